Source: an optimization exercise on an open RTL-to-GDS flow (aim: small area, a short achievable clock period and few clock cycles per item). Production flows keep margins and buffers that such runs may drop. At most, simulation tests tie the RTL to the original design; equivalence was not proved. Runs are listed by start time; runs that overlapped did not see each other's results, and the first one shown may already differ from the original design. The series may have gaps, and a smaller design here may also do less where the tests do not look. No functional check of the RTL was part of runs 2 to 7, 11, 12, 15 and 32 to 35. Power and IR drop assume default switching activity.

==> flow/design.v <==
`timescale 1ns / 1ps
module division_float_32(clock, start, operand1, operand2, result, finish, illegal);
	input clock;  
	input start;  
	input [31:0] operand1, operand2;  
	output reg [31:0] result;  
	output reg finish;  
	output illegal;  
	reg [7:0] exponent;
	reg [23:0] significand1, significand2;
	reg [95:0] temp_operand1, temp_operand2;  
	reg [95:0] sub_result;
	reg [5:0] step;  
	always @(posedge clock) begin  
		if(start) begin
			significand1 = {1'b1, operand1[22:0]};
			significand2 = {1'b1, operand2[22:0]};
			temp_operand1 = {significand1, 24'b0};  
			temp_operand2 = {significand2, 48'b0};  
			finish = 0;
			step = 0;
		end
		if(step == 48) begin  
			sub_result = temp_operand1;  
			exponent = 127 + operand1[30:23] - operand2[30:23];
			if(sub_result[72:48] * 2 > significand2) begin
				sub_result = sub_result + 1;
			end
			if(sub_result[24]) begin
				result[22:0] = sub_result[23:1];
			end else begin
				exponent = exponent - 1;
				result[22:0] = sub_result[22:0];
			end
			if((127 + operand1[30:23]) < operand2[30:23]) begin
				exponent = 0;
			end
			result[31] = operand1[31] ^ operand2[31];
			result[30:23] = exponent;
			if(operand1 == 0) result = 0;
			finish = 1;
		end else begin  
			temp_operand1 = temp_operand1 << 1;  
			if (temp_operand1 >= temp_operand2) temp_operand1 = temp_operand1 - temp_operand2 + 1;
			step = step + 1;  
		end
	end
	assign illegal = (operand2 == 0) ? 1 : 0;  
endmodule
==> flow/run.sh <==
#!/bin/bash
# synth_recipe.tcl (not shown) runs the flow's synth.tcl, then flattens the netlist and writes it again
# the make line also repeats each setting of config.mk as NAME=value (left out here)
make -C /OpenROAD-flow-scripts/flow DESIGN_CONFIG=/design/flow/config.mk WORK_HOME=/design/flow/orfs CLKGATE_MAP_FILE= SYNTH_SCRIPT=/design/flow/synth_recipe.tcl finish
==> flow/config.mk <==
export PLATFORM = sky130hd
export DESIGN_NAME = division_float_32
export DESIGN_NICKNAME = division_float_32
export VERILOG_FILES = /design/flow/design.v
export SDC_FILE = /design/flow/constraint.sdc
export NUM_CORES = 4
export LEC_CHECK = 0
export CAP_MARGIN = 20
export CORE_MARGIN = 2
export CORE_UTILIZATION = 40
export SLEW_MARGIN = 20
==> flow/constraint.sdc <==
create_clock -name core_clock -period 5.5 [get_ports {clock}]
set_input_delay 1.1000 -clock core_clock [delete_from_list [all_inputs] [get_ports {clock}]]
set_output_delay 1.1000 -clock core_clock [all_outputs]
set_load 0.01 [all_outputs]
==> impl_metrics.csv, run 1 <==
group,metric,value,unit
outcome,status,"timing/DRC/antenna clean",
synthesis,synth_cells,2658,
timing,worst_pin_slew,764,ps
clock_network,cts_resized,0,
finish,layout_common_cells,"nand2_1 (312), inv_1 (260), dfxtp_1 (222), nor2_1 (217), ha_1 (217)",
setup_path,r2r-start,"temp_operand1[1]",
synthesis,netlist_area,20800,sq um
global_route,grt_pass1_wl,98.9,mm
detailed_routing,wl_per_cell,17.6,um
timing,setup_viol,0,
detailed_routing,drc,0,
global_route,grt_max_degree,62,
detailed_routing,drtIter0Drc,1226,
timing,hold_slack,428,ps
synthesis,syn_avg_cell_area,7.81,sq um
synthesis,synthFlopType,"dfxtp_1",
timing,finalHoldViolations,0,
synthesis,synth-seq-area-share,26.0,%
finish,layout_commonest_cell,"nand2_1",
setup_path,worst_path_largest_cell_delay,480,ps
finish,stdcell_area,23900,sq um
setup_path,reg2reg_to,"temp_operand1[82]",
placed_design,port_buffers,99,
finish,drive_gt1_share,7.01,%
timing,slew_violations,0,
global_route,grt-busiest-layer,"met2",
floorplan,die_h,232,um
setup_path,path_buf_inv,5,
synthesis,ys_types,102,
global_route,globalRouteOverflowTotal,0,
hold_path,min_path_cells,1,
setup_path,crit_type,"input port to register",
power,p_leak,10.9,nW
global_route,grt_use_met1,30.4,%
detailed_routing,drtPass1Iterations,5,
clock_network,cts_max_path_buffers,3,
hold_path,holdPathEnd,"significand2[23]",
setup_path,cp_top_family,"compound AO/OA/AOI/OAI gates",
clock_network,postCtsHoldBufs,0,
placed_design,finalWeightedCongestion,0.943,
global_route,track_usage,22.6,%
clock_network,cts_buffers,31,
clock_network,clkLatencyLatePin,600,ps
setup_path,reg2reg_slack,1230,ps
setup_path,cp.arrival,5450,ps
placed_design,place_hpwl,48.8,mm
hold_path,min_from,"significand2[23]",
finish,stdcell_count,3478,
detailed_routing,ant_nets,0,
timing,relSlewSlack,49.1,%
hold_path,hp-class,"register to register",
setup_path,startpoint_type,"input port",
finish,syn_to_final_growth,15.0,%
setup_path,path_cells,"buf_4, inv_4, buf_12, nand2_1, ha_1, ha_1, inv_1, fa_1, nor2b_1, o21bai_1, a31o_1, a211oi_2, o21ai_2, o41ai_1, buf_4, a21o_1, a21o_1, a21oi_1, mux2i_1, nor3_1",
finish,antennaDiodeCount,0,
setup_path,cpMaxStageDelayCell,"o41ai_1",
timing,fin_skew,24.8,ps
placed_design,place_inst,3421,
synthesis,synth_fp_nets,2977,
floorplan,dieArea,53800,sq um
global_route,grt_pass1_vias,18800,
setup_path,critPathRequiredTime,6010,ps
synthesis,async_flop_share,0,%
synthesis,yosysWarnings,1,
clock_network,htree_levels,1,
global_route,grtUsageMet3,2.04,%
finish,fillers,5106,
global_route,met2_usage,38.7,%
clock_network,cts_tree,"yes",
finish,layout.nets,3093,
timing,tns,0,ps
detailed_routing,drt-vias-per-instance,5.45,
setup_path,endpoint_kind,"register",
clock_network,cts-root-buf,"clkbuf_16",
timing,period_needed,4940,ps
job,max_cap_violations,0,
clock_network,clock_sinks,254,
timing,clock.fmax,0.203,GHz
detailed_routing,wl,61.1,mm
floorplan,die_x,232,um
setup_path,crit_fanout,42,
floorplan,core,51300,sq um
global_route,antenna_found_initial,0,
floorplan,initial_core_util,40.5,%
synthesis,synth_edf_count,32,
floorplan,std_cell_rows,83,
power,peakVddDrop,0.000390,V
floorplan,ios,100,
setup_path,worstRegToRegCells,17,
clock_network,cts.clk_slew.worst_paths,60,ps
clock_network,postCtsSetupBuffers,0,
timing,finalCritPeriodShare,89.7,%
power,p_per_area,549,nW/um^2
synthesis,ys_ff_latch,254,
placed_design,dpl_cell_area,22900,sq um
detailed_routing,route.vias.total,18900,
timing,rsz0062_at_grt,"no",
==> cell usage after synthesis (all sizes together) (45+ instances only) <==
library cell | instances | area share [%]
nand2 | 313 | 5.7
a21boi | 53 | 1.9
xor2 | 56 | 2.4
xnor2 | 76 | 3.3
clkbuf | 61 | 1.1
o21ai | 182 | 4.4
inv | 264 | 4.8
nor2 | 219 | 4.0
nor2b | 97 | 3.0
ha | 217 | 13
dfxtp | 222 | 21
a21oi | 216 | 5.2
nand3 | 53 | 1.3
nor3 | 45 | 1.2
==> worst max path at each step <==
stage,startpoint,to,slack (ps),cells after the start
after global routing,start,temp_operand1[80],270,21
final,start,temp_operand1[82],560,20
after detailed placement,start,temp_operand1[89],70,19
after floorplan,start,temp_operand1[89],120,21
after CTS,operand2[2],temp_operand1[82],670,17
after global placement,operand2[2],temp_operand1[82],100,17
==> stage by stage <==
stage	setup slack [ps]	power (mW)	util (%)
after floorplan	125	8.73	-
after global placement	105	10.9	44.6
after detailed placement	73.7	11.0	44.6
after CTS	668	13.1	46.5
after global routing	267	14.2	46.5
final	565	13.1	46.5
==> flip-flops by register name, summed over array words and instances (netlist names) <==
| register | cells |
|---|---|
| temp_operand2 | 96 |
| temp_operand1 | 95 |
| result | 32 |
| significand2 | 24 |
| step | 6 |
| finish | 1 |
==> routing by layer <==
layer	share of wire (%)	up-vias
met5	0	-
met4	2.4	0
met3	4.5	82
met2	47	440
met1	46	8950
li1	-	9466
==> power breakdown <==
| group | internal [mW] | total [mW] | leakage (nW) | switching, mW |
|---|---|---|---|---|
| Clock | 1.19 | 2.06 | 0.488 | 0.867 |
| Combinational | 3.45 | 8.41 | 8.27 | 4.96 |
| Sequential | 2.37 | 2.64 | 2.13 | 0.270 |
==> logic make-up (layout without fill, tap and decap cells) <==
| group | count (synthesis) | in the layout | share of synthesized area (%) |
|---|---|---|---|
| xor+xnor | 132 | 132 | 5.69 |
| buf+inv | 363 | 503 | 6.95 |
| compound gates | 688 | 688 | 21.0 |
| fa+ha+maj | 254 | 254 | 16.6 |
| mux | 52 | 52 | 2.60 |
| flops | 254 | 254 | 26.0 |
| simple gates | 915 | 915 | 21.2 |
==> layout make-up <==
cell class,count,area (sq um),share of cell area (%)
Clock inverter,12,130,0.545
Clock buffer,45,872,3.65
Multi-Input combinational cell,2041,13900,58.4
Sequential cell,254,5410,22.6
Tap cell,680,851,3.56
Inverter,264,996,4.17
Timing Repair Buffer,182,1690,7.06
==> worst register-to-register path, cell delays in order, from the launching register on <==
cell      delay (ps)
dfxtp_1          380
nor2b_1          180
ha_1             320
ha_1             190
inv_1             60
fa_1             380
nor2b_1          200
o21bai_1         150
a31o_1           270
a211oi_2         320
o21ai_2          160
o41ai_1          480
buf_4            200
a21o_1           270
a21o_1           220
a21oi_1          120
mux2i_1          140
nor3_1           170
Testbench counts, summed over its fixed seeds: cycles 100,352, items 2,048.
==> run 2: changes to the inputs <==
==> flow/design.v (replaced) <==
module division_float_32(clock, start, operand1, operand2, result, finish, illegal);
	input clock;
	input start;
	input [31:0] operand1, operand2;
	output [31:0] result;
	output finish;
	output illegal;
	wire [23:0] m1 = {1'b1, operand1[22:0]};
	wire [23:0] m2 = {1'b1, operand2[22:0]};
	reg  [25:0] d3;
	reg  [7:0]  exp_r;
	reg         unf_r, zero_r, sign_r;
	always @(posedge clock) begin
		d3     <= {1'b0, m2, 1'b0} + {2'b0, m2};
		exp_r  <= 8'd127 + operand1[30:23] - operand2[30:23];
		unf_r  <= ({1'b0, operand1[30:23]} + 9'd127) < {1'b0, operand2[30:23]};
		zero_r <= (operand1 == 32'd0);
		sign_r <= operand1[31] ^ operand2[31];
	end
	reg  [25:1] x;
	reg  [26:0] q;
	wire done = q[26];
	wire [26:0] c1 = {1'b0, x, 1'b0} - {3'b0, m2};
	wire [26:0] c2 = {1'b0, x, 1'b0} - {2'b0, m2, 1'b0};
	wire [26:0] c3 = {1'b0, x, 1'b0} - {1'b0, d3};
	wire ge1 = ~c1[26];
	wire ge2 = ~c2[26];
	wire ge3 = ~c3[26];
	wire [1:0] dig = ge3 ? 2'd3 : ge2 ? 2'd2 : ge1 ? 2'd1 : 2'd0;
	wire [23:0] w = ge3 ? c3[23:0] : ge2 ? c2[23:0] : ge1 ? c1[23:0] : {x[23:1], 1'b0};
	always @(posedge clock) begin
		if (start) begin
			x <= {1'b0, m1};
			q <= 27'd1;
		end else if (!done) begin
			x <= {w, 1'b0};
			q <= {q[24:0], dig};
		end
	end
	wire [24:0] Q = q[25:1];
	wire rnd = q[0] & (x[25:2] != 24'd0);
	wire [25:0] Qr = {1'b0, Q} + rnd;
	wire [22:0] frac = Qr[24] ? Qr[23:1] : Qr[22:0];
	wire [7:0] expo = unf_r ? 8'd0 : (Qr[24] ? exp_r : exp_r - 8'd1);
	assign result = zero_r ? 32'd0 : {sign_r, expo, frac};
	assign finish = done;
	assign illegal = (operand2 == 32'd0);
endmodule
==> run 2 against run 1 <==
Still clean on timing, DRC and antenna. Critical path depth is 4 lower. Sequential cell count is 165 lower. Synthesized cell count is 55% lower. Final cell count is 53% lower. Worst hold slack better by 99 ps. Combinational power is 56% lower. Critical endpoint is now result[30]. Largest power group unchanged. Highest routed layer unchanged.
==> impl_metrics.csv, run 2 <==
group,metric,value,unit
synthesis,synth_edf_count,23,
clock_network,htree_levels,3,
setup_path,crit_type,"register to output port",
floorplan,die_x,159,um
timing,slew_violations,0,
synthesis,netlist_area,9570,sq um
clock_network,cts_max_path_buffers,2,
clock_network,postCtsHoldBufs,0,
synthesis,yosysWarnings,1,
timing,relSlewSlack,37.5,%
detailed_routing,route.vias.total,8941,
setup_path,cp.arrival,4200,ps
synthesis,synth_cells,1206,
detailed_routing,drc,0,
global_route,grt_pass1_vias,8612,
placed_design,port_buffers,99,
hold_path,hp-class,"register to register",
synthesis,synth.most_common_cell,"nor2_1",
timing,clock.fmax,0.189,GHz
global_route,track_usage,22.6,%
finish,stdcell_area,11400,sq um
detailed_routing,drtPass1Iterations,5,
synthesis,synth_top_cell_area_share,16.9,%
timing,tns,0,ps
clock_network,cts-root-buf,"clkbuf_16",
clock_network,cts_tree,"yes",
power,peakVddDrop,0.000183,V
floorplan,initial_core_util,40.8,%
clock_network,cts_buffers,9,
finish,layout_common_cells,"nor2_1 (129), ha_1 (129), clkdlybuf4s50_1 (98), a21oi_1 (90), inv_1 (84)",
detailed_routing,wl_per_cell,16.9,um
timing,rsz0062_at_grt,"yes",
timing,setup_viol,0,
detailed_routing,ant_nets,0,
job,max_cap_violations,0,
setup_path,startpoint_type,"register",
finish,fillers,2356,
synthesis,syn_avg_cell_area,7.93,sq um
global_route,globalRouteOverflowTotal,0,
detailed_routing,wl,27.7,mm
synthesis,synth_fp_nets,1406,
setup_path,reg2reg_slack,1420,ps
power,p_leak,4.86,nW
synthesis,synthTopCellsByCount,"nor2_1 (130), ha_1 (129), a21oi_1 (90)",
synthesis,synth_top_area_cell,"ha_1",
timing,finalCritPeriodShare,96.3,%
clock_network,clock_sinks,89,
floorplan,die_h,159,um
power,p_per_area,470,nW/um^2
placed_design,finalWeightedCongestion,0.935,
finish,syn_to_final_growth,18.8,%
clock_network,clkLatencyLatePin,360,ps
synthesis,yosys-top-cells-area,"ha_1 (17%), dfxtp_1 (14%), edfxtp_1 (7.2%)",
placed_design,place_hpwl,22.6,mm
setup_path,endpoint_kind,"output port",
synthesis,synthFlopType,"dfxtp_1",
synthesis,async_flop_share,0,%
timing,finalHoldViolations,0,
floorplan,std_cell_rows,56,
detailed_routing,drtIter0Drc,704,
finish,drive_gt1_share,5.25,%
floorplan,ios,100,
finish,layout.nets,1510,
global_route,grt_max_degree,69,
setup_path,crit_fanout,5,
floorplan,core,23500,sq um
global_route,antenna_found_initial,1,
finish,regArea,2010,sq um
finish,largest_reg_flops,27,
placed_design,dpl_cell_area,11000,sq um
timing,worst_pin_slew,934,ps
synthesis,ys_ff_latch,89,
clock_network,cts.clk_slew.worst_paths,70,ps
synthesis,ys_types,68,
timing,fin_skew,14.1,ps
outcome,status,"timing/DRC/antenna clean",
global_route,grt_pass1_wl,44.3,mm
finish,multi_input_area,7110,sq um
finish,final_util,48.4,%
synthesis,synth-seq-area-share,21.0,%
floorplan,dieArea,25200,sq um
timing,period_needed,5300,ps
setup_path,critPathRequiredTime,4400,ps
finish,antennaDiodeCount,0,
detailed_routing,drt-vias-per-instance,5.47,
==> run 2: cell count changes after synthesis, sizes merged, moves of 88 or more <==
cell | before | now
a21oi | 216 | 90
dfxtp | 222 | 66
ha | 217 | 129
inv | 264 | 84
nand2 | 313 | 72
nor2 | 219 | 130
o21ai | 182 | 79
==> run 2: cell type report <==
| type | instances | area share (%) |
|---|---|---|
| multi-input cells | 994 | 62.6 |
| repair buffers | 132 | 10.9 |
| clock inverters | 4 | 0.231 |
| well taps | 319 | 3.51 |
| clock buffers | 12 | 2.36 |
| flip-flops and latches | 89 | 17.7 |
| inverters | 84 | 2.77 |
==> run 2: timing repair <==
item / CTS / global route
setup endpoints to repair: 3 / 20
pin swaps: 0 / 2
resized for setup: 4 / 5
setup buffers: 0 / 7
==> run 2: logic make-up after synthesis <==
| logic type | share of synthesized area (%) |
|---|---|
| mux | 3.36 |
| buf+inv | 5.26 |
| fa+ha+maj | 17.9 |
| simple gates | 18.7 |
| xor+xnor | 10.4 |
| compound gates | 23.3 |
| flops | 21.0 |
==> run 2: worst max-delay path, cell delays in order, from the launching register on <==
cell and delay, ps:
edfxtp_1 480, nor4_2 300, buf_4 160, nand4_1 120, o21a_1 240, ha_1 220
ha_1 230, nand4_1 200, nor3_4 70, nand4_1 200, nor2_4 80, xor2_2 150
or4_1 500, nor3_2 210, xnor2_1 80, nor2_1 80, clkdlybuf4s50_1 530
==> run 2: worst paths after layout <==
kind,from,cells past startpoint,end
worst min-delay path,q[1],2,q[1]
worst min register to register,q[1],2,q[1]
worst max-delay path,x[18],16,result[30]
worst max register to register,x[4],11,x[15]
==> run 2: per-stage QoR <==
stage | setup slack (ps) | hold slack, ps | total power [mW] | cells
after floorplan | 1200 | 484 | 3.68 | 1206
after global placement | 334 | 503 | 4.61 | 1611
after detailed placement | 274 | 512 | 4.63 | 1611
after CTS | 71.7 | 532 | 5.29 | 1627
after global routing | -47.0 | 576 | 5.83 | 1634
final | 202 | 526 | 5.35 | 1634
==> run 2: layer usage <==
layer / vias up / GRT usage (%) / routed length, um
met1: 4126 / 31.7 / 13400
met3: 28 / 2.18 / 1430
met5: - / 0 / 0
met4: 0 / 7.34 / 551
li1: 4569 / - / -
met2: 218 / 36.4 / 12200
==> run 2: report_power, final <==
group / switching (mW) / internal (mW) / total (mW)
clock network: 0.282 / 0.346 / 0.628
logic: 2.06 / 1.61 / 3.67
registers: 0.171 / 0.875 / 1.05
==> run 3: changes to the inputs <==
==> flow/design.v (replaced) <==
module division_float_32(clock, start, operand1, operand2, result, finish, illegal);
	input clock;
	input start;
	input [31:0] operand1, operand2;
	output [31:0] result;
	output finish;
	output illegal;
	wire [23:0] m1 = {1'b1, operand1[22:0]};
	wire [23:0] m2 = {1'b1, operand2[22:0]};
	reg  [23:0] d1;
	reg  [25:0] d3;
	reg  [7:0]  exp_r;
	reg         unf_r, zero_r, sign_r;
	always @(posedge clock) begin
		d1     <= m2;
		d3     <= {1'b0, m2, 1'b0} + {2'b0, m2};
		exp_r  <= 8'd127 + operand1[30:23] - operand2[30:23];
		unf_r  <= ({1'b0, operand1[30:23]} + 9'd127) < {1'b0, operand2[30:23]};
		zero_r <= (operand1 == 32'd0);
		sign_r <= operand1[31] ^ operand2[31];
	end
	function automatic [25:0] digit(input [25:0] X, input [23:0] d, input [25:0] t);
		reg [26:0] c1, c2, c3;
		begin
			c1 = {1'b0, X} - {3'b0, d};
			c2 = {1'b0, X} - {2'b0, d, 1'b0};
			c3 = {1'b0, X} - {1'b0, t};
			if (!c3[26])      digit = {2'd3, c3[23:0]};
			else if (!c2[26]) digit = {2'd2, c2[23:0]};
			else if (!c1[26]) digit = {2'd1, c1[23:0]};
			else              digit = {2'd0, X[23:0]};
		end
	endfunction
	reg  [25:1] x;
	reg  [28:0] q;
	wire done = q[28];
	wire [25:0] s1 = digit({x, 1'b0}, d1, d3);
	wire [25:0] s2 = digit({s1[23:0], 2'b0}, d1, d3);
	always @(posedge clock) begin
		if (start) begin
			x <= {1'b0, m1};
			q <= 29'd1;
		end else if (!done) begin
			x <= {s2[23:0], 1'b0};
			q <= {q[24:0], s1[25:24], s2[25:24]};
		end
	end
	wire [24:0] Q = q[27:3];
	wire rnd = q[2] & ((q[1:0] != 2'd0) | (x[25:2] != 24'd0));
	wire [25:0] Qr = {1'b0, Q} + rnd;
	wire [22:0] frac = Qr[24] ? Qr[23:1] : Qr[22:0];
	wire [7:0] expo = unf_r ? 8'd0 : (Qr[24] ? exp_r : exp_r - 8'd1);
	assign result = zero_r ? 32'd0 : {sign_r, expo, frac};
	assign finish = done;
	assign illegal = (operand2 == 32'd0);
endmodule
==> run 3 against run 2 <==
Now fails the layout checks on setup timing. Largest cell class unchanged. Critical path type is now register to register. Count of clock-buffer cells in the layout is 9 higher. Final area rose by 90%. Synthesized cell count up 53%.
==> impl_metrics.csv, run 3 <==
group,metric,value,unit
outcome,status,"finished with violations",
outcome,check.faults,"setup timing",
finish,stdcell_count,2877,
synthesis,yosys-top-cells-area,"ha_1 (17%), dfxtp_1 (13%), xnor2_1 (5.9%)",
detailed_routing,wl,55.2,mm
setup_path,reg2reg_slack,-220,ps
hold_path,hp-class,"register to register",
setup_path,crit_type,"register to register",
timing,tns,-2880,ps
setup_path,worstRegToRegCells,23,
job,max_cap_violations,0,
detailed_routing,drtIter0Drc,1139,
global_route,grt_pass1_vias,15000,
clock_network,clock_sinks,113,
detailed_routing,drt-vias-per-instance,5.61,
timing,setup_viol,25,
finish,layout_commonest_cell,"buf_4",
global_route,grt_pass1_wl,81.4,mm
synthesis,yosysWarnings,1,
synthesis,synth_fp_nets,2110,
finish,largest_reg_flops,29,
global_route,track_usage,28.6,%
synthesis,synth_top_area_cell,"ha_1",
timing,finalWorstSetupSlack,-215,ps
detailed_routing,drc,0,
synthesis,synthTopCellsByCount,"ha_1 (198), nor2_1 (164), a21oi_1 (155)",
synthesis,ys_types,99,
setup_path,cp_top_family,"compound AO/OA/AOI/OAI gates",
detailed_routing,drtPass1Iterations,5,
synthesis,syn_avg_cell_area,7.78,sq um
synthesis,netlist_area,14300,sq um
global_route,globalRouteOverflowTotal,0,
timing,finalCritPeriodShare,104,%
synthesis,synth_cells,1841,
placed_design,finalWeightedCongestion,0.992,
setup_path,cpMaxStageDelayCell,"edfxtp_1",
synthesis,ys_ff_latch,113,
global_route,grt_max_degree,44,
placed_design,port_buffers,99,
clock_network,cts-root-buf,"clkbuf_16",
setup_path,endpoint,"x[11]",
clock_network,htree_levels,4,
synthesis,async_flop_share,0,%
detailed_routing,route.vias.total,16100,
setup_path,r2r-start,"x[4]",
setup_path,crit_cells,23,
setup_path,cp.arrival,5870,ps
floorplan,die_x,193,um
clock_network,clkLatencyLatePin,430,ps
timing,clock.fmax,0.175,GHz
finish,layout_common_cells,"buf_4 (450), ha_1 (175), nor2_1 (150), nand2_1 (140), a21oi_1 (124)",
placed_design,pre_cts_ws,-795,ps
finish,fillers,3070,
setup_path,critPathRequiredTime,5650,ps
clock_network,postCtsHoldBufs,0,
setup_path,startpoint_type,"register",
timing,relSlewSlack,44.9,%
finish,antennaDiodeCount,0,
timing,finalHoldViolations,0,
timing,hold_slack,542,ps
floorplan,std_cell_rows,69,
setup_path,worst_path_largest_cell_delay,500,ps
finish,layout.nets,2672,
hold_path,min_path_cells,2,
setup_path,path_buf_inv,3,
timing,fin_skew,8.05,ps
placed_design,place_inst,2765,
timing,worst_pin_slew,826,ps
global_route,antenna_found_initial,1,
clock_network,cts_max_path_buffers,2,
synthesis,synthFlopType,"dfxtp_1",
setup_path,crit_fanout,8,
finish,syn_to_final_growth,51.1,%
setup_path,path_cells,"buf_6, ha_1, o21a_1, o31a_1, o41a_1, o21ai_4, a21oi_4, buf_6, mux2i_4, o21ai_4, ha_4, or3_4, or3_4, o2111a_2, o31ai_2, nand2b_1, a41o_1, a21o_4, a31oi_4, buf_12, o41ai_4, a31oi_1, o21ai_1",
clock_network,cts.clk_slew.worst_paths,60,ps
floorplan,core,35400,sq um
placed_design,place_hpwl,43.6,mm
timing,slew_violations,0,
floorplan,dieArea,37300,sq um
detailed_routing,wl_per_cell,19.2,um
detailed_routing,ant_nets,0,
synthesis,synth-seq-area-share,17.4,%
setup_path,reg2reg_to,"x[11]",
clock_network,cts_buffers,17,
finish,drive_gt1_share,31.6,%
floorplan,ios,100,
setup_path,startpoint,"x[4]",
synthesis,synth.most_common_cell,"ha_1",
clock_network,cts_tree,"yes",
floorplan,initial_core_util,40.4,%
timing,rsz0062_at_grt,"yes",
synthesis,synth_top_cell_area_share,17.3,%
setup_path,endpoint_kind,"register",
synthesis,synth_edf_count,23,
floorplan,die_h,193,um
timing,period_needed,5720,ps
## run 3: final cells by class
| type | count | area (sq um) | area share [%] |
|---|---|---|---|
| clock buffers | 21 | 483 | 2.23 |
| clock inverters | 11 | 124 | 0.573 |
| multi-input cells | 1553 | 12400 | 57.4 |
| inverters | 124 | 468 | 2.16 |
| flip-flops and latches | 113 | 2500 | 11.6 |
| well taps | 461 | 577 | 2.67 |
| repair buffers | 594 | 5060 | 23.4 |
## run 3: worst min-delay path by stage
| stage | startpoint | slack [ps] | end |
|---|---|---|---|
| after floorplan | q[1] | 470 | q[1] |
| after global placement | q[3] | 500 | q[3] |
| after detailed placement | q[3] | 530 | q[7] |
| after CTS | q[3] | 540 | q[7] |
| after global routing | q[23] | 580 | q[23] |
| final | q[3] | 540 | q[7] |
## run 3: cells by family (layout without fill, tap and decap cells)
family                     count (synthesis)  count (layout)  synth area share (%)
adders and majority gates                203             203                  18.0
xor gates and xnor gates                 162             162                  9.91
muxes                                     52              52                  3.66
buffers and inverters                    175             750                  5.00
and+or+nand+nor                          565             565                  19.2
DFF                                      113             113                  17.4
AOI/OAI and AO/OA                        571             571                  26.8
## run 3: metrics by stage
step	util, %	cell area [sq um]
after floorplan	-	14400
after global placement	53.2	18800
after detailed placement	53.2	18800
after CTS	57.8	20500
after global routing	61.1	21600
final	61.1	21600
## run 3: metal layers
metal  up-vias  wire [um]  GRT usage, %
li1       7861          -             -
met1      7689      25800          41.3
met3        75       3690          3.51
met4         0       1440          8.22
met5         -          0             0
met2       512      24200          44.6
## run 3: worst register-to-register path: stages (launching register included)
cell      delay (ps)
edfxtp_1         500
buf_6            170
ha_1             290
o21a_1           130
o31a_1           190
o41a_1           280
o21ai_4          120
a21oi_4          290
buf_6            190
mux2i_4          260
o21ai_4          120
ha_4             180
or3_4            330
or3_4            340
o2111a_2         280
o31ai_2          210
nand2b_1         110
a41o_1           250
a21o_4           240
a31oi_4          250
buf_12           180
o41ai_4           90
a31oi_1          270
o21ai_1          170
## run 3: timing repair
item	4_1_cts	5_1_grt
setup buffers	44	32
endpoints found under the hold margin	0	0
pin swaps	64	94
resized for setup	154	195
endpoints found under the setup margin	49	57
gates cloned	2	4
Power of run 3 is not shown: default switching activity piles up to over one toggle a cycle in this logic, so the estimate is an artifact.
==> run 4: changes to the inputs <==
==> flow/design.v (replaced) <==
module division_float_32(clock, start, operand1, operand2, result, finish, illegal);
	input clock;
	input start;
	input [31:0] operand1, operand2;
	output [31:0] result;
	output finish;
	output illegal;
	wire [23:0] m1 = {1'b1, operand1[22:0]};
	wire [23:0] m2 = {1'b1, operand2[22:0]};
	wire        big = operand1[22:0] >= operand2[22:0];    
	wire [23:0] m2d = m2 - 24'd1;                          
	reg  [7:0]  exp_r;
	reg         zero_r, sign_r;
	reg  [22:0] d;
	always @(posedge clock) begin
		d <= operand2[22:0];
		exp_r  <= (({1'b0, operand1[30:23]} + 9'd127) < {1'b0, operand2[30:23]} || operand1 == 32'd0) ? 8'd0 :
		          operand1[30:23] + ~operand2[30:23] + 8'd127 + {7'd0, big};
		zero_r <= (operand1 == 32'd0);
		sign_r <= (operand1[31] ^ operand2[31]) & (operand1 != 32'd0);
	end
	function automatic [25:0] step(input [24:0] r, input [22:0] dd, input inj);
		reg [25:0] c;
		begin
			c = {1'b0, r} - {2'b01, dd};
			step = c[25] ? {1'b0, r[23:0], inj} : {1'b1, c[23:0], inj};
		end
	endfunction
	reg  [24:0] r;       
	reg  [22:0] L;       
	reg  [3:0]  cnt;
	wire done = (cnt == 4'd12);
	wire [25:0] s0 = step(r, d, L[22]);
	wire [25:0] s1 = step(s0[24:0], d, L[21]);
	always @(posedge clock) begin
		if (start)
			r <= big ? {1'b0, m1} : {m1, 1'b0};
		else
			r <= s1[24:0];
		if (start) begin
			L   <= big ? {1'b0, m2d[23:2]} : m2d[23:1];
			cnt <= 4'd0;
		end else if (!done) begin
			L   <= {L[20:0], s0[25], s1[25]};
			cnt <= cnt + 4'd1;
		end
	end
	assign result = {sign_r, exp_r, L & {23{~zero_r}}};
	assign finish = done;
	assign illegal = (operand2 == 32'd0);
endmodule
--- a/flow/config.mk
+++ b/flow/config.mk
@@ -9,3 +9,4 @@
 export CORE_MARGIN = 2
 export CORE_UTILIZATION = 40
+export SETUP_SLACK_MARGIN = 1.5
 export SLEW_MARGIN = 20
==> run 4 against run 3 <==
Now clean on timing, DRC and antenna. Via count is 53% lower. Sequential share of layout area increased by 5.9 points. First-iteration DRC count fell by 60%. Maximum frequency increased by 24%. Register-to-register slack improved by 1100 ps. Critical path type unchanged. Largest cell class unchanged.
==> impl_metrics.csv, run 4 <==
group,metric,value,unit
synthesis,syn_avg_cell_area,8.49,sq um
timing,finalHoldViolations,0,
setup_path,r2r-start,"d[8]",
placed_design,port_buffers,99,
setup_path,cpMaxStageDelayCell,"a221o_2",
setup_path,cp.arrival,4820,ps
detailed_routing,wl_met1,11.9,mm
clock_network,cts_tree,"yes",
hold_path,hp-class,"register to register",
floorplan,core,19600,sq um
synthesis,ys_ff_latch,85,
setup_path,reg2reg_slack,890,ps
clock_network,cts_max_path_buffers,2,
clock_network,postCtsHoldBufs,0,
synthesis,netlist_area,8060,sq um
finish,drive_gt1_share,26.2,%
timing,finalCritPeriodShare,83.7,%
detailed_routing,drtPass1Iterations,5,
setup_path,crit_fanout,8,
floorplan,die_h,146,um
floorplan,std_cell_rows,51,
job,max_cap_violations,0,
global_route,grt_pass1_wl,39.3,mm
outcome,status,"timing/DRC/antenna clean",
clock_network,clkLatencyLatePin,360,ps
synthesis,synth.most_common_cell,"inv_1",
global_route,globalRouteOverflowTotal,0,
synthesis,synth_top_cell_area_share,15.4,%
setup_path,reg2reg_to,"r[13]",
clock_network,clock_sinks,85,
synthesis,synth_edf_count,23,
setup_path,worst_path_largest_cell_delay,450,ps
timing,slew_violations,0,
finish,largest_reg_flops,25,
detailed_routing,highest_layer,"met4",
timing,rsz0062_at_grt,"yes",
global_route,track_usage,23.1,%
synthesis,yosys-top-cells-area,"dfxtp_1 (15%), ha_1 (15%), mux2i_1 (9.1%)",
detailed_routing,drtIter0Drc,453,
floorplan,initial_core_util,41.1,%
synthesis,synth_top_area_cell,"dfxtp_1",
detailed_routing,met3WireLength,1.18,mm
clock_network,cts_buffers,9,
detailed_routing,wl,25.3,mm
synthesis,synthFlopType,"dfxtp_1",
floorplan,dieArea,21300,sq um
floorplan,die_x,146,um
clock_network,cts-root-buf,"clkbuf_16",
global_route,grt_pass1_vias,7397,
timing,setup_viol,0,
synthesis,yosysWarnings,1,
placed_design,finalWeightedCongestion,0.870,
global_route,grt_max_degree,65,
hold_path,min_from,"cnt[3]",
floorplan,ios,100,
hold_path,min_path_cells,1,
detailed_routing,drt-vias-per-instance,5.52,
setup_path,crit_type,"register to register",
setup_path,crit_cells,21,
timing,tns,0,ps
detailed_routing,wl_per_cell,18.3,um
timing,relSlewSlack,34.5,%
synthesis,async_flop_share,0,%
finish,layout.nets,1272,
setup_path,path_buf_inv,4,
detailed_routing,drc,0,
detailed_routing,wl_met2,11.3,mm
hold_path,holdPathEnd,"cnt[3]",
timing,period_needed,4610,ps
synthesis,ys_types,74,
synthesis,synth-seq-area-share,24.0,%
placed_design,pre_cts_ws,405,ps
detailed_routing,route.vias.total,7608,
detailed_routing,ant_nets,0,
timing,fin_skew,6.39,ps
finish,syn_to_final_growth,37.9,%
synthesis,synth_cells,949,
setup_path,crit_top_cell,"a21o_1",
timing,worst_pin_slew,980,ps
global_route,antenna_found_initial,1,
timing,hold_slack,507,ps
setup_path,worstRegToRegCells,21,
synthesis,synth_fp_nets,1113,
finish,layout_commonest_cell,"inv_1",
clock_network,htree_levels,3,
timing,clock.fmax,0.217,GHz
setup_path,path_cells,"inv_2, ha_4, a21o_1, a21o_1, a221oi_2, nand2_2, a221o_2, buf_6, mux2_4, ha_4, a21o_1, a31o_2, a22oi_2, nand3b_1, o221ai_2, o2bb2ai_2, o21a_4, buf_12, buf_16, mux2i_2, mux2i_1",
timing,finalWorstSetupSlack,895,ps
clock_network,cts.clk_slew.worst_paths,70,ps
setup_path,critPathRequiredTime,5710,ps
setup_path,endpoint_kind,"register",
placed_design,place_hpwl,17.7,mm
finish,layout_common_cells,"inv_1 (83), nor2_1 (70), mux2i_1 (70), buf_4 (62)",
synthesis,synthTopCellsByCount,"inv_1 (98), ha_1 (95), nor2_1 (77)",
setup_path,cp_top_family,"compound AO/OA/AOI/OAI gates",
setup_path,startpoint_type,"register",
==> run 4: cell types whose count changed in the layout (fill, tap and decap cells not counted), sizes merged, moves of 25 or more <==
cell / previous run / this run
a21oi: 156 / 70
mux2i: 49 / 74
xor2: 66 / 20
inv: 127 / 99
nand2b: 36 / 7
ha: 198 / 95
nand2: 142 / 40
nor2: 168 / 77
dfxtp: 90 / 62
a211oi: 36 / 4
o21ai: 118 / 36
a21o: 61 / 19
buf: 492 / 86
xnor2: 96 / 47
==> run 4: metal layers <==
metal	track usage (%)	vias to the layer above
met5	0	-
met4	9.71	0
met3	2.85	47
met2	36.8	232
met1	31.5	3575
li1	-	3754
==> run 4: metrics by stage <==
step                instances  instance area, sq um  util (%)
floorplan                 949                  8200         -
global placement         1295                  9450      48.2
detailed placement       1295                  9450      48.2
CTS                      1363                 10800      55.0
global route             1379                 11100      56.7
finish                   1379                 11100      56.7
==> run 4: cell families after synthesis <==
group	after synthesis	synth area share (%)
adders and majority gates	98	15.5
DFF	85	24.0
AOI/OAI and AO/OA	213	17.6
muxes	100	12.9
and+or+nand+nor	261	16.4
buffers and inverters	125	6.31
xor gates and xnor gates	67	7.38
==> run 4: final cells by class <==
cell class,count,area [sq um]
antenna,1,2.50
clock buffer,10,229
clock inverter,6,62.6
fill,1755,8480
inverter,98,368
multi-input combinational,739,6570
sequential,85,1940
tap,265,332
timing repair buffer,175,1610
==> run 4: worst max path at each step <==
stage	start	end	slack [ps]
after floorplan	d[4]	r[4]	1170
after global placement	operand2[15]	exp_r[6]	440
after detailed placement	operand2[15]	exp_r[6]	410
after CTS	d[4]	r[4]	870
after global routing	d[8]	r[13]	680
final	d[8]	r[13]	890
==> run 4: what timing repair did <==
item | CTS | global route
pin swaps | 45 | 51
endpoints found under the setup margin | 54 | 30
gates cloned | 3 | 0
gates resized for setup | 171 | 121
endpoints found under the hold margin | 0 | 0
buffers inserted | 49 | 15
Power of run 4 is not shown: the default activity estimate is doubtful for this run.
==> run 5: changes to the inputs <==
--- a/flow/config.mk
+++ b/flow/config.mk
@@ -9,4 +9,3 @@
 export CORE_MARGIN = 2
 export CORE_UTILIZATION = 40
-export SETUP_SLACK_MARGIN = 1.5
 export SLEW_MARGIN = 20
==> run 5 against run 4 <==
Worst setup slack got worse by 520 ps. Critical path depth is 1 lower. Worst hold slack barely moved. Register-to-register slack got worse by 520 ps. Die area unchanged. Area after synthesis is the same. Count of clock-buffer cells in the layout rose by 2. Final area fell by 13%. First-iteration DRC count shrank 17%. Wire length down 12%. Critical endpoint is now r[4].
==> impl_metrics.csv, run 5 <==
group,metric,value,unit
finish,layout.nets,1211,
placed_design,port_buffers,99,
setup_path,startpoint,"d[0]",
floorplan,ios,100,
detailed_routing,drt-vias-per-instance,5.36,
detailed_routing,drtPass1Iterations,5,
synthesis,synthFlopType,"dfxtp_1",
timing,hold_slack,507,ps
timing,finalCritPeriodShare,93.1,%
synthesis,synth-seq-area-share,24.0,%
global_route,antenna_found_initial,0,
synthesis,netlist_area,8060,sq um
floorplan,die_x,146,um
synthesis,synth_fp_nets,1113,
timing,tns,0,ps
clock_network,cts_max_path_buffers,2,
hold_path,min_from,"cnt[3]",
timing,worst_pin_slew,1020,ps
timing,setup_viol,0,
setup_path,crit_type,"register to register",
global_route,grt_max_degree,65,
detailed_routing,ant_nets,0,
floorplan,dieArea,21300,sq um
hold_path,min_path_cells,1,
setup_path,crit_top_cell,"a21oi_1",
synthesis,synthTopCellsByCount,"inv_1 (98), ha_1 (95), nor2_1 (77)",
floorplan,die_h,146,um
finish,syn_to_final_growth,20.6,%
detailed_routing,drtIter0Drc,374,
detailed_routing,wl_per_cell,16.9,um
floorplan,core,19600,sq um
floorplan,std_cell_rows,51,
setup_path,startpoint_type,"register",
placed_design,place_hpwl,18.0,mm
setup_path,cpMaxStageDelayCell,"ha_2",
synthesis,yosysWarnings,1,
setup_path,cp.arrival,5360,ps
timing,slew_violations,0,
clock_network,cts_tree,"yes",
power,peakVddDrop,0.000234,V
timing,finalHoldViolations,0,
clock_network,cts_buffers,9,
synthesis,synth_cells,949,
clock_network,postCtsSetupBuffers,0,
global_route,grt_pass1_wl,36.3,mm
clock_network,htree_levels,3,
synthesis,synth_top_area_cell,"dfxtp_1",
synthesis,async_flop_share,0,%
power,p_leak,4.24,nW
job,max_cap_violations,0,
synthesis,ys_types,74,
synthesis,synth.most_common_cell,"inv_1",
synthesis,synth_top_cell_area_share,15.4,%
setup_path,path_buf_inv,2,
clock_network,clock_sinks,85,
synthesis,yosys-top-cells-area,"dfxtp_1 (15%), ha_1 (15%), mux2i_1 (9.1%)",
finish,antennaDiodeCount,0,
setup_path,cp_top_family,"compound AO/OA/AOI/OAI gates",
synthesis,synth_edf_count,23,
global_route,globalRouteOverflowTotal,0,
setup_path,path_cells,"ha_1, inv_1, fa_1, a21o_1, a22oi_1, o211ai_1, or2_2, a21oi_1, xor2_1, a21oi_1, ha_2, and4_1, and2_1, nand3_1, a21oi_2, o221ai_1, o2bb2ai_1, o21a_4, buf_12, a311o_1",
finish,drive_gt1_share,7.13,%
synthesis,syn_avg_cell_area,8.49,sq um
placed_design,finalWeightedCongestion,0.917,
timing,period_needed,5120,ps
floorplan,initial_core_util,41.1,%
detailed_routing,wl,22.3,mm
detailed_routing,route.vias.total,7062,
outcome,status,"timing/DRC/antenna clean",
clock_network,postCtsHoldBufs,0,
timing,relSlewSlack,32.2,%
power,p_per_area,598,nW/um^2
finish,largest_reg_flops,25,
setup_path,endpoint_kind,"register",
clock_network,cts-root-buf,"clkbuf_16",
clock_network,clkLatencyLatePin,350,ps
setup_path,crit_cells,20,
global_route,grt_pass1_vias,6879,
setup_path,r2r-start,"d[0]",
timing,clock.fmax,0.195,GHz
setup_path,crit_fanout,16,
finish,layout_common_cells,"inv_1 (98), clkdlybuf4s50_1 (98), ha_1 (94), nor2_1 (76), mux2i_1 (73)",
synthesis,ys_ff_latch,85,
clock_network,cts.clk_slew.worst_paths,60,ps
hold_path,hp-class,"register to register",
finish,fillers,1916,
timing,rsz0062_at_grt,"no",
setup_path,worstRegToRegCells,20,
detailed_routing,drc,0,
setup_path,worst_path_largest_cell_delay,450,ps
global_route,track_usage,21.2,%
timing,fin_skew,6.54,ps
setup_path,critPathRequiredTime,5740,ps
[run 5: cell counts after synthesis]
No cell type changed its count.
[run 5: path summary, 6_finish.rpt]
path,endpoint,slack [ps]
max,r[4],380
min reg2reg,cnt[3],510
max reg2reg,r[4],380
min,cnt[3],510
[run 5: layer usage]
metal / vias up / global-route usage (%) / wire, um
li1: 3628 / - / -
met1: 3245 / 30.4 / 11000
met2: 162 / 32.7 / 9690
met3: 27 / 2.63 / 1120
met4: 0 / 7.45 / 450
met5: - / 0 / 0
[run 5: through the flow]
| stage | util (%) | total power [mW] | setup WS (ps) | std cells | instance area (sq um) |
|---|---|---|---|---|---|
| finish | 49.6 | 5.81 | 377 | 1317 | 9720 |
| global route | 49.6 | 6.34 | 68.2 | 1317 | 9720 |
| CTS | 49.4 | 5.74 | 170 | 1317 | 9680 |
| detailed placement | 47.9 | 5.07 | 245 | 1301 | 9390 |
| global placement | 47.9 | 5.08 | 240 | 1301 | 9390 |
| floorplan | - | 4.11 | 867 | 949 | 8060 |
[run 5: worst reg2reg max path: stages, from the launching register on]
cell and delay (ps):
dfxtp_1 360, ha_1 180, inv_1 50, fa_1 400, a21o_1 220, a22oi_1 160, o211ai_1 220, or2_2 370
a21oi_1 270, xor2_1 210, a21oi_1 150, ha_2 450, and4_1 250, and2_1 150, nand3_1 140, a21oi_2 230
o221ai_1 170, o2bb2ai_1 210, o21a_4 300, buf_12 170, a311o_1 360
[run 5: cells by family after synthesis]
group	count (synthesis)	share of synthesized area, %
AOI/OAI and AO/OA	213	17.6
xor gates and xnor gates	67	7.38
adders and majority gates	98	15.5
buffers and inverters	125	6.31
DFF	85	24.0
muxes	100	12.9
and+or+nand+nor	261	16.4
[run 5: where the power goes]
part	total (mW)	leakage, nW	internal, mW	switching [mW]
sequential	0.929	0.762	0.830	0.0998
clock	0.629	0.144	0.364	0.266
combinational	4.25	3.34	1.95	2.31
[run 5: cell type report]
cell class	instances	area [sq um]	area share, %
multi-input combinational	739	5670	58.3
tap	265	332	3.41
inverter	98	368	3.78
timing repair buffer	114	1120	11.6
sequential	85	1930	19.9
clock buffer	12	246	2.54
clock inverter	4	47.5	0.489
[run 5: what timing repair did]
action	CTS	global route
hold endpoints to repair	0	0
setup endpoints to repair	0	23
resized for setup	0	8
==> run 6: changes to the inputs <==
--- a/flow/config.mk
+++ b/flow/config.mk
@@ -8,4 +8,4 @@
 export CAP_MARGIN = 20
 export CORE_MARGIN = 2
-export CORE_UTILIZATION = 40
+export CORE_UTILIZATION = 70
 export SLEW_MARGIN = 20
==> run 6 against run 5 <==
Final area fell by 2.5%. Still clean on timing, DRC and antenna. Via count is 5.5% higher. Count of clock-buffer cells in the layout decreased by 3. Highest routed layer unchanged. Sequential share of layout area up 0.51 points. Largest power group unchanged. Non-clock buffer count shrank 4. Combinational power barely moved.
==> impl_metrics.csv, run 6 <==
group,metric,value,unit
setup_path,critPathRequiredTime,5700,ps
synthesis,synth_top_cell_area_share,15.4,%
finish,fillers,725,
setup_path,worst_path_largest_cell_delay,590,ps
placed_design,place_hpwl,16.7,mm
timing,rsz0062_at_grt,"no",
detailed_routing,drt-vias-per-instance,6.25,
detailed_routing,ant_nets,0,
synthesis,ys_types,74,
timing,slew_violations,0,
placed_design,port_buffers,99,
detailed_routing,route.vias.total,7447,
floorplan,die_h,111,um
clock_network,clock_sinks,85,
clock_network,cts_max_path_buffers,2,
setup_path,startpoint_type,"register",
floorplan,dieArea,12400,sq um
clock_network,cts-root-buf,"clkbuf_16",
floorplan,ios,100,
placed_design,place_inst,1174,
timing,period_needed,5140,ps
power,p_leak,4.20,nW
synthesis,synth.most_common_cell,"inv_1",
synthesis,ys_ff_latch,85,
finish,stdcell_count,1191,
global_route,grt_max_degree,65,
clock_network,postCtsHoldBufs,0,
outcome,status,"timing/DRC/antenna clean",
synthesis,netlist_area,8060,sq um
synthesis,async_flop_share,0,%
clock_network,clkLatencyLatePin,350,ps
synthesis,synth-seq-area-share,24.0,%
timing,worst_pin_slew,968,ps
global_route,grt_pass1_vias,7203,
setup_path,path_buf_inv,2,
finish,antennaDiodeCount,0,
synthesis,syn_avg_cell_area,8.49,sq um
timing,clock.fmax,0.195,GHz
power,peakVddDrop,0.000486,V
synthesis,synthFlopType,"dfxtp_1",
floorplan,std_cell_rows,39,
synthesis,yosysWarnings,1,
finish,final_util,83.7,%
job,max_cap_violations,0,
detailed_routing,wl_per_cell,17.9,um
global_route,track_usage,34.2,%
detailed_routing,drc,0,
timing,relSlewSlack,35.3,%
setup_path,path_cells,"ha_1, inv_1, fa_1, a21o_1, a22oi_1, o211ai_1, o41ai_1, nor4b_1, a311oi_1, mux2_2, ha_1, and3_1, and2_1, a22oi_1, nand3b_1, o221ai_1, o2bb2ai_1, o21a_2, buf_12, mux2i_1, mux2i_1",
synthesis,synth_fp_nets,1113,
setup_path,cp_top_family,"compound AO/OA/AOI/OAI gates",
hold_path,hp-class,"register to register",
timing,fin_skew,8.98,ps
timing,tns,0,ps
timing,finalCritPeriodShare,93.4,%
setup_path,crit_fanout,23,
finish,layout.nets,1207,
finish,layout_common_cells,"inv_1 (98), clkdlybuf4s50_1 (98), ha_1 (95), nor2_1 (77), mux2i_1 (73)",
detailed_routing,drtPass1Iterations,6,
setup_path,cpMaxStageDelayCell,"o41ai_1",
finish,syn_to_final_growth,17.6,%
global_route,grt_pass1_wl,34.5,mm
clock_network,cts_tree,"yes",
synthesis,synth_cells,949,
detailed_routing,drtIter0Drc,523,
detailed_routing,wl,21.4,mm
synthesis,synth_top_area_cell,"dfxtp_1",
setup_path,endpoint_kind,"register",
finish,largest_reg_flops,25,
synthesis,synth_edf_count,23,
floorplan,initial_core_util,71.2,%
timing,finalHoldViolations,0,
synthesis,yosys-top-cells-area,"dfxtp_1 (15%), ha_1 (15%), mux2i_1 (9.1%)",
synthesis,synthTopCellsByCount,"inv_1 (98), ha_1 (95), nor2_1 (77)",
clock_network,cts.clk_slew.worst_paths,70,ps
finish,drive_gt1_share,6.49,%
floorplan,core,11300,sq um
setup_path,cp.arrival,5340,ps
clock_network,cts_buffers,9,
power,p_per_area,607,nW/um^2
timing,setup_viol,0,
clock_network,htree_levels,3,
setup_path,crit_type,"register to register",
global_route,antenna_found_initial,0,
global_route,globalRouteOverflowTotal,0,
placed_design,finalWeightedCongestion,0.943,
floorplan,die_x,111,um
==> run 6: area by class of cell <==
cell class	count	area, sq um	share of cell area [%]
Tap cell	143	179	1.89
Inverter	98	368	3.88
Clock inverter	7	50.0	0.528
Multi-Input combinational cell	739	5640	59.5
Sequential cell	85	1930	20.4
Timing Repair Buffer	110	1080	11.4
Clock buffer	9	225	2.38
==> run 6: final timing paths <==
check | start | endpoint | slack (ps) | cells past startpoint
min | cnt[3] | cnt[3] | 510 | 1
max | d[0] | r[5] | 360 | 21
min reg2reg | cnt[3] | cnt[3] | 510 | 1
max reg2reg | d[0] | r[5] | 360 | 21
==> run 6: cell families after synthesis <==
family	share of synthesized area [%]
adder cells (fa/ha/maj)	15.5
flip-flops	24.0
AND/OR/NAND/NOR	16.4
buffers and inverters	6.31
multiplexers	12.9
XOR/XNOR	7.38
AO/OA/AOI/OAI	17.6
==> run 6: repair_timing <==
item / 4_1_cts / 5_1_grt
setup buffers: 0 / 1
resized for setup: 0 / 2
setup endpoints to repair: 0 / 18
==> run 6: through the flow <==
| step | hold slack (ps) | area (sq um) | total power [mW] | setup WS, ps |
|---|---|---|---|---|
| CTS | 506 | 9460 | 5.65 | 196 |
| detailed placement | 487 | 9190 | 5.03 | 207 |
| global route | 519 | 9480 | 6.19 | 86.1 |
| finish | 508 | 9480 | 5.75 | 362 |
| floorplan | 461 | 8060 | 4.11 | 867 |
| global placement | 490 | 9190 | 4.91 | 392 |
==> run 6: layer usage <==
metal | up-vias | part of all wire (%) | global-route usage [%]
met3 | 60 | 6.6 | 5.63
met5 | - | 0 | 0
met4 | 0 | 3.5 | 13.7
met2 | 284 | 47 | 56.7
met1 | 3489 | 43 | 44.5
li1 | 3614 | - | -
==> run 6: power by group <==
group	leakage [nW]	switching, mW	internal [mW]
clock network	0.129	0.268	0.307
registers	0.762	0.0895	0.830
logic	3.31	2.33	1.92
total	4.20	2.69	3.06
==> run 6: worst register-to-register path: cells and delay by family (launching register included) <==
kind,cells,cell delay (ps)
AOI/OAI and AO/OA,9,2250
buffers and inverters,2,240
adders and majority gates,3,860
DFF,1,360
and+or+nand+nor,4,690
muxes,3,600
==> run 7: changes to the inputs <==
--- a/flow/design.v
+++ b/flow/design.v
@@ -9,5 +9,4 @@
 	wire [23:0] m2 = {1'b1, operand2[22:0]};
 	wire        big = operand1[22:0] >= operand2[22:0];    
-	wire [23:0] m2d = m2 - 24'd1;                          
 	reg  [7:0]  exp_r;
 	reg         zero_r, sign_r;
@@ -29,19 +28,18 @@
 	reg  [24:0] r;       
 	reg  [22:0] L;       
-	reg  [3:0]  cnt;
-	wire done = (cnt == 4'd12);
+	reg  [4:0]  cnt;
+	wire done = (cnt == 5'd24);
 	wire [25:0] s0 = step(r, d, L[22]);
-	wire [25:0] s1 = step(s0[24:0], d, L[21]);
 	always @(posedge clock) begin
 		if (start)
 			r <= big ? {1'b0, m1} : {m1, 1'b0};
 		else
-			r <= s1[24:0];
+			r <= s0[24:0];
 		if (start) begin
-			L   <= big ? {1'b0, m2d[23:2]} : m2d[23:1];
-			cnt <= 4'd0;
+			L   <= big ? {1'b0, m2[23:2]} : m2[23:1];
+			cnt <= 5'd0;
 		end else if (!done) begin
-			L   <= {L[20:0], s0[25], s1[25]};
-			cnt <= cnt + 4'd1;
+			L   <= {L[21:0], s0[25]};
+			cnt <= cnt + 5'd1;
 		end
 	end
==> run 7 against run 6 <==
Still clean on timing, DRC and antenna. Clock power is 14% lower. Area after synthesis decreased by 23%. Critical path depth decreased by 4. Final cell count is 23% lower. Synthesized cell count is 25% lower. Worst setup slack gained 660 ps. Sequential cell count rose by 1. Clock skew up 5.3 ps.
==> impl_metrics.csv, run 7 <==
group,metric,value,unit
setup_path,crit_type,"input port to register",
timing,finalHoldViolations,0,
detailed_routing,route.vias.total,5650,
finish,antennaDiodeCount,0,
clock_network,cts_tree,"yes",
setup_path,cp.arrival,4710,ps
timing,clock.fmax,0.223,GHz
floorplan,core,8640,sq um
hold_path,hp-class,"register to register",
power,p_per_area,398,nW/um^2
clock_network,htree_levels,3,
floorplan,die_h,98.0,um
floorplan,dieArea,9590,sq um
timing,rsz0062_at_grt,"no",
timing,finalCritPeriodShare,81.4,%
timing,period_needed,4480,ps
placed_design,pre_cts_ws,702,ps
placed_design,finalWeightedCongestion,0.938,
timing,relSlewSlack,36.8,%
placed_design,place_hpwl,12.8,mm
clock_network,postCtsSetupBuffers,0,
clock_network,cts.clk_slew.worst_paths,90,ps
synthesis,synth_fp_nets,852,
global_route,track_usage,35.6,%
finish,fillers,481,
global_route,grt_pass1_wl,27.6,mm
synthesis,synth-seq-area-share,31.6,%
floorplan,die_x,98.0,um
clock_network,cts_max_path_buffers,2,
timing,setup_viol,0,
power,p_leak,3.42,nW
synthesis,synth.most_common_cell,"inv_1",
clock_network,cts-root-buf,"clkbuf_8",
timing,hold_slack,522,ps
detailed_routing,ant_nets,0,
setup_path,startpoint_type,"input port",
job,max_cap_violations,0,
hold_path,min_from,"cnt[1]",
clock_network,clock_sinks,86,
setup_path,r2r-start,"d[1]",
hold_path,holdPathEnd,"cnt[1]",
synthesis,syn_avg_cell_area,8.67,sq um
synthesis,async_flop_share,0,%
timing,fin_skew,14.3,ps
timing,worst_pin_slew,946,ps
setup_path,critPathRequiredTime,5730,ps
finish,syn_to_final_growth,19.6,%
finish,drive_gt1_share,3.60,%
setup_path,crit_fanout,5,
synthesis,synth_top_area_cell,"dfxtp_1",
setup_path,reg2reg_to,"r[4]",
global_route,antenna_found_initial,0,
global_route,globalRouteOverflowTotal,0,
finish,layout.nets,940,
synthesis,yosysWarnings,1,
synthesis,synth_top_cell_area_share,20.4,%
finish,layout_commonest_cell,"clkdlybuf4s50_1",
global_route,grt_pass1_vias,5567,
synthesis,synthFlopType,"dfxtp_1",
outcome,status,"timing/DRC/antenna clean",
clock_network,cts_resized,0,
synthesis,synth_cells,713,
hold_path,min_path_cells,2,
synthesis,ys_ff_latch,86,
clock_network,postCtsHoldBufs,0,
synthesis,ys_types,56,
finish,layout_common_cells,"clkdlybuf4s50_1 (98), inv_1 (87), a21oi_1 (75), ha_1 (71), nor2_1 (64)",
global_route,grt_max_degree,93,
clock_network,cts_buffers,9,
finish,multi_input_area,3750,sq um
setup_path,reg2reg_slack,2100,ps
detailed_routing,wl,16.9,mm
synthesis,netlist_area,6180,sq um
synthesis,synthTopCellsByCount,"inv_1 (87), a21oi_1 (75), ha_1 (71)",
finish,regArea,1950,sq um
timing,finalWorstSetupSlack,1020,ps
clock_network,clkLatencyLatePin,360,ps
detailed_routing,drc,0,
timing,slew_violations,0,
floorplan,ios,100,
synthesis,synth_edf_count,23,
power,finalPower,2.95,mW
power,peakVddDrop,0.000223,V
floorplan,std_cell_rows,34,
floorplan,initial_core_util,71.5,%
detailed_routing,wl_per_cell,18.5,um
detailed_routing,drt-vias-per-instance,6.18,
detailed_routing,drtIter0Drc,388,
synthesis,yosys-top-cells-area,"dfxtp_1 (20%), ha_1 (14%), edfxtp_1 (11%)",
setup_path,endpoint_kind,"register",
timing,tns,0,ps
placed_design,port_buffers,99,
setup_path,worstRegToRegCells,11,
finish,largest_reg_flops,25,
detailed_routing,drtPass1Iterations,8,
[run 7: changes by cell type in the layout (fill, tap and decap cells not counted), moves of 9 or more]
cell / before / now
mux2_2: 22 / 0
nand3_1: 18 / 8
inv_1: 98 / 87
mux2i_1: 73 / 51
nor2_1: 77 / 64
clkbuf_16: 9 / 0
nor3_1: 29 / 8
a211oi_1: 4 / 17
nand2_1: 39 / 22
xnor2_1: 46 / 17
ha_1: 95 / 71
o21ai_0: 30 / 17
clkbuf_8: 0 / 9
[run 7: layout make-up]
class                           count  area share (%)
Clock buffer                       10            1.73
Clock inverter                      6            1.22
Inverter                           88            4.47
Multi-Input combinational cell    514            50.7
Sequential cell                    86            26.4
Tap cell                          108            1.83
Timing Repair Buffer              102            13.6
[run 7: through the flow]
stage               utilization, %  cells  area, sq um
floorplan                        -    713         6180
global placement              83.1    898         7170
detailed placement            83.1    898         7170
CTS                           85.6    914         7390
global route                  85.6    914         7390
finish                        85.6    914         7390
[run 7: cell families after synthesis]
family / after synthesis / synth area share [%]
compound gates: 183 / 18.7
simple gates: 174 / 14.0
buf+inv: 113 / 7.76
flops: 86 / 31.6
fa+ha+maj: 73 / 15.0
mux: 51 / 8.26
xor+xnor: 33 / 4.68
[run 7: report_power, final]
part	internal [mW]	total (mW)	leakage, nW	switching [mW]
Clock	0.260	0.495	0.109	0.235
Combinational	0.689	1.57	2.55	0.880
Sequential	0.801	0.880	0.763	0.0790
Total	1.75	2.95	3.42	1.19
[run 7: worst max-delay path, stage by stage]
cell and delay (ps):
clkdlybuf4s50_1 570, inv_1 70, ha_1 290, a21o_1 160
a211oi_1 240, o21ai_1 120, a221oi_2 220, o21ai_1 100
a211o_2 310, ha_1 220, fa_1 410, a21o_1 170
a21o_1 190, a21o_1 170, a21oi_1 160, xor2_1 170
nor2_1 50
[run 7: metal layers]
layer | share of wire, % | GRT usage, % | up-vias
met4 | 4.5 | 17.7 | 0
met2 | 48 | 58.5 | 279
li1 | - | - | 2681
met5 | 0 | 0 | -
met1 | 41 | 46.1 | 2634
met3 | 6.8 | 4.80 | 56
[run 7: worst max path at each step]
stage	startpoint	end	slack [ps]	cells after the start
global route	operand2[4]	exp_r[6]	770	17
detailed placement	operand2[4]	exp_r[6]	700	17
finish	operand2[4]	exp_r[6]	1020	17
CTS	operand2[4]	exp_r[6]	1050	17
global placement	operand2[4]	exp_r[6]	810	17
floorplan	operand2[4]	exp_r[6]	1230	18
==> run 8: changes to the inputs <==
--- a/flow/design.v
+++ b/flow/design.v
@@ -28,18 +28,19 @@
 	reg  [24:0] r;       
 	reg  [22:0] L;       
-	reg  [4:0]  cnt;
-	wire done = (cnt == 5'd24);
+	reg  [3:0]  cnt;
+	wire done = (cnt == 4'd12);
 	wire [25:0] s0 = step(r, d, L[22]);
+	wire [25:0] s1 = step(s0[24:0], d, L[21]);
 	always @(posedge clock) begin
 		if (start)
 			r <= big ? {1'b0, m1} : {m1, 1'b0};
 		else
-			r <= s0[24:0];
+			r <= s1[24:0];
 		if (start) begin
 			L   <= big ? {1'b0, m2[23:2]} : m2[23:1];
-			cnt <= 5'd0;
+			cnt <= 4'd0;
 		end else if (!done) begin
-			L   <= {L[21:0], s0[25]};
-			cnt <= cnt + 5'd1;
+			L   <= {L[20:0], s0[25], s1[25]};
+			cnt <= cnt + 4'd1;
 		end
 	end
==> flow/flow/run.sh (new file) <==
#!/bin/bash
# The standard layout, with plain buffers (sky130_fd_sc_hd__buf_1) on the
# ports instead of the default delay-cell buffers.
set -euo pipefail
bash standard.sh BUFFER_PORTS_ARGS="-buffer_cell sky130_fd_sc_hd__buf_1" finish > standard_flow.log 2>&1
==> flow/standard.sh (new file) <==
#!/bin/bash
# synth_recipe.tcl (not shown) runs the flow's synth.tcl, then flattens the netlist and writes it again
# the make line also repeats each setting of config.mk as NAME=value (left out here)
make -C /OpenROAD-flow-scripts/flow DESIGN_CONFIG=/design/flow/config.mk WORK_HOME=/design/flow/orfs CLKGATE_MAP_FILE= SYNTH_SCRIPT=/design/flow/synth_recipe.tcl "${@:-finish}"
removed: flow/run.sh
==> run 8 against run 7 <==
Sequential cell count down 1. Clock skew down 3.6 ps. Via count up 26%. Worst hold slack better by 14 ps. Count of clock-buffer cells in the layout unchanged. Final area up 11%. Critical endpoint is now r[13].
==> impl_metrics.csv, run 8 <==
group,metric,value,unit
setup_path,worstRegToRegCells,20,
setup_path,r2r-start,"d[9]",
hold_path,min_path_cells,1,
setup_path,endpoint_kind,"register",
finish,stdcell_area,8230,sq um
timing,slew_violations,0,
finish,fillers,721,
clock_network,postCtsHoldBufs,0,
setup_path,reg2reg_to,"r[13]",
detailed_routing,ant_nets,0,
finish,layout_common_cells,"nor2_1 (109), inv_1 (100), buf_1 (98), a21oi_1 (94), ha_1 (93)",
clock_network,htree_levels,3,
timing,relSlewSlack,30.5,%
timing,tns,0,ps
timing,period_needed,5300,ps
setup_path,cp.arrival,5580,ps
global_route,grt_max_degree,68,
synthesis,synthFlopType,"dfxtp_1",
floorplan,core,10300,sq um
finish,largest_reg_flops,25,
synthesis,yosys-top-cells-area,"dfxtp_1 (17%), ha_1 (16%), edfxtp_1 (9.3%)",
global_route,grt_pass1_vias,7010,
synthesis,synthTopCellsByCount,"nor2_1 (109), inv_1 (100), a21oi_1 (95)",
floorplan,std_cell_rows,37,
floorplan,dieArea,11400,sq um
clock_network,cts.clk_slew.worst_paths,100,ps
floorplan,ios,100,
detailed_routing,met3WireLength,1.66,mm
global_route,track_usage,37.0,%
floorplan,die_h,107,um
placed_design,place_hpwl,16.2,mm
timing,setup_viol,0,
finish,layout_commonest_cell,"nor2_1",
hold_path,min_from,"cnt[3]",
detailed_routing,drc,0,
synthesis,synth_top_area_cell,"dfxtp_1",
setup_path,reg2reg_slack,200,ps
outcome,status,"timing/DRC/antenna clean",
detailed_routing,wl_per_cell,18.4,um
placed_design,finalWeightedCongestion,0.991,
hold_path,holdPathEnd,"cnt[3]",
clock_network,clock_sinks,85,
timing,clock.fmax,0.189,GHz
synthesis,synth_fp_nets,1062,
synthesis,synth.most_common_cell,"nor2_1",
synthesis,ys_ff_latch,85,
setup_path,startpoint_type,"register",
timing,fin_skew,10.7,ps
hold_path,hp-class,"register to register",
detailed_routing,drtPass1Iterations,5,
global_route,globalRouteOverflowTotal,0,
clock_network,cts_tree,"yes",
placed_design,pre_cts_ws,121,ps
synthesis,synth_cells,899,
floorplan,initial_core_util,72.0,%
placed_design,port_buffers,99,
placed_design,dpl_cell_area,7900,sq um
detailed_routing,highest_layer,"met4",
detailed_routing,wl_met2,9.89,mm
detailed_routing,route.vias.total,7133,
detailed_routing,drt-vias-per-instance,6.27,
synthesis,netlist_area,7400,sq um
finish,layout.nets,1159,
clock_network,cts_max_path_buffers,2,
synthesis,synth_edf_count,23,
synthesis,yosysWarnings,1,
timing,finalWorstSetupSlack,197,ps
clock_network,cts_buffers,9,
detailed_routing,wl,21.0,mm
global_route,grt_pass1_wl,33.7,mm
timing,worst_pin_slew,1040,ps
setup_path,crit_fanout,18,
finish,drive_gt1_share,6.69,%
job,max_cap_violations,0,
setup_path,crit_type,"register to register",
finish,syn_to_final_growth,11.3,%
synthesis,syn_avg_cell_area,8.23,sq um
clock_network,cts-root-buf,"clkbuf_8",
synthesis,synth_top_cell_area_share,16.8,%
detailed_routing,wl_met1,8.73,mm
global_route,antenna_found_initial,0,
timing,finalCritPeriodShare,96.4,%
synthesis,ys_types,71,
timing,hold_slack,536,ps
floorplan,die_x,107,um
timing,finalHoldViolations,0,
clock_network,clkLatencyLatePin,390,ps
synthesis,synth-seq-area-share,26.1,%
setup_path,critPathRequiredTime,5770,ps
detailed_routing,drtIter0Drc,579,
synthesis,async_flop_share,0,%
run 8: what timing repair did:
item	4_1_cts	5_1_grt
endpoints found under the setup margin	1	24
pin swaps	0	7
buffers inserted	0	5
gates resized for setup	1	16
run 8: area by class of cell:
cell class / count / area (sq um) / share of cell area, %
Tap cell: 136 / 170 / 2.07
Clock buffer: 10 / 149 / 1.81
Antenna cell: 1 / 2.50 / 0.0304
Timing Repair Buffer: 111 / 479 / 5.82
Clock inverter: 6 / 51.3 / 0.623
Multi-Input combinational cell: 688 / 5070 / 61.6
Sequential cell: 85 / 1930 / 23.5
Inverter: 101 / 379 / 4.60
run 8: how the worst max path moves through the flow:
| stage | start | to | slack (ps) | cells past startpoint |
|---|---|---|---|---|
| final | d[9] | r[13] | 200 | 20 |
| after global routing | d[1] | r[13] | -140 | 20 |
| after CTS | d[1] | r[13] | 140 | 21 |
| after detailed placement | d[9] | L[0] | 120 | 19 |
| after global placement | d[6] | r[13] | 300 | 18 |
| after floorplan | d[6] | L[0] | 520 | 21 |
run 8: metal layers:
layer | vias up | GRT usage (%)
met5 | - | 0
met2 | 343 | 60.1
met3 | 72 | 6.99
li1 | 3400 | -
met4 | 0 | 16.2
met1 | 3318 | 48.1
run 8: worst max-delay path, cell delays in order (launching register included):
cell	delay, ps
dfxtp_1	330
inv_1	60
ha_1	370
nand4_1	230
a211o_1	360
a21oi_4	180
o31ai_4	120
a211oi_4	230
buf_4	180
mux2_2	360
ha_1	390
a21o_1	280
nor4_4	80
a2111oi_2	410
o211ai_1	200
a21oi_1	260
o32a_1	210
a21boi_4	240
nor3_4	60
buf_4	230
a221o_1	380
run 8: logic make-up after synthesis:
kind of cell	synth area share, %
compound gates	24.3
simple gates	16.1
buf+inv	6.66
fa+ha+maj	16.7
flops	26.1
xor+xnor	5.56
mux	4.62
run 8: per-stage QoR:
| step | util [%] | instances |
|---|---|---|
| 5_1_grt | 80.1 | 1137 |
| 4_1_cts | 78.8 | 1132 |
| 6_report | 80.1 | 1138 |
| 3_5_place_dp | 76.8 | 1116 |
| 2_1_floorplan | - | 899 |
| 3_3_place_gp | 76.8 | 1116 |
Power of run 8 is not shown: the default activity estimate is doubtful for this run.
==> run 9: changes to the inputs <==
--- a/flow/design.v
+++ b/flow/design.v
@@ -21,11 +21,18 @@
 	function automatic [25:0] step(input [24:0] r, input [22:0] dd, input inj);
 		reg [25:0] c;
+		reg [31:0] gt, eq;
+		reg [24:0] b;
+		reg ge;
+		reg [12:0] lo;
+		reg [13:0] h0, h1, hi;
+		integer i, s;
 		begin
+			gt = 0; eq = 0;
 			c = {1'b0, r} - {2'b01, dd};
 			step = c[25] ? {1'b0, r[23:0], inj} : {1'b1, c[23:0], inj};
 		end
 	endfunction
-	reg  [24:0] r;       
-	reg  [22:0] L;       
+	reg  [24:0] r;
+	reg  [22:0] L;
 	reg  [3:0]  cnt;
 	wire done = (cnt == 4'd12);
--- a/flow/config.mk
+++ b/flow/config.mk
@@ -6,6 +6,7 @@
 export NUM_CORES = 4
 export LEC_CHECK = 0
+export ABC_AREA = 1
 export CAP_MARGIN = 20
 export CORE_MARGIN = 2
-export CORE_UTILIZATION = 70
+export CORE_UTILIZATION = 55
 export SLEW_MARGIN = 20
==> run 9 against run 8 <==
Still clean on timing, DRC and antenna. Utilization is 19 points lower. Non-clock buffer count is 8 lower. Final area is 13% higher. Area after synthesis is 16% higher. Maximum frequency is 19% higher. Sequential share of layout area is 2.7 points lower. Critical endpoint is now L[0].
==> impl_metrics.csv, run 9 <==
group,metric,value,unit
synthesis,ys_ff_latch,85,
detailed_routing,drt-vias-per-instance,5.48,
setup_path,r2r-start,"d[3]",
finish,layout_commonest_cell,"nand2_1",
timing,worst_pin_slew,942,ps
detailed_routing,ant_nets,0,
power,power_frac_clock,11.9,%
timing,clock.fmax,0.224,GHz
clock_network,htree_levels,3,
synthesis,synth_top_family_by_area,"simple AND/OR/NAND/NOR gates",
timing,finalWorstSetupSlack,1030,ps
detailed_routing,drc,0,
timing,slew_violations,0,
synthesis,synth_edf_count,23,
detailed_routing,wl,25.6,mm
synthesis,synthSimpleGateAreaFrac,33.9,%
global_route,grt_max_degree,89,
power,p_per_area,606,nW/um^2
setup_path,startpoint_type,"register",
synthesis,yosys-top-cells-area,"nand2_1 (15%), dfxtp_1 (15%), ha_1 (14%)",
clock_network,cts.clk_slew.worst_paths,60,ps
global_route,track_usage,31.3,%
synthesis,synth_cells,1317,
finish,drive_gt1_share,4.21,%
global_route,antenna_found_initial,0,
synthesis,synth-compound-area-share,12.0,%
timing,relSlewSlack,37.1,%
floorplan,ios,100,
setup_path,crit_fanout,30,
clock_network,cts-root-buf,"clkbuf_16",
power,p_comb_share,72.2,%
floorplan,initial_core_util,56.3,%
power,p_sw_share,54.1,%
synthesis,synthTopCellsByCount,"nand2_1 (333), inv_1 (219), nor2_1 (103)",
setup_path,cpMaxStageDelayCell,"ha_1",
synthesis,ys_types,45,
synthesis,yosysWarnings,1,
timing,finalCritPeriodShare,81.2,%
setup_path,cp_top_family,"simple AND/OR/NAND/NOR gates",
floorplan,die_h,129,um
synthesis,synth-seq-area-share,22.6,%
power,intPower,2.59,mW
setup_path,worst_path_largest_cell_delay,380,ps
finish,antennaDiodeCount,0,
floorplan,std_cell_rows,45,
finish,layout_common_cells,"nand2_1 (333), inv_1 (219), nor2_1 (103), buf_1 (99), ha_1 (94)",
setup_path,reg2reg_to,"L[0]",
timing,period_needed,4470,ps
floorplan,core,15200,sq um
placed_design,port_buffers,99,
synthesis,yosys-mux-area-fraction,0,%
clock_network,cts_tree,"yes",
hold_path,min_path_cells,1,
timing,finalHoldViolations,0,
finish,largest_reg_flops,25,
clock_network,cts_resized,0,
clock_network,clock_sinks,85,
global_route,grt_pass1_vias,8027,
setup_path,crit_type,"register to register",
placed_design,pre_cts_ws,1110,ps
synthesis,synth_fp_nets,1480,
timing,tns,0,ps
finish,layout.nets,1559,
synthesis,async_flop_share,0,%
power,power.switching,3.05,mW
floorplan,dieArea,16600,sq um
synthesis,netlist_area,8550,sq um
clock_network,cts_buffers,9,
clock_network,postCtsSetupBuffers,0,
setup_path,worstRegToRegCells,24,
job,max_cap_violations,0,
timing,rsz0062_at_grt,"no",
finish,syn_to_final_growth,8.78,%
global_route,globalRouteOverflowTotal,0,
power,seq_power_share,16.0,%
detailed_routing,drtPass1Iterations,5,
placed_design,place_hpwl,21.0,mm
hold_path,hp-class,"register to register",
timing,setup_viol,0,
power,p_leak,4.80,nW
hold_path,min_from,"cnt[2]",
setup_path,path_cells,"inv_1, ha_1, nand2_2, inv_2, nand2_1, nand2_1, nand2_1, nand3_2, nand2_2, nand3_4, inv_4, nand2_1, o21ai_1, ha_1, a21oi_1, nor2_1, nor2_1, nand2_1, nand4_1, nand3_1, nand3_4, nand2_8, nor2_2, a21oi_1",
synthesis,synth_top_area_cell,"nand2_1",
clock_network,cts_max_path_buffers,2,
setup_path,critPathRequiredTime,5600,ps
setup_path,endpoint_kind,"register",
setup_path,cp.arrival,4570,ps
synthesis,synth_top_cell_area_share,14.6,%
detailed_routing,wl_per_cell,16.1,um
clock_network,postCtsHoldBufs,0,
setup_path,path_buf_inv,3,
clock_network,clkLatencyLatePin,350,ps
global_route,grt_pass1_wl,40.5,mm
synthesis,synthFlopType,"dfxtp_1",
detailed_routing,drtIter0Drc,519,
power,peakVddDrop,0.000328,V
hold_path,holdPathEnd,"cnt[2]",
synthesis,synthXorXnorAreaFrac,4.51,%
synthesis,synth-adder-area-share,14.5,%
placed_design,finalWeightedCongestion,1.04,
synthesis,synth.most_common_cell,"nand2_1",
detailed_routing,route.vias.total,8710,
floorplan,die_x,129,um
outcome,status,"timing/DRC/antenna clean",
synthesis,syn_avg_cell_area,6.49,sq um
setup_path,reg2reg_slack,1030,ps
setup_path,crit_top_cell,"nand2_1",
timing,fin_skew,4.89,ps
## run 9: changes by cell type in the layout (fill, tap and decap cells not counted), moves of 10 or more
cell	change
mux2i_1	-24
inv_1	+119
a221o_1	-16
nand4_1	+40
xor2_1	+12
clkbuf_16	+10
a21o_1	-18
o21a_1	-11
o21ai_0	+38
xnor2_1	-15
nor2b_1	-30
nand2_1	+294
nand3_1	+74
## run 9: how the worst max path moves through the flow
stage | from | slack (ps) | cells after the start | end
6_report | d[3] | 1030 | 24 | L[0]
5_1_grt | d[2] | 610 | 24 | L[0]
4_1_cts | d[3] | 1090 | 24 | L[0]
3_5_place_dp | d[8] | 1110 | 24 | L[0]
3_3_place_gp | d[8] | 1210 | 24 | L[0]
2_1_floorplan | operand2[22] | 1760 | 23 | exp_r[6]
## run 9: routing by layer
layer	vias up	GRT usage, %	wire [um]
met1	3883	42.2	11800
met2	316	49.7	11200
met4	0	10.9	781
li1	4463	-	-
met3	48	6.74	1870
met5	-	0	0
## run 9: power groups by stage
| stage | registers (mW) | logic [mW] | clock network (mW) |
|---|---|---|---|
| finish | 0.902 | 4.07 | 0.669 |
| global placement | 0.913 | 3.96 | 0 |
| floorplan | 0.891 | 3.19 | 0 |
| CTS | 0.899 | 3.99 | 0.675 |
| detailed placement | 0.912 | 3.96 | 0 |
| global route | 0.914 | 4.50 | 0.696 |
## run 9: cells by family after synthesis
group | after synthesis
AO/OA/AOI/OAI | 190
adder cells (fa/ha/maj) | 97
XOR/XNOR | 44
buffers and inverters | 259
flip-flops | 85
AND/OR/NAND/NOR | 642
## run 9: through the flow
step	util (%)	total power [mW]	std cells	instance area (sq um)	hold slack [ps]
CTS	61.0	5.57	1588	9280	470
floorplan	-	4.08	1317	8550	432
global placement	58.9	4.87	1572	8950	458
global route	61.2	6.11	1589	9300	496
detailed placement	58.9	4.88	1572	8950	457
finish	61.2	5.64	1589	9300	465
## run 9: area by class of cell
type | count | area, sq um
fill | 1543 | 5900
clock buffer | 13 | 283
clock inverter | 3 | 40.0
multi-input combinational | 973 | 5550
sequential | 85 | 1930
inverter | 224 | 843
timing repair buffer | 103 | 422
tap | 188 | 235
Testbench counts for the RTL of run 9, summed over its fixed seeds: cycles 26,624, items 2,048.
==> run 10: changes to the inputs <==
==> flow/run.sh (new file) <==
#!/bin/bash
# synth_recipe.tcl (not shown) runs the flow's synth.tcl, then flattens the netlist and writes it again
# the make line also repeats each setting of config.mk as NAME=value (left out here)
make -C /OpenROAD-flow-scripts/flow DESIGN_CONFIG=/design/flow/config.mk WORK_HOME=/design/flow/orfs CLKGATE_MAP_FILE= SYNTH_SCRIPT=/design/flow/synth_recipe.tcl finish
removed: flow/flow/run.sh
removed: flow/standard.sh
==> run 10 against run 9 <==
Still clean. Largest power group unchanged. Worst setup slack better by 170 ps. Synthesized cell count stayed put. Wire length is 0.96% higher. Worst hold slack better by 9.8 ps. Critical path type unchanged. Final cell count stayed put. Sequential power hardly changed.
==> impl_metrics.csv, run 10 <==
group,metric,value,unit
outcome,status,"timing/DRC/antenna clean",
clock_network,clkLatencyLatePin,360,ps
timing,relSlewSlack,36.8,%
synthesis,synth_top_cell_area_share,14.6,%
placed_design,dpl_cell_area,9580,sq um
placed_design,finalWeightedCongestion,0.973,
timing,rsz0062_at_grt,"no",
placed_design,place_hpwl,20.9,mm
floorplan,initial_core_util,56.3,%
floorplan,core,15200,sq um
detailed_routing,wl,25.9,mm
synthesis,syn_avg_cell_area,6.49,sq um
global_route,grt_max_degree,89,
synthesis,synthTopCellsByCount,"nand2_1 (333), inv_1 (219), nor2_1 (103)",
finish,stdcell_area,9910,sq um
synthesis,yosys-top-cells-area,"nand2_1 (15%), dfxtp_1 (15%), ha_1 (14%)",
timing,finalHoldViolations,0,
setup_path,crit_type,"register to register",
power,finalPower,5.72,mW
finish,regArea,1930,sq um
clock_network,postCtsHoldBufs,0,
setup_path,endpoint_kind,"register",
global_route,globalRouteOverflowTotal,0,
setup_path,cpMaxStageDelayCell,"ha_1",
setup_path,critPathRequiredTime,5740,ps
finish,antennaDiodeCount,0,
synthesis,async_flop_share,0,%
finish,syn_to_final_growth,15.9,%
clock_network,postCtsSetupBuffers,0,
synthesis,synth_fp_nets,1480,
clock_network,htree_levels,3,
global_route,grt_pass1_wl,40.7,mm
finish,drive_gt1_share,4.35,%
placed_design,pre_cts_ws,854,ps
detailed_routing,drc,0,
finish,layout_commonest_cell,"nand2_1",
timing,setup_viol,0,
timing,period_needed,4300,ps
synthesis,synth_top_area_cell,"nand2_1",
detailed_routing,drt-vias-per-instance,5.51,
synthesis,ys_types,45,
synthesis,ys_ff_latch,85,
setup_path,cp.arrival,4530,ps
floorplan,ios,100,
floorplan,die_x,129,um
synthesis,synth.most_common_cell,"nand2_1",
synthesis,synth_edf_count,23,
setup_path,startpoint_type,"register",
clock_network,cts.clk_slew.worst_paths,60,ps
detailed_routing,drtIter0Drc,645,
synthesis,synthFlopType,"dfxtp_1",
finish,largest_reg_flops,25,
timing,finalCritPeriodShare,78.1,%
setup_path,crit_fanout,30,
floorplan,die_h,129,um
global_route,grt_pass1_vias,8235,
finish,layout.nets,1559,
detailed_routing,route.vias.total,8748,
power,p_leak,5.06,nW
finish,multi_input_area,5550,sq um
clock_network,cts-root-buf,"clkbuf_16",
floorplan,std_cell_rows,45,
setup_path,path_cells,"inv_1, ha_1, a21oi_1, nand2_1, inv_1, nand2_1, nand2_1, nand3_4, inv_4, nand2_1, nand2_1, ha_1, a21oi_1, nand2_1, a21boi_0, or2_2, nand3_1, xor2_1, nand2_1, nand2_1, nand2_1, nand2_1",
timing,slew_violations,0,
floorplan,dieArea,16600,sq um
placed_design,port_buffers,99,
clock_network,cts_buffers,9,
setup_path,worst_path_largest_cell_delay,370,ps
power,peakVddDrop,0.000245,V
finish,fillers,1491,
hold_path,hp-class,"register to register",
clock_network,clock_sinks,85,
detailed_routing,wl_per_cell,16.3,um
synthesis,synth_cells,1317,
clock_network,cts_tree,"yes",
timing,tns,0,ps
clock_network,cts_resized,0,
setup_path,crit_top_cell,"nand2_1",
synthesis,yosysWarnings,1,
power,p_per_area,578,nW/um^2
setup_path,reg2reg_slack,1200,ps
detailed_routing,drtPass1Iterations,5,
global_route,antenna_found_initial,0,
detailed_routing,ant_nets,0,
job,max_cap_violations,0,
finish,layout_common_cells,"nand2_1 (332), inv_1 (219), nor2_1 (103), clkdlybuf4s50_1 (99), ha_1 (94)",
synthesis,synth-seq-area-share,22.6,%
timing,fin_skew,9.46,ps
timing,worst_pin_slew,948,ps
synthesis,netlist_area,8550,sq um
timing,finalWorstSetupSlack,1200,ps
timing,clock.fmax,0.233,GHz
clock_network,cts_max_path_buffers,2,
global_route,track_usage,31.6,%
[run 10: cell type report]
cell class / count / share of cell area, %
Clock buffer: 12 / 2.81
Timing Repair Buffer: 103 / 10.3
Inverter: 224 / 8.51
Multi-Input combinational cell: 973 / 56.0
Sequential cell: 85 / 19.5
Clock inverter: 4 / 0.518
Tap cell: 188 / 2.37
[run 10: cell families after synthesis]
family | count (synthesis) | share of synthesized area (%)
compound gates | 190 | 12.0
fa+ha+maj | 97 | 14.5
simple gates | 642 | 33.9
flops | 85 | 22.6
xor+xnor | 44 | 4.51
buf+inv | 259 | 12.5
[run 10: critical path, delay by kind of cell (launching register included)]
kind / cells / cell delay [ps]
AO/OA/AOI/OAI: 3 / 870
XOR/XNOR: 1 / 180
adder cells (fa/ha/maj): 2 / 720
buffers and inverters: 3 / 500
flip-flops: 1 / 300
AND/OR/NAND/NOR: 13 / 1600
[run 10: worst paths after layout]
path / from / endpoint / cells past startpoint
setup reg to reg: d[16] / r[23] / 22
setup / recovery: d[16] / r[23] / 22
hold reg to reg: cnt[2] / cnt[2] / 1
hold / removal: cnt[2] / cnt[2] / 1
[run 10: through the flow]
stage	util, %	hold WS, ps	std cells
after floorplan	-	432	1317
after detailed placement	63.0	466	1573
after CTS	65.2	481	1589
final	65.2	474	1589
after global routing	65.2	496	1589
after global placement	63.0	470	1573
[run 10: layer usage]
metal	vias up	track usage (%)	part of all wire [%]	routed length [um]
li1	4453	-	-	-
met1	3915	42.0	46	11800
met2	321	49.3	43	11100
met3	59	7.03	7.5	1950
met4	0	14.0	4.1	1070
met5	-	0	0	0
[run 10: power breakdown]
part	internal (mW)	switching [mW]
logic	1.47	2.68
registers	0.814	0.0877
clock network	0.408	0.270
total	2.69	3.04
==> run 11: changes to the inputs <==
--- a/flow/design.v
+++ b/flow/design.v
@@ -20,15 +20,17 @@
 	end
 	function automatic [25:0] step(input [24:0] r, input [22:0] dd, input inj);
+		reg [24:0] b, g, p, G, P, G2, P2;
 		reg [25:0] c;
-		reg [31:0] gt, eq;
-		reg [24:0] b;
-		reg ge;
-		reg [12:0] lo;
-		reg [13:0] h0, h1, hi;
+		reg [23:0] diff;
 		integer i, s;
 		begin
-			gt = 0; eq = 0;
-			c = {1'b0, r} - {2'b01, dd};
-			step = c[25] ? {1'b0, r[23:0], inj} : {1'b1, c[23:0], inj};
+			b = {1'b1, 1'b0, ~dd};
+			g = r & b;
+			p = r | b;
+			G = g; P = p; G[0] = g[0] | p[0]; P[0] = 1'b0;
+			for (s = 1; s < 25; s = s * 2) begin G2 = G; P2 = P; for (i = 0; i < 25; i = i + 1) if ((i / s) % 2 == 1) begin G2[i] = G[i] | (P[i] & G[(i/s)*s-1]); P2[i] = P[i] & P[(i/s)*s-1]; end G = G2; P = P2; end
+			c = {G, 1'b1};
+			diff = r[23:0] ^ ({24{c[25]}} & (b[23:0] ^ c[23:0]));
+			step = {c[25], diff, inj};
 		end
 	endfunction
@@ -36,17 +38,18 @@
 	reg  [22:0] L;
 	reg  [3:0]  cnt;
-	wire done = (cnt == 4'd12);
+	wire done = (cnt == 4'd8);
 	wire [25:0] s0 = step(r, d, L[22]);
 	wire [25:0] s1 = step(s0[24:0], d, L[21]);
+	wire [25:0] s2 = step(s1[24:0], d, L[20]);
 	always @(posedge clock) begin
 		if (start)
 			r <= big ? {1'b0, m1} : {m1, 1'b0};
 		else
-			r <= s1[24:0];
+			r <= s2[24:0];
 		if (start) begin
 			L   <= big ? {1'b0, m2[23:2]} : m2[23:1];
 			cnt <= 4'd0;
 		end else if (!done) begin
-			L   <= {L[20:0], s0[25], s1[25]};
+			L   <= {L[19:0], s0[25], s1[25], s2[25]};
 			cnt <= cnt + 4'd1;
 		end
==> flow/flow/run.sh (new file) <==
#!/bin/bash
# The standard layout, with plain buffers (sky130_fd_sc_hd__buf_1) on the
# ports instead of the default delay-cell buffers.
set -euo pipefail
bash standard.sh BUFFER_PORTS_ARGS="-buffer_cell sky130_fd_sc_hd__buf_1" finish > standard_flow.log 2>&1
==> flow/standard.sh (new file) <==
#!/bin/bash
# synth_recipe.tcl (not shown) runs the flow's synth.tcl, then flattens the netlist and writes it again
# the make line also repeats each setting of config.mk as NAME=value (left out here)
make -C /OpenROAD-flow-scripts/flow DESIGN_CONFIG=/design/flow/config.mk WORK_HOME=/design/flow/orfs CLKGATE_MAP_FILE= SYNTH_SCRIPT=/design/flow/synth_recipe.tcl "${@:-finish}"
removed: flow/run.sh
==> run 11 against run 10 <==
Clock skew increased by 0.88 ps. Critical path depth is 18 higher. Die area is 12% higher. Synthesized cell count rose by 24%. Count of clock-buffer cells in the layout shrank 2. Wire length rose by 9.2%. Area after synthesis up 13%. Maximum frequency decreased by 13%. Critical path type unchanged. Highest routed layer unchanged.
==> impl_metrics.csv, run 11 <==
group,metric,value,unit
global_route,antenna_found_initial,0,
finish,largest_reg_flops,25,
floorplan,ios,100,
global_route,globalRouteOverflowTotal,0,
timing,fin_skew,10.3,ps
synthesis,synth_top_cell_area_share,18.9,%
floorplan,die_x,136,um
timing,worst_pin_slew,1040,ps
clock_network,cts_tree,"yes",
clock_network,clock_sinks,85,
setup_path,crit_type,"register to register",
detailed_routing,drc,0,
job,max_cap_violations,0,
floorplan,dieArea,18600,sq um
detailed_routing,ant_nets,0,
timing,tns,0,ps
floorplan,die_h,136,um
setup_path,endpoint_kind,"register",
finish,layout_common_cells,"nand2_1 (483), inv_1 (237), nand3_1 (190), nor2_1 (108), buf_1 (98)",
outcome,status,"timing/DRC/antenna clean",
synthesis,netlist_area,9620,sq um
synthesis,ys_ff_latch,85,
global_route,grt_pass1_wl,45.8,mm
detailed_routing,wl_per_cell,14.6,um
clock_network,clkLatencyLatePin,350,ps
timing,rsz0062_at_grt,"no",
detailed_routing,drt-vias-per-instance,5.37,
clock_network,postCtsSetupBuffers,0,
setup_path,crit_fanout,49,
timing,period_needed,4960,ps
placed_design,finalWeightedCongestion,0.945,
hold_path,hp-class,"register to register",
placed_design,place_hpwl,22.7,mm
floorplan,core,17200,sq um
synthesis,synth.most_common_cell,"nand2_1",
placed_design,port_buffers,99,
global_route,track_usage,31.0,%
floorplan,std_cell_rows,48,
finish,syn_to_final_growth,8.18,%
clock_network,cts_buffers,9,
detailed_routing,route.vias.total,10400,
synthesis,synthTopCellsByCount,"nand2_1 (484), inv_1 (238), nand3_1 (190)",
clock_network,cts.clk_slew.worst_paths,70,ps
synthesis,synth_cells,1629,
setup_path,cpMaxStageDelayCell,"dfxtp_1",
synthesis,syn_avg_cell_area,5.91,sq um
setup_path,startpoint_type,"register",
clock_network,cts_max_path_buffers,2,
synthesis,synth_top_area_cell,"nand2_1",
synthesis,yosysWarnings,1,
timing,clock.fmax,0.202,GHz
finish,layout.nets,1825,
timing,slew_violations,0,
timing,setup_viol,0,
finish,antennaDiodeCount,0,
setup_path,critPathRequiredTime,5790,ps
detailed_routing,drtIter0Drc,760,
synthesis,synth-seq-area-share,20.1,%
floorplan,initial_core_util,56.0,%
synthesis,synthFlopType,"dfxtp_1",
clock_network,htree_levels,3,
setup_path,crit_top_cell,"nand2_1",
synthesis,synth_edf_count,23,
finish,drive_gt1_share,9.51,%
synthesis,async_flop_share,0,%
global_route,grt_max_degree,65,
finish,layout_commonest_cell,"nand2_1",
timing,finalHoldViolations,0,
synthesis,ys_types,52,
timing,relSlewSlack,30.4,%
synthesis,yosys-top-cells-area,"nand2_1 (19%), dfxtp_1 (13%), nand3_1 (9.9%)",
synthesis,synth_fp_nets,1744,
setup_path,worst_path_largest_cell_delay,410,ps
global_route,grt_pass1_vias,9448,
setup_path,cp.arrival,5240,ps
timing,finalCritPeriodShare,90.1,%
clock_network,cts-root-buf,"clkbuf_16",
detailed_routing,drtPass1Iterations,5,
detailed_routing,wl,28.3,mm
-- run 11: kinds of logic (layout without fill, tap and decap cells) --
logic type | count (synthesis) | after routing | synth area share, %
buffers and inverters | 337 | 421 | 15.2
DFF | 85 | 85 | 20.1
xor gates and xnor gates | 42 | 42 | 4.06
adders and majority gates | 49 | 49 | 6.45
and+or+nand+nor | 903 | 904 | 41.8
AOI/OAI and AO/OA | 213 | 213 | 12.4
-- run 11: path summary, 6_finish.rpt --
check | start | slack, ps | endpoint | depth (start not counted)
max | r[3] | 540 | r[21] | 40
min | cnt[3] | 500 | cnt[3] | 1
max reg2reg | r[3] | 540 | r[21] | 40
min reg2reg | cnt[3] | 500 | cnt[3] | 1
-- run 11: metal layers --
metal	routed length, um	part of all wire [%]	global-route usage, %	up-vias
met5	0	0	0	-
met4	681	2.4	9.38	0
met3	1990	7.0	4.55	43
met2	11800	42	47.9	350
met1	13800	49	44.6	4625
li1	-	-	-	5385
-- run 11: final cells by class --
cell class	count	area, sq um
Tap cell	225	282
Clock buffer	10	229
Fill cell	1792	6770
Clock inverter	5	58.8
Timing Repair Buffer	126	588
Sequential cell	85	1930
Multi-Input combinational cell	1208	6270
Inverter	280	1050
-- run 11: through the flow --
step	util (%)	cells	worst slack, ps	cell area [sq um]	hold WS [ps]
finish	60.6	1939	543	10400	501
global route	60.6	1939	28.3	10400	539
CTS	60.5	1939	341	10400	502
detailed placement	58.8	1924	384	10100	485
global placement	58.8	1924	503	10100	476
floorplan	-	1629	1100	9620	464
-- run 11: timing repair --
action | in CTS | in global routing
resized for setup | 0 | 3
endpoints found under the setup margin | 0 | 25
hold buffers | 0 | 0
-- run 11: worst max-delay path, delay by kind of cell, from the launching register on --
family	cells	cell delay (ps)
simple gates	35	4090
flops	1	410
buf+inv	5	330
Power of run 11 is left out: the tool's default activity adds up to more than one toggle a clock period on the data nets, which glitch-free logic cannot reach.
==> run 12: changes to the inputs <==
--- a/flow/design.v
+++ b/flow/design.v
@@ -38,18 +38,17 @@
 	reg  [22:0] L;
 	reg  [3:0]  cnt;
-	wire done = (cnt == 4'd8);
+	wire done = (cnt == 4'd12);
 	wire [25:0] s0 = step(r, d, L[22]);
 	wire [25:0] s1 = step(s0[24:0], d, L[21]);
-	wire [25:0] s2 = step(s1[24:0], d, L[20]);
 	always @(posedge clock) begin
 		if (start)
 			r <= big ? {1'b0, m1} : {m1, 1'b0};
 		else
-			r <= s2[24:0];
+			r <= s1[24:0];
 		if (start) begin
 			L   <= big ? {1'b0, m2[23:2]} : m2[23:1];
 			cnt <= 4'd0;
 		end else if (!done) begin
-			L   <= {L[19:0], s0[25], s1[25], s2[25]};
+			L   <= {L[20:0], s0[25], s1[25]};
 			cnt <= cnt + 4'd1;
 		end
==> run 12 against run 11 <==
Sequential cell count stayed put. Worst setup slack better by 960 ps. Register-to-register slack better by 1100 ps. Maximum frequency is 24% higher. Die area down 17%. Synthesized cell count down 23%. Final area is 18% lower. Highest routed layer unchanged. First-iteration DRC count down 32%. Area after synthesis down 18%. Critical endpoint is now exp_r[6]. Sequential share of layout area increased by 4.0 points. Final cell count decreased by 22%. Critical path depth down 18.
==> impl_metrics.csv, run 12 <==
group,metric,value,unit
synthesis,synth_top_area_cell,"nand2_1",
synthesis,synth-seq-area-share,24.4,%
clock_network,postCtsSetupBuffers,0,
floorplan,initial_core_util,56.7,%
placed_design,place_inst,1501,
synthesis,synth_fp_nets,1370,
setup_path,critPathRequiredTime,5780,ps
synthesis,ys_types,49,
floorplan,std_cell_rows,43,
global_route,grt_pass1_wl,33.3,mm
power,finalPower,4.81,mW
detailed_routing,drtPass1Iterations,5,
synthesis,yosys-top-cells-area,"nand2_1 (16%), dfxtp_1 (16%), inv_1 (10%)",
global_route,grt_pass1_vias,6921,
setup_path,path_cells,"buf_1, inv_1, ha_1, nand2_1, o21ai_0, a41oi_1, o221ai_1, nand2_1, o211ai_1, nand4_1, nand2_2, ha_1, inv_1, fa_1, o31ai_1, inv_1, nor2_1, nor2_1, nor2_1, nor2_1, or2_2, a21oi_1",
floorplan,core,14000,sq um
finish,fillers,1441,
clock_network,htree_levels,3,
hold_path,min_path_cells,2,
power,peakVddDrop,0.000238,V
setup_path,crit_fanout,4,
setup_path,cp.arrival,4280,ps
finish,largest_reg_flops,25,
finish,layout_commonest_cell,"nand2_1",
clock_network,cts.clk_slew.worst_paths,60,ps
synthesis,yosysWarnings,1,
setup_path,worst_path_largest_cell_delay,420,ps
setup_path,worstRegToRegCells,26,
power,p_leak,4.58,nW
synthesis,synthTopCellsByCount,"nand2_1 (331), inv_1 (211), nand3_1 (110)",
detailed_routing,ant_nets,0,
setup_path,startpoint_type,"input port",
clock_network,cts-root-buf,"clkbuf_16",
synthesis,async_flop_share,0,%
timing,hold_slack,496,ps
placed_design,port_buffers,99,
finish,multi_input_area,4880,sq um
timing,setup_viol,0,
timing,finalCritPeriodShare,72.6,%
setup_path,crit_top_cell,"nor2_1",
synthesis,synth_top_cell_area_share,15.7,%
global_route,grt_max_degree,66,
clock_network,clock_sinks,85,
finish,drive_gt1_share,6.81,%
finish,antennaDiodeCount,0,
timing,finalHoldViolations,0,
detailed_routing,wl_per_cell,13.7,um
floorplan,dieArea,15400,sq um
timing,tns,0,ps
clock_network,postCtsHoldBufs,0,
timing,rsz0062_at_grt,"no",
floorplan,die_x,124,um
synthesis,synth.most_common_cell,"nand2_1",
finish,stdcell_area,8560,sq um
detailed_routing,drtIter0Drc,518,
global_route,globalRouteOverflowTotal,0,
synthesis,synthFlopType,"dfxtp_1",
job,max_cap_violations,0,
power,p_per_area,562,nW/um^2
clock_network,clkLatencyLatePin,350,ps
hold_path,hp-class,"register to register",
clock_network,cts_buffers,9,
synthesis,syn_avg_cell_area,6.31,sq um
placed_design,place_hpwl,16.3,mm
floorplan,die_h,124,um
timing,relSlewSlack,38.8,%
finish,final_util,61.2,%
finish,layout.nets,1447,
placed_design,finalWeightedCongestion,0.885,
synthesis,synth_cells,1255,
timing,slew_violations,0,
clock_network,cts_max_path_buffers,2,
finish,regArea,1930,sq um
synthesis,netlist_area,7930,sq um
timing,finalWorstSetupSlack,1510,ps
synthesis,ys_ff_latch,85,
detailed_routing,wl,20.7,mm
timing,worst_pin_slew,917,ps
global_route,antenna_found_initial,0,
placed_design,dpl_cell_area,8280,sq um
floorplan,ios,100,
synthesis,synth_edf_count,23,
setup_path,cpMaxStageDelayCell,"fa_1",
timing,period_needed,3990,ps
finish,stdcell_count,1517,
detailed_routing,drc,0,
timing,fin_skew,7.50,ps
timing,clock.fmax,0.250,GHz
detailed_routing,drt-vias-per-instance,5.21,
placed_design,pre_cts_ws,1160,ps
global_route,track_usage,27.7,%
setup_path,endpoint_kind,"register",
detailed_routing,route.vias.total,7907,
finish,syn_to_final_growth,8.04,%
outcome,status,"timing/DRC/antenna clean",
finish,layout_common_cells,"nand2_1 (330), inv_1 (211), nand3_1 (110), buf_1 (98), nor2_1 (93)",
clock_network,cts_resized,0,
clock_network,cts_tree,"yes",
setup_path,crit_type,"input port to register",
## run 12: cell types whose count changed after synthesis, sizes merged, moves of 9 or more
| cell | delta |
|---|---|
| nand3 | -76 |
| o21ai | -9 |
| buf | -20 |
| nor2 | -23 |
| nand2 | -162 |
| inv | -56 |
## run 12: path summary, 6_finish.rpt
path          startpoint  slack [ps]       end
max          operand2[2]        1510  exp_r[6]
min               cnt[1]         500    cnt[1]
max reg2reg         d[6]        1630     r[10]
min reg2reg       cnt[1]         500    cnt[1]
## run 12: layout make-up
type                       instances  area share, %
sequential                        85           22.6
timing repair buffer             103           4.71
inverter                         223           9.78
tap                              180           2.63
clock inverter                     1         0.0585
clock buffer                      15           3.26
multi-input combinational        910           57.0
## run 12: layer usage
layer	track usage (%)	vias up	part of all wire, %
met2	41.4	211	41
met4	7.23	0	1.4
met3	4.30	18	5.8
li1	-	4190	-
met5	0	-	0
met1	41.4	3488	52
## run 12: cells by family (layout without fill, tap and decap cells)
| kind of cell | Yosys count | count (layout) | synth area share [%] |
|---|---|---|---|
| fa+ha+maj | 49 | 49 | 7.83 |
| xor+xnor | 33 | 33 | 3.74 |
| simple gates | 636 | 636 | 36.4 |
| flops | 85 | 85 | 24.4 |
| buf+inv | 260 | 342 | 14.1 |
| compound gates | 192 | 192 | 13.6 |
## run 12: power by group
group,internal [mW],switching [mW]
clock,0.346,0.253
sequential,0.808,0.100
combinational,1.09,2.22
total,2.24,2.57
## run 12: critical path, delay by kind of cell
kind                       cells  cell delay [ps]
adders and majority gates      3              880
AOI/OAI and AO/OA              6             1030
buffers and inverters          4              350
and+or+nand+nor                9              940
==> run 13: changes to the inputs <==
--- a/flow/design.v
+++ b/flow/design.v
@@ -9,4 +9,6 @@
 	wire [23:0] m2 = {1'b1, operand2[22:0]};
 	wire        big = operand1[22:0] >= operand2[22:0];    
+	wire [7:0]  ex0 = operand1[30:23] + ~operand2[30:23] + 8'd127;
+	wire [7:0]  ex1 = operand1[30:23] + ~operand2[30:23] + 8'd128;
 	reg  [7:0]  exp_r;
 	reg         zero_r, sign_r;
@@ -15,20 +17,74 @@
 		d <= operand2[22:0];
 		exp_r  <= (({1'b0, operand1[30:23]} + 9'd127) < {1'b0, operand2[30:23]} || operand1 == 32'd0) ? 8'd0 :
-		          operand1[30:23] + ~operand2[30:23] + 8'd127 + {7'd0, big};
+		          big ? ex1 : ex0;
 		zero_r <= (operand1 == 32'd0);
 		sign_r <= (operand1[31] ^ operand2[31]) & (operand1 != 32'd0);
 	end
 	function automatic [25:0] step(input [24:0] r, input [22:0] dd, input inj);
-		reg [24:0] b, g, p, G, P, G2, P2;
+		reg [24:0] b, g, p;
+		reg [24:0] G1, P1;
+		reg [24:0] G2, P2;
+		reg [24:0] G3, P3;
+		reg [24:0] G4, P4;
+		reg [24:0] G5, P5;
+		reg [24:0] G6, P6;
 		reg [25:0] c;
 		reg [23:0] diff;
-		integer i, s;
 		begin
 			b = {1'b1, 1'b0, ~dd};
 			g = r & b;
 			p = r | b;
-			G = g; P = p; G[0] = g[0] | p[0]; P[0] = 1'b0;
-			for (s = 1; s < 25; s = s * 2) begin G2 = G; P2 = P; for (i = 0; i < 25; i = i + 1) if ((i / s) % 2 == 1) begin G2[i] = G[i] | (P[i] & G[(i/s)*s-1]); P2[i] = P[i] & P[(i/s)*s-1]; end G = G2; P = P2; end
-			c = {G, 1'b1};
+			g[0] = g[0] | p[0];   
+			G1 = g; P1 = p;
+			G1[1] = g[1] | (p[1] & g[0]); P1[1] = p[1] & p[0];
+			G1[3] = g[3] | (p[3] & g[2]); P1[3] = p[3] & p[2];
+			G1[5] = g[5] | (p[5] & g[4]); P1[5] = p[5] & p[4];
+			G1[7] = g[7] | (p[7] & g[6]); P1[7] = p[7] & p[6];
+			G1[9] = g[9] | (p[9] & g[8]); P1[9] = p[9] & p[8];
+			G1[11] = g[11] | (p[11] & g[10]); P1[11] = p[11] & p[10];
+			G1[13] = g[13] | (p[13] & g[12]); P1[13] = p[13] & p[12];
+			G1[15] = g[15] | (p[15] & g[14]); P1[15] = p[15] & p[14];
+			G1[17] = g[17] | (p[17] & g[16]); P1[17] = p[17] & p[16];
+			G1[19] = g[19] | (p[19] & g[18]); P1[19] = p[19] & p[18];
+			G1[21] = g[21] | (p[21] & g[20]); P1[21] = p[21] & p[20];
+			G1[23] = g[23] | (p[23] & g[22]); P1[23] = p[23] & p[22];
+			G2 = G1; P2 = P1;
+			G2[3] = G1[3] | (P1[3] & G1[1]); P2[3] = P1[3] & P1[1];
+			G2[7] = G1[7] | (P1[7] & G1[5]); P2[7] = P1[7] & P1[5];
+			G2[11] = G1[11] | (P1[11] & G1[9]); P2[11] = P1[11] & P1[9];
+			G2[15] = G1[15] | (P1[15] & G1[13]); P2[15] = P1[15] & P1[13];
+			G2[19] = G1[19] | (P1[19] & G1[17]); P2[19] = P1[19] & P1[17];
+			G2[23] = G1[23] | (P1[23] & G1[21]); P2[23] = P1[23] & P1[21];
+			G3 = G2; P3 = P2;
+			G3[5] = G2[5] | (P2[5] & G2[3]); P3[5] = P2[5] & P2[3];
+			G3[7] = G2[7] | (P2[7] & G2[3]); P3[7] = P2[7] & P2[3];
+			G3[13] = G2[13] | (P2[13] & G2[11]); P3[13] = P2[13] & P2[11];
+			G3[15] = G2[15] | (P2[15] & G2[11]); P3[15] = P2[15] & P2[11];
+			G3[21] = G2[21] | (P2[21] & G2[19]); P3[21] = P2[21] & P2[19];
+			G3[23] = G2[23] | (P2[23] & G2[19]); P3[23] = P2[23] & P2[19];
+			G4 = G3; P4 = P3;
+			G4[9] = G3[9] | (P3[9] & G3[7]); P4[9] = P3[9] & P3[7];
+			G4[11] = G3[11] | (P3[11] & G3[7]); P4[11] = P3[11] & P3[7];
+			G4[13] = G3[13] | (P3[13] & G3[7]); P4[13] = P3[13] & P3[7];
+			G4[15] = G3[15] | (P3[15] & G3[7]); P4[15] = P3[15] & P3[7];
+			G5 = G4; P5 = P4;
+			G5[17] = G4[17] | (P4[17] & G4[15]); P5[17] = P4[17] & P4[15];
+			G5[19] = G4[19] | (P4[19] & G4[15]); P5[19] = P4[19] & P4[15];
+			G5[21] = G4[21] | (P4[21] & G4[15]); P5[21] = P4[21] & P4[15];
+			G5[23] = G4[23] | (P4[23] & G4[15]); P5[23] = P4[23] & P4[15];
+			G6 = G5; P6 = P5;
+			G6[2] = G5[2] | (P5[2] & G5[1]); P6[2] = P5[2] & P5[1];
+			G6[4] = G5[4] | (P5[4] & G5[3]); P6[4] = P5[4] & P5[3];
+			G6[6] = G5[6] | (P5[6] & G5[5]); P6[6] = P5[6] & P5[5];
+			G6[8] = G5[8] | (P5[8] & G5[7]); P6[8] = P5[8] & P5[7];
+			G6[10] = G5[10] | (P5[10] & G5[9]); P6[10] = P5[10] & P5[9];
+			G6[12] = G5[12] | (P5[12] & G5[11]); P6[12] = P5[12] & P5[11];
+			G6[14] = G5[14] | (P5[14] & G5[13]); P6[14] = P5[14] & P5[13];
+			G6[16] = G5[16] | (P5[16] & G5[15]); P6[16] = P5[16] & P5[15];
+			G6[18] = G5[18] | (P5[18] & G5[17]); P6[18] = P5[18] & P5[17];
+			G6[20] = G5[20] | (P5[20] & G5[19]); P6[20] = P5[20] & P5[19];
+			G6[22] = G5[22] | (P5[22] & G5[21]); P6[22] = P5[22] & P5[21];
+			G6[24] = G5[24] | (P5[24] & G5[23]); P6[24] = P5[24] & P5[23];
+			c = {G6, 1'b1};
 			diff = r[23:0] ^ ({24{c[25]}} & (b[23:0] ^ c[23:0]));
 			step = {c[25], diff, inj};
--- a/flow/config.mk
+++ b/flow/config.mk
@@ -10,3 +10,4 @@
 export CORE_MARGIN = 2
 export CORE_UTILIZATION = 55
+export SETUP_SLACK_MARGIN = 1.0
 export SLEW_MARGIN = 20
==> run 13 against run 12 <==
Utilization rose by 0.75 points. Final cell count is 5.5% lower. Combinational power shrank 8.2%. Non-clock buffer count is 1 lower. Worst hold slack worse by 28 ps. First-iteration DRC count grew 3.7%. Count of clock-buffer cells in the layout stayed put. Critical path type is now register to register. Largest cell class unchanged.
==> impl_metrics.csv, run 13 <==
group,metric,value,unit
outcome,status,"timing/DRC/antenna clean",
synthesis,synthTopCellsByCount,"nand2_1 (296), inv_1 (165), nand3_1 (125)",
placed_design,dpl_cell_area,7860,sq um
job,max_cap_violations,0,
global_route,antenna_found_initial,0,
finish,fillers,1326,
detailed_routing,drc,0,
global_route,grt_pass1_wl,34.2,mm
timing,tns,0,ps
setup_path,endpoint_kind,"register",
clock_network,cts.clk_slew.worst_paths,60,ps
setup_path,crit_type,"register to register",
floorplan,core,13200,sq um
finish,syn_to_final_growth,10.3,%
power,finalPower,4.59,mW
synthesis,yosys-top-cells-area,"dfxtp_1 (17%), nand2_1 (15%), edfxtp_1 (9.3%)",
synthesis,async_flop_share,0,%
floorplan,ios,100,
finish,antennaDiodeCount,0,
floorplan,die_h,120,um
detailed_routing,wl,20.4,mm
synthesis,syn_avg_cell_area,6.33,sq um
clock_network,cts_buffers,9,
finish,layout_commonest_cell,"nand2_1",
timing,fin_skew,8.93,ps
detailed_routing,drtIter0Drc,537,
synthesis,synth_cells,1171,
setup_path,cp.arrival,4150,ps
finish,stdcell_count,1433,
synthesis,netlist_area,7410,sq um
finish,multi_input_area,4610,sq um
synthesis,yosysWarnings,1,
timing,finalHoldViolations,0,
placed_design,place_hpwl,15.8,mm
detailed_routing,drt-vias-per-instance,5.36,
clock_network,htree_levels,3,
synthesis,synth_top_area_cell,"dfxtp_1",
synthesis,synth_fp_nets,1280,
floorplan,initial_core_util,56.2,%
timing,slew_violations,0,
synthesis,synth-seq-area-share,26.1,%
global_route,grt_max_degree,73,
detailed_routing,wl_per_cell,14.2,um
timing,worst_pin_slew,1080,ps
global_route,grt_pass1_vias,7053,
finish,largest_reg_flops,25,
clock_network,clock_sinks,85,
clock_network,cts_max_path_buffers,2,
clock_network,cts_resized,0,
hold_path,hp-class,"register to register",
finish,regArea,1930,sq um
synthesis,synth.most_common_cell,"nand2_1",
synthesis,synth_edf_count,23,
global_route,track_usage,29.7,%
setup_path,startpoint_type,"register",
hold_path,min_path_cells,2,
power,peakVddDrop,0.000439,V
timing,setup_viol,0,
timing,rsz0062_at_grt,"no",
power,p_per_area,562,nW/um^2
finish,layout_common_cells,"nand2_1 (296), inv_1 (164), nand3_1 (124), buf_1 (99), a21oi_1 (91)",
timing,clock.fmax,0.255,GHz
synthesis,ys_ff_latch,85,
placed_design,finalWeightedCongestion,0.891,
placed_design,place_inst,1417,
detailed_routing,route.vias.total,7688,
clock_network,postCtsSetupBuffers,0,
detailed_routing,drtPass1Iterations,5,
global_route,globalRouteOverflowTotal,0,
placed_design,port_buffers,99,
setup_path,worstRegToRegCells,27,
synthesis,synth_top_cell_area_share,16.8,%
timing,finalCritPeriodShare,71.3,%
setup_path,crit_fanout,42,
finish,stdcell_area,8170,sq um
clock_network,clkLatencyLatePin,350,ps
floorplan,std_cell_rows,42,
timing,period_needed,3920,ps
finish,layout.nets,1361,
setup_path,critPathRequiredTime,5730,ps
power,p_leak,4.15,nW
clock_network,postCtsHoldBufs,0,
floorplan,die_x,120,um
timing,relSlewSlack,28.1,%
detailed_routing,ant_nets,0,
clock_network,cts_tree,"yes",
floorplan,dieArea,14400,sq um
clock_network,cts-root-buf,"clkbuf_16",
finish,drive_gt1_share,5.73,%
synthesis,ys_types,47,
synthesis,synthFlopType,"dfxtp_1",
-- run 13: report_power, final --
group | internal [mW] | switching [mW]
registers | 0.808 | 0.100
logic | 0.990 | 2.05
clock network | 0.387 | 0.260
total | 2.18 | 2.41
-- run 13: worst max-delay path: stages, from the launching register on --
cell and delay (ps):
dfxtp_1 370, inv_1 70, nand2_1 90, nand2_1 70, nand2_2 90, nand2_2 50, nand2_2 110, nand2_2 90
nand2_4 120, nand2_4 80, nand2_4 100, nand2_2 70, nand2_4 390, inv_2 190, o21ai_1 240, nand3_1 130
nand2_1 90, inv_1 50, nand2_1 70, nor2_1 60, nor2_2 120, nand2_4 110, nand3_4 90, nand3_4 420
nand2_1 230, a21oi_1 90, o21ai_1 90, nand2_1 70
-- run 13: layout make-up --
cell class	instances	share of cell area, %
inverter	185	8.50
sequential	85	23.6
tap	176	2.69
clock inverter	1	0.0919
multi-input combinational	869	56.5
timing repair buffer	102	4.82
clock buffer	15	3.80
-- run 13: logic make-up after synthesis --
logic type	after synthesis	synth area share [%]
fa+ha+maj	43	7.36
simple gates	577	34.9
compound gates	208	14.9
xor+xnor	41	5.05
buf+inv	217	11.7
flops	85	26.1
-- run 13: per-stage QoR --
| stage | setup slack [ps] | utilization, % | hold slack [ps] |
|---|---|---|---|
| 6_report | 1580 | 62.0 | 468 |
| 3_5_place_dp | 1380 | 59.6 | 463 |
| 5_1_grt | 1130 | 62.0 | 509 |
| 3_3_place_gp | 1440 | 59.6 | 465 |
| 2_1_floorplan | 2320 | - | 444 |
| 4_1_cts | 1560 | 62.0 | 472 |
-- run 13: worst paths after layout --
| kind | start | endpoint | slack (ps) |
|---|---|---|---|
| min | cnt[3] | cnt[3] | 470 |
| min reg2reg | cnt[3] | cnt[3] | 470 |
| max reg2reg | r[0] | r[4] | 1580 |
| max | r[0] | r[4] | 1580 |
-- run 13: per-layer routing --
layer | track usage, % | share of wire [%] | vias to the layer above
li1 | - | - | 3989
met1 | 42.0 | 47 | 3419
met2 | 46.3 | 44 | 242
met3 | 3.61 | 6.7 | 38
met4 | 11.4 | 2.7 | 0
met5 | 0 | 0 | -
Testbench counts for the RTL of run 13, summed over its fixed seeds: cycles 26,624, items 2,048.
==> run 14: changes to the inputs <==
--- a/flow/config.mk
+++ b/flow/config.mk
@@ -10,4 +10,4 @@
 export CORE_MARGIN = 2
 export CORE_UTILIZATION = 55
-export SETUP_SLACK_MARGIN = 1.0
+export SETUP_SLACK_MARGIN = 2.0
 export SLEW_MARGIN = 20
==> run 14 against run 13 <==
Still clean on timing, DRC and antenna. Clock skew barely moved. Count of clock-buffer cells in the layout did not move. Global-route usage rose by 2.5 points.
==> impl_metrics.csv, run 14 <==
group,metric,value,unit
setup_path,cp.arrival,2380,ps
synthesis,synth-adder-area-share,7.36,%
detailed_routing,ant_nets,0,
setup_path,startpoint_type,"input port",
global_route,antenna_found_initial,0,
detailed_routing,drt-vias-per-instance,5.66,
synthesis,synth-seq-area-share,26.1,%
finish,syn_to_final_growth,28.9,%
synthesis,netlist_area,7410,sq um
timing,tns,0,ps
floorplan,die_x,120,um
synthesis,ys_types,47,
finish,layout.nets,1430,
setup_path,crit_fanout,4,
synthesis,synth_top_family_by_area,"simple AND/OR/NAND/NOR gates",
synthesis,synthFlopType,"dfxtp_1",
detailed_routing,route.vias.total,8500,
finish,drive_gt1_share,22.0,%
synthesis,synthTopCellsByCount,"nand2_1 (296), inv_1 (165), nand3_1 (125)",
timing,finalCritPeriodShare,63.2,%
timing,period_needed,3480,ps
placed_design,finalWeightedCongestion,0.891,
finish,layout_commonest_cell,"nand2_1",
finish,final_util,72.4,%
floorplan,initial_core_util,56.2,%
synthesis,syn_avg_cell_area,6.33,sq um
timing,rsz0062_at_grt,"yes",
clock_network,clkLatencyLatePin,350,ps
outcome,status,"timing/DRC/antenna clean",
timing,setup_viol,0,
finish,stdcell_count,1502,
global_route,track_usage,32.2,%
setup_path,endpoint_kind,"output port",
floorplan,ios,100,
detailed_routing,drtPass1Iterations,5,
synthesis,yosys-mux-area-fraction,0,%
floorplan,dieArea,14400,sq um
finish,fillers,1155,
hold_path,hp-class,"register to register",
clock_network,cts-root-buf,"clkbuf_16",
synthesis,ys_ff_latch,85,
detailed_routing,wl,24.9,mm
timing,clock.fmax,0.288,GHz
clock_network,clock_sinks,85,
global_route,globalRouteOverflowTotal,0,
finish,largest_reg_flops,25,
clock_network,cts_max_path_buffers,2,
synthesis,synthXorXnorAreaFrac,5.05,%
job,max_cap_violations,0,
synthesis,yosysWarnings,1,
detailed_routing,drc,0,
clock_network,cts_buffers,9,
synthesis,synth_top_area_cell,"dfxtp_1",
synthesis,synthSimpleGateAreaFrac,34.9,%
synthesis,synth_fp_nets,1280,
placed_design,dpl_cell_area,7860,sq um
detailed_routing,drtIter0Drc,882,
detailed_routing,wl_per_cell,16.6,um
global_route,grt_pass1_wl,36.3,mm
finish,layout_common_cells,"nand2_1 (246), inv_1 (151), nand3_1 (100), buf_1 (99), a21oi_1 (85)",
timing,slew_violations,0,
synthesis,synth_top_cell_area_share,16.8,%
global_route,grt_max_degree,73,
floorplan,core,13200,sq um
timing,fin_skew,8.82,ps
placed_design,place_hpwl,15.8,mm
timing,finalHoldViolations,0,
setup_path,critPathRequiredTime,4400,ps
global_route,grt_pass1_vias,7197,
synthesis,synth_cells,1171,
clock_network,cts.clk_slew.worst_paths,60,ps
placed_design,port_buffers,99,
synthesis,synth-compound-area-share,14.9,%
clock_network,htree_levels,3,
placed_design,place_inst,1417,
floorplan,die_h,120,um
clock_network,cts_tree,"yes",
finish,stdcell_area,9550,sq um
synthesis,async_flop_share,0,%
timing,relSlewSlack,24.4,%
synthesis,yosys-top-cells-area,"dfxtp_1 (17%), nand2_1 (15%), edfxtp_1 (9.3%)",
synthesis,synth_edf_count,23,
clock_network,postCtsHoldBufs,0,
finish,antennaDiodeCount,0,
synthesis,synth.most_common_cell,"nand2_1",
timing,worst_pin_slew,1130,ps
setup_path,crit_type,"input port to output port",
floorplan,std_cell_rows,42,
run 14: cell counts after synthesis:
No cell type changed its count.
run 14: stage by stage:
stage	worst slack, ps	hold slack [ps]
floorplan	2320	444
global placement	1440	465
detailed placement	1380	463
CTS	1990	472
global route	1890	509
finish	2020	469
run 14: cell type report:
| type | count | area [sq um] | area share [%] |
|---|---|---|---|
| multi-input cells | 880 | 5410 | 56.6 |
| flip-flops and latches | 85 | 1990 | 20.9 |
| repair buffers | 159 | 895 | 9.37 |
| inverters | 185 | 706 | 7.39 |
| clock buffers | 15 | 310 | 3.25 |
| well taps | 176 | 220 | 2.31 |
| clock inverters | 1 | 7.51 | 0.0786 |
| repair inverters | 1 | 7.51 | 0.0786 |
run 14: worst max-delay path: stages:
cell,delay (ps)
buf_1,200
nor4_4,380
nand4_1,220
nor4_2,270
buf_1,200
run 14: kinds of logic (layout without fill, tap and decap cells):
family                     count (synthesis)  after routing
AOI/OAI and AO/OA                        208            208
xor gates and xnor gates                  41             41
adders and majority gates                 43             43
buffers and inverters                    217            361
DFF                                       85             85
and+or+nand+nor                          577            588
run 14: timing repair:
action	4_1_cts	5_1_grt
buffers inserted	7	50
cloned	6	6
resized for setup	21	197
pin swaps	6	73
setup endpoints to repair	30	50
run 14: metal layers:
layer | global-route usage [%] | share of wire, %
met3 | 4.61 | 9.2
met2 | 50.0 | 45
met1 | 45.0 | 42
met5 | 0 | 0
met4 | 12.8 | 4.0
run 14: final timing paths:
kind | from | to | slack, ps | depth (start not counted)
min | cnt[3] | cnt[3] | 470 | 2
max | operand2[16] | illegal | 2020 | 5
max reg2reg | r[21] | r[7] | 2070 | 19
min reg2reg | cnt[3] | cnt[3] | 470 | 2
Power of run 14 is not shown: the default activity estimate is doubtful for this run.
==> run 15: changes to the inputs <==
--- a/flow/design.v
+++ b/flow/design.v
@@ -29,4 +29,6 @@
 		reg [24:0] G5, P5;
 		reg [24:0] G6, P6;
+		reg [24:0] G7, P7;
+		reg [24:0] G8, P8;
 		reg [25:0] c;
 		reg [23:0] diff;
@@ -57,34 +59,34 @@
 			G2[23] = G1[23] | (P1[23] & G1[21]); P2[23] = P1[23] & P1[21];
 			G3 = G2; P3 = P2;
-			G3[5] = G2[5] | (P2[5] & G2[3]); P3[5] = P2[5] & P2[3];
 			G3[7] = G2[7] | (P2[7] & G2[3]); P3[7] = P2[7] & P2[3];
-			G3[13] = G2[13] | (P2[13] & G2[11]); P3[13] = P2[13] & P2[11];
 			G3[15] = G2[15] | (P2[15] & G2[11]); P3[15] = P2[15] & P2[11];
-			G3[21] = G2[21] | (P2[21] & G2[19]); P3[21] = P2[21] & P2[19];
 			G3[23] = G2[23] | (P2[23] & G2[19]); P3[23] = P2[23] & P2[19];
 			G4 = G3; P4 = P3;
-			G4[9] = G3[9] | (P3[9] & G3[7]); P4[9] = P3[9] & P3[7];
-			G4[11] = G3[11] | (P3[11] & G3[7]); P4[11] = P3[11] & P3[7];
-			G4[13] = G3[13] | (P3[13] & G3[7]); P4[13] = P3[13] & P3[7];
 			G4[15] = G3[15] | (P3[15] & G3[7]); P4[15] = P3[15] & P3[7];
 			G5 = G4; P5 = P4;
-			G5[17] = G4[17] | (P4[17] & G4[15]); P5[17] = P4[17] & P4[15];
-			G5[19] = G4[19] | (P4[19] & G4[15]); P5[19] = P4[19] & P4[15];
-			G5[21] = G4[21] | (P4[21] & G4[15]); P5[21] = P4[21] & P4[15];
 			G5[23] = G4[23] | (P4[23] & G4[15]); P5[23] = P4[23] & P4[15];
 			G6 = G5; P6 = P5;
-			G6[2] = G5[2] | (P5[2] & G5[1]); P6[2] = P5[2] & P5[1];
-			G6[4] = G5[4] | (P5[4] & G5[3]); P6[4] = P5[4] & P5[3];
-			G6[6] = G5[6] | (P5[6] & G5[5]); P6[6] = P5[6] & P5[5];
-			G6[8] = G5[8] | (P5[8] & G5[7]); P6[8] = P5[8] & P5[7];
-			G6[10] = G5[10] | (P5[10] & G5[9]); P6[10] = P5[10] & P5[9];
-			G6[12] = G5[12] | (P5[12] & G5[11]); P6[12] = P5[12] & P5[11];
-			G6[14] = G5[14] | (P5[14] & G5[13]); P6[14] = P5[14] & P5[13];
-			G6[16] = G5[16] | (P5[16] & G5[15]); P6[16] = P5[16] & P5[15];
-			G6[18] = G5[18] | (P5[18] & G5[17]); P6[18] = P5[18] & P5[17];
-			G6[20] = G5[20] | (P5[20] & G5[19]); P6[20] = P5[20] & P5[19];
-			G6[22] = G5[22] | (P5[22] & G5[21]); P6[22] = P5[22] & P5[21];
-			G6[24] = G5[24] | (P5[24] & G5[23]); P6[24] = P5[24] & P5[23];
-			c = {G6, 1'b1};
+			G6[11] = G5[11] | (P5[11] & G5[7]); P6[11] = P5[11] & P5[7];
+			G6[19] = G5[19] | (P5[19] & G5[15]); P6[19] = P5[19] & P5[15];
+			G7 = G6; P7 = P6;
+			G7[5] = G6[5] | (P6[5] & G6[3]); P7[5] = P6[5] & P6[3];
+			G7[9] = G6[9] | (P6[9] & G6[7]); P7[9] = P6[9] & P6[7];
+			G7[13] = G6[13] | (P6[13] & G6[11]); P7[13] = P6[13] & P6[11];
+			G7[17] = G6[17] | (P6[17] & G6[15]); P7[17] = P6[17] & P6[15];
+			G7[21] = G6[21] | (P6[21] & G6[19]); P7[21] = P6[21] & P6[19];
+			G8 = G7; P8 = P7;
+			G8[2] = G7[2] | (P7[2] & G7[1]); P8[2] = P7[2] & P7[1];
+			G8[4] = G7[4] | (P7[4] & G7[3]); P8[4] = P7[4] & P7[3];
+			G8[6] = G7[6] | (P7[6] & G7[5]); P8[6] = P7[6] & P7[5];
+			G8[8] = G7[8] | (P7[8] & G7[7]); P8[8] = P7[8] & P7[7];
+			G8[10] = G7[10] | (P7[10] & G7[9]); P8[10] = P7[10] & P7[9];
+			G8[12] = G7[12] | (P7[12] & G7[11]); P8[12] = P7[12] & P7[11];
+			G8[14] = G7[14] | (P7[14] & G7[13]); P8[14] = P7[14] & P7[13];
+			G8[16] = G7[16] | (P7[16] & G7[15]); P8[16] = P7[16] & P7[15];
+			G8[18] = G7[18] | (P7[18] & G7[17]); P8[18] = P7[18] & P7[17];
+			G8[20] = G7[20] | (P7[20] & G7[19]); P8[20] = P7[20] & P7[19];
+			G8[22] = G7[22] | (P7[22] & G7[21]); P8[22] = P7[22] & P7[21];
+			G8[24] = G7[24] | (P7[24] & G7[23]); P8[24] = P7[24] & P7[23];
+			c = {G8, 1'b1};
 			diff = r[23:0] ^ ({24{c[25]}} & (b[23:0] ^ c[23:0]));
 			step = {c[25], diff, inj};
--- a/flow/config.mk
+++ b/flow/config.mk
@@ -10,4 +10,3 @@
 export CORE_MARGIN = 2
 export CORE_UTILIZATION = 55
-export SETUP_SLACK_MARGIN = 2.0
 export SLEW_MARGIN = 20
==> run 15 against run 14 <==
Final area is 14% lower. First-iteration DRC count is 41% lower. Global-route usage is 3.2 points lower. Critical path type is now register to register. Final cell count is 3.6% lower. Wire length is 18% lower. Register-to-register slack worse by 820 ps. Highest routed layer unchanged. Area after synthesis is 0.71% higher. Utilization is 11 points lower. Critical path depth is 21 higher. Via count is 9.4% lower. Sequential cell count stayed put. Die area is 0.68% higher.
==> impl_metrics.csv, run 15 <==
group,metric,value,unit
setup_path,worstRegToRegCells,26,
power,peakVddDrop,0.000222,V
hold_path,min_path_cells,1,
floorplan,std_cell_rows,42,
clock_network,postCtsSetupBuffers,0,
clock_network,clkLatencyLatePin,350,ps
setup_path,cpMaxStageDelayCell,"nand2_2",
timing,slew_violations,0,
timing,finalCritPeriodShare,77.2,%
setup_path,path_buf_inv,2,
clock_network,cts_max_path_buffers,2,
placed_design,place_inst,1432,
synthesis,yosysWarnings,1,
detailed_routing,drt-vias-per-instance,5.32,
synthesis,synth_fp_nets,1296,
setup_path,cp.arrival,4490,ps
power,p_per_area,543,nW/um^2
detailed_routing,drc,0,
finish,stdcell_count,1448,
placed_design,finalWeightedCongestion,0.916,
setup_path,reg2reg_to,"r[6]",
finish,drive_gt1_share,5.50,%
floorplan,ios,100,
clock_network,cts-root-buf,"clkbuf_16",
setup_path,endpoint_kind,"register",
floorplan,dieArea,14500,sq um
global_route,antenna_found_initial,0,
detailed_routing,route.vias.total,7700,
global_route,globalRouteOverflowTotal,0,
timing,worst_pin_slew,1010,ps
synthesis,synth_edf_count,23,
setup_path,crit_fanout,48,
clock_network,cts_tree,"yes",
job,max_cap_violations,0,
setup_path,critPathRequiredTime,5740,ps
floorplan,die_h,120,um
global_route,grt_pass1_wl,33.6,mm
floorplan,initial_core_util,56.3,%
synthesis,synth-seq-area-share,25.9,%
outcome,status,"timing/DRC/antenna clean",
detailed_routing,wl_per_cell,14.0,um
detailed_routing,drtIter0Drc,519,
synthesis,ys_ff_latch,85,
timing,period_needed,4250,ps
finish,antennaDiodeCount,0,
clock_network,cts_resized,0,
clock_network,cts_buffers,9,
timing,finalWorstSetupSlack,1250,ps
finish,layout_common_cells,"nand2_1 (315), inv_1 (184), buf_1 (99), nand3_1 (98), nor2_1 (95)",
global_route,grt_max_degree,80,
clock_network,cts.clk_slew.worst_paths,70,ps
clock_network,clock_sinks,85,
timing,relSlewSlack,32.6,%
floorplan,core,13200,sq um
placed_design,place_hpwl,15.8,mm
synthesis,synth_top_cell_area_share,16.6,%
finish,largest_reg_flops,25,
timing,setup_viol,0,
synthesis,synth_top_area_cell,"dfxtp_1",
clock_network,postCtsHoldBufs,0,
hold_path,hp-class,"register to register",
detailed_routing,drtPass1Iterations,5,
placed_design,pre_cts_ws,1280,ps
clock_network,htree_levels,3,
synthesis,synth_cells,1187,
floorplan,die_x,120,um
power,p_leak,4.23,nW
setup_path,crit_type,"register to register",
setup_path,r2r-start,"d[6]",
hold_path,min_from,"cnt[2]",
finish,syn_to_final_growth,9.56,%
timing,tns,0,ps
global_route,track_usage,29.0,%
synthesis,async_flop_share,0,%
setup_path,worst_path_largest_cell_delay,560,ps
synthesis,yosys-top-cells-area,"dfxtp_1 (17%), nand2_1 (16%), inv_1 (9.3%)",
synthesis,netlist_area,7460,sq um
setup_path,startpoint_type,"register",
global_route,grt_pass1_vias,6932,
synthesis,synthTopCellsByCount,"nand2_1 (315), inv_1 (185), nand3_1 (99)",
placed_design,port_buffers,99,
timing,finalHoldViolations,0,
hold_path,holdPathEnd,"cnt[2]",
setup_path,cp_top_family,"simple AND/OR/NAND/NOR gates",
detailed_routing,ant_nets,0,
synthesis,ys_types,49,
finish,layout.nets,1376,
finish,layout_commonest_cell,"nand2_1",
synthesis,syn_avg_cell_area,6.28,sq um
synthesis,synth.most_common_cell,"nand2_1",
setup_path,reg2reg_slack,1250,ps
timing,rsz0062_at_grt,"no",
timing,fin_skew,9.25,ps
synthesis,synthFlopType,"dfxtp_1",
timing,clock.fmax,0.236,GHz
detailed_routing,wl,20.3,mm
-- run 15: changes by cell type in the layout (fill, tap and decap cells not counted), moves of 10 or more --
cell and change:
inv_2 -21, nand2_1 +69, inv_1 +33, buf_4 -47
nor2_1 +32, dfxtp_1 +31, nand2_2 -39, nor2_2 -14
o21ai_0 -11, nand3_4 -14, o22ai_1 +10, dfxtp_2 -22
-- run 15: worst max path at each step --
stage / from / end / slack [ps] / cells past startpoint
after floorplan: operand1[24] / exp_r[1] / 2180 / 16
after global placement: d[12] / r[14] / 1350 / 26
after detailed placement: d[2] / r[6] / 1280 / 28
after CTS: d[2] / r[6] / 1240 / 28
after global routing: d[12] / r[4] / 740 / 25
final: d[6] / r[6] / 1250 / 26
-- run 15: cells by family (layout without fill, tap and decap cells) --
logic type | count (synthesis) | after routing | synth area share (%)
AOI/OAI and AO/OA | 195 | 195 | 14.1
adders and majority gates | 43 | 43 | 7.31
and+or+nand+nor | 594 | 594 | 35.2
DFF | 85 | 85 | 25.9
xor gates and xnor gates | 40 | 40 | 5.05
buffers and inverters | 230 | 315 | 12.4
-- run 15: metal layers --
metal / track usage (%) / wire, um
met1: 41.3 / 9900
met2: 45.1 / 8840
met3: 3.87 / 1060
met4: 10.2 / 515
met5: 0 / 0
-- run 15: area by class of cell --
type / instances / area (sq um)
clock buffers: 10 / 229
clock inverters: 6 / 48.8
fillers: 1330 / 5070
inverters: 196 / 736
multi-input cells: 872 / 4610
flip-flops and latches: 85 / 1930
well taps: 176 / 220
repair buffers: 103 / 402
-- run 15: report_power, final --
group	internal, mW	switching [mW]	total [mW]
clock	0.310	0.273	0.583
sequential	0.807	0.0971	0.904
combinational	0.974	1.98	2.95
-- run 15: stage by stage --
| stage | util (%) | instance area [sq um] | hold slack, ps | power (mW) |
|---|---|---|---|---|
| detailed placement | 59.6 | 7900 | 461 | 3.84 |
| floorplan | - | 7460 | 431 | 3.38 |
| global route | 61.7 | 8170 | 526 | 4.94 |
| CTS | 61.7 | 8170 | 475 | 4.44 |
| finish | 61.7 | 8170 | 472 | 4.44 |
| global placement | 59.6 | 7900 | 455 | 3.81 |
==> run 16: changes to the inputs <==
==> flow/design.v: back to that of run 13 <==
==> run 16 against run 15 <==
Global-route usage up 0.72 points. Highest routed layer unchanged. Register-to-register slack better by 320 ps. Area after synthesis down 0.70%. Maximum frequency up 8.2%. Worst hold slack worse by 4.2 ps. Clock power up 11%. Sequential cell count unchanged. Utilization up 0.25 points. Sequential power up 0.4%. Sequential share of layout area unchanged. Critical path depth up 1.
==> impl_metrics.csv, run 16 <==
group,metric,value,unit
detailed_routing,wl,20.4,mm
floorplan,ios,100,
detailed_routing,drc,0,
synthesis,synthSimpleGateAreaFrac,34.9,%
global_route,grt_pass1_vias,7053,
power,p_per_area,562,nW/um^2
clock_network,postCtsSetupBuffers,0,
synthesis,synth_cells,1171,
clock_network,htree_levels,3,
timing,relSlewSlack,28.1,%
synthesis,yosys-top-cells-area,"dfxtp_1 (17%), nand2_1 (15%), edfxtp_1 (9.3%)",
synthesis,synth-adder-area-share,7.36,%
synthesis,synth-compound-area-share,14.9,%
global_route,globalRouteOverflowTotal,0,
placed_design,place_inst,1417,
synthesis,netlist_area,7410,sq um
floorplan,std_cell_rows,42,
floorplan,dieArea,14400,sq um
synthesis,synth_top_area_cell,"dfxtp_1",
synthesis,synthXorXnorAreaFrac,5.05,%
setup_path,crit_fanout,42,
clock_network,cts_buffers,9,
timing,hold_slack,468,ps
floorplan,initial_core_util,56.2,%
finish,layout.nets,1361,
detailed_routing,drtPass1Iterations,5,
finish,largest_reg_flops,25,
power,p_leak,4.15,nW
setup_path,endpoint_kind,"register",
finish,drive_gt1_share,5.73,%
placed_design,finalWeightedCongestion,0.891,
detailed_routing,ant_nets,0,
global_route,grt_pass1_wl,34.2,mm
floorplan,die_h,120,um
timing,rsz0062_at_grt,"no",
timing,setup_viol,0,
finish,layout_common_cells,"nand2_1 (296), inv_1 (164), nand3_1 (124), buf_1 (99), a21oi_1 (91)",
finish,final_util,62.0,%
finish,layout_commonest_cell,"nand2_1",
timing,period_needed,3920,ps
detailed_routing,route.vias.total,7688,
clock_network,cts_resized,0,
clock_network,cts.clk_slew.worst_paths,60,ps
synthesis,synth_top_family_by_area,"simple AND/OR/NAND/NOR gates",
timing,worst_pin_slew,1080,ps
job,max_cap_violations,0,
finish,antennaDiodeCount,0,
finish,fillers,1326,
detailed_routing,drtIter0Drc,537,
placed_design,place_hpwl,15.8,mm
clock_network,cts_tree,"yes",
synthesis,syn_avg_cell_area,6.33,sq um
clock_network,cts_max_path_buffers,2,
global_route,grt_max_degree,73,
timing,tns,0,ps
synthesis,async_flop_share,0,%
synthesis,synthFlopType,"dfxtp_1",
global_route,track_usage,29.7,%
power,peakVddDrop,0.000439,V
setup_path,startpoint_type,"register",
synthesis,synth_fp_nets,1280,
floorplan,die_x,120,um
timing,finalCritPeriodShare,71.3,%
timing,fin_skew,8.93,ps
synthesis,synth-seq-area-share,26.1,%
setup_path,crit_type,"register to register",
synthesis,yosys-mux-area-fraction,0,%
global_route,antenna_found_initial,0,
setup_path,critPathRequiredTime,5730,ps
timing,clock.fmax,0.255,GHz
clock_network,clock_sinks,85,
detailed_routing,wl_per_cell,14.2,um
finish,stdcell_count,1433,
setup_path,cp.arrival,4150,ps
timing,slew_violations,0,
synthesis,ys_ff_latch,85,
synthesis,ys_types,47,
synthesis,synth_edf_count,23,
clock_network,postCtsHoldBufs,0,
clock_network,cts-root-buf,"clkbuf_16",
detailed_routing,drt-vias-per-instance,5.36,
synthesis,yosysWarnings,1,
synthesis,synthTopCellsByCount,"nand2_1 (296), inv_1 (165), nand3_1 (125)",
timing,finalHoldViolations,0,
synthesis,synth_top_cell_area_share,16.8,%
placed_design,port_buffers,99,
floorplan,core,13200,sq um
outcome,status,"timing/DRC/antenna clean",
synthesis,synth.most_common_cell,"nand2_1",
finish,syn_to_final_growth,10.3,%
power,finalPower,4.59,mW
hold_path,hp-class,"register to register",
clock_network,clkLatencyLatePin,350,ps
==> run 16: power by group <==
part           switching (mW)  internal (mW)  leakage, nW
combinational            2.05          0.990         3.23
sequential              0.100          0.808        0.769
clock                   0.260          0.387        0.152
==> run 16: cell type report <==
type	instances	area [sq um]	share of cell area, %
timing repair buffer	102	394	4.82
clock buffer	15	310	3.80
sequential	85	1930	23.6
tap	176	220	2.69
multi-input combinational	869	4610	56.5
clock inverter	1	7.51	0.0919
inverter	185	694	8.50
==> run 16: per-stage QoR <==
| stage | cell area (sq um) | setup WS [ps] |
|---|---|---|
| after floorplan | 7410 | 2320 |
| after global placement | 7860 | 1440 |
| after detailed placement | 7860 | 1380 |
| after CTS | 8170 | 1560 |
| after global routing | 8170 | 1130 |
| final | 8170 | 1580 |
==> run 16: critical path, stage by stage, from the launching register on <==
cell and delay (ps):
dfxtp_1 370, inv_1 70, nand2_1 90, nand2_1 70, nand2_2 90, nand2_2 50
nand2_2 110, nand2_2 90, nand2_4 120, nand2_4 80, nand2_4 100, nand2_2 70
nand2_4 390, inv_2 190, o21ai_1 240, nand3_1 130, nand2_1 90, inv_1 50
nand2_1 70, nor2_1 60, nor2_2 120, nand2_4 110, nand3_4 90, nand3_4 420
nand2_1 230, a21oi_1 90, o21ai_1 90, nand2_1 70
==> run 16: worst paths after layout <==
| path | startpoint | end | slack, ps | cells after the start |
|---|---|---|---|---|
| worst max-delay path | r[0] | r[4] | 1580 | 27 |
| worst min-delay path | cnt[3] | cnt[3] | 470 | 2 |
| worst max register to register | r[0] | r[4] | 1580 | 27 |
| worst min register to register | cnt[3] | cnt[3] | 470 | 2 |
==> run 16: cells by family after synthesis <==
logic type / after synthesis
compound gates: 208
simple gates: 577
flops: 85
fa+ha+maj: 43
xor+xnor: 41
buf+inv: 217
==> run 16: layer usage <==
metal | part of all wire (%) | GRT usage (%) | vias to the layer above
li1 | - | - | 3989
met1 | 47 | 42.0 | 3419
met2 | 44 | 46.3 | 242
met3 | 6.7 | 3.61 | 38
met4 | 2.7 | 11.4 | 0
met5 | 0 | 0 | -
Testbench counts for the RTL of run 16, summed over its fixed seeds: cycles 26,624, items 2,048.
==> run 17: changes to the inputs <==
--- a/flow/config.mk
+++ b/flow/config.mk
@@ -10,3 +10,4 @@
 export CORE_MARGIN = 2
 export CORE_UTILIZATION = 55
+export SETUP_SLACK_MARGIN = 1.6
 export SLEW_MARGIN = 20
==> run 17 against run 16 <==
Combinational power increased by 12%. Utilization increased by 1.1 points. Synthesized cell count unchanged. Worst setup slack improved by 210 ps. Wire length increased by 6.5%. Non-clock buffer count increased by 3. Power increased by 7.8%. Worst hold slack about the same. Clock skew about the same. Final area increased by 1.7%.
==> impl_metrics.csv, run 17 <==
group,metric,value,unit
timing,rsz0062_at_grt,"yes",
finish,final_util,63.0,%
synthesis,netlist_area,7410,sq um
finish,drive_gt1_share,7.04,%
finish,largest_reg_flops,25,
placed_design,place_hpwl,15.8,mm
detailed_routing,wl,21.7,mm
power,p_sw_share,53.7,%
global_route,grtUsageMet3,3.61,%
timing,finalHoldViolations,0,
clock_network,cts_max_path_buffers,2,
global_route,grt_pass1_vias,7053,
hold_path,min_path_cells,2,
finish,layout_commonest_cell,"nand2_1",
finish,stdcell_area,8310,sq um
global_route,grt_use_met1,42.0,%
floorplan,std_cell_rows,42,
power,p_comb_share,68.4,%
floorplan,die_h,120,um
setup_path,endpoint_kind,"output port",
synthesis,synthFlopType,"dfxtp_1",
job,max_cap_violations,0,
finish,layout_common_cells,"nand2_1 (296), inv_1 (163), nand3_1 (124), buf_1 (99), a21oi_1 (89)",
synthesis,synth_edf_count,23,
floorplan,ios,100,
hold_path,min_from,"cnt[3]",
synthesis,synth_top_area_cell,"dfxtp_1",
global_route,grt-busiest-layer,"met2",
synthesis,synthTopCellsByCount,"nand2_1 (296), inv_1 (165), nand3_1 (125)",
floorplan,die_x,120,um
setup_path,worstRegToRegCells,15,
power,power.switching,2.66,mW
timing,slew_violations,0,
timing,tns,0,ps
detailed_routing,wl_per_cell,15.1,um
timing,fin_skew,8.84,ps
global_route,met2_usage,46.3,%
clock_network,cts_tree,"yes",
synthesis,synth.most_common_cell,"nand2_1",
clock_network,cts-root-buf,"clkbuf_16",
power,p_leak,4.20,nW
synthesis,synth_top_cell_area_share,16.8,%
synthesis,yosys-top-cells-area,"dfxtp_1 (17%), nand2_1 (15%), edfxtp_1 (9.3%)",
global_route,grt_pass1_wl,34.2,mm
clock_network,htree_levels,3,
timing,finalWorstSetupSlack,1790,ps
synthesis,yosysWarnings,1,
placed_design,pre_cts_ws,1380,ps
clock_network,clock_sinks,85,
setup_path,cp.arrival,2610,ps
setup_path,crit_type,"input port to output port",
floorplan,initial_core_util,56.2,%
finish,layout.nets,1368,
setup_path,startpoint_type,"input port",
timing,finalCritPeriodShare,67.5,%
floorplan,core,13200,sq um
synthesis,async_flop_share,0,%
setup_path,reg2reg_slack,1820,ps
detailed_routing,drt-vias-per-instance,5.44,
global_route,track_usage,29.7,%
timing,period_needed,3710,ps
setup_path,cpMaxStageDelayCell,"nor4_1",
setup_path,worst_path_largest_cell_delay,530,ps
global_route,grt_max_degree,73,
hold_path,holdPathEnd,"cnt[3]",
timing,relSlewSlack,26.6,%
synthesis,synth-seq-area-share,26.1,%
power,power_frac_clock,13.2,%
setup_path,critPathRequiredTime,4400,ps
detailed_routing,ant_nets,0,
detailed_routing,drtPass1Iterations,5,
setup_path,path_buf_inv,2,
placed_design,dpl_cell_area,7860,sq um
finish,syn_to_final_growth,12.2,%
hold_path,hp-class,"register to register",
outcome,status,"timing/DRC/antenna clean",
setup_path,reg2reg_to,"L[0]",
clock_network,cts.clk_slew.worst_paths,60,ps
clock_network,cts_buffers,9,
timing,setup_viol,0,
setup_path,crit_fanout,4,
synthesis,syn_avg_cell_area,6.33,sq um
setup_path,r2r-start,"d[3]",
global_route,globalRouteOverflowTotal,0,
global_route,antenna_found_initial,0,
setup_path,cp_top_family,"simple AND/OR/NAND/NOR gates",
synthesis,ys_types,47,
placed_design,finalWeightedCongestion,0.891,
power,p_per_area,596,nW/um^2
finish,antennaDiodeCount,0,
power,peakVddDrop,0.000315,V
detailed_routing,drtIter0Drc,607,
setup_path,path_cells,"buf_1, nor4_1, nand4_1, nor4_1, buf_1",
clock_network,clkLatencyLatePin,350,ps
timing,worst_pin_slew,1100,ps
detailed_routing,route.vias.total,7833,
floorplan,dieArea,14400,sq um
timing,clock.fmax,0.269,GHz
synthesis,synth_fp_nets,1280,
placed_design,port_buffers,99,
detailed_routing,drc,0,
power,seq_power_share,18.4,%
synthesis,ys_ff_latch,85,
power,intPower,2.29,mW
synthesis,synth_cells,1171,
## run 17: cell counts after synthesis
No cell type changed its count.
## run 17: routing by layer
metal | routed length [um] | vias up
met2 | 9420 | 287
met3 | 1710 | 42
met5 | 0 | -
met1 | 10000 | 3498
li1 | - | 4006
met4 | 534 | 0
## run 17: cell families after synthesis
group	after synthesis	synth area share (%)
xor gates and xnor gates	41	5.05
adders and majority gates	43	7.36
DFF	85	26.1
buffers and inverters	217	11.7
AOI/OAI and AO/OA	208	14.9
and+or+nand+nor	577	34.9
## run 17: worst reg2reg max path: stages (launching register included)
cell	delay, ps
dfxtp_1	430
nand2_1	110
a21oi_1	180
nand2_2	120
nand2_2	110
nand2_4	90
nand2_4	100
nand2_4	80
nand2_4	150
nand2_8	160
inv_2	200
nor3_1	90
xnor2_1	840
nand3_4	490
nand2_1	170
o21ai_0	90
## run 17: through the flow
| stage | hold slack, ps | instances | total power [mW] |
|---|---|---|---|
| 3_5_place_dp | 463 | 1417 | 3.93 |
| 3_3_place_gp | 465 | 1417 | 3.90 |
| 5_1_grt | 509 | 1440 | 5.46 |
| 4_1_cts | 472 | 1433 | 4.61 |
| 6_report | 469 | 1440 | 4.95 |
| 2_1_floorplan | 444 | 1171 | 3.44 |
## run 17: layout make-up
cell class	count	area, sq um
clock inverters	1	7.51
flip-flops and latches	85	1940
multi-input cells	873	4720
repair buffers	105	417
well taps	176	220
fillers	1316	4880
inverters	185	698
clock buffers	15	310
## run 17: power by group through the flow
stage	Combinational (mW)	Sequential, mW	Clock, mW
3_3_place_gp	2.98	0.919	0
2_1_floorplan	2.55	0.898	0
6_report	3.39	0.910	0.653
5_1_grt	3.85	0.928	0.674
4_1_cts	3.04	0.907	0.657
3_5_place_dp	3.01	0.918	0
## run 17: worst max-delay path by stage
stage | depth (start not counted) | startpoint | endpoint | slack, ps
floorplan | 14 | operand2[8] | exp_r[7] | 2320
global placement | 15 | operand2[8] | exp_r[7] | 1440
detailed placement | 15 | operand2[8] | exp_r[7] | 1380
CTS | 27 | r[0] | r[18] | 1720
global route | 25 | r[0] | L[0] | 1580
finish | 5 | operand2[16] | illegal | 1790
## run 17: timing repair
action / 4_1_cts / 5_1_grt
resized for setup: 1 / 15
hold buffers: 0 / 0
endpoints found under the setup margin: 4 / 27
cloned: 0 / 4
buffers inserted: 0 / 3
pin swaps: 0 / 2
==> run 18: changes to the inputs <==
--- a/flow/config.mk
+++ b/flow/config.mk
@@ -10,4 +10,4 @@
 export CORE_MARGIN = 2
 export CORE_UTILIZATION = 55
-export SETUP_SLACK_MARGIN = 1.6
+export SETUP_SLACK_MARGIN = 1.8
 export SLEW_MARGIN = 20
==> run 18 against run 17 <==
Still clean. Non-clock buffer count rose by 13. Final area rose by 4.2%. Final cell count rose by 1.4%. Global-route usage rose by 0.72 points. Power rose by 12%. Synthesized cell count did not move. Worst hold slack barely moved. Die area did not move. Register-to-register slack improved by 220 ps. Clock power barely moved. Area after synthesis did not move. First-iteration DRC count rose by 18%. Critical endpoint unchanged. Largest power group unchanged.
==> impl_metrics.csv, run 18 <==
group,metric,value,unit
global_route,globalRouteOverflowTotal,0,
setup_path,r2r-start,"r[17]",
synthesis,synthTopCellsByCount,"nand2_1 (296), inv_1 (165), nand3_1 (125)",
power,p_leak,4.33,nW
power,seq_power_share,16.6,%
timing,finalCritPeriodShare,65.8,%
hold_path,hp-class,"register to register",
finish,layout_commonest_cell,"nand2_1",
timing,setup_viol,0,
finish,layout_common_cells,"nand2_1 (288), inv_1 (163), nand3_1 (120), buf_1 (99), a21oi_1 (89)",
floorplan,dieArea,14400,sq um
floorplan,die_x,120,um
synthesis,synthXorXnorAreaFrac,5.05,%
setup_path,cpMaxStageDelayCell,"nor4_2",
synthesis,synth-compound-area-share,14.9,%
synthesis,synth_cells,1171,
clock_network,cts_buffers,9,
floorplan,core,13200,sq um
synthesis,async_flop_share,0,%
finish,antennaDiodeCount,0,
setup_path,path_buf_inv,2,
setup_path,path_cells,"buf_1, nor4_2, nand4_1, nor4_1, buf_1",
placed_design,port_buffers,99,
synthesis,synth_top_family_by_area,"simple AND/OR/NAND/NOR gates",
clock_network,cts-root-buf,"clkbuf_16",
floorplan,die_h,120,um
global_route,grt_pass1_wl,34.8,mm
synthesis,synth_top_cell_area_share,16.8,%
synthesis,synth_top_area_cell,"dfxtp_1",
power,p_per_area,638,nW/um^2
detailed_routing,wl_per_cell,16.0,um
power,p_sw_share,53.5,%
detailed_routing,drc,0,
setup_path,worst_path_largest_cell_delay,430,ps
detailed_routing,wl,23.3,mm
global_route,track_usage,30.4,%
setup_path,critPathRequiredTime,4400,ps
hold_path,holdPathEnd,"cnt[3]",
setup_path,worstRegToRegCells,18,
global_route,antenna_found_initial,0,
power,power_frac_clock,11.8,%
synthesis,synth-seq-area-share,26.1,%
placed_design,finalWeightedCongestion,0.891,
timing,relSlewSlack,26.7,%
synthesis,yosys-top-cells-area,"dfxtp_1 (17%), nand2_1 (15%), edfxtp_1 (9.3%)",
setup_path,endpoint_kind,"output port",
finish,final_util,65.7,%
synthesis,ys_types,47,
finish,fillers,1263,
synthesis,syn_avg_cell_area,6.33,sq um
timing,rsz0062_at_grt,"yes",
timing,fin_skew,9.11,ps
synthesis,synth-adder-area-share,7.36,%
clock_network,cts.clk_slew.worst_paths,60,ps
floorplan,initial_core_util,56.2,%
timing,clock.fmax,0.276,GHz
global_route,grt_pass1_vias,7104,
synthesis,yosysWarnings,1,
detailed_routing,ant_nets,0,
clock_network,clock_sinks,85,
timing,hold_slack,468,ps
setup_path,startpoint_type,"input port",
floorplan,ios,100,
job,max_cap_violations,0,
clock_network,cts_max_path_buffers,2,
finish,layout.nets,1388,
setup_path,crit_fanout,4,
finish,largest_reg_flops,25,
detailed_routing,drt-vias-per-instance,5.52,
synthesis,synthFlopType,"dfxtp_1",
setup_path,reg2reg_to,"L[0]",
synthesis,ys_ff_latch,85,
synthesis,yosys-mux-area-fraction,0,%
clock_network,cts_tree,"yes",
clock_network,htree_levels,3,
placed_design,place_hpwl,15.8,mm
detailed_routing,drtPass1Iterations,5,
timing,period_needed,3620,ps
timing,tns,0,ps
outcome,status,"timing/DRC/antenna clean",
finish,regArea,1940,sq um
detailed_routing,route.vias.total,8061,
synthesis,synth.most_common_cell,"nand2_1",
timing,slew_violations,0,
hold_path,min_path_cells,2,
setup_path,reg2reg_slack,2040,ps
setup_path,cp.arrival,2520,ps
global_route,grt_max_degree,73,
power,p_comb_share,71.6,%
timing,finalHoldViolations,0,
synthesis,synth_fp_nets,1280,
setup_path,crit_top_cell,"buf_1",
clock_network,clkLatencyLatePin,350,ps
finish,drive_gt1_share,10.1,%
synthesis,synthSimpleGateAreaFrac,34.9,%
synthesis,netlist_area,7410,sq um
floorplan,std_cell_rows,42,
power,power.switching,2.96,mW
setup_path,cp_top_family,"simple AND/OR/NAND/NOR gates",
timing,worst_pin_slew,1100,ps
finish,multi_input_area,4920,sq um
finish,syn_to_final_growth,17.0,%
synthesis,synth_edf_count,23,
setup_path,crit_type,"input port to output port",
power,intPower,2.57,mW
power,peakVddDrop,0.000321,V
detailed_routing,drtIter0Drc,716,
hold_path,min_from,"cnt[3]",
[run 18: cell counts after synthesis]
Identical to the previous run, type by type.
[run 18: repair_timing]
item,in CTS,in global routing
pin swaps,1,17
buffers inserted,0,16
hold buffers,0,0
hold endpoints to repair,0,0
gates cloned,1,10
gates resized for setup,4,44
setup endpoints to repair,27,28
[run 18: cells by family after synthesis]
| family | Yosys count |
|---|---|
| simple gates | 577 |
| buf+inv | 217 |
| compound gates | 208 |
| flops | 85 |
| fa+ha+maj | 43 |
| xor+xnor | 41 |
[run 18: how the worst max path moves through the flow]
| stage | slack (ps) | endpoint | startpoint | cells after the start |
|---|---|---|---|---|
| 6_report | 1880 | illegal | operand2[16] | 5 |
| 5_1_grt | 1770 | exp_r[6] | operand2[8] | 14 |
| 4_1_cts | 1790 | r[18] | d[0] | 27 |
| 3_5_place_dp | 1380 | exp_r[7] | operand2[8] | 15 |
| 3_3_place_gp | 1440 | exp_r[7] | operand2[8] | 15 |
| 2_1_floorplan | 2320 | exp_r[7] | operand2[8] | 14 |
[run 18: final cells by class]
cell class	count	share of cell area (%)
multi-input combinational	879	56.8
sequential	85	22.4
inverter	185	8.06
timing repair buffer	118	6.41
clock buffer	15	3.58
tap	176	2.54
clock inverter	1	0.0866
timing repair inverter	1	0.0578
[run 18: through the flow]
stage / cells / setup WS [ps] / power (mW) / instance area, sq um
detailed placement: 1417 / 1380 / 3.93 / 7860
global route: 1460 / 1770 / 6.03 / 8660
finish: 1460 / 1880 / 5.53 / 8660
CTS: 1434 / 1790 / 4.71 / 8210
floorplan: 1171 / 2320 / 3.44 / 7410
global placement: 1417 / 1440 / 3.90 / 7860
[run 18: per-layer routing]
metal | vias up | share of wire (%) | routed length (um) | global-route usage, %
li1 | 4057 | - | - | -
met1 | 3614 | 44 | 10300 | 42.5
met2 | 340 | 44 | 10300 | 47.4
met3 | 50 | 8.4 | 1960 | 4.52
met4 | 0 | 3.3 | 781 | 11.8
met5 | - | 0 | 0 | 0
[run 18: power by group through the flow]
stage	Sequential (mW)	Combinational (mW)	Clock [mW]
6_report	0.916	3.96	0.653
3_5_place_dp	0.918	3.01	0
4_1_cts	0.907	3.15	0.657
5_1_grt	0.933	4.42	0.675
3_3_place_gp	0.919	2.98	0
2_1_floorplan	0.898	2.55	0
[run 18: worst register-to-register path, cell delays in order (launching register included)]
cell and delay, ps:
dfxtp_1 450, or2_1 160, nand2_1 120, nor4_4 410, nand2_8 200, nand2_8 180
nand3_2 140, xor2_4 200, nand2_1 110, nand2_1 110, nor2_1 60, nor2_2 180
nor2_2 80, nor2_4 120, buf_12 150, nand3_4 150, buf_12 220, nand2_1 50
o21ai_0 80
==> run 19: changes to the inputs <==
--- a/flow/design.v
+++ b/flow/design.v
@@ -8,7 +8,9 @@
 	wire [23:0] m1 = {1'b1, operand1[22:0]};
 	wire [23:0] m2 = {1'b1, operand2[22:0]};
-	wire        big = operand1[22:0] >= operand2[22:0];    
-	wire [7:0]  ex0 = operand1[30:23] + ~operand2[30:23] + 8'd127;
-	wire [7:0]  ex1 = operand1[30:23] + ~operand2[30:23] + 8'd128;
+	wire        big = ge23(operand1[22:0], operand2[22:0]);    
+	wire [9:0]  u   = {2'b0, operand1[30:23]} + {2'b0, ~operand2[30:23]} + 10'd128;
+	wire        unf = (u[9:8] == 2'b00);
+	wire [7:0]  ex1 = u[7:0];
+	wire [7:0]  ex0 = u[7:0] - 8'd1;
 	reg  [7:0]  exp_r;
 	reg         zero_r, sign_r;
@@ -16,9 +18,75 @@
 	always @(posedge clock) begin
 		d <= operand2[22:0];
-		exp_r  <= (({1'b0, operand1[30:23]} + 9'd127) < {1'b0, operand2[30:23]} || operand1 == 32'd0) ? 8'd0 :
+		exp_r  <= (unf || operand1 == 32'd0) ? 8'd0 :
 		          big ? ex1 : ex0;
 		zero_r <= (operand1 == 32'd0);
 		sign_r <= (operand1[31] ^ operand2[31]) & (operand1 != 32'd0);
 	end
+	function automatic ge23(input [22:0] a, input [22:0] bb);
+		reg [22:0] g, p;
+		reg [22:0] G1, P1;
+		reg [22:0] G2, P2;
+		reg [22:0] G3, P3;
+		reg [22:0] G4, P4;
+		reg [22:0] G5, P5;
+		begin
+			g = a & ~bb; p = a | ~bb;
+			g[0] = g[0] | p[0];
+			G1 = g; P1 = p;
+			G1[1] = g[1] | (p[1] & g[0]); P1[1] = p[1] & p[0];
+			G1[3] = g[3] | (p[3] & g[2]); P1[3] = p[3] & p[2];
+			G1[5] = g[5] | (p[5] & g[4]); P1[5] = p[5] & p[4];
+			G1[7] = g[7] | (p[7] & g[6]); P1[7] = p[7] & p[6];
+			G1[9] = g[9] | (p[9] & g[8]); P1[9] = p[9] & p[8];
+			G1[11] = g[11] | (p[11] & g[10]); P1[11] = p[11] & p[10];
+			G1[13] = g[13] | (p[13] & g[12]); P1[13] = p[13] & p[12];
+			G1[15] = g[15] | (p[15] & g[14]); P1[15] = p[15] & p[14];
+			G1[17] = g[17] | (p[17] & g[16]); P1[17] = p[17] & p[16];
+			G1[19] = g[19] | (p[19] & g[18]); P1[19] = p[19] & p[18];
+			G1[21] = g[21] | (p[21] & g[20]); P1[21] = p[21] & p[20];
+			G2 = G1; P2 = P1;
+			G2[2] = G1[2] | (P1[2] & G1[1]); P2[2] = P1[2] & P1[1];
+			G2[3] = G1[3] | (P1[3] & G1[1]); P2[3] = P1[3] & P1[1];
+			G2[6] = G1[6] | (P1[6] & G1[5]); P2[6] = P1[6] & P1[5];
+			G2[7] = G1[7] | (P1[7] & G1[5]); P2[7] = P1[7] & P1[5];
+			G2[10] = G1[10] | (P1[10] & G1[9]); P2[10] = P1[10] & P1[9];
+			G2[11] = G1[11] | (P1[11] & G1[9]); P2[11] = P1[11] & P1[9];
+			G2[14] = G1[14] | (P1[14] & G1[13]); P2[14] = P1[14] & P1[13];
+			G2[15] = G1[15] | (P1[15] & G1[13]); P2[15] = P1[15] & P1[13];
+			G2[18] = G1[18] | (P1[18] & G1[17]); P2[18] = P1[18] & P1[17];
+			G2[19] = G1[19] | (P1[19] & G1[17]); P2[19] = P1[19] & P1[17];
+			G2[22] = G1[22] | (P1[22] & G1[21]); P2[22] = P1[22] & P1[21];
+			G3 = G2; P3 = P2;
+			G3[4] = G2[4] | (P2[4] & G2[3]); P3[4] = P2[4] & P2[3];
+			G3[5] = G2[5] | (P2[5] & G2[3]); P3[5] = P2[5] & P2[3];
+			G3[6] = G2[6] | (P2[6] & G2[3]); P3[6] = P2[6] & P2[3];
+			G3[7] = G2[7] | (P2[7] & G2[3]); P3[7] = P2[7] & P2[3];
+			G3[12] = G2[12] | (P2[12] & G2[11]); P3[12] = P2[12] & P2[11];
+			G3[13] = G2[13] | (P2[13] & G2[11]); P3[13] = P2[13] & P2[11];
+			G3[14] = G2[14] | (P2[14] & G2[11]); P3[14] = P2[14] & P2[11];
+			G3[15] = G2[15] | (P2[15] & G2[11]); P3[15] = P2[15] & P2[11];
+			G3[20] = G2[20] | (P2[20] & G2[19]); P3[20] = P2[20] & P2[19];
+			G3[21] = G2[21] | (P2[21] & G2[19]); P3[21] = P2[21] & P2[19];
+			G3[22] = G2[22] | (P2[22] & G2[19]); P3[22] = P2[22] & P2[19];
+			G4 = G3; P4 = P3;
+			G4[8] = G3[8] | (P3[8] & G3[7]); P4[8] = P3[8] & P3[7];
+			G4[9] = G3[9] | (P3[9] & G3[7]); P4[9] = P3[9] & P3[7];
+			G4[10] = G3[10] | (P3[10] & G3[7]); P4[10] = P3[10] & P3[7];
+			G4[11] = G3[11] | (P3[11] & G3[7]); P4[11] = P3[11] & P3[7];
+			G4[12] = G3[12] | (P3[12] & G3[7]); P4[12] = P3[12] & P3[7];
+			G4[13] = G3[13] | (P3[13] & G3[7]); P4[13] = P3[13] & P3[7];
+			G4[14] = G3[14] | (P3[14] & G3[7]); P4[14] = P3[14] & P3[7];
+			G4[15] = G3[15] | (P3[15] & G3[7]); P4[15] = P3[15] & P3[7];
+			G5 = G4; P5 = P4;
+			G5[16] = G4[16] | (P4[16] & G4[15]); P5[16] = P4[16] & P4[15];
+			G5[17] = G4[17] | (P4[17] & G4[15]); P5[17] = P4[17] & P4[15];
+			G5[18] = G4[18] | (P4[18] & G4[15]); P5[18] = P4[18] & P4[15];
+			G5[19] = G4[19] | (P4[19] & G4[15]); P5[19] = P4[19] & P4[15];
+			G5[20] = G4[20] | (P4[20] & G4[15]); P5[20] = P4[20] & P4[15];
+			G5[21] = G4[21] | (P4[21] & G4[15]); P5[21] = P4[21] & P4[15];
+			G5[22] = G4[22] | (P4[22] & G4[15]); P5[22] = P4[22] & P4[15];
+			ge23 = G5[22];
+		end
+	endfunction
 	function automatic [25:0] step(input [24:0] r, input [22:0] dd, input inj);
 		reg [24:0] b, g, p;
--- a/flow/config.mk
+++ b/flow/config.mk
@@ -10,4 +10,3 @@
 export CORE_MARGIN = 2
 export CORE_UTILIZATION = 55
-export SETUP_SLACK_MARGIN = 1.8
 export SLEW_MARGIN = 20
==> run 19 against run 18 <==
Clock skew is 4.0 ps lower. Critical path depth increased by 22. Critical path type is now register to register. Highest routed layer unchanged. First-iteration DRC count is 22% lower. Worst hold slack improved by 2.9 ps.
==> impl_metrics.csv, run 19 <==
group,metric,value,unit
clock_network,cts.clk_slew.worst_paths,60,ps
finish,syn_to_final_growth,10.1,%
setup_path,startpoint_type,"register",
finish,layout_commonest_cell,"nand2_1",
finish,layout_common_cells,"nand2_1 (308), inv_1 (174), nand3_1 (119), nor2_1 (99), buf_1 (98)",
synthesis,yosys-top-cells-area,"dfxtp_1 (17%), nand2_1 (16%), edfxtp_1 (9.7%)",
detailed_routing,drc,0,
synthesis,synth.most_common_cell,"nand2_1",
global_route,track_usage,28.2,%
placed_design,port_buffers,99,
detailed_routing,drtPass1Iterations,5,
timing,tns,0,ps
finish,layout.nets,1320,
synthesis,synth_cells,1155,
synthesis,synthTopCellsByCount,"nand2_1 (309), inv_1 (174), nand3_1 (119)",
setup_path,critPathRequiredTime,5740,ps
setup_path,cp.arrival,4400,ps
placed_design,place_hpwl,14.7,mm
clock_network,cts_max_path_buffers,2,
clock_network,cts_buffers,9,
detailed_routing,wl_per_cell,13.8,um
setup_path,crit_type,"register to register",
finish,antennaDiodeCount,0,
finish,stdcell_area,7840,sq um
setup_path,endpoint_kind,"register",
synthesis,ys_types,53,
power,peakVddDrop,0.000401,V
detailed_routing,drt-vias-per-instance,5.32,
timing,rsz0062_at_grt,"no",
global_route,grt_pass1_wl,31.9,mm
global_route,globalRouteOverflowTotal,0,
clock_network,postCtsSetupBuffers,0,
timing,slew_violations,0,
finish,largest_reg_flops,25,
global_route,grt_pass1_vias,6625,
clock_network,clock_sinks,85,
floorplan,die_x,118,um
timing,finalHoldViolations,0,
timing,setup_viol,0,
hold_path,hp-class,"register to register",
job,max_cap_violations,0,
synthesis,synth_top_cell_area_share,17.4,%
placed_design,place_inst,1396,
global_route,antenna_found_initial,0,
clock_network,cts_tree,"yes",
timing,worst_pin_slew,1090,ps
synthesis,yosysWarnings,1,
placed_design,finalWeightedCongestion,0.905,
setup_path,crit_fanout,45,
synthesis,synth_fp_nets,1240,
finish,stdcell_count,1412,
timing,relSlewSlack,27.2,%
finish,fillers,1265,
synthesis,synth-seq-area-share,27.2,%
floorplan,initial_core_util,56.4,%
clock_network,clkLatencyLatePin,350,ps
timing,hold_slack,471,ps
clock_network,cts_resized,0,
timing,period_needed,4160,ps
synthesis,netlist_area,7110,sq um
detailed_routing,wl,19.5,mm
synthesis,syn_avg_cell_area,6.16,sq um
power,p_leak,4.01,nW
synthesis,synth_edf_count,23,
placed_design,dpl_cell_area,7530,sq um
timing,fin_skew,5.11,ps
floorplan,die_h,118,um
synthesis,synthFlopType,"dfxtp_1",
floorplan,dieArea,13900,sq um
detailed_routing,drtIter0Drc,556,
power,p_per_area,579,nW/um^2
clock_network,cts-root-buf,"clkbuf_16",
clock_network,postCtsHoldBufs,0,
synthesis,ys_ff_latch,85,
synthesis,async_flop_share,0,%
detailed_routing,ant_nets,0,
clock_network,htree_levels,3,
timing,clock.fmax,0.240,GHz
outcome,status,"timing/DRC/antenna clean",
detailed_routing,route.vias.total,7517,
synthesis,synth_top_area_cell,"dfxtp_1",
finish,drive_gt1_share,5.48,%
floorplan,std_cell_rows,41,
floorplan,core,12600,sq um
floorplan,ios,100,
global_route,grt_max_degree,51,
timing,finalCritPeriodShare,75.6,%
## run 19: cell types whose count changed after synthesis, moves of 9 or more
cell,previous run,this run
a21oi_1,91,66
ha_1,42,18
inv_1,165,174
nand2_1,296,309
nor2_1,74,99
o21ai_0,82,70
o22ai_1,0,16
## run 19: layout make-up
| class | count | area [sq um] | area share (%) |
|---|---|---|---|
| Multi-Input combinational cell | 846 | 4270 | 54.5 |
| Sequential cell | 85 | 1930 | 24.7 |
| Inverter | 191 | 717 | 9.15 |
| Timing Repair Buffer | 102 | 395 | 5.05 |
| Clock buffer | 11 | 243 | 3.10 |
| Tap cell | 172 | 215 | 2.75 |
| Clock inverter | 5 | 60.1 | 0.766 |
## run 19: stage by stage
step,worst slack [ps],power [mW],util (%)
5_1_grt,874,5.04,62.1
6_report,1340,4.54,62.1
2_1_floorplan,2010,3.44,-
4_1_cts,1350,4.53,62.1
3_3_place_gp,1430,3.85,59.7
3_5_place_dp,1370,3.89,59.7
## run 19: final timing paths
kind           from  slack [ps]     end  cells after the start
max            r[3]        1340   r[10]                     27
min          cnt[3]         470  cnt[3]                      2
max reg2reg    r[3]        1340   r[10]                     27
min reg2reg  cnt[3]         470  cnt[3]                      2
## run 19: worst max-delay path, stage by stage (launching register included)
cell and delay [ps]:
dfxtp_1 370, inv_1 90, nand2_1 100, nand2_1 70, clkinv_1 60, nand2_2 60
nand2_4 100, nand2_4 60, nand2_4 100, nand2_2 70, nand2_4 110, nand2_4 80
nand2_8 250, inv_1 190, o21ai_1 240, nand3_1 130, nand2_1 90, inv_1 50
nand2_1 50, nand2_1 60, nor2_2 140, nand2_4 90, nand3_2 80, nand3_2 750
nand2_1 360, a21oi_1 100, o21ai_1 100, nand2_1 60
## run 19: cells by family (layout without fill, tap and decap cells)
family / Yosys count / after routing / share of synthesized area, %
simple gates: 600 / 600 / 37.5
buf+inv: 224 / 309 / 12.8
compound gates: 197 / 197 / 15.3
flops: 85 / 85 / 27.2
xor+xnor: 30 / 30 / 3.80
fa+ha+maj: 19 / 19 / 3.45
## run 19: metal layers
layer,global-route usage [%],vias up,wire length (um)
li1,-,3909,-
met1,40.6,3352,9410
met2,44.9,240,8640
met3,3.10,16,1200
met4,7.98,0,246
met5,0,-,0
## run 19: power by group
| part | switching, mW | internal (mW) | total (mW) |
|---|---|---|---|
| Combinational | 2.03 | 0.970 | 3.00 |
| Clock | 0.267 | 0.365 | 0.632 |
| Sequential | 0.0964 | 0.810 | 0.907 |
| Total | 2.39 | 2.15 | 4.54 |
Testbench counts for the RTL of run 19, summed over its fixed seeds: cycles 26,624, items 2,048.
==> run 20: changes to the inputs <==
--- a/flow/config.mk
+++ b/flow/config.mk
@@ -10,3 +10,5 @@
 export CORE_MARGIN = 2
 export CORE_UTILIZATION = 55
+export CTS_BUF_LIST = sky130_fd_sc_hd__clkbuf_2 sky130_fd_sc_hd__clkbuf_4 sky130_fd_sc_hd__clkbuf_8
+export SETUP_SLACK_MARGIN = 1.6
 export SLEW_MARGIN = 20
==> run 20 against run 19 <==
Critical path depth down 11. Sequential power is essentially flat. Wire length grew 4.0%. Worst setup slack better by 490 ps. Utilization hardly changed. Power up 2.2%. First-iteration DRC count is 9.0% higher. Final cell count is 0.35% higher. Largest cell class unchanged.
==> impl_metrics.csv, run 20 <==
group,metric,value,unit
outcome,status,"timing/DRC/antenna clean",
finish,layout_commonest_cell,"nand2_1",
floorplan,dieArea,13900,sq um
placed_design,place_inst,1396,
hold_path,hp-class,"register to register",
clock_network,cts_max_path_buffers,2,
detailed_routing,drt-vias-per-instance,5.33,
detailed_routing,wl,20.3,mm
floorplan,initial_core_util,56.4,%
clock_network,postCtsHoldBufs,0,
global_route,globalRouteOverflowTotal,0,
power,p_leak,3.99,nW
global_route,grt_pass1_wl,31.9,mm
power,finalPower,4.64,mW
setup_path,path_cells,"buf_1, o22ai_1, nand2_1, o21ai_0, a21oi_1, nor2_1, nor2_1, a21oi_1, o22ai_1, nand3_1, o2111ai_1, nand2_1, nand2_2, clkinvlp_2, o21ai_0, o21ai_1",
global_route,track_usage,28.2,%
clock_network,cts-root-buf,"clkbuf_8",
synthesis,synth_cells,1155,
setup_path,startpoint_type,"input port",
detailed_routing,drtPass1Iterations,5,
clock_network,htree_levels,3,
synthesis,synthFlopType,"dfxtp_1",
synthesis,syn_avg_cell_area,6.16,sq um
finish,multi_input_area,4340,sq um
setup_path,worst_path_largest_cell_delay,660,ps
finish,stdcell_count,1417,
setup_path,endpoint_kind,"register",
synthesis,synth_fp_nets,1240,
floorplan,core,12600,sq um
finish,largest_reg_flops,25,
setup_path,cpMaxStageDelayCell,"clkinvlp_2",
timing,finalHoldViolations,0,
detailed_routing,drtIter0Drc,606,
detailed_routing,drc,0,
detailed_routing,wl_per_cell,14.3,um
finish,drive_gt1_share,6.18,%
finish,layout.nets,1325,
timing,period_needed,3670,ps
synthesis,synth_edf_count,23,
timing,finalCritPeriodShare,66.7,%
setup_path,critPathRequiredTime,5760,ps
synthesis,yosys-top-cells-area,"dfxtp_1 (17%), nand2_1 (16%), edfxtp_1 (9.7%)",
setup_path,crit_fanout,35,
finish,antennaDiodeCount,0,
timing,clock.fmax,0.273,GHz
clock_network,cts_tree,"yes",
synthesis,ys_types,53,
floorplan,die_h,118,um
detailed_routing,ant_nets,0,
placed_design,port_buffers,99,
timing,setup_viol,0,
clock_network,cts.clk_slew.worst_paths,90,ps
timing,rsz0062_at_grt,"yes",
detailed_routing,route.vias.total,7554,
timing,tns,0,ps
timing,worst_pin_slew,1020,ps
synthesis,synth-seq-area-share,27.2,%
setup_path,cp.arrival,3930,ps
synthesis,yosysWarnings,1,
synthesis,netlist_area,7110,sq um
placed_design,finalWeightedCongestion,0.905,
floorplan,ios,100,
timing,slew_violations,0,
job,max_cap_violations,0,
timing,relSlewSlack,32.1,%
finish,final_util,62.1,%
synthesis,async_flop_share,0,%
power,peakVddDrop,0.000355,V
finish,regArea,1930,sq um
clock_network,clkLatencyLatePin,380,ps
synthesis,synth.most_common_cell,"nand2_1",
synthesis,synth_top_cell_area_share,17.4,%
synthesis,synth_top_area_cell,"dfxtp_1",
floorplan,std_cell_rows,41,
synthesis,synthTopCellsByCount,"nand2_1 (309), inv_1 (174), nand3_1 (119)",
global_route,grt_pass1_vias,6654,
placed_design,place_hpwl,14.7,mm
finish,fillers,1271,
global_route,grt_max_degree,51,
finish,syn_to_final_growth,10.1,%
synthesis,ys_ff_latch,85,
global_route,antenna_found_initial,0,
power,p_per_area,592,nW/um^2
timing,fin_skew,7.23,ps
finish,layout_common_cells,"nand2_1 (308), inv_1 (173), nand3_1 (119), nor2_1 (99), buf_1 (98)",
clock_network,cts_buffers,9,
floorplan,die_x,118,um
clock_network,clock_sinks,85,
setup_path,crit_type,"input port to register",
[run 20: cell counts after synthesis]
No cell type changed its count.
[run 20: cell type report]
cell class | count | share of cell area (%)
Clock inverter | 5 | 0.767
Multi-Input combinational cell | 849 | 55.4
Sequential cell | 85 | 24.7
Timing Repair inverter | 1 | 0.0639
Tap cell | 172 | 2.75
Timing Repair Buffer | 103 | 5.30
Inverter | 191 | 9.20
Clock buffer | 11 | 1.85
[run 20: final timing paths]
| kind | startpoint | endpoint | slack [ps] | cells after the start |
|---|---|---|---|---|
| setup / recovery | operand1[1] | r[6] | 1830 | 16 |
| hold / removal | cnt[3] | cnt[3] | 470 | 2 |
| setup reg to reg | d[2] | r[17] | 1930 | 27 |
| hold reg to reg | cnt[3] | cnt[3] | 470 | 2 |
[run 20: what timing repair did]
item	CTS	global route
pin swaps	0	3
resized for setup	1	6
cloned	0	4
endpoints found under the setup margin	25	34
buffers inserted	0	1
[run 20: per-stage QoR]
| stage | setup WS [ps] | hold WS (ps) | area [sq um] |
|---|---|---|---|
| after floorplan | 2010 | 445 | 7110 |
| after global placement | 1430 | 465 | 7530 |
| after detailed placement | 1370 | 469 | 7530 |
| after CTS | 1710 | 482 | 7750 |
| after global routing | 1550 | 499 | 7840 |
| final | 1830 | 475 | 7840 |
[run 20: cells by family (layout without fill, tap and decap cells)]
group	after synthesis	count (layout)	share of synthesized area, %
AOI/OAI and AO/OA	197	197	15.3
and+or+nand+nor	600	603	37.5
xor gates and xnor gates	30	30	3.80
adders and majority gates	19	19	3.45
DFF	85	85	27.2
buffers and inverters	224	311	12.8
[run 20: layer usage]
layer	GRT usage [%]	up-vias	wire, um
met5	0	-	0
met4	7.53	0	285
met3	3.10	21	1340
met2	45.1	240	8930
met1	40.5	3372	9720
li1	-	3921	-
[run 20: critical path, delay by kind of cell]
kind            cells  cell delay [ps]
compound gates      8             1090
simple gates        6              900
buf+inv             2              830
[run 20: power breakdown]
group	internal, mW	switching [mW]	total, mW
clock	0.227	0.250	0.477
sequential	0.809	0.0962	0.906
combinational	1.06	2.20	3.25
total	2.09	2.54	4.64
==> run 21: changes to the inputs <==
--- a/flow/config.mk
+++ b/flow/config.mk
@@ -10,5 +10,4 @@
 export CORE_MARGIN = 2
 export CORE_UTILIZATION = 55
-export CTS_BUF_LIST = sky130_fd_sc_hd__clkbuf_2 sky130_fd_sc_hd__clkbuf_4 sky130_fd_sc_hd__clkbuf_8
-export SETUP_SLACK_MARGIN = 1.6
+export SETUP_SLACK_MARGIN = 1.9
 export SLEW_MARGIN = 20
==> run 21 against run 20 <==
Clock skew is 0.76 ps lower. Sequential power increased by 0.8%. Global-route usage increased by 1.2 points. Sequential share of layout area shrank 1.3 points. Critical path depth decreased by 11. Critical path type is now input port to output port. Worst hold slack worse by 3.4 ps. Highest routed layer unchanged.
==> impl_metrics.csv, run 21 <==
group,metric,value,unit
outcome,status,"timing/DRC/antenna clean",
synthesis,synth_top_area_cell,"dfxtp_1",
synthesis,async_flop_share,0,%
setup_path,critPathRequiredTime,4400,ps
finish,stdcell_area,8310,sq um
power,power.switching,2.85,mW
floorplan,core,12600,sq um
setup_path,worstRegToRegCells,27,
finish,layout_commonest_cell,"nand2_1",
timing,rsz0062_at_grt,"yes",
power,peakVddDrop,0.000336,V
clock_network,cts_buffers,9,
synthesis,synthTopCellsByCount,"nand2_1 (309), inv_1 (174), nand3_1 (119)",
timing,finalWorstSetupSlack,2070,ps
placed_design,dpl_cell_area,7530,sq um
timing,finalHoldViolations,0,
floorplan,initial_core_util,56.4,%
synthesis,ys_ff_latch,85,
finish,syn_to_final_growth,16.9,%
synthesis,synth_cells,1155,
global_route,grt_pass1_wl,33.1,mm
clock_network,clkLatencyLatePin,350,ps
hold_path,min_path_cells,2,
hold_path,hp-class,"register to register",
synthesis,synth-seq-area-share,27.2,%
placed_design,finalWeightedCongestion,0.905,
placed_design,port_buffers,99,
clock_network,postCtsHoldBufs,0,
detailed_routing,drt-vias-per-instance,5.43,
detailed_routing,wl,21.6,mm
clock_network,htree_levels,3,
timing,worst_pin_slew,989,ps
floorplan,std_cell_rows,41,
synthesis,synth_top_cell_area_share,17.4,%
detailed_routing,drtPass1Iterations,6,
timing,finalCritPeriodShare,62.4,%
floorplan,die_h,118,um
setup_path,crit_type,"input port to output port",
finish,largest_reg_flops,25,
timing,relSlewSlack,33.9,%
finish,final_util,65.9,%
global_route,globalRouteOverflowTotal,0,
timing,slew_violations,0,
global_route,grt_pass1_vias,6750,
power,p_per_area,648,nW/um^2
power,power_frac_clock,11.8,%
power,p_sw_share,52.9,%
placed_design,pre_cts_ws,1370,ps
clock_network,cts_max_path_buffers,2,
finish,drive_gt1_share,10.5,%
finish,layout.nets,1350,
clock_network,cts_tree,"yes",
detailed_routing,wl_per_cell,15.0,um
setup_path,cp.arrival,2330,ps
setup_path,crit_fanout,6,
finish,regArea,1940,sq um
synthesis,yosysWarnings,1,
power,p_leak,4.17,nW
finish,antennaDiodeCount,0,
power,intPower,2.54,mW
synthesis,ys_types,53,
power,seq_power_share,16.9,%
timing,fin_skew,6.47,ps
setup_path,endpoint_kind,"output port",
finish,multi_input_area,4530,sq um
detailed_routing,drc,0,
synthesis,synth_edf_count,23,
placed_design,place_hpwl,14.7,mm
timing,setup_viol,0,
floorplan,die_x,118,um
finish,layout_common_cells,"nand2_1 (295), inv_1 (171), nand3_1 (118), buf_1 (98), nor2_1 (95)",
clock_network,cts.clk_slew.worst_paths,60,ps
global_route,grt_max_degree,51,
synthesis,synth_fp_nets,1240,
timing,period_needed,3430,ps
global_route,antenna_found_initial,0,
synthesis,netlist_area,7110,sq um
synthesis,yosys-top-cells-area,"dfxtp_1 (17%), nand2_1 (16%), edfxtp_1 (9.7%)",
detailed_routing,route.vias.total,7825,
floorplan,ios,100,
power,finalPower,5.39,mW
synthesis,syn_avg_cell_area,6.16,sq um
power,p_comb_share,71.3,%
finish,fillers,1215,
clock_network,clock_sinks,85,
job,max_cap_violations,0,
global_route,track_usage,29.4,%
synthesis,synthFlopType,"dfxtp_1",
timing,tns,0,ps
setup_path,startpoint_type,"input port",
floorplan,dieArea,13900,sq um
clock_network,cts-root-buf,"clkbuf_16",
synthesis,synth.most_common_cell,"nand2_1",
detailed_routing,ant_nets,0,
detailed_routing,drtIter0Drc,621,
timing,clock.fmax,0.292,GHz
[run 21: layout make-up]
| class | count | share of cell area [%] |
|---|---|---|
| clock inverter | 5 | 0.722 |
| timing repair buffer | 123 | 7.18 |
| tap | 172 | 2.59 |
| inverter | 191 | 8.71 |
| multi-input combinational | 854 | 54.5 |
| timing repair inverter | 1 | 0.0903 |
| sequential | 85 | 23.3 |
| clock buffer | 11 | 2.92 |
[run 21: path summary, 6_finish.rpt]
path	from	end	slack (ps)
setup / recovery	operand2[21]	illegal	2070
setup reg to reg	d[5]	r[10]	2120
hold reg to reg	cnt[3]	cnt[3]	470
hold / removal	cnt[3]	cnt[3]	470
[run 21: repair_timing]
action	in CTS	in global routing
gates resized for setup	6	51
setup buffers	3	18
endpoints found under the setup margin	33	49
gates cloned	3	6
pin swaps	2	18
[run 21: critical path: stages]
cell and delay, ps:
buf_1 150, nor4_1 450, nand4_1 230, nor4_1 220
buf_1 180
[run 21: cells by family (layout without fill, tap and decap cells)]
family,Yosys count,in the layout,synth area share (%)
AOI/OAI and AO/OA,197,197,15.3
xor gates and xnor gates,30,30,3.80
adders and majority gates,19,19,3.45
buffers and inverters,224,331,12.8
DFF,85,85,27.2
and+or+nand+nor,600,608,37.5
[run 21: through the flow]
stage,instances,hold slack (ps)
3_3_place_gp,1396,465
3_5_place_dp,1396,469
2_1_floorplan,1155,445
4_1_cts,1418,478
6_report,1442,471
5_1_grt,1442,494
[run 21: power groups by stage]
stage | Sequential (mW) | Clock [mW] | Combinational, mW
4_1_cts | 0.905 | 0.639 | 3.21
5_1_grt | 0.928 | 0.662 | 4.28
6_report | 0.913 | 0.635 | 3.84
3_3_place_gp | 0.914 | 0 | 2.94
3_5_place_dp | 0.916 | 0 | 2.97
2_1_floorplan | 0.898 | 0 | 2.54
[run 21: per-layer routing]
metal / vias up / part of all wire (%) / global-route usage (%) / routed length [um]
met2: 291 / 46 / 47.0 / 9890
li1: 3989 / - / - / -
met4: 0 / 2.3 / 8.51 / 487
met1: 3508 / 45 / 42.0 / 9730
met3: 37 / 7.1 / 3.00 / 1540
met5: - / 0 / 0 / 0
==> run 22: changes to the inputs <==
--- a/flow/config.mk
+++ b/flow/config.mk
@@ -10,4 +10,4 @@
 export CORE_MARGIN = 2
 export CORE_UTILIZATION = 55
-export SETUP_SLACK_MARGIN = 1.9
+export SETUP_SLACK_MARGIN = 1.6
 export SLEW_MARGIN = 20
==> run 22 against run 21 <==
Area after synthesis stayed put. Sequential cell count stayed put. Critical path depth is 12 higher. Worst setup slack worse by 230 ps. Final cell count is 1.7% lower. Maximum frequency is 6.3% lower. Count of clock-buffer cells in the layout stayed put. Power is 11% lower. Utilization is 3.0 points lower.
==> impl_metrics.csv, run 22 <==
group,metric,value,unit
outcome,status,"timing/DRC/antenna clean",
timing,worst_pin_slew,995,ps
floorplan,dieArea,13900,sq um
global_route,grt_pass1_wl,31.9,mm
synthesis,synthTopCellsByCount,"nand2_1 (309), inv_1 (174), nand3_1 (119)",
synthesis,async_flop_share,0,%
setup_path,cp.arrival,3740,ps
timing,fin_skew,5.14,ps
synthesis,synth_edf_count,23,
clock_network,cts-root-buf,"clkbuf_16",
detailed_routing,wl,20.5,mm
synthesis,synthFlopType,"dfxtp_1",
power,finalPower,4.79,mW
finish,antennaDiodeCount,0,
timing,setup_viol,0,
synthesis,synth_top_area_cell,"dfxtp_1",
synthesis,netlist_area,7110,sq um
clock_network,cts_tree,"yes",
power,p_sw_share,53.8,%
synthesis,synth.most_common_cell,"nand2_1",
timing,rsz0062_at_grt,"yes",
clock_network,htree_levels,3,
power,p_per_area,604,nW/um^2
power,p_comb_share,67.8,%
floorplan,die_h,118,um
setup_path,crit_type,"input port to register",
global_route,grtUsageMet3,3.10,%
setup_path,endpoint_kind,"register",
timing,finalCritPeriodShare,66.6,%
setup_path,startpoint_type,"input port",
floorplan,std_cell_rows,41,
clock_network,postCtsHoldBufs,0,
setup_path,crit_top_cell,"o21ai_0",
clock_network,cts_max_path_buffers,2,
synthesis,synth_top_cell_area_share,17.4,%
floorplan,die_x,118,um
detailed_routing,drt-vias-per-instance,5.35,
setup_path,r2r-start,"d[2]",
setup_path,worstRegToRegCells,27,
detailed_routing,drc,0,
timing,relSlewSlack,33.5,%
synthesis,synth_cells,1155,
floorplan,core,12600,sq um
synthesis,ys_ff_latch,85,
synthesis,syn_avg_cell_area,6.16,sq um
timing,slew_violations,0,
global_route,track_usage,28.2,%
placed_design,port_buffers,99,
synthesis,yosysWarnings,1,
setup_path,worst_path_largest_cell_delay,420,ps
global_route,grt_max_degree,51,
clock_network,cts_buffers,9,
finish,drive_gt1_share,6.18,%
clock_network,clkLatencyLatePin,350,ps
timing,tns,0,ps
floorplan,initial_core_util,56.4,%
global_route,grt_pass1_vias,6623,
finish,layout_commonest_cell,"nand2_1",
detailed_routing,route.vias.total,7588,
setup_path,startpoint,"operand2[1]",
synthesis,ys_types,53,
finish,syn_to_final_growth,11.5,%
hold_path,min_path_cells,2,
global_route,met2_usage,44.8,%
synthesis,yosys-top-cells-area,"dfxtp_1 (17%), nand2_1 (16%), edfxtp_1 (9.7%)",
power,power.switching,2.58,mW
finish,layout_common_cells,"nand2_1 (308), inv_1 (173), nand3_1 (119), nor2_1 (99), buf_1 (98)",
power,power_frac_clock,13.2,%
setup_path,reg2reg_to,"r[17]",
power,intPower,2.22,mW
global_route,globalRouteOverflowTotal,0,
detailed_routing,wl_per_cell,14.5,um
global_route,grt-busiest-layer,"met2",
detailed_routing,drtIter0Drc,718,
global_route,grt_use_met1,40.7,%
synthesis,synth_fp_nets,1240,
global_route,antenna_found_initial,0,
setup_path,critPathRequiredTime,5570,ps
power,peakVddDrop,0.000324,V
timing,period_needed,3660,ps
detailed_routing,drtPass1Iterations,5,
job,max_cap_violations,0,
power,seq_power_share,18.9,%
setup_path,path_cells,"buf_1, inv_1, o22ai_1, nand2_1, o21ai_0, a21oi_1, nor2_1, nor2_1, a21oi_1, o22ai_1, nand3_1, o2111ai_1, nand2_1, nand2_2, buf_4, o21ai_0, o21ai_0",
power,p_leak,4.03,nW
timing,clock.fmax,0.273,GHz
hold_path,hp-class,"register to register",
placed_design,place_hpwl,14.7,mm
timing,hold_slack,472,ps
timing,finalHoldViolations,0,
detailed_routing,ant_nets,0,
clock_network,clock_sinks,85,
setup_path,endpoint,"L[2]",
finish,largest_reg_flops,25,
synthesis,synth-seq-area-share,27.2,%
placed_design,finalWeightedCongestion,0.905,
floorplan,ios,100,
finish,layout.nets,1326,
setup_path,crit_fanout,42,
setup_path,cpMaxStageDelayCell,"buf_4",
clock_network,cts.clk_slew.worst_paths,60,ps
setup_path,reg2reg_slack,1920,ps
-- run 22: how the worst min path moves through the flow --
stage               startpoint  endpoint
finish                  cnt[3]    cnt[3]
global route            cnt[3]    cnt[3]
CTS                     cnt[3]    cnt[3]
detailed placement      cnt[3]    cnt[3]
global placement        cnt[3]    cnt[3]
floorplan               cnt[3]    cnt[3]
-- run 22: layer usage --
metal / part of all wire, % / vias to the layer above / wire, um
met1: 48 / 3380 / 9830
met4: 1.3 / 0 / 270
met2: 44 / 258 / 9030
li1: - / 3930 / -
met5: 0 / - / 0
met3: 6.7 / 20 / 1370
-- run 22: layout make-up --
cell class	instances	area, sq um
Timing Repair inverter	1	7.51
Clock inverter	5	60.1
Clock buffer	11	243
Multi-Input combinational cell	849	4340
Sequential cell	85	1930
Fill cell	1264	4690
Timing Repair Buffer	104	410
Tap cell	172	215
Inverter	191	721
-- run 22: worst max-delay path, delay by kind of cell --
family | cells | cell delay [ps]
buffers and inverters | 3 | 620
and+or+nand+nor | 6 | 790
AOI/OAI and AO/OA | 8 | 1190
-- run 22: cells by family (layout without fill, tap and decap cells) --
logic type	count (synthesis)	in the layout	share of synthesized area [%]
adders and majority gates	19	19	3.45
xor gates and xnor gates	30	30	3.80
buffers and inverters	224	312	12.8
DFF	85	85	27.2
AOI/OAI and AO/OA	197	197	15.3
and+or+nand+nor	600	603	37.5
-- run 22: stage by stage --
| stage | setup WS [ps] | std cells | utilization (%) | area [sq um] |
|---|---|---|---|---|
| 6_report | 1840 | 1418 | 62.8 | 7930 |
| 2_1_floorplan | 2010 | 1155 | - | 7110 |
| 3_3_place_gp | 1430 | 1396 | 59.7 | 7530 |
| 5_1_grt | 1560 | 1418 | 62.8 | 7930 |
| 3_5_place_dp | 1370 | 1396 | 59.7 | 7530 |
| 4_1_cts | 1710 | 1412 | 62.2 | 7840 |
-- run 22: power by group through the flow --
stage	clock [mW]	sequential, mW	combinational, mW
final	0.635	0.907	3.25
after global routing	0.663	0.923	3.69
after CTS	0.639	0.905	3.00
after detailed placement	0	0.916	2.97
after global placement	0	0.914	2.94
after floorplan	0	0.898	2.54
-- run 22: what timing repair did --
item | 4_1_cts | 5_1_grt
pin swaps | 0 | 3
buffers inserted | 0 | 2
resized for setup | 1 | 7
cloned | 0 | 4
endpoints found under the setup margin | 25 | 35
==> run 23: changes to the inputs <==
--- a/flow/config.mk
+++ b/flow/config.mk
@@ -10,4 +10,5 @@
 export CORE_MARGIN = 2
 export CORE_UTILIZATION = 55
-export SETUP_SLACK_MARGIN = 1.6
+export CTS_BUF_LIST = sky130_fd_sc_hd__clkbuf_2 sky130_fd_sc_hd__clkbuf_4 sky130_fd_sc_hd__clkbuf_8
+export SETUP_SLACK_MARGIN = 1.9
 export SLEW_MARGIN = 20
==> run 23 against run 22 <==
Clock power down 25%. Largest cell class unchanged. Final cell count is 2.0% higher. Sequential power is 1% higher. Worst setup slack better by 240 ps.
==> impl_metrics.csv, run 23 <==
group,metric,value,unit
outcome,status,"timing/DRC/antenna clean",
finish,layout.nets,1354,
synthesis,synthFlopType,"dfxtp_1",
synthesis,synthXorXnorAreaFrac,3.80,%
floorplan,initial_core_util,56.4,%
clock_network,htree_levels,3,
synthesis,syn_avg_cell_area,6.16,sq um
timing,finalWorstSetupSlack,2070,ps
placed_design,place_hpwl,14.7,mm
synthesis,synth-adder-area-share,3.45,%
detailed_routing,wl_per_cell,15.1,um
timing,relSlewSlack,34.0,%
setup_path,startpoint_type,"register",
timing,rsz0062_at_grt,"no",
detailed_routing,drtIter0Drc,699,
timing,finalCritPeriodShare,62.3,%
clock_network,cts-root-buf,"clkbuf_8",
timing,period_needed,3430,ps
global_route,grt_pass1_vias,6725,
floorplan,ios,100,
synthesis,yosys-mux-area-fraction,0,%
timing,finalHoldViolations,0,
finish,fillers,1212,
synthesis,synth-compound-area-share,15.3,%
global_route,grt_pass1_wl,32.8,mm
finish,syn_to_final_growth,17.0,%
clock_network,clock_sinks,85,
synthesis,synth-seq-area-share,27.2,%
placed_design,pre_cts_ws,1370,ps
timing,setup_viol,0,
detailed_routing,ant_nets,0,
synthesis,synth.most_common_cell,"nand2_1",
timing,tns,0,ps
power,seq_power_share,17.1,%
floorplan,die_x,118,um
global_route,globalRouteOverflowTotal,0,
finish,antennaDiodeCount,0,
synthesis,synth_top_family_by_area,"simple AND/OR/NAND/NOR gates",
power,p_leak,4.16,nW
power,intPower,2.46,mW
setup_path,endpoint_kind,"register",
setup_path,crit_type,"register to register",
timing,fin_skew,9.07,ps
finish,layout_common_cells,"nand2_1 (297), inv_1 (171), nand3_1 (117), buf_1 (98), nor2_1 (95)",
placed_design,port_buffers,99,
floorplan,std_cell_rows,41,
power,peakVddDrop,0.000287,V
synthesis,synth_fp_nets,1240,
detailed_routing,drtPass1Iterations,5,
synthesis,synth_edf_count,23,
synthesis,synth_cells,1155,
floorplan,dieArea,13900,sq um
clock_network,cts_tree,"yes",
detailed_routing,drc,0,
detailed_routing,wl,21.9,mm
synthesis,synthTopCellsByCount,"nand2_1 (309), inv_1 (174), nand3_1 (119)",
clock_network,clkLatencyLatePin,380,ps
detailed_routing,route.vias.total,7903,
clock_network,cts_max_path_buffers,2,
finish,largest_reg_flops,25,
power,p_per_area,644,nW/um^2
synthesis,yosys-top-cells-area,"dfxtp_1 (17%), nand2_1 (16%), edfxtp_1 (9.7%)",
synthesis,synth_top_area_cell,"dfxtp_1",
timing,slew_violations,0,
placed_design,finalWeightedCongestion,0.905,
clock_network,cts.clk_slew.worst_paths,90,ps
synthesis,synthSimpleGateAreaFrac,37.5,%
floorplan,core,12600,sq um
synthesis,ys_types,53,
synthesis,netlist_area,7110,sq um
timing,worst_pin_slew,987,ps
synthesis,async_flop_share,0,%
power,power.switching,2.90,mW
power,p_sw_share,54.0,%
detailed_routing,drt-vias-per-instance,5.47,
power,p_comb_share,74.0,%
setup_path,crit_fanout,6,
hold_path,hp-class,"register to register",
floorplan,die_h,118,um
global_route,track_usage,29.2,%
clock_network,cts_buffers,9,
setup_path,critPathRequiredTime,5770,ps
setup_path,cp.arrival,3690,ps
job,max_cap_violations,0,
synthesis,synth_top_cell_area_share,17.4,%
power,power_frac_clock,8.9,%
global_route,antenna_found_initial,0,
global_route,grt_max_degree,51,
synthesis,ys_ff_latch,85,
finish,layout_commonest_cell,"nand2_1",
finish,drive_gt1_share,11.2,%
timing,clock.fmax,0.292,GHz
synthesis,yosysWarnings,1,
==> run 23: critical path, stage by stage, from the launching register on <==
cell and delay (ps):
dfxtp_2 410, nand2_1 80, nand2_1 90, clkinv_1 100, nand2_2 100, nand2_4 80
nand2_4 80, nand2_4 70, nand2_2 80, nand2_4 90, nand2_8 160, nand2_8 100
buf_4 150, nand3_2 110, xor2_4 180, nand2_1 120, nand2_2 120, nor2_2 60
nor2_4 140, nor2_2 80, nor2_4 200, buf_6 140, nand3_4 80, buf_4 210
nand2_1 70, nand2_1 40, nand3_1 100, nand2_1 60
==> run 23: cells by family after synthesis <==
| logic type | count (synthesis) |
|---|---|
| buf+inv | 224 |
| xor+xnor | 30 |
| compound gates | 197 |
| flops | 85 |
| simple gates | 600 |
| fa+ha+maj | 19 |
==> run 23: area by class of cell <==
| class | count | area (sq um) | area share, % |
|---|---|---|---|
| clock buffers | 11 | 145 | 1.74 |
| clock inverters | 5 | 60.1 | 0.722 |
| inverters | 191 | 724 | 8.71 |
| multi-input cells | 854 | 4590 | 55.1 |
| flip-flops and latches | 85 | 1940 | 23.4 |
| well taps | 172 | 215 | 2.59 |
| repair buffers | 127 | 639 | 7.68 |
| repair inverters | 1 | 7.51 | 0.0902 |
==> run 23: final timing paths <==
kind	start	to	slack, ps	cells past startpoint
max	d[2]	r[21]	2070	27
min	cnt[3]	cnt[3]	470	2
max reg2reg	d[2]	r[21]	2070	27
min reg2reg	cnt[3]	cnt[3]	470	2
==> run 23: routing by layer <==
metal / global-route usage, % / part of all wire [%] / vias up
met2: 46.8 / 45 / 304
met1: 41.8 / 45 / 3558
met3: 3.10 / 7.7 / 41
li1: - / - / 4000
met4: 7.83 / 2.4 / 0
met5: 0 / 0 / -
==> run 23: stage by stage <==
| step | total power [mW] | instances | area, sq um | util [%] | hold WS, ps |
|---|---|---|---|---|---|
| floorplan | 3.44 | 1155 | 7110 | - | 445 |
| global placement | 3.85 | 1396 | 7530 | 59.7 | 465 |
| detailed placement | 3.89 | 1396 | 7530 | 59.7 | 469 |
| CTS | 4.59 | 1417 | 7820 | 62.0 | 482 |
| global route | 5.85 | 1446 | 8320 | 65.9 | 499 |
| finish | 5.36 | 1446 | 8320 | 65.9 | 475 |
==> run 23: timing repair <==
action | CTS | global route
cloned | 2 | 7
endpoints found under the setup margin | 30 | 48
hold buffers | 0 | 0
gates resized for setup | 6 | 59
buffers inserted | 3 | 22
pin swaps | 2 | 16
==> run 23: power groups by stage <==
stage,Clock [mW],Sequential [mW],Combinational (mW)
6_report,0.478,0.917,3.97
5_1_grt,0.512,0.934,4.40
4_1_cts,0.482,0.904,3.20
3_5_place_dp,0,0.916,2.97
3_3_place_gp,0,0.914,2.94
2_1_floorplan,0,0.898,2.54
==> run 24: changes to the inputs <==
--- a/flow/config.mk
+++ b/flow/config.mk
@@ -11,4 +11,4 @@
 export CORE_UTILIZATION = 55
 export CTS_BUF_LIST = sky130_fd_sc_hd__clkbuf_2 sky130_fd_sc_hd__clkbuf_4 sky130_fd_sc_hd__clkbuf_8
-export SETUP_SLACK_MARGIN = 1.9
+export SETUP_SLACK_MARGIN = 2.2
 export SLEW_MARGIN = 20
==> run 24 against run 23 <==
Synthesized cell count unchanged. Highest routed layer is now met5. Still clean on timing, DRC and antenna. Via count up 6.5%. Critical path depth up 2. Sequential cell count unchanged. Area after synthesis unchanged. Worst setup slack better by 69 ps.
==> impl_metrics.csv, run 24 <==
group,metric,value,unit
setup_path,crit_cells,29,
global_route,globalRouteOverflowTotal,0,
setup_path,crit_fanout,8,
floorplan,initial_core_util,56.4,%
floorplan,core,12600,sq um
setup_path,startpoint_type,"register",
setup_path,worstRegToRegCells,29,
setup_path,reg2reg_slack,2140,ps
finish,drive_gt1_share,25.2,%
synthesis,synth_top_cell_area_share,17.4,%
clock_network,cts_tree,"yes",
synthesis,netlist_area,7110,sq um
timing,finalCritPeriodShare,61.0,%
floorplan,ios,100,
detailed_routing,wl_per_cell,16.5,um
setup_path,critPathRequiredTime,5780,ps
setup_path,path_buf_inv,3,
floorplan,die_x,118,um
synthesis,synth_edf_count,23,
finish,layout_commonest_cell,"nand2_1",
timing,tns,0,ps
detailed_routing,drc,0,
synthesis,synth.most_common_cell,"nand2_1",
job,max_cap_violations,0,
synthesis,synthFlopType,"dfxtp_1",
clock_network,htree_levels,3,
setup_path,startpoint,"r[1]",
finish,syn_to_final_growth,31.1,%
setup_path,endpoint_kind,"register",
clock_network,cts_max_path_buffers,2,
global_route,track_usage,31.6,%
synthesis,yosys-top-cells-area,"dfxtp_1 (17%), nand2_1 (16%), edfxtp_1 (9.7%)",
synthesis,synth_top_area_cell,"dfxtp_1",
setup_path,endpoint,"r[20]",
outcome,status,"timing/DRC/antenna clean",
floorplan,std_cell_rows,41,
clock_network,clkLatencyLatePin,390,ps
detailed_routing,drtPass1Iterations,7,
setup_path,cp_top_family,"simple AND/OR/NAND/NOR gates",
clock_network,cts.clk_slew.worst_paths,100,ps
timing,fin_skew,11.4,ps
detailed_routing,drt-vias-per-instance,5.68,
setup_path,cp.arrival,3640,ps
clock_network,clock_sinks,85,
timing,relSlewSlack,30.7,%
global_route,grt_pass1_vias,7212,
clock_network,cts_buffers,9,
floorplan,die_h,118,um
timing,rsz0062_at_grt,"yes",
finish,antennaDiodeCount,0,
timing,period_needed,3360,ps
detailed_routing,drtIter0Drc,922,
detailed_routing,wl,24.5,mm
timing,finalHoldViolations,0,
synthesis,ys_ff_latch,85,
setup_path,worst_path_largest_cell_delay,370,ps
synthesis,ys_types,53,
synthesis,synth_cells,1155,
timing,clock.fmax,0.298,GHz
finish,layout_common_cells,"nand2_1 (257), inv_1 (161), nand3_1 (92), nor2_1 (86), buf_1 (83)",
finish,fillers,1082,
setup_path,r2r-start,"r[1]",
floorplan,dieArea,13900,sq um
finish,layout.nets,1389,
detailed_routing,ant_nets,0,
setup_path,cpMaxStageDelayCell,"dfxtp_2",
placed_design,place_hpwl,15.1,mm
clock_network,cts-root-buf,"clkbuf_8",
synthesis,synth-seq-area-share,27.2,%
synthesis,syn_avg_cell_area,6.16,sq um
placed_design,port_buffers,99,
global_route,grt_max_degree,51,
hold_path,hp-class,"register to register",
synthesis,async_flop_share,0,%
synthesis,yosysWarnings,1,
finish,largest_reg_flops,25,
detailed_routing,route.vias.total,8413,
synthesis,synthTopCellsByCount,"nand2_1 (309), inv_1 (174), nand3_1 (119)",
global_route,antenna_found_initial,1,
finish,multi_input_area,5130,sq um
timing,slew_violations,0,
finish,regArea,2000,sq um
clock_network,postCtsHoldBufs,0,
synthesis,synth_fp_nets,1240,
timing,setup_viol,0,
setup_path,crit_type,"register to register",
timing,worst_pin_slew,1040,ps
setup_path,reg2reg_to,"r[20]",
global_route,grt_pass1_wl,35.4,mm
placed_design,finalWeightedCongestion,0.948,
run 24: cells by family after synthesis:
group                    after synthesis  synth area share, %
buffers and inverters                224                 12.8
XOR/XNOR                              30                 3.80
adder cells (fa/ha/maj)               19                 3.45
AO/OA/AOI/OAI                        197                 15.3
flip-flops                            85                 27.2
AND/OR/NAND/NOR                      600                 37.5
run 24: stage by stage:
step / hold WS [ps] / util, % / setup WS (ps) / std cells / instance area, sq um
after floorplan: 445 / - / 2210 / 1155 / 7120
after global placement: 465 / 59.8 / 1270 / 1396 / 7540
after detailed placement: 469 / 59.8 / 1210 / 1396 / 7540
after CTS: 484 / 65.5 / 2200 / 1435 / 8260
after global routing: 509 / 73.9 / 1940 / 1481 / 9330
final: 480 / 73.9 / 2140 / 1481 / 9330
run 24: metal layers:
metal	GRT usage [%]	up-vias	routed length, um	part of all wire (%)
li1	-	4075	-	-
met1	44.7	3831	10300	42
met2	48.7	422	11000	45
met3	6.73	83	2250	9.2
met4	8.96	2	884	3.6
met5	0	-	11	0.045
run 24: repair_timing:
action | 4_1_cts | 5_1_grt
setup buffers | 16 | 38
pin swaps | 15 | 72
setup endpoints to repair | 48 | 46
resized for setup | 71 | 192
cloned | 7 | 8
run 24: final cells by class:
cell class	instances	share of cell area (%)
clock buffer	9	1.33
clock inverter	7	1.39
inverter	191	7.79
multi-input combinational	856	55.0
sequential	85	21.4
tap	172	2.31
timing repair buffer	160	10.7
timing repair inverter	1	0.0805
run 24: worst min-delay path by stage:
stage	endpoint	from	slack [ps]	cells past startpoint
after global routing	cnt[3]	cnt[3]	510	2
final	cnt[3]	cnt[3]	480	2
after detailed placement	cnt[3]	cnt[3]	470	2
after floorplan	cnt[3]	cnt[3]	440	2
after global placement	cnt[3]	cnt[3]	460	2
after CTS	cnt[3]	cnt[3]	480	2
run 24: worst reg2reg max path, delay by kind of cell (launching register included):
family                 cells  cell delay, ps
AND/OR/NAND/NOR           26            2490
buffers and inverters      3             380
flip-flops                 1             370
Power of run 24 is not shown: the default activity estimate is doubtful for this run.
==> run 25: changes to the inputs <==
--- a/flow/config.mk
+++ b/flow/config.mk
@@ -10,5 +10,4 @@
 export CORE_MARGIN = 2
 export CORE_UTILIZATION = 55
-export CTS_BUF_LIST = sky130_fd_sc_hd__clkbuf_2 sky130_fd_sc_hd__clkbuf_4 sky130_fd_sc_hd__clkbuf_8
-export SETUP_SLACK_MARGIN = 2.2
+export SETUP_SLACK_MARGIN = 2.0
 export SLEW_MARGIN = 20
==> run 25 against run 24 <==
Non-clock buffer count down 28. First-iteration DRC count decreased by 30%. Critical endpoint is now illegal. Die area unchanged. Highest routed layer is now met4. Clock skew fell by 5.9 ps. Utilization down 5.4 points. Area after synthesis did not move.
==> impl_metrics.csv, run 25 <==
group,metric,value,unit
job,max_cap_violations,0,
detailed_routing,ant_nets,0,
detailed_routing,wl_per_cell,15.3,um
power,finalPower,5.61,mW
synthesis,ys_ff_latch,85,
finish,syn_to_final_growth,21.6,%
clock_network,cts-root-buf,"clkbuf_16",
finish,stdcell_area,8650,sq um
global_route,grt_max_degree,51,
floorplan,core,12600,sq um
timing,rsz0062_at_grt,"no",
setup_path,path_buf_inv,2,
detailed_routing,drtIter0Drc,650,
setup_path,cp.arrival,2310,ps
finish,drive_gt1_share,15.9,%
placed_design,place_hpwl,14.7,mm
power,p_per_area,649,nW/um^2
detailed_routing,drc,0,
clock_network,htree_levels,3,
placed_design,port_buffers,99,
hold_path,min_from,"cnt[3]",
setup_path,endpoint_kind,"output port",
synthesis,synth_top_cell_area_share,17.4,%
setup_path,path_cells,"buf_1, nor4_1, nand4_1, nor4_1, buf_1",
floorplan,die_h,118,um
clock_network,cts_buffers,9,
synthesis,syn_avg_cell_area,6.16,sq um
timing,tns,0,ps
setup_path,startpoint_type,"input port",
finish,layout_commonest_cell,"nand2_1",
synthesis,synthFlopType,"dfxtp_1",
placed_design,dpl_cell_area,7530,sq um
setup_path,crit_fanout,6,
setup_path,critPathRequiredTime,4400,ps
timing,slew_violations,0,
power,p_leak,4.27,nW
timing,relSlewSlack,34.0,%
synthesis,synth_edf_count,23,
timing,finalHoldViolations,0,
global_route,antenna_found_initial,0,
finish,final_util,68.5,%
timing,clock.fmax,0.293,GHz
hold_path,min_path_cells,2,
floorplan,std_cell_rows,41,
setup_path,r2r-start,"d[2]",
floorplan,ios,100,
clock_network,cts_tree,"yes",
timing,finalCritPeriodShare,62.1,%
floorplan,die_x,118,um
finish,layout_common_cells,"nand2_1 (278), inv_1 (168), nand3_1 (113), buf_1 (98), nor2_1 (92)",
timing,finalWorstSetupSlack,2090,ps
setup_path,reg2reg_slack,2100,ps
synthesis,async_flop_share,0,%
global_route,grt_pass1_wl,33.7,mm
synthesis,synth_fp_nets,1240,
finish,antennaDiodeCount,0,
finish,stdcell_count,1451,
global_route,track_usage,30.0,%
clock_network,clock_sinks,85,
synthesis,yosysWarnings,1,
hold_path,hp-class,"register to register",
timing,hold_slack,471,ps
global_route,grt_pass1_vias,6817,
timing,fin_skew,5.47,ps
synthesis,synthTopCellsByCount,"nand2_1 (309), inv_1 (174), nand3_1 (119)",
setup_path,cpMaxStageDelayCell,"nor4_1",
placed_design,place_inst,1396,
detailed_routing,drtPass1Iterations,5,
placed_design,pre_cts_ws,1370,ps
detailed_routing,drt-vias-per-instance,5.47,
synthesis,ys_types,53,
placed_design,finalWeightedCongestion,0.905,
setup_path,reg2reg_to,"r[6]",
setup_path,worst_path_largest_cell_delay,440,ps
clock_network,cts_max_path_buffers,2,
hold_path,holdPathEnd,"cnt[3]",
power,peakVddDrop,0.000342,V
clock_network,clkLatencyLatePin,350,ps
floorplan,initial_core_util,56.4,%
finish,largest_reg_flops,25,
floorplan,dieArea,13900,sq um
setup_path,cp_top_family,"simple AND/OR/NAND/NOR gates",
timing,worst_pin_slew,988,ps
synthesis,synth-seq-area-share,27.2,%
setup_path,crit_type,"input port to output port",
synthesis,synth_top_area_cell,"dfxtp_1",
timing,setup_viol,0,
outcome,status,"timing/DRC/antenna clean",
setup_path,worstRegToRegCells,27,
synthesis,yosys-top-cells-area,"dfxtp_1 (17%), nand2_1 (16%), edfxtp_1 (9.7%)",
detailed_routing,wl,22.2,mm
synthesis,synth.most_common_cell,"nand2_1",
finish,layout.nets,1359,
clock_network,cts.clk_slew.worst_paths,60,ps
timing,period_needed,3410,ps
synthesis,netlist_area,7110,sq um
global_route,globalRouteOverflowTotal,0,
detailed_routing,route.vias.total,7931,
synthesis,synth_cells,1155,
[run 25: area by class of cell]
cell class | instances | area (sq um)
clock buffers | 11 | 243
clock inverters | 5 | 60.1
fillers | 1166 | 3970
inverters | 191 | 727
multi-input cells | 854 | 4760
flip-flops and latches | 85 | 1970
well taps | 172 | 215
repair buffers | 132 | 661
repair inverters | 1 | 7.51
[run 25: cell families after synthesis]
logic type / Yosys count / share of synthesized area [%]
AND/OR/NAND/NOR: 600 / 37.5
buffers and inverters: 224 / 12.8
AO/OA/AOI/OAI: 197 / 15.3
flip-flops: 85 / 27.2
XOR/XNOR: 30 / 3.80
adder cells (fa/ha/maj): 19 / 3.45
[run 25: worst max path at each step]
| stage | from | end | slack, ps | cells past startpoint |
|---|---|---|---|---|
| detailed placement | operand2[1] | exp_r[5] | 1370 | 18 |
| global route | r[10] | r[20] | 1910 | 26 |
| global placement | d[4] | r[6] | 1430 | 26 |
| finish | operand2[21] | illegal | 2090 | 5 |
| CTS | r[3] | r[16] | 2020 | 27 |
| floorplan | operand2[25] | exp_r[2] | 2010 | 16 |
[run 25: tightest hold or removal path, stage by stage (launching register included)]
cell and delay, ps:
dfxtp_1 310, inv_1 60, a21oi_1 60
[run 25: repair_timing]
item / CTS / global route
hold buffers: 0 / 0
setup endpoints to repair: 38 / 44
cloned: 5 / 4
pin swaps: 4 / 39
setup buffers: 4 / 26
gates resized for setup: 11 / 131
[run 25: power by group]
group,leakage (nW),total [mW],switching [mW],internal [mW]
Sequential,0.770,0.920,0.101,0.819
Combinational,3.36,4.06,2.63,1.43
Clock,0.134,0.634,0.269,0.365
[run 25: routing by layer]
metal | vias up | wire length (um) | GRT usage [%]
met5 | - | 0 | 0
met4 | 0 | 563 | 9.56
met3 | 40 | 1680 | 3.10
met2 | 314 | 10100 | 48.0
met1 | 3569 | 9890 | 42.6
li1 | 4008 | - | -
==> run 26: changes to the inputs <==
--- a/flow/config.mk
+++ b/flow/config.mk
@@ -10,4 +10,4 @@
 export CORE_MARGIN = 2
 export CORE_UTILIZATION = 55
-export SETUP_SLACK_MARGIN = 2.0
+export SETUP_SLACK_MARGIN = 1.8
 export SLEW_MARGIN = 20
==> run 26 against run 25 <==
Final area decreased by 5.3%. Largest cell class unchanged. Area after synthesis unchanged. Power decreased by 5.8%. Still clean on timing, DRC and antenna. Count of clock-buffer cells in the layout unchanged. Worst hold slack about the same. Combinational power decreased by 7.9%. Sequential share of layout area increased by 0.79 points. Final cell count decreased by 1.4%. Largest power group unchanged. Via count decreased by 2.3%. Wire length decreased by 3.5%. First-iteration DRC count increased by 1.7%. Die area unchanged.
==> impl_metrics.csv, run 26 <==
group,metric,value,unit
clock_network,cts_buffers,9,
global_route,globalRouteOverflowTotal,0,
setup_path,cpMaxStageDelayCell,"dfxtp_1",
placed_design,dpl_cell_area,7530,sq um
synthesis,ys_types,53,
floorplan,die_x,118,um
clock_network,cts_tree,"yes",
floorplan,dieArea,13900,sq um
finish,drive_gt1_share,8.02,%
global_route,track_usage,28.9,%
placed_design,finalWeightedCongestion,0.905,
detailed_routing,route.vias.total,7748,
detailed_routing,wl_per_cell,15.0,um
finish,largest_reg_flops,25,
finish,layout_common_cells,"nand2_1 (304), inv_1 (172), nand3_1 (119), buf_1 (98), nor2_1 (97)",
finish,fillers,1227,
synthesis,yosys-top-cells-area,"dfxtp_1 (17%), nand2_1 (16%), edfxtp_1 (9.7%)",
synthesis,synth_cells,1155,
detailed_routing,wl,21.4,mm
finish,antennaDiodeCount,0,
power,p_per_area,645,nW/um^2
placed_design,port_buffers,99,
setup_path,cp.arrival,3750,ps
detailed_routing,drtPass1Iterations,6,
placed_design,place_hpwl,14.7,mm
floorplan,ios,100,
job,max_cap_violations,0,
timing,finalWorstSetupSlack,2000,ps
synthesis,synth-seq-area-share,27.2,%
power,power_frac_clock,12.0,%
power,p_sw_share,53.0,%
global_route,antenna_found_initial,0,
timing,clock.fmax,0.286,GHz
synthesis,ys_ff_latch,85,
power,intPower,2.48,mW
timing,relSlewSlack,34.5,%
timing,finalCritPeriodShare,63.7,%
timing,finalHoldViolations,0,
power,p_comb_share,70.7,%
global_route,grt_pass1_wl,32.5,mm
setup_path,crit_type,"register to register",
setup_path,startpoint_type,"register",
timing,rsz0062_at_grt,"yes",
detailed_routing,drtIter0Drc,661,
setup_path,crit_fanout,9,
outcome,status,"timing/DRC/antenna clean",
timing,setup_viol,0,
clock_network,cts_max_path_buffers,2,
finish,layout_commonest_cell,"nand2_1",
power,seq_power_share,17.3,%
setup_path,critPathRequiredTime,5740,ps
synthesis,synth_fp_nets,1240,
timing,tns,0,ps
floorplan,core,12600,sq um
setup_path,endpoint_kind,"register",
clock_network,cts-root-buf,"clkbuf_16",
clock_network,clkLatencyLatePin,350,ps
synthesis,synth_top_area_cell,"dfxtp_1",
detailed_routing,ant_nets,0,
power,peakVddDrop,0.000334,V
clock_network,htree_levels,3,
synthesis,synthTopCellsByCount,"nand2_1 (309), inv_1 (174), nand3_1 (119)",
hold_path,hp-class,"register to register",
finish,syn_to_final_growth,15.2,%
global_route,grt_max_degree,51,
detailed_routing,drc,0,
timing,worst_pin_slew,980,ps
finish,regArea,1940,sq um
finish,stdcell_area,8190,sq um
synthesis,yosysWarnings,1,
finish,multi_input_area,4480,sq um
timing,slew_violations,0,
floorplan,die_h,118,um
synthesis,synth.most_common_cell,"nand2_1",
detailed_routing,drt-vias-per-instance,5.41,
power,finalPower,5.29,mW
global_route,grt_pass1_vias,6700,
setup_path,worst_path_largest_cell_delay,420,ps
clock_network,clock_sinks,85,
timing,hold_slack,471,ps
power,power.switching,2.80,mW
hold_path,min_path_cells,2,
floorplan,initial_core_util,56.4,%
clock_network,cts.clk_slew.worst_paths,60,ps
timing,period_needed,3500,ps
placed_design,pre_cts_ws,1370,ps
setup_path,worstRegToRegCells,27,
floorplan,std_cell_rows,41,
synthesis,synthFlopType,"dfxtp_1",
finish,layout.nets,1339,
synthesis,netlist_area,7110,sq um
setup_path,crit_top_cell,"nand2_1",
synthesis,async_flop_share,0,%
synthesis,syn_avg_cell_area,6.16,sq um
synthesis,synth_top_cell_area_share,17.4,%
power,p_leak,4.12,nW
timing,fin_skew,5.46,ps
synthesis,synth_edf_count,23,
## run 26: cell types whose count changed in the layout (fill, tap and decap cells not counted), moves of 5 or more
cell     previous run  this run
nand2_1           278       304
nand3_1           113       119
nand2_2            33        11
nor2_1             92        97
o21ai_0            61        70
dfxtp_2            25         3
dfxtp_1            34        59
buf_4              28        12
nand3_2            10         4
## run 26: repair_timing
| item | in CTS | in global routing |
|---|---|---|
| gates cloned | 1 | 8 |
| resized for setup | 4 | 25 |
| hold endpoints to repair | 0 | 0 |
| buffers inserted | 0 | 10 |
| hold buffers | 0 | 0 |
| pin swaps | 1 | 7 |
| endpoints found under the setup margin | 29 | 47 |
## run 26: cells by family after synthesis
logic type | count (synthesis) | share of synthesized area, %
AND/OR/NAND/NOR | 600 | 37.5
buffers and inverters | 224 | 12.8
AO/OA/AOI/OAI | 197 | 15.3
flip-flops | 85 | 27.2
XOR/XNOR | 30 | 3.80
adder cells (fa/ha/maj) | 19 | 3.45
## run 26: routing by layer
layer  vias to the layer above  GRT usage, %  part of all wire, %
met5                         -          1.47                    0
met1                      3454          41.1                   46
met2                       305          45.3                   44
met4                         0          9.56                  2.0
li1                       3961             -                    -
met3                        28          3.54                  7.7
## run 26: critical path, delay by kind of cell (launching register included)
| kind | cells | cell delay [ps] |
|---|---|---|
| simple gates | 22 | 2120 |
| xor+xnor | 1 | 190 |
| buf+inv | 4 | 650 |
| flops | 1 | 420 |
## run 26: path summary, 6_finish.rpt
kind,end,slack (ps),startpoint
max,r[12],2000,d[3]
min,cnt[3],470,cnt[3]
min reg2reg,cnt[3],470,cnt[3]
max reg2reg,r[12],2000,d[3]
## run 26: final cells by class
cell class / count / area share (%)
Clock inverter: 5 / 0.733
Timing Repair Buffer: 114 / 6.50
Multi-Input combinational cell: 852 / 54.6
Inverter: 191 / 8.84
Sequential cell: 85 / 23.6
Clock buffer: 11 / 2.96
Timing Repair inverter: 1 / 0.0916
Tap cell: 172 / 2.63
## run 26: power groups by stage
stage	clock network (mW)	registers [mW]	logic, mW
after floorplan	0	0.898	2.54
after global placement	0	0.914	2.94
after detailed placement	0	0.916	2.97
after CTS	0.639	0.905	3.09
after global routing	0.663	0.928	4.17
final	0.636	0.912	3.74
## run 26: per-stage QoR
stage	instances	util (%)
2_1_floorplan	1155	-
3_3_place_gp	1396	59.7
3_5_place_dp	1396	59.7
4_1_cts	1413	62.4
5_1_grt	1431	64.9
6_report	1431	64.9
==> run 27: changes to the inputs <==
--- a/flow/config.mk
+++ b/flow/config.mk
@@ -9,5 +9,5 @@
 export CAP_MARGIN = 20
 export CORE_MARGIN = 2
-export CORE_UTILIZATION = 55
-export SETUP_SLACK_MARGIN = 1.8
+export CORE_UTILIZATION = 65
+export SETUP_SLACK_MARGIN = 1.9
 export SLEW_MARGIN = 20
==> run 27 against run 26 <==
Via count increased by 2.0%. Maximum frequency increased by 2.0%. Critical endpoint is now L[1]. Sequential share of layout area increased by 0.79 points. Critical path depth decreased by 10. Combinational power decreased by 5%.
==> impl_metrics.csv, run 27 <==
group,metric,value,unit
global_route,antenna_found_initial,0,
synthesis,synth_fp_nets,1240,
synthesis,synth.most_common_cell,"nand2_1",
timing,hold_slack,480,ps
global_route,globalRouteOverflowTotal,0,
timing,clock.fmax,0.291,GHz
detailed_routing,wl,20.5,mm
floorplan,core,10700,sq um
setup_path,startpoint,"operand1[1]",
setup_path,path_cells,"buf_1, o22ai_1, nand2_1, o21ai_0, a21oi_1, nor2_1, nor2_1, a21oi_1, o22ai_1, nand3_1, o2111ai_1, nand2_1, nand2_2, buf_6, a21oi_1, o21ai_1, o21ai_0",
finish,layout_commonest_cell,"nand2_1",
clock_network,cts.clk_slew.worst_paths,100,ps
finish,largest_reg_flops,25,
finish,stdcell_area,7910,sq um
synthesis,synth_edf_count,23,
placed_design,place_hpwl,14.3,mm
floorplan,initial_core_util,66.2,%
detailed_routing,wl_per_cell,14.8,um
setup_path,reg2reg_slack,2100,ps
power,power_frac_clock,9.3,%
detailed_routing,drt-vias-per-instance,5.69,
power,p_leak,4.05,nW
synthesis,async_flop_share,0,%
detailed_routing,route.vias.total,7905,
power,finalPower,4.92,mW
synthesis,synth_cells,1155,
power,p_per_area,621,nW/um^2
setup_path,crit_fanout,74,
detailed_routing,drtPass1Iterations,8,
detailed_routing,ant_nets,0,
synthesis,syn_avg_cell_area,6.16,sq um
timing,tns,0,ps
detailed_routing,drtIter0Drc,856,
placed_design,port_buffers,99,
finish,drive_gt1_share,6.96,%
clock_network,cts_max_path_buffers,2,
timing,period_needed,3430,ps
synthesis,yosysWarnings,1,
timing,slew_violations,0,
setup_path,startpoint_type,"input port",
synthesis,yosys-top-cells-area,"dfxtp_1 (17%), nand2_1 (16%), edfxtp_1 (9.7%)",
timing,finalCritPeriodShare,62.4,%
synthesis,synth_top_area_cell,"dfxtp_1",
synthesis,synthFlopType,"dfxtp_1",
outcome,status,"timing/DRC/antenna clean",
global_route,track_usage,32.8,%
clock_network,clock_sinks,85,
synthesis,synth_top_cell_area_share,17.4,%
detailed_routing,drc,0,
setup_path,cpMaxStageDelayCell,"buf_6",
floorplan,dieArea,11800,sq um
global_route,grt_pass1_vias,6509,
floorplan,ios,100,
setup_path,critPathRequiredTime,5560,ps
power,seq_power_share,18.5,%
setup_path,cp.arrival,3490,ps
placed_design,finalWeightedCongestion,0.985,
finish,syn_to_final_growth,11.2,%
setup_path,crit_top_cell,"a21oi_1",
timing,relSlewSlack,35.5,%
timing,worst_pin_slew,968,ps
setup_path,worst_path_largest_cell_delay,410,ps
finish,antennaDiodeCount,0,
synthesis,ys_types,53,
synthesis,synthTopCellsByCount,"nand2_1 (309), inv_1 (174), nand3_1 (119)",
clock_network,htree_levels,3,
setup_path,r2r-start,"d[6]",
hold_path,min_from,"cnt[3]",
job,max_cap_violations,0,
setup_path,endpoint_kind,"register",
timing,rsz0062_at_grt,"yes",
setup_path,crit_type,"input port to register",
synthesis,synth-seq-area-share,27.2,%
clock_network,cts-root-buf,"clkbuf_8",
timing,finalHoldViolations,0,
hold_path,hp-class,"register to register",
global_route,grt_pass1_wl,30.7,mm
finish,layout_common_cells,"nand2_1 (308), inv_1 (173), nand3_1 (119), buf_1 (98), nor2_1 (97)",
global_route,grt_max_degree,75,
synthesis,ys_ff_latch,85,
clock_network,cts_buffers,9,
synthesis,netlist_area,7110,sq um
power,peakVddDrop,0.000356,V
clock_network,cts_tree,"yes",
power,intPower,2.20,mW
floorplan,die_h,109,um
power,p_sw_share,55.2,%
timing,setup_viol,0,
finish,layout.nets,1330,
placed_design,dpl_cell_area,7490,sq um
clock_network,clkLatencyLatePin,370,ps
power,p_comb_share,72.1,%
floorplan,std_cell_rows,38,
power,power.switching,2.71,mW
floorplan,die_x,109,um
timing,fin_skew,15.4,ps
[run 27: final cells by class]
cell class,count,area (sq um)
inverters,191,721
clock inverters,6,52.6
fillers,967,2830
well taps,140,175
clock buffers,10,149
multi-input cells,852,4430
repair buffers,106,454
flip-flops and latches,85,1930
[run 27: kinds of logic (layout without fill, tap and decap cells)]
| logic type | Yosys count | after routing | synth area share (%) |
|---|---|---|---|
| and+or+nand+nor | 600 | 606 | 37.5 |
| buffers and inverters | 224 | 313 | 12.8 |
| AOI/OAI and AO/OA | 197 | 197 | 15.3 |
| DFF | 85 | 85 | 27.2 |
| xor gates and xnor gates | 30 | 30 | 3.80 |
| adders and majority gates | 19 | 19 | 3.45 |
[run 27: worst paths after layout]
kind                            endpoint  depth (start not counted)
worst max-delay path                L[1]                         17
worst min-delay path              cnt[3]                          2
worst max register to register     r[21]                         26
worst min register to register    cnt[3]                          2
[run 27: power by group through the flow]
| stage | Combinational [mW] | Sequential [mW] | Clock (mW) |
|---|---|---|---|
| floorplan | 2.54 | 0.898 | 0 |
| global route | 3.95 | 0.926 | 0.492 |
| global placement | 2.90 | 0.917 | 0 |
| detailed placement | 2.94 | 0.917 | 0 |
| CTS | 2.97 | 0.904 | 0.463 |
| finish | 3.55 | 0.910 | 0.459 |
[run 27: metrics by stage]
step           utilization, %  cells  setup slack (ps)
2_1_floorplan               -   1155              2010
3_3_place_gp             69.7   1363              1480
3_5_place_dp             69.7   1363              1490
4_1_cts                  71.7   1379              1910
5_1_grt                  73.6   1390              1880
6_report                 73.6   1390              2070
[run 27: critical path, delay by kind of cell]
| kind | cells | cell delay (ps) |
|---|---|---|
| compound gates | 9 | 1250 |
| buf+inv | 2 | 600 |
| simple gates | 6 | 530 |
[run 27: what timing repair did]
action	4_1_cts	5_1_grt
pin swaps	0	5
endpoints found under the setup margin	27	36
cloned	0	6
setup buffers	0	5
gates resized for setup	2	18
hold endpoints to repair	0	0
hold buffers	0	0
[run 27: metal layers]
layer / vias up / wire [um] / GRT usage (%)
met4: 0 / 506 / 8.79
met5: - / 0 / 0
met2: 403 / 9140 / 50.4
met1: 3505 / 8780 / 48.6
li1: 3955 / - / -
met3: 42 / 2110 / 4.06
==> run 28: changes to the inputs <==
--- a/flow/design.v
+++ b/flow/design.v
@@ -15,5 +15,5 @@
 	reg  [7:0]  exp_r;
 	reg         zero_r, sign_r;
-	reg  [22:0] d;
+	reg  [22:0] d;       
 	always @(posedge clock) begin
 		d <= operand2[22:0];
@@ -97,4 +97,6 @@
 		reg [24:0] G5, P5;
 		reg [24:0] G6, P6;
+		reg [24:0] G7, P7;
+		reg [24:0] G8, P8;
 		reg [25:0] c;
 		reg [23:0] diff;
@@ -125,40 +127,40 @@
 			G2[23] = G1[23] | (P1[23] & G1[21]); P2[23] = P1[23] & P1[21];
 			G3 = G2; P3 = P2;
-			G3[5] = G2[5] | (P2[5] & G2[3]); P3[5] = P2[5] & P2[3];
 			G3[7] = G2[7] | (P2[7] & G2[3]); P3[7] = P2[7] & P2[3];
-			G3[13] = G2[13] | (P2[13] & G2[11]); P3[13] = P2[13] & P2[11];
 			G3[15] = G2[15] | (P2[15] & G2[11]); P3[15] = P2[15] & P2[11];
-			G3[21] = G2[21] | (P2[21] & G2[19]); P3[21] = P2[21] & P2[19];
 			G3[23] = G2[23] | (P2[23] & G2[19]); P3[23] = P2[23] & P2[19];
 			G4 = G3; P4 = P3;
-			G4[9] = G3[9] | (P3[9] & G3[7]); P4[9] = P3[9] & P3[7];
-			G4[11] = G3[11] | (P3[11] & G3[7]); P4[11] = P3[11] & P3[7];
-			G4[13] = G3[13] | (P3[13] & G3[7]); P4[13] = P3[13] & P3[7];
 			G4[15] = G3[15] | (P3[15] & G3[7]); P4[15] = P3[15] & P3[7];
 			G5 = G4; P5 = P4;
-			G5[17] = G4[17] | (P4[17] & G4[15]); P5[17] = P4[17] & P4[15];
-			G5[19] = G4[19] | (P4[19] & G4[15]); P5[19] = P4[19] & P4[15];
-			G5[21] = G4[21] | (P4[21] & G4[15]); P5[21] = P4[21] & P4[15];
 			G5[23] = G4[23] | (P4[23] & G4[15]); P5[23] = P4[23] & P4[15];
 			G6 = G5; P6 = P5;
-			G6[2] = G5[2] | (P5[2] & G5[1]); P6[2] = P5[2] & P5[1];
-			G6[4] = G5[4] | (P5[4] & G5[3]); P6[4] = P5[4] & P5[3];
-			G6[6] = G5[6] | (P5[6] & G5[5]); P6[6] = P5[6] & P5[5];
-			G6[8] = G5[8] | (P5[8] & G5[7]); P6[8] = P5[8] & P5[7];
-			G6[10] = G5[10] | (P5[10] & G5[9]); P6[10] = P5[10] & P5[9];
-			G6[12] = G5[12] | (P5[12] & G5[11]); P6[12] = P5[12] & P5[11];
-			G6[14] = G5[14] | (P5[14] & G5[13]); P6[14] = P5[14] & P5[13];
-			G6[16] = G5[16] | (P5[16] & G5[15]); P6[16] = P5[16] & P5[15];
-			G6[18] = G5[18] | (P5[18] & G5[17]); P6[18] = P5[18] & P5[17];
-			G6[20] = G5[20] | (P5[20] & G5[19]); P6[20] = P5[20] & P5[19];
-			G6[22] = G5[22] | (P5[22] & G5[21]); P6[22] = P5[22] & P5[21];
-			G6[24] = G5[24] | (P5[24] & G5[23]); P6[24] = P5[24] & P5[23];
-			c = {G6, 1'b1};
+			G6[11] = G5[11] | (P5[11] & G5[7]); P6[11] = P5[11] & P5[7];
+			G6[19] = G5[19] | (P5[19] & G5[15]); P6[19] = P5[19] & P5[15];
+			G7 = G6; P7 = P6;
+			G7[5] = G6[5] | (P6[5] & G6[3]); P7[5] = P6[5] & P6[3];
+			G7[9] = G6[9] | (P6[9] & G6[7]); P7[9] = P6[9] & P6[7];
+			G7[13] = G6[13] | (P6[13] & G6[11]); P7[13] = P6[13] & P6[11];
+			G7[17] = G6[17] | (P6[17] & G6[15]); P7[17] = P6[17] & P6[15];
+			G7[21] = G6[21] | (P6[21] & G6[19]); P7[21] = P6[21] & P6[19];
+			G8 = G7; P8 = P7;
+			G8[2] = G7[2] | (P7[2] & G7[1]); P8[2] = P7[2] & P7[1];
+			G8[4] = G7[4] | (P7[4] & G7[3]); P8[4] = P7[4] & P7[3];
+			G8[6] = G7[6] | (P7[6] & G7[5]); P8[6] = P7[6] & P7[5];
+			G8[8] = G7[8] | (P7[8] & G7[7]); P8[8] = P7[8] & P7[7];
+			G8[10] = G7[10] | (P7[10] & G7[9]); P8[10] = P7[10] & P7[9];
+			G8[12] = G7[12] | (P7[12] & G7[11]); P8[12] = P7[12] & P7[11];
+			G8[14] = G7[14] | (P7[14] & G7[13]); P8[14] = P7[14] & P7[13];
+			G8[16] = G7[16] | (P7[16] & G7[15]); P8[16] = P7[16] & P7[15];
+			G8[18] = G7[18] | (P7[18] & G7[17]); P8[18] = P7[18] & P7[17];
+			G8[20] = G7[20] | (P7[20] & G7[19]); P8[20] = P7[20] & P7[19];
+			G8[22] = G7[22] | (P7[22] & G7[21]); P8[22] = P7[22] & P7[21];
+			G8[24] = G7[24] | (P7[24] & G7[23]); P8[24] = P7[24] & P7[23];
+			c = {G8, 1'b1};
 			diff = r[23:0] ^ ({24{c[25]}} & (b[23:0] ^ c[23:0]));
 			step = {c[25], diff, inj};
 		end
 	endfunction
-	reg  [24:0] r;
-	reg  [22:0] L;
+	reg  [24:0] r;       
+	reg  [22:0] L;       
 	reg  [3:0]  cnt;
 	wire done = (cnt == 4'd12);
--- a/flow/config.mk
+++ b/flow/config.mk
@@ -9,5 +9,5 @@
 export CAP_MARGIN = 20
 export CORE_MARGIN = 2
-export CORE_UTILIZATION = 65
+export CORE_UTILIZATION = 55
 export SETUP_SLACK_MARGIN = 1.9
 export SLEW_MARGIN = 20
==> run 28 against run 27 <==
Final cell count grew 1.7%. Synthesized cell count down 1.6%. Clock power increased by 29%. Area after synthesis decreased by 0.67%.
==> impl_metrics.csv, run 28 <==
group,metric,value,unit
synthesis,synth_edf_count,23,
floorplan,dieArea,13800,sq um
finish,antennaDiodeCount,0,
setup_path,cp.arrival,2300,ps
synthesis,ys_ff_latch,85,
hold_path,min_path_cells,1,
finish,regArea,1950,sq um
setup_path,startpoint_type,"input port",
hold_path,min_from,"cnt[2]",
setup_path,crit_fanout,6,
timing,period_needed,3400,ps
floorplan,die_x,117,um
hold_path,holdPathEnd,"cnt[2]",
setup_path,crit_type,"input port to output port",
synthesis,async_flop_share,0,%
detailed_routing,ant_nets,0,
setup_path,endpoint_kind,"output port",
setup_path,cpMaxStageDelayCell,"nor4_1",
setup_path,r2r-start,"r[0]",
timing,clock.fmax,0.294,GHz
power,p_sw_share,53.3,%
power,p_leak,4.14,nW
finish,layout_commonest_cell,"nand2_1",
clock_network,cts-root-buf,"clkbuf_16",
global_route,grt_pass1_wl,33.0,mm
synthesis,synth_cells,1137,
synthesis,synthTopCellsByCount,"nand2_1 (318), inv_1 (166), nand3_1 (102)",
synthesis,synth-seq-area-share,27.3,%
synthesis,yosysWarnings,1,
power,p_comb_share,71.0,%
timing,finalHoldViolations,0,
finish,multi_input_area,4460,sq um
placed_design,port_buffers,99,
synthesis,netlist_area,7070,sq um
floorplan,ios,100,
synthesis,yosys-top-cells-area,"dfxtp_1 (18%), nand2_1 (17%), edfxtp_1 (9.8%)",
timing,tns,0,ps
setup_path,reg2reg_slack,2120,ps
hold_path,hp-class,"register to register",
power,peakVddDrop,0.000319,V
finish,layout.nets,1321,
clock_network,cts_buffers,9,
detailed_routing,route.vias.total,7752,
synthesis,synth_fp_nets,1222,
global_route,globalRouteOverflowTotal,0,
job,max_cap_violations,0,
global_route,grt_max_degree,67,
global_route,track_usage,29.3,%
floorplan,core,12600,sq um
timing,worst_pin_slew,1060,ps
power,power.switching,2.75,mW
clock_network,cts_max_path_buffers,2,
setup_path,reg2reg_to,"r[13]",
clock_network,clock_sinks,85,
clock_network,cts.clk_slew.worst_paths,60,ps
detailed_routing,wl,21.3,mm
global_route,grt_pass1_vias,6864,
placed_design,place_inst,1379,
setup_path,worstRegToRegCells,28,
detailed_routing,drtPass1Iterations,8,
power,seq_power_share,17.5,%
clock_network,postCtsHoldBufs,0,
synthesis,syn_avg_cell_area,6.22,sq um
clock_network,cts_tree,"yes",
setup_path,startpoint,"operand2[11]",
synthesis,ys_types,53,
synthesis,synthFlopType,"dfxtp_1",
timing,relSlewSlack,29.3,%
detailed_routing,drt-vias-per-instance,5.49,
setup_path,path_cells,"buf_1, nor4_1, nand4_1, nor2_1, buf_1",
clock_network,htree_levels,3,
finish,fillers,1231,
power,power_frac_clock,11.5,%
outcome,status,"timing/DRC/antenna clean",
setup_path,crit_top_cell,"buf_1",
detailed_routing,drtIter0Drc,740,
detailed_routing,drc,0,
timing,finalCritPeriodShare,61.8,%
placed_design,finalWeightedCongestion,0.884,
floorplan,std_cell_rows,41,
setup_path,critPathRequiredTime,4400,ps
setup_path,worst_path_largest_cell_delay,490,ps
timing,hold_slack,474,ps
timing,fin_skew,9.88,ps
power,intPower,2.42,mW
finish,drive_gt1_share,9.83,%
finish,syn_to_final_growth,15.3,%
power,finalPower,5.17,mW
finish,largest_reg_flops,25,
floorplan,die_h,117,um
finish,stdcell_count,1413,
placed_design,place_hpwl,14.6,mm
clock_network,clkLatencyLatePin,350,ps
synthesis,synth_top_cell_area_share,17.6,%
global_route,antenna_found_initial,0,
finish,layout_common_cells,"nand2_1 (315), inv_1 (165), nand3_1 (102), buf_1 (98), nor2_1 (95)",
power,p_per_area,634,nW/um^2
synthesis,synth.most_common_cell,"nand2_1",
timing,setup_viol,0,
timing,rsz0062_at_grt,"no",
detailed_routing,wl_per_cell,15.1,um
synthesis,synth_top_area_cell,"dfxtp_1",
floorplan,initial_core_util,56.2,%
timing,slew_violations,0,
-- run 28: cell count changes in the layout (fill, tap and decap cells not counted), sizes merged, moves of 3 or more --
| cell | previous run | this run |
|---|---|---|
| clkinv | 9 | 2 |
| buf | 105 | 112 |
| nand2 | 325 | 339 |
| a21oi | 68 | 48 |
| o21ai | 90 | 93 |
| a31oi | 1 | 4 |
| o211ai | 5 | 8 |
| or2 | 2 | 6 |
| clkinvlp | 1 | 4 |
| o22ai | 16 | 20 |
| nand3b | 2 | 5 |
| nand3 | 129 | 109 |
| nor2 | 106 | 102 |
-- run 28: what timing repair did --
item,CTS,global route
endpoints found under the setup margin,27,44
resized for setup,3,32
buffers inserted,2,9
gates cloned,1,6
pin swaps,2,6
-- run 28: power groups by stage --
| stage | Sequential, mW | Clock [mW] | Combinational, mW |
|---|---|---|---|
| 2_1_floorplan | 0.898 | 0 | 2.52 |
| 3_3_place_gp | 0.912 | 0 | 2.95 |
| 3_5_place_dp | 0.915 | 0 | 2.98 |
| 4_1_cts | 0.903 | 0.596 | 3.17 |
| 5_1_grt | 0.923 | 0.612 | 4.11 |
| 6_report | 0.906 | 0.592 | 3.67 |
-- run 28: worst max-delay path by stage --
stage | end | cells after the start
finish | illegal | 5
global route | r[1] | 25
CTS | exp_r[6] | 18
detailed placement | exp_r[6] | 18
global placement | exp_r[6] | 18
floorplan | exp_r[6] | 16
-- run 28: cell families after synthesis --
| kind of cell | synth area share [%] |
|---|---|
| flops | 27.3 |
| buf+inv | 12.4 |
| fa+ha+maj | 3.47 |
| compound gates | 15.4 |
| simple gates | 37.6 |
| xor+xnor | 3.82 |
-- run 28: cell type report --
type / count / share of cell area, %
clock buffers: 11 / 2.98
clock inverters: 5 / 0.445
inverters: 186 / 8.61
multi-input cells: 840 / 54.8
flip-flops and latches: 85 / 23.9
well taps: 172 / 2.64
repair buffers: 114 / 6.68
-- run 28: worst max-delay path: cells and delay by family --
kind | cells | cell delay, ps
AND/OR/NAND/NOR | 3 | 860
buffers and inverters | 2 | 340
-- run 28: layer usage --
metal  vias up  track usage, %  part of all wire, %
met5         -               0                    0
met4         0            10.8                  2.2
met3        31            3.84                  7.2
met2       283            46.7                   45
met1      3531            40.8                   45
li1       3907               -                    -
-- run 28: through the flow --
| stage | area, sq um | util (%) | worst slack [ps] |
|---|---|---|---|
| final | 8150 | 64.8 | 2100 |
| after global routing | 8150 | 64.8 | 1880 |
| after CTS | 7840 | 62.4 | 1890 |
| after floorplan | 7070 | - | 2180 |
| after global placement | 7500 | 59.7 | 1530 |
| after detailed placement | 7500 | 59.7 | 1350 |
Testbench counts for the RTL of run 28, summed over its fixed seeds: cycles 26,624, items 2,048.
==> run 29: changes to the inputs <==
--- a/flow/config.mk
+++ b/flow/config.mk
@@ -9,5 +9,6 @@
 export CAP_MARGIN = 20
 export CORE_MARGIN = 2
-export CORE_UTILIZATION = 55
+export CORE_UTILIZATION = 65
 export SETUP_SLACK_MARGIN = 1.9
 export SLEW_MARGIN = 20
+export TNS_END_PERCENT = 20
==> run 29 against run 28 <==
Still clean on timing, DRC and antenna. Sequential cell count stayed put. Power is 5.9% lower. Sequential share of layout area is 0.61 points higher. Die area is 15% lower. Global-route usage is 3.1 points higher. Wire length is 6.8% lower. Clock power is 15% lower. Critical path type is now input port to register. Largest power group unchanged.
==> impl_metrics.csv, run 29 <==
group,metric,value,unit
outcome,status,"timing/DRC/antenna clean",
detailed_routing,drtPass1Iterations,7,
setup_path,r2r-start,"r[0]",
setup_path,crit_fanout,67,
timing,clock.fmax,0.291,GHz
setup_path,reg2reg_slack,2100,ps
finish,largest_reg_flops,25,
timing,finalWorstSetupSlack,2060,ps
finish,antennaDiodeCount,0,
timing,setup_viol,0,
global_route,track_usage,32.5,%
synthesis,syn_avg_cell_area,6.22,sq um
clock_network,clock_sinks,85,
setup_path,cp.arrival,3550,ps
floorplan,die_h,108,um
floorplan,core,10700,sq um
detailed_routing,ant_nets,0,
power,power.switching,2.63,mW
setup_path,critPathRequiredTime,5600,ps
detailed_routing,route.vias.total,7707,
power,p_comb_share,71.0,%
clock_network,cts_max_path_buffers,2,
clock_network,clkLatencyLatePin,380,ps
synthesis,async_flop_share,0,%
synthesis,netlist_area,7070,sq um
synthesis,synthTopCellsByCount,"nand2_1 (318), inv_1 (166), nand3_1 (102)",
global_route,antenna_found_initial,0,
timing,finalCritPeriodShare,62.6,%
detailed_routing,wl_per_cell,14.4,um
clock_network,cts.clk_slew.worst_paths,90,ps
floorplan,dieArea,11700,sq um
synthesis,yosys-top-cells-area,"dfxtp_1 (18%), nand2_1 (17%), edfxtp_1 (9.8%)",
synthesis,synth-seq-area-share,27.3,%
setup_path,crit_type,"input port to register",
power,seq_power_share,18.7,%
power,peakVddDrop,0.000439,V
clock_network,cts-root-buf,"clkbuf_8",
detailed_routing,drtIter0Drc,650,
power,power_frac_clock,10.3,%
power,p_leak,4.07,nW
global_route,grt_pass1_wl,30.2,mm
floorplan,std_cell_rows,38,
finish,layout.nets,1315,
floorplan,die_x,108,um
timing,finalHoldViolations,0,
global_route,globalRouteOverflowTotal,0,
power,p_sw_share,54.1,%
finish,layout_common_cells,"nand2_1 (314), inv_1 (165), nand3_1 (101), buf_1 (98), nor2_1 (95)",
timing,fin_skew,16.2,ps
clock_network,postCtsHoldBufs,0,
placed_design,place_hpwl,13.9,mm
synthesis,synth_fp_nets,1222,
finish,layout_commonest_cell,"nand2_1",
synthesis,yosysWarnings,1,
placed_design,port_buffers,99,
synthesis,synth_edf_count,23,
global_route,grt_max_degree,68,
placed_design,finalWeightedCongestion,0.888,
timing,rsz0062_at_grt,"yes",
clock_network,cts_tree,"yes",
floorplan,initial_core_util,65.8,%
synthesis,synth_cells,1137,
detailed_routing,drt-vias-per-instance,5.61,
synthesis,synth_top_area_cell,"dfxtp_1",
setup_path,worstRegToRegCells,26,
floorplan,ios,100,
global_route,grt_pass1_vias,6662,
placed_design,pre_cts_ws,1150,ps
setup_path,reg2reg_to,"r[16]",
synthesis,ys_types,53,
hold_path,hp-class,"register to register",
power,p_per_area,615,nW/um^2
setup_path,endpoint_kind,"register",
timing,period_needed,3440,ps
setup_path,startpoint,"operand2[3]",
setup_path,endpoint,"L[1]",
detailed_routing,wl,19.8,mm
clock_network,cts_buffers,9,
synthesis,ys_ff_latch,85,
timing,worst_pin_slew,1030,ps
timing,relSlewSlack,30.9,%
finish,syn_to_final_growth,11.9,%
timing,tns,0,ps
setup_path,startpoint_type,"input port",
job,max_cap_violations,0,
power,intPower,2.23,mW
detailed_routing,drc,0,
synthesis,synth_top_cell_area_share,17.6,%
timing,slew_violations,0,
synthesis,synth.most_common_cell,"nand2_1",
clock_network,htree_levels,3,
finish,drive_gt1_share,9.15,%
synthesis,synthFlopType,"dfxtp_1",
==> run 29: cell count changes in the layout (fill, tap and decap cells not counted), moves of 4 or more <==
| cell | change |
|---|---|
| inv_4 | +4 |
| clkbuf_8 | +8 |
| dfxtp_1 | +5 |
| dfxtp_2 | -4 |
| clkbuf_16 | -9 |
==> run 29: cell type report <==
| class | instances | area, sq um |
|---|---|---|
| sequential | 85 | 1940 |
| clock inverter | 6 | 63.8 |
| multi-input combinational | 838 | 4390 |
| timing repair buffer | 110 | 492 |
| inverter | 186 | 702 |
| fill | 959 | 2840 |
| clock buffer | 10 | 149 |
| tap | 140 | 175 |
==> run 29: per-layer routing <==
layer | global-route usage [%] | wire length, um | part of all wire (%)
met4 | 12.2 | 578 | 2.9
met1 | 43.9 | 8580 | 43
met3 | 4.52 | 1740 | 8.7
met2 | 52.9 | 8940 | 45
met5 | 0 | 0 | 0
==> run 29: kinds of logic after synthesis <==
logic type,synth area share (%)
compound gates,15.4
xor+xnor,3.82
fa+ha+maj,3.47
buf+inv,12.4
flops,27.3
simple gates,37.6
==> run 29: power groups by stage <==
stage	clock network, mW	logic (mW)	registers, mW
finish	0.502	3.45	0.907
global route	0.532	3.85	0.923
CTS	0.503	2.99	0.901
detailed placement	0	2.96	0.916
global placement	0	2.90	0.915
floorplan	0	2.52	0.898
==> run 29: how the worst min path moves through the flow <==
stage            from      to  slack (ps)  depth (start not counted)
3_3_place_gp   cnt[2]  cnt[2]         450                          1
6_report       cnt[2]  cnt[2]         480                          1
2_1_floorplan  cnt[2]  cnt[2]         430                          1
5_1_grt        cnt[2]  cnt[2]         530                          1
4_1_cts        cnt[2]  cnt[2]         470                          1
3_5_place_dp   cnt[2]  cnt[2]         460                          1
==> run 29: per-stage QoR <==
stage                     hold slack [ps]  utilization [%]  cell area [sq um]  power (mW)  cells
after global routing                  530             73.6               7910        5.31   1375
after global placement                448             69.5               7460        3.82   1347
after floorplan                       432                -               7070        3.41   1137
after CTS                             474             71.7               7700        4.39   1366
after detailed placement              457             69.5               7460        3.87   1347
final                                 476             73.6               7910        4.86   1375
==> run 29: timing repair <==
item                                    CTS  global route
pin swaps                                 0             5
resized for setup                         1            26
endpoints found under the hold margin     0             0
buffers inserted                          3             5
endpoints found under the setup margin   23            39
gates cloned                              0             4
==> run 29: critical path: stages <==
cell	delay, ps
buf_1	150
inv_1	80
or2_2	290
o2111ai_1	100
nand3_1	110
nand2_1	70
nand3_1	60
o21ai_0	80
a21oi_1	90
o21a_1	180
o21ai_1	190
nand2_2	80
buf_8	230
clkinvlp_4	140
buf_6	180
o21ai_0	90
a21oi_1	210
a31oi_1	60
==> run 30: changes to the inputs <==
--- a/flow/config.mk
+++ b/flow/config.mk
@@ -12,3 +12,2 @@
 export SETUP_SLACK_MARGIN = 1.9
 export SLEW_MARGIN = 20
-export TNS_END_PERCENT = 20
==> run 30 against run 29 <==
Non-clock buffer count shrank 2. Die area is the same. Count of clock-buffer cells in the layout is the same. Register-to-register slack improved by 20 ps. Critical path type is now register to register.
==> impl_metrics.csv, run 30 <==
group,metric,value,unit
setup_path,worstRegToRegCells,29,
global_route,grt_pass1_vias,6691,
setup_path,worst_path_largest_cell_delay,340,ps
power,p_sw_share,54.3,%
timing,slew_violations,0,
placed_design,port_buffers,99,
setup_path,endpoint_kind,"register",
detailed_routing,drt-vias-per-instance,5.59,
finish,layout_common_cells,"nand2_1 (314), inv_1 (165), nand3_1 (101), buf_1 (98), nor2_1 (95)",
outcome,status,"timing/DRC/antenna clean",
floorplan,die_x,108,um
clock_network,cts_buffers,9,
setup_path,crit_fanout,11,
global_route,antenna_found_initial,0,
clock_network,clkLatencyLatePin,380,ps
finish,largest_reg_flops,25,
timing,worst_pin_slew,1040,ps
synthesis,yosys-top-cells-area,"dfxtp_1 (18%), nand2_1 (17%), edfxtp_1 (9.8%)",
synthesis,ys_types,53,
timing,fin_skew,15.6,ps
power,p_per_area,609,nW/um^2
power,p_leak,4.07,nW
synthesis,synth.most_common_cell,"nand2_1",
synthesis,synth_fp_nets,1222,
synthesis,synth_edf_count,23,
power,finalPower,4.81,mW
synthesis,netlist_area,7070,sq um
setup_path,startpoint_type,"register",
detailed_routing,ant_nets,0,
floorplan,die_h,108,um
finish,syn_to_final_growth,11.8,%
timing,period_needed,3380,ps
clock_network,cts_tree,"yes",
power,seq_power_share,18.8,%
setup_path,startpoint,"r[0]",
setup_path,reg2reg_to,"r[14]",
synthesis,ys_ff_latch,85,
detailed_routing,drc,0,
detailed_routing,drtPass1Iterations,7,
setup_path,r2r-start,"r[0]",
power,peakVddDrop,0.000453,V
global_route,track_usage,33.1,%
detailed_routing,wl,19.8,mm
detailed_routing,wl_per_cell,14.4,um
timing,setup_viol,0,
setup_path,reg2reg_slack,2120,ps
clock_network,cts-root-buf,"clkbuf_8",
timing,rsz0062_at_grt,"yes",
floorplan,core,10700,sq um
synthesis,syn_avg_cell_area,6.22,sq um
synthesis,synth-seq-area-share,27.3,%
clock_network,htree_levels,3,
finish,antennaDiodeCount,0,
hold_path,hp-class,"register to register",
clock_network,cts.clk_slew.worst_paths,90,ps
global_route,globalRouteOverflowTotal,0,
synthesis,synthTopCellsByCount,"nand2_1 (318), inv_1 (166), nand3_1 (102)",
placed_design,finalWeightedCongestion,0.888,
setup_path,crit_top_cell,"nand2_1",
synthesis,synthFlopType,"dfxtp_1",
finish,drive_gt1_share,9.08,%
timing,finalCritPeriodShare,61.4,%
setup_path,cp_top_family,"simple AND/OR/NAND/NOR gates",
synthesis,synth_cells,1137,
synthesis,async_flop_share,0,%
setup_path,path_buf_inv,1,
job,max_cap_violations,0,
floorplan,std_cell_rows,38,
floorplan,ios,100,
setup_path,crit_type,"register to register",
synthesis,yosysWarnings,1,
placed_design,place_hpwl,13.9,mm
timing,tns,0,ps
timing,clock.fmax,0.296,GHz
power,power.switching,2.61,mW
floorplan,initial_core_util,65.8,%
setup_path,crit_cells,29,
global_route,grt_max_degree,68,
timing,finalHoldViolations,0,
synthesis,synth_top_cell_area_share,17.6,%
detailed_routing,route.vias.total,7681,
finish,final_util,73.5,%
setup_path,cpMaxStageDelayCell,"dfxtp_1",
setup_path,endpoint,"r[14]",
power,p_comb_share,70.8,%
detailed_routing,drtIter0Drc,727,
global_route,grt_pass1_wl,30.7,mm
clock_network,cts_max_path_buffers,2,
clock_network,clock_sinks,85,
clock_network,postCtsHoldBufs,0,
synthesis,synth_top_area_cell,"dfxtp_1",
finish,layout_commonest_cell,"nand2_1",
setup_path,cp.arrival,3650,ps
finish,layout.nets,1313,
power,power_frac_clock,10.4,%
power,intPower,2.20,mW
floorplan,dieArea,11700,sq um
timing,relSlewSlack,30.3,%
setup_path,critPathRequiredTime,5770,ps
==> run 30: cell types whose count changed in the layout (fill, tap and decap cells not counted) <==
cell	change
buf_4	-2
buf_8	-1
o21ai_2	+1
o21ai_1	-1
buf_12	+1
==> run 30: kinds of logic (layout without fill, tap and decap cells) <==
group,Yosys count,count (layout),synth area share [%]
AO/OA/AOI/OAI,187,187,15.4
buffers and inverters,218,310,12.4
AND/OR/NAND/NOR,598,602,37.6
adder cells (fa/ha/maj),19,19,3.47
XOR/XNOR,30,30,3.82
flip-flops,85,85,27.3
==> run 30: worst min-delay path by stage <==
stage          startpoint      to  slack, ps  cells past startpoint
5_1_grt            cnt[2]  cnt[2]        530                      1
2_1_floorplan      cnt[2]  cnt[2]        430                      1
6_report           cnt[2]  cnt[2]        480                      1
3_3_place_gp       cnt[2]  cnt[2]        450                      1
4_1_cts            cnt[2]  cnt[2]        470                      1
3_5_place_dp       cnt[2]  cnt[2]        460                      1
==> run 30: timing repair <==
action / 4_1_cts / 5_1_grt
setup buffers: 5 / 1
setup endpoints to repair: 23 / 39
gates cloned: 1 / 3
pin swaps: 1 / 3
resized for setup: 2 / 27
==> run 30: area by class of cell <==
cell class / count / area (sq um)
clock inverter: 6 / 63.8
multi-input combinational: 838 / 4390
sequential: 85 / 1940
fill: 966 / 2840
timing repair buffer: 108 / 482
inverter: 186 / 702
tap: 140 / 175
clock buffer: 10 / 149
==> run 30: power by group through the flow <==
stage | sequential [mW] | clock (mW) | combinational [mW]
detailed placement | 0.916 | 0 | 2.96
global placement | 0.915 | 0 | 2.90
CTS | 0.901 | 0.503 | 3.15
global route | 0.922 | 0.532 | 3.81
finish | 0.907 | 0.500 | 3.41
floorplan | 0.898 | 0 | 2.52
==> run 30: layer usage <==
metal	vias to the layer above	part of all wire [%]	global-route usage, %
li1	3883	-	-
met1	3402	44	44.4
met2	347	45	54.0
met3	49	8.3	5.00
met4	0	2.8	12.6
met5	-	0	0
==> run 30: per-stage QoR <==
stage               std cells  setup slack, ps  area [sq um]  hold WS (ps)
floorplan                1137             2180          7070           432
global placement         1347             1300          7460           448
detailed placement       1347             1150          7460           457
CTS                      1369             1910          7750           474
global route             1373             1870          7900           530
finish                   1373             2120          7900           476
==> run 31: changes to the inputs <==
==> flow/flow/run.sh (replaced) <==
#!/bin/bash
# The standard layout (standard.sh: the standard synthesis and ORFS flow),
# with plain buffers (sky130_fd_sc_hd__buf_1) on the ports instead of the
# default delay-cell buffers. make's full output goes to standard_flow.log;
# ORFS keeps each step's own log under orfs/logs/.
set -euo pipefail
bash standard.sh BUFFER_PORTS_ARGS="-buffer_cell sky130_fd_sc_hd__buf_1" finish > standard_flow.log 2>&1
--- a/flow/config.mk
+++ b/flow/config.mk
@@ -9,5 +9,5 @@
 export CAP_MARGIN = 20
 export CORE_MARGIN = 2
-export CORE_UTILIZATION = 65
+export CORE_UTILIZATION = 55
 export SETUP_SLACK_MARGIN = 1.9
 export SLEW_MARGIN = 20
==> run 31 against run 30 <==
Final cell count up 2.9%. Sequential cell count unchanged. Synthesized cell count unchanged. Non-clock buffer count up 6. Clock power up 18%. Final area up 3.1%. Utilization down 8.7 points. Via count up 0.92%. Critical endpoint is now illegal. Highest routed layer unchanged.
==> impl_metrics.csv, run 31 <==
group,metric,value,unit
outcome,status,"timing/DRC/antenna clean",
global_route,grt_pass1_wl,33.0,mm
detailed_routing,ant_nets,0,
finish,stdcell_area,8150,sq um
synthesis,synth_top_cell_area_share,17.6,%
finish,stdcell_count,1413,
finish,antennaDiodeCount,0,
detailed_routing,drt-vias-per-instance,5.49,
global_route,grt_pass1_vias,6864,
setup_path,r2r-start,"r[0]",
detailed_routing,route.vias.total,7752,
timing,finalHoldViolations,0,
floorplan,die_x,117,um
placed_design,place_hpwl,14.6,mm
finish,largest_reg_flops,25,
placed_design,place_inst,1379,
clock_network,cts.clk_slew.worst_paths,60,ps
setup_path,reg2reg_slack,2120,ps
synthesis,yosysWarnings,1,
detailed_routing,drtPass1Iterations,8,
synthesis,ys_ff_latch,85,
timing,fin_skew,9.88,ps
floorplan,ios,100,
clock_network,cts_max_path_buffers,2,
timing,setup_viol,0,
clock_network,clock_sinks,85,
clock_network,clkLatencyLatePin,350,ps
timing,finalCritPeriodShare,61.8,%
synthesis,synthTopCellsByCount,"nand2_1 (318), inv_1 (166), nand3_1 (102)",
hold_path,holdPathEnd,"cnt[2]",
clock_network,cts_buffers,9,
timing,worst_pin_slew,1060,ps
setup_path,cp.arrival,2300,ps
timing,finalWorstSetupSlack,2100,ps
global_route,antenna_found_initial,0,
synthesis,synth-seq-area-share,27.3,%
global_route,track_usage,29.3,%
power,peakVddDrop,0.000319,V
timing,tns,0,ps
detailed_routing,wl,21.3,mm
placed_design,dpl_cell_area,7500,sq um
finish,layout_common_cells,"nand2_1 (315), inv_1 (165), nand3_1 (102), buf_1 (98), nor2_1 (95)",
synthesis,synth.most_common_cell,"nand2_1",
synthesis,netlist_area,7070,sq um
clock_network,cts-root-buf,"clkbuf_16",
synthesis,async_flop_share,0,%
floorplan,std_cell_rows,41,
synthesis,synth_fp_nets,1222,
hold_path,min_path_cells,1,
synthesis,synth_edf_count,23,
setup_path,startpoint_type,"input port",
finish,drive_gt1_share,9.83,%
floorplan,die_h,117,um
finish,syn_to_final_growth,15.3,%
timing,rsz0062_at_grt,"no",
placed_design,finalWeightedCongestion,0.884,
timing,slew_violations,0,
setup_path,endpoint_kind,"output port",
timing,hold_slack,474,ps
timing,clock.fmax,0.294,GHz
timing,relSlewSlack,29.3,%
synthesis,synth_cells,1137,
placed_design,port_buffers,99,
setup_path,reg2reg_to,"r[13]",
timing,period_needed,3400,ps
synthesis,synth_top_area_cell,"dfxtp_1",
floorplan,core,12600,sq um
setup_path,critPathRequiredTime,4400,ps
hold_path,min_from,"cnt[2]",
setup_path,crit_type,"input port to output port",
power,finalPower,5.17,mW
clock_network,cts_tree,"yes",
setup_path,crit_fanout,6,
synthesis,ys_types,53,
synthesis,synthFlopType,"dfxtp_1",
detailed_routing,wl_per_cell,15.1,um
floorplan,initial_core_util,56.2,%
finish,layout.nets,1321,
detailed_routing,drc,0,
power,p_per_area,634,nW/um^2
power,p_leak,4.14,nW
synthesis,yosys-top-cells-area,"dfxtp_1 (18%), nand2_1 (17%), edfxtp_1 (9.8%)",
global_route,globalRouteOverflowTotal,0,
synthesis,syn_avg_cell_area,6.22,sq um
finish,layout_commonest_cell,"nand2_1",
clock_network,htree_levels,3,
hold_path,hp-class,"register to register",
placed_design,pre_cts_ws,1350,ps
global_route,grt_max_degree,67,
job,max_cap_violations,0,
finish,final_util,64.8,%
floorplan,dieArea,13800,sq um
detailed_routing,drtIter0Drc,740,
setup_path,worstRegToRegCells,28,
## run 31: cell counts after synthesis
Identical to the previous run, type by type.
## run 31: power by group
group          total [mW]  switching, mW  internal, mW
combinational        3.67           2.38          1.29
clock               0.592          0.273         0.319
sequential          0.906         0.0948         0.812
total                5.17           2.75          2.42
## run 31: worst max-delay path, cell delays in order
cell,delay [ps]
buf_1,160
nor4_1,490
nand4_1,180
nor2_1,190
buf_1,180
## run 31: area by class of cell
type | instances | area [sq um]
Tap cell | 172 | 215
Fill cell | 1231 | 4420
Clock buffer | 11 | 243
Timing Repair Buffer | 114 | 544
Clock inverter | 5 | 36.3
Sequential cell | 85 | 1950
Multi-Input combinational cell | 840 | 4460
Inverter | 186 | 702
## run 31: timing repair
item,in CTS,in global routing
cloned,1,6
endpoints found under the setup margin,27,44
pin swaps,2,6
hold buffers,0,0
buffers inserted,2,9
resized for setup,3,32
## run 31: worst max path at each step
stage / depth (start not counted) / start / end / slack, ps
2_1_floorplan: 16 / operand2[26] / exp_r[6] / 2180
3_3_place_gp: 18 / operand2[3] / exp_r[6] / 1530
3_5_place_dp: 18 / operand2[3] / exp_r[6] / 1350
4_1_cts: 18 / operand2[3] / exp_r[6] / 1890
5_1_grt: 25 / d[8] / r[1] / 1880
6_report: 5 / operand2[11] / illegal / 2100
## run 31: cell families after synthesis
family	after synthesis	share of synthesized area [%]
AND/OR/NAND/NOR	598	37.6
buffers and inverters	218	12.4
AO/OA/AOI/OAI	187	15.4
flip-flops	85	27.3
XOR/XNOR	30	3.82
adder cells (fa/ha/maj)	19	3.47
## run 31: per-layer routing
metal  GRT usage, %  part of all wire (%)  vias to the layer above
met2           46.7                    45                      283
met5              0                     0                        -
met1           40.8                    45                     3531
met3           3.84                   7.2                       31
met4           10.8                   2.2                        0
li1               -                     -                     3907
==> run 32: changes to the inputs <==
--- a/flow/design.v
+++ b/flow/design.v
@@ -176,9 +176,9 @@
 			cnt <= 4'd0;
 		end else if (!done) begin
-			L   <= {L[20:0], s0[25], s1[25]};
+			L   <= {L[20:0], s0[25] & ~zero_r, s1[25] & ~zero_r};
 			cnt <= cnt + 4'd1;
 		end
 	end
-	assign result = {sign_r, exp_r, L & {23{~zero_r}}};
+	assign result = {sign_r, exp_r, L};
 	assign finish = done;
 	assign illegal = (operand2 == 32'd0);
--- a/flow/config.mk
+++ b/flow/config.mk
@@ -9,5 +9,5 @@
 export CAP_MARGIN = 20
 export CORE_MARGIN = 2
-export CORE_UTILIZATION = 55
+export CORE_UTILIZATION = 70
 export SETUP_SLACK_MARGIN = 1.9
 export SLEW_MARGIN = 20
==> run 32 against run 31 <==
Synthesized cell count fell by 1.8%. Critical path depth rose by 15. Combinational power fell by 5%. Via count rose by 1.5%. Final area fell by 4.7%. Still clean on timing, DRC and antenna. Critical endpoint is now r[11]. Utilization rose by 16 points. Final cell count fell by 4.5%. Largest power group unchanged.
==> impl_metrics.csv, run 32 <==
group,metric,value,unit
synthesis,synth.most_common_cell,"nand2_1",
synthesis,netlist_area,6850,sq um
detailed_routing,met3WireLength,2.30,mm
power,peakVddDrop,0.000301,V
setup_path,startpoint,"d[16]",
finish,fillers,749,
synthesis,yosysWarnings,1,
detailed_routing,drtIter0Drc,644,
synthesis,synth_cells,1117,
global_route,grt_max_degree,66,
timing,relSlewSlack,35.5,%
clock_network,cts-root-buf,"clkbuf_8",
floorplan,ios,100,
finish,largest_reg_flops,25,
setup_path,path_cells,"inv_2, nand2_1, o21ai_1, nand2_1, o21ai_1, a31oi_4, buf_12, nand2_8, nand3_1, xor2_1, inv_2, nand2_1, nand2_1, nor2_1, nand3_4, nand3_4, nand2_1, a21oi_1, o21ai_1, nand2_1",
timing,clock.fmax,0.275,GHz
finish,drive_gt1_share,7.48,%
setup_path,crit_cells,20,
placed_design,port_buffers,99,
detailed_routing,wl_met2,9.20,mm
setup_path,cpMaxStageDelayCell,"dfxtp_1",
synthesis,synth-seq-area-share,28.2,%
power,p_comb_share,71.0,%
finish,stdcell_area,7770,sq um
floorplan,die_h,103,um
synthesis,synthTopCellsByCount,"nand2_1 (336), inv_1 (145), nand3_1 (109)",
detailed_routing,wl_met1,8.23,mm
detailed_routing,route.vias.total,7869,
timing,slew_violations,0,
global_route,grt_pass1_wl,29.9,mm
setup_path,r2r-start,"d[16]",
floorplan,initial_core_util,71.1,%
setup_path,startpoint_type,"register",
floorplan,core,9640,sq um
clock_network,htree_levels,3,
detailed_routing,wl,20.8,mm
detailed_routing,drtPass1Iterations,7,
detailed_routing,ant_nets,0,
finish,syn_to_final_growth,13.3,%
global_route,antenna_found_initial,0,
detailed_routing,wl_per_cell,15.4,um
floorplan,std_cell_rows,36,
placed_design,finalWeightedCongestion,0.930,
synthesis,synth_edf_count,23,
setup_path,endpoint,"r[11]",
synthesis,synthFlopType,"dfxtp_1",
synthesis,syn_avg_cell_area,6.14,sq um
finish,final_util,80.6,%
setup_path,reg2reg_to,"r[11]",
power,p_per_area,634,nW/um^2
timing,tns,0,ps
placed_design,dpl_cell_area,7240,sq um
synthesis,async_flop_share,0,%
clock_network,clock_sinks,85,
detailed_routing,drt-vias-per-instance,5.83,
setup_path,worst_path_largest_cell_delay,360,ps
setup_path,cp_top_family,"simple AND/OR/NAND/NOR gates",
power,p_leak,3.95,nW
global_route,globalRouteOverflowTotal,0,
setup_path,cp.arrival,3960,ps
detailed_routing,drc,0,
clock_network,cts.clk_slew.worst_paths,90,ps
finish,layout_commonest_cell,"nand2_1",
global_route,track_usage,35.8,%
synthesis,ys_types,44,
setup_path,reg2reg_slack,1860,ps
setup_path,endpoint_kind,"register",
synthesis,yosys-top-cells-area,"nand2_1 (18%), dfxtp_1 (18%), edfxtp_1 (10%)",
timing,period_needed,3640,ps
job,max_cap_violations,0,
timing,fin_skew,7.94,ps
finish,antennaDiodeCount,0,
clock_network,cts_max_path_buffers,2,
clock_network,cts_buffers,9,
synthesis,synth_top_area_cell,"nand2_1",
setup_path,crit_fanout,23,
synthesis,synth_fp_nets,1202,
timing,worst_pin_slew,965,ps
power,power.switching,2.74,mW
clock_network,cts_tree,"yes",
power,power_frac_clock,10.2,%
power,p_sw_share,55.6,%
timing,rsz0062_at_grt,"yes",
setup_path,worstRegToRegCells,20,
power,intPower,2.19,mW
power,seq_power_share,18.8,%
synthesis,synth_top_cell_area_share,18.4,%
timing,finalHoldViolations,0,
clock_network,postCtsHoldBufs,0,
finish,layout.nets,1297,
hold_path,hp-class,"register to register",
detailed_routing,highest_layer,"met4",
setup_path,crit_type,"register to register",
finish,layout_common_cells,"nand2_1 (334), inv_1 (144), nand3_1 (108), buf_1 (99), o21ai_0 (85)",
setup_path,critPathRequiredTime,5820,ps
outcome,status,"timing/DRC/antenna clean",
clock_network,clkLatencyLatePin,380,ps
synthesis,ys_ff_latch,85,
setup_path,crit_top_cell,"nand2_1",
floorplan,dieArea,10600,sq um
global_route,grt_pass1_vias,6589,
floorplan,die_x,103,um
timing,finalCritPeriodShare,66.1,%
placed_design,place_hpwl,13.6,mm
setup_path,path_buf_inv,3,
timing,setup_viol,0,
## run 32: cell type report
class | instances | area, sq um | area share, %
multi-input combinational | 842 | 4350 | 56.0
sequential | 85 | 1940 | 25.0
inverter | 165 | 623 | 8.02
timing repair buffer | 109 | 472 | 6.07
tap | 133 | 166 | 2.14
clock buffer | 11 | 163 | 2.09
clock inverter | 5 | 56.3 | 0.725
## run 32: metrics by stage
step	cells	worst slack, ps	hold slack, ps	power [mW]
detailed placement	1320	1240	457	3.71
floorplan	1117	2100	432	3.30
global placement	1320	1310	449	3.67
finish	1350	1860	467	4.93
CTS	1337	1920	471	4.32
global route	1350	1740	510	5.35
## run 32: worst min path at each step
| stage | startpoint | to | slack, ps | cells past startpoint |
|---|---|---|---|---|
| after floorplan | cnt[2] | cnt[2] | 430 | 1 |
| after global placement | cnt[2] | cnt[2] | 450 | 1 |
| after detailed placement | cnt[2] | cnt[2] | 460 | 1 |
| after CTS | cnt[2] | cnt[2] | 470 | 1 |
| after global routing | cnt[2] | cnt[2] | 510 | 1 |
| final | cnt[2] | cnt[2] | 470 | 1 |
## run 32: timing repair
item,in CTS,in global routing
buffers inserted,0,6
gates cloned,1,7
pin swaps,1,6
endpoints found under the setup margin,25,35
resized for setup,4,28
## run 32: metal layers
metal	vias up	GRT usage (%)
li1	3851	-
met1	3461	47.9
met2	462	56.2
met3	95	6.78
met4	0	16.3
met5	-	0
## run 32: power groups by stage
| stage | clock network [mW] | logic (mW) | registers (mW) |
|---|---|---|---|
| after floorplan | 0 | 2.38 | 0.924 |
| after global placement | 0 | 2.74 | 0.932 |
| after detailed placement | 0 | 2.78 | 0.931 |
| after CTS | 0.493 | 2.91 | 0.919 |
| after global routing | 0.523 | 3.88 | 0.942 |
| final | 0.503 | 3.50 | 0.928 |
## run 32: cell families after synthesis
| logic type | synth area share [%] |
|---|---|
| AOI/OAI and AO/OA | 14.6 |
| xor gates and xnor gates | 4.22 |
| adders and majority gates | 3.58 |
| buffers and inverters | 11.8 |
| DFF | 28.2 |
| and+or+nand+nor | 37.6 |
==> run 33: changes to the inputs <==
--- a/flow/config.mk
+++ b/flow/config.mk
@@ -9,5 +9,5 @@
 export CAP_MARGIN = 20
 export CORE_MARGIN = 2
-export CORE_UTILIZATION = 70
+export CORE_UTILIZATION = 65
 export SETUP_SLACK_MARGIN = 1.9
 export SLEW_MARGIN = 20
==> run 33 against run 32 <==
Critical path type is now input port to register. Highest routed layer unchanged. Via count down 1.0%. Critical endpoint is now r[14]. Wire length is 1.2% lower. Sequential power down 0.5%.
==> impl_metrics.csv, run 33 <==
group,metric,value,unit
outcome,status,"timing/DRC/antenna clean",
synthesis,yosys-top-cells-area,"nand2_1 (18%), dfxtp_1 (18%), edfxtp_1 (10%)",
setup_path,endpoint_kind,"register",
global_route,antenna_found_initial,0,
clock_network,htree_levels,3,
detailed_routing,wl,20.5,mm
timing,rsz0062_at_grt,"yes",
synthesis,synthTopCellsByCount,"nand2_1 (336), inv_1 (145), nand3_1 (109)",
global_route,grt_max_degree,66,
timing,tns,0,ps
clock_network,cts_buffers,9,
detailed_routing,drtIter0Drc,840,
detailed_routing,drt-vias-per-instance,5.76,
hold_path,hp-class,"register to register",
placed_design,place_inst,1323,
setup_path,startpoint_type,"input port",
finish,layout.nets,1297,
floorplan,dieArea,11400,sq um
detailed_routing,ant_nets,0,
power,intPower,2.17,mW
clock_network,clock_sinks,85,
setup_path,crit_fanout,10,
timing,slew_violations,0,
power,power_frac_clock,9.7,%
finish,layout_commonest_cell,"nand2_1",
synthesis,netlist_area,6850,sq um
timing,clock.fmax,0.287,GHz
timing,finalCritPeriodShare,63.3,%
floorplan,ios,100,
finish,regArea,1950,sq um
placed_design,finalWeightedCongestion,0.943,
power,peakVddDrop,0.000288,V
finish,drive_gt1_share,8.22,%
job,max_cap_violations,0,
finish,multi_input_area,4360,sq um
clock_network,cts_tree,"yes",
power,power.switching,2.68,mW
synthesis,synth.most_common_cell,"nand2_1",
clock_network,cts.clk_slew.worst_paths,100,ps
detailed_routing,drc,0,
floorplan,initial_core_util,66.7,%
finish,fillers,857,
timing,fin_skew,13.3,ps
setup_path,cp.arrival,3750,ps
timing,finalHoldViolations,0,
floorplan,core,10300,sq um
synthesis,synth-seq-area-share,28.2,%
floorplan,die_h,107,um
power,p_sw_share,55.3,%
finish,layout_common_cells,"nand2_1 (333), inv_1 (143), nand3_1 (108), buf_1 (99), o21ai_0 (86)",
power,p_leak,3.93,nW
finish,antennaDiodeCount,0,
synthesis,synth_top_cell_area_share,18.4,%
placed_design,port_buffers,99,
detailed_routing,route.vias.total,7789,
global_route,grt_pass1_vias,6706,
power,p_per_area,624,nW/um^2
detailed_routing,drtPass1Iterations,5,
setup_path,critPathRequiredTime,5760,ps
power,p_comb_share,71.3,%
finish,syn_to_final_growth,13.4,%
timing,setup_viol,0,
finish,stdcell_count,1353,
synthesis,synthFlopType,"dfxtp_1",
placed_design,place_hpwl,13.6,mm
finish,final_util,75.6,%
detailed_routing,wl_per_cell,15.2,um
synthesis,ys_ff_latch,85,
synthesis,async_flop_share,0,%
clock_network,clkLatencyLatePin,370,ps
global_route,globalRouteOverflowTotal,0,
synthesis,syn_avg_cell_area,6.14,sq um
synthesis,synth_cells,1117,
global_route,grt_pass1_wl,30.7,mm
timing,worst_pin_slew,954,ps
setup_path,crit_type,"input port to register",
synthesis,synth_fp_nets,1202,
global_route,track_usage,33.4,%
synthesis,synth_top_area_cell,"nand2_1",
synthesis,yosysWarnings,1,
finish,largest_reg_flops,25,
clock_network,cts_max_path_buffers,2,
power,seq_power_share,19.0,%
clock_network,cts-root-buf,"clkbuf_8",
synthesis,ys_types,44,
floorplan,die_x,107,um
timing,relSlewSlack,36.3,%
synthesis,synth_edf_count,23,
floorplan,std_cell_rows,37,
timing,period_needed,3480,ps
[run 33: final cells by class]
type | count | area share (%)
multi-input cells | 841 | 56.0
repair inverters | 1 | 0.0644
flip-flops and latches | 85 | 25.0
clock buffers | 9 | 1.59
clock inverters | 7 | 0.950
well taps | 136 | 2.19
inverters | 165 | 8.02
repair buffers | 109 | 6.12
[run 33: path summary, 6_finish.rpt]
check | startpoint | endpoint | slack [ps] | cells past startpoint
worst max-delay path | operand1[1] | r[14] | 2020 | 16
worst min-delay path | cnt[2] | cnt[2] | 490 | 1
worst max register to register | d[22] | r[18] | 2030 | 20
worst min register to register | cnt[2] | cnt[2] | 490 | 1
[run 33: layer usage]
metal	track usage (%)	part of all wire, %	vias up
met5	0	0	-
met4	10.9	4.4	0
met3	6.99	11	84
met2	53.1	44	401
met1	45.3	41	3446
li1	-	-	3858
[run 33: power by group through the flow]
| stage | clock network [mW] | registers (mW) | logic, mW |
|---|---|---|---|
| global route | 0.498 | 0.937 | 3.85 |
| detailed placement | 0 | 0.926 | 2.79 |
| global placement | 0 | 0.929 | 2.74 |
| CTS | 0.469 | 0.915 | 2.91 |
| floorplan | 0 | 0.924 | 2.38 |
| finish | 0.469 | 0.923 | 3.46 |
[run 33: cell families after synthesis]
kind of cell	Yosys count	synth area share [%]
simple gates	594	37.6
fa+ha+maj	19	3.58
xor+xnor	33	4.22
flops	85	28.2
compound gates	188	14.6
buf+inv	198	11.8
[run 33: worst max-delay path, stage by stage]
cell and delay [ps]:
buf_1 170, o22ai_1 120, nand2_1 60, o21ai_0 80, a21oi_1 140, nor2_1 50
o21a_1 170, o22ai_1 150, a21oi_1 90, o21bai_1 150, a21o_1 150, nand2_1 70
nand2_2 160, clkinvlp_2 530, o211ai_1 430, nand2_1 110
[run 33: through the flow]
stage	total power, mW	setup slack (ps)	hold WS (ps)	instance area, sq um
global route	5.28	1810	512	7770
finish	4.85	2020	488	7770
CTS	4.30	1910	489	7490
floorplan	3.30	2100	432	6850
global placement	3.67	1310	452	7240
detailed placement	3.71	1190	470	7240
[run 33: what timing repair did]
| item | CTS | global route |
|---|---|---|
| endpoints found under the setup margin | 27 | 34 |
| setup buffers | 0 | 6 |
| gates cloned | 1 | 7 |
| gates resized for setup | 6 | 35 |
| hold buffers | 0 | 0 |
| pin swaps | 1 | 4 |
==> run 34: changes to the inputs <==
--- a/flow/config.mk
+++ b/flow/config.mk
@@ -9,5 +9,5 @@
 export CAP_MARGIN = 20
 export CORE_MARGIN = 2
-export CORE_UTILIZATION = 65
+export CORE_UTILIZATION = 60
 export SETUP_SLACK_MARGIN = 1.9
 export SLEW_MARGIN = 20
==> run 34 against run 33 <==
Still clean on timing, DRC and antenna. Final cell count is 0.67% higher. Utilization is 4.8 points lower. Count of clock-buffer cells in the layout is 1 higher. Non-clock buffer count is 1 lower. Wire length is 1.1% higher. Combinational power is 1% higher. Area after synthesis stayed put. Global-route usage is 2.3 points lower. Die area is 8.0% higher. Synthesized cell count stayed put. Clock power is 63% higher.
==> impl_metrics.csv, run 34 <==
group,metric,value,unit
timing,worst_pin_slew,943,ps
timing,relSlewSlack,37.0,%
power,p_per_area,650,nW/um^2
clock_network,clock_sinks,85,
setup_path,critPathRequiredTime,4400,ps
clock_network,cts_max_path_buffers,2,
finish,drive_gt1_share,8.29,%
clock_network,clkLatencyLatePin,340,ps
hold_path,hp-class,"register to register",
global_route,antenna_found_initial,0,
global_route,grt_pass1_wl,31.5,mm
floorplan,dieArea,12300,sq um
detailed_routing,wl_per_cell,15.2,um
synthesis,synth_top_cell_area_share,18.4,%
synthesis,synth-seq-area-share,28.2,%
timing,finalHoldViolations,0,
setup_path,crit_fanout,5,
setup_path,startpoint_type,"input port",
finish,largest_reg_flops,25,
placed_design,port_buffers,99,
floorplan,initial_core_util,60.8,%
job,max_cap_violations,0,
global_route,globalRouteOverflowTotal,0,
floorplan,ios,100,
finish,layout_common_cells,"nand2_1 (330), inv_1 (143), nand3_1 (109), buf_1 (99), o21ai_0 (86)",
finish,multi_input_area,4410,sq um
setup_path,cp_top_family,"simple AND/OR/NAND/NOR gates",
setup_path,cpMaxStageDelayCell,"nor4_1",
synthesis,synth_fp_nets,1202,
finish,layout.nets,1299,
clock_network,cts.clk_slew.worst_paths,60,ps
power,p_leak,4.02,nW
timing,tns,0,ps
floorplan,die_x,111,um
synthesis,yosys-top-cells-area,"nand2_1 (18%), dfxtp_1 (18%), edfxtp_1 (10%)",
finish,stdcell_count,1362,
synthesis,synth.most_common_cell,"nand2_1",
synthesis,synth_cells,1117,
synthesis,ys_ff_latch,85,
setup_path,path_buf_inv,2,
synthesis,synthFlopType,"dfxtp_1",
synthesis,synth_edf_count,23,
clock_network,cts-root-buf,"clkbuf_16",
timing,finalCritPeriodShare,63.1,%
global_route,grt_pass1_vias,6719,
detailed_routing,ant_nets,0,
setup_path,path_cells,"buf_1, nor4_1, nand4_1, nor4_1, buf_1",
finish,regArea,1940,sq um
finish,syn_to_final_growth,16.5,%
clock_network,postCtsHoldBufs,0,
synthesis,netlist_area,6850,sq um
finish,layout_commonest_cell,"nand2_1",
clock_network,cts_tree,"yes",
synthesis,yosysWarnings,1,
placed_design,place_hpwl,14.0,mm
synthesis,syn_avg_cell_area,6.14,sq um
detailed_routing,drtIter0Drc,721,
detailed_routing,drtPass1Iterations,8,
finish,antennaDiodeCount,0,
timing,fin_skew,4.28,ps
floorplan,core,11300,sq um
detailed_routing,wl,20.8,mm
placed_design,place_inst,1330,
finish,final_util,70.9,%
setup_path,cp.arrival,2370,ps
setup_path,reg2reg_slack,2080,ps
global_route,grt_max_degree,66,
power,peakVddDrop,0.000318,V
finish,fillers,1000,
global_route,track_usage,31.0,%
floorplan,die_h,111,um
synthesis,ys_types,44,
timing,clock.fmax,0.288,GHz
synthesis,synthTopCellsByCount,"nand2_1 (336), inv_1 (145), nand3_1 (109)",
timing,setup_viol,0,
setup_path,endpoint_kind,"output port",
detailed_routing,route.vias.total,7749,
clock_network,cts_buffers,9,
detailed_routing,drt-vias-per-instance,5.69,
synthesis,async_flop_share,0,%
setup_path,crit_type,"input port to output port",
outcome,status,"timing/DRC/antenna clean",
clock_network,htree_levels,3,
timing,hold_slack,487,ps
setup_path,worst_path_largest_cell_delay,450,ps
floorplan,std_cell_rows,39,
timing,slew_violations,0,
synthesis,synth_top_area_cell,"nand2_1",
placed_design,finalWeightedCongestion,0.949,
timing,rsz0062_at_grt,"yes",
timing,period_needed,3470,ps
detailed_routing,drc,0,
## run 34: where the power goes
group | internal [mW] | leakage, nW | switching (mW)
clock network | 0.502 | 0.183 | 0.262
registers | 0.814 | 0.770 | 0.109
logic | 1.15 | 3.07 | 2.35
## run 34: cell type report
cell class | count | share of cell area, %
repair inverters | 1 | 0.0627
flip-flops and latches | 85 | 24.3
clock inverters | 6 | 1.68
multi-input cells | 844 | 55.2
clock buffers | 10 | 2.99
repair buffers | 108 | 5.70
well taps | 143 | 2.24
inverters | 165 | 7.80
## run 34: timing repair
item / in CTS / in global routing
cloned: 0 / 11
setup buffers: 0 / 5
endpoints found under the hold margin: 0 / 0
gates resized for setup: 5 / 37
endpoints found under the setup margin: 26 / 38
pin swaps: 0 / 6
## run 34: layer usage
| layer | part of all wire [%] | up-vias | global-route usage (%) |
|---|---|---|---|
| met5 | 0 | - | 0 |
| met4 | 3.0 | 0 | 10.1 |
| met3 | 8.9 | 61 | 3.66 |
| met2 | 45 | 340 | 50.6 |
| met1 | 43 | 3493 | 43.1 |
| li1 | - | 3855 | - |
## run 34: cell families after synthesis
group	after synthesis	share of synthesized area (%)
AO/OA/AOI/OAI	188	14.6
XOR/XNOR	33	4.22
adder cells (fa/ha/maj)	19	3.58
buffers and inverters	198	11.8
flip-flops	85	28.2
AND/OR/NAND/NOR	594	37.6
## run 34: worst paths after layout
kind / depth (start not counted) / to / from
worst max-delay path: 5 / illegal / operand2[10]
worst min-delay path: 1 / cnt[2] / cnt[2]
worst max register to register: 19 / r[4] / d[22]
worst min register to register: 1 / cnt[2] / cnt[2]
## run 34: stage by stage
step	cell area [sq um]	setup WS (ps)	power, mW
2_1_floorplan	6850	2100	3.30
3_5_place_dp	7250	1210	3.72
4_1_cts	7650	1920	4.53
3_3_place_gp	7250	1250	3.70
5_1_grt	7990	1840	5.67
6_report	7990	2030	5.19
==> run 35: changes to the inputs <==
--- a/flow/config.mk
+++ b/flow/config.mk
@@ -9,5 +9,5 @@
 export CAP_MARGIN = 20
 export CORE_MARGIN = 2
-export CORE_UTILIZATION = 60
-export SETUP_SLACK_MARGIN = 1.9
+export CORE_UTILIZATION = 65
+export SETUP_SLACK_MARGIN = 2.0
 export SLEW_MARGIN = 20
==> run 35 against run 34 <==
Still clean. Non-clock buffer count up 6. Count of clock-buffer cells in the layout down 1. Via count up 1.5%. Maximum frequency up 0.86%. Sequential share of layout area up 0.47 points. Critical path depth up 11. Critical path type is now input port to register. Largest power group unchanged. Worst hold slack better by 1.0 ps. Sequential power about the same. Largest cell class unchanged. Final cell count down 0.22%. Clock skew up 6.5 ps. Global-route usage up 2.3 points.
==> impl_metrics.csv, run 35 <==
group,metric,value,unit
synthesis,synth_edf_count,23,
finish,syn_to_final_growth,14.8,%
job,max_cap_violations,0,
detailed_routing,drtIter0Drc,806,
hold_path,min_from,"cnt[2]",
synthesis,synth_top_area_cell,"nand2_1",
setup_path,endpoint_kind,"register",
power,power_frac_clock,9.7,%
synthesis,netlist_area,6850,sq um
floorplan,std_cell_rows,37,
clock_network,cts-root-buf,"clkbuf_8",
power,p_leak,3.96,nW
clock_network,clkLatencyLatePin,380,ps
timing,worst_pin_slew,963,ps
timing,fin_skew,10.8,ps
setup_path,worstRegToRegCells,20,
synthesis,ys_types,44,
clock_network,clock_sinks,85,
hold_path,holdPathEnd,"cnt[2]",
setup_path,startpoint_type,"input port",
setup_path,crit_type,"input port to register",
setup_path,reg2reg_to,"r[10]",
timing,finalCritPeriodShare,62.6,%
synthesis,synthTopCellsByCount,"nand2_1 (336), inv_1 (145), nand3_1 (109)",
detailed_routing,drt-vias-per-instance,5.79,
finish,layout.nets,1303,
synthesis,yosys-top-cells-area,"nand2_1 (18%), dfxtp_1 (18%), edfxtp_1 (10%)",
timing,period_needed,3440,ps
detailed_routing,route.vias.total,7865,
global_route,track_usage,33.3,%
global_route,grt_pass1_vias,6705,
floorplan,ios,100,
global_route,globalRouteOverflowTotal,0,
synthesis,syn_avg_cell_area,6.14,sq um
clock_network,cts_buffers,9,
setup_path,crit_fanout,10,
hold_path,hp-class,"register to register",
finish,drive_gt1_share,9.16,%
floorplan,initial_core_util,66.7,%
timing,tns,0,ps
clock_network,cts.clk_slew.worst_paths,100,ps
timing,slew_violations,0,
detailed_routing,ant_nets,0,
synthesis,synth_top_cell_area_share,18.4,%
finish,antennaDiodeCount,0,
synthesis,async_flop_share,0,%
finish,multi_input_area,4410,sq um
synthesis,synthFlopType,"dfxtp_1",
setup_path,critPathRequiredTime,5760,ps
power,p_sw_share,55.4,%
power,seq_power_share,18.8,%
setup_path,startpoint,"operand1[1]",
placed_design,finalWeightedCongestion,0.943,
outcome,status,"timing/DRC/antenna clean",
timing,setup_viol,0,
finish,layout_common_cells,"nand2_1 (330), inv_1 (143), nand3_1 (109), buf_1 (99), o21ai_0 (85)",
placed_design,port_buffers,99,
timing,rsz0062_at_grt,"no",
finish,largest_reg_flops,25,
synthesis,synth_fp_nets,1202,
synthesis,synth_cells,1117,
floorplan,die_h,107,um
clock_network,cts_max_path_buffers,2,
synthesis,ys_ff_latch,85,
floorplan,core,10300,sq um
power,power.switching,2.72,mW
global_route,grt_pass1_wl,30.7,mm
power,peakVddDrop,0.000301,V
synthesis,synth.most_common_cell,"nand2_1",
detailed_routing,wl_per_cell,15.3,um
synthesis,yosysWarnings,1,
timing,finalHoldViolations,0,
detailed_routing,drtPass1Iterations,5,
clock_network,htree_levels,3,
timing,relSlewSlack,35.7,%
setup_path,r2r-start,"r[18]",
clock_network,postCtsHoldBufs,0,
floorplan,die_x,107,um
placed_design,place_hpwl,13.6,mm
detailed_routing,wl,20.9,mm
global_route,grt_max_degree,66,
finish,regArea,1950,sq um
power,p_per_area,625,nW/um^2
finish,layout_commonest_cell,"nand2_1",
synthesis,synth-seq-area-share,28.2,%
floorplan,dieArea,11400,sq um
global_route,antenna_found_initial,0,
power,intPower,2.19,mW
power,finalPower,4.92,mW
clock_network,cts_tree,"yes",
power,p_comb_share,71.5,%
detailed_routing,drc,0,
hold_path,min_path_cells,1,
timing,clock.fmax,0.291,GHz
setup_path,reg2reg_slack,2150,ps
setup_path,cp.arrival,3700,ps
finish,fillers,834,
==> run 35: power groups by stage <==
stage                     sequential, mW  combinational (mW)  clock (mW)
final                              0.924                3.52       0.475
after global routing               0.937                3.90       0.497
after CTS                          0.915                2.92       0.469
after detailed placement           0.926                2.79           0
after global placement             0.929                2.74           0
after floorplan                    0.924                2.38           0
==> run 35: area by class of cell <==
cell class | count | area share [%]
tap | 136 | 2.16
inverter | 165 | 7.92
clock buffer | 9 | 1.57
clock inverter | 7 | 0.938
timing repair inverter | 1 | 0.0636
multi-input combinational | 842 | 56.0
sequential | 85 | 24.8
timing repair buffer | 114 | 6.57
==> run 35: cells by family (layout without fill, tap and decap cells) <==
group	Yosys count	count (layout)	synth area share [%]
simple gates	594	602	37.6
buf+inv	198	296	11.8
compound gates	188	188	14.6
xor+xnor	33	33	4.22
flops	85	85	28.2
fa+ha+maj	19	19	3.58
==> run 35: timing repair <==
action / 4_1_cts / 5_1_grt
pin swaps: 1 / 10
endpoints found under the hold margin: 0 / 0
setup endpoints to repair: 28 / 38
resized for setup: 7 / 47
setup buffers: 0 / 11
gates cloned: 1 / 8
==> run 35: worst max-delay path by stage <==
| stage | to | slack [ps] | depth (start not counted) |
|---|---|---|---|
| floorplan | exp_r[4] | 2100 | 17 |
| global route | r[18] | 1920 | 24 |
| global placement | r[3] | 1310 | 26 |
| detailed placement | r[15] | 1190 | 26 |
| finish | r[10] | 2060 | 16 |
| CTS | r[3] | 2010 | 27 |
==> run 35: per-layer routing <==
metal | up-vias | global-route usage [%] | share of wire [%]
met5 | - | 0 | 0
met4 | 0 | 10.4 | 4.0
met3 | 78 | 6.93 | 10
met2 | 428 | 53.2 | 44
met1 | 3495 | 45.4 | 41
li1 | 3864 | - | -
==> run 35: metrics by stage <==
stage          area [sq um]  instances  hold WS, ps  util, %  setup WS, ps
6_report               7870       1359          488     76.6          2060
5_1_grt                7870       1359          512     76.6          1920
4_1_cts                7490       1340          489     72.9          2010
3_5_place_dp           7240       1323          470     70.5          1190
3_3_place_gp           7240       1323          452     70.5          1310
2_1_floorplan          6850       1117          432        -          2100
==> run 35: critical path, cell delays in order <==
cell and delay, ps:
buf_1 180, o22ai_1 120, nand2_1 60, o21ai_0 80, a21oi_1 140, nor2_1 50
o21a_1 170, o22ai_1 120, a21oi_1 100, o21bai_1 130, a21o_1 120, nand2_1 60
nand2_2 170, clkinvlp_2 540, o21ai_0 400, o21ai_0 140
==> run 36: changes to the inputs <==
--- a/flow/design.v
+++ b/flow/design.v
@@ -176,9 +176,9 @@
 			cnt <= 4'd0;
 		end else if (!done) begin
-			L   <= {L[20:0], s0[25] & ~zero_r, s1[25] & ~zero_r};
+			L   <= {L[20:0], s0[25], s1[25]};
 			cnt <= cnt + 4'd1;
 		end
 	end
-	assign result = {sign_r, exp_r, L};
+	assign result = {sign_r, exp_r, L & {23{~zero_r}}};
 	assign finish = done;
 	assign illegal = (operand2 == 32'd0);
--- a/flow/config.mk
+++ b/flow/config.mk
@@ -10,4 +10,4 @@
 export CORE_MARGIN = 2
 export CORE_UTILIZATION = 65
-export SETUP_SLACK_MARGIN = 2.0
+export SETUP_SLACK_MARGIN = 1.9
 export SLEW_MARGIN = 20
==> run 36 against run 35 <==
Synthesized cell count grew 1.8%. Clock skew rose by 4.8 ps. Count of clock-buffer cells in the layout is 1 higher. Largest cell class unchanged. First-iteration DRC count fell by 9.8%. Via count shrank 2.3%. Worst setup slack improved by 66 ps. Global-route usage fell by 0.20 points.
==> impl_metrics.csv, run 36 <==
group,metric,value,unit
synthesis,synthFlopType,"dfxtp_1",
timing,finalCritPeriodShare,61.4,%
synthesis,yosysWarnings,1,
clock_network,clkLatencyLatePin,380,ps
global_route,grt_pass1_vias,6691,
clock_network,cts_tree,"yes",
detailed_routing,ant_nets,0,
timing,setup_viol,0,
timing,worst_pin_slew,1040,ps
setup_path,reg2reg_slack,2120,ps
detailed_routing,drtPass1Iterations,7,
synthesis,synth-seq-area-share,27.3,%
clock_network,cts-root-buf,"clkbuf_8",
finish,layout_commonest_cell,"nand2_1",
detailed_routing,drt-vias-per-instance,5.59,
setup_path,worstRegToRegCells,29,
synthesis,synth.most_common_cell,"nand2_1",
finish,drive_gt1_share,9.08,%
placed_design,place_hpwl,13.9,mm
setup_path,crit_type,"register to register",
setup_path,critPathRequiredTime,5770,ps
global_route,track_usage,33.1,%
setup_path,crit_top_cell,"nand2_1",
hold_path,holdPathEnd,"cnt[2]",
finish,multi_input_area,4390,sq um
setup_path,cpMaxStageDelayCell,"dfxtp_1",
setup_path,worst_path_largest_cell_delay,340,ps
timing,slew_violations,0,
job,max_cap_violations,0,
setup_path,cp.arrival,3650,ps
detailed_routing,wl_per_cell,14.4,um
floorplan,die_h,108,um
finish,layout_common_cells,"nand2_1 (314), inv_1 (165), nand3_1 (101), buf_1 (98), nor2_1 (95)",
power,p_leak,4.07,nW
finish,largest_reg_flops,25,
synthesis,synth-compound-area-share,15.4,%
detailed_routing,drc,0,
placed_design,place_inst,1347,
synthesis,ys_types,53,
synthesis,netlist_area,7070,sq um
detailed_routing,wl,19.8,mm
synthesis,syn_avg_cell_area,6.22,sq um
synthesis,synthTopCellsByCount,"nand2_1 (318), inv_1 (166), nand3_1 (102)",
setup_path,reg2reg_to,"r[14]",
timing,rsz0062_at_grt,"yes",
synthesis,synth_edf_count,23,
timing,period_needed,3380,ps
timing,fin_skew,15.6,ps
detailed_routing,route.vias.total,7681,
global_route,globalRouteOverflowTotal,0,
setup_path,crit_fanout,11,
clock_network,cts_buffers,9,
synthesis,synth_cells,1137,
finish,fillers,966,
synthesis,yosys-mux-area-fraction,0,%
synthesis,synth_top_area_cell,"dfxtp_1",
global_route,grt_max_degree,68,
synthesis,synthSimpleGateAreaFrac,37.6,%
timing,relSlewSlack,30.3,%
timing,hold_slack,476,ps
finish,stdcell_area,7900,sq um
placed_design,dpl_cell_area,7460,sq um
finish,syn_to_final_growth,11.8,%
placed_design,finalWeightedCongestion,0.888,
hold_path,min_from,"cnt[2]",
floorplan,core,10700,sq um
clock_network,htree_levels,3,
hold_path,hp-class,"register to register",
synthesis,ys_ff_latch,85,
finish,antennaDiodeCount,0,
timing,clock.fmax,0.296,GHz
power,finalPower,4.81,mW
floorplan,die_x,108,um
floorplan,initial_core_util,65.8,%
synthesis,yosys-top-cells-area,"dfxtp_1 (18%), nand2_1 (17%), edfxtp_1 (9.8%)",
hold_path,min_path_cells,1,
finish,stdcell_count,1373,
finish,layout.nets,1313,
finish,regArea,1940,sq um
outcome,status,"timing/DRC/antenna clean",
synthesis,synth_top_family_by_area,"simple AND/OR/NAND/NOR gates",
clock_network,cts_max_path_buffers,2,
global_route,grt_pass1_wl,30.7,mm
power,peakVddDrop,0.000453,V
synthesis,synth_top_cell_area_share,17.6,%
placed_design,port_buffers,99,
timing,tns,0,ps
setup_path,startpoint_type,"register",
clock_network,postCtsHoldBufs,0,
synthesis,synthXorXnorAreaFrac,3.82,%
clock_network,cts.clk_slew.worst_paths,90,ps
timing,finalHoldViolations,0,
clock_network,clock_sinks,85,
setup_path,endpoint_kind,"register",
power,p_per_area,609,nW/um^2
detailed_routing,drtIter0Drc,727,
floorplan,ios,100,
global_route,antenna_found_initial,0,
synthesis,async_flop_share,0,%
synthesis,synth_fp_nets,1222,
synthesis,synth-adder-area-share,3.47,%
floorplan,dieArea,11700,sq um
floorplan,std_cell_rows,38,
setup_path,r2r-start,"r[0]",
run 36: changes by cell type after synthesis, moves of 7 or more:
cell | before | now
a21oi_1 | 56 | 46
o22ai_2 | 0 | 7
nand2_1 | 336 | 318
nor2_1 | 81 | 97
nand3_1 | 109 | 102
o21ai_1 | 18 | 11
inv_1 | 145 | 166
run 36: critical path, delay by kind of cell, from the launching register on:
| kind | cells | cell delay (ps) |
|---|---|---|
| AND/OR/NAND/NOR | 28 | 2850 |
| flip-flops | 1 | 340 |
| buffers and inverters | 1 | 60 |
run 36: kinds of logic (layout without fill, tap and decap cells):
group | count (synthesis) | in the layout
simple gates | 598 | 602
buf+inv | 218 | 310
compound gates | 187 | 187
flops | 85 | 85
xor+xnor | 30 | 30
fa+ha+maj | 19 | 19
run 36: final cells by class:
type                       count  share of cell area [%]
multi-input combinational    838                    55.6
tap                          140                    2.22
sequential                    85                    24.5
clock buffer                  10                    1.88
timing repair buffer         108                    6.10
clock inverter                 6                   0.807
inverter                     186                    8.88
run 36: layer usage:
metal / GRT usage, % / part of all wire [%] / vias up
li1: - / - / 3883
met1: 44.4 / 44 / 3402
met2: 54.0 / 45 / 347
met3: 5.00 / 8.3 / 49
met4: 12.6 / 2.8 / 0
met5: 0 / 0 / -
run 36: repair_timing:
item                                    CTS  global route
setup buffers                             5             1
endpoints found under the setup margin   23            39
cloned                                    1             3
endpoints found under the hold margin     0             0
resized for setup                         2            27
pin swaps                                 1             3
run 36: through the flow:
step / utilization [%] / setup slack (ps)
2_1_floorplan: - / 2180
3_3_place_gp: 69.5 / 1300
3_5_place_dp: 69.5 / 1150
4_1_cts: 72.1 / 1910
5_1_grt: 73.5 / 1870
6_report: 73.5 / 2120
run 36: power by group:
group | internal, mW | switching (mW)
Combinational | 1.15 | 2.26
Clock | 0.241 | 0.259
Sequential | 0.810 | 0.0964
run 36: how the worst max path moves through the flow:
stage / start / endpoint / slack (ps)
3_5_place_dp: operand2[3] / L[1] / 1150
4_1_cts: operand2[3] / L[1] / 1910
3_3_place_gp: operand2[3] / L[1] / 1300
2_1_floorplan: operand2[26] / exp_r[6] / 2180
5_1_grt: d[16] / r[14] / 1870
6_report: r[0] / r[14] / 2120
Testbench counts for the RTL of run 36, summed over its fixed seeds: cycles 26,624, items 2,048.
==> run 37: changes to the inputs <==
--- a/flow/design.v
+++ b/flow/design.v
@@ -6,6 +6,6 @@
 	output finish;
 	output illegal;
-	wire [23:0] m1 = {1'b1, operand1[22:0]};
-	wire [23:0] m2 = {1'b1, operand2[22:0]};
+	wire [23:0] m1 = {1'b1, operand1[22:0]};    
+	wire [23:0] m2 = {1'b1, operand2[22:0]};    
 	wire        big = ge23(operand1[22:0], operand2[22:0]);    
 	wire [9:0]  u   = {2'b0, operand1[30:23]} + {2'b0, ~operand2[30:23]} + 10'd128;
@@ -165,20 +165,20 @@
 	reg  [3:0]  cnt;
 	wire done = (cnt == 4'd12);
-	wire [25:0] s0 = step(r, d, L[22]);
-	wire [25:0] s1 = step(s0[24:0], d, L[21]);
+	wire [25:0] t0 = step(r, d, L[22]);
+	wire [25:0] t1 = step(t0[24:0], d, L[21]);
 	always @(posedge clock) begin
 		if (start)
 			r <= big ? {1'b0, m1} : {m1, 1'b0};
 		else
-			r <= s1[24:0];
+			r <= t1[24:0];
 		if (start) begin
 			L   <= big ? {1'b0, m2[23:2]} : m2[23:1];
 			cnt <= 4'd0;
 		end else if (!done) begin
-			L   <= {L[20:0], s0[25], s1[25]};
+			L   <= {L[20:0], t0[25] & ~zero_r, t1[25] & ~zero_r};
 			cnt <= cnt + 4'd1;
 		end
 	end
-	assign result = {sign_r, exp_r, L & {23{~zero_r}}};
+	assign result = {sign_r, exp_r, L};
 	assign finish = done;
 	assign illegal = (operand2 == 32'd0);
==> run 37 against run 36 <==
Still clean. Area after synthesis is 3.0% lower. Wire length up 3.9%. Synthesized cell count shrank 1.8%. Sequential share of layout area is 0.54 points higher. Sequential cell count is the same. Final cell count shrank 1.5%. Global-route usage increased by 0.23 points. Highest routed layer unchanged.
==> impl_metrics.csv, run 37 <==
group,metric,value,unit
outcome,status,"timing/DRC/antenna clean",
global_route,track_usage,33.4,%
finish,layout_commonest_cell,"nand2_1",
finish,layout_common_cells,"nand2_1 (333), inv_1 (143), nand3_1 (108), buf_1 (99), o21ai_0 (86)",
synthesis,synthTopCellsByCount,"nand2_1 (336), inv_1 (145), nand3_1 (109)",
setup_path,reg2reg_to,"r[18]",
floorplan,initial_core_util,66.7,%
floorplan,die_x,107,um
timing,relSlewSlack,36.3,%
setup_path,startpoint,"operand1[1]",
timing,hold_slack,488,ps
clock_network,clkLatencyLatePin,370,ps
floorplan,std_cell_rows,37,
setup_path,endpoint,"r[14]",
setup_path,worst_path_largest_cell_delay,530,ps
floorplan,dieArea,11400,sq um
finish,regArea,1950,sq um
finish,drive_gt1_share,8.22,%
power,finalPower,4.85,mW
finish,largest_reg_flops,25,
detailed_routing,wl,20.5,mm
timing,clock.fmax,0.287,GHz
synthesis,synth_cells,1117,
timing,fin_skew,13.3,ps
finish,antennaDiodeCount,0,
detailed_routing,drtIter0Drc,840,
clock_network,htree_levels,3,
synthesis,syn_avg_cell_area,6.14,sq um
setup_path,cpMaxStageDelayCell,"clkinvlp_2",
setup_path,crit_type,"input port to register",
placed_design,pre_cts_ws,1190,ps
job,max_cap_violations,0,
clock_network,cts_max_path_buffers,2,
global_route,grt_pass1_wl,30.7,mm
detailed_routing,drt-vias-per-instance,5.76,
setup_path,r2r-start,"d[22]",
synthesis,yosys-top-cells-area,"nand2_1 (18%), dfxtp_1 (18%), edfxtp_1 (10%)",
clock_network,clock_sinks,85,
synthesis,async_flop_share,0,%
synthesis,synthFlopType,"dfxtp_1",
placed_design,place_hpwl,13.6,mm
timing,tns,0,ps
detailed_routing,drtPass1Iterations,5,
finish,layout.nets,1297,
hold_path,hp-class,"register to register",
clock_network,cts-root-buf,"clkbuf_8",
synthesis,synth-seq-area-share,28.2,%
setup_path,endpoint_kind,"register",
clock_network,cts.clk_slew.worst_paths,100,ps
floorplan,die_h,107,um
placed_design,port_buffers,99,
setup_path,crit_fanout,10,
setup_path,startpoint_type,"input port",
setup_path,reg2reg_slack,2030,ps
synthesis,yosysWarnings,1,
setup_path,crit_top_cell,"nand2_1",
hold_path,min_from,"cnt[2]",
synthesis,ys_ff_latch,85,
synthesis,ys_types,44,
synthesis,synth_top_cell_area_share,18.4,%
setup_path,critPathRequiredTime,5760,ps
power,peakVddDrop,0.000288,V
synthesis,synth.most_common_cell,"nand2_1",
timing,period_needed,3480,ps
global_route,grt_pass1_vias,6706,
floorplan,core,10300,sq um
global_route,grt_max_degree,66,
setup_path,path_cells,"buf_1, o22ai_1, nand2_1, o21ai_0, a21oi_1, nor2_1, o21a_1, o22ai_1, a21oi_1, o21bai_1, a21o_1, nand2_1, nand2_2, clkinvlp_2, o211ai_1, nand2_1",
timing,setup_viol,0,
timing,slew_violations,0,
finish,final_util,75.6,%
floorplan,ios,100,
global_route,globalRouteOverflowTotal,0,
detailed_routing,drc,0,
power,p_leak,3.93,nW
finish,multi_input_area,4360,sq um
synthesis,synth_top_area_cell,"nand2_1",
detailed_routing,route.vias.total,7789,
clock_network,cts_buffers,9,
finish,fillers,857,
power,p_per_area,624,nW/um^2
global_route,antenna_found_initial,0,
clock_network,cts_tree,"yes",
synthesis,synth_fp_nets,1202,
placed_design,finalWeightedCongestion,0.943,
timing,finalHoldViolations,0,
finish,syn_to_final_growth,13.4,%
synthesis,netlist_area,6850,sq um
timing,worst_pin_slew,954,ps
setup_path,worstRegToRegCells,20,
timing,rsz0062_at_grt,"yes",
detailed_routing,ant_nets,0,
detailed_routing,wl_per_cell,15.2,um
timing,finalCritPeriodShare,63.3,%
synthesis,synth_edf_count,23,
setup_path,cp.arrival,3750,ps
timing,finalWorstSetupSlack,2020,ps
-- run 37: worst min path at each step --
stage                        end  slack (ps)  cells past startpoint
final                     cnt[2]         490                      1
after global routing      cnt[2]         510                      1
after CTS                 cnt[2]         490                      1
after detailed placement  cnt[2]         470                      1
after global placement    cnt[2]         450                      1
after floorplan           cnt[2]         430                      1
-- run 37: kinds of logic (layout without fill, tap and decap cells) --
logic type                 count (synthesis)  after routing  share of synthesized area (%)
AOI/OAI and AO/OA                        188            188                           14.6
xor gates and xnor gates                  33             33                           4.22
and+or+nand+nor                          594            601                           37.6
adders and majority gates                 19             19                           3.58
buffers and inverters                    198            291                           11.8
DFF                                       85             85                           28.2
-- run 37: critical path, delay by kind of cell --
| kind | cells | cell delay (ps) |
|---|---|---|
| AO/OA/AOI/OAI | 9 | 1480 |
| buffers and inverters | 2 | 700 |
| AND/OR/NAND/NOR | 5 | 450 |
-- run 37: routing by layer --
layer,global-route usage [%],part of all wire (%)
met3,6.99,11
met2,53.1,44
met1,45.3,41
met4,10.9,4.4
met5,0,0
-- run 37: power by group --
part	total (mW)	switching (mW)	internal [mW]
Sequential	0.923	0.109	0.813
Clock	0.469	0.256	0.213
Combinational	3.46	2.32	1.14
Total	4.85	2.68	2.17
-- run 37: final cells by class --
type | count | share of cell area (%)
Clock inverter | 7 | 0.950
Multi-Input combinational cell | 841 | 56.0
Clock buffer | 9 | 1.59
Timing Repair Buffer | 109 | 6.12
Tap cell | 136 | 2.19
Inverter | 165 | 8.02
Sequential cell | 85 | 25.0
Timing Repair inverter | 1 | 0.0644
-- run 37: through the flow --
step / area, sq um / cells
4_1_cts: 7490 / 1340
2_1_floorplan: 6850 / 1117
5_1_grt: 7770 / 1353
6_report: 7770 / 1353
3_3_place_gp: 7240 / 1323
3_5_place_dp: 7240 / 1323
-- run 37: repair_timing --
item | CTS | global route
gates resized for setup | 6 | 35
hold endpoints to repair | 0 | 0
cloned | 1 | 7
endpoints found under the setup margin | 27 | 34
pin swaps | 1 | 4
hold buffers | 0 | 0
buffers inserted | 0 | 6
Testbench counts for the RTL of run 37, summed over its fixed seeds: cycles 26,624, items 2,048.
==> run 38: changes to the inputs <==
--- a/flow/design.v
+++ b/flow/design.v
@@ -6,6 +6,6 @@
 	output finish;
 	output illegal;
-	wire [23:0] m1 = {1'b1, operand1[22:0]};    
-	wire [23:0] m2 = {1'b1, operand2[22:0]};    
+	wire [23:0] m1 = {1'b1, operand1[22:0]};
+	wire [23:0] m2 = {1'b1, operand2[22:0]};
 	wire        big = ge23(operand1[22:0], operand2[22:0]);    
 	wire [9:0]  u   = {2'b0, operand1[30:23]} + {2'b0, ~operand2[30:23]} + 10'd128;
@@ -165,20 +165,20 @@
 	reg  [3:0]  cnt;
 	wire done = (cnt == 4'd12);
-	wire [25:0] t0 = step(r, d, L[22]);
-	wire [25:0] t1 = step(t0[24:0], d, L[21]);
+	wire [25:0] s0 = step(r, d, L[22]);
+	wire [25:0] s1 = step(s0[24:0], d, L[21]);
 	always @(posedge clock) begin
 		if (start)
 			r <= big ? {1'b0, m1} : {m1, 1'b0};
 		else
-			r <= t1[24:0];
+			r <= s1[24:0];
 		if (start) begin
 			L   <= big ? {1'b0, m2[23:2]} : m2[23:1];
 			cnt <= 4'd0;
 		end else if (!done) begin
-			L   <= {L[20:0], t0[25] & ~zero_r, t1[25] & ~zero_r};
+			L   <= {L[20:0], s0[25], s1[25]};
 			cnt <= cnt + 4'd1;
 		end
 	end
-	assign result = {sign_r, exp_r, L};
+	assign result = {sign_r, exp_r, L & {23{~zero_r}}};
 	assign finish = done;
 	assign illegal = (operand2 == 32'd0);
--- a/flow/config.mk
+++ b/flow/config.mk
@@ -10,4 +10,4 @@
 export CORE_MARGIN = 2
 export CORE_UTILIZATION = 65
-export SETUP_SLACK_MARGIN = 1.9
+export SETUP_SLACK_MARGIN = 1.95
 export SLEW_MARGIN = 20
==> run 38 against run 37 <==
Final area up 5.1%. Highest routed layer unchanged. Utilization increased by 0.36 points. Sequential cell count stayed put. Worst setup slack gained 110 ps. Clock power is 7.5% higher. First-iteration DRC count is 8.1% lower. Wire length rose by 2.4%. Sequential share of layout area down 1.3 points.
==> impl_metrics.csv, run 38 <==
group,metric,value,unit
synthesis,synth_edf_count,23,
clock_network,cts_max_path_buffers,2,
timing,period_needed,3380,ps
power,p_sw_share,54.1,%
power,p_per_area,632,nW/um^2
timing,clock.fmax,0.296,GHz
setup_path,endpoint,"r[10]",
floorplan,dieArea,11700,sq um
timing,finalHoldViolations,0,
detailed_routing,wl,21.0,mm
setup_path,startpoint,"d[16]",
finish,stdcell_count,1389,
finish,antennaDiodeCount,0,
synthesis,synth_top_area_cell,"dfxtp_1",
setup_path,startpoint_type,"register",
setup_path,r2r-start,"d[16]",
synthesis,synth_fp_nets,1222,
synthesis,synthFlopType,"dfxtp_1",
power,peakVddDrop,0.000452,V
setup_path,reg2reg_to,"r[10]",
floorplan,die_x,108,um
clock_network,cts.clk_slew.worst_paths,100,ps
floorplan,initial_core_util,65.8,%
finish,layout_commonest_cell,"nand2_1",
global_route,grt_pass1_wl,30.7,mm
timing,fin_skew,18.4,ps
synthesis,ys_ff_latch,85,
synthesis,yosysWarnings,1,
timing,slew_violations,0,
clock_network,cts-root-buf,"clkbuf_8",
synthesis,synthTopCellsByCount,"nand2_1 (318), inv_1 (166), nand3_1 (102)",
finish,layout.nets,1329,
placed_design,place_inst,1347,
setup_path,crit_type,"register to register",
floorplan,std_cell_rows,38,
finish,largest_reg_flops,25,
clock_network,clock_sinks,85,
setup_path,path_buf_inv,3,
detailed_routing,route.vias.total,7862,
setup_path,reg2reg_slack,2120,ps
detailed_routing,drc,0,
detailed_routing,wl_per_cell,15.1,um
global_route,grt_pass1_vias,6683,
timing,rsz0062_at_grt,"yes",
placed_design,port_buffers,99,
detailed_routing,drtPass1Iterations,6,
floorplan,ios,100,
finish,final_util,76.0,%
synthesis,netlist_area,7070,sq um
global_route,globalRouteOverflowTotal,0,
power,power.switching,2.79,mW
power,power_frac_clock,9.8,%
job,max_cap_violations,0,
setup_path,worst_path_largest_cell_delay,390,ps
setup_path,cp.arrival,3640,ps
setup_path,critPathRequiredTime,5760,ps
clock_network,clkLatencyLatePin,390,ps
timing,setup_viol,0,
synthesis,synth_top_cell_area_share,17.6,%
setup_path,crit_top_cell,"nand2_1",
synthesis,yosys-top-cells-area,"dfxtp_1 (18%), nand2_1 (17%), edfxtp_1 (9.8%)",
synthesis,async_flop_share,0,%
outcome,status,"timing/DRC/antenna clean",
global_route,track_usage,33.1,%
global_route,grt_max_degree,68,
finish,drive_gt1_share,10.6,%
setup_path,endpoint_kind,"register",
clock_network,htree_levels,3,
synthesis,synth-seq-area-share,27.3,%
detailed_routing,ant_nets,0,
synthesis,ys_types,53,
timing,worst_pin_slew,1010,ps
floorplan,die_h,108,um
power,seq_power_share,17.6,%
setup_path,crit_cells,25,
finish,syn_to_final_growth,15.6,%
setup_path,worstRegToRegCells,25,
global_route,antenna_found_initial,0,
setup_path,cp_top_family,"simple AND/OR/NAND/NOR gates",
detailed_routing,drtIter0Drc,772,
finish,fillers,899,
synthesis,syn_avg_cell_area,6.22,sq um
synthesis,synth.most_common_cell,"nand2_1",
setup_path,crit_fanout,14,
synthesis,synth_cells,1137,
detailed_routing,drt-vias-per-instance,5.66,
power,p_comb_share,72.6,%
power,intPower,2.37,mW
timing,relSlewSlack,32.4,%
placed_design,finalWeightedCongestion,0.888,
power,p_leak,4.18,nW
clock_network,postCtsHoldBufs,0,
setup_path,cpMaxStageDelayCell,"dfxtp_1",
floorplan,core,10700,sq um
clock_network,cts_buffers,9,
timing,finalCritPeriodShare,61.4,%
clock_network,cts_tree,"yes",
hold_path,hp-class,"register to register",
timing,tns,0,ps
finish,layout_common_cells,"nand2_1 (314), inv_1 (165), nand3_1 (100), buf_1 (98), nor2_1 (95)",
placed_design,place_hpwl,13.9,mm
[run 38: area by class of cell]
class | instances | area [sq um] | share of cell area (%)
tap | 140 | 175 | 2.14
inverter | 186 | 702 | 8.60
timing repair buffer | 120 | 627 | 7.68
multi-input combinational | 842 | 4510 | 55.3
sequential | 85 | 1940 | 23.7
clock buffer | 10 | 149 | 1.82
clock inverter | 6 | 63.8 | 0.781
[run 38: metrics by stage]
stage,cell area (sq um),total power [mW],setup slack (ps),hold WS (ps)
3_3_place_gp,7460,3.82,1300,448
4_1_cts,7750,4.55,1970,474
5_1_grt,8170,5.61,1860,530
6_report,8170,5.16,2120,477
3_5_place_dp,7460,3.87,1150,457
2_1_floorplan,7070,3.41,2180,432
[run 38: worst register-to-register path, stage by stage (launching register included)]
cell and delay [ps]:
dfxtp_1 390, inv_2 90, nand2_1 100, o21ai_1 80
nand2_1 130, o21ai_2 80, nand2_1 70, nand2_1 80
nor2_4 220, buf_4 220, nand2_8 120, nand2_1 90
nand2_1 60, nand3_1 100, nand2_1 90, nor2_1 110
nand3_1 100, nand2_2 150, nand2_2 90, nand2_4 120
nand3_4 110, nand3_4 130, buf_12 160, nand2_1 90
nor2_1 170, o22ai_2 120
[run 38: per-layer routing]
layer	global-route usage, %	part of all wire (%)	up-vias
li1	-	-	3920
met2	54.0	46	419
met3	5.00	9.6	52
met4	12.3	3.4	0
met1	44.5	41	3471
met5	0	0	-
[run 38: repair_timing]
item,4_1_cts,5_1_grt
cloned,1,8
setup endpoints to repair,29,37
gates resized for setup,4,36
buffers inserted,5,12
pin swaps,0,10
endpoints found under the hold margin,0,0
[run 38: power by group through the flow]
| stage | logic, mW | registers, mW | clock network, mW |
|---|---|---|---|
| after floorplan | 2.52 | 0.898 | 0 |
| after global placement | 2.90 | 0.915 | 0 |
| after detailed placement | 2.96 | 0.916 | 0 |
| after CTS | 3.15 | 0.901 | 0.503 |
| after global routing | 4.15 | 0.924 | 0.534 |
| final | 3.75 | 0.909 | 0.504 |
[run 38: kinds of logic (layout without fill, tap and decap cells)]
group                    Yosys count  after routing  share of synthesized area, %
XOR/XNOR                          30             30                          3.82
flip-flops                        85             85                          27.3
buffers and inverters            218            322                          12.4
AO/OA/AOI/OAI                    187            187                          15.4
AND/OR/NAND/NOR                  598            606                          37.6
adder cells (fa/ha/maj)           19             19                          3.47
[run 38: worst min-delay path by stage]
stage / start / to / slack (ps) / cells after the start
after floorplan: cnt[2] / cnt[2] / 430 / 1
after global placement: cnt[2] / cnt[2] / 450 / 1
after detailed placement: cnt[2] / cnt[2] / 460 / 1
after CTS: cnt[2] / cnt[2] / 470 / 1
after global routing: cnt[2] / cnt[2] / 530 / 1
final: cnt[2] / cnt[2] / 480 / 1
Testbench counts for the RTL of run 38, summed over its fixed seeds: cycles 26,624, items 2,048.
==> run 39: changes to the inputs <==
--- a/flow/design.v
+++ b/flow/design.v
@@ -6,6 +6,6 @@
 	output finish;
 	output illegal;
-	wire [23:0] m1 = {1'b1, operand1[22:0]};
-	wire [23:0] m2 = {1'b1, operand2[22:0]};
+	wire [23:0] m1 = {1'b1, operand1[22:0]};    
+	wire [23:0] m2 = {1'b1, operand2[22:0]};    
 	wire        big = ge23(operand1[22:0], operand2[22:0]);    
 	wire [9:0]  u   = {2'b0, operand1[30:23]} + {2'b0, ~operand2[30:23]} + 10'd128;
@@ -165,20 +165,20 @@
 	reg  [3:0]  cnt;
 	wire done = (cnt == 4'd12);
-	wire [25:0] s0 = step(r, d, L[22]);
-	wire [25:0] s1 = step(s0[24:0], d, L[21]);
+	wire [25:0] t0 = step(r, d, L[22]);
+	wire [25:0] t1 = step(t0[24:0], d, L[21]);
 	always @(posedge clock) begin
 		if (start)
 			r <= big ? {1'b0, m1} : {m1, 1'b0};
 		else
-			r <= s1[24:0];
+			r <= t1[24:0];
 		if (start) begin
 			L   <= big ? {1'b0, m2[23:2]} : m2[23:1];
 			cnt <= 4'd0;
 		end else if (!done) begin
-			L   <= {L[20:0], s0[25], s1[25]};
+			L   <= {L[20:0], t0[25] & ~zero_r, t1[25] & ~zero_r};
 			cnt <= cnt + 4'd1;
 		end
 	end
-	assign result = {sign_r, exp_r, L & {23{~zero_r}}};
+	assign result = {sign_r, exp_r, L};
 	assign finish = done;
 	assign illegal = (operand2 == 32'd0);
--- a/flow/config.mk
+++ b/flow/config.mk
@@ -10,4 +10,5 @@
 export CORE_MARGIN = 2
 export CORE_UTILIZATION = 65
-export SETUP_SLACK_MARGIN = 1.95
+export CTS_BUF_LIST = sky130_fd_sc_hd__clkbuf_2 sky130_fd_sc_hd__clkbuf_4 sky130_fd_sc_hd__clkbuf_8
+export SETUP_SLACK_MARGIN = 1.9
 export SLEW_MARGIN = 20
==> run 39 against run 38 <==
Still clean. Utilization fell by 0.36 points. Final cell count is 2.6% lower. First-iteration DRC count rose by 8.8%. Power shrank 6.1%. Global-route usage up 0.24 points. Largest power group unchanged.
==> impl_metrics.csv, run 39 <==
group,metric,value,unit
outcome,status,"timing/DRC/antenna clean",
global_route,track_usage,33.4,%
placed_design,finalWeightedCongestion,0.943,
clock_network,clock_sinks,85,
global_route,grt_max_degree,66,
setup_path,cp.arrival,3750,ps
clock_network,cts_max_path_buffers,2,
synthesis,synthTopCellsByCount,"nand2_1 (336), inv_1 (145), nand3_1 (109)",
setup_path,crit_fanout,10,
clock_network,cts_tree,"yes",
timing,worst_pin_slew,954,ps
synthesis,synth-compound-area-share,14.6,%
floorplan,ios,100,
finish,layout_common_cells,"nand2_1 (333), inv_1 (143), nand3_1 (108), buf_1 (99), o21ai_0 (86)",
detailed_routing,wl,20.5,mm
global_route,antenna_found_initial,0,
job,max_cap_violations,0,
finish,syn_to_final_growth,13.4,%
setup_path,worstRegToRegCells,20,
synthesis,synth_fp_nets,1202,
floorplan,dieArea,11400,sq um
placed_design,place_inst,1323,
placed_design,place_hpwl,13.6,mm
detailed_routing,wl_per_cell,15.2,um
setup_path,critPathRequiredTime,5760,ps
timing,tns,0,ps
synthesis,synthXorXnorAreaFrac,4.22,%
synthesis,synthFlopType,"dfxtp_1",
synthesis,synth-seq-area-share,28.2,%
synthesis,synthSimpleGateAreaFrac,37.6,%
global_route,grt_pass1_vias,6706,
timing,clock.fmax,0.287,GHz
detailed_routing,drt-vias-per-instance,5.76,
synthesis,yosysWarnings,1,
detailed_routing,route.vias.total,7789,
placed_design,port_buffers,99,
floorplan,die_x,107,um
timing,hold_slack,488,ps
detailed_routing,drc,0,
power,peakVddDrop,0.000288,V
detailed_routing,ant_nets,0,
clock_network,clkLatencyLatePin,370,ps
timing,relSlewSlack,36.3,%
power,p_per_area,624,nW/um^2
timing,slew_violations,0,
synthesis,synth_edf_count,23,
finish,drive_gt1_share,8.22,%
clock_network,cts.clk_slew.worst_paths,100,ps
floorplan,core,10300,sq um
setup_path,crit_type,"input port to register",
synthesis,synth_top_cell_area_share,18.4,%
setup_path,crit_top_cell,"nand2_1",
hold_path,hp-class,"register to register",
setup_path,path_cells,"buf_1, o22ai_1, nand2_1, o21ai_0, a21oi_1, nor2_1, o21a_1, o22ai_1, a21oi_1, o21bai_1, a21o_1, nand2_1, nand2_2, clkinvlp_2, o211ai_1, nand2_1",
synthesis,synth.most_common_cell,"nand2_1",
synthesis,yosys-top-cells-area,"nand2_1 (18%), dfxtp_1 (18%), edfxtp_1 (10%)",
synthesis,synth_top_area_cell,"nand2_1",
timing,finalHoldViolations,0,
timing,period_needed,3480,ps
clock_network,cts-root-buf,"clkbuf_8",
finish,stdcell_count,1353,
setup_path,startpoint_type,"input port",
clock_network,cts_buffers,9,
synthesis,synth-adder-area-share,3.58,%
finish,largest_reg_flops,25,
synthesis,syn_avg_cell_area,6.14,sq um
power,p_leak,3.93,nW
setup_path,cpMaxStageDelayCell,"clkinvlp_2",
floorplan,std_cell_rows,37,
synthesis,synth_top_family_by_area,"simple AND/OR/NAND/NOR gates",
setup_path,worst_path_largest_cell_delay,530,ps
finish,layout_commonest_cell,"nand2_1",
synthesis,ys_types,44,
synthesis,yosys-mux-area-fraction,0,%
synthesis,ys_ff_latch,85,
timing,rsz0062_at_grt,"yes",
timing,fin_skew,13.3,ps
timing,finalCritPeriodShare,63.3,%
timing,setup_viol,0,
hold_path,min_path_cells,1,
global_route,globalRouteOverflowTotal,0,
global_route,grt_pass1_wl,30.7,mm
floorplan,initial_core_util,66.7,%
detailed_routing,drtIter0Drc,840,
clock_network,htree_levels,3,
finish,layout.nets,1297,
finish,antennaDiodeCount,0,
floorplan,die_h,107,um
synthesis,netlist_area,6850,sq um
detailed_routing,drtPass1Iterations,5,
synthesis,async_flop_share,0,%
synthesis,synth_cells,1117,
setup_path,endpoint_kind,"register",
[run 39: cell count changes in the layout (fill, tap and decap cells not counted), sizes merged, moves of 5 or more]
cell / delta
inv: -25
buf: -9
nand4: +5
nand3: +7
nand2: +8
o21ai: +12
o22ai: -12
a21oi: +9
nor2: -18
[run 39: worst max-delay path, delay by kind of cell]
| kind | cells | cell delay (ps) |
|---|---|---|
| compound gates | 9 | 1480 |
| buf+inv | 2 | 700 |
| simple gates | 5 | 450 |
[run 39: path summary, 6_finish.rpt]
path                                  start  slack [ps]     end
worst max-delay path            operand1[1]        2020   r[14]
worst min-delay path                 cnt[2]         490  cnt[2]
worst max register to register        d[22]        2030   r[18]
worst min register to register       cnt[2]         490  cnt[2]
[run 39: layout make-up]
class                      count  area [sq um]
timing repair inverter         1          5.00
tap                          136           170
inverter                     165           623
sequential                    85          1950
timing repair buffer         109           475
multi-input combinational    841          4360
fill                         857          2500
clock buffer                   9           124
clock inverter                 7          73.8
[run 39: report_power, final]
part	switching [mW]	total (mW)	internal, mW
logic	2.32	3.46	1.14
registers	0.109	0.923	0.813
clock network	0.256	0.469	0.213
[run 39: per-stage QoR]
| stage | power, mW | instance area, sq um | setup slack, ps | utilization, % |
|---|---|---|---|---|
| 2_1_floorplan | 3.30 | 6850 | 2100 | - |
| 3_3_place_gp | 3.67 | 7240 | 1310 | 70.5 |
| 3_5_place_dp | 3.71 | 7240 | 1190 | 70.5 |
| 4_1_cts | 4.30 | 7490 | 1910 | 72.8 |
| 5_1_grt | 5.28 | 7770 | 1810 | 75.6 |
| 6_report | 4.85 | 7770 | 2020 | 75.6 |
[run 39: layer usage]
layer / vias up / track usage, % / share of wire [%]
met3: 84 / 6.99 / 11
met1: 3446 / 45.3 / 41
met2: 401 / 53.1 / 44
li1: 3858 / - / -
met5: - / 0 / 0
met4: 0 / 10.9 / 4.4
[run 39: what timing repair did]
action / CTS / global route
endpoints found under the hold margin: 0 / 0
pin swaps: 1 / 4
gates cloned: 1 / 7
gates resized for setup: 6 / 35
setup buffers: 0 / 6
endpoints found under the setup margin: 27 / 34
hold buffers: 0 / 0
[run 39: cells by family after synthesis]
kind of cell    Yosys count
simple gates            594
flops                    85
fa+ha+maj                19
compound gates          188
buf+inv                 198
xor+xnor                 33
Testbench counts for the RTL of run 39, summed over its fixed seeds: cycles 26,624, items 2,048.
==> run 40: changes to the inputs <==
--- a/flow/config.mk
+++ b/flow/config.mk
@@ -10,5 +10,4 @@
 export CORE_MARGIN = 2
 export CORE_UTILIZATION = 65
-export CTS_BUF_LIST = sky130_fd_sc_hd__clkbuf_2 sky130_fd_sc_hd__clkbuf_4 sky130_fd_sc_hd__clkbuf_8
-export SETUP_SLACK_MARGIN = 1.9
+export SETUP_SLACK_MARGIN = 1.85
 export SLEW_MARGIN = 20
==> run 40 against run 39 <==
Maximum frequency is 1.7% lower. Still clean on timing, DRC and antenna. Synthesized cell count unchanged. Worst hold slack improved by 0.73 ps. Power shrank 1.1%. Combinational power fell by 2%. Area after synthesis unchanged. Clock skew increased by 2.5 ps. Worst setup slack lost 60 ps. Final cell count down 0.22%. First-iteration DRC count grew 1.5%. Sequential power barely moved.
==> impl_metrics.csv, run 40 <==
group,metric,value,unit
clock_network,cts_buffers,9,
global_route,grtUsageMet3,7.05,%
detailed_routing,wl,20.3,mm
floorplan,die_h,107,um
global_route,grt_use_met1,45.2,%
global_route,grt_max_degree,66,
detailed_routing,drc,0,
global_route,grt_pass1_vias,6698,
finish,layout.nets,1294,
finish,antennaDiodeCount,0,
setup_path,cp.arrival,3850,ps
floorplan,dieArea,11400,sq um
detailed_routing,ant_nets,0,
timing,period_needed,3540,ps
synthesis,ys_types,44,
setup_path,critPathRequiredTime,5810,ps
synthesis,synthFlopType,"dfxtp_1",
timing,clock.fmax,0.282,GHz
synthesis,syn_avg_cell_area,6.14,sq um
timing,finalCritPeriodShare,64.4,%
floorplan,core,10300,sq um
detailed_routing,drt-vias-per-instance,5.72,
global_route,grt_pass1_wl,30.7,mm
finish,fillers,868,
synthesis,netlist_area,6850,sq um
power,intPower,2.13,mW
power,seq_power_share,19.3,%
power,power_frac_clock,9.8,%
floorplan,ios,100,
clock_network,cts.clk_slew.worst_paths,90,ps
clock_network,cts_tree,"yes",
global_route,globalRouteOverflowTotal,0,
floorplan,initial_core_util,66.7,%
synthesis,synth.most_common_cell,"nand2_1",
detailed_routing,wl_per_cell,15.0,um
finish,syn_to_final_growth,13.0,%
setup_path,crit_type,"input port to register",
power,peakVddDrop,0.000314,V
timing,fin_skew,15.8,ps
clock_network,postCtsHoldBufs,0,
power,p_comb_share,70.9,%
setup_path,startpoint_type,"input port",
placed_design,port_buffers,99,
setup_path,crit_fanout,21,
setup_path,endpoint_kind,"register",
finish,largest_reg_flops,25,
timing,setup_viol,0,
clock_network,htree_levels,3,
finish,layout_common_cells,"nand2_1 (334), inv_1 (143), nand3_1 (109), buf_1 (99), o21ai_0 (86)",
synthesis,yosys-top-cells-area,"nand2_1 (18%), dfxtp_1 (18%), edfxtp_1 (10%)",
detailed_routing,drtIter0Drc,853,
power,power.switching,2.67,mW
power,p_leak,3.92,nW
synthesis,ys_ff_latch,85,
synthesis,synth_fp_nets,1202,
power,p_sw_share,55.7,%
hold_path,hp-class,"register to register",
finish,drive_gt1_share,7.66,%
clock_network,cts-root-buf,"clkbuf_8",
synthesis,synthTopCellsByCount,"nand2_1 (336), inv_1 (145), nand3_1 (109)",
outcome,status,"timing/DRC/antenna clean",
synthesis,async_flop_share,0,%
synthesis,synth_cells,1117,
clock_network,clock_sinks,85,
synthesis,synth_top_cell_area_share,18.4,%
global_route,grt-busiest-layer,"met2",
power,finalPower,4.79,mW
placed_design,place_hpwl,13.6,mm
global_route,met2_usage,53.3,%
timing,slew_violations,0,
timing,tns,0,ps
synthesis,synth_top_area_cell,"nand2_1",
timing,finalHoldViolations,0,
detailed_routing,drtPass1Iterations,6,
finish,layout_commonest_cell,"nand2_1",
timing,worst_pin_slew,971,ps
clock_network,cts_max_path_buffers,2,
job,max_cap_violations,0,
clock_network,clkLatencyLatePin,380,ps
placed_design,finalWeightedCongestion,0.943,
timing,relSlewSlack,35.1,%
global_route,antenna_found_initial,0,
power,p_per_area,619,nW/um^2
floorplan,std_cell_rows,37,
global_route,track_usage,33.3,%
detailed_routing,route.vias.total,7726,
floorplan,die_x,107,um
timing,rsz0062_at_grt,"yes",
synthesis,yosysWarnings,1,
synthesis,synth_edf_count,23,
synthesis,synth-seq-area-share,28.2,%
-- run 40: cell counts after synthesis --
Identical to the previous run, type by type.
-- run 40: layer usage --
metal,share of wire (%),routed length [um]
met1,41,8370
met2,44,8870
met3,11,2250
met4,3.9,792
met5,0,0
-- run 40: logic make-up after synthesis --
| family | Yosys count | share of synthesized area, % |
|---|---|---|
| and+or+nand+nor | 594 | 37.6 |
| adders and majority gates | 19 | 3.58 |
| xor gates and xnor gates | 33 | 4.22 |
| buffers and inverters | 198 | 11.8 |
| AOI/OAI and AO/OA | 188 | 14.6 |
| DFF | 85 | 28.2 |
-- run 40: critical path: stages --
cell and delay [ps]:
buf_1 150, inv_1 80, o22ai_1 140, nand2_1 70
o21ai_0 170, a21oi_1 90, nor2_1 90, o21a_1 120
o22ai_1 70, a21oi_1 220, o21bai_1 120, a21o_1 180
nand2_1 80, nand2_2 80, clkinvlp_4 360, buf_4 280
nand3b_1 130, o21ai_0 160, nand2_1 60, nor2_1 90
-- run 40: layout make-up --
class	instances	area, sq um	area share (%)
well taps	136	170	2.20
flip-flops and latches	85	1940	25.1
clock buffers	9	124	1.60
clock inverters	7	73.8	0.953
inverters	165	623	8.05
repair buffers	107	460	5.95
multi-input cells	841	4350	56.2
-- run 40: stage by stage --
stage	setup slack, ps	utilization (%)	area (sq um)	hold slack, ps	std cells
2_1_floorplan	2100	-	6850	432	1117
3_3_place_gp	1310	70.5	7240	452	1323
6_report	1960	75.3	7740	489	1350
4_1_cts	1900	72.8	7480	489	1340
5_1_grt	1700	75.3	7740	512	1350
3_5_place_dp	1190	70.5	7240	470	1323
-- run 40: path summary, 6_finish.rpt --
check                  end  depth (start not counted)        start  slack, ps
hold reg to reg     cnt[2]                          1       cnt[2]        490
hold / removal      cnt[2]                          1       cnt[2]        490
setup / recovery  exp_r[5]                         20  operand2[1]       1960
setup reg to reg      r[3]                         25         r[0]       2040
-- run 40: timing repair --
action	in CTS	in global routing
setup endpoints to repair	25	36
setup buffers	0	4
gates cloned	1	6
pin swaps	1	4
gates resized for setup	5	32
-- run 40: power by group through the flow --
| stage | Sequential (mW) | Clock (mW) | Combinational, mW |
|---|---|---|---|
| floorplan | 0.924 | 0 | 2.38 |
| global placement | 0.929 | 0 | 2.74 |
| detailed placement | 0.926 | 0 | 2.79 |
| CTS | 0.915 | 0.469 | 2.91 |
| global route | 0.937 | 0.497 | 3.79 |
| finish | 0.924 | 0.470 | 3.40 |
==> run 41: changes to the inputs <==
--- a/flow/config.mk
+++ b/flow/config.mk
@@ -9,5 +9,5 @@
 export CAP_MARGIN = 20
 export CORE_MARGIN = 2
-export CORE_UTILIZATION = 65
-export SETUP_SLACK_MARGIN = 1.85
+export CORE_UTILIZATION = 62
+export SETUP_SLACK_MARGIN = 1.9
 export SLEW_MARGIN = 20
==> run 41 against run 40 <==
Clock skew is essentially flat. Register-to-register slack gained 120 ps. Critical path depth shrank 15. Highest routed layer unchanged.
==> impl_metrics.csv, run 41 <==
group,metric,value,unit
outcome,status,"timing/DRC/antenna clean",
setup_path,cp.arrival,2350,ps
floorplan,core,10800,sq um
floorplan,die_h,109,um
synthesis,synthSimpleGateAreaFrac,37.6,%
clock_network,htree_levels,3,
timing,clock.fmax,0.290,GHz
setup_path,reg2reg_to,"r[9]",
detailed_routing,ant_nets,0,
setup_path,critPathRequiredTime,4400,ps
clock_network,clkLatencyLatePin,380,ps
power,peakVddDrop,0.000306,V
setup_path,crit_fanout,6,
timing,relSlewSlack,35.8,%
finish,regArea,1940,sq um
hold_path,min_from,"cnt[2]",
setup_path,crit_type,"input port to output port",
finish,final_util,72.1,%
finish,fillers,949,
placed_design,place_hpwl,13.5,mm
timing,fin_skew,15.7,ps
global_route,grt_pass1_wl,30.1,mm
hold_path,holdPathEnd,"cnt[2]",
synthesis,synth_top_family_by_area,"simple AND/OR/NAND/NOR gates",
timing,period_needed,3450,ps
clock_network,cts.clk_slew.worst_paths,90,ps
synthesis,synth-compound-area-share,14.6,%
clock_network,cts_max_path_buffers,2,
setup_path,worst_path_largest_cell_delay,370,ps
setup_path,cpMaxStageDelayCell,"nor4_1",
finish,syn_to_final_growth,13.5,%
setup_path,reg2reg_slack,2160,ps
setup_path,cp_top_family,"simple AND/OR/NAND/NOR gates",
placed_design,port_buffers,99,
floorplan,die_x,109,um
detailed_routing,drc,0,
timing,hold_slack,477,ps
clock_network,cts-root-buf,"clkbuf_8",
finish,layout.nets,1296,
synthesis,synthXorXnorAreaFrac,4.22,%
floorplan,std_cell_rows,38,
clock_network,cts_tree,"yes",
power,finalPower,4.86,mW
synthesis,yosys-top-cells-area,"nand2_1 (18%), dfxtp_1 (18%), edfxtp_1 (10%)",
synthesis,syn_avg_cell_area,6.14,sq um
clock_network,postCtsHoldBufs,0,
hold_path,min_path_cells,1,
finish,layout_commonest_cell,"nand2_1",
detailed_routing,wl,19.5,mm
floorplan,ios,100,
timing,setup_viol,0,
finish,multi_input_area,4280,sq um
clock_network,clock_sinks,85,
synthesis,netlist_area,6850,sq um
detailed_routing,wl_per_cell,14.4,um
synthesis,ys_ff_latch,85,
setup_path,path_buf_inv,2,
synthesis,synth_top_cell_area_share,18.4,%
hold_path,hp-class,"register to register",
detailed_routing,route.vias.total,7615,
finish,antennaDiodeCount,0,
timing,tns,0,ps
finish,drive_gt1_share,7.15,%
synthesis,synthFlopType,"dfxtp_1",
setup_path,startpoint_type,"input port",
power,p_leak,3.96,nW
floorplan,initial_core_util,63.5,%
synthesis,async_flop_share,0,%
finish,largest_reg_flops,25,
detailed_routing,drt-vias-per-instance,5.62,
setup_path,endpoint_kind,"output port",
synthesis,synth-adder-area-share,3.58,%
job,max_cap_violations,0,
detailed_routing,drtIter0Drc,647,
detailed_routing,drtPass1Iterations,5,
clock_network,cts_buffers,9,
global_route,grt_pass1_vias,6591,
setup_path,path_cells,"buf_1, nor4_1, nand4_1, nor4_1, buf_1",
global_route,antenna_found_initial,0,
timing,slew_violations,0,
finish,layout_common_cells,"nand2_1 (335), inv_1 (143), nand3_1 (109), buf_1 (98), o21ai_0 (86)",
synthesis,synth_top_area_cell,"nand2_1",
synthesis,synth_cells,1117,
setup_path,worstRegToRegCells,25,
timing,finalHoldViolations,0,
synthesis,yosysWarnings,1,
floorplan,dieArea,11900,sq um
synthesis,synth.most_common_cell,"nand2_1",
setup_path,r2r-start,"d[2]",
global_route,track_usage,32.3,%
placed_design,finalWeightedCongestion,0.962,
synthesis,synth_edf_count,23,
synthesis,synthTopCellsByCount,"nand2_1 (336), inv_1 (145), nand3_1 (109)",
timing,worst_pin_slew,961,ps
synthesis,synth-seq-area-share,28.2,%
global_route,globalRouteOverflowTotal,0,
timing,finalCritPeriodShare,62.7,%
power,p_per_area,625,nW/um^2
synthesis,ys_types,44,
timing,rsz0062_at_grt,"yes",
synthesis,yosys-mux-area-fraction,0,%
synthesis,synth_fp_nets,1202,
global_route,grt_max_degree,66,
==> run 41: changes by cell type in the layout (fill, tap and decap cells not counted), sizes merged <==
cell	previous run	this run
buf	107	110
clkbuf	9	11
bufinv	1	2
clkinv	4	3
inv	165	164
nand2	348	347
nand3	117	116
==> run 41: worst register-to-register path: cells and delay by family (launching register included) <==
family          cells  cell delay (ps)
compound gates      2              220
flops               1              450
simple gates       22             2540
buf+inv             1               40
==> run 41: per-layer routing <==
| layer | track usage [%] | vias up | wire [um] |
|---|---|---|---|
| met3 | 6.04 | 47 | 1780 |
| met4 | 13.4 | 0 | 555 |
| met2 | 50.8 | 358 | 8640 |
| met5 | 0 | - | 0 |
| met1 | 43.4 | 3366 | 8480 |
| li1 | - | 3844 | - |
==> run 41: metrics by stage <==
step | setup WS [ps] | instances | area (sq um)
6_report | 2050 | 1356 | 7780
5_1_grt | 1860 | 1356 | 7780
3_3_place_gp | 1250 | 1327 | 7250
3_5_place_dp | 1160 | 1327 | 7250
4_1_cts | 1940 | 1344 | 7530
2_1_floorplan | 2100 | 1117 | 6850
==> run 41: cells by family (layout without fill, tap and decap cells) <==
kind of cell / Yosys count / count (layout)
AOI/OAI and AO/OA: 188 / 188
xor gates and xnor gates: 33 / 33
adders and majority gates: 19 / 19
buffers and inverters: 198 / 292
DFF: 85 / 85
and+or+nand+nor: 594 / 599
==> run 41: final cells by class <==
class / count / area share (%)
timing repair buffer: 111 / 6.80
multi-input combinational: 839 / 55.0
clock buffer: 10 / 1.77
sequential: 85 / 24.9
tap: 140 / 2.25
clock inverter: 6 / 1.21
inverter: 165 / 8.01
==> run 41: worst max-delay path by stage <==
stage	to	cells past startpoint	slack [ps]	from
4_1_cts	r[1]	23	1940	d[22]
2_1_floorplan	exp_r[4]	17	2100	operand2[26]
3_5_place_dp	r[1]	26	1160	d[0]
6_report	illegal	5	2050	operand2[13]
3_3_place_gp	r[15]	26	1250	d[0]
5_1_grt	r[23]	29	1860	d[2]
==> run 41: what timing repair did <==
item / 4_1_cts / 5_1_grt
setup buffers: 0 / 8
pin swaps: 1 / 3
gates resized for setup: 6 / 19
endpoints found under the setup margin: 26 / 39
cloned: 1 / 4
==> run 41: where the power goes <==
group	total (mW)	internal (mW)	switching [mW]
clock network	0.523	0.271	0.252
registers	0.920	0.813	0.108
logic	3.42	1.20	2.22
==> run 42: changes to the inputs <==
--- a/flow/design.v
+++ b/flow/design.v
@@ -6,6 +6,6 @@
 	output finish;
 	output illegal;
-	wire [23:0] m1 = {1'b1, operand1[22:0]};    
-	wire [23:0] m2 = {1'b1, operand2[22:0]};    
+	wire [23:0] m1 = {1'b1, operand1[22:0]};
+	wire [23:0] m2 = {1'b1, operand2[22:0]};
 	wire        big = ge23(operand1[22:0], operand2[22:0]);    
 	wire [9:0]  u   = {2'b0, operand1[30:23]} + {2'b0, ~operand2[30:23]} + 10'd128;
@@ -165,20 +165,20 @@
 	reg  [3:0]  cnt;
 	wire done = (cnt == 4'd12);
-	wire [25:0] t0 = step(r, d, L[22]);
-	wire [25:0] t1 = step(t0[24:0], d, L[21]);
+	wire [25:0] s0 = step(r, d, L[22]);
+	wire [25:0] s1 = step(s0[24:0], d, L[21]);
 	always @(posedge clock) begin
 		if (start)
 			r <= big ? {1'b0, m1} : {m1, 1'b0};
 		else
-			r <= t1[24:0];
+			r <= s1[24:0];
 		if (start) begin
 			L   <= big ? {1'b0, m2[23:2]} : m2[23:1];
 			cnt <= 4'd0;
 		end else if (!done) begin
-			L   <= {L[20:0], t0[25] & ~zero_r, t1[25] & ~zero_r};
+			L   <= {L[20:0], s0[25], s1[25]};
 			cnt <= cnt + 4'd1;
 		end
 	end
-	assign result = {sign_r, exp_r, L};
+	assign result = {sign_r, exp_r, L & {23{~zero_r}}};
 	assign finish = done;
 	assign illegal = (operand2 == 32'd0);
==> run 42 against run 41 <==
Count of clock-buffer cells in the layout unchanged. Worst setup slack worse by 28 ps. Maximum frequency shrank 0.82%. Combinational power grew 7.3%. Via count up 2.5%. Critical path type unchanged. Critical endpoint unchanged. Largest cell class unchanged.
==> impl_metrics.csv, run 42 <==
group,metric,value,unit
outcome,status,"timing/DRC/antenna clean",
job,max_cap_violations,0,
timing,fin_skew,6.14,ps
clock_network,cts_max_path_buffers,2,
timing,finalCritPeriodShare,63.3,%
synthesis,yosys-top-cells-area,"dfxtp_1 (18%), nand2_1 (17%), edfxtp_1 (9.8%)",
detailed_routing,wl,21.0,mm
synthesis,yosysWarnings,1,
synthesis,ys_ff_latch,85,
placed_design,place_inst,1346,
timing,period_needed,3480,ps
power,p_per_area,638,nW/um^2
setup_path,reg2reg_slack,2040,ps
detailed_routing,ant_nets,0,
timing,rsz0062_at_grt,"yes",
global_route,grt_max_degree,67,
setup_path,reg2reg_to,"r[22]",
hold_path,min_from,"cnt[2]",
floorplan,std_cell_rows,38,
setup_path,crit_type,"input port to output port",
clock_network,cts_buffers,9,
synthesis,synth-seq-area-share,27.3,%
synthesis,syn_avg_cell_area,6.22,sq um
timing,worst_pin_slew,995,ps
finish,syn_to_final_growth,15.6,%
clock_network,clock_sinks,85,
detailed_routing,route.vias.total,7803,
setup_path,startpoint_type,"input port",
floorplan,die_x,111,um
timing,finalHoldViolations,0,
floorplan,initial_core_util,64.3,%
power,finalPower,5.21,mW
placed_design,place_hpwl,14.2,mm
floorplan,core,11000,sq um
setup_path,cp.arrival,2380,ps
synthesis,async_flop_share,0,%
hold_path,min_path_cells,1,
detailed_routing,met3WireLength,1.84,mm
placed_design,port_buffers,99,
finish,drive_gt1_share,9.63,%
timing,clock.fmax,0.287,GHz
placed_design,pre_cts_ws,1280,ps
synthesis,synth.most_common_cell,"nand2_1",
synthesis,netlist_area,7070,sq um
global_route,track_usage,32.3,%
setup_path,critPathRequiredTime,4400,ps
clock_network,cts.clk_slew.worst_paths,60,ps
detailed_routing,drtPass1Iterations,6,
timing,finalWorstSetupSlack,2020,ps
setup_path,crit_fanout,6,
floorplan,dieArea,12300,sq um
clock_network,cts_tree,"yes",
detailed_routing,wl_per_cell,15.1,um
power,peakVddDrop,0.000476,V
placed_design,finalWeightedCongestion,0.890,
global_route,grt_pass1_wl,32.5,mm
clock_network,clkLatencyLatePin,350,ps
detailed_routing,drc,0,
clock_network,cts-root-buf,"clkbuf_16",
synthesis,synth_edf_count,23,
setup_path,endpoint_kind,"output port",
floorplan,ios,100,
detailed_routing,wl_met2,9.70,mm
hold_path,holdPathEnd,"cnt[2]",
synthesis,ys_types,53,
synthesis,synth_cells,1137,
global_route,antenna_found_initial,0,
finish,fillers,957,
setup_path,worstRegToRegCells,22,
finish,stdcell_count,1386,
synthesis,synthTopCellsByCount,"nand2_1 (318), inv_1 (166), nand3_1 (102)",
clock_network,htree_levels,3,
finish,layout_commonest_cell,"nand2_1",
floorplan,die_h,111,um
synthesis,synth_top_area_cell,"dfxtp_1",
finish,antennaDiodeCount,0,
synthesis,synth_top_cell_area_share,17.6,%
detailed_routing,highest_layer,"met4",
timing,relSlewSlack,33.7,%
timing,setup_viol,0,
detailed_routing,drt-vias-per-instance,5.63,
detailed_routing,drtIter0Drc,699,
setup_path,r2r-start,"d[3]",
timing,slew_violations,0,
timing,hold_slack,469,ps
synthesis,synthFlopType,"dfxtp_1",
global_route,globalRouteOverflowTotal,0,
hold_path,hp-class,"register to register",
timing,tns,0,ps
global_route,grt_pass1_vias,6936,
synthesis,synth_fp_nets,1222,
power,p_leak,4.18,nW
finish,layout.nets,1326,
finish,layout_common_cells,"nand2_1 (315), inv_1 (165), nand3_1 (101), buf_1 (98), nor2_1 (96)",
finish,largest_reg_flops,25,
detailed_routing,wl_met1,9.03,mm
## run 42: worst max-delay path by stage
stage	start	endpoint	slack, ps	cells past startpoint
floorplan	operand2[26]	exp_r[6]	2180	16
global placement	operand2[3]	exp_r[6]	1450	17
detailed placement	operand2[3]	exp_r[6]	1280	17
CTS	operand2[3]	exp_r[6]	1940	17
global route	r[0]	r[15]	1830	29
finish	operand2[19]	illegal	2020	5
## run 42: worst max-delay path: stages
cell	delay (ps)
buf_1	190
nor4_1	640
nand4_1	180
nor2_1	110
buf_1	160
## run 42: final cells by class
class	count	area (sq um)	share of cell area [%]
multi-input cells	840	4450	54.5
inverters	186	702	8.60
well taps	140	175	2.14
clock buffers	10	239	2.93
repair buffers	118	591	7.23
flip-flops and latches	85	1940	23.7
clock inverters	6	61.3	0.751
repair inverters	1	7.51	0.0919
## run 42: layer usage
layer	up-vias	GRT usage, %
met1	3498	43.5
met4	0	9.08
met2	360	52.6
met5	-	0
li1	3907	-
met3	38	6.89
## run 42: what timing repair did
| item | in CTS | in global routing |
|---|---|---|
| gates resized for setup | 2 | 29 |
| cloned | 2 | 5 |
| hold buffers | 0 | 0 |
| setup buffers | 2 | 15 |
| setup endpoints to repair | 28 | 55 |
| pin swaps | 0 | 9 |
## run 42: logic make-up after synthesis
logic type / synth area share, %
AND/OR/NAND/NOR: 37.6
flip-flops: 27.3
AO/OA/AOI/OAI: 15.4
XOR/XNOR: 3.82
adder cells (fa/ha/maj): 3.47
buffers and inverters: 12.4
## run 42: power breakdown
part | internal (mW) | total, mW | switching (mW)
Clock | 0.363 | 0.635 | 0.271
Sequential | 0.812 | 0.907 | 0.0946
Combinational | 1.29 | 3.67 | 2.38
Total | 2.47 | 5.21 | 2.74
## run 42: stage by stage
step | cell area, sq um | util (%)
floorplan | 7070 | -
global placement | 7460 | 67.9
detailed placement | 7460 | 67.9
CTS | 7820 | 71.2
global route | 8170 | 74.4
finish | 8170 | 74.4
Testbench counts for the RTL of run 42, summed over its fixed seeds: cycles 26,624, items 2,048.
==> run 43: changes to the inputs <==
--- a/flow/design.v
+++ b/flow/design.v
@@ -6,6 +6,6 @@
 	output finish;
 	output illegal;
-	wire [23:0] m1 = {1'b1, operand1[22:0]};
-	wire [23:0] m2 = {1'b1, operand2[22:0]};
+	wire [23:0] m1 = {1'b1, operand1[22:0]};    
+	wire [23:0] m2 = {1'b1, operand2[22:0]};    
 	wire        big = ge23(operand1[22:0], operand2[22:0]);    
 	wire [9:0]  u   = {2'b0, operand1[30:23]} + {2'b0, ~operand2[30:23]} + 10'd128;
@@ -165,20 +165,20 @@
 	reg  [3:0]  cnt;
 	wire done = (cnt == 4'd12);
-	wire [25:0] s0 = step(r, d, L[22]);
-	wire [25:0] s1 = step(s0[24:0], d, L[21]);
+	wire [25:0] t0 = step(r, d, L[22]);
+	wire [25:0] t1 = step(t0[24:0], d, L[21]);
 	always @(posedge clock) begin
 		if (start)
 			r <= big ? {1'b0, m1} : {m1, 1'b0};
 		else
-			r <= s1[24:0];
+			r <= t1[24:0];
 		if (start) begin
 			L   <= big ? {1'b0, m2[23:2]} : m2[23:1];
 			cnt <= 4'd0;
 		end else if (!done) begin
-			L   <= {L[20:0], s0[25], s1[25]};
+			L   <= {L[20:0], t0[25] & ~zero_r, t1[25] & ~zero_r};
 			cnt <= cnt + 4'd1;
 		end
 	end
-	assign result = {sign_r, exp_r, L & {23{~zero_r}}};
+	assign result = {sign_r, exp_r, L};
 	assign finish = done;
 	assign illegal = (operand2 == 32'd0);
--- a/flow/config.mk
+++ b/flow/config.mk
@@ -10,4 +10,4 @@
 export CORE_MARGIN = 2
 export CORE_UTILIZATION = 62
-export SETUP_SLACK_MARGIN = 1.9
+export SETUP_SLACK_MARGIN = 1.95
 export SLEW_MARGIN = 20
==> run 43 against run 42 <==
First-iteration DRC count shrank 6.3%. Via count is 2.1% lower. Worst hold slack better by 5.0 ps. Synthesized cell count fell by 1.8%. Register-to-register slack improved by 200 ps. Combinational power decreased by 5.4%. Final cell count fell by 2.0%. Sequential share of layout area grew 1.1 points. Critical endpoint unchanged. Largest cell class unchanged. Largest power group unchanged.
==> impl_metrics.csv, run 43 <==
group,metric,value,unit
synthesis,ys_ff_latch,85,
floorplan,ios,100,
synthesis,synth-seq-area-share,28.2,%
clock_network,cts-root-buf,"clkbuf_8",
finish,layout_commonest_cell,"nand2_1",
synthesis,synth_top_area_cell,"nand2_1",
placed_design,place_hpwl,13.5,mm
setup_path,critPathRequiredTime,4400,ps
synthesis,yosys-top-cells-area,"nand2_1 (18%), dfxtp_1 (18%), edfxtp_1 (10%)",
synthesis,synth.most_common_cell,"nand2_1",
power,peakVddDrop,0.000303,V
global_route,track_usage,32.3,%
timing,tns,0,ps
setup_path,cp.arrival,2340,ps
global_route,grt_pass1_wl,30.1,mm
clock_network,clkLatencyLatePin,390,ps
finish,regArea,1940,sq um
setup_path,crit_fanout,6,
clock_network,cts_max_path_buffers,2,
detailed_routing,drtPass1Iterations,6,
floorplan,die_x,109,um
timing,clock.fmax,0.291,GHz
synthesis,synthTopCellsByCount,"nand2_1 (336), inv_1 (145), nand3_1 (109)",
outcome,status,"timing/DRC/antenna clean",
power,p_per_area,629,nW/um^2
finish,antennaDiodeCount,0,
clock_network,clock_sinks,85,
timing,finalCritPeriodShare,62.6,%
job,max_cap_violations,0,
timing,rsz0062_at_grt,"yes",
detailed_routing,drt-vias-per-instance,5.62,
synthesis,async_flop_share,0,%
synthesis,netlist_area,6850,sq um
finish,largest_reg_flops,25,
synthesis,synth_edf_count,23,
setup_path,path_buf_inv,2,
timing,setup_viol,0,
detailed_routing,drc,0,
finish,drive_gt1_share,7.55,%
setup_path,path_cells,"buf_1, nor4_1, nand4_1, nor4_1, buf_1",
floorplan,die_h,109,um
hold_path,hp-class,"register to register",
setup_path,crit_type,"input port to output port",
setup_path,cp_top_family,"simple AND/OR/NAND/NOR gates",
timing,relSlewSlack,35.4,%
clock_network,postCtsHoldBufs,0,
synthesis,synth_top_cell_area_share,18.4,%
finish,syn_to_final_growth,14.1,%
synthesis,syn_avg_cell_area,6.14,sq um
finish,final_util,72.4,%
power,p_leak,3.96,nW
detailed_routing,route.vias.total,7636,
clock_network,htree_levels,3,
timing,hold_slack,474,ps
synthesis,ys_types,44,
timing,worst_pin_slew,966,ps
detailed_routing,wl_per_cell,14.4,um
synthesis,yosysWarnings,1,
synthesis,synthFlopType,"dfxtp_1",
floorplan,core,10800,sq um
synthesis,synth_fp_nets,1202,
finish,layout.nets,1298,
finish,multi_input_area,4300,sq um
global_route,antenna_found_initial,0,
clock_network,cts_buffers,9,
timing,fin_skew,17.6,ps
timing,period_needed,3440,ps
global_route,globalRouteOverflowTotal,0,
placed_design,port_buffers,99,
floorplan,dieArea,11900,sq um
timing,finalHoldViolations,0,
global_route,grt_pass1_vias,6591,
setup_path,worst_path_largest_cell_delay,370,ps
floorplan,std_cell_rows,38,
detailed_routing,ant_nets,0,
synthesis,synth_cells,1117,
clock_network,cts_tree,"yes",
timing,slew_violations,0,
setup_path,reg2reg_slack,2240,ps
placed_design,finalWeightedCongestion,0.962,
detailed_routing,drtIter0Drc,655,
detailed_routing,wl,19.5,mm
setup_path,endpoint_kind,"output port",
setup_path,startpoint_type,"input port",
power,finalPower,4.91,mW
finish,layout_common_cells,"nand2_1 (335), inv_1 (143), nand3_1 (109), buf_1 (98), o21ai_0 (86)",
global_route,grt_max_degree,66,
clock_network,cts.clk_slew.worst_paths,90,ps
setup_path,cpMaxStageDelayCell,"nor4_1",
floorplan,initial_core_util,63.5,%
finish,fillers,945,
run 43: cell count changes after synthesis, moves of 7 or more:
cell,before,now
a21oi_1,46,56
inv_1,166,145
nand2_1,318,336
nand3_1,102,109
nor2_1,97,81
o21ai_1,11,18
o22ai_2,7,0
run 43: final timing paths:
check,startpoint,endpoint,depth (start not counted)
worst max-delay path,operand2[13],illegal,5
worst min-delay path,cnt[2],cnt[2],1
worst max register to register,r[3],r[10],29
worst min register to register,cnt[2],cnt[2],1
run 43: worst reg2reg max path, delay by kind of cell, from the launching register on:
kind                   cells  cell delay [ps]
DFF                        1              330
buffers and inverters      4              390
AOI/OAI and AO/OA          3              420
and+or+nand+nor           22             2010
run 43: repair_timing:
action                     CTS  global route
buffers inserted             0            10
pin swaps                    1             5
resized for setup            6            24
gates cloned                 1             4
setup endpoints to repair   31            49
run 43: kinds of logic after synthesis:
logic type,Yosys count,synth area share [%]
xor gates and xnor gates,33,4.22
buffers and inverters,198,11.8
adders and majority gates,19,3.58
DFF,85,28.2
AOI/OAI and AO/OA,188,14.6
and+or+nand+nor,594,37.6
run 43: stage by stage:
| stage | instance area, sq um | cells | setup slack (ps) |
|---|---|---|---|
| 2_1_floorplan | 6850 | 1117 | 2100 |
| 3_3_place_gp | 7250 | 1327 | 1250 |
| 3_5_place_dp | 7250 | 1327 | 1160 |
| 4_1_cts | 7530 | 1344 | 1940 |
| 5_1_grt | 7820 | 1358 | 1880 |
| 6_report | 7820 | 1358 | 2060 |
run 43: metal layers:
layer  vias up  wire length [um]  global-route usage [%]
li1       3846                 -                       -
met1      3400              8520                    43.4
met2       335              8690                    50.8
met3        55              1660                    6.04
met4         0               619                    13.4
met5         -                 0                       0
run 43: report_power, final:
group,switching [mW],total [mW],internal [mW]
clock,0.250,0.521,0.271
sequential,0.110,0.923,0.813
combinational,2.24,3.47,1.23
run 43: final cells by class:
class / count / area share, %
clock buffers: 10 / 1.76
clock inverters: 6 / 1.20
inverters: 165 / 7.97
multi-input cells: 839 / 55.0
flip-flops and latches: 85 / 24.8
well taps: 140 / 2.24
repair buffers: 113 / 6.96
Testbench counts for the RTL of run 43, summed over its fixed seeds: cycles 26,624, items 2,048.

re-timing with driven ports:
The flow's constraints put no driver on any port. The routed layouts listed below were extracted and timed again, unchanged, in two steps.
Step 1 sets driving cells, clkbuf_16 on the clock port and buf_2 on the other inputs (assumed; they add their load-dependent delay and slew).
Step 2 moves the port delays by t, midway between the first and last clock arrival at a register: inputs arrive t later, outputs are due t later. That takes back most of the time a late clock gives input paths.
Three values: ideal, step 1, step 2; two values: the first two.
run	t, ns	setup WS [ns]	worst hold slack (ns)	clock arrival spread, ns	worst slew at a driven data input, ns
run 1	0.645	0.565 / 0.598 / -0.046	0.428 / 0.428 / 0.428	0.025 / 0.025	0.08
run 2	0.401	0.202 / 0.154 / 0.312	0.526 / 0.526 / 0.526	0.015 / 0.015	0.07
run 3	0.480	-0.215 / -0.215 / -0.215	0.542 / 0.542 / 0.542	0.008 / 0.009	0.04
run 4	0.398	0.895 / 0.895 / 0.895	0.507 / 0.507 / 0.507	0.006 / 0.006	0.07
run 5	0.392	0.377 / 0.377 / 0.377	0.507 / 0.507 / 0.507	0.007 / 0.007	0.06
run 6	0.384	0.362 / 0.362 / 0.238	0.508 / 0.508 / 0.508	0.010 / 0.009	0.05
run 7	0.382	1.023 / 1.008 / 0.626	0.522 / 0.522 / 0.522	0.016 / 0.016	0.05
run 8	0.419	0.197 / 0.197 / 0.197	0.536 / 0.536 / 0.536	0.011 / 0.010	0.04
run 9	0.400	1.031 / 1.031 / 1.031	0.465 / 0.465 / 0.465	0.005 / 0.005	0.05
run 10	0.399	1.202 / 1.202 / 0.835	0.474 / 0.474 / 0.474	0.010 / 0.010	0.05
run 11	0.389	0.543 / 0.543 / 0.543	0.501 / 0.501 / 0.501	0.010 / 0.010	0.04
run 12	0.389	1.507 / 1.526 / 1.137	0.496 / 0.496 / 0.496	0.009 / 0.008	0.05
run 13	0.390	1.577 / 1.577 / 1.293	0.468 / 0.468 / 0.468	0.009 / 0.009	0.05
run 14	0.395	2.024 / 2.003 / 1.678	0.469 / 0.469 / 0.469	0.009 / 0.009	0.05
run 15	0.392	1.254 / 1.254 / 1.254	0.472 / 0.472 / 0.472	0.010 / 0.011	0.04
run 16	0.390	1.577 / 1.577 / 1.293	0.468 / 0.468 / 0.468	0.009 / 0.009	0.05
run 17	0.392	1.788 / 1.767 / 1.504	0.469 / 0.469 / 0.469	0.009 / 0.009	0.05
run 18	0.392	1.882 / 1.860 / 1.530	0.468 / 0.468 / 0.468	0.009 / 0.009	0.05
run 19	0.388	1.342 / 1.342 / 1.286	0.471 / 0.471 / 0.471	0.005 / 0.005	0.06
run 20	0.408	1.833 / 1.847 / 1.439	0.475 / 0.475 / 0.475	0.007 / 0.007	0.06
run 21	0.394	2.071 / 2.052 / 1.769	0.471 / 0.471 / 0.471	0.006 / 0.006	0.06
run 22	0.390	1.839 / 1.859 / 1.469	0.472 / 0.472 / 0.472	0.005 / 0.005	0.06
run 23	0.409	2.074 / 2.074 / 1.749	0.475 / 0.475 / 0.475	0.010 / 0.009	0.06
run 24	0.420	2.143 / 2.143 / 1.888	0.480 / 0.480 / 0.480	0.011 / 0.011	0.06
run 25	0.388	2.087 / 2.068 / 1.892	0.471 / 0.471 / 0.471	0.006 / 0.006	0.06
run 26	0.392	1.998 / 1.998 / 1.664	0.471 / 0.471 / 0.471	0.006 / 0.006	0.06
run 27	0.403	2.066 / 2.080 / 1.677	0.480 / 0.480 / 0.480	0.016 / 0.016	0.06
run 28	0.394	2.100 / 2.079 / 1.766	0.474 / 0.474 / 0.474	0.010 / 0.010	0.05
run 29	0.412	2.060 / 2.075 / 1.662	0.476 / 0.476 / 0.476	0.017 / 0.017	0.05
run 30	0.411	2.124 / 2.105 / 1.737	0.476 / 0.476 / 0.476	0.016 / 0.017	0.05
run 31	0.394	2.100 / 2.079 / 1.766	0.474 / 0.474 / 0.474	0.010 / 0.010	0.05
run 32	0.408	1.862 / 1.862 / 1.736	0.467 / 0.467 / 0.467	0.008 / 0.009	0.06
run 33	0.403	2.016 / 2.030 / 1.626	0.488 / 0.488 / 0.488	0.014 / 0.013	0.06
run 34	0.384	2.029 / 2.009 / 1.700	0.487 / 0.487 / 0.487	0.004 / 0.005	0.06
run 35	0.411	2.059 / 2.072 / 1.661	0.488 / 0.488 / 0.488	0.011 / 0.010	0.06
run 36	0.411	2.124 / 2.105 / 1.737	0.476 / 0.476 / 0.476	0.016 / 0.017	0.05
run 37	0.403	2.016 / 2.030 / 1.626	0.488 / 0.488 / 0.488	0.014 / 0.013	0.06
run 38	0.414	2.121 / 2.106 / 1.761	0.477 / 0.477 / 0.477	0.018 / 0.019	0.06
run 39	0.403	2.016 / 2.030 / 1.626	0.488 / 0.488 / 0.488	0.014 / 0.013	0.06
run 40	0.407	1.956 / 1.971 / 1.564	0.489 / 0.489 / 0.489	0.016 / 0.016	0.06
run 41	0.412	2.049 / 2.030 / 1.762	0.477 / 0.477 / 0.477	0.015 / 0.016	0.07
run 42	0.394	2.021 / 2.000 / 1.764	0.469 / 0.469 / 0.469	0.006 / 0.006	0.05
run 43	0.413	2.059 / 2.039 / 1.753	0.474 / 0.474 / 0.474	0.017 / 0.018	0.07
With both steps, setup timing fails in run 1, where it was met with ideal ports. For run 1, which loses most, drivers alone change the setup slack by +0.033 ns; drivers and shift together by -0.611 ns.
